This is an optimization exercise on Yosys and OpenROAD, whose aim is small area, not a production implementation. At most, simulation tests tie the RTL to the original design; equivalence was not proved. Order is by start time. A run may have started before the one above it ended, and the first run may already hold edits. Some runs may be left out. An edit can pass the tests and still lose a function that they never use. For runs 5, 10 and 15, only the layout was checked, not whether the RTL still works. Power figures rest on the tool's default switching activity, not on a simulated workload.

==> flow/design.v <==
module rst_synch(RST_n, clk, rst_n);
input RST_n, clk;
output rst_n;
wire set, out1;
assign set = 1'b1;
d_flipflop 	flop1(.q(out1), .d(set), .rst_n(RST_n), .clk(clk)),
	flop2(.q(rst_n), .d(out1), .rst_n(RST_n), .clk(clk));
endmodule
module d_flipflop(q, d, rst_n, clk);
input d, clk, rst_n;
output reg q;
always @(posedge clk, negedge rst_n)
  if(!rst_n)
    q <= 0;
  else
    q <= d;
endmodule
module SPI_mstr16(clk, rst_n, wrt, cmd, MISO, SS_n, SCLK, MOSI, done, rd_data);
input clk, rst_n, wrt, MISO;
input [15:0] cmd;
output reg SS_n, SCLK, MOSI, done;
output reg [15:0] rd_data;
enum {IDLE, FRONT, BACK, GO} state, nxt_state;
wire MISO_smpl, shft_nxt, smpl;
wire [3:0] bit_cnt;
reg SS_n_d, shft, en_SCLK, set_done, clr_done;
spi_counter_5bit sclk_count(.clk(clk), .rst_n(rst_n), .rst_cnt(SS_n), .en(en_SCLK), .SCLK(SCLK), .rise_next(smpl), .fall_next(shft_nxt));
spi_counter_4bit bit_count(.clk(clk), .rst_n(rst_n), .rst_bit_cnt(SS_n), .inc(shft & (state==GO)), .cnt(bit_cnt));
spi_shft_reg16 shiftreg(.clk(clk), .rst_n(rst_n), .wrt(wrt), .shft(shft), .cmd(cmd), .MISO_smpl(MISO_smpl), .MOSI(MOSI));
sample_MISO sample(.clk(clk), .rst_n(rst_n), .smpl(smpl), .MISO(MISO), .MISO_smpl(MISO_smpl));
sr_ff done_flop(.q(done), .s(set_done), .r(clr_done), .rst_n(rst_n), .clk(clk));
always @(posedge clk, negedge rst_n)
	if(!rst_n) begin
		state <= IDLE;
		SS_n <= 1;	 
	end else begin
		state <= nxt_state;
		SS_n <= SS_n_d;	 
	end
always @(posedge clk, negedge rst_n)
	if(!rst_n)
		rd_data <= 16'h0;
	else if(shft)
		rd_data <= {rd_data[14:0], MISO_smpl};
always_comb begin
	nxt_state = IDLE;
	SS_n_d = 1;
	shft = 0;
	en_SCLK = 0;
	set_done = 0;
	clr_done = 0;
	case(state)
	  IDLE :	 
	    begin
		if(wrt) begin
			nxt_state = FRONT;
			SS_n_d = 0;
			en_SCLK = 1;
			clr_done = 1;
		end
	    end
	  FRONT :	 
	    begin
		if(shft_nxt) begin
			nxt_state = GO;
			SS_n_d = 0;
			en_SCLK = 1;
		end else begin
			nxt_state = FRONT;
			SS_n_d = 0;
			en_SCLK = 1;
		end
	    end
	  GO :		 
	    begin
		if(bit_cnt == 4'hF) begin
			nxt_state = BACK;
			SS_n_d = 0;
		end else begin
			nxt_state = GO;
			SS_n_d = 0;
			en_SCLK = 1;
			if(shft_nxt)
				shft = 1;
			else
				shft = 0;
		end
	    end
	  BACK :	 
	    begin
		if(shft_nxt) begin
			nxt_state = IDLE;
			shft = 1;
			SS_n_d = 1;
			set_done = 1;
		end else begin
			nxt_state = BACK;
			SS_n_d = 0;
			en_SCLK = 1;
		end
	    end
	  default : begin nxt_state = IDLE; end
	endcase
end
endmodule
module spi_counter_5bit(clk, rst_n, rst_cnt, en, SCLK, rise_next, fall_next);
input clk, rst_n, rst_cnt, en;
output SCLK, rise_next, fall_next;
reg [4:0] sclk_div;
assign SCLK = sclk_div[4];
assign rise_next = ~sclk_div[4] & (&sclk_div[3:0]);	 
assign fall_next = &sclk_div;	 
always @(posedge clk, negedge rst_n)
	if(!rst_n)
		sclk_div <= 5'h00;
	else if(rst_cnt)
		sclk_div <= 5'b10111;	 
	else if(en)
		sclk_div <= sclk_div + 1;
endmodule
module spi_counter_4bit(clk, rst_n, rst_bit_cnt, inc, cnt);
input clk, rst_n, inc, rst_bit_cnt;
output reg [3:0] cnt;	 
always @(posedge clk, negedge rst_n)
	if(!rst_n)
		cnt <= 0;
	else if(rst_bit_cnt)
		cnt <= 0;
	else if(inc)
		cnt <= cnt + 1;
endmodule
module spi_shft_reg16(clk, rst_n, wrt, shft, cmd, MISO_smpl, MOSI);
input clk, rst_n, wrt, shft, MISO_smpl;
input [15:0] cmd;
output MOSI;
reg [15:0] shft_reg;
assign MOSI = shft_reg[15];
always @(posedge clk, negedge rst_n)
	if(!rst_n)
		shft_reg <= 16'h0;
	else if(wrt)
		shft_reg <= cmd;
	else if(shft)
		shft_reg <= {shft_reg[14:0], MISO_smpl};
endmodule
module sample_MISO(clk, rst_n, smpl, MISO, MISO_smpl);
input clk, rst_n, smpl, MISO;
output reg MISO_smpl;
always @(posedge clk, negedge rst_n)	 
	if(!rst_n)
		MISO_smpl <= 0;
	else if(smpl)
		MISO_smpl <= MISO;
endmodule
module sr_ff(q, s, r, rst_n, clk);
input clk, s, r, rst_n;
output reg q;
always_ff @(posedge clk, negedge rst_n)
  if(!rst_n)
    q <= 0;
  else if(r)
    q <= 0;
  else if(s)
    q <= 1;
endmodule
module A2D_intf(clk, rst_n, nxt, MISO, lft_ld, rght_ld, batt, a2d_SS_n, SCLK, MOSI);
input clk, rst_n, nxt;
input MISO;
output [11:0] lft_ld, rght_ld, batt;
output a2d_SS_n, SCLK, MOSI;
wire done, lft_en, rght_en, batt_en;
wire [15:0] rd_data;
wire [2:0] chnl;
wire [1:0] rnd_cnt;
reg wrt, update;
reg [15:0] cmd;
SPI_mstr16 SPI(.clk(clk), .rst_n(rst_n), .wrt(wrt), .cmd(cmd), .MISO(MISO), .SS_n(a2d_SS_n), .SCLK(SCLK), .MOSI(MOSI), .done(done), .rd_data(rd_data));
round_counter rnd_counter(.clk(clk), .rst_n(rst_n), .update(update), .rnd_cnt(rnd_cnt));
assign lft_en = update && (rnd_cnt == 2'b00);
assign rght_en = update && rnd_cnt[0];
assign batt_en = update && rnd_cnt[1];
lft_ld_reg LFT(.clk(clk), .rst_n(rst_n), .en(lft_en), .lft_data_in(rd_data[11:0]), .lft_data_out(lft_ld));
rght_ld_reg RGHT(.clk(clk), .rst_n(rst_n), .en(rght_en), .rght_data_in(rd_data[11:0]), .rght_data_out(rght_ld));
batt_reg BATT(.clk(clk), .rst_n(rst_n), .en(batt_en), .batt_data_in(rd_data[11:0]), .batt_data_out(batt));
enum bit [1:0] {IDLE, SEND_1ST, WAIT_1, SEND_2ND} state, nxt_state;
always @(posedge clk, negedge rst_n)
	if(!rst_n)
		state <= IDLE;
	else
		state <= nxt_state;
assign chnl = (rnd_cnt == 2'b01) ? 3'h4 : (rnd_cnt == 2'b10) ? 3'h5 : 3'h0;
assign cmd = {2'b00, chnl, 11'h000};
always_comb begin
	nxt_state = IDLE;
	wrt = 0;
	update = 0;
	case(state)
	  IDLE : begin
		if(nxt) begin
			nxt_state = SEND_1ST;
			wrt = 1;
		end
	  end
	  SEND_1ST : begin
		if(done)
			nxt_state = WAIT_1;
		else
			nxt_state = SEND_1ST;
	  end
	  WAIT_1 : begin
		nxt_state = SEND_2ND;
		wrt = 1;
	  end
	  SEND_2ND : begin
		if(done) begin
			nxt_state = IDLE;
			update = 1;
		end
		else
			nxt_state = SEND_2ND;
	  end
	endcase
end
endmodule
module round_counter(clk, rst_n, update, rnd_cnt);
input clk, rst_n, update;
output reg [1:0] rnd_cnt;
always @(posedge clk, negedge rst_n)
	if(!rst_n)
		rnd_cnt <= 2'b00;
	else if(update)
		if(rnd_cnt == 2'b10)
			rnd_cnt <= 2'b00;
		else
			rnd_cnt <= rnd_cnt + 1;
endmodule
module lft_ld_reg(clk, rst_n, en, lft_data_in, lft_data_out);
input clk, rst_n, en;
input [11:0] lft_data_in;
output reg [11:0] lft_data_out;
always @(posedge clk, negedge rst_n)
	if(!rst_n)
		lft_data_out <= 0;
	else if(en)
		lft_data_out <= lft_data_in;
endmodule
module rght_ld_reg(clk, rst_n, en, rght_data_in, rght_data_out);
input clk, rst_n, en;
input [11:0] rght_data_in;
output reg [11:0] rght_data_out;
always @(posedge clk, negedge rst_n)
	if(!rst_n)
		rght_data_out <= 0;
	else if(en)
		rght_data_out <= rght_data_in;
endmodule
module batt_reg(clk, rst_n, en, batt_data_in, batt_data_out);
input clk, rst_n, en;
input [11:0] batt_data_in;
output reg [11:0] batt_data_out;
always @(posedge clk, negedge rst_n)
	if(!rst_n)
		batt_data_out <= 0;
	else if(en)
		batt_data_out <= batt_data_in;
endmodule
module UART_rcv(clk,rst_n,RX,rdy,rx_data,clr_rdy);
input clk,rst_n;			 
input RX;					 
input clr_rdy;			 
output rdy;				 
output [7:0] rx_data;		 
enum reg {IDLE, RX_STATE} state, nxt_state;
reg [8:0] shift_reg;		 
reg [3:0] bit_cnt;			 
reg [11:0] baud_cnt;			 
reg rdy;					 
reg rx_ff1, rx_ff2;			 
logic start, set_rdy, receiving;		 
wire shift;
always_ff @(posedge clk or negedge rst_n)
  if (!rst_n)
    state <= IDLE;
  else
    state <= nxt_state;
always_ff @(posedge clk or negedge rst_n)
  if (!rst_n)
    bit_cnt <= 4'b0000;
  else if (start)
    bit_cnt <= 4'b0000;
  else if (shift)
    bit_cnt <= bit_cnt+1;
always_ff @(posedge clk or negedge rst_n)
  if (!rst_n)
    baud_cnt <= 1302;			 
  else if (start)
    baud_cnt <= 1302;			 
  else if (shift)
    baud_cnt <= 2604;			 
  else if (receiving)
    baud_cnt <= baud_cnt-1;		 
always_ff @(posedge clk)
  if (shift)
    shift_reg <= {rx_ff2,shift_reg[8:1]};    
always @(posedge clk or negedge rst_n)
  if (!rst_n)
    rdy <= 1'b0;
  else if (start || clr_rdy)
    rdy <= 1'b0;			 
  else if (set_rdy)
    rdy <= 1'b1;
always_ff @(posedge clk or negedge rst_n)
  if (!rst_n)
    begin
      rx_ff1 <= 1'b1;			 
      rx_ff2 <= 1'b1;
    end
  else
    begin
      rx_ff1 <= RX;
      rx_ff2 <= rx_ff1;
    end
always_comb
  begin
    start         = 0;
    set_rdy    = 0;
    receiving     = 0;
    nxt_state     = IDLE;	 
    case (state)
      IDLE : begin
        if (!rx_ff2)		 
          begin
            nxt_state = RX_STATE;
            start = 1;
          end
        else nxt_state = IDLE;
      end
      default : begin		 
        if (bit_cnt==4'b1010)
          begin
            set_rdy = 1;
            nxt_state = IDLE;
          end
        else
          nxt_state = RX_STATE;
        receiving = 1;
      end
    endcase
  end
assign shift = ~|baud_cnt; 						 
assign rx_data = shift_reg[7:0];				 
endmodule
module Auth_blk(clk, rst_n, RX, rider_off, pwr_up);
input clk, rst_n, RX, rider_off;
output reg pwr_up;
wire [7:0] rx_data;
wire rx_rdy, g, s;
reg clr_rx_rdy;
UART_rcv RCV(.clk(clk), .rst_n(rst_n), .RX(RX), .clr_rdy(clr_rx_rdy), .rx_data(rx_data), .rdy(rx_rdy));
enum bit [1:0] {OFF, PWR1, PWR2} state, nxt_state;
assign g = rx_rdy & (rx_data == 8'h67);
assign s = rx_rdy & (rx_data == 8'h73);
always @(posedge clk, negedge rst_n)
	if(!rst_n)
		state <= OFF;
	else
		state <= nxt_state;
always_comb begin
	nxt_state = OFF;
	pwr_up = 0;
	clr_rx_rdy = 0;
	case(state)
	  OFF : begin
		if(g) begin
			nxt_state = PWR1;
			pwr_up = 1;
			clr_rx_rdy = 1;
		end
	  end
	  PWR1 : begin
		if(!s) begin
			nxt_state = PWR1;
			pwr_up = 1;
			clr_rx_rdy = 0;
		end
		else if(s) begin
			nxt_state = PWR2;
			pwr_up = 1;
			clr_rx_rdy = 1;
		end
	  end
	  PWR2 : begin
		if(g) begin
			nxt_state = PWR1;
			pwr_up = 1;
			clr_rx_rdy = 1;
		end
		else if(!rider_off) begin
			nxt_state = PWR2;
			pwr_up = 1;
			clr_rx_rdy = 0;
		end 
		else if(rider_off) begin
			nxt_state = OFF;
			pwr_up = 0;
			clr_rx_rdy = 0;
		end
	  end
	endcase
end
endmodule
module PWM11(clk, rst_n, duty, PWM_sig);
input clk, rst_n;
input unsigned [10:0] duty;
output PWM_sig;
wire set, reset;
reg unsigned [10:0] cnt;
sr_flipflop pwm_flop(.q(PWM_sig), .s(set), .r(reset), .rst_n(rst_n), .clk(clk));
assign reset = (cnt >= duty) ? 1 : 0;
assign set = ~|cnt;
always @(posedge clk, negedge rst_n)
  if(!rst_n)
    cnt <= 0;
  else
    cnt <= cnt + 1;
endmodule
module sr_flipflop(q, s, r, rst_n, clk);
input clk, s, r, rst_n;
output reg q;
always_ff @(posedge clk, negedge rst_n)
  if(!rst_n)
    q <= 0;
  else if(r)
    q <= 0;
  else if(s)
    q <= 1;
  else
    q <= q;
endmodule
module mtr_drv(clk, rst_n, lft_spd, rght_spd, lft_rev, rght_rev, PWM_rev_lft, PWM_rev_rght, PWM_frwrd_lft, PWM_frwrd_rght);
input clk, rst_n;
input [10:0] lft_spd, rght_spd;
input lft_rev, rght_rev;
output PWM_rev_lft, PWM_rev_rght;
output PWM_frwrd_lft, PWM_frwrd_rght;
wire lft_pwm_sig, rght_pwm_sig;
assign PWM_rev_lft = lft_rev & lft_pwm_sig;
assign PWM_frwrd_lft = ~lft_rev & lft_pwm_sig;
assign PWM_rev_rght = rght_rev & rght_pwm_sig;
assign PWM_frwrd_rght = ~rght_rev & rght_pwm_sig;
PWM11	l_pwm(.clk(clk), .rst_n(rst_n), .duty(lft_spd), .PWM_sig(lft_pwm_sig)),		 
	r_pwm(.clk(clk), .rst_n(rst_n), .duty(rght_spd), .PWM_sig(rght_pwm_sig));	 
endmodule
module Piezo_Timer(clk, rst_n, reset, steer_en_tmr_full, cnt);
parameter fast_sim = 1'b0;
input clk, rst_n, reset;
output steer_en_tmr_full;
output reg [26:0] cnt;
assign steer_en_tmr_full = fast_sim ? &cnt[14:0] : &cnt[25:0];
always @(posedge clk, negedge rst_n)
	if(!rst_n) begin
		cnt <= 27'h0000000;
	end
	else if(reset) begin
		cnt <= 27'h0000000;
	end
	else
		cnt <= cnt + 1;
endmodule
module piezo(clk, rst_n, en_steer, ovr_spd, batt_low, steer_en_clr_tmr, piezo, piezo_n, steer_en_tmr_full);
parameter fast_sim = 1'b0;	 
input clk, rst_n, en_steer, ovr_spd, batt_low, steer_en_clr_tmr;
output piezo, piezo_n, steer_en_tmr_full;
wire wave;
wire [26:0] cnt;
Piezo_Timer #(fast_sim) piezo_timer(.clk(clk), .rst_n(rst_n), .reset(~(en_steer | ovr_spd | batt_low) & steer_en_clr_tmr), .cnt(cnt), .steer_en_tmr_full(steer_en_tmr_full));
assign wave = 	(ovr_spd) ? (~cnt[12] & ~cnt[24]) :
		(en_steer) ? (~cnt[14] & ~cnt[25] & ~cnt[26]) : 1'b0;
assign piezo = (wave | (batt_low & ~cnt[15] & cnt[26] & ~cnt[25]));
assign piezo_n = (en_steer | ovr_spd | batt_low) & ~piezo; 
endmodule
module inertial_integrator(clk, rst_n, vld, ptch_rt, AZ, ptch);
input clk, rst_n, vld;
input signed [15:0] ptch_rt, AZ;
output reg [15:0] ptch;
localparam AZ_OFFSET = 16'hFE80;
localparam PTCH_RT_OFFSET = 16'h03C2;
reg [26:0] ptch_int;
wire signed [25:0] ptch_acc_product;
wire signed [15:0] ptch_acc, ptch_rt_comp, AZ_comp;
wire [26:0] fusion_ptch_offset;
assign ptch = ptch_int[26:11];
always @(posedge clk, negedge rst_n)
	if(!rst_n)
		ptch_int <= 0;
	else if(vld)
		ptch_int <= ptch_int - {{11{ptch_rt_comp[15]}}, ptch_rt_comp} + fusion_ptch_offset;
assign AZ_comp = AZ - AZ_OFFSET;
assign ptch_rt_comp = ptch_rt - PTCH_RT_OFFSET;
assign ptch_acc_product = AZ_comp * $signed(327);
assign ptch_acc = {{3{ptch_acc_product[25]}}, ptch_acc_product[25:13]};
assign fusion_ptch_offset = ($signed(ptch_acc) > $signed(ptch)) ? 27'h0000400 : 27'h7FFFC00;
endmodule
module inert_intf(clk, rst_n, vld, ptch, SS_n, SCLK, MOSI, MISO, INT);
  input clk, rst_n;
  input INT;   
  output vld;
  output [15:0] ptch;
  reg INT1, INT_stable;
  reg [7:0] ptchL, ptchH, AZL, AZH;
  input MISO;
  output SS_n, SCLK, MOSI;
  reg [15:0] timer16;   
  reg [15:0] ptch_rt, AZ;   
  typedef enum reg [3:0] {INIT1, INIT2, INIT3, INIT4, WAIT, RD1, RD2, RD3, RD4} state_t;   
  state_t state, nxt_state;
  logic [15:0] cmd, full_rd_data;
  logic [7:0] rd_data;
  logic wrt, done, vldSM, ptchL_en, ptchH_en, AZL_en, AZH_en;
  assign rd_data = full_rd_data[7:0];
  SPI_mstr16 iSPI(.clk(clk), .rst_n(rst_n), .SS_n(SS_n), .SCLK(SCLK), .MOSI(MOSI), 
                  .MISO(MISO), .wrt(wrt), .cmd(cmd), .done(done), .rd_data(full_rd_data));
  inertial_integrator iINT(.clk(clk), .rst_n(rst_n), .vld(vld), .ptch_rt(ptch_rt), .AZ(AZ), .ptch(ptch));
  always_ff@(posedge clk, negedge rst_n)
    if(!rst_n)
      timer16 <= 16'h0000;
    else
      timer16 <= timer16 + 1;  
  always_ff@(posedge clk, negedge rst_n)
    if(!rst_n)
      INT1 <= 1'b0;
    else
      INT1 <= INT;
  always_ff@(posedge clk, negedge rst_n)
    if(!rst_n)
      INT_stable <= 1'b0;
    else
      INT_stable <= INT1;
  always_ff@(posedge clk, negedge rst_n)
    if(!rst_n) begin
      ptch_rt <= 16'h0000;
      AZ <= 16'h0000;
    end
    else if(vld) begin
      ptch_rt <= {ptchH, ptchL};
      AZ <= {AZH, AZL};
    end    
  always_ff@(posedge clk, negedge rst_n)
    if(!rst_n)
      state <= INIT1;
    else
      state <= nxt_state;
  always_comb begin
    wrt = 0;
    vldSM = 0;
    cmd = 16'h0D02;
    ptchL_en = 0;
    ptchH_en = 0;
    AZL_en = 0;
    AZH_en = 0;
    nxt_state = INIT1;
    case(state)
      INIT1: begin
	cmd = 16'h0D02;
	if(&timer16) begin
	  wrt = 1;
	  nxt_state = INIT2;
	end
      end
      INIT2: begin
	cmd = 16'h1053;
	if(done) begin
	  wrt = 1;
	  nxt_state = INIT3;
	end
	else
	  nxt_state = INIT2;
      end
      INIT3: begin
	cmd = 16'h1150;
	if(done) begin
	  wrt = 1;
	  nxt_state = INIT4;
	end
	else
	  nxt_state = INIT3;
      end
      INIT4: begin
	cmd = 16'h1460;
	if(done) begin
	  wrt = 1;
	  nxt_state = WAIT;
	end
	else
	  nxt_state = INIT4;
      end
      WAIT: begin
	cmd = 16'hA200;
	if(done && INT_stable) begin
	  wrt = 1;
	  ptchL_en = 1;
	  nxt_state = RD1;
	end
	else
	  nxt_state = WAIT;
      end
      RD1: begin
	cmd = 16'hA300;
	if(done) begin
	  wrt = 1;
	  ptchH_en = 1;
	  nxt_state = RD2;
	end
	else
	  nxt_state = RD1;
      end
      RD2: begin
	cmd = 16'hAC00;
	if(done) begin
	  wrt = 1;
	  AZL_en = 1;
	  nxt_state = RD3;
	end
	else
	  nxt_state = RD2;
      end
      RD3: begin
	cmd = 16'hAD00;
	if(done) begin
	  wrt = 1;
	  AZH_en = 1;
	  nxt_state = RD4;
	end
	else
	  nxt_state = RD3;
      end
      RD4: begin
	if(done) begin
	  vldSM = 1;
	  nxt_state = WAIT;
	end
	else
	  nxt_state = RD4;
      end
    endcase
  end
  assign vld = vldSM;
  always_ff@(posedge clk, negedge rst_n)
    if(!rst_n)
      ptchL <= 8'h00;
    else if(ptchL_en)
      ptchL <= rd_data;
  always_ff@(posedge clk, negedge rst_n)
    if(!rst_n)
      ptchH <= 8'h00;
    else if(ptchH_en)
      ptchH <= rd_data;
  always_ff@(posedge clk, negedge rst_n)
    if(!rst_n)
      AZL <= 8'h00;
    else if(AZL_en)
      AZL <= rd_data;
  always_ff@(posedge clk, negedge rst_n)
    if(!rst_n)
      AZH <= 8'h00;
    else if(AZH_en)
      AZH <= rd_data;
endmodule
module balance_cntrl(clk, rst_n, vld, pwr_up, ptch, ld_cell_diff, rider_off, en_steer,
		     lft_spd, lft_rev, rght_spd, rght_rev, too_fast);
  parameter fast_sim = 1'b0;
  input clk, rst_n;
  input vld;						 
  input pwr_up;
  input signed [15:0] ptch;			 
  input signed [11:0] ld_cell_diff;	 
  input rider_off;					 
  input en_steer;
  output [10:0] lft_spd;			 
  output lft_rev;					 
  output [10:0] rght_spd;			 
  output rght_rev;					 
  output too_fast;
  	reg [17:0] full_integrator;
	reg [9:0] prev_ptch_err, intermediate;
	wire signed [9:0] ptch_err_sat, ptch_D_diff;
	reg signed [14:0] ptch_P_term;
	wire signed [17:0] next_integrator;
	wire ov, lft_torque_sel, rght_torque_sel;
	wire signed [11:0] integrator;
	wire signed [6:0] ptch_D_diff_sat;
	reg signed [12:0] ptch_D_term;
	wire signed [15:0] 	PID_cntrl,
				lft_torque, rght_torque,
				lft_torque_abs, rght_torque_abs,
				lft_torque_mult, rght_torque_mult,
				lft_torque_adjusted, rght_torque_adjusted,
				lft_shaped, rght_shaped,
				lft_speed_presat, rght_speed_presat;
  localparam P_COEFF = 5'h0E;
  localparam D_COEFF = 6'h14;				 
  localparam LOW_TORQUE_BAND = 8'h46;	 
  localparam GAIN_MULTIPLIER = 6'h0F;	 
  localparam MIN_DUTY = 15'h03D4;		 
	assign ptch_err_sat = ptch[15] ? &ptch[14:9] ? ptch[9:0] : 10'h200 :
					|ptch[14:9] ? 10'h1FF : ptch[9:0];
	assign ptch_P_term = ptch_err_sat * ($signed(P_COEFF));
	assign next_integrator = {{8{ptch_err_sat[9]}}, ptch_err_sat} + full_integrator;
	assign ov = (ptch_err_sat[9] & full_integrator[17] & ~next_integrator[17]) | (~ptch_err_sat[9] & ~full_integrator[17] & next_integrator[17]);
	assign integrator = (fast_sim != 0) ? full_integrator[17:2] : full_integrator[17:6];
	always @(posedge clk, negedge rst_n)
		if(!rst_n)
			full_integrator <= 18'h0;
		else if(rider_off | ~pwr_up)
			full_integrator <= 18'h0;
		else if(vld & ~ov & pwr_up)
			full_integrator <= next_integrator;
	always @(posedge clk, negedge rst_n)
		if(!rst_n) begin
			prev_ptch_err <= 10'h0;
			intermediate <= 10'h0;
		end
		else if(vld) begin
			prev_ptch_err <= intermediate;
			intermediate <= ptch_err_sat;
		end
 	assign ptch_D_diff = ptch_err_sat - prev_ptch_err;
	assign ptch_D_diff_sat = ptch_D_diff[9] ? &ptch_D_diff[8:6] ? ptch_D_diff[6:0] : 7'h40 :
					|ptch_D_diff[8:6] ? 10'h3F : ptch_D_diff[6:0];
	assign ptch_D_term = ptch_D_diff_sat * ($signed(D_COEFF));
	assign PID_cntrl = {ptch_P_term[14], ptch_P_term} + {{4{integrator[11]}}, integrator} + {{3{ptch_D_term[12]}}, ptch_D_term};
	assign lft_torque = en_steer ? PID_cntrl - {{7{ld_cell_diff[11]}}, ld_cell_diff[11:3]} : PID_cntrl;
	assign rght_torque = en_steer ? PID_cntrl + {{7{ld_cell_diff[11]}}, ld_cell_diff[11:3]} : PID_cntrl;
	assign lft_torque_mult = lft_torque * ($signed(GAIN_MULTIPLIER));
	assign rght_torque_mult = rght_torque * ($signed(GAIN_MULTIPLIER));
	assign lft_torque_adjusted = lft_torque[15] ? lft_torque - MIN_DUTY : lft_torque + MIN_DUTY;
	assign rght_torque_adjusted = rght_torque[15] ? rght_torque - MIN_DUTY : rght_torque + MIN_DUTY;
	assign lft_torque_abs = lft_torque[15] ? (~lft_torque + 1) : lft_torque;
	assign rght_torque_abs = rght_torque[15] ? (~rght_torque + 1) : rght_torque;
	assign lft_torque_sel = lft_torque_abs >= LOW_TORQUE_BAND;
	assign rght_torque_sel = rght_torque_abs >= LOW_TORQUE_BAND;
	assign lft_shaped = lft_torque_sel ? lft_torque_adjusted : lft_torque_mult;
	assign rght_shaped = rght_torque_sel ? rght_torque_adjusted : rght_torque_mult;
	reg signed [15:0] lft_shaped_f, rght_shaped_f;
	reg lft_rev_f, rght_rev_f;
	always_ff@(posedge clk,negedge rst_n)
		if (!rst_n) begin
			lft_rev_f <= 0;
			lft_shaped_f <= 0; end
		else 
		begin 
		lft_rev_f <= lft_shaped[15];
		lft_shaped_f <= lft_shaped; end 
	always_ff@(posedge clk,negedge rst_n)
		if (!rst_n) begin
			rght_rev_f <= 0;
			rght_shaped_f <= 0; end
		else 
		begin 
		rght_rev_f <= rght_shaped[15];
		rght_shaped_f <= rght_shaped; end
	assign lft_rev = lft_rev_f;
	assign rght_rev = rght_rev_f;
	assign lft_speed_presat = lft_rev ? (~lft_shaped_f + 1) : lft_shaped_f;
	assign rght_speed_presat = rght_rev ? (~rght_shaped_f + 1) : rght_shaped_f;
	assign lft_spd = pwr_up ? 
				|lft_speed_presat[15:11] ? 11'h7FF : lft_speed_presat[10:0]
			 : 11'h0;
	assign rght_spd = pwr_up ? 
				|rght_speed_presat[15:11] ? 11'h7FF : rght_speed_presat[10:0]
			  : 11'h0;
	assign too_fast = (lft_spd > 11'h600) || (rght_spd > 11'h600);
endmodule 
module steer_en_SM(clk, rst_n, lft_load, rght_load, tmr_full, en_steer, rider_off, clr_tmr, load_cell_diff);
  input clk;				 
  input rst_n;				 
  input [11:0] lft_load, rght_load;      
  input tmr_full;			 
  output reg en_steer;	 
  output reg rider_off;	 
  output reg clr_tmr;		 
  typedef enum reg [1:0] {IDLE, WAIT, STEER} state_t;
  state_t state, nxt_state;
  localparam MIN_RIDER_WEIGHT = 12'h200;
  localparam HYSTERESIS = 12'h020;
  logic sum_gt_min;			 
  logic sum_lt_min;			 
  logic diff_gt_1_4;			 
  logic diff_gt_15_16;			 
  logic [12:0] load_cell_sum;		 
  logic signed [11:0] signed_load_cell_diff;
  output [11:0] load_cell_diff;    
  assign load_cell_sum = lft_load + rght_load;
  assign sum_gt_min = load_cell_sum > (MIN_RIDER_WEIGHT + HYSTERESIS);
  assign sum_lt_min = load_cell_sum < (MIN_RIDER_WEIGHT - HYSTERESIS);
  assign signed_load_cell_diff = lft_load - rght_load;
  assign load_cell_diff = signed_load_cell_diff[11] ? (~signed_load_cell_diff + 1) : signed_load_cell_diff;
  assign diff_gt_1_4 = load_cell_diff > (load_cell_sum>>2);
  assign diff_gt_15_16 = load_cell_diff > ((load_cell_sum>>4) * 15);
  always_ff@(posedge clk, negedge rst_n)
    if(!rst_n)
      state <= IDLE;
    else
      state <= nxt_state;
  always_comb begin
    clr_tmr = 0;
    en_steer = 0;
    rider_off = 1; 
    nxt_state = IDLE;
    case(state)
    IDLE: if(sum_gt_min) begin
      clr_tmr = 1;
      rider_off = 0;
      nxt_state = WAIT;
    end
    WAIT: if(sum_lt_min) begin
      rider_off = 1;
      nxt_state = IDLE;
    end
    else if(diff_gt_1_4) begin
      clr_tmr = 1;
      nxt_state = WAIT;
      rider_off = 0;
    end
    else if(tmr_full) begin
      en_steer = 1;
      nxt_state = STEER;
      rider_off = 0;
    end
    else begin
      nxt_state = WAIT;
      rider_off = 0;
    end
    STEER: if(sum_lt_min) begin
      rider_off = 1;
      nxt_state = IDLE;
    end
    else if(diff_gt_15_16) begin
      clr_tmr = 1;
      nxt_state = WAIT;
      rider_off = 0;
    end
    else begin
      en_steer = 1;
      nxt_state = STEER;
      rider_off = 0;
    end
    default: nxt_state = IDLE;
    endcase
  end
endmodule
module Segway(clk,RST_n,LED,INERT_SS_n,INERT_MOSI,
              INERT_SCLK,INERT_MISO,A2D_SS_n,A2D_MOSI,A2D_SCLK,
			  A2D_MISO,PWM_rev_rght,PWM_frwrd_rght,PWM_rev_lft,
			  PWM_frwrd_lft,piezo_n,piezo,INT,RX);
  input clk,RST_n;
  input INERT_MISO;						 
  input A2D_MISO;						 
  input INT;							 
  input RX;								 
  output [7:0] LED;						 
  output A2D_SS_n, INERT_SS_n;			 
  output A2D_MOSI, INERT_MOSI;			 
  output A2D_SCLK, INERT_SCLK;			 
  output PWM_rev_rght, PWM_frwrd_rght;   
  output PWM_rev_lft, PWM_frwrd_lft;	 
  output piezo_n,piezo;					 
  localparam fast_sim = 1'b1;	 
  wire rst_n;                            
  localparam BATT_THRESHOLD = 12'h800;
  wire [11:0] lft_ld, rght_ld, batt;
  wire pwr_up;
  wire [15:0] ptch;
  wire vld;
  assign LED = ptch[15:8];
  wire [10:0] lft_spd, rght_spd;
  wire lft_rev, rght_rev, too_fast;
  wire rider_off, en_steer, clr_tmr;
  wire batt_low;
  assign batt_low = $unsigned(batt) < $unsigned(BATT_THRESHOLD);
  wire [11:0] load_cell_diff;
  wire steer_en_tmr_full, steer_en_clr_tmr;
  A2D_intf a2d_intf_DUT( 
			.clk(clk),
			.rst_n(rst_n),
			.nxt(vld),
			.MISO(A2D_MISO),
			.lft_ld(lft_ld),
			.rght_ld(rght_ld),
			.batt(batt),
			.a2d_SS_n(A2D_SS_n),
			.SCLK(A2D_SCLK),
			.MOSI(A2D_MOSI)
			);
  Auth_blk auth_blk_DUT( 
			.clk(clk),
			.rst_n(rst_n),
			.RX(RX),
			.rider_off(rider_off),
			.pwr_up(pwr_up));
  mtr_drv mtr_drv_DUT(	 
			.clk(clk),
			.rst_n(rst_n),
			.lft_spd(lft_spd),
			.rght_spd(rght_spd),
			.lft_rev(lft_rev),
			.rght_rev(rght_rev),
			.PWM_rev_lft(PWM_rev_lft),
			.PWM_rev_rght(PWM_rev_rght),
			.PWM_frwrd_lft(PWM_frwrd_lft),
			.PWM_frwrd_rght(PWM_frwrd_rght)
		      );
  piezo #(fast_sim)
	piezo_DUT(	 
			.clk(clk),
			.rst_n(rst_n),
			.en_steer(en_steer),
			.ovr_spd(too_fast),
			.batt_low(batt_low),
			.steer_en_clr_tmr(steer_en_clr_tmr),
			.piezo(piezo),
			.piezo_n(piezo_n),
			.steer_en_tmr_full(steer_en_tmr_full)
		  );
  inert_intf inert_intf_DUT(	 
				.clk(clk),
				.rst_n(rst_n),
				.INT(INT),
				.MISO(INERT_MISO),
				.vld(vld),
				.ptch(ptch),
				.SS_n(INERT_SS_n),
				.SCLK(INERT_SCLK),
				.MOSI(INERT_MOSI)
			    );
  balance_cntrl #(fast_sim)
		balance_ctrl_DUT( 
				.clk(clk),
				.rst_n(rst_n),
				.pwr_up(pwr_up),
				.vld(vld),
				.ptch(ptch),
				.ld_cell_diff(load_cell_diff),	 
				.rider_off(rider_off),
				.en_steer(en_steer),
				.lft_spd(lft_spd),
				.lft_rev(lft_rev),
				.rght_spd(rght_spd),
				.rght_rev(rght_rev),
				.too_fast(too_fast)
				);
  steer_en_SM steer_en_DUT(	 
				.clk(clk),
				.rst_n(rst_n),
				.lft_load(lft_ld),
				.rght_load(rght_ld),
				.tmr_full(steer_en_tmr_full),
				.en_steer(en_steer),
				.rider_off(rider_off),
				.load_cell_diff(load_cell_diff),
				.clr_tmr(steer_en_clr_tmr)
			   );
  rst_synch iRST(.clk(clk), .RST_n(RST_n), .rst_n(rst_n));
endmodule
==> flow/run.sh <==
#!/bin/bash
# synth_recipe.tcl (not shown) runs the flow's synth.tcl, then flattens the netlist and writes it again
# the make line also repeats each setting of config.mk as NAME=value (left out here)
make -C /OpenROAD-flow-scripts/flow DESIGN_CONFIG=/design/flow/config.mk WORK_HOME=/design/flow/orfs CLKGATE_MAP_FILE= SYNTH_SCRIPT=/design/flow/synth_recipe.tcl finish
==> flow/config.mk <==
export PLATFORM = sky130hd
export DESIGN_NAME = Segway
export DESIGN_NICKNAME = Segway
export VERILOG_FILES = /design/flow/design.v
export SDC_FILE = /design/flow/constraint.sdc
export NUM_CORES = 4
export LEC_CHECK = 0
export CAP_MARGIN = 20
export CORE_MARGIN = 2
export CORE_UTILIZATION = 40
export PLACE_DENSITY = 0.6
export SLEW_MARGIN = 20
==> flow/constraint.sdc <==
create_clock -name core_clock -period 20.0 [get_ports {clk}]
set_input_delay 4.0000 -clock core_clock [delete_from_list [all_inputs] [get_ports {clk}]]
set_output_delay 4.0000 -clock core_clock [all_outputs]
set_load 0.01 [all_outputs]
==> results of run 1 <==
[layout by cell type (no fill, tap or decap), types with 112 or more instances in the layout]
master	count
a21oi_1	201
dfrtp_1	358
fa_1	149
ha_1	459
inv_1	456
nand2_1	375
nor2_1	233
o21ai_0	179
xnor2_1	206
xor2_1	112
[power groups by stage]
stage | Sequential [µW] | Combinational (µW) | Clock (µW)
finish | 797 | 48.7 | 837
global route | 799 | 58.4 | 897
CTS | 797 | 50.3 | 870
detailed placement | 810 | 50.2 | 0
global placement | 810 | 49.5 | 0
floorplan | 816 | 30.0 | 0
[cells in the mapped netlist, types with 75 or more instances]
cell type and n:
ha_1 459, inv_1 456, nand2_1 375, nor2_1 234, dfrtp_1 359, mux2_2 75
xor2_1 113, o21ai_0 180, nand3_1 78, xnor2_1 207, fa_1 149, a21oi_1 201
[per-layer routing]
layer,up-vias,track usage [%],share of wire [%]
met1,11940,21.0,47
met3,72,1.77,2.2
met4,0,3.54,1.8
met2,233,29.1,49
met5,-,0,0
li1,12847,-,-
[area by class of cell]
| cell class | count | area, µm² |
|---|---|---|
| clock buffer | 64 | 1290 |
| clock inverter | 20 | 220 |
| fill | 8446 | 47700 |
| inverter | 464 | 1750 |
| multi-input combinational | 2836 | 22800 |
| sequential | 377 | 9490 |
| tap | 1144 | 1430 |
| timing repair buffer | 50 | 439 |
[logic make-up after synthesis]
group / after synthesis
and+or+nand+nor: 1023
AOI/OAI and AO/OA: 723
adders and majority gates: 611
buffers and inverters: 558
DFF: 377
xor gates and xnor gates: 324
muxes: 154
other: 1
[worst register-to-register path, delay by kind of cell, from the launching register on]
family | cells | cell delay [ps]
flip-flops | 1 | 830
multiplexers | 1 | 80
XOR/XNOR | 6 | 1350
AND/OR/NAND/NOR | 9 | 1440
AO/OA/AOI/OAI | 24 | 5590
buffers and inverters | 5 | 780
adder cells (fa/ha/maj) | 8 | 2920
[final timing paths]
path | startpoint | end | slack (ps) | depth (start not counted)
setup / recovery | inert_intf_DUT.iINT.ptch_int[26]$_DFFE_PN0P_ | balance_ctrl_DUT.rght_shaped_f[14]$_DFF_PN0_ | 6850 | 53
hold / removal | iRST.flop2.q$_DFF_PN0_ | a2d_intf_DUT.SPI.sclk_count.sclk_div[2]$_DFFE_PN0P_ | 310 | 0
setup reg to reg | inert_intf_DUT.iINT.ptch_int[26]$_DFFE_PN0P_ | balance_ctrl_DUT.rght_shaped_f[14]$_DFF_PN0_ | 6850 | 53
hold reg to reg | iRST.flop2.q$_DFF_PN0_ | a2d_intf_DUT.SPI.sclk_count.sclk_div[2]$_DFFE_PN0P_ | 310 | 0
max in group asynchronous | RST_n | iRST.flop2.q$_DFF_PN0_ | 16320 | 1
min in group core_clock | iRST.flop1.q$_DFF_PN0_ | iRST.flop2.q$_DFF_PN0_ | 350 | 0
[stage by stage]
| stage | instance area, µm² | cells | hold WS [ps] | setup WS [ps] |
|---|---|---|---|---|
| 2_1_floorplan | 34400 | 3771 | 331 | 8570 |
| 3_3_place_gp | 35900 | 4870 | 333 | 7120 |
| 3_5_place_dp | 35900 | 4871 | 334 | 6910 |
| 4_1_cts | 37400 | 4955 | 340 | 6850 |
| 5_1_grt | 37400 | 4955 | 351 | 5420 |
| 6_report | 37400 | 4955 | 309 | 6850 |
==> impl_results.md, run 1 <==
- Pwr dens: 45.0 nW/µm²
- Crit path arrival time: 13600 ps
- Comb pwr share: 2.9%
- Global route overflow: 0
- Most frequent CP cell: a21oi_1
- Peak VDD IR: 0.0000709 V
- Final Wtd Congestion: 0.863
- Unrepaired setup endpoints after global routing: false
- Net count after synthesis: 4385
- Max Cap Violations: 0
- Multiplexer share of the synthesized area: 4.84%
- Tmin final: 13150 ps
- Final WL: 70.7 mm
- Post-synthesis compound-gate area fraction: 13.4%
- Post-DR wirelength/cell: 14.3 µm
- Final core utilization: 43.9%
- Skew-Pair Late Insertion Delay: 610 ps
- Vias in the first global route: 25368
- Ports: 26
- Max stage delay cell, worst path: dfrtp_1
- Critical Path RT: 20450 ps
- Critical Path Fanout Max: 21
- Simple-gate share of the synthesized area: 14.0%
- Buffers on Ports: 25
- Largest family of logic cells by synthesized area: adder cells
- Internal Pwr Total: 1290 µW
- Post-synth ARST share: 97.6%
- Root Driver: clkbuf_16
- Tot Pwr: 1680 µW
- Cell taking the most area after synthesis: dfrtp_1
- Final setup viols: 0
- Max transition margin: 30.3%
- CP max stage delay: 830 ps
- Setup bufs post-CTS: 0
- Lkg Pwr: 0.0193 µW
- Die W: 297 µm
- Crit end category: register
- Synth Area in Adders: 25.4%
- Slew Limit Fails: 0
- Initial DRT Pass Iterations: 5
- Syn Std Cell Area: 34400 µm²
- Row cnt: 107
- XOR/XNOR Fraction of Synth Area: 8.40%
- Sequential-to-total area share from yosys stat: 27.6%
- WP buf/inv: 5
- Starting Density: 40.4%
- Number of synthesized register bits: 377
- Setup_tns: 0 ps
- Fin crit share: 65.7%
- Outcome: timing/DRC/antenna clean
- Antenna diodes: 0
- Die Height: 297 µm
- Core area: 85100 µm²
- NetSw: 390 µW
- Clk pwr share: 49.8%
- Sw Share: 23.2%
- Die Area: 88400 µm²
- Post-CTS sizing: 0
- Hold WC Path Type: register to async pin
- Worst-Margin Slew: 1050 ps
- Number of flops mapped to enable cells by yosys: 9
- DRC Markers: 0
- Post-route ant nets: 0
- Syn_area_per_cell: 9.13 µm²
- Initial antenna violation count: 0
- Clock sink total: 377
- Vias per Instance: 5.06
- Yosys warning count: 25
- Yosys top cell area share: 26.1%
- Fmax: 76.1 MHz
- Distinct cells, synth: 102
- Iteration-0 DRC Markers: 937
- Critical Path Source Type: register
- Synth area leaders: dfrtp_1, ha_1, fa_1, xnor2_1, inv_1
- Flop pwr share: 47.4%
- Largest net degree at the start of global routing: 97
- Clk buf depth: 3
- Post-Route Skew: 28.5 ps
- Crit Path Class: register to register
- Crit path max-delay family: compound AO/OA/AOI/OAI gates
- Clk pin slew, worst setup/hold paths: 60 ps
- Fraction of layout cells with a size suffix above 1: 6.25%
- Top FF cell, synth: dfrtp_1
- Total Routing Usage GR: 16.2%
- Cts hold-fix bufs: 0
- Synth-to-Final Area Change: 8.74%
- Htree depth: 2
- Regs by FF count: inert_intf_DUT.iINT.ptch_int: 27 flops, piezo_DUT.piezo_timer.cnt: 27 flops, balance_ctrl_DUT.full_integrator: 18 flops
- CTS buffer count: 47
- CTS tree: done
- DR vias: 25092
- DP HPWL: 55.0 mm
- Global-route wire length before repair: 123 mm
- Mapped Cells: 3771
- Count of final hold-check violations: 0
- Nets@finish: 4390
==> inputs of run 2 (changes only) <==
--- a/flow/config.mk
+++ b/flow/config.mk
@@ -5,6 +5,7 @@
 export SDC_FILE = /design/flow/constraint.sdc
 export NUM_CORES = 4
 export LEC_CHECK = 0
+export ABC_AREA = 1
 export CAP_MARGIN = 20
 export CORE_MARGIN = 2
 export CORE_UTILIZATION = 40
==> run 2 against run 1 <==
Against the previous run: global-route usage grew 1.3 points; maximum frequency grew 5.6%; register-to-register slack gained 960 ps; still clean; core utilization is essentially flat; sequential share of layout area shrank 0.53 points; clock power grew 8.4%; die area grew 2.1%; setup slack gained 700 ps; combinational power grew 24%; cell count grew 15%; critical path depth shrank 14.
==> impl_results.md, run 2 <==
- Outcome: timing/DRC/antenna clean
- Synth-to-Final Area Change: 8.79% (about the same)
- Post-route ant nets: 0 (unchanged)
- Clk pin slew, worst setup/hold paths: 60 ps (about the same)
- Max transition margin: 40.1% (+9.8 points)
- Pwr dens: 46.2 nW/µm² (+2.7%)
- Vias per Instance: 4.91 (-3.1%)
- Sequential-to-total area share from yosys stat: 27.0% (-0.57 points)
- Tmin final: 12450 ps (-695 ps)
- Core area: 86900 µm² (+2.0%)
- Filler cells: 8787 (+4.0%)
- DP HPWL: 61.8 mm (+12%)
- Clock sink total: 377 (unchanged)
- DR vias: 27872 (+11%)
- Regs by FF count: inert_intf_DUT.iINT.ptch_int: 27 flops, piezo_DUT.piezo_timer.cnt: 27 flops, balance_ctrl_DUT.full_integrator: 18 flops
- Number of synthesized register bits: 377 (unchanged)
- Crit Path Class: register to primary output
- Most frequent CP cell: nand2_1
- Commonest cells after routing, fill and taps aside: nand2_1, inv_1, ha_1
- Worst R2R Setup Slack: 7810 ps (+960 ps)
- NetSw: 402 µW (+2.9%)
- Final WL: 78.0 mm (+10%)
- Fraction of layout cells with a size suffix above 1: 4.02% (-2.2 points)
- Slew Limit Fails: 0 (unchanged)
- Most frequent cells after synthesis: nand2_1, inv_1, ha_1, dfrtp_1, o21ai_0
- Critical Path Fanout Max: 27 (+29%)
- Final Wtd Congestion: 0.914 (+5.9%)
- Yosys warning count: 25 (unchanged)
- Setup WS post-layout: 7550 ps (+695 ps)
- Row cnt: 108 (+0.93%)
- Antenna diodes: 0 (unchanged)
- Post-DR wirelength/cell: 13.7 µm (-3.7%)
- Clk pwr share: 51.4% (+1.6 points)
- Max stage delay cell, worst path: clkdlybuf4s50_1
- CTS buffer count: 46 (-2.1%)
- Hold WC Path Type: register to register
- Comb pwr share: 3.4% (+0.5 points)
- Mapped Cells: 4481 (+19%)
- Crit end category: primary output
- Lkg Pwr: 0.0207 µW (+7.3%)
- Unrepaired setup endpoints after global routing: false
- Net count after synthesis: 5095 (+16%)
- Root Driver: clkbuf_16
- Final core utilization: 44.0% (about the same)
- Critical Path RT: 16000 ps (-4450 ps)
- Initial antenna violation count: 0 (unchanged)
- Most common cell after layout, fill and taps aside: nand2_1
- Setup WS pre-CTS: 7920 ps (+1010 ps)
- Post-Route Skew: 29.2 ps (+0.629 ps)
- Die W: 300 µm (+1.0%)
- Count of final hold-check violations: 0 (unchanged)
- Clk buf depth: 3 (unchanged)
- Syn_area_per_cell: 7.84 µm² (-14%)
- Die Area: 90200 µm² (+2.1%)
- Count leader, synth: nand2_1
- Peak VDD IR: 0.0000542 V (-24%)
- Ports: 26 (unchanged)
- Initial DRT Pass Iterations: 5 (unchanged)
- Global-route wire length before repair: 133 mm (+8.4%)
- CTS tree: done
- CP max stage delay: 550 ps (-280 ps)
- Top FF cell, synth: dfrtp_1
- Cell taking the most area after synthesis: dfrtp_1
- Largest net degree at the start of global routing: 79 (-19%)
- Syn Std Cell Area: 35100 µm² (+2.1%)
- Nets@finish: 5100 (+16%)
- Worst-Margin Slew: 891 ps (-155 ps)
- Total Routing Usage GR: 17.6% (+1.3 points)
- Flop pwr share: 45.2% (-2.2 points)
- Starting Density: 40.4% (about the same)
- Number of flops mapped to enable cells by yosys: 9 (unchanged)
- Crit path arrival time: 8450 ps (-5150 ps)
- Buffers on Ports: 25 (unchanged)
- Distinct cells, synth: 65 (-36%)
- Max Cap Violations: 0 (unchanged)
- Reg area: 9490 µm² (unchanged)
- Multi-input logic area: 22200 µm² (-2.7%)
- Htree depth: 2 (unchanged)
- Post-synth ARST share: 97.6% (unchanged)
- Fin crit share: 62.3% (-3.5 points)
- Vias in the first global route: 27124 (+6.9%)
- Internal Pwr Total: 1360 µW (+5.5%)
- Setup bufs post-CTS: 0 (unchanged)
- Setup_tns: 0 ps (unchanged)
- Cts hold-fix bufs: 0 (unchanged)
- Fmax: 80.3 MHz (+5.6%)
- Global route overflow: 0 (unchanged)
- Critical Path Source Type: register
- Skew-Pair Late Insertion Delay: 600 ps (about the same)
- Die Height: 300 µm (+1.0%)
- Yosys top cell area share: 25.6% (-0.54 points)
- Iteration-0 DRC Markers: 1305 (+39%)
- Tot Pwr: 1760 µW (+4.9%)
- Synth area leaders: dfrtp_1, ha_1, nand2_1, fa_1, inv_1
- DRC Markers: 0 (unchanged)
- Final setup viols: 0 (unchanged)
- Sw Share: 22.8% (-0.45 points)
- Post-CTS sizing: 0 (unchanged)
- Hold slack: 346 ps (+36.9 ps)
-- run 2: cell count changes after synthesis, moves of 95 or more --
cell,before,now
nand2_1,375,867
xor2_1,113,208
nand3_1,78,230
inv_1,456,794
xnor2_1,207,72
o21ai_0,180,333
-- run 2: layout make-up --
cell class                      instances  area share (%)
Clock buffer                           66            3.50
Clock inverter                         20           0.854
Inverter                              808            7.95
Multi-Input combinational cell       3208            58.0
Sequential cell                       377            24.8
Tap cell                             1155            3.78
Timing Repair Buffer                   45            1.07
-- run 2: power by group through the flow --
stage | clock network, µW | logic [µW] | registers, µW
global route | 974 | 71.9 | 800
detailed placement | 0 | 61.7 | 811
floorplan | 0 | 39.0 | 817
finish | 907 | 60.5 | 798
global placement | 0 | 61.1 | 811
CTS | 941 | 62.1 | 798
-- run 2: stage by stage --
stage	std cells	area (µm²)
2_1_floorplan	4481	35100
3_3_place_gp	5592	36500
3_5_place_dp	5592	36500
4_1_cts	5678	38200
5_1_grt	5679	38200
6_report	5679	38200
-- run 2: worst paths after layout --
kind / to / depth (start not counted) / start
min in group asynchronous: a2d_intf_DUT.SPI.bit_count.cnt[3]$_DFFE_PN0P_ / 0 / iRST.flop2.q$_DFF_PN0_
max reg2reg: balance_ctrl_DUT.rght_shaped_f[14]$_DFF_PN0_ / 64 / inert_intf_DUT.iINT.ptch_int[26]$_DFFE_PN0P_
min reg2reg: iRST.flop2.q$_DFF_PN0_ / 0 / iRST.flop1.q$_DFF_PN0_
max in group asynchronous: iRST.flop2.q$_DFF_PN0_ / 1 / RST_n
max: piezo / 39 / a2d_intf_DUT.RGHT.rght_data_out[2]$_DFFE_PN0P_
min: iRST.flop2.q$_DFF_PN0_ / 0 / iRST.flop1.q$_DFF_PN0_
-- run 2: routing by layer --
layer  vias up  global-route usage, %  share of wire [%]
met5         -                      0                  0
met1     12989                   23.9                 48
met3        77                   1.83                2.8
li1      14465                      -                  -
met4         0                   4.00                2.1
met2       341                   30.1                 47
-- run 2: logic make-up after synthesis --
kind of cell	share of synthesized area (%)
AND/OR/NAND/NOR	19.3
multiplexers	0.0320
XOR/XNOR	6.98
adder cells (fa/ha/maj)	24.8
AO/OA/AOI/OAI	11.9
buffers and inverters	9.96
flip-flops	27.0
other	0.0107
-- run 2: critical path: cells and delay by family, from the launching register on --
family	cells	cell delay [ps]
compound gates	9	1580
simple gates	16	2200
fa+ha+maj	5	2060
buf+inv	7	1020
flops	1	370
xor+xnor	2	640
==> inputs of run 3 (changes only) <==
==> flow/design.v (replaced) <==
module rst_synch(RST_n, clk, rst_n);
input RST_n, clk;
output reg rst_n;
reg out1;
always @(posedge clk, negedge RST_n)
  if (!RST_n) begin
    out1 <= 1'b0;
    rst_n <= 1'b0;
  end else begin
    out1 <= 1'b1;
    rst_n <= out1;
  end
endmodule
module SPI_mstr16(clk, rst_n, wrt, MISO, SS_n, SCLK, done, busy, shft, bit_cnt, MISO_smpl, first_smpl);
input clk, rst_n, wrt, MISO;
output reg SS_n, done;
output SCLK;
output busy;			 
output reg shft;		 
output reg [3:0] bit_cnt;
output reg MISO_smpl;
output reg first_smpl;		 
localparam IDLE = 2'd0, FRONT = 2'd1, GO = 2'd2, BACK = 2'd3;
reg [1:0] state, nxt_state;
reg [4:0] sclk_div;
reg SS_n_d, en_SCLK, set_done;
wire [4:0] sclk_inc;
wire sclk_all1;
rc_inc #(5) u_sinc(.a(sclk_div), .ci(1'b1), .s(sclk_inc), .co(sclk_all1));
wire [3:0] bit_inc;
wire bit_all1;
rc_inc #(4) u_binc(.a(bit_cnt), .ci(1'b1), .s(bit_inc), .co(bit_all1));
assign SCLK = sclk_div[4];
wire smpl = ~sclk_div[4] & (&sclk_div[3:0]);
wire shft_nxt = sclk_all1;
assign busy = (state != IDLE);
always @(posedge clk, negedge rst_n)
	if(!rst_n) begin
		state <= IDLE;
		SS_n <= 1'b1;
	end else begin
		state <= nxt_state;
		SS_n <= SS_n_d;
	end
always @(posedge clk, negedge rst_n)
	if(!rst_n)
		sclk_div <= 5'h00;
	else if(SS_n)
		sclk_div <= 5'b10111;
	else if(en_SCLK)
		sclk_div <= sclk_inc;
always @(posedge clk, negedge rst_n)
	if(!rst_n)
		bit_cnt <= 4'h0;
	else if(SS_n)
		bit_cnt <= 4'h0;
	else if(shft & (state == GO))
		bit_cnt <= bit_inc;
always @(posedge clk, negedge rst_n)
	if(!rst_n)
		MISO_smpl <= 1'b0;
	else if(smpl)
		MISO_smpl <= MISO;
always @(posedge clk, negedge rst_n)
	if(!rst_n)
		first_smpl <= 1'b0;
	else if(shft & (state == GO) & (bit_cnt == 4'h0))
		first_smpl <= MISO_smpl;
always @(posedge clk, negedge rst_n)
	if(!rst_n)
		done <= 1'b0;
	else if(wrt & (state == IDLE))
		done <= 1'b0;
	else if(set_done)
		done <= 1'b1;
always @* begin
	nxt_state = state;
	SS_n_d = 1'b0;
	shft = 1'b0;
	en_SCLK = 1'b0;
	set_done = 1'b0;
	case(state)
	  IDLE : begin
		SS_n_d = ~wrt;
		en_SCLK = wrt;
		if(wrt) nxt_state = FRONT;
	  end
	  FRONT : begin
		en_SCLK = 1'b1;
		if(shft_nxt) nxt_state = GO;
	  end
	  GO : begin
		if(bit_all1) nxt_state = BACK;
		else begin
			en_SCLK = 1'b1;
			shft = shft_nxt;
		end
	  end
	  default : begin	 
		if(shft_nxt) begin
			nxt_state = IDLE;
			shft = 1'b1;
			SS_n_d = 1'b1;
			set_done = 1'b1;
		end else
			en_SCLK = 1'b1;
	  end
	endcase
end
endmodule
module A2D_intf(clk, rst_n, nxt, MISO, lft_ld, rght_ld, batt_low, a2d_SS_n, SCLK, MOSI);
input clk, rst_n, nxt;
input MISO;
output reg [11:0] lft_ld, rght_ld;
output batt_low;
output a2d_SS_n, SCLK, MOSI;
wire done, busy, shft, MISO_smpl, first_smpl;
wire [3:0] bit_cnt;
reg wrt, update;
reg [1:0] rnd_cnt;
reg [11:0] rd;		 
reg batt11;		 
SPI_mstr16 SPI(.clk(clk), .rst_n(rst_n), .wrt(wrt), .MISO(MISO), .SS_n(a2d_SS_n), .SCLK(SCLK),
		.done(done), .busy(busy), .shft(shft), .bit_cnt(bit_cnt), .MISO_smpl(MISO_smpl), .first_smpl(first_smpl));
wire [2:0] chnl = {rnd_cnt[0] | rnd_cnt[1], 1'b0, rnd_cnt[1]};
reg cmd_bit;
always @* begin
	case(bit_cnt)
	  4'd2: cmd_bit = chnl[2];
	  4'd3: cmd_bit = chnl[1];
	  4'd4: cmd_bit = chnl[0];
	  default: cmd_bit = 1'b0;
	endcase
end
assign MOSI = busy ? cmd_bit : first_smpl;
always @(posedge clk)
	if(shft)
		rd <= {rd[10:0], MISO_smpl};
always @(posedge clk, negedge rst_n)
	if(!rst_n)
		rnd_cnt <= 2'b00;
	else if(update)
		rnd_cnt <= {rnd_cnt[0], ~rnd_cnt[0] & ~rnd_cnt[1]};
always @(posedge clk, negedge rst_n)
	if(!rst_n)
		lft_ld <= 12'h000;
	else if(update & ~rnd_cnt[0] & ~rnd_cnt[1])
		lft_ld <= rd;
always @(posedge clk, negedge rst_n)
	if(!rst_n)
		rght_ld <= 12'h000;
	else if(update & rnd_cnt[0])
		rght_ld <= rd;
always @(posedge clk, negedge rst_n)
	if(!rst_n)
		batt11 <= 1'b0;
	else if(update & rnd_cnt[1])
		batt11 <= rd[11];
assign batt_low = ~batt11;
localparam IDLE = 2'd0, SEND_1ST = 2'd1, WAIT_1 = 2'd2, SEND_2ND = 2'd3;
reg [1:0] state, nxt_state;
always @(posedge clk, negedge rst_n)
	if(!rst_n)
		state <= IDLE;
	else
		state <= nxt_state;
always @* begin
	nxt_state = state;
	wrt = 1'b0;
	update = 1'b0;
	case(state)
	  IDLE : if(nxt) begin nxt_state = SEND_1ST; wrt = 1'b1; end
	  SEND_1ST : if(done) nxt_state = WAIT_1;
	  WAIT_1 : begin nxt_state = SEND_2ND; wrt = 1'b1; end
	  default : if(done) begin nxt_state = IDLE; update = 1'b1; end
	endcase
end
endmodule
module UART_rcv(clk, rst_n, RX, clr_rdy, rdy_g, rdy_s);
input clk, rst_n;
input RX;
input clr_rdy;
output rdy_g, rdy_s;		 
reg state;			 
reg [3:0] bit_cnt;
reg [11:0] baud_cnt;
reg rx_ff1, rx_ff2;
reg gm, sm;			 
wire [11:0] baud_dec;
wire baud_nz;
wire [12:0] br;
assign br[0] = 1'b1;
genvar i;
generate for (i = 0; i < 12; i = i + 1) begin : g
	assign baud_dec[i] = baud_cnt[i] ^ br[i];
	assign br[i+1] = ~baud_cnt[i] & br[i];
end endgenerate
wire shift = br[12];		 
wire [3:0] bit_inc;
wire bit_co;
rc_inc #(4) u_binc(.a(bit_cnt), .ci(1'b1), .s(bit_inc), .co(bit_co));
wire start = ~state & ~rx_ff2;
wire last = state & (bit_cnt == 4'b1010);
always @(posedge clk or negedge rst_n)
  if (!rst_n)
    state <= 1'b0;
  else if (start)
    state <= 1'b1;
  else if (last)
    state <= 1'b0;
always @(posedge clk or negedge rst_n)
  if (!rst_n)
    bit_cnt <= 4'b0000;
  else if (start)
    bit_cnt <= 4'b0000;
  else if (shift)
    bit_cnt <= bit_inc;
always @(posedge clk or negedge rst_n)
  if (!rst_n)
    baud_cnt <= 12'd1302;
  else if (start)
    baud_cnt <= 12'd1302;
  else if (shift)
    baud_cnt <= 12'd2604;
  else if (state)
    baud_cnt <= baud_dec;
reg exp_g, exp_s, dbit;
always @* begin
  dbit = 1'b1;
  exp_g = 1'b0;
  exp_s = 1'b0;
  case (bit_cnt)
    4'd1: begin exp_g = 1'b1; exp_s = 1'b1; end
    4'd2: begin exp_g = 1'b1; exp_s = 1'b1; end
    4'd3: begin exp_g = 1'b1; exp_s = 1'b0; end
    4'd4: begin exp_g = 1'b0; exp_s = 1'b0; end
    4'd5: begin exp_g = 1'b0; exp_s = 1'b1; end
    4'd6: begin exp_g = 1'b1; exp_s = 1'b1; end
    4'd7: begin exp_g = 1'b1; exp_s = 1'b1; end
    4'd8: begin exp_g = 1'b0; exp_s = 1'b0; end
    default: dbit = 1'b0;
  endcase
end
always @(posedge clk or negedge rst_n)
  if (!rst_n) begin
    gm <= 1'b0;
    sm <= 1'b0;
  end else if (start) begin
    gm <= 1'b1;
    sm <= 1'b1;
  end else if (clr_rdy) begin
    gm <= 1'b0;
    sm <= 1'b0;
  end else if (shift & dbit) begin
    gm <= gm & (rx_ff2 == exp_g);
    sm <= sm & (rx_ff2 == exp_s);
  end
always_ff @(posedge clk or negedge rst_n)
  if (!rst_n)
    begin
      rx_ff1 <= 1'b1;
      rx_ff2 <= 1'b1;
    end
  else
    begin
      rx_ff1 <= RX;
      rx_ff2 <= rx_ff1;
    end
assign rdy_g = ~state & gm;
assign rdy_s = ~state & sm;
endmodule
module Auth_blk(clk, rst_n, RX, rider_off, pwr_up);
input clk, rst_n, RX, rider_off;
output reg pwr_up;
wire g, s;
reg clr_rx_rdy;
UART_rcv RCV(.clk(clk), .rst_n(rst_n), .RX(RX), .clr_rdy(clr_rx_rdy), .rdy_g(g), .rdy_s(s));
localparam OFF = 2'd0, PWR1 = 2'd1, PWR2 = 2'd2;
reg [1:0] state, nxt_state;
always @(posedge clk, negedge rst_n)
	if(!rst_n)
		state <= OFF;
	else
		state <= nxt_state;
always @* begin
	nxt_state = OFF;
	pwr_up = 1'b0;
	clr_rx_rdy = 1'b0;
	case(state)
	  OFF : if(g) begin nxt_state = PWR1; pwr_up = 1'b1; clr_rx_rdy = 1'b1; end
	  PWR1 : begin
		pwr_up = 1'b1;
		if(s) begin nxt_state = PWR2; clr_rx_rdy = 1'b1; end
		else nxt_state = PWR1;
	  end
	  PWR2 : begin
		if(g) begin nxt_state = PWR1; pwr_up = 1'b1; clr_rx_rdy = 1'b1; end
		else if(!rider_off) begin nxt_state = PWR2; pwr_up = 1'b1; end
	  end
	  default : ;
	endcase
end
endmodule
module PWM11(clk, rst_n, cnt, duty, PWM_sig);
input clk, rst_n;
input [10:0] cnt;
input [10:0] duty;
output reg PWM_sig;
wire ge;
rc_carry #(11) u_cmp(.a(cnt), .b(~duty), .ci(1'b1), .co(ge));
always @(posedge clk, negedge rst_n)
  if(!rst_n)
    PWM_sig <= 1'b0;
  else if(ge)
    PWM_sig <= 1'b0;
  else if(~|cnt)
    PWM_sig <= 1'b1;
endmodule
module mtr_drv(clk, rst_n, cnt, lft_spd, rght_spd, lft_rev, rght_rev, PWM_rev_lft, PWM_rev_rght, PWM_frwrd_lft, PWM_frwrd_rght);
input clk, rst_n;
input [10:0] cnt;
input [10:0] lft_spd, rght_spd;
input lft_rev, rght_rev;
output PWM_rev_lft, PWM_rev_rght;
output PWM_frwrd_lft, PWM_frwrd_rght;
wire lft_pwm_sig, rght_pwm_sig;
assign PWM_rev_lft = lft_rev & lft_pwm_sig;
assign PWM_frwrd_lft = ~lft_rev & lft_pwm_sig;
assign PWM_rev_rght = rght_rev & rght_pwm_sig;
assign PWM_frwrd_rght = ~rght_rev & rght_pwm_sig;
PWM11 l_pwm(.clk(clk), .rst_n(rst_n), .cnt(cnt), .duty(lft_spd), .PWM_sig(lft_pwm_sig)),
      r_pwm(.clk(clk), .rst_n(rst_n), .cnt(cnt), .duty(rght_spd), .PWM_sig(rght_pwm_sig));
endmodule
module Piezo_Timer(clk, rst_n, reset, steer_en_tmr_full, cnt);
input clk, rst_n, reset;
output steer_en_tmr_full;
output reg [26:0] cnt;
wire [26:0] nxt;
wire [27:0] c;
assign c[0] = 1'b1;
genvar i;
generate for (i = 0; i < 27; i = i + 1) begin : g
	assign nxt[i] = cnt[i] ^ c[i];
	assign c[i+1] = cnt[i] & c[i];
end endgenerate
assign steer_en_tmr_full = c[15];	 
always @(posedge clk, negedge rst_n)
	if(!rst_n)
		cnt <= 27'h0;
	else if(reset)
		cnt <= 27'h0;
	else
		cnt <= nxt;
endmodule
module piezo(clk, rst_n, en_steer, ovr_spd, batt_low, steer_en_clr_tmr, piezo, piezo_n, steer_en_tmr_full);
input clk, rst_n, en_steer, ovr_spd, batt_low, steer_en_clr_tmr;
output piezo, piezo_n, steer_en_tmr_full;
wire wave;
wire [26:0] cnt;
wire any = en_steer | ovr_spd | batt_low;
Piezo_Timer piezo_timer(.clk(clk), .rst_n(rst_n), .reset(~any & steer_en_clr_tmr), .cnt(cnt), .steer_en_tmr_full(steer_en_tmr_full));
assign wave = 	(ovr_spd) ? (~cnt[12] & ~cnt[24]) :
		(en_steer) ? (~cnt[14] & ~cnt[25] & ~cnt[26]) : 1'b0;
assign piezo = (wave | (batt_low & ~cnt[15] & cnt[26] & ~cnt[25]));
assign piezo_n = any & ~piezo;
endmodule
module inertial_integrator(clk, rst_n, vld, ld_cmp, ptch_rt, AZ, ptch);
input clk, rst_n, vld, ld_cmp;
input [15:0] ptch_rt, AZ;
output [15:0] ptch;
reg [26:0] ptch_int;
reg [16:0] inc;
reg cmp;
assign ptch = ptch_int[26:11];
wire [26:0] ptch_int_nxt;
wire pn_co;
rc_add #(27) u_pn(.a(ptch_int), .b({{10{inc[16]}}, inc}), .ci(1'b0), .s(ptch_int_nxt), .co(pn_co));
wire [15:0] ptch_nxt = ptch_int_nxt[26:11];
wire [15:0] A;
wire a_co;
rc_add #(16) u_a(.a(AZ), .b(16'h0180), .ci(1'b0), .s(A), .co(a_co));
wire [25:0] As = {{10{A[15]}}, A};
wire [25:0] t1, t2, P;
wire t1_co, t2_co, p_co;
rc_add #(26) u_t1(.a({As[22:0], 3'b000}), .b(~As), .ci(1'b1), .s(t1), .co(t1_co));	 
rc_add #(26) u_t2(.a(t1), .b({As[19:0], 6'b000000}), .ci(1'b0), .s(t2), .co(t2_co));	 
rc_add #(26) u_p(.a(t2), .b({As[17:0], 8'h00}), .ci(1'b0), .s(P), .co(p_co));		 
wire [15:0] acc = {{3{P[25]}}, P[25:13]};
wire ge;
rc_carry #(16) u_ge(.a({~ptch_nxt[15], ptch_nxt[14:0]}), .b(~{~acc[15], acc[14:0]}), .ci(1'b1), .co(ge));
always @(posedge clk)
	if(ld_cmp)
		cmp <= ~ge;
wire [15:0] rtc;
wire rtc_co;
rc_add #(16) u_rtc(.a(ptch_rt), .b(16'hFC3E), .ci(1'b0), .s(rtc), .co(rtc_co));
wire [16:0] inc_nxt;
wire in_co;
rc_add #(17) u_in(.a(~{rtc[15], rtc}), .b({{6{~cmp}}, 1'b1, 10'h000}), .ci(1'b1), .s(inc_nxt), .co(in_co));
always @(posedge clk, negedge rst_n)
	if(!rst_n) begin
		ptch_int <= 27'h0;
		inc <= 17'h007C2;
	end else if(vld) begin
		ptch_int <= ptch_int_nxt;
		inc <= inc_nxt;
	end
endmodule
module inert_intf(clk, rst_n, vld, ptch, SS_n, SCLK, MOSI, MISO, INT, init_go);
  input clk, rst_n;
  input INT;
  input init_go;		 
  output vld;
  output [15:0] ptch;
  input MISO;
  output SS_n, SCLK, MOSI;
  reg INT1, INT_stable;
  reg [7:0] ptchL, ptchH, AZL;
  reg [7:0] rd;			 
  localparam INIT1 = 4'd0, INIT2 = 4'd1, INIT3 = 4'd2, INIT4 = 4'd3, WAIT = 4'd4,
	     RD1 = 4'd5, RD2 = 4'd6, RD3 = 4'd7, RD4 = 4'd8;
  reg [3:0] state, nxt_state;
  reg wrt;
  wire done, busy, shft, MISO_smpl, first_smpl;
  wire [3:0] bit_cnt;
  SPI_mstr16 iSPI(.clk(clk), .rst_n(rst_n), .wrt(wrt), .MISO(MISO), .SS_n(SS_n), .SCLK(SCLK),
		  .done(done), .busy(busy), .shft(shft), .bit_cnt(bit_cnt), .MISO_smpl(MISO_smpl), .first_smpl(first_smpl));
  inertial_integrator iINT(.clk(clk), .rst_n(rst_n), .vld(vld), .ld_cmp((state == RD3) & done),
			   .ptch_rt({ptchH, ptchL}), .AZ({rd, AZL}), .ptch(ptch));
  reg [15:0] cip;
  always @* begin
    case(state)
      INIT2: cip = 16'h0D02;
      INIT3: cip = 16'h1053;
      INIT4: cip = 16'h1150;
      WAIT:  cip = 16'h1460;
      RD1:   cip = 16'hA200;
      RD2:   cip = 16'hA300;
      RD3:   cip = 16'hAC00;
      RD4:   cip = 16'hAD00;
      default: cip = 16'h0D02;
    endcase
  end
  assign MOSI = busy ? cip[~bit_cnt] : first_smpl;
  always @(posedge clk)
    if(shft)
      rd <= {rd[6:0], MISO_smpl};
  always_ff@(posedge clk, negedge rst_n)
    if(!rst_n) begin
      INT1 <= 1'b0;
      INT_stable <= 1'b0;
    end else begin
      INT1 <= INT;
      INT_stable <= INT1;
    end
  always_ff@(posedge clk, negedge rst_n)
    if(!rst_n)
      state <= INIT1;
    else
      state <= nxt_state;
  always_comb begin
    wrt = 1'b0;
    nxt_state = state;
    case(state)
      INIT1: if(init_go) begin wrt = 1'b1; nxt_state = INIT2; end
      INIT2: if(done) begin wrt = 1'b1; nxt_state = INIT3; end
      INIT3: if(done) begin wrt = 1'b1; nxt_state = INIT4; end
      INIT4: if(done) begin wrt = 1'b1; nxt_state = WAIT; end
      WAIT:  if(done & INT_stable) begin wrt = 1'b1; nxt_state = RD1; end
      RD1:   if(done) begin wrt = 1'b1; nxt_state = RD2; end
      RD2:   if(done) begin wrt = 1'b1; nxt_state = RD3; end
      RD3:   if(done) begin wrt = 1'b1; nxt_state = RD4; end
      RD4:   if(done) nxt_state = WAIT;
      default: nxt_state = INIT1;
    endcase
  end
  assign vld = (state == RD4) & done;
  always_ff@(posedge clk)
    if((state == WAIT) & done & INT_stable)
      ptchL <= rd;
  always_ff@(posedge clk)
    if((state == RD1) & done)
      ptchH <= rd;
  always_ff@(posedge clk)
    if((state == RD2) & done)
      AZL <= rd;
endmodule
module balance_cntrl(clk, rst_n, vld, pwr_up, ptch, ld_cell_diff, rider_off, en_steer,
		     lft_spd, lft_rev, rght_spd, rght_rev, too_fast);
  input clk, rst_n;
  input vld;
  input pwr_up;
  input [15:0] ptch;
  input [11:0] ld_cell_diff;
  input rider_off;
  input en_steer;
  output [10:0] lft_spd;
  output lft_rev;
  output [10:0] rght_spd;
  output rght_rev;
  output too_fast;
  reg [17:0] full_integrator;
  reg [9:0] prev_ptch_err, intermediate;
  wire [9:0] e = ptch[15] ? (&ptch[14:9] ? ptch[9:0] : 10'h200) :
			     (|ptch[14:9] ? 10'h1FF : ptch[9:0]);
  wire [17:0] next_integrator;
  wire ni_co;
  rc_add #(18) u_int(.a(full_integrator), .b({{8{e[9]}}, e}), .ci(1'b0), .s(next_integrator), .co(ni_co));
  wire ov = (e[9] & full_integrator[17] & ~next_integrator[17]) |
	    (~e[9] & ~full_integrator[17] & next_integrator[17]);
  always @(posedge clk, negedge rst_n)
	if(!rst_n)
		full_integrator <= 18'h0;
	else if(rider_off | ~pwr_up)
		full_integrator <= 18'h0;
	else if(vld & ~ov)
		full_integrator <= next_integrator;
  always @(posedge clk, negedge rst_n)
	if(!rst_n) begin
		prev_ptch_err <= 10'h0;
		intermediate <= 10'h0;
	end
	else if(vld) begin
		prev_ptch_err <= intermediate;
		intermediate <= e;
	end
  wire [9:0] dd;
  wire dd_co;
  rc_add #(10) u_dd(.a(e), .b(~prev_ptch_err), .ci(1'b1), .s(dd), .co(dd_co));
  wire [6:0] d = dd[9] ? (&dd[8:6] ? dd[6:0] : 7'h40) :
			 (|dd[8:6] ? 7'h3F : dd[6:0]);
  wire [10:0] w;		 
  wire w_co;
  rc_add #(11) u_w(.a({e[9], e}), .b({{4{d[6]}}, d}), .ci(1'b0), .s(w), .co(w_co));
  wire [13:0] v1;
  wire v1_co;
  rc_add #(13) u_v1(.a({w, 2'b00}), .b({{6{d[6]}}, d}), .ci(1'b0), .s(v1[13:1]), .co(v1_co));
  assign v1[0] = 1'b0;
  wire [13:0] v;
  wire v_co;
  rc_add #(14) u_v(.a(v1), .b(~{{4{e[9]}}, e}), .ci(1'b1), .s(v), .co(v_co));
  wire [11:0] I = full_integrator[13:2];
  wire [14:0] pid;
  wire pid_co;
  rc_add #(14) u_pid(.a(v), .b({{3{I[11]}}, I[11:1]}), .ci(1'b0), .s(pid[14:1]), .co(pid_co));
  assign pid[0] = I[0];
  wire [8:0] st = ld_cell_diff[11:3];
  wire [14:0] st_l = en_steer ? ~{{6{st[8]}}, st} : 15'h0;	 
  wire [14:0] st_r = en_steer ?  {{6{st[8]}}, st} : 15'h0;
  wire [10:0] lspd_n, rspd_n;
  wire lrev_n, rrev_n;
  torque_shape u_l(.pid(pid), .x(st_l), .ci(en_steer), .spd(lspd_n), .rev(lrev_n));
  torque_shape u_r(.pid(pid), .x(st_r), .ci(1'b0), .spd(rspd_n), .rev(rrev_n));
  reg [10:0] lspd_f, rspd_f;
  reg lft_rev_f, rght_rev_f;
  always_ff@(posedge clk,negedge rst_n)
	if (!rst_n) begin
		lft_rev_f <= 0;
		lspd_f <= 0;
		rght_rev_f <= 0;
		rspd_f <= 0;
	end else begin
		lft_rev_f <= lrev_n;
		lspd_f <= lspd_n;
		rght_rev_f <= rrev_n;
		rspd_f <= rspd_n;
	end
  assign lft_rev = lft_rev_f;
  assign rght_rev = rght_rev_f;
  assign lft_spd = pwr_up ? lspd_f : 11'h0;
  assign rght_spd = pwr_up ? rspd_f : 11'h0;
  assign too_fast = pwr_up & ((lspd_f[10] & lspd_f[9] & (|lspd_f[8:0])) |
			      (rspd_f[10] & rspd_f[9] & (|rspd_f[8:0])));
endmodule
module torque_shape(input [14:0] pid, input [14:0] x, input ci, output [10:0] spd, output rev);
  wire [14:0] t;
  wire t_co;
  rc_add #(15) u_t(.a(pid), .b(x), .ci(ci), .s(t), .co(t_co));
  assign rev = t[14];
  wire [13:0] oc = t[13:0] ^ {14{t[14]}};	 
  wire big = (|oc[13:7]) | (oc[6] & (oc[5] | oc[4] | oc[3] | (oc[2] & (oc[1] | (rev & oc[0])))));
  wire [10:0] adj;
  wire adj_co;
  rc_add #(11) u_adj(.a(oc[10:0]), .b(11'd980), .ci(rev), .s(adj), .co(adj_co));
  wire sat = adj_co | (|oc[13:11]);
  wire [6:0] a;
  wire a_co;
  rc_inc #(7) u_a(.a(oc[6:0]), .ci(rev), .s(a), .co(a_co));
  wire [10:0] m;
  wire m_co;
  rc_add #(11) u_m(.a({a, 4'b0000}), .b(~{4'b0000, a}), .ci(1'b1), .s(m), .co(m_co));
  assign spd = big ? (sat ? 11'h7FF : adj) : m;
endmodule
module steer_en_SM(clk, rst_n, lft_load, rght_load, tmr_full, en_steer, rider_off, clr_tmr, load_cell_diff);
  input clk;
  input rst_n;
  input [11:0] lft_load, rght_load;
  input tmr_full;
  output reg en_steer;
  output reg rider_off;
  output reg clr_tmr;
  output [11:0] load_cell_diff;
  localparam IDLE = 2'd0, WAIT = 2'd1, STEER = 2'd2;
  reg [1:0] state, nxt_state;
  wire [11:0] sum_lo;
  wire sum_hi;
  rc_add #(12) u_sum(.a(lft_load), .b(rght_load), .ci(1'b0), .s(sum_lo), .co(sum_hi));
  wire [12:0] sum = {sum_hi, sum_lo};
  wire sum_gt_min = sum > 13'h220;
  wire sum_lt_min = sum < 13'h1E0;
  wire [11:0] dif;
  wire dif_co;
  rc_add #(12) u_dif(.a(lft_load), .b(~rght_load), .ci(1'b1), .s(dif), .co(dif_co));
  wire [11:0] dif_oc = dif ^ {12{dif[11]}};
  wire abs_co;
  rc_inc #(12) u_abs(.a(dif_oc), .ci(dif[11]), .s(load_cell_diff), .co(abs_co));
  wire diff_gt_1_4;
  rc_carry #(12) u_c14(.a(load_cell_diff), .b(~{1'b0, sum[12:2]}), .ci(1'b0), .co(diff_gt_1_4));
  wire [8:0] q = sum[12:4];
  wire [11:0] y_lo;
  wire y_co;
  rc_add #(12) u_y(.a(load_cell_diff), .b({3'b000, q}), .ci(1'b0), .s(y_lo), .co(y_co));
  wire [12:0] y = {y_co, y_lo};
  wire diff_gt_15_16;
  rc_carry #(9) u_c1516(.a(y[12:4]), .b(~q), .ci(|y[3:0]), .co(diff_gt_15_16));
  always_ff@(posedge clk, negedge rst_n)
    if(!rst_n)
      state <= IDLE;
    else
      state <= nxt_state;
  always_comb begin
    clr_tmr = 0;
    en_steer = 0;
    rider_off = 1;
    nxt_state = IDLE;
    case(state)
    IDLE: if(sum_gt_min) begin
      clr_tmr = 1;
      rider_off = 0;
      nxt_state = WAIT;
    end
    WAIT: if(sum_lt_min) begin
      rider_off = 1;
      nxt_state = IDLE;
    end
    else if(diff_gt_1_4) begin
      clr_tmr = 1;
      nxt_state = WAIT;
      rider_off = 0;
    end
    else if(tmr_full) begin
      en_steer = 1;
      nxt_state = STEER;
      rider_off = 0;
    end
    else begin
      nxt_state = WAIT;
      rider_off = 0;
    end
    STEER: if(sum_lt_min) begin
      rider_off = 1;
      nxt_state = IDLE;
    end
    else if(diff_gt_15_16) begin
      clr_tmr = 1;
      nxt_state = WAIT;
      rider_off = 0;
    end
    else begin
      en_steer = 1;
      nxt_state = STEER;
      rider_off = 0;
    end
    default: nxt_state = IDLE;
    endcase
  end
endmodule
module Segway(clk,RST_n,LED,INERT_SS_n,INERT_MOSI,
              INERT_SCLK,INERT_MISO,A2D_SS_n,A2D_MOSI,A2D_SCLK,
			  A2D_MISO,PWM_rev_rght,PWM_frwrd_rght,PWM_rev_lft,
			  PWM_frwrd_lft,piezo_n,piezo,INT,RX);
  input clk,RST_n;
  input INERT_MISO;
  input A2D_MISO;
  input INT;
  input RX;
  output [7:0] LED;
  output A2D_SS_n, INERT_SS_n;
  output A2D_MOSI, INERT_MOSI;
  output A2D_SCLK, INERT_SCLK;
  output PWM_rev_rght, PWM_frwrd_rght;
  output PWM_rev_lft, PWM_frwrd_lft;
  output piezo_n,piezo;
  wire rst_n;
  wire [11:0] lft_ld, rght_ld;
  wire batt_low;
  wire pwr_up;
  wire [15:0] ptch;
  wire vld;
  wire [10:0] lft_spd, rght_spd;
  wire lft_rev, rght_rev, too_fast;
  wire rider_off, en_steer;
  wire [11:0] load_cell_diff;
  wire steer_en_tmr_full, steer_en_clr_tmr;
  wire [15:0] tmr16;
  wire init_go;
  assign LED = ptch[15:8];
  free_tmr iTMR(.clk(clk), .rst_n(rst_n), .cnt(tmr16), .full(init_go));
  A2D_intf a2d_intf_DUT(.clk(clk), .rst_n(rst_n), .nxt(vld), .MISO(A2D_MISO),
			.lft_ld(lft_ld), .rght_ld(rght_ld), .batt_low(batt_low),
			.a2d_SS_n(A2D_SS_n), .SCLK(A2D_SCLK), .MOSI(A2D_MOSI));
  Auth_blk auth_blk_DUT(.clk(clk), .rst_n(rst_n), .RX(RX), .rider_off(rider_off), .pwr_up(pwr_up));
  mtr_drv mtr_drv_DUT(.clk(clk), .rst_n(rst_n), .cnt(tmr16[10:0]),
			.lft_spd(lft_spd), .rght_spd(rght_spd), .lft_rev(lft_rev), .rght_rev(rght_rev),
			.PWM_rev_lft(PWM_rev_lft), .PWM_rev_rght(PWM_rev_rght),
			.PWM_frwrd_lft(PWM_frwrd_lft), .PWM_frwrd_rght(PWM_frwrd_rght));
  piezo piezo_DUT(.clk(clk), .rst_n(rst_n), .en_steer(en_steer), .ovr_spd(too_fast),
			.batt_low(batt_low), .steer_en_clr_tmr(steer_en_clr_tmr),
			.piezo(piezo), .piezo_n(piezo_n), .steer_en_tmr_full(steer_en_tmr_full));
  inert_intf inert_intf_DUT(.clk(clk), .rst_n(rst_n), .INT(INT), .MISO(INERT_MISO), .init_go(init_go),
				.vld(vld), .ptch(ptch), .SS_n(INERT_SS_n), .SCLK(INERT_SCLK), .MOSI(INERT_MOSI));
  balance_cntrl balance_ctrl_DUT(.clk(clk), .rst_n(rst_n), .pwr_up(pwr_up), .vld(vld), .ptch(ptch),
				.ld_cell_diff(load_cell_diff), .rider_off(rider_off), .en_steer(en_steer),
				.lft_spd(lft_spd), .lft_rev(lft_rev), .rght_spd(rght_spd), .rght_rev(rght_rev),
				.too_fast(too_fast));
  steer_en_SM steer_en_DUT(.clk(clk), .rst_n(rst_n), .lft_load(lft_ld), .rght_load(rght_ld),
				.tmr_full(steer_en_tmr_full), .en_steer(en_steer), .rider_off(rider_off),
				.load_cell_diff(load_cell_diff), .clr_tmr(steer_en_clr_tmr));
  rst_synch iRST(.clk(clk), .RST_n(RST_n), .rst_n(rst_n));
endmodule
module rc_add #(parameter W = 8) (input [W-1:0] a, input [W-1:0] b, input ci, output [W-1:0] s, output co);
  wire [W:0] c;
  assign c[0] = ci;
  genvar i;
  generate for (i = 0; i < W; i = i + 1) begin : g
    wire p = a[i] ^ b[i];
    assign s[i] = p ^ c[i];
    assign c[i+1] = (a[i] & b[i]) | (p & c[i]);
  end endgenerate
  assign co = c[W];
endmodule
module rc_carry #(parameter W = 8) (input [W-1:0] a, input [W-1:0] b, input ci, output co);
  wire [W:0] c;
  assign c[0] = ci;
  genvar i;
  generate for (i = 0; i < W; i = i + 1) begin : g
    assign c[i+1] = (a[i] & b[i]) | ((a[i] | b[i]) & c[i]);
  end endgenerate
  assign co = c[W];
endmodule
module rc_inc #(parameter W = 8) (input [W-1:0] a, input ci, output [W-1:0] s, output co);
  wire [W:0] c;
  assign c[0] = ci;
  genvar i;
  generate for (i = 0; i < W; i = i + 1) begin : g
    assign s[i] = a[i] ^ c[i];
    assign c[i+1] = a[i] & c[i];
  end endgenerate
  assign co = c[W];
endmodule
module free_tmr(input clk, input rst_n, output reg [15:0] cnt, output full);
  wire [15:0] nxt;
  rc_inc #(16) u_inc(.a(cnt), .ci(1'b1), .s(nxt), .co(full));
  always @(posedge clk, negedge rst_n)
    if (!rst_n) cnt <= 16'h0;
    else cnt <= nxt;
endmodule
--- a/flow/config.mk
+++ b/flow/config.mk
@@ -5,7 +5,6 @@
 export SDC_FILE = /design/flow/constraint.sdc
 export NUM_CORES = 4
 export LEC_CHECK = 0
-export ABC_AREA = 1
 export CAP_MARGIN = 20
 export CORE_MARGIN = 2
 export CORE_UTILIZATION = 40
==> run 3 against run 2 <==
Against the previous run: still clean; critical path depth is 32 higher; maximum frequency is 35% lower; combinational power is 21% lower; synthesized cell count is 59% lower; critical endpoint is now balance_ctrl_DUT.rspd_f[10]$_DFF_PN0_; largest cell class unchanged.
==> impl_results.md, run 3 <==
- Outcome: timing/DRC/antenna clean
- Critical Path Fanout Max: 5 (-81%)
- DRC Markers: 0 (unchanged)
- Synth-to-Final Area Change: 11.3%
- Ports: 26 (unchanged)
- Iteration-0 DRC Markers: 622 (-52%)
- Antenna diodes: 0 (unchanged)
- CTS buffer count: 35 (-24%)
- Setup_tns: 0 ps (unchanged)
- Total Routing Usage GR: 14.6% (-3.0 points)
- Post-route ant nets: 0 (unchanged)
- Vias in the first global route: 13360 (-51%)
- WP buf/inv: 11 (+4)
- Regs by FF count: inert_intf_DUT.iINT.ptch_int: 27 flops, piezo_DUT.piezo_timer.cnt: 27 flops, balance_ctrl_DUT.full_integrator: 18 flops
- Crit path max-delay family: adder cells
- Finished Layout Cells: 2591 (-54%)
- Core area: 50300 µm² (-42%)
- Syn_area_per_cell: 11.0 µm² (+40%)
- Row cnt: 82 (-24%)
- Htree depth: 2 (unchanged)
- Crit path arrival time: 19740 ps (+11290 ps)
- Max Cap Violations: 0 (unchanged)
- Initial antenna violation count: 0 (unchanged)
- Cts hold-fix bufs: 0 (unchanged)
- Root Driver: clkbuf_16
- Die Area: 53000 µm² (-41%)
- Buffers on Ports: 25 (unchanged)
- Lkg Pwr: 0.0110 µW (-47%)
- Final WL: 36.7 mm (-53%)
- Final Wtd Congestion: 0.828 (-9.4%)
- Commonest cells after routing, fill and taps aside: inv_1, dfrtp_1, ha_1
- Starting Density: 40.7% (+0.24 points)
- Top FF cell, synth: dfrtp_1
- Vias per Instance: 4.87 (-0.73%)
- Syn Std Cell Area: 20500 µm² (-42%)
- Peak VDD IR: 0.0000471 V (-13%)
- Yosys warning count: 12 (-52%)
- Fin crit share: 96.4% (+34 points)
- Most frequent CP cell: fa_1
- Global-route wire length before repair: 64.6 mm (-51%)
- Cell taking the most area after synthesis: dfrtp_1
- Global route overflow: 0 (unchanged)
- Die W: 230 µm (-23%)
- Critical Path Source Type: register
- Final setup viols: 0 (unchanged)
- Distinct cells, synth: 82 (+26%)
- Pwr dens: 57.7 nW/µm² (+25%)
- Max transition margin: 35.9% (-4.2 points)
- Post-DR wirelength/cell: 14.2 µm (+3.1%)
- Crit end category: register
- Most common cell after layout, fill and taps aside: inv_1
- Count leader, synth: inv_1
- Nets@finish: 2305 (-55%)
- CP max stage delay: 460 ps (-90 ps)
- Max stage delay cell, worst path: fa_1
- DP HPWL: 27.7 mm (-55%)
- Clock sink total: 288 (-24%)
- Critical path launch point: a2d_intf_DUT.lft_ld[0]$_DFFE_PN0P_
- Number of synthesized register bits: 288 (-24%)
- Clk pin slew, worst setup/hold paths: 60 ps (about the same)
- Die Height: 230 µm (-23%)
- Count of final hold-check violations: 0 (unchanged)
- Largest net degree at the start of global routing: 98 (+24%)
- Skew-Pair Late Insertion Delay: 550 ps (-50 ps)
- Net count after synthesis: 2270 (-55%)
- Yosys top cell area share: 27.9% (+2.3 points)
- Final Instance Area: 22800 µm² (-40%)
- Tot Pwr: 1310 µW (-26%)
- Fmax: 51.9 MHz (-35%)
- Tmin final: 19280 ps (+6830 ps)
- Fraction of layout cells with a size suffix above 1: 8.08% (+4.1 points)
- Worst-Margin Slew: 949 ps (+58.4 ps)
- Initial DRT Pass Iterations: 4 (-1)
- Hold WC Path Type: register to async pin
- Post-synth ARST share: 84.4% (-13 points)
- Number of flops mapped to enable cells by yosys: 45 (+36)
- Sequential-to-total area share from yosys stat: 36.4% (+9.4 points)
- Clk buf depth: 3 (unchanged)
- Placed Instances: 2520 (-55%)
- R2R Path Start: a2d_intf_DUT.lft_ld[0]$_DFFE_PN0P_
- Most frequent cells after synthesis: inv_1, dfrtp_1, fa_1, ha_1, nand2_1
- Crit Path Class: register to register
- DR vias: 12624 (-55%)
- Placement Cell Area: 21500 µm² (-41%)
- Slew Limit Fails: 0 (unchanged)
- Mapped Cells: 1858 (-59%)
- Synth area leaders: dfrtp_1, fa_1, ha_1, edfxtp_1, inv_1
- Post-Route Skew: 33.3 ps (+4.12 ps)
- CTS tree: done
- Critical Path RT: 20460 ps (+4460 ps)
==> run 3: area by class of cell <==
| type | instances | area [µm²] |
|---|---|---|
| clock buffers | 49 | 958 |
| clock inverters | 14 | 211 |
| repair buffers | 51 | 453 |
| inverters | 281 | 1060 |
| multi-input cells | 1236 | 11800 |
| fillers | 4688 | 27500 |
| flip-flops and latches | 288 | 7450 |
| well taps | 672 | 841 |
==> run 3: worst paths after layout <==
check | end | slack [ps] | cells past startpoint
max in group asynchronous | iRST.rst_n$_DFF_PN0_ | 16250 | 1
min in group core_clock | iRST.rst_n$_DFF_PN0_ | 350 | 0
worst min-delay path | inert_intf_DUT.state[3]$_DFFE_PN0P_ | 220 | 0
worst max-delay path | balance_ctrl_DUT.rspd_f[10]$_DFF_PN0_ | 720 | 71
worst min register to register | inert_intf_DUT.state[3]$_DFFE_PN0P_ | 220 | 0
worst max register to register | balance_ctrl_DUT.rspd_f[10]$_DFF_PN0_ | 720 | 71
==> run 3: where the power goes <==
part           internal [µW]  switching, µW  total (µW)
Clock                    390            257         647
Sequential               611           7.63         619
Combinational           19.4           28.2        47.6
Total                   1020            292        1310
==> run 3: cells by family (layout without fill, tap and decap cells) <==
logic type / count (synthesis) / in the layout / share of synthesized area [%]
compound gates: 263 / 263 / 8.41
xor+xnor: 63 / 63 / 3.03
fa+ha+maj: 426 / 426 / 33.3
buf+inv: 334 / 395 / 6.45
flops: 288 / 288 / 36.4
mux: 50 / 50 / 2.58
other cells: 1 / 1 / 0.0183
simple gates: 433 / 433 / 9.77
==> run 3: routing by layer <==
metal / wire length (µm) / up-vias / track usage, %
met5: 0 / - / 0
met4: 696 / 0 / 3.77
met3: 1100 / 48 / 2.48
met2: 18100 / 130 / 24.7
met1: 16800 / 6299 / 19.5
li1: - / 6147 / -
==> run 3: stage by stage <==
| step | hold WS (ps) | utilization, % | setup slack (ps) |
|---|---|---|---|
| 6_report | 219 | 45.3 | 719 |
| 5_1_grt | 256 | 45.3 | -11.5 |
| 4_1_cts | 235 | 45.1 | 5.32 |
| 3_5_place_dp | 230 | 42.7 | -262 |
| 3_3_place_gp | 225 | 42.7 | 229 |
| 2_1_floorplan | 331 | - | 31.5 |
==> run 3: what timing repair did <==
item	4_1_cts	5_1_grt
pin swaps	2	7
buffers inserted	3	5
endpoints found under the setup margin	3	22
resized for setup	4	23
hold endpoints to repair	0	0
==> inputs of run 4 (changes only) <==
--- a/flow/config.mk
+++ b/flow/config.mk
@@ -8,5 +8,8 @@
 export CAP_MARGIN = 20
 export CORE_MARGIN = 2
 export CORE_UTILIZATION = 40
+export CTS_BUF_LIST = sky130_fd_sc_hd__clkbuf_16
+export CTS_CLUSTER_DIAMETER = 100
+export CTS_CLUSTER_SIZE = 30
 export PLACE_DENSITY = 0.6
 export SLEW_MARGIN = 20
==> run 4 against run 3 <==
Against the previous run: still clean on timing, DRC and antenna; critical path depth unchanged; count of clock-buffer cells in the layout decreased by 32; sequential share of layout area increased by 0.89 points; clock power decreased by about 40%; global-route usage decreased by 0.36 points; clock skew decreased by 4.4 ps; wire length decreased by 1.8%; core utilization decreased by 1.2 points; first-iteration DRC count decreased by 0.96%; via count decreased by 0.90%; register-to-register slack improved by 40 ps; setup slack improved by 38 ps; critical path type unchanged; largest power group is now registers; highest routed layer unchanged.
==> impl_results.md, run 4 <==
- Outcome: timing/DRC/antenna clean
- DR vias: 12511 (-0.90%)
- Fraction of layout cells with a size suffix above 1: 6.95% (-1.1 points)
- Final WL: 36.0 mm (-1.8%)
- Peak VDD IR: 0.0000412 V (-12%)
- Mapped Cells: 1858 (unchanged)
- Fmax: 52.0 MHz (+0.20%)
- Post-synth ARST share: 84.4% (unchanged)
- Net count after synthesis: 2270 (unchanged)
- Pwr dens: 47.5 nW/µm² (-18%)
- Htree depth: 1 (-1)
- Total Routing Usage GR: 14.2% (-0.36 points)
- Filler cells: 4736 (+1.0%)
- Global route overflow: 0 (unchanged)
- Slew Limit Fails: 0 (unchanged)
- Critical Path RT: 20460 ps (about the same)
- Ports: 26 (unchanged)
- DP HPWL: 27.7 mm (unchanged)
- Commonest cells after routing, fill and taps aside: inv_1, dfrtp_1, ha_1
- Die W: 230 µm (unchanged)
- Number of synthesized register bits: 288 (unchanged)
- Worst-Margin Slew: 977 ps (+28.4 ps)
- Max stage delay cell, worst path: fa_1
- Syn_area_per_cell: 11.0 µm² (unchanged)
- Max Cap Violations: 0 (unchanged)
- Max transition margin: 34.8% (-1.1 points)
- Critical Path Source Type: register
- Multi-input logic area: 11800 µm² (about the same)
- Die Height: 230 µm (unchanged)
- Distinct cells, synth: 82 (unchanged)
- Crit end category: register
- Die Area: 53000 µm² (unchanged)
- Skew-Pair Late Insertion Delay: 530 ps (-20 ps)
- Largest net degree at the start of global routing: 98 (unchanged)
- Root Driver: clkbuf_16
- Nets@finish: 2287 (-0.78%)
- Most frequent cells after synthesis: inv_1, dfrtp_1, fa_1, ha_1, nand2_1
- Cell taking the most area after synthesis: dfrtp_1
- Initial antenna violation count: 0 (unchanged)
- CTS tree: done
- Tmin final: 19240 ps (-37.9 ps)
- Clk buf depth: 3 (unchanged)
- Crit Path Class: register to register
- Worst R2R Setup Slack: 760 ps (+40 ps)
- Unrepaired setup endpoints after global routing: false
- R2R Path Start: a2d_intf_DUT.lft_ld[0]$_DFFE_PN0P_
- FF-to-FF End: balance_ctrl_DUT.rspd_f[10]$_DFF_PN0_
- Regs by FF count: inert_intf_DUT.iINT.ptch_int: 27 flops, piezo_DUT.piezo_timer.cnt: 27 flops, balance_ctrl_DUT.full_integrator: 18 flops
- Final setup viols: 0 (unchanged)
- Post-DR wirelength/cell: 14.1 µm (-0.51%)
- Buffers on Ports: 25 (unchanged)
- Final Wtd Congestion: 0.828 (unchanged)
- Antenna diodes: 0 (unchanged)
- Sequential-to-total area share from yosys stat: 36.4% (unchanged)
- Count leader, synth: inv_1
- Crit path arrival time: 19710 ps (-30 ps)
- Vias per Instance: 4.89 (+0.42%)
- Yosys top cell area share: 27.9% (unchanged)
- Core area: 50300 µm² (unchanged)
- WP buf/inv: 11 (unchanged)
- Post-route ant nets: 0 (unchanged)
- Starting Density: 40.7% (unchanged)
- Fin crit share: 96.2% (-0.19 points)
- Global-route wire length before repair: 63.6 mm (-1.5%)
- Tot Pwr: 1050 µW (-20%)
- Most common cell after layout, fill and taps aside: inv_1
- Post-Route Skew: 28.9 ps (-4.38 ps)
- Crit path max-delay family: adder cells
- Reg area: 7450 µm² (unchanged)
- DRC Markers: 0 (unchanged)
- Count of final hold-check violations: 0 (unchanged)
- Final Instance Area: 22200 µm² (-2.6%)
- Yosys warning count: 12 (unchanged)
- Placement Cell Area: 21500 µm² (unchanged)
- Top FF cell, synth: dfrtp_1
- Number of flops mapped to enable cells by yosys: 45 (unchanged)
- Most frequent CP cell: fa_1
- Synth area leaders: dfrtp_1, fa_1, ha_1, edfxtp_1, inv_1
- Hold WC Path Type: register to async pin
- Row cnt: 82 (unchanged)
- Synth-to-Final Area Change: 8.41%
- Clock sink total: 288 (unchanged)
- Syn Std Cell Area: 20500 µm² (unchanged)
- Lkg Pwr: 0.0107 µW (-2.6%)
- Vias in the first global route: 13052 (-2.3%)
- CTS buffer count: 16 (-54%)
- FF-to-FF path depth: 71 (unchanged)
- Initial DRT Pass Iterations: 6 (+2)
- Clk pin slew, worst setup/hold paths: 110 ps (+50 ps)
- Critical Path Fanout Max: 5 (unchanged)
- Iteration-0 DRC Markers: 616 (-0.96%)
- CP max stage delay: 460 ps (about the same)
[run 4: cell counts after synthesis]
No cell type changed its count.
[run 4: repair_timing]
item                                    in CTS  in global routing
endpoints found under the setup margin       3                 22
setup buffers                                3                  6
pin swaps                                    2                  7
hold buffers                                 0                  0
resized for setup                            4                 24
[run 4: how the worst max path moves through the flow]
stage	startpoint	endpoint	cells past startpoint
after global placement	a2d_intf_DUT.lft_ld[0]$_DFFE_PN0P_	balance_ctrl_DUT.rspd_f[10]$_DFF_PN0_	70
after floorplan	a2d_intf_DUT.lft_ld[0]$_DFFE_PN0P_	balance_ctrl_DUT.rspd_f[10]$_DFF_PN0_	74
after CTS	a2d_intf_DUT.lft_ld[0]$_DFFE_PN0P_	balance_ctrl_DUT.rspd_f[10]$_DFF_PN0_	71
after global routing	a2d_intf_DUT.lft_ld[0]$_DFFE_PN0P_	balance_ctrl_DUT.rspd_f[10]$_DFF_PN0_	71
after detailed placement	a2d_intf_DUT.lft_ld[0]$_DFFE_PN0P_	balance_ctrl_DUT.rspd_f[10]$_DFF_PN0_	70
final	a2d_intf_DUT.lft_ld[0]$_DFFE_PN0P_	balance_ctrl_DUT.rspd_f[10]$_DFF_PN0_	71
[run 4: power by group]
group          total (µW)  switching [µW]  internal, µW  leakage (µW)
clock                 388             219           168      0.000284
sequential            618            7.64           610       0.00364
combinational        47.5            28.1          19.4       0.00675
total                1050             255           798        0.0107
[run 4: cell type report]
cell class,count,area share (%)
Timing Repair Buffer,52,2.08
Clock inverter,11,0.604
Inverter,281,4.77
Sequential cell,288,33.6
Clock buffer,17,1.92
Multi-Input combinational cell,1236,53.2
Tap cell,672,3.79
[run 4: kinds of logic after synthesis]
logic type / synth area share [%]
compound gates: 8.41
xor+xnor: 3.03
fa+ha+maj: 33.3
buf+inv: 6.45
flops: 36.4
mux: 2.58
other cells: 0.0183
simple gates: 9.77
[run 4: layer usage]
| metal | global-route usage [%] | wire length [µm] | vias up |
|---|---|---|---|
| met5 | 0 | 0 | - |
| met4 | 2.68 | 646 | 0 |
| met3 | 1.66 | 723 | 37 |
| met2 | 24.6 | 18100 | 101 |
| met1 | 19.4 | 16600 | 6285 |
| li1 | - | - | 6088 |
[run 4: metrics by stage]
| step | setup TNS, ps | std cells | hold slack [ps] | utilization, % | setup slack [ps] |
|---|---|---|---|---|---|
| floorplan | 0 | 1858 | 331 | - | 31.5 |
| global placement | 0 | 2520 | 225 | 42.7 | 229 |
| detailed placement | -425 | 2520 | 230 | 42.7 | -262 |
| CTS | 0 | 2551 | 233 | 43.9 | 44.8 |
| global route | 0 | 2557 | 260 | 44.1 | 21.7 |
| finish | 0 | 2557 | 217 | 44.1 | 757 |
==> inputs of run 5 (changes only) <==
--- a/flow/design.v
+++ b/flow/design.v
@@ -44,22 +44,23 @@
 	end
 always @(posedge clk, negedge rst_n)
 	if(!rst_n)
-		sclk_div <= 5'h00;
+		sclk_div[4] <= 1'b0;
 	else if(SS_n)
-		sclk_div <= 5'b10111;
+		sclk_div[4] <= 1'b1;
 	else if(en_SCLK)
-		sclk_div <= sclk_inc;
-always @(posedge clk, negedge rst_n)
-	if(!rst_n)
-		bit_cnt <= 4'h0;
-	else if(SS_n)
+		sclk_div[4] <= sclk_inc[4];
+always @(posedge clk)
+	if(SS_n)
+		sclk_div[3:0] <= 4'b0111;
+	else if(en_SCLK)
+		sclk_div[3:0] <= sclk_inc[3:0];
+always @(posedge clk)
+	if(SS_n)
 		bit_cnt <= 4'h0;
 	else if(shft & (state == GO))
 		bit_cnt <= bit_inc;
-always @(posedge clk, negedge rst_n)
-	if(!rst_n)
-		MISO_smpl <= 1'b0;
-	else if(smpl)
+always @(posedge clk)
+	if(smpl)
 		MISO_smpl <= MISO;
 always @(posedge clk, negedge rst_n)
 	if(!rst_n)
@@ -208,17 +209,13 @@
     state <= 1'b1;
   else if (last)
     state <= 1'b0;
-always @(posedge clk or negedge rst_n)
-  if (!rst_n)
-    bit_cnt <= 4'b0000;
-  else if (start)
+always @(posedge clk)
+  if (start)
     bit_cnt <= 4'b0000;
   else if (shift)
     bit_cnt <= bit_inc;
-always @(posedge clk or negedge rst_n)
-  if (!rst_n)
-    baud_cnt <= 12'd1302;
-  else if (start)
+always @(posedge clk)
+  if (start)
     baud_cnt <= 12'd1302;
   else if (shift)
     baud_cnt <= 12'd2604;
@@ -445,14 +442,10 @@
   always @(posedge clk)
     if(shft)
       rd <= {rd[6:0], MISO_smpl};
-  always_ff@(posedge clk, negedge rst_n)
-    if(!rst_n) begin
-      INT1 <= 1'b0;
-      INT_stable <= 1'b0;
-    end else begin
-      INT1 <= INT;
-      INT_stable <= INT1;
-    end
+  always_ff@(posedge clk) begin
+    INT1 <= INT;
+    INT_stable <= INT1;
+  end
   always_ff@(posedge clk, negedge rst_n)
     if(!rst_n)
       state <= INIT1;
@@ -508,10 +501,8 @@
   rc_add #(18) u_int(.a(full_integrator), .b({{8{e[9]}}, e}), .ci(1'b0), .s(next_integrator), .co(ni_co));
   wire ov = (e[9] & full_integrator[17] & ~next_integrator[17]) |
 	    (~e[9] & ~full_integrator[17] & next_integrator[17]);
-  always @(posedge clk, negedge rst_n)
-	if(!rst_n)
-		full_integrator <= 18'h0;
-	else if(rider_off | ~pwr_up)
+  always @(posedge clk)
+	if(rider_off | ~pwr_up)
 		full_integrator <= 18'h0;
 	else if(vld & ~ov)
 		full_integrator <= next_integrator;
@@ -544,27 +535,26 @@
   wire pid_co;
   rc_add #(14) u_pid(.a(v), .b({{3{I[11]}}, I[11:1]}), .ci(1'b0), .s(pid[14:1]), .co(pid_co));
   assign pid[0] = I[0];
-  wire [8:0] st = ld_cell_diff[11:3];
-  wire [14:0] st_l = en_steer ? ~{{6{st[8]}}, st} : 15'h0;	 
-  wire [14:0] st_r = en_steer ?  {{6{st[8]}}, st} : 15'h0;
+  wire [11:0] dif = ld_cell_diff;
+  wire [14:0] D8 = {{6{dif[11]}}, dif[11:3]};
+  wire nz = |dif[2:0];
+  wire neg = dif[11] & (|dif[10:0]);
+  wire [14:0] st_l = en_steer ? (neg ? D8 : ~D8) : 15'h0;
+  wire [14:0] st_r = en_steer ? (neg ? ~D8 : D8) : 15'h0;
+  wire ci_l = en_steer & (neg ? nz : 1'b1);
+  wire ci_r = en_steer & neg & ~nz;
   wire [10:0] lspd_n, rspd_n;
   wire lrev_n, rrev_n;
-  torque_shape u_l(.pid(pid), .x(st_l), .ci(en_steer), .spd(lspd_n), .rev(lrev_n));
-  torque_shape u_r(.pid(pid), .x(st_r), .ci(1'b0), .spd(rspd_n), .rev(rrev_n));
+  torque_shape u_l(.pid(pid), .x(st_l), .ci(ci_l), .spd(lspd_n), .rev(lrev_n));
+  torque_shape u_r(.pid(pid), .x(st_r), .ci(ci_r), .spd(rspd_n), .rev(rrev_n));
   reg [10:0] lspd_f, rspd_f;
   reg lft_rev_f, rght_rev_f;
-  always_ff@(posedge clk,negedge rst_n)
-	if (!rst_n) begin
-		lft_rev_f <= 0;
-		lspd_f <= 0;
-		rght_rev_f <= 0;
-		rspd_f <= 0;
-	end else begin
+  always_ff@(posedge clk) begin
 		lft_rev_f <= lrev_n;
 		lspd_f <= lspd_n;
 		rght_rev_f <= rrev_n;
 		rspd_f <= rspd_n;
-	end
+  end
   assign lft_rev = lft_rev_f;
   assign rght_rev = rght_rev_f;
   assign lft_spd = pwr_up ? lspd_f : 11'h0;
@@ -611,15 +601,15 @@
   wire [11:0] dif;
   wire dif_co;
   rc_add #(12) u_dif(.a(lft_load), .b(~rght_load), .ci(1'b1), .s(dif), .co(dif_co));
-  wire [11:0] dif_oc = dif ^ {12{dif[11]}};
-  wire abs_co;
-  rc_inc #(12) u_abs(.a(dif_oc), .ci(dif[11]), .s(load_cell_diff), .co(abs_co));
+  wire sgn = dif[11];
+  wire [11:0] dif_oc = dif ^ {12{sgn}};
+  assign load_cell_diff = dif;	 
   wire diff_gt_1_4;
-  rc_carry #(12) u_c14(.a(load_cell_diff), .b(~{1'b0, sum[12:2]}), .ci(1'b0), .co(diff_gt_1_4));
+  rc_carry #(12) u_c14(.a(dif_oc), .b(~{1'b0, sum[12:2]}), .ci(sgn), .co(diff_gt_1_4));
   wire [8:0] q = sum[12:4];
   wire [11:0] y_lo;
   wire y_co;
-  rc_add #(12) u_y(.a(load_cell_diff), .b({3'b000, q}), .ci(1'b0), .s(y_lo), .co(y_co));
+  rc_add #(12) u_y(.a(dif_oc), .b({3'b000, q}), .ci(sgn), .s(y_lo), .co(y_co));
   wire [12:0] y = {y_co, y_lo};
   wire diff_gt_15_16;
   rc_carry #(9) u_c1516(.a(y[12:4]), .b(~q), .ci(|y[3:0]), .co(diff_gt_15_16));
--- a/flow/config.mk
+++ b/flow/config.mk
@@ -8,8 +8,8 @@
 export CAP_MARGIN = 20
 export CORE_MARGIN = 2
 export CORE_UTILIZATION = 40
-export CTS_BUF_LIST = sky130_fd_sc_hd__clkbuf_16
-export CTS_CLUSTER_DIAMETER = 100
-export CTS_CLUSTER_SIZE = 30
+export CTS_BUF_LIST = sky130_fd_sc_hd__clkbuf_8
+export CTS_CLUSTER_DIAMETER = 80
+export CTS_CLUSTER_SIZE = 16
 export PLACE_DENSITY = 0.6
 export SLEW_MARGIN = 20
==> run 5 against run 4 <==
Against the previous run: still clean on timing, DRC and antenna; sequential share of layout area down 1.3 points; flip-flop and latch count is 3 higher; global-route usage is 0.59 points higher; synthesized cell count rose by 4.5%; first-iteration DRC count is 16% higher; largest power group unchanged.
==> impl_results.md, run 5 <==
- Ports: 26 (unchanged)
- Most frequent cells after synthesis: inv_1, fa_1, nand2_1, ha_1, dfrtp_1
- Post-DR wirelength/cell: 14.2 µm (+1.0%)
- Htree depth: 1 (unchanged)
- Met3 Usage GRT: 1.82% (+0.16 points)
- Global-route wire length before repair: 66.1 mm (+3.9%)
- CTS buffer count: 26 (+10)
- Crit path arrival time: 19670 ps (-40 ps)
- Number of flops mapped to enable cells by yosys: 47 (+4.4%)
- Yosys top cell area share: 20.0% (-7.9 points)
- Met2 Usage GRT: 25.7% (+1.0 points)
- Total Routing Usage GR: 14.8% (+0.59 points)
- Fmax: 52.2 MHz (+0.38%)
- Root Driver: clkbuf_8
- Nets@finish: 2351 (+2.8%)
- Fin crit share: 95.8% (-0.37 points)
- Clk pin slew, worst setup/hold paths: 110 ps (about the same)
- Synth-to-Final Area Change: 7.89%
- Critical Path Source Type: register
- Post-synth ARST share: 56.7% (-28 points)
- Hold WC Path Type: register to async pin
- Vias per Instance: 4.87 (-0.44%)
- Crit Path Class: register to register
- Die W: 230 µm (about the same)
- Count of final hold-check violations: 0 (unchanged)
- Setup WS pre-CTS: -50.7 ps (+212 ps)
- Lkg Pwr: 0.0100 µW (-5.9%)
- Most used routing layer: met2
- Initial DRT Pass Iterations: 5 (-1)
- Number of synthesized register bits: 291 (+1.0%)
- Regs by FF count: inert_intf_DUT.iINT.ptch_int: 27 flops, piezo_DUT.piezo_timer.cnt: 27 flops, balance_ctrl_DUT.full_integrator: 18 flops
- Critical Path RT: 20500 ps (+40 ps)
- Tot Pwr: 1060 µW (+0.28%)
- Max stage delay cell, worst path: fa_2
- Vias in the first global route: 13554 (+3.8%)
- DP HPWL: 29.1 mm (+5.0%)
- Initial antenna violation count: 0 (unchanged)
- Yosys warning count: 12 (unchanged)
- Crit end category: register
- Core area: 50300 µm² (unchanged)
- Clk buf depth: 3 (unchanged)
- Placement Cell Area: 21400 µm² (-0.26%)
- Sequential-to-total area share from yosys stat: 34.9% (-1.5 points)
- Largest net degree at the start of global routing: 85 (-13%)
- Final Wtd Congestion: 0.831 (+0.35%)
- Outcome: timing/DRC/antenna clean
- DR vias: 12885 (+3.0%)
- Pwr dens: 47.9 nW/µm² (+0.81%)
- Final WL: 37.6 mm (+4.5%)
- Max transition margin: 36.8% (+2.0 points)
- Starting Density: 40.7% (about the same)
- Most common cell after layout, fill and taps aside: inv_1
- Synth area leaders: fa_1, dfrtp_1, ha_1, dfxtp_1, edfxtp_1
- Top FF cell, synth: dfrtp_1
- Slew Limit Fails: 0 (unchanged)
- Cts hold-fix bufs: 0 (unchanged)
- Worst R2R Setup Slack: 830 ps (+70 ps)
- Count leader, synth: inv_1
- Critical Path Fanout Max: 9 (+4)
- Post-route ant nets: 0 (unchanged)
- Row cnt: 82 (unchanged)
- Skew-Pair Late Insertion Delay: 630 ps (+100 ps)
- Final Instance Area: 22100 µm² (-0.53%)
- Tmin final: 19170 ps (-73.5 ps)
- Clock sink total: 291 (+1.0%)
- Final core utilization: 43.9% (-0.23 points)
- Net count after synthesis: 2340 (+3.1%)
- Peak VDD IR: 0.0000477 V (+16%)
- Fraction of layout cells with a size suffix above 1: 6.59% (-0.36 points)
- Iteration-0 DRC Markers: 712 (+16%)
- Final setup viols: 0 (unchanged)
- Commonest cells after routing, fill and taps aside: inv_1, fa_1, nand2_1
- Worst-Margin Slew: 943 ps (-34.4 ps)
- Syn_area_per_cell: 10.5 µm² (-4.4%)
- Global route overflow: 0 (unchanged)
- Antenna diodes: 0 (unchanged)
- Post-Route Skew: 22.6 ps (-6.31 ps)
- Filler cells: 4799 (+1.3%)
- Max Cap Violations: 0 (unchanged)
- CTS tree: done
- Syn Std Cell Area: 20400 µm² (about the same)
- Distinct cells, synth: 80 (-2.4%)
- Placed Instances: 2590 (+2.8%)
- Finished Layout Cells: 2645 (+3.4%)
- Die Area: 52900 µm² (about the same)
- Die Height: 230 µm (about the same)
- Mapped Cells: 1942 (+4.5%)
- CP max stage delay: 480 ps (+20 ps)
- DRC Markers: 0 (unchanged)
- Setup WS post-layout: 831 ps (+73.5 ps)
- Cell taking the most area after synthesis: fa_1
- Most frequent CP cell: fa_1
- Met1 Use GR: 19.6% (+0.23 points)
- Buffers on Ports: 25 (unchanged)
## run 5: area by class of cell
cell class | instances | area [µm²] | share of cell area [%]
clock inverter | 21 | 150 | 0.681
multi-input combinational | 1304 | 12100 | 54.7
timing repair buffer | 52 | 453 | 2.05
sequential | 291 | 7140 | 32.4
tap | 672 | 841 | 3.81
inverter | 278 | 1040 | 4.73
clock buffer | 27 | 372 | 1.68
## run 5: repair_timing
item	in CTS	in global routing
setup buffers	0	7
gates resized for setup	1	9
pin swaps	0	3
setup endpoints to repair	4	22
## run 5: kinds of logic after synthesis
family	share of synthesized area [%]
and+or+nand+nor	11.0
adders and majority gates	32.6
buffers and inverters	6.68
AOI/OAI and AO/OA	9.66
DFF	34.9
xor gates and xnor gates	3.11
muxes	2.07
other	0.0183
## run 5: through the flow
step / setup TNS [ps] / hold slack, ps
final: 0 / 290
after detailed placement: -109 / 301
after global placement: 0 / 296
after CTS: 0 / 316
after global routing: -0.350 / 338
after floorplan: 0 / 310
## run 5: worst paths after layout
path,depth (start not counted),startpoint,end
worst min register to register,0,iRST.rst_n$_DFF_PN0_,a2d_intf_DUT.SPI.state[1]$_DFFE_PN0P_
worst max-delay path,70,a2d_intf_DUT.lft_ld[0]$_DFFE_PN0P_,balance_ctrl_DUT.lspd_f[10]$_DFF_P_
worst min-delay path,0,iRST.rst_n$_DFF_PN0_,a2d_intf_DUT.SPI.state[1]$_DFFE_PN0P_
min in group core_clock,0,inert_intf_DUT.INT1$_DFF_P_,inert_intf_DUT.INT_stable$_DFF_P_
max in group asynchronous,1,RST_n,iRST.rst_n$_DFF_PN0_
worst max register to register,70,a2d_intf_DUT.lft_ld[0]$_DFFE_PN0P_,balance_ctrl_DUT.lspd_f[10]$_DFF_P_
## run 5: critical path: cells and delay by family (launching register included)
family | cells | cell delay, ps
XOR/XNOR | 5 | 980
AND/OR/NAND/NOR | 5 | 840
flip-flops | 1 | 390
adder cells (fa/ha/maj) | 45 | 15100
AO/OA/AOI/OAI | 5 | 1060
buffers and inverters | 10 | 670
## run 5: where the power goes
group,total [µW],internal [µW],switching (µW)
clock network,364,135,229
registers,629,617,11.9
logic,63.0,28.1,34.9
## run 5: metal layers
metal	part of all wire, %	up-vias
met1	47	6303
li1	-	6387
met3	2.3	58
met2	48	137
met4	2.7	0
met5	0	-
==> inputs of run 6 (changes only) <==
--- a/flow/design.v
+++ b/flow/design.v
@@ -11,9 +11,9 @@
     rst_n <= out1;
   end
 endmodule
-module SPI_mstr16(clk, rst_n, wrt, MISO, SS_n, SCLK, done, busy, shft, bit_cnt, MISO_smpl, first_smpl);
+module SPI_mstr16(clk, rst_n, wrt, MISO, SS_n, SCLK, busy, shft, bit_cnt, MISO_smpl, first_smpl);
 input clk, rst_n, wrt, MISO;
-output reg SS_n, done;
+output SS_n;
 output SCLK;
 output busy;			 
 output reg shft;		 
@@ -23,7 +23,7 @@
 localparam IDLE = 2'd0, FRONT = 2'd1, GO = 2'd2, BACK = 2'd3;
 reg [1:0] state, nxt_state;
 reg [4:0] sclk_div;
-reg SS_n_d, en_SCLK, set_done;
+reg en_SCLK;
 wire [4:0] sclk_inc;
 wire sclk_all1;
 rc_inc #(5) u_sinc(.a(sclk_div), .ci(1'b1), .s(sclk_inc), .co(sclk_all1));
@@ -34,14 +34,12 @@
 wire smpl = ~sclk_div[4] & (&sclk_div[3:0]);
 wire shft_nxt = sclk_all1;
 assign busy = (state != IDLE);
+assign SS_n = ~busy;
 always @(posedge clk, negedge rst_n)
-	if(!rst_n) begin
+	if(!rst_n)
 		state <= IDLE;
-		SS_n <= 1'b1;
-	end else begin
+	else
 		state <= nxt_state;
-		SS_n <= SS_n_d;
-	end
 always @(posedge clk, negedge rst_n)
 	if(!rst_n)
 		sclk_div[4] <= 1'b0;
@@ -67,25 +65,12 @@
 		first_smpl <= 1'b0;
 	else if(shft & (state == GO) & (bit_cnt == 4'h0))
 		first_smpl <= MISO_smpl;
-always @(posedge clk, negedge rst_n)
-	if(!rst_n)
-		done <= 1'b0;
-	else if(wrt & (state == IDLE))
-		done <= 1'b0;
-	else if(set_done)
-		done <= 1'b1;
 always @* begin
 	nxt_state = state;
-	SS_n_d = 1'b0;
 	shft = 1'b0;
 	en_SCLK = 1'b0;
-	set_done = 1'b0;
 	case(state)
-	  IDLE : begin
-		SS_n_d = ~wrt;
-		en_SCLK = wrt;
-		if(wrt) nxt_state = FRONT;
-	  end
+	  IDLE : if(wrt) nxt_state = FRONT;
 	  FRONT : begin
 		en_SCLK = 1'b1;
 		if(shft_nxt) nxt_state = GO;
@@ -101,8 +86,6 @@
 		if(shft_nxt) begin
 			nxt_state = IDLE;
 			shft = 1'b1;
-			SS_n_d = 1'b1;
-			set_done = 1'b1;
 		end else
 			en_SCLK = 1'b1;
 	  end
@@ -115,14 +98,15 @@
 output reg [11:0] lft_ld, rght_ld;
 output batt_low;
 output a2d_SS_n, SCLK, MOSI;
-wire done, busy, shft, MISO_smpl, first_smpl;
+wire busy, shft, MISO_smpl, first_smpl;
 wire [3:0] bit_cnt;
 reg wrt, update;
 reg [1:0] rnd_cnt;
 reg [11:0] rd;		 
 reg batt11;		 
+wire done = ~busy;
 SPI_mstr16 SPI(.clk(clk), .rst_n(rst_n), .wrt(wrt), .MISO(MISO), .SS_n(a2d_SS_n), .SCLK(SCLK),
-		.done(done), .busy(busy), .shft(shft), .bit_cnt(bit_cnt), .MISO_smpl(MISO_smpl), .first_smpl(first_smpl));
+		.busy(busy), .shft(shft), .bit_cnt(bit_cnt), .MISO_smpl(MISO_smpl), .first_smpl(first_smpl));
 wire [2:0] chnl = {rnd_cnt[0] | rnd_cnt[1], 1'b0, rnd_cnt[1]};
 reg cmd_bit;
 always @* begin
@@ -417,11 +401,12 @@
   localparam INIT1 = 4'd0, INIT2 = 4'd1, INIT3 = 4'd2, INIT4 = 4'd3, WAIT = 4'd4,
 	     RD1 = 4'd5, RD2 = 4'd6, RD3 = 4'd7, RD4 = 4'd8;
   reg [3:0] state, nxt_state;
+  wire done = ~busy & (state != INIT1);
   reg wrt;
-  wire done, busy, shft, MISO_smpl, first_smpl;
+  wire busy, shft, MISO_smpl, first_smpl;
   wire [3:0] bit_cnt;
   SPI_mstr16 iSPI(.clk(clk), .rst_n(rst_n), .wrt(wrt), .MISO(MISO), .SS_n(SS_n), .SCLK(SCLK),
-		  .done(done), .busy(busy), .shft(shft), .bit_cnt(bit_cnt), .MISO_smpl(MISO_smpl), .first_smpl(first_smpl));
+		  .busy(busy), .shft(shft), .bit_cnt(bit_cnt), .MISO_smpl(MISO_smpl), .first_smpl(first_smpl));
   inertial_integrator iINT(.clk(clk), .rst_n(rst_n), .vld(vld), .ld_cmp((state == RD3) & done),
 			   .ptch_rt({ptchH, ptchL}), .AZ({rd, AZL}), .ptch(ptch));
   reg [15:0] cip;
@@ -520,21 +505,9 @@
   rc_add #(10) u_dd(.a(e), .b(~prev_ptch_err), .ci(1'b1), .s(dd), .co(dd_co));
   wire [6:0] d = dd[9] ? (&dd[8:6] ? dd[6:0] : 7'h40) :
 			 (|dd[8:6] ? 7'h3F : dd[6:0]);
-  wire [10:0] w;		 
-  wire w_co;
-  rc_add #(11) u_w(.a({e[9], e}), .b({{4{d[6]}}, d}), .ci(1'b0), .s(w), .co(w_co));
-  wire [13:0] v1;
-  wire v1_co;
-  rc_add #(13) u_v1(.a({w, 2'b00}), .b({{6{d[6]}}, d}), .ci(1'b0), .s(v1[13:1]), .co(v1_co));
-  assign v1[0] = 1'b0;
-  wire [13:0] v;
-  wire v_co;
-  rc_add #(14) u_v(.a(v1), .b(~{{4{e[9]}}, e}), .ci(1'b1), .s(v), .co(v_co));
   wire [11:0] I = full_integrator[13:2];
   wire [14:0] pid;
-  wire pid_co;
-  rc_add #(14) u_pid(.a(v), .b({{3{I[11]}}, I[11:1]}), .ci(1'b0), .s(pid[14:1]), .co(pid_co));
-  assign pid[0] = I[0];
+  pid_sum u_pid(.e(e), .d(d), .I(I), .y(pid));
   wire [11:0] dif = ld_cell_diff;
   wire [14:0] D8 = {{6{dif[11]}}, dif[11:3]};
   wire nz = |dif[2:0];
@@ -581,6 +554,72 @@
   rc_add #(11) u_m(.a({a, 4'b0000}), .b(~{4'b0000, a}), .ci(1'b1), .s(m), .co(m_co));
   assign spd = big ? (sat ? 11'h7FF : adj) : m;
 endmodule
+module pid_sum(input [9:0] e, input [6:0] d, input [11:0] I, output [14:0] y);
+  wire s0 = ~e[0] ^ I[1] ^ 1'b1;
+  wire c0 = (~e[0] & I[1]) | (~e[0] & 1'b1) | (I[1] & 1'b1);
+  wire s1 = ~e[1] ^ d[0] ^ I[2];
+  wire c1 = (~e[1] & d[0]) | (~e[1] & I[2]) | (d[0] & I[2]);
+  wire s2 = ~e[2] ^ d[1] ^ I[3];
+  wire c2 = (~e[2] & d[1]) | (~e[2] & I[3]) | (d[1] & I[3]);
+  wire s3 = e[0] ^ ~e[3] ^ d[0];
+  wire c3 = (e[0] & ~e[3]) | (e[0] & d[0]) | (~e[3] & d[0]);
+  wire s4 = d[2] ^ I[4] ^ c2;
+  wire c4 = (d[2] & I[4]) | (d[2] & c2) | (I[4] & c2);
+  wire s5 = e[1] ^ ~e[4] ^ d[1];
+  wire c5 = (e[1] & ~e[4]) | (e[1] & d[1]) | (~e[4] & d[1]);
+  wire s6 = d[3] ^ I[5] ^ c3;
+  wire c6 = (d[3] & I[5]) | (d[3] & c3) | (I[5] & c3);
+  wire s7 = c4 ^ s5 ^ s6;
+  wire c7 = (c4 & s5) | (c4 & s6) | (s5 & s6);
+  wire s8 = e[2] ^ ~e[5] ^ d[2];
+  wire c8 = (e[2] & ~e[5]) | (e[2] & d[2]) | (~e[5] & d[2]);
+  wire s9 = d[4] ^ I[6] ^ c5;
+  wire c9 = (d[4] & I[6]) | (d[4] & c5) | (I[6] & c5);
+  wire s10 = c6 ^ c7 ^ s8;
+  wire c10 = (c6 & c7) | (c6 & s8) | (c7 & s8);
+  wire s11 = e[3] ^ ~e[6] ^ d[3];
+  wire c11 = (e[3] & ~e[6]) | (e[3] & d[3]) | (~e[6] & d[3]);
+  wire s12 = d[5] ^ I[7] ^ c8;
+  wire c12 = (d[5] & I[7]) | (d[5] & c8) | (I[7] & c8);
+  wire s13 = c9 ^ c10 ^ s11;
+  wire c13 = (c9 & c10) | (c9 & s11) | (c10 & s11);
+  wire s14 = e[4] ^ ~e[7] ^ d[4];
+  wire c14 = (e[4] & ~e[7]) | (e[4] & d[4]) | (~e[7] & d[4]);
+  wire s15 = ~d[6] ^ I[8] ^ 1'b1;
+  wire c15 = (~d[6] & I[8]) | (~d[6] & 1'b1) | (I[8] & 1'b1);
+  wire s16 = c11 ^ c12 ^ c13;
+  wire c16 = (c11 & c12) | (c11 & c13) | (c12 & c13);
+  wire s17 = s14 ^ s15 ^ s16;
+  wire c17 = (s14 & s15) | (s14 & s16) | (s15 & s16);
+  wire s18 = e[5] ^ ~e[8] ^ d[5];
+  wire c18 = (e[5] & ~e[8]) | (e[5] & d[5]) | (~e[8] & d[5]);
+  wire s19 = I[9] ^ 1'b1 ^ c14;
+  wire c19 = (I[9] & 1'b1) | (I[9] & c14) | (1'b1 & c14);
+  wire s20 = c15 ^ c16 ^ c17;
+  wire c20 = (c15 & c16) | (c15 & c17) | (c16 & c17);
+  wire s21 = s18 ^ s19 ^ s20;
+  wire c21 = (s18 & s19) | (s18 & s20) | (s19 & s20);
+  wire s22 = e[6] ^ e[9] ^ ~d[6];
+  wire c22 = (e[6] & e[9]) | (e[6] & ~d[6]) | (e[9] & ~d[6]);
+  wire s23 = I[10] ^ 1'b1 ^ c18;
+  wire c23 = (I[10] & 1'b1) | (I[10] & c18) | (1'b1 & c18);
+  wire s24 = c19 ^ c20 ^ c21;
+  wire c24 = (c19 & c20) | (c19 & c21) | (c20 & c21);
+  wire s25 = s22 ^ s23 ^ s24;
+  wire c25 = (s22 & s23) | (s22 & s24) | (s23 & s24);
+  wire s26 = e[7] ^ ~I[11] ^ 1'b1;
+  wire c26 = (e[7] & ~I[11]) | (e[7] & 1'b1) | (~I[11] & 1'b1);
+  wire s27 = c22 ^ c23 ^ c24;
+  wire c27 = (c22 & c23) | (c22 & c24) | (c23 & c24);
+  wire s28 = c25 ^ s26 ^ s27;
+  wire c28 = (c25 & s26) | (c25 & s27) | (s26 & s27);
+  wire s29 = e[8] ^ c26 ^ c27;
+  wire c29 = (e[8] & c26) | (e[8] & c27) | (c26 & c27);
+  wire [14:0] r1 = {1'b1, ~e[9], c28, s28, s25, s21, s17, s12, s9, s7, s3, c1, c0, s0, I[0]};
+  wire [14:0] r2 = {1'b0, c29, s29, 1'b0, 1'b0, 1'b0, 1'b0, s13, s10, 1'b0, s4, s2, s1, 1'b0, 1'b0};
+  wire co;
+  rc_add #(15) u_add(.a(r1), .b(r2), .ci(1'b0), .s(y), .co(co));
+endmodule
 module steer_en_SM(clk, rst_n, lft_load, rght_load, tmr_full, en_steer, rider_off, clr_tmr, load_cell_diff);
   input clk;
   input rst_n;
==> run 6 against run 5 <==
Against the previous run: maximum frequency up 0.65%; wire length down 2.4%; critical path type unchanged; hold slack worse by 11 ps; highest routed layer unchanged; critical path depth down 2; clock power about the same; sequential share of layout area down 0.077 points; sequential power down 1%; global-route usage down 0.21 points; still clean; non-clock buffer count down 1; combinational power down 4.9%; total power down 0.87%; register-to-register slack better by 120 ps.
==> impl_results.md, run 6 <==
- Synth-to-Final Area Change: 8.04%
- Critical Path Fanout Max: 4 (-5)
- Reg area: 7040 µm² (-1.4%)
- Tmin final: 19050 ps (-124 ps)
- Worst-Margin Slew: 880 ps (-62.6 ps)
- Final WL: 36.7 mm (-2.4%)
- Cell taking the most area after synthesis: fa_1
- Post-synth ARST share: 56.1% (-0.60 points)
- Most common cell after layout, fill and taps aside: inv_1
- Critical Path RT: 20500 ps (about the same)
- Row cnt: 82 (unchanged)
- Placed Instances: 2534 (-2.2%)
- Skew-Pair Late Insertion Delay: 610 ps (-20 ps)
- Ports: 26 (unchanged)
- FF-to-FF End: balance_ctrl_DUT.rspd_f[10]$_DFF_P_
- Hold WC Path Type: register to async pin
- Number of flops mapped to enable cells by yosys: 47 (unchanged)
- Starting Density: 40.4% (-0.30 points)
- Yosys top cell area share: 19.2% (-0.82 points)
- Antenna diodes: 0 (unchanged)
- Slew Limit Fails: 0 (unchanged)
- Fmax: 52.5 MHz (+0.65%)
- Max transition margin: 41.3% (+4.5 points)
- DRC Markers: 0 (unchanged)
- Syn_area_per_cell: 10.7 µm² (+1.5%)
- Nets@finish: 2290 (-2.6%)
- Post-route ant nets: 0 (unchanged)
- Synth area leaders: fa_1, dfrtp_1, ha_1, dfxtp_1, edfxtp_1
- Count of final hold-check violations: 0 (unchanged)
- Die Height: 229 µm (-0.66%)
- Buffers on Ports: 25 (unchanged)
- Initial DRT Pass Iterations: 5 (unchanged)
- Outcome: timing/DRC/antenna clean
- Simple-gate share of the synthesized area: 9.14% (-1.8 points)
- Net count after synthesis: 2279 (-2.6%)
- Synth Area in Adders: 32.3% (-0.25 points)
- Lkg Pwr: 0.00999 µW (-0.51%)
- Htree depth: 1 (unchanged)
- Final Wtd Congestion: 0.822 (-1.1%)
- Final Instance Area: 21800 µm² (-1.2%)
- Critical path launch point: a2d_intf_DUT.lft_ld[0]$_DFFE_PN0P_
- Core area: 50000 µm² (-0.61%)
- Commonest cells after routing, fill and taps aside: inv_1, ha_1, fa_1
- Iteration-0 DRC Markers: 664 (-6.7%)
- Placement Cell Area: 21100 µm² (-1.3%)
- Post-Route Skew: 34.2 ps (+11.6 ps)
- CTS buffer count: 25 (-3.8%)
- Die W: 229 µm (-0.66%)
- Multiplexer share of the synthesized area: 4.21% (+2.1 points)
- Root Driver: clkbuf_8
- Crit end category: register
- DP HPWL: 28.4 mm (-2.5%)
- Vias in the first global route: 13247 (-2.3%)
- FF-to-FF path depth: 68 (-2.9%)
- Largest net degree at the start of global routing: 80 (-5.9%)
- Multi-input logic area: 11800 µm² (-2.5%)
- Critical Path Source Type: register
- Clk buf depth: 3 (unchanged)
- Finished Layout Cells: 2589 (-2.1%)
- Most frequent cells after synthesis: inv_1, fa_1, ha_1, dfrtp_1, nor2_1
- Pwr dens: 48.0 nW/µm² (+0.33%)
- Fraction of layout cells with a size suffix above 1: 8.50% (+1.9 points)
- Global route overflow: 0 (unchanged)
- Max Cap Violations: 0 (unchanged)
- XOR/XNOR Fraction of Synth Area: 3.19% (+0.086 points)
- Clk pin slew, worst setup/hold paths: 110 ps (about the same)
- Die Area: 52200 µm² (-1.3%)
- Initial antenna violation count: 0 (unchanged)
- Setup_tns: 0 ps (unchanged)
- Post-synthesis compound-gate area fraction: 8.85% (-0.82 points)
- Cts hold-fix bufs: 0 (unchanged)
- CP max stage delay: 480 ps (about the same)
- Capture point of the worst path: balance_ctrl_DUT.rspd_f[10]$_DFF_P_
- Hold slack: 279 ps (-11.3 ps)
- Top FF cell, synth: dfrtp_1
- Clock sink total: 287 (-1.4%)
- Post-DR wirelength/cell: 14.2 µm (-0.27%)
- Worst R2R Setup Slack: 950 ps (+120 ps)
- Most frequent CP cell: fa_1
- Final setup viols: 0 (unchanged)
- Max stage delay cell, worst path: fa_1
- CTS tree: done
- Vias per Instance: 4.86 (-0.22%)
- Global-route wire length before repair: 64.7 mm (-2.2%)
- Number of synthesized register bits: 287 (-1.4%)
- Crit path arrival time: 19540 ps (-130 ps)
- Distinct cells, synth: 78 (-2.5%)
- Total Routing Usage GR: 14.6% (-0.21 points)
- Yosys warning count: 12 (unchanged)
- Largest family of logic cells by synthesized area: adder cells
- R2R Path Start: a2d_intf_DUT.lft_ld[0]$_DFFE_PN0P_
- Peak VDD IR: 0.0000435 V (-8.9%)
- Syn Std Cell Area: 20200 µm² (-1.3%)
- Unrepaired setup endpoints after global routing: false
- Fin crit share: 95.2% (-0.62 points)
- Mapped Cells: 1888 (-2.8%)
- Count leader, synth: inv_1
- Crit Path Class: register to register
- Filler cells: 4716 (-1.7%)
- Regs by FF count: inert_intf_DUT.iINT.ptch_int: 27 flops, piezo_DUT.piezo_timer.cnt: 27 flops, balance_ctrl_DUT.full_integrator: 18 flops
- DR vias: 12584 (-2.3%)
- Sequential-to-total area share from yosys stat: 34.9% (about the same)
-- run 6: cell types whose count changed after synthesis, sizes merged, moves of 7 or more --
cell     before  now
nor3         10   23
and2         16   28
inv         278  317
a21oi        60   69
and2b         7    0
nor2b        43   19
nand2       190  103
nor3b         2    9
nor2        126  108
a2bb2oi       7    0
fa          204  193
mux2         20   57
-- run 6: where the power goes --
group          internal, µW  switching, µW  total (µW)
clock                   150            217         367
sequential              608           11.8         620
combinational          28.1           31.8        59.9
-- run 6: final cells by class --
| cell class | count | share of cell area, % |
|---|---|---|
| clock buffer | 25 | 1.58 |
| clock inverter | 20 | 0.810 |
| inverter | 317 | 5.46 |
| multi-input combinational | 1217 | 53.9 |
| sequential | 287 | 32.3 |
| tap | 672 | 3.86 |
| timing repair buffer | 51 | 2.06 |
-- run 6: repair_timing --
| action | 4_1_cts | 5_1_grt |
|---|---|---|
| resized for setup | 0 | 11 |
| endpoints found under the setup margin | 0 | 22 |
| setup buffers | 0 | 9 |
| hold endpoints to repair | 0 | 0 |
-- run 6: through the flow --
step	setup WS (ps)	util, %	total power [µW]
after global placement	699	42.3	689
after global routing	39.1	43.6	1100
after CTS	206	43.3	1070
final	955	43.6	1050
after floorplan	310	-	678
after detailed placement	213	42.3	695
-- run 6: how the worst min path moves through the flow --
stage	start	endpoint	slack, ps	cells after the start
after floorplan	inert_intf_DUT.INT1$_DFF_P_	inert_intf_DUT.INT_stable$_DFF_P_	310	0
after global placement	iRST.rst_n$_DFF_PN0_	a2d_intf_DUT.SPI.sclk_div[4]$_DFFE_PN0P_	300	0
after detailed placement	iRST.rst_n$_DFF_PN0_	inert_intf_DUT.state[1]$_DFFE_PN0P_	300	0
after CTS	iRST.rst_n$_DFF_PN0_	a2d_intf_DUT.SPI.sclk_div[4]$_DFFE_PN0P_	310	0
after global routing	iRST.rst_n$_DFF_PN0_	a2d_intf_DUT.SPI.sclk_div[4]$_DFFE_PN0P_	320	0
final	iRST.rst_n$_DFF_PN0_	a2d_intf_DUT.SPI.sclk_div[4]$_DFFE_PN0P_	280	0
-- run 6: routing by layer --
layer / track usage, % / share of wire, %
met1: 19.6 / 47
met5: 0 / 0
met3: 1.78 / 2.5
met4: 2.96 / 2.1
met2: 25.4 / 49
-- run 6: logic make-up after synthesis --
logic type | Yosys count
AOI/OAI and AO/OA | 285
xor gates and xnor gates | 69
adders and majority gates | 409
buffers and inverters | 385
DFF | 287
muxes | 77
other | 1
and+or+nand+nor | 375
-- run 6: worst max-delay path, delay by kind of cell, from the launching register on --
family,cells,cell delay (ps)
simple gates,2,180
fa+ha+maj,45,15660
compound gates,6,930
xor+xnor,7,1270
buf+inv,8,510
flops,1,390
==> inputs of run 7 (changes only) <==
--- a/flow/design.v
+++ b/flow/design.v
@@ -11,11 +11,12 @@
     rst_n <= out1;
   end
 endmodule
-module SPI_mstr16(clk, rst_n, wrt, MISO, SS_n, SCLK, busy, shft, bit_cnt, MISO_smpl, first_smpl);
+module SPI_mstr16(clk, rst_n, wrt, MISO, SS_n, SCLK, busy, front, shft, bit_cnt, MISO_smpl, first_smpl);
 input clk, rst_n, wrt, MISO;
 output SS_n;
 output SCLK;
 output busy;			 
+output front;			 
 output reg shft;		 
 output reg [3:0] bit_cnt;
 output reg MISO_smpl;
@@ -24,17 +25,17 @@
 reg [1:0] state, nxt_state;
 reg [4:0] sclk_div;
 reg en_SCLK;
-wire [4:0] sclk_inc;
-wire sclk_all1;
-rc_inc #(5) u_sinc(.a(sclk_div), .ci(1'b1), .s(sclk_inc), .co(sclk_all1));
-wire [3:0] bit_inc;
-wire bit_all1;
-rc_inc #(4) u_binc(.a(bit_cnt), .ci(1'b1), .s(bit_inc), .co(bit_all1));
+wire [8:0] cnt_inc;
+wire cnt_co;
+rc_inc #(9) u_cinc(.a({bit_cnt, sclk_div}), .ci(1'b1), .s(cnt_inc), .co(cnt_co));
+wire sclk_all1 = &sclk_div;
+wire bit_all1 = &bit_cnt;
 assign SCLK = sclk_div[4];
 wire smpl = ~sclk_div[4] & (&sclk_div[3:0]);
 wire shft_nxt = sclk_all1;
 assign busy = (state != IDLE);
 assign SS_n = ~busy;
+assign front = (state == FRONT);
 always @(posedge clk, negedge rst_n)
 	if(!rst_n)
 		state <= IDLE;
@@ -46,17 +47,12 @@
 	else if(SS_n)
 		sclk_div[4] <= 1'b1;
 	else if(en_SCLK)
-		sclk_div[4] <= sclk_inc[4];
+		sclk_div[4] <= cnt_inc[4];
 always @(posedge clk)
 	if(SS_n)
-		sclk_div[3:0] <= 4'b0111;
+		{bit_cnt, sclk_div[3:0]} <= 8'hF7;
 	else if(en_SCLK)
-		sclk_div[3:0] <= sclk_inc[3:0];
-always @(posedge clk)
-	if(SS_n)
-		bit_cnt <= 4'h0;
-	else if(shft & (state == GO))
-		bit_cnt <= bit_inc;
+		{bit_cnt, sclk_div[3:0]} <= {cnt_inc[8:5], cnt_inc[3:0]};
 always @(posedge clk)
 	if(smpl)
 		MISO_smpl <= MISO;
@@ -106,7 +102,7 @@
 reg batt11;		 
 wire done = ~busy;
 SPI_mstr16 SPI(.clk(clk), .rst_n(rst_n), .wrt(wrt), .MISO(MISO), .SS_n(a2d_SS_n), .SCLK(SCLK),
-		.busy(busy), .shft(shft), .bit_cnt(bit_cnt), .MISO_smpl(MISO_smpl), .first_smpl(first_smpl));
+		.busy(busy), .front(), .shft(shft), .bit_cnt(bit_cnt), .MISO_smpl(MISO_smpl), .first_smpl(first_smpl));
 wire [2:0] chnl = {rnd_cnt[0] | rnd_cnt[1], 1'b0, rnd_cnt[1]};
 reg cmd_bit;
 always @* begin
@@ -171,16 +167,9 @@
 reg [11:0] baud_cnt;
 reg rx_ff1, rx_ff2;
 reg gm, sm;			 
-wire [11:0] baud_dec;
-wire baud_nz;
-wire [12:0] br;
-assign br[0] = 1'b1;
-genvar i;
-generate for (i = 0; i < 12; i = i + 1) begin : g
-	assign baud_dec[i] = baud_cnt[i] ^ br[i];
-	assign br[i+1] = ~baud_cnt[i] & br[i];
-end endgenerate
-wire shift = br[12];		 
+localparam [11:0] BAUD_END = 12'h800, BAUD_HALF = 12'h564, BAUD_FULL = 12'hE47;
+wire shift = (baud_cnt == BAUD_END);
+wire [11:0] baud_step = {baud_cnt[10:0], baud_cnt[11] ^ baud_cnt[10]};
 wire [3:0] bit_inc;
 wire bit_co;
 rc_inc #(4) u_binc(.a(bit_cnt), .ci(1'b1), .s(bit_inc), .co(bit_co));
@@ -200,11 +189,11 @@
     bit_cnt <= bit_inc;
 always @(posedge clk)
   if (start)
-    baud_cnt <= 12'd1302;
+    baud_cnt <= BAUD_HALF;
   else if (shift)
-    baud_cnt <= 12'd2604;
+    baud_cnt <= BAUD_FULL;
   else if (state)
-    baud_cnt <= baud_dec;
+    baud_cnt <= baud_step;
 reg exp_g, exp_s, dbit;
 always @* begin
   dbit = 1'b1;
@@ -403,10 +392,10 @@
   reg [3:0] state, nxt_state;
   wire done = ~busy & (state != INIT1);
   reg wrt;
-  wire busy, shft, MISO_smpl, first_smpl;
+  wire busy, front, shft, MISO_smpl, first_smpl;
   wire [3:0] bit_cnt;
   SPI_mstr16 iSPI(.clk(clk), .rst_n(rst_n), .wrt(wrt), .MISO(MISO), .SS_n(SS_n), .SCLK(SCLK),
-		  .busy(busy), .shft(shft), .bit_cnt(bit_cnt), .MISO_smpl(MISO_smpl), .first_smpl(first_smpl));
+		  .busy(busy), .front(front), .shft(shft), .bit_cnt(bit_cnt), .MISO_smpl(MISO_smpl), .first_smpl(first_smpl));
   inertial_integrator iINT(.clk(clk), .rst_n(rst_n), .vld(vld), .ld_cmp((state == RD3) & done),
 			   .ptch_rt({ptchH, ptchL}), .AZ({rd, AZL}), .ptch(ptch));
   reg [15:0] cip;
@@ -423,7 +412,7 @@
       default: cip = 16'h0D02;
     endcase
   end
-  assign MOSI = busy ? cip[~bit_cnt] : first_smpl;
+  assign MOSI = busy ? cip[front ? 4'hF : ~bit_cnt] : first_smpl;
   always @(posedge clk)
     if(shft)
       rd <= {rd[6:0], MISO_smpl};
==> run 7 against run 6 <==
Against the previous run: register-to-register slack got worse by 120 ps; count of clock-buffer cells in the layout rose by 3; synthesized cell count rose by 3.0%; sequential power rose by 2%; clock power fell by 1%; core utilization fell by 0.14 points; first-iteration DRC count fell by 8.6%; hold slack got worse by 140 ps; maximum frequency fell by 0.64%; critical path type unchanged.
==> impl_results.md, run 7 <==
- Max stage delay cell, worst path: fa_1
- Peak VDD IR: 0.0000441 V (+1.4%)
- Cell taking the most area after synthesis: fa_1
- Nets@finish: 2330 (+1.7%)
- Critical Path Source Type: register
- Post-CTS sizing: 0 (unchanged)
- DR vias: 13003 (+3.3%)
- Yosys warning count: 12 (unchanged)
- Slew Limit Fails: 0 (unchanged)
- Number of synthesized register bits: 287 (unchanged)
- Initial antenna violation count: 0 (unchanged)
- Fraction of layout cells with a size suffix above 1: 6.44% (-2.1 points)
- Post-synth ARST share: 56.1% (unchanged)
- Lkg Pwr: 0.00978 µW (-2.1%)
- Final setup viols: 0 (unchanged)
- Clock sink total: 287 (unchanged)
- Yosys top cell area share: 19.3% (+0.13 points)
- Die W: 228 µm (-0.33%)
- Hold WC Path Type: register to async pin
- Cts hold-fix bufs: 0 (unchanged)
- CTS tree: done
- Mapped Cells: 1944 (+3.0%)
- Finished Layout Cells: 2644 (+2.1%)
- DP HPWL: 28.6 mm (+0.74%)
- Fin crit share: 95.8% (+0.61 points)
- Final WL: 37.1 mm (+0.99%)
- Synth-to-Final Area Change: 7.98% (about the same)
- Die Height: 228 µm (-0.33%)
- Root Driver: clkbuf_8
- Ports: 26 (unchanged)
- Max transition margin: 31.6% (-9.8 points)
- CP max stage delay: 460 ps (-20 ps)
- Count leader, synth: inv_1
- Setup WS pre-CTS: 293 ps (+79.6 ps)
- Largest net degree at the start of global routing: 97 (+21%)
- Worst R2R Setup Slack: 830 ps (-120 ps)
- Setup bufs post-CTS: 0 (unchanged)
- Regs by FF count: inert_intf_DUT.iINT.ptch_int: 27 flops, piezo_DUT.piezo_timer.cnt: 27 flops, balance_ctrl_DUT.full_integrator: 18 flops
- Crit end category: register
- Critical Path RT: 20530 ps (+30 ps)
- Setup WS post-layout: 833 ps (-122 ps)
- Core area: 49800 µm² (-0.41%)
- Critical Path Fanout Max: 17 (+13)
- Post-route ant nets: 0 (unchanged)
- Number of flops mapped to enable cells by yosys: 47 (unchanged)
- Sequential-to-total area share from yosys stat: 35.1% (+0.24 points)
- CTS buffer count: 26 (+4.0%)
- Placed Instances: 2595 (+2.4%)
- Skew-Pair Late Insertion Delay: 620 ps (about the same)
- Clk pin slew, worst setup/hold paths: 110 ps (about the same)
- Die Area: 51900 µm² (-0.66%)
- Synth area leaders: fa_1, dfrtp_1, ha_1, dfxtp_1, edfxtp_1
- Most frequent CP cell: fa_1
- Row cnt: 82 (unchanged)
- Most common cell after layout, fill and taps aside: inv_1
- Max Cap Violations: 0 (unchanged)
- R2R Path Start: a2d_intf_DUT.lft_ld[0]$_DFFE_PN0P_
- Post-DR wirelength/cell: 14.0 µm (-1.1%)
- Outcome: timing/DRC/antenna clean
- Distinct cells, synth: 81 (+3.8%)
- Iteration-0 DRC Markers: 607 (-8.6%)
- Hold slack: 143 ps (-136 ps)
- Tmin final: 19170 ps (+122 ps)
- Crit path arrival time: 19700 ps (+160 ps)
- Buffers on Ports: 25 (unchanged)
- Top FF cell, synth: dfrtp_1
- Vias per Instance: 4.92 (+1.2%)
- Starting Density: 40.3% (-0.11 points)
- DRC Markers: 0 (unchanged)
- Global-route wire length before repair: 64.6 mm (-0.11%)
- Unrepaired setup endpoints after global routing: false
- Vias in the first global route: 13334 (+0.66%)
- Worst-Margin Slew: 1020 ps (+139 ps)
- Htree depth: 1 (unchanged)
- Initial DRT Pass Iterations: 6 (+1)
- Most frequent cells after synthesis: inv_1, nand2_1, fa_1, ha_1, dfrtp_1
- Final core utilization: 43.5% (-0.14 points)
- Final Wtd Congestion: 0.872 (+6.1%)
- Count of final hold-check violations: 0 (unchanged)
- Post-Route Skew: 34.3 ps (+0.0686 ps)
- Total Routing Usage GR: 14.6% (about the same)
- Fmax: 52.2 MHz (-0.64%)
- Pwr dens: 48.4 nW/µm² (+0.83%)
- Net count after synthesis: 2322 (+1.9%)
- Setup_tns: 0 ps (unchanged)
- Syn Std Cell Area: 20000 µm² (-0.68%)
- Commonest cells after routing, fill and taps aside: inv_1, nand2_1, fa_1
- Clk buf depth: 3 (unchanged)
- Critical path launch point: a2d_intf_DUT.lft_ld[0]$_DFFE_PN0P_
- Syn_area_per_cell: 10.3 µm² (-3.5%)
- Antenna diodes: 0 (unchanged)
- Crit Path Class: register to register
- Global route overflow: 0 (unchanged)
[run 7: cells by family after synthesis]
| family | after synthesis | synth area share, % |
|---|---|---|
| compound gates | 309 | 10.1 |
| xor+xnor | 60 | 2.73 |
| fa+ha+maj | 391 | 31.5 |
| buf+inv | 373 | 7.20 |
| flops | 287 | 35.1 |
| mux | 38 | 2.02 |
| other cells | 1 | 0.0187 |
| simple gates | 485 | 11.3 |
[run 7: metal layers]
layer  GRT usage, %  share of wire [%]  up-vias
met4           2.75                1.8        0
met2           25.8                 49      134
met5              0                  0        -
met1           19.3                 46     6409
li1               -                  -     6418
met3           1.83                2.5       42
[run 7: path summary, 6_finish.rpt]
kind | endpoint | depth (start not counted)
max in group asynchronous | iRST.rst_n$_DFF_PN0_ | 1
min in group core_clock | inert_intf_DUT.INT_stable$_DFF_P_ | 0
max | balance_ctrl_DUT.rspd_f[10]$_DFF_P_ | 69
min | iTMR.cnt[11]$_DFF_PN0_ | 0
min reg2reg | iTMR.cnt[11]$_DFF_PN0_ | 0
max reg2reg | balance_ctrl_DUT.rspd_f[10]$_DFF_P_ | 69
[run 7: area by class of cell]
cell class | instances | area [µm²]
multi-input combinational | 1284 | 11600
sequential | 287 | 7040
clock inverter | 20 | 141
fill | 4742 | 28100
clock buffer | 28 | 385
timing repair buffer | 46 | 439
inverter | 307 | 1150
tap | 672 | 841
[run 7: critical path: cells and delay by family (launching register included)]
| kind | cells | cell delay [ps] |
|---|---|---|
| AO/OA/AOI/OAI | 6 | 960 |
| XOR/XNOR | 4 | 730 |
| adder cells (fa/ha/maj) | 44 | 15210 |
| flip-flops | 1 | 390 |
| AND/OR/NAND/NOR | 7 | 1050 |
| buffers and inverters | 8 | 690 |
[run 7: report_power, final]
part | internal, µW | total (µW) | switching (µW)
sequential | 612 | 631 | 18.6
clock | 139 | 362 | 223
combinational | 25.7 | 54.5 | 28.8
total | 777 | 1050 | 271
[run 7: stage by stage]
step	area (µm²)	total power, µW
after CTS	21500	1070
after global routing	21600	1100
after global placement	21000	696
final	21600	1050
after detailed placement	21000	699
after floorplan	20000	683
==> inputs of run 8 (changes only) <==
==> flow/flow/run.sh (new file) <==
#!/bin/bash
# The standard layout (standard.sh, unchanged synthesis, floorplan,
# placement and routing), with clock tree synthesis told not to add dummy
# loads.  Each tool's output stays in the ORFS logs under orfs/logs.
set -euo pipefail
bash standard.sh \
  "CTS_ARGS=-sink_clustering_enable -repair_clock_nets -sink_clustering_size 16 -sink_clustering_max_diameter 80 -buf_list sky130_fd_sc_hd__clkbuf_8 -dont_use_dummy_load" \
  finish > standard.log 2>&1
==> flow/standard.sh (new file) <==
#!/bin/bash
# synth_recipe.tcl (not shown) runs the flow's synth.tcl, then flattens the netlist and writes it again
# the make line also repeats each setting of config.mk as NAME=value (left out here)
make -C /OpenROAD-flow-scripts/flow DESIGN_CONFIG=/design/flow/config.mk WORK_HOME=/design/flow/orfs CLKGATE_MAP_FILE= SYNTH_SCRIPT=/design/flow/synth_recipe.tcl "${@:-finish}"
removed: flow/run.sh
==> run 8 against run 7 <==
Against the previous run: still clean; wire length fell by 0.31%; critical path depth did not move; register-to-register slack got worse by 40 ps; core utilization fell by 0.33 points.
==> impl_results.md, run 8 <==
- Slew Limit Fails: 0 (unchanged)
- Synth area leaders: fa_1, dfrtp_1, ha_1, dfxtp_1, edfxtp_1
- CTS tree: done
- Comb pwr share: 5.5% (+0.3 points)
- Starting Density: 40.3% (unchanged)
- CTS buffer count: 26 (unchanged)
- Placement Cell Area: 21000 µm² (unchanged)
- Crit Path Class: register to register
- Synth-to-Final Area Change: 7.16%
- Critical Path RT: 20480 ps (-50 ps)
- FF-to-FF path depth: 69 (unchanged)
- Max Cap Violations: 0 (unchanged)
- Die Height: 228 µm (unchanged)
- Critical Path Source Type: register
- Syn_area_per_cell: 10.3 µm² (unchanged)
- DP HPWL: 28.6 mm (unchanged)
- Most common cell after layout, fill and taps aside: inv_1
- Clk pin slew, worst setup/hold paths: 110 ps (about the same)
- Syn Std Cell Area: 20000 µm² (unchanged)
- Finished Layout Cells: 2622 (-0.83%)
- Die W: 228 µm (unchanged)
- Post-Route Skew: 71.2 ps (+36.9 ps)
- Yosys top cell area share: 19.3% (unchanged)
- NetSw: 239 µW (-12%)
- Final setup viols: 0 (unchanged)
- Reg area: 7040 µm² (unchanged)
- Vias per Instance: 4.94 (+0.47%)
- Sw Share: 24.1% (-1.8 points)
- Htree depth: 1 (unchanged)
- Number of flops mapped to enable cells by yosys: 47 (unchanged)
- Die Area: 51900 µm² (unchanged)
- Setup bufs post-CTS: 0 (unchanged)
- Outcome: timing/DRC/antenna clean
- Ports: 26 (unchanged)
- Internal Pwr Total: 753 µW (-3.0%)
- Hold WC Path Type: register to async pin
- Iteration-0 DRC Markers: 580 (-4.4%)
- Root Driver: clkbuf_8
- Count of final hold-check violations: 0 (unchanged)
- Count leader, synth: inv_1
- Placed Instances: 2595 (unchanged)
- Setup_tns: 0 ps (unchanged)
- DR vias: 12955 (-0.37%)
- Row cnt: 82 (unchanged)
- Critical Path Fanout Max: 17 (unchanged)
- Skew-Pair Late Insertion Delay: 610 ps (about the same)
- Flop pwr share: 63.6% (+3.4 points)
- Most frequent cells after synthesis: inv_1, nand2_1, fa_1, ha_1, dfrtp_1
- Distinct cells, synth: 81 (unchanged)
- Yosys warning count: 12 (unchanged)
- Regs by FF count: inert_intf_DUT.iINT.ptch_int: 27 flops, piezo_DUT.piezo_timer.cnt: 27 flops, balance_ctrl_DUT.full_integrator: 18 flops
- Sequential-to-total area share from yosys stat: 35.1% (unchanged)
- Post-route ant nets: 0 (unchanged)
- Crit end category: register
- Global route overflow: 0 (unchanged)
- Core area: 49800 µm² (unchanged)
- Pwr dens: 46.2 nW/µm² (-4.6%)
- Filler cells: 4749 (+0.15%)
- Global-route wire length before repair: 64.4 mm (-0.24%)
- Vias in the first global route: 13265 (-0.52%)
- Commonest cells after routing, fill and taps aside: inv_1, nand2_1, fa_1
- Top FF cell, synth: dfrtp_1
- Number of synthesized register bits: 287 (unchanged)
- Clock sink total: 287 (unchanged)
- Mapped Cells: 1944 (unchanged)
- Fin crit share: 96.0% (+0.20 points)
- Clk pwr share: 30.9% (-3.7 points)
- Antenna diodes: 0 (unchanged)
- Tmin final: 19210 ps (+39.2 ps)
- Post-synth ARST share: 56.1% (unchanged)
- Most frequent CP cell: fa_1
- Final WL: 37.0 mm (-0.31%)
- Fraction of layout cells with a size suffix above 1: 6.00% (-0.44 points)
- Cell taking the most area after synthesis: fa_1
- Unrepaired setup endpoints after global routing: false
- Crit path arrival time: 19690 ps (about the same)
- Post-DR wirelength/cell: 14.1 µm (+0.53%)
- Buffers on Ports: 25 (unchanged)
- DRC Markers: 0 (unchanged)
- Net count after synthesis: 2322 (unchanged)
- Nets@finish: 2330 (unchanged)
- Max stage delay cell, worst path: fa_1
- Clk buf depth: 3 (unchanged)
- Peak VDD IR: 0.0000378 V (-14%)
- Total Routing Usage GR: 14.6% (-0.028 points)
- Initial antenna violation count: 0 (unchanged)
- Fmax: 52.1 MHz (-0.20%)
- Max transition margin: 30.7% (-0.82 points)
- Initial DRT Pass Iterations: 5 (-1)
- Lkg Pwr: 0.00966 µW (-1.2%)
- Final Wtd Congestion: 0.872 (unchanged)
- CP max stage delay: 460 ps (about the same)
- Worst-Margin Slew: 1030 ps (+12.2 ps)
- Final Instance Area: 21500 µm² (-0.76%)
- Largest net degree at the start of global routing: 97 (unchanged)
- Multi-input logic area: 11600 µm² (about the same)
-- run 8: cell families after synthesis --
logic type | share of synthesized area (%)
simple gates | 11.3
mux | 2.02
flops | 35.1
xor+xnor | 2.73
compound gates | 10.1
fa+ha+maj | 31.5
other cells | 0.0187
buf+inv | 7.20
-- run 8: path summary, 6_finish.rpt --
path,from,slack (ps),endpoint
hold reg to reg,iRST.rst_n$_DFF_PN0_,140,iTMR.cnt[11]$_DFF_PN0_
hold / removal,iRST.rst_n$_DFF_PN0_,140,iTMR.cnt[11]$_DFF_PN0_
max in group asynchronous,RST_n,16330,iRST.rst_n$_DFF_PN0_
setup reg to reg,a2d_intf_DUT.lft_ld[0]$_DFFE_PN0P_,790,balance_ctrl_DUT.rspd_f[10]$_DFF_P_
min in group core_clock,inert_intf_DUT.INT1$_DFF_P_,340,inert_intf_DUT.INT_stable$_DFF_P_
setup / recovery,a2d_intf_DUT.lft_ld[0]$_DFFE_PN0P_,790,balance_ctrl_DUT.rspd_f[10]$_DFF_P_
-- run 8: metal layers --
metal / part of all wire [%] / track usage, % / vias up
met1: 46 / 19.3 / 6395
li1: - / - / 6389
met3: 2.5 / 1.81 / 45
met2: 49 / 25.7 / 126
met4: 1.8 / 2.69 / 0
met5: 0 / 0 / -
-- run 8: worst max-delay path: cells and delay by family (launching register included) --
family	cells	cell delay (ps)
compound gates	6	980
buf+inv	8	690
flops	1	390
xor+xnor	4	730
fa+ha+maj	44	15110
simple gates	7	1160
-- run 8: layout make-up --
type	count	share of cell area, %
Clock buffer	26	1.67
Inverter	307	5.37
Multi-Input combinational cell	1284	54.2
Sequential cell	287	32.8
Tap cell	672	3.92
Timing Repair Buffer	46	2.05
-- run 8: metrics by stage --
step | hold slack, ps | setup slack (ps) | utilization [%] | total power (µW)
floorplan | 310 | 34.9 | - | 683
global placement | 140 | 660 | 42.2 | 696
detailed placement | 135 | 293 | 42.2 | 699
CTS | 147 | 193 | 43.0 | 1010
global route | 156 | 33.9 | 43.1 | 1050
finish | 140 | 794 | 43.1 | 992
-- run 8: what timing repair did --
item,CTS,global route
hold buffers,0,0
hold endpoints to repair,0,0
setup endpoints to repair,0,2
gates resized for setup,0,14
-- run 8: power by group through the flow --
stage | combinational (µW) | clock (µW) | sequential [µW]
finish | 54.6 | 307 | 631
global route | 65.0 | 346 | 635
detailed placement | 56.0 | 0 | 643
floorplan | 42.5 | 0 | 640
global placement | 53.3 | 0 | 643
CTS | 56.2 | 326 | 631
==> inputs of run 9 (changes only) <==
--- a/flow/design.v
+++ b/flow/design.v
@@ -11,7 +11,7 @@
     rst_n <= out1;
   end
 endmodule
-module SPI_mstr16(clk, rst_n, wrt, MISO, SS_n, SCLK, busy, front, shft, bit_cnt, MISO_smpl, first_smpl);
+module SPI_mstr16(clk, rst_n, wrt, MISO, SS_n, SCLK, busy, front, shft, bit_cnt, sclk_cnt, MISO_smpl, first_smpl);
 input clk, rst_n, wrt, MISO;
 output SS_n;
 output SCLK;
@@ -19,6 +19,7 @@
 output front;			 
 output reg shft;		 
 output reg [3:0] bit_cnt;
+output [4:0] sclk_cnt;		 
 output reg MISO_smpl;
 output reg first_smpl;		 
 localparam IDLE = 2'd0, FRONT = 2'd1, GO = 2'd2, BACK = 2'd3;
@@ -31,6 +32,7 @@
 wire sclk_all1 = &sclk_div;
 wire bit_all1 = &bit_cnt;
 assign SCLK = sclk_div[4];
+assign sclk_cnt = sclk_div;
 wire smpl = ~sclk_div[4] & (&sclk_div[3:0]);
 wire shft_nxt = sclk_all1;
 assign busy = (state != IDLE);
@@ -102,7 +104,7 @@
 reg batt11;		 
 wire done = ~busy;
 SPI_mstr16 SPI(.clk(clk), .rst_n(rst_n), .wrt(wrt), .MISO(MISO), .SS_n(a2d_SS_n), .SCLK(SCLK),
-		.busy(busy), .front(), .shft(shft), .bit_cnt(bit_cnt), .MISO_smpl(MISO_smpl), .first_smpl(first_smpl));
+		.busy(busy), .front(), .shft(shft), .bit_cnt(bit_cnt), .sclk_cnt(), .MISO_smpl(MISO_smpl), .first_smpl(first_smpl));
 wire [2:0] chnl = {rnd_cnt[0] | rnd_cnt[1], 1'b0, rnd_cnt[1]};
 reg cmd_bit;
 always @* begin
@@ -192,7 +194,7 @@
     baud_cnt <= BAUD_HALF;
   else if (shift)
     baud_cnt <= BAUD_FULL;
-  else if (state)
+  else
     baud_cnt <= baud_step;
 reg exp_g, exp_s, dbit;
 always @* begin
@@ -221,7 +223,7 @@
   end else if (clr_rdy) begin
     gm <= 1'b0;
     sm <= 1'b0;
-  end else if (shift & dbit) begin
+  end else if (shift & dbit & state) begin
     gm <= gm & (rx_ff2 == exp_g);
     sm <= sm & (rx_ff2 == exp_s);
   end
@@ -334,8 +336,11 @@
 assign piezo = (wave | (batt_low & ~cnt[15] & cnt[26] & ~cnt[25]));
 assign piezo_n = any & ~piezo;
 endmodule
-module inertial_integrator(clk, rst_n, vld, ld_cmp, ptch_rt, AZ, ptch);
+module inertial_integrator(clk, rst_n, vld, ld_cmp, cmp_en, sclk_cnt, bit_cnt, ptch_rt, AZ, ptch);
 input clk, rst_n, vld, ld_cmp;
+input cmp_en;			 
+input [4:0] sclk_cnt;		 
+input [3:0] bit_cnt;		 
 input [15:0] ptch_rt, AZ;
 output [15:0] ptch;
 reg [26:0] ptch_int;
@@ -345,22 +350,68 @@
 wire [26:0] ptch_int_nxt;
 wire pn_co;
 rc_add #(27) u_pn(.a(ptch_int), .b({{10{inc[16]}}, inc}), .ci(1'b0), .s(ptch_int_nxt), .co(pn_co));
-wire [15:0] ptch_nxt = ptch_int_nxt[26:11];
-wire [15:0] A;
-wire a_co;
-rc_add #(16) u_a(.a(AZ), .b(16'h0180), .ci(1'b0), .s(A), .co(a_co));
-wire [25:0] As = {{10{A[15]}}, A};
-wire [25:0] t1, t2, P;
-wire t1_co, t2_co, p_co;
-rc_add #(26) u_t1(.a({As[22:0], 3'b000}), .b(~As), .ci(1'b1), .s(t1), .co(t1_co));	 
-rc_add #(26) u_t2(.a(t1), .b({As[19:0], 6'b000000}), .ci(1'b0), .s(t2), .co(t2_co));	 
-rc_add #(26) u_p(.a(t2), .b({As[17:0], 8'h00}), .ci(1'b0), .s(P), .co(p_co));		 
-wire [15:0] acc = {{3{P[25]}}, P[25:13]};
-wire ge;
-rc_carry #(16) u_ge(.a({~ptch_nxt[15], ptch_nxt[14:0]}), .b(~{~acc[15], acc[14:0]}), .ci(1'b1), .co(ge));
-always @(posedge clk)
-	if(ld_cmp)
-		cmp <= ~ge;
+wire [15:0] p = ptch_int_nxt[26:11];
+reg [7:0] dl;			 
+reg oc;				 
+reg asgn;			 
+reg [2:0] sc;			 
+reg az_k, pb_k, off_k;
+always @* begin
+  az_k = asgn;
+  case (sclk_cnt)
+    5'd23: az_k = AZ[0];   5'd24: az_k = AZ[1];   5'd25: az_k = AZ[2];
+    5'd26: az_k = AZ[3];   5'd27: az_k = AZ[4];   5'd28: az_k = AZ[5];
+    5'd29: az_k = AZ[6];   5'd30: az_k = AZ[7];   5'd31: az_k = AZ[8];
+    5'd0:  az_k = AZ[9];   5'd1:  az_k = AZ[10];  5'd2:  az_k = AZ[11];
+    5'd3:  az_k = AZ[12];  5'd4:  az_k = AZ[13];  5'd5:  az_k = AZ[14];
+    5'd6:  az_k = AZ[15];
+    default: ;
+  endcase
+  off_k = (sclk_cnt == 5'd30) | (sclk_cnt == 5'd31);	 
+  pb_k = 1'b0;
+  case (sclk_cnt)
+    5'd4:  pb_k = ~p[0];   5'd5:  pb_k = ~p[1];   5'd6:  pb_k = ~p[2];
+    5'd7:  pb_k = ~p[3];   5'd8:  pb_k = ~p[4];   5'd9:  pb_k = ~p[5];
+    5'd10: pb_k = ~p[6];   5'd11: pb_k = ~p[7];   5'd12: pb_k = ~p[8];
+    5'd13: pb_k = ~p[9];   5'd14: pb_k = ~p[10];  5'd15: pb_k = ~p[11];
+    5'd16: pb_k = ~p[12];  5'd17: pb_k = ~p[13];  5'd18: pb_k = ~p[14];
+    5'd19: pb_k = ~p[15];  5'd20: pb_k = ~p[15];
+    default: ;
+  endcase
+end
+wire in_az = (sclk_cnt[4] & (sclk_cnt[3] | (sclk_cnt[2] & sclk_cnt[1] & sclk_cnt[0]))) |	 
+	     (~sclk_cnt[4] & ~sclk_cnt[3] & ~(sclk_cnt[2] & sclk_cnt[1] & sclk_cnt[0]));	 
+wire a_k = in_az ? (az_k ^ off_k ^ oc) : asgn;
+wire oc_n = (az_k & off_k) | (az_k & oc) | (off_k & oc);
+wire nak = ~a_k;
+wire f1s = dl[7] ^ dl[5] ^ dl[2];
+wire f1c = (dl[7] & dl[5]) | (dl[7] & dl[2]) | (dl[5] & dl[2]);
+wire f2s = nak ^ pb_k ^ sc[0];
+wire f2c = (nak & pb_k) | (nak & sc[0]) | (pb_k & sc[0]);
+wire x_k = f1s ^ f2s;			 
+wire h0c = f1s & f2s;
+wire f3s = f1c ^ f2c ^ h0c;
+wire f3c = (f1c & f2c) | (f1c & h0c) | (f2c & h0c);
+wire t1 = f3s ^ sc[1];
+wire h1c = f3s & sc[1];
+wire t2 = f3c ^ h1c ^ sc[2];
+wire t3 = (f3c & h1c) | (f3c & sc[2]) | (h1c & sc[2]);
+wire [2:0] sc_n = {t3, t2, t1};
+always @(posedge clk) begin
+  if (ld_cmp) begin
+    dl <= 8'h00;
+    oc <= 1'b0;
+    sc <= 3'd1;
+  end else begin
+    dl <= {dl[6:0], a_k};
+    oc <= oc_n;
+    sc <= sc_n;
+  end
+  if (sclk_cnt == 5'd6)
+    asgn <= a_k;
+  if (cmp_en & (bit_cnt == 4'd0) & (sclk_cnt == 5'd20))
+    cmp <= ~x_k;
+end
 wire [15:0] rtc;
 wire rtc_co;
 rc_add #(16) u_rtc(.a(ptch_rt), .b(16'hFC3E), .ci(1'b0), .s(rtc), .co(rtc_co));
@@ -394,9 +445,11 @@
   reg wrt;
   wire busy, front, shft, MISO_smpl, first_smpl;
   wire [3:0] bit_cnt;
+  wire [4:0] sclk_cnt;
   SPI_mstr16 iSPI(.clk(clk), .rst_n(rst_n), .wrt(wrt), .MISO(MISO), .SS_n(SS_n), .SCLK(SCLK),
-		  .busy(busy), .front(front), .shft(shft), .bit_cnt(bit_cnt), .MISO_smpl(MISO_smpl), .first_smpl(first_smpl));
+		  .busy(busy), .front(front), .shft(shft), .bit_cnt(bit_cnt), .sclk_cnt(sclk_cnt), .MISO_smpl(MISO_smpl), .first_smpl(first_smpl));
   inertial_integrator iINT(.clk(clk), .rst_n(rst_n), .vld(vld), .ld_cmp((state == RD3) & done),
+			   .cmp_en(state == RD4), .sclk_cnt(sclk_cnt), .bit_cnt(bit_cnt),
 			   .ptch_rt({ptchH, ptchL}), .AZ({rd, AZL}), .ptch(ptch));
   reg [15:0] cip;
   always @* begin
==> run 9 against run 8 <==
Against the previous run: critical path depth down 2; maximum frequency down 0.16%; largest power group unchanged; sequential power up 3.8%; critical path type unchanged.
==> impl_results.md, run 9 <==
- Clk buf depth: 3 (unchanged)
- Pwr dens: 48.7 nW/µm² (+5.3%)
- Syn Std Cell Area: 19300 µm² (-3.4%)
- M1 WL: 16.8 mm (-1.8%)
- Post-synth ARST share: 53.7% (-2.4 points)
- CP max stage delay: 480 ps (+20 ps)
- Initial DRT Pass Iterations: 5 (unchanged)
- Clk pin slew, worst setup/hold paths: 100 ps (about the same)
- Mapped Cells: 1821 (-6.3%)
- Cts hold-fix bufs: 0 (unchanged)
- Crit end category: register
- Final core utilization: 43.6% (+0.47 points)
- CTS tree: done
- Vias per Instance: 5.08 (+2.8%)
- Filler cells: 4531 (-4.6%)
- DP HPWL: 27.9 mm (-2.5%)
- WP buf/inv: 7 (-1)
- Largest net degree at the start of global routing: 81 (-16%)
- Met3 WL: 1.07 mm (+15%)
- Fin crit share: 96.2% (+0.15 points)
- Peak VDD IR: 0.0000509 V (+35%)
- Regs by FF count: inert_intf_DUT.iINT.ptch_int: 27 flops, piezo_DUT.piezo_timer.cnt: 27 flops, balance_ctrl_DUT.full_integrator: 18 flops
- Most common cell after layout, fill and taps aside: inv_1
- Fmax: 52.0 MHz (-0.16%)
- Buffers on Ports: 25 (unchanged)
- Cell taking the most area after synthesis: dfrtp_1
- Critical Path RT: 20470 ps (about the same)
- Slew Limit Fails: 0 (unchanged)
- Critical Path Source Type: register
- Reg area: 7310 µm² (+3.8%)
- Synth area leaders: dfrtp_1, fa_1, ha_1, dfxtp_1, edfxtp_1
- Vias in the first global route: 12756 (-3.8%)
- Row cnt: 80 (-2.4%)
- Crit path max-delay family: adder cells
- Max Cap Violations: 0 (unchanged)
- Count leader, synth: inv_1
- Most frequent CP cell: fa_1
- Max transition margin: 35.4% (+4.7 points)
- Yosys top cell area share: 19.8% (+0.50 points)
- DR vias: 12460 (-3.8%)
- DR WL met2: 17.9 mm (-1.8%)
- Post-Route Skew: 111 ps (+40.3 ps)
- Skew-Pair Late Insertion Delay: 630 ps (+20 ps)
- Most frequent cells after synthesis: inv_1, ha_1, fa_1, dfrtp_1, nand2_1
- Global route overflow: 0 (unchanged)
- Starting Density: 40.5% (+0.27 points)
- Critical Path Fanout Max: 7 (-10)
- CTS buffer count: 25 (-3.8%)
- Top FF cell, synth: dfrtp_1
- Post-route ant nets: 0 (unchanged)
- Nets@finish: 2169 (-6.9%)
- Number of flops mapped to enable cells by yosys: 48 (+2.1%)
- Die W: 224 µm (-1.7%)
- Total Routing Usage GR: 15.1% (+0.49 points)
- Initial antenna violation count: 0 (unchanged)
- Tmin final: 19240 ps (+30.2 ps)
- Commonest cells after routing, fill and taps aside: inv_1, ha_1, dfrtp_1
- Synth-to-Final Area Change: 7.60%
- Yosys warning count: 12 (unchanged)
- Iteration-0 DRC Markers: 565 (-2.6%)
- Lkg Pwr: 0.00937 µW (-3.0%)
- Sequential-to-total area share from yosys stat: 37.7% (+2.6 points)
- Net count after synthesis: 2151 (-7.4%)
- Distinct cells, synth: 85 (+4.9%)
- Root Driver: clkbuf_8
- Fraction of layout cells with a size suffix above 1: 8.93% (+2.9 points)
- Max stage delay cell, worst path: fa_1
- Number of synthesized register bits: 300 (+4.5%)
- Count of final hold-check violations: 0 (unchanged)
- Worst-Margin Slew: 964 ps (-68.1 ps)
- Setup_tns: 0 ps (unchanged)
- Final setup viols: 0 (unchanged)
- Hold slack: 224 ps (+84.0 ps)
- Die Height: 224 µm (-1.7%)
- Crit Path Class: register to register
- Final WL: 36.6 mm (-0.99%)
- Global-route wire length before repair: 63.2 mm (-1.9%)
- Multi-input logic area: 10900 µm² (-6.7%)
- Final Wtd Congestion: 0.847 (-2.9%)
- Post-DR wirelength/cell: 14.9 µm (+5.9%)
- Setup WS post-layout: 763 ps (-30.2 ps)
- Antenna diodes: 0 (unchanged)
- Clock sink total: 300 (+4.5%)
- Ports: 26 (unchanged)
- Die Area: 50100 µm² (-3.3%)
- Setup WS pre-CTS: -67.6 ps (-360 ps)
- Max layer used: met4
- Hold WC Path Type: register to async pin
- Core area: 47700 µm² (-4.0%)
- DRC Markers: 0 (unchanged)
- Htree depth: 1 (unchanged)
- Crit path arrival time: 19710 ps (+20 ps)
- Syn_area_per_cell: 10.6 µm² (+3.1%)
- Outcome: timing/DRC/antenna clean
==> run 9: worst register-to-register path: cells and delay by family, from the launching register on <==
| kind | cells | cell delay (ps) |
|---|---|---|
| compound gates | 2 | 290 |
| xor+xnor | 6 | 1210 |
| fa+ha+maj | 46 | 15910 |
| buf+inv | 7 | 470 |
| flops | 1 | 380 |
| mux | 1 | 90 |
| simple gates | 5 | 810 |
==> run 9: cell type report <==
type,instances,share of cell area [%]
Clock buffer,25,1.65
Inverter,264,4.78
Multi-Input combinational cell,1184,52.2
Sequential cell,300,35.1
Tap cell,615,3.70
Timing Repair Buffer,63,2.59
Timing Repair inverter,1,0.0361
==> run 9: where the power goes <==
group	switching, µW	internal, µW
combinational	29.2	24.4
sequential	15.2	640
clock	194	111
==> run 9: per-stage QoR <==
stage                     std cells  power [µW]  cell area, µm²
after floorplan                1821         706           19300
after global placement         2405         719           20200
after detailed placement       2405         723           20200
after CTS                      2430        1030           20500
after global routing           2452        1060           20800
final                          2452        1010           20800
==> run 9: final timing paths <==
| kind | cells after the start | start | slack (ps) | to |
|---|---|---|---|---|
| setup / recovery | 67 | a2d_intf_DUT.lft_ld[0]$_DFFE_PN0P_ | 760 | balance_ctrl_DUT.rspd_f[10]$_DFF_P_ |
| hold / removal | 0 | iRST.rst_n$_DFF_PN0_ | 220 | a2d_intf_DUT.SPI.first_smpl$_DFFE_PN0P_ |
| setup reg to reg | 67 | a2d_intf_DUT.lft_ld[0]$_DFFE_PN0P_ | 760 | balance_ctrl_DUT.rspd_f[10]$_DFF_P_ |
| hold reg to reg | 0 | iRST.rst_n$_DFF_PN0_ | 220 | a2d_intf_DUT.SPI.first_smpl$_DFFE_PN0P_ |
| max in group asynchronous | 1 | RST_n | 16340 | iRST.out1$_DFF_PN0_ |
| min in group core_clock | 0 | inert_intf_DUT.INT1$_DFF_P_ | 330 | inert_intf_DUT.INT_stable$_DFF_P_ |
==> run 9: repair_timing <==
action                                  in CTS  in global routing
setup buffers                                0                 20
pin swaps                                    0                  7
gates cloned                                 0                  1
endpoints found under the setup margin       3                 22
gates resized for setup                      1                 17
endpoints found under the hold margin        0                  0
==> run 9: logic make-up after synthesis <==
| family | synth area share, % |
|---|---|
| AO/OA/AOI/OAI | 9.56 |
| flip-flops | 37.7 |
| XOR/XNOR | 2.92 |
| AND/OR/NAND/NOR | 10.9 |
| other | 0.0194 |
| multiplexers | 4.35 |
| buffers and inverters | 6.83 |
| adder cells (fa/ha/maj) | 27.7 |
==> run 9: per-layer routing <==
metal / track usage (%) / vias up
li1: - / 6097
met1: 20.4 / 6159
met2: 26.0 / 158
met3: 1.76 / 46
met4: 3.25 / 0
met5: 0 / -
==> inputs of run 10 (changes only) <==
--- a/flow/design.v
+++ b/flow/design.v
@@ -273,25 +273,24 @@
 	endcase
 end
 endmodule
-module PWM11(clk, rst_n, cnt, duty, PWM_sig);
+module PWM11(clk, rst_n, cnt, clr, PWM_sig);
 input clk, rst_n;
 input [10:0] cnt;
-input [10:0] duty;
+input clr;
 output reg PWM_sig;
-wire ge;
-rc_carry #(11) u_cmp(.a(cnt), .b(~duty), .ci(1'b1), .co(ge));
 always @(posedge clk, negedge rst_n)
   if(!rst_n)
     PWM_sig <= 1'b0;
-  else if(ge)
+  else if(clr)
     PWM_sig <= 1'b0;
   else if(~|cnt)
     PWM_sig <= 1'b1;
 endmodule
-module mtr_drv(clk, rst_n, cnt, lft_spd, rght_spd, lft_rev, rght_rev, PWM_rev_lft, PWM_rev_rght, PWM_frwrd_lft, PWM_frwrd_rght);
+module mtr_drv(clk, rst_n, cnt, pwr_up, lft_ge, rght_ge, lft_rev, rght_rev, PWM_rev_lft, PWM_rev_rght, PWM_frwrd_lft, PWM_frwrd_rght);
 input clk, rst_n;
 input [10:0] cnt;
-input [10:0] lft_spd, rght_spd;
+input pwr_up;			 
+input lft_ge, rght_ge;		 
 input lft_rev, rght_rev;
 output PWM_rev_lft, PWM_rev_rght;
 output PWM_frwrd_lft, PWM_frwrd_rght;
@@ -300,8 +299,8 @@
 assign PWM_frwrd_lft = ~lft_rev & lft_pwm_sig;
 assign PWM_rev_rght = rght_rev & rght_pwm_sig;
 assign PWM_frwrd_rght = ~rght_rev & rght_pwm_sig;
-PWM11 l_pwm(.clk(clk), .rst_n(rst_n), .cnt(cnt), .duty(lft_spd), .PWM_sig(lft_pwm_sig)),
-      r_pwm(.clk(clk), .rst_n(rst_n), .cnt(cnt), .duty(rght_spd), .PWM_sig(rght_pwm_sig));
+PWM11 l_pwm(.clk(clk), .rst_n(rst_n), .cnt(cnt), .clr(~pwr_up | lft_ge), .PWM_sig(lft_pwm_sig)),
+      r_pwm(.clk(clk), .rst_n(rst_n), .cnt(cnt), .clr(~pwr_up | rght_ge), .PWM_sig(rght_pwm_sig));
 endmodule
 module Piezo_Timer(clk, rst_n, reset, steer_en_tmr_full, cnt);
 input clk, rst_n, reset;
@@ -506,7 +505,7 @@
       AZL <= rd;
 endmodule
 module balance_cntrl(clk, rst_n, vld, pwr_up, ptch, ld_cell_diff, rider_off, en_steer,
-		     lft_spd, lft_rev, rght_spd, rght_rev, too_fast);
+		     cnt_nxt, lft_ge, lft_rev, rght_ge, rght_rev, too_fast);
   input clk, rst_n;
   input vld;
   input pwr_up;
@@ -514,9 +513,10 @@
   input [11:0] ld_cell_diff;
   input rider_off;
   input en_steer;
-  output [10:0] lft_spd;
+  input [10:0] cnt_nxt;		 
+  output lft_ge;		 
   output lft_rev;
-  output [10:0] rght_spd;
+  output rght_ge;
   output rght_rev;
   output too_fast;
   reg [17:0] full_integrator;
@@ -558,29 +558,33 @@
   wire [14:0] st_r = en_steer ? (neg ? ~D8 : D8) : 15'h0;
   wire ci_l = en_steer & (neg ? nz : 1'b1);
   wire ci_r = en_steer & neg & ~nz;
+  wire [14:0] tl, tr;
+  wire tl_co, tr_co;
+  rc_add #(15) u_tl(.a(pid), .b(st_l), .ci(ci_l), .s(tl), .co(tl_co));
+  rc_add #(15) u_tr(.a(pid), .b(st_r), .ci(ci_r), .s(tr), .co(tr_co));
   wire [10:0] lspd_n, rspd_n;
   wire lrev_n, rrev_n;
-  torque_shape u_l(.pid(pid), .x(st_l), .ci(ci_l), .spd(lspd_n), .rev(lrev_n));
-  torque_shape u_r(.pid(pid), .x(st_r), .ci(ci_r), .spd(rspd_n), .rev(rrev_n));
-  reg [10:0] lspd_f, rspd_f;
-  reg lft_rev_f, rght_rev_f;
+  torque_shape u_l(.t(tl), .spd(lspd_n), .rev(lrev_n));
+  torque_shape u_r(.t(tr), .spd(rspd_n), .rev(rrev_n));
+  wire lge_n, rge_n;
+  rc_carry #(11) u_lge(.a(cnt_nxt), .b(~lspd_n), .ci(1'b1), .co(lge_n));
+  rc_carry #(11) u_rge(.a(cnt_nxt), .b(~rspd_n), .ci(1'b1), .co(rge_n));
+  wire tf_n = (lspd_n[10] & lspd_n[9] & (|lspd_n[8:0])) | (rspd_n[10] & rspd_n[9] & (|rspd_n[8:0]));
+  reg lft_ge_f, rght_ge_f, lft_rev_f, rght_rev_f, tf_f;
   always_ff@(posedge clk) begin
+		lft_ge_f <= lge_n;
+		rght_ge_f <= rge_n;
 		lft_rev_f <= lrev_n;
-		lspd_f <= lspd_n;
 		rght_rev_f <= rrev_n;
-		rspd_f <= rspd_n;
+		tf_f <= tf_n;
   end
+  assign lft_ge = lft_ge_f;
+  assign rght_ge = rght_ge_f;
   assign lft_rev = lft_rev_f;
   assign rght_rev = rght_rev_f;
-  assign lft_spd = pwr_up ? lspd_f : 11'h0;
-  assign rght_spd = pwr_up ? rspd_f : 11'h0;
-  assign too_fast = pwr_up & ((lspd_f[10] & lspd_f[9] & (|lspd_f[8:0])) |
-			      (rspd_f[10] & rspd_f[9] & (|rspd_f[8:0])));
-endmodule
-module torque_shape(input [14:0] pid, input [14:0] x, input ci, output [10:0] spd, output rev);
-  wire [14:0] t;
-  wire t_co;
-  rc_add #(15) u_t(.a(pid), .b(x), .ci(ci), .s(t), .co(t_co));
+  assign too_fast = pwr_up & tf_f;
+endmodule
+module torque_shape(input [14:0] t, output [10:0] spd, output rev);
   assign rev = t[14];
   wire [13:0] oc = t[13:0] ^ {14{t[14]}};	 
   wire big = (|oc[13:7]) | (oc[6] & (oc[5] | oc[4] | oc[3] | (oc[2] & (oc[1] | (rev & oc[0])))));
@@ -768,21 +772,21 @@
   wire pwr_up;
   wire [15:0] ptch;
   wire vld;
-  wire [10:0] lft_spd, rght_spd;
   wire lft_rev, rght_rev, too_fast;
   wire rider_off, en_steer;
   wire [11:0] load_cell_diff;
   wire steer_en_tmr_full, steer_en_clr_tmr;
-  wire [15:0] tmr16;
+  wire [15:0] tmr16, tmr16_nxt;
+  wire lft_ge, rght_ge;
   wire init_go;
   assign LED = ptch[15:8];
-  free_tmr iTMR(.clk(clk), .rst_n(rst_n), .cnt(tmr16), .full(init_go));
+  free_tmr iTMR(.clk(clk), .rst_n(rst_n), .cnt(tmr16), .nxt(tmr16_nxt), .full(init_go));
   A2D_intf a2d_intf_DUT(.clk(clk), .rst_n(rst_n), .nxt(vld), .MISO(A2D_MISO),
 			.lft_ld(lft_ld), .rght_ld(rght_ld), .batt_low(batt_low),
 			.a2d_SS_n(A2D_SS_n), .SCLK(A2D_SCLK), .MOSI(A2D_MOSI));
   Auth_blk auth_blk_DUT(.clk(clk), .rst_n(rst_n), .RX(RX), .rider_off(rider_off), .pwr_up(pwr_up));
-  mtr_drv mtr_drv_DUT(.clk(clk), .rst_n(rst_n), .cnt(tmr16[10:0]),
-			.lft_spd(lft_spd), .rght_spd(rght_spd), .lft_rev(lft_rev), .rght_rev(rght_rev),
+  mtr_drv mtr_drv_DUT(.clk(clk), .rst_n(rst_n), .cnt(tmr16[10:0]), .pwr_up(pwr_up),
+			.lft_ge(lft_ge), .rght_ge(rght_ge), .lft_rev(lft_rev), .rght_rev(rght_rev),
 			.PWM_rev_lft(PWM_rev_lft), .PWM_rev_rght(PWM_rev_rght),
 			.PWM_frwrd_lft(PWM_frwrd_lft), .PWM_frwrd_rght(PWM_frwrd_rght));
   piezo piezo_DUT(.clk(clk), .rst_n(rst_n), .en_steer(en_steer), .ovr_spd(too_fast),
@@ -792,7 +796,7 @@
 				.vld(vld), .ptch(ptch), .SS_n(INERT_SS_n), .SCLK(INERT_SCLK), .MOSI(INERT_MOSI));
   balance_cntrl balance_ctrl_DUT(.clk(clk), .rst_n(rst_n), .pwr_up(pwr_up), .vld(vld), .ptch(ptch),
 				.ld_cell_diff(load_cell_diff), .rider_off(rider_off), .en_steer(en_steer),
-				.lft_spd(lft_spd), .lft_rev(lft_rev), .rght_spd(rght_spd), .rght_rev(rght_rev),
+				.cnt_nxt(tmr16_nxt[10:0]), .lft_ge(lft_ge), .lft_rev(lft_rev), .rght_ge(rght_ge), .rght_rev(rght_rev),
 				.too_fast(too_fast));
   steer_en_SM steer_en_DUT(.clk(clk), .rst_n(rst_n), .lft_load(lft_ld), .rght_load(rght_ld),
 				.tmr_full(steer_en_tmr_full), .en_steer(en_steer), .rider_off(rider_off),
@@ -829,8 +833,7 @@
   end endgenerate
   assign co = c[W];
 endmodule
-module free_tmr(input clk, input rst_n, output reg [15:0] cnt, output full);
-  wire [15:0] nxt;
+module free_tmr(input clk, input rst_n, output reg [15:0] cnt, output [15:0] nxt, output full);
   rc_inc #(16) u_inc(.a(cnt), .ci(1'b1), .s(nxt), .co(full));
   always @(posedge clk, negedge rst_n)
     if (!rst_n) cnt <= 16'h0;
==> run 10 against run 9 <==
Against the previous run: still clean on timing, DRC and antenna; non-clock buffer count up 9; clock power decreased by 5%; wire length grew 1.8%; cell count is 0.33% higher; flip-flop and latch count is 19 lower; hold slack got worse by 8.7 ps; total power down 5.5%; first-iteration DRC count rose by 21%; combinational power is 6.0% lower; die area fell by 1.3%; via count is 1.0% higher; largest cell class unchanged.
==> impl_results.md, run 10 <==
- Slew Limit Fails: 0 (unchanged)
- DRC Markers: 0 (unchanged)
- Die Area: 49500 µm² (-1.3%)
- Most frequent CP cell: fa_1
- Synth area leaders: dfrtp_1, fa_1, ha_1, dfxtp_1, edfxtp_1
- Global route overflow: 0 (unchanged)
- Htree depth: 1 (unchanged)
- Final setup viols: 0 (unchanged)
- Number of flops mapped to enable cells by yosys: 48 (unchanged)
- Multi-input logic area: 11000 µm² (+0.91%)
- Crit Path Class: register to register
- Commonest cells after routing, fill and taps aside: inv_1, ha_1, dfrtp_1
- Number of synthesized register bits: 281 (-6.3%)
- Skew-Pair Late Insertion Delay: 620 ps (about the same)
- Worst-Margin Slew: 1030 ps (+62.8 ps)
- Count of final hold-check violations: 0 (unchanged)
- Critical Path RT: 20460 ps (about the same)
- Mapped Cells: 1817 (-0.22%)
- DR vias: 12590 (+1.0%)
- Most common cell after layout, fill and taps aside: inv_1
- Most frequent cells after synthesis: inv_1, ha_1, fa_1, dfrtp_1, nor2_1
- Buffers on Ports: 25 (unchanged)
- Vias in the first global route: 13077 (+2.5%)
- Worst R2R Setup Slack: 860 ps (+90 ps)
- R2R Path Start: a2d_intf_DUT.lft_ld[0]$_DFFE_PN0P_
- Placed Instances: 2432 (+1.1%)
- Pwr dens: 46.5 nW/µm² (-4.5%)
- Syn_area_per_cell: 10.5 µm² (-1.2%)
- Clk buf depth: 3 (unchanged)
- Reg area: 6930 µm² (-5.2%)
- Yosys top cell area share: 20.1% (+0.28 points)
- Lkg Pwr: 0.00936 µW (-0.14%)
- CP max stage delay: 450 ps (-30 ps)
- Critical Path Fanout Max: 13 (+6)
- Distinct cells, synth: 91 (+7.1%)
- Cell taking the most area after synthesis: dfrtp_1
- Die Height: 222 µm (-0.67%)
- Global-route wire length before repair: 64.8 mm (+2.6%)
- Ports: 26 (unchanged)
- Crit path arrival time: 19600 ps (-110 ps)
- Vias per Instance: 5.12 (+0.71%)
- Tmin final: 19140 ps (-92.3 ps)
- Regs by FF count: inert_intf_DUT.iINT.ptch_int: 27 flops, piezo_DUT.piezo_timer.cnt: 27 flops, balance_ctrl_DUT.full_integrator: 18 flops
- Max stage delay cell, worst path: fa_2
- Iteration-0 DRC Markers: 681 (+21%)
- Antenna diodes: 0 (unchanged)
- FF-to-FF End: balance_ctrl_DUT.lft_ge_f$_DFF_P_
- Fraction of layout cells with a size suffix above 1: 10.5% (+1.5 points)
- Filler cells: 4516 (-0.33%)
- Syn Std Cell Area: 19100 µm² (-1.4%)
- Die W: 222 µm (-0.67%)
- Critical Path Source Type: register
- Synth-to-Final Area Change: 7.95%
- Post-DR wirelength/cell: 15.2 µm (+1.5%)
- Final Instance Area: 20600 µm² (-1.1%)
- Fmax: 52.2 MHz (+0.48%)
- Final WL: 37.3 mm (+1.8%)
- Finished Layout Cells: 2460 (+0.33%)
- Total Routing Usage GR: 15.6% (+0.58 points)
- Post-route ant nets: 0 (unchanged)
- Net count after synthesis: 2150 (-0.046%)
- Yosys warning count: 12 (unchanged)
- Sequential-to-total area share from yosys stat: 36.3% (-1.5 points)
- Outcome: timing/DRC/antenna clean
- DP HPWL: 28.8 mm (+3.3%)
- Tot Pwr: 958 µW (-5.5%)
- Root Driver: clkbuf_8
- Placement Cell Area: 20100 µm² (-0.35%)
- Final Wtd Congestion: 0.858 (+1.3%)
- Peak VDD IR: 0.0000401 V (-21%)
- Hold WC Path Type: register to async pin
- Core area: 47400 µm² (-0.63%)
- Cts hold-fix bufs: 0 (unchanged)
- Max transition margin: 31.1% (-4.3 points)
- Initial DRT Pass Iterations: 6 (+1)
- Fin crit share: 95.7% (-0.46 points)
- Clk pin slew, worst setup/hold paths: 100 ps (about the same)
- Row cnt: 80 (unchanged)
- Initial antenna violation count: 0 (unchanged)
- Clock sink total: 281 (-6.3%)
- CTS buffer count: 23 (-8.0%)
- Max Cap Violations: 0 (unchanged)
- Count leader, synth: inv_1
- CTS tree: done
- Top FF cell, synth: dfrtp_1
- Largest net degree at the start of global routing: 84 (+3.7%)
- Post-synth ARST share: 57.3% (+3.6 points)
- Starting Density: 40.2% (-0.30 points)
- Nets@finish: 2180 (+0.51%)
- Post-Route Skew: 109 ps (-2.17 ps)
- Crit end category: register
- FF-to-FF path depth: 78 (+16%)
-- run 10: changes by cell type in the layout (fill, tap and decap cells not counted), sizes merged, moves of 7 or more --
cell / change
a211o: +9
nor2b: -24
nand2: -15
xor2: +7
inv: +9
dfxtp: -19
nor2: +31
buf: +9
xnor2: -12
maj3: -12
nand3: +8
and2: +24
-- run 10: timing repair --
item                       in CTS  in global routing
hold endpoints to repair        0                  0
resized for setup               9                 27
setup endpoints to repair       3                  3
pin swaps                       2                 13
setup buffers                   2                  2
-- run 10: logic make-up (layout without fill, tap and decap cells) --
| kind of cell | count (synthesis) | count (layout) | synth area share, % |
|---|---|---|---|
| xor gates and xnor gates | 56 | 56 | 3.00 |
| adders and majority gates | 330 | 330 | 27.7 |
| buffers and inverters | 340 | 368 | 7.06 |
| AOI/OAI and AO/OA | 310 | 310 | 10.8 |
| and+or+nand+nor | 426 | 426 | 10.9 |
| muxes | 73 | 73 | 4.28 |
| other | 1 | 1 | 0.0196 |
| DFF | 281 | 281 | 36.3 |
-- run 10: area by class of cell --
type                       count  area share (%)
clock buffer                  23            1.54
tap                          615            3.74
timing repair buffer          72            2.95
inverter                     273            4.97
sequential                   281            33.6
multi-input combinational   1196            53.2
-- run 10: per-stage QoR --
stage                     worst slack [ps]  hold slack, ps  util [%]  TNS [ps]
after floorplan                       7.53             310         -         0
after global placement                 126             299      42.4         0
after detailed placement              -257             294      42.4      -350
after CTS                             51.2             238      43.2         0
after global routing                 -7.96             283      43.4     -7.96
final                                  856             215      43.4         0
-- run 10: critical path: cells and delay by family, from the launching register on --
family	cells	cell delay, ps
AOI/OAI and AO/OA	9	1340
xor gates and xnor gates	3	530
adders and majority gates	45	14000
buffers and inverters	13	1320
DFF	1	400
muxes	1	260
and+or+nand+nor	7	1150
-- run 10: layer usage --
layer	routed length (µm)	vias to the layer above	GRT usage (%)	part of all wire (%)
met2	18100	179	26.9	49
met3	1090	63	2.00	2.9
li1	-	6143	-	-
met4	952	0	4.16	2.6
met5	0	-	0	0
met1	17100	6205	20.9	46
-- run 10: worst max path at each step --
stage	from	end	cells after the start
final	a2d_intf_DUT.lft_ld[0]$_DFFE_PN0P_	balance_ctrl_DUT.lft_ge_f$_DFF_P_	78
after global routing	a2d_intf_DUT.lft_ld[0]$_DFFE_PN0P_	balance_ctrl_DUT.lft_ge_f$_DFF_P_	81
after CTS	a2d_intf_DUT.lft_ld[0]$_DFFE_PN0P_	balance_ctrl_DUT.rght_ge_f$_DFF_P_	77
after detailed placement	a2d_intf_DUT.lft_ld[0]$_DFFE_PN0P_	balance_ctrl_DUT.rght_ge_f$_DFF_P_	71
after global placement	a2d_intf_DUT.lft_ld[0]$_DFFE_PN0P_	balance_ctrl_DUT.rght_ge_f$_DFF_P_	76
after floorplan	a2d_intf_DUT.lft_ld[0]$_DFFE_PN0P_	balance_ctrl_DUT.rght_ge_f$_DFF_P_	74
-- run 10: power breakdown --
group | internal (µW) | total, µW | switching, µW | leakage [µW]
clock | 103 | 291 | 188 | 0.000165
combinational | 23.2 | 50.5 | 27.3 | 0.00600
sequential | 601 | 616 | 15.0 | 0.00319
total | 727 | 958 | 230 | 0.00936
==> inputs of run 11 (changes only) <==
--- a/flow/design.v
+++ b/flow/design.v
@@ -302,9 +302,10 @@
 PWM11 l_pwm(.clk(clk), .rst_n(rst_n), .cnt(cnt), .clr(~pwr_up | lft_ge), .PWM_sig(lft_pwm_sig)),
       r_pwm(.clk(clk), .rst_n(rst_n), .cnt(cnt), .clr(~pwr_up | rght_ge), .PWM_sig(rght_pwm_sig));
 endmodule
-module Piezo_Timer(clk, rst_n, reset, steer_en_tmr_full, cnt);
+module Piezo_Timer(clk, rst_n, reset, steer_en_tmr_full, cnt16_full, cnt);
 input clk, rst_n, reset;
 output steer_en_tmr_full;
+output cnt16_full;
 output reg [26:0] cnt;
 wire [26:0] nxt;
 wire [27:0] c;
@@ -315,6 +316,7 @@
 	assign c[i+1] = cnt[i] & c[i];
 end endgenerate
 assign steer_en_tmr_full = c[15];	 
+assign cnt16_full = c[16];		 
 always @(posedge clk, negedge rst_n)
 	if(!rst_n)
 		cnt <= 27'h0;
@@ -323,13 +325,13 @@
 	else
 		cnt <= nxt;
 endmodule
-module piezo(clk, rst_n, en_steer, ovr_spd, batt_low, steer_en_clr_tmr, piezo, piezo_n, steer_en_tmr_full);
+module piezo(clk, rst_n, en_steer, ovr_spd, batt_low, steer_en_clr_tmr, piezo, piezo_n, steer_en_tmr_full, cnt16_full);
 input clk, rst_n, en_steer, ovr_spd, batt_low, steer_en_clr_tmr;
-output piezo, piezo_n, steer_en_tmr_full;
+output piezo, piezo_n, steer_en_tmr_full, cnt16_full;
 wire wave;
 wire [26:0] cnt;
 wire any = en_steer | ovr_spd | batt_low;
-Piezo_Timer piezo_timer(.clk(clk), .rst_n(rst_n), .reset(~any & steer_en_clr_tmr), .cnt(cnt), .steer_en_tmr_full(steer_en_tmr_full));
+Piezo_Timer piezo_timer(.clk(clk), .rst_n(rst_n), .reset(~any & steer_en_clr_tmr), .cnt(cnt), .steer_en_tmr_full(steer_en_tmr_full), .cnt16_full(cnt16_full));
 assign wave = 	(ovr_spd) ? (~cnt[12] & ~cnt[24]) :
 		(en_steer) ? (~cnt[14] & ~cnt[25] & ~cnt[26]) : 1'b0;
 assign piezo = (wave | (batt_low & ~cnt[15] & cnt[26] & ~cnt[25]));
@@ -776,11 +778,11 @@
   wire rider_off, en_steer;
   wire [11:0] load_cell_diff;
   wire steer_en_tmr_full, steer_en_clr_tmr;
-  wire [15:0] tmr16, tmr16_nxt;
+  wire [10:0] tmr16, tmr16_nxt;
   wire lft_ge, rght_ge;
   wire init_go;
   assign LED = ptch[15:8];
-  free_tmr iTMR(.clk(clk), .rst_n(rst_n), .cnt(tmr16), .nxt(tmr16_nxt), .full(init_go));
+  free_tmr iTMR(.clk(clk), .rst_n(rst_n), .cnt(tmr16), .nxt(tmr16_nxt));
   A2D_intf a2d_intf_DUT(.clk(clk), .rst_n(rst_n), .nxt(vld), .MISO(A2D_MISO),
 			.lft_ld(lft_ld), .rght_ld(rght_ld), .batt_low(batt_low),
 			.a2d_SS_n(A2D_SS_n), .SCLK(A2D_SCLK), .MOSI(A2D_MOSI));
@@ -791,7 +793,7 @@
 			.PWM_frwrd_lft(PWM_frwrd_lft), .PWM_frwrd_rght(PWM_frwrd_rght));
   piezo piezo_DUT(.clk(clk), .rst_n(rst_n), .en_steer(en_steer), .ovr_spd(too_fast),
 			.batt_low(batt_low), .steer_en_clr_tmr(steer_en_clr_tmr),
-			.piezo(piezo), .piezo_n(piezo_n), .steer_en_tmr_full(steer_en_tmr_full));
+			.piezo(piezo), .piezo_n(piezo_n), .steer_en_tmr_full(steer_en_tmr_full), .cnt16_full(init_go));
   inert_intf inert_intf_DUT(.clk(clk), .rst_n(rst_n), .INT(INT), .MISO(INERT_MISO), .init_go(init_go),
 				.vld(vld), .ptch(ptch), .SS_n(INERT_SS_n), .SCLK(INERT_SCLK), .MOSI(INERT_MOSI));
   balance_cntrl balance_ctrl_DUT(.clk(clk), .rst_n(rst_n), .pwr_up(pwr_up), .vld(vld), .ptch(ptch),
@@ -833,9 +835,10 @@
   end endgenerate
   assign co = c[W];
 endmodule
-module free_tmr(input clk, input rst_n, output reg [15:0] cnt, output [15:0] nxt, output full);
-  rc_inc #(16) u_inc(.a(cnt), .ci(1'b1), .s(nxt), .co(full));
+module free_tmr(input clk, input rst_n, output reg [10:0] cnt, output [10:0] nxt);
+  wire co;
+  rc_inc #(11) u_inc(.a(cnt), .ci(1'b1), .s(nxt), .co(co));
   always @(posedge clk, negedge rst_n)
-    if (!rst_n) cnt <= 16'h0;
+    if (!rst_n) cnt <= 11'h0;
     else cnt <= nxt;
 endmodule
==> run 11 against run 10 <==
Against the previous run: still clean; maximum frequency shrank 0.36%; final area shrank 0.70%; via count shrank 0.32%; die area shrank 0.44%; non-clock buffer count shrank 14; flip-flop and latch count shrank 5; hold slack gained 4.3 ps; highest routed layer unchanged.
==> impl_results.md, run 11 <==
- DR vias: 12550 (-0.32%)
- Tot Pwr: 943 µW (-1.5%)
- Die Area: 49300 µm² (-0.44%)
- Starting Density: 40.6% (+0.41 points)
- Hold slack: 220 ps (+4.34 ps)
- Vias per Instance: 5.16 (+0.79%)
- Max transition margin: 34.5% (+3.4 points)
- Most frequent CP cell: fa_1
- R2R Path Start: a2d_intf_DUT.lft_ld[0]$_DFFE_PN0P_
- Vias in the first global route: 12834 (-1.9%)
- Synth area leaders: dfrtp_1, fa_1, ha_1, dfxtp_1, edfxtp_1
- Lkg Pwr: 0.00900 µW (-3.8%)
- Unrepaired setup endpoints after global routing: true
- Final core utilization: 43.8% (+0.33 points)
- Fmax: 52.0 MHz (-0.36%)
- Hold WC Path Type: register to async pin
- Final setup viols: 0 (unchanged)
- Multi-input logic area: 11100 µm² (+1.2%)
- Total Routing Usage GR: 15.3% (-0.32 points)
- Yosys warning count: 12 (unchanged)
- Global-route wire length before repair: 63.5 mm (-2.1%)
- Max Cap Violations: 0 (unchanged)
- Max stage delay cell, worst path: fa_2
- Commonest cells after routing, fill and taps aside: inv_1, ha_1, dfrtp_1
- Core area: 46800 µm² (-1.5%)
- Final Wtd Congestion: 0.856 (-0.20%)
- Fraction of layout cells with a size suffix above 1: 10.5% (about the same)
- Worst-Margin Slew: 983 ps (-43.6 ps)
- Largest net degree at the start of global routing: 76 (-9.5%)
- Tmin final: 19210 ps (+69.4 ps)
- Yosys top cell area share: 19.5% (-0.57 points)
- Critical Path Fanout Max: 11 (-2)
- Syn Std Cell Area: 19000 µm² (-0.45%)
- Root Driver: clkbuf_8
- Post-synth ARST share: 56.5% (-0.77 points)
- Number of synthesized register bits: 276 (-1.8%)
- Outcome: timing/DRC/antenna clean
- Antenna diodes: 0 (unchanged)
- Die W: 222 µm (-0.22%)
- Nets@finish: 2154 (-1.2%)
- Most common cell after layout, fill and taps aside: inv_1
- Mapped Cells: 1815 (-0.11%)
- Crit path arrival time: 19670 ps (+70 ps)
- Die Height: 222 µm (-0.22%)
- Ports: 26 (unchanged)
- Critical Path Source Type: register
- Top FF cell, synth: dfrtp_1
- Most frequent cells after synthesis: inv_1, ha_1, fa_1, dfrtp_1, nand2_1
- Distinct cells, synth: 89 (-2.2%)
- DP HPWL: 28.2 mm (-1.8%)
- CTS buffer count: 23 (unchanged)
- Row cnt: 79 (-1.3%)
- Iteration-0 DRC Markers: 815 (+20%)
- Htree depth: 1 (unchanged)
- Final WL: 36.9 mm (-1.0%)
- Post-Route Skew: 89.3 ps (-20.0 ps)
- Slew Limit Fails: 0 (unchanged)
- Buffers on Ports: 25 (unchanged)
- Initial DRT Pass Iterations: 5 (-1)
- Count leader, synth: inv_1
- Regs by FF count: inert_intf_DUT.iINT.ptch_int: 27 flops, piezo_DUT.piezo_timer.cnt: 27 flops, balance_ctrl_DUT.full_integrator: 18 flops
- Clk pin slew, worst setup/hold paths: 110 ps (about the same)
- DRC Markers: 0 (unchanged)
- Count of final hold-check violations: 0 (unchanged)
- Number of flops mapped to enable cells by yosys: 48 (unchanged)
- Critical path launch point: a2d_intf_DUT.lft_ld[0]$_DFFE_PN0P_
- Synth-to-Final Area Change: 7.67%
- Post-route ant nets: 0 (unchanged)
- Crit Path Class: register to register
- Initial antenna violation count: 0 (unchanged)
- Filler cells: 4425 (-2.0%)
- Pwr dens: 46.1 nW/µm² (-0.84%)
- CTS tree: done
- Net count after synthesis: 2141 (-0.42%)
- Clock sink total: 276 (-1.8%)
- CP max stage delay: 470 ps (+20 ps)
- Cell taking the most area after synthesis: dfrtp_1
- Skew-Pair Late Insertion Delay: 610 ps (about the same)
- Clk buf depth: 3 (unchanged)
- Fin crit share: 96.1% (+0.35 points)
- Cts hold-fix bufs: 0 (unchanged)
- Syn_area_per_cell: 10.5 µm² (-0.34%)
- Crit end category: register
- Peak VDD IR: 0.0000388 V (-3.2%)
- Post-DR wirelength/cell: 15.2 µm (about the same)
- Global route overflow: 0 (unchanged)
- Critical Path RT: 20460 ps (about the same)
- Sequential-to-total area share from yosys stat: 35.8% (-0.49 points)
- Reg area: 6800 µm² (-1.8%)
## run 11: cell types whose count changed in the layout (fill, tap and decap cells not counted), moves of 7 or more
| cell | delta |
|---|---|
| nor3_1 | +11 |
| and2_1 | -28 |
| buf_4 | -14 |
| nor2b_1 | +23 |
| inv_1 | -14 |
| nor2_1 | -16 |
| nand2_1 | +8 |
| fa_1 | -7 |
## run 11: layer usage
layer	track usage, %	share of wire, %	vias up
li1	-	-	6127
met1	20.8	47	6215
met2	26.2	48	160
met3	2.08	2.9	48
met4	3.44	1.9	0
met5	0	0	-
## run 11: area by class of cell
| type | count | share of cell area, % |
|---|---|---|
| Inverter | 261 | 4.83 |
| Tap cell | 607 | 3.71 |
| Multi-Input combinational cell | 1208 | 54.2 |
| Sequential cell | 276 | 33.2 |
| Clock buffer | 23 | 1.55 |
| Timing Repair Buffer | 58 | 2.45 |
## run 11: path summary, 6_finish.rpt
check	slack (ps)	cells past startpoint	end
max	790	76	balance_ctrl_DUT.lft_ge_f$_DFF_P_
min	220	0	inert_intf_DUT.state[1]$_DFFE_PN0P_
max reg2reg	790	76	balance_ctrl_DUT.lft_ge_f$_DFF_P_
min reg2reg	220	0	inert_intf_DUT.state[1]$_DFFE_PN0P_
max in group asynchronous	16310	1	iRST.rst_n$_DFF_PN0_
min in group core_clock	330	0	inert_intf_DUT.INT_stable$_DFF_P_
## run 11: report_power, final
group          internal (µW)  switching (µW)  leakage (µW)
clock network            103             181      0.000165
registers                592            15.0       0.00312
logic                   24.2            28.0       0.00571
total                    719             224       0.00900
## run 11: through the flow
stage | instance area [µm²] | instances | worst slack, ps | TNS (ps)
finish | 20500 | 2433 | 786 | 0
global route | 20500 | 2433 | -46.8 | -46.8
CTS | 20300 | 2430 | 32.2 | 0
detailed placement | 20000 | 2406 | -252 | -404
global placement | 20000 | 2406 | 225 | 0
floorplan | 19000 | 1815 | 80.1 | 0
## run 11: worst max-delay path, delay by kind of cell, from the launching register on
| family | cells | cell delay [ps] |
|---|---|---|
| xor+xnor | 3 | 670 |
| flops | 1 | 390 |
| simple gates | 9 | 1140 |
| buf+inv | 11 | 940 |
| fa+ha+maj | 46 | 14830 |
| compound gates | 7 | 1050 |
## run 11: repair_timing
item / 4_1_cts / 5_1_grt
setup buffers: 1 / 2
hold endpoints to repair: 0 / 0
pin swaps: 3 / 9
resized for setup: 4 / 30
setup endpoints to repair: 3 / 3
## run 11: kinds of logic after synthesis
| logic type | count (synthesis) | synth area share (%) |
|---|---|---|
| muxes | 63 | 3.68 |
| other | 1 | 0.0197 |
| buffers and inverters | 331 | 6.90 |
| DFF | 276 | 35.8 |
| and+or+nand+nor | 431 | 11.2 |
| xor gates and xnor gates | 59 | 3.31 |
| AOI/OAI and AO/OA | 328 | 11.6 |
| adders and majority gates | 326 | 27.5 |
==> inputs of run 12 (changes only) <==
--- a/flow/config.mk
+++ b/flow/config.mk
@@ -7,9 +7,9 @@
 export LEC_CHECK = 0
 export CAP_MARGIN = 20
 export CORE_MARGIN = 2
-export CORE_UTILIZATION = 40
+export CORE_UTILIZATION = 60
 export CTS_BUF_LIST = sky130_fd_sc_hd__clkbuf_8
 export CTS_CLUSTER_DIAMETER = 80
 export CTS_CLUSTER_SIZE = 16
-export PLACE_DENSITY = 0.6
+export PLACE_DENSITY = 0.75
 export SLEW_MARGIN = 20
==> run 12 against run 11 <==
Against the previous run: critical path depth up 2; largest cell class unchanged; clock skew down 36 ps; sequential power about the same; core utilization up 21 points; count of clock-buffer cells in the layout unchanged; via count up 2.1%; area after synthesis unchanged; total power down 0.74%; combinational power down 3%; sequential share of layout area up 0.39 points; first-iteration DRC count down 28%.
==> impl_results.md, run 12 <==
- Root Driver: clkbuf_8
- Post-route ant nets: 0 (unchanged)
- Lkg Pwr: 0.00899 µW (-0.18%)
- Count leader, synth: inv_1
- Post-synth ARST share: 56.5% (unchanged)
- Crit end category: register
- Number of flops mapped to enable cells by yosys: 48 (unchanged)
- Most frequent CP cell: fa_2
- Critical Path Source Type: register
- Most frequent cells after synthesis: inv_1, ha_1, fa_1, dfrtp_1, nand2_1
- Worst-Margin Slew: 896 ps (-87.2 ps)
- Fmax: 52.0 MHz (about the same)
- Row cnt: 65 (-18%)
- Filler cells: 2464 (-44%)
- Iteration-0 DRC Markers: 588 (-28%)
- Largest net degree at the start of global routing: 77 (+1.3%)
- Initial DRT Pass Iterations: 8 (+3)
- Post-Route Skew: 53.3 ps (-36.0 ps)
- Core area: 31400 µm² (-33%)
- Fraction of layout cells with a size suffix above 1: 10.8% (+0.37 points)
- Top FF cell, synth: dfrtp_1
- Yosys top cell area share: 19.5% (unchanged)
- Final WL: 36.2 mm (-2.0%)
- Unrepaired setup endpoints after global routing: false
- Finished Layout Cells: 2230 (-8.3%)
- Internal Pwr Total: 719 µW (about the same)
- Peak VDD IR: 0.0000428 V (+10%)
- Comb pwr share: 5.4% (about the same)
- Nets@finish: 2156 (+0.093%)
- Slew Limit Fails: 0 (unchanged)
- Vias per Instance: 5.75 (+11%)
- Clock sink total: 276 (unchanged)
- Flop pwr share: 64.9% (+0.5 points)
- Sw Share: 23.2% (-0.58 points)
- Count of final hold-check violations: 0 (unchanged)
- Die Height: 182 µm (-18%)
- Tmin final: 19220 ps (+3.91 ps)
- Post-DR wirelength/cell: 16.2 µm (+6.9%)
- Cell taking the most area after synthesis: dfrtp_1
- Max transition margin: 40.3% (+5.8 points)
- Placed Instances: 2200 (-8.6%)
- Crit Path Class: register to register
- Clk pwr share: 29.7% (-0.4 points)
- Distinct cells, synth: 89 (unchanged)
- Final Wtd Congestion: 0.913 (+6.6%)
- DRC Markers: 0 (unchanged)
- Sequential-to-total area share from yosys stat: 35.8% (unchanged)
- Final setup viols: 0 (unchanged)
- Synth area leaders: dfrtp_1, fa_1, ha_1, dfxtp_1, edfxtp_1
- CTS tree: done
- Ports: 26 (unchanged)
- CTS buffer count: 23 (unchanged)
- Htree depth: 1 (unchanged)
- Setup WS pre-CTS: -415 ps (-162 ps)
- Clk pin slew, worst setup/hold paths: 100 ps (about the same)
- CP max stage delay: 480 ps (about the same)
- WP buf/inv: 10 (-1)
- Total Routing Usage GR: 22.6% (+7.3 points)
- Vias in the first global route: 13066 (+1.8%)
- Die W: 182 µm (-18%)
- Synth-to-Final Area Change: 6.43%
- Regs by FF count: inert_intf_DUT.iINT.ptch_int: 27 flops, piezo_DUT.piezo_timer.cnt: 27 flops, balance_ctrl_DUT.full_integrator: 18 flops
- Die Area: 33100 µm² (-33%)
- Initial antenna violation count: 0 (unchanged)
- Yosys warning count: 12 (unchanged)
- Antenna diodes: 0 (unchanged)
- Net count after synthesis: 2141 (unchanged)
- Pwr dens: 46.3 nW/µm² (+0.42%)
- Number of synthesized register bits: 276 (unchanged)
- Critical Path Fanout Max: 6 (-5)
- Skew-Pair Late Insertion Delay: 580 ps (-30 ps)
- Clk buf depth: 3 (unchanged)
- NetSw: 217 µW (-3.2%)
- Buffers on Ports: 25 (unchanged)
- Syn_area_per_cell: 10.5 µm² (unchanged)
- Max stage delay cell, worst path: fa_2
- Hold WC Path Type: register to async pin
- Global-route wire length before repair: 61.9 mm (-2.5%)
- Fin crit share: 96.1% (about the same)
- Final core utilization: 64.4% (+21 points)
- Syn Std Cell Area: 19000 µm² (unchanged)
- Crit path max-delay family: adder cells
- Starting Density: 60.5% (+20 points)
- Crit path arrival time: 19630 ps (-40 ps)
- Critical Path RT: 20420 ps (-40 ps)
- Outcome: timing/DRC/antenna clean
- Tot Pwr: 936 µW (-0.74%)
- DP HPWL: 28.0 mm (-0.74%)
- Max Cap Violations: 0 (unchanged)
- Setup WS post-layout: 782 ps (-3.91 ps)
- Hold slack: 336 ps (+116 ps)
- Commonest cells after routing, fill and taps aside: inv_1, ha_1, dfrtp_1
- Mapped Cells: 1815 (unchanged)
- DR vias: 12815 (+2.1%)
- Cts hold-fix bufs: 0 (unchanged)
- Most common cell after layout, fill and taps aside: inv_1
- Global route overflow: 0 (unchanged)
-- run 12: metal layers --
metal / GRT usage, % / wire, µm / vias up
met5: 0 / 0 / -
met4: 6.13 / 874 / 0
met3: 3.07 / 1640 / 76
met2: 39.9 / 18100 / 272
met1: 29.5 / 15500 / 6335
li1: - / - / 6132
-- run 12: power groups by stage --
stage | clock (µW) | sequential, µW | combinational (µW)
after floorplan | 0 | 618 | 38.3
after global placement | 0 | 619 | 49.0
after detailed placement | 0 | 620 | 51.9
after CTS | 290 | 608 | 52.2
after global routing | 309 | 611 | 59.9
final | 278 | 607 | 50.6
-- run 12: cells by family after synthesis --
kind of cell	Yosys count	synth area share [%]
compound gates	328	11.6
fa+ha+maj	326	27.5
mux	63	3.68
buf+inv	331	6.90
simple gates	431	11.2
xor+xnor	59	3.31
flops	276	35.8
other cells	1	0.0197
-- run 12: through the flow --
stage | cell area, µm² | TNS, ps
finish | 20200 | 0
global route | 20200 | 0
CTS | 20000 | 0
detailed placement | 19700 | -689
global placement | 19700 | 0
floorplan | 19000 | 0
-- run 12: path summary, 6_finish.rpt --
kind | startpoint | to | slack [ps] | depth (start not counted)
setup / recovery | a2d_intf_DUT.lft_ld[0]$_DFFE_PN0P_ | balance_ctrl_DUT.rght_ge_f$_DFF_P_ | 780 | 78
hold / removal | iRST.rst_n$_DFF_PN0_ | piezo_DUT.piezo_timer.cnt[16]$_DFF_PN0_ | 340 | 0
setup reg to reg | a2d_intf_DUT.lft_ld[0]$_DFFE_PN0P_ | balance_ctrl_DUT.rght_ge_f$_DFF_P_ | 780 | 78
hold reg to reg | iRST.rst_n$_DFF_PN0_ | piezo_DUT.piezo_timer.cnt[16]$_DFF_PN0_ | 340 | 0
max in group asynchronous | RST_n | iRST.rst_n$_DFF_PN0_ | 16290 | 1
min in group core_clock | inert_intf_DUT.INT1$_DFF_P_ | inert_intf_DUT.INT_stable$_DFF_P_ | 340 | 0
-- run 12: layout make-up --
| cell class | count | area (µm²) | area share, % |
|---|---|---|---|
| multi-input combinational | 1208 | 11100 | 54.9 |
| sequential | 276 | 6800 | 33.6 |
| inverter | 261 | 987 | 4.88 |
| timing repair buffer | 60 | 517 | 2.56 |
| tap | 402 | 503 | 2.49 |
| clock buffer | 23 | 317 | 1.57 |
-- run 12: worst reg2reg max path: cells and delay by family (launching register included) --
kind,cells,cell delay [ps]
AO/OA/AOI/OAI,7,1090
AND/OR/NAND/NOR,9,1090
buffers and inverters,10,520
XOR/XNOR,4,740
multiplexers,1,300
flip-flops,1,390
adder cells (fa/ha/maj),47,14930
-- run 12: timing repair --
action,in CTS,in global routing
gates resized for setup,8,31
setup buffers,1,5
endpoints found under the setup margin,3,3
pin swaps,3,14
==> inputs of run 13 (changes only) <==
==> flow/flow/run.sh (replaced) <==
#!/bin/bash
# The standard layout (standard.sh: unchanged synthesis, floorplan,
# power grid, placement, routing), with two changes: clock tree synthesis
# adds no dummy loads, and the port buffers use the smallest buffer cell.
# Each tool's output stays in the ORFS logs under orfs/logs.
set -euo pipefail
bash standard.sh \
  "CTS_ARGS=-sink_clustering_enable -repair_clock_nets -sink_clustering_size 16 -sink_clustering_max_diameter 80 -buf_list sky130_fd_sc_hd__clkbuf_8 -dont_use_dummy_load" \
  "BUFFER_PORTS_ARGS=-buffer_cell sky130_fd_sc_hd__buf_1" \
  finish > standard.log 2>&1
--- a/flow/config.mk
+++ b/flow/config.mk
@@ -7,9 +7,9 @@
 export LEC_CHECK = 0
 export CAP_MARGIN = 20
 export CORE_MARGIN = 2
-export CORE_UTILIZATION = 60
+export CORE_UTILIZATION = 40
 export CTS_BUF_LIST = sky130_fd_sc_hd__clkbuf_8
 export CTS_CLUSTER_DIAMETER = 80
 export CTS_CLUSTER_SIZE = 16
-export PLACE_DENSITY = 0.75
+export PLACE_DENSITY = 0.6
 export SLEW_MARGIN = 20
==> run 13 against run 12 <==
Against the previous run: area after synthesis unchanged; clock skew increased by 31 ps; highest routed layer unchanged; wire length increased by 2.9%; critical endpoint unchanged; setup slack got worse by 6.2 ps; cell count increased by 9.1%; still clean on timing, DRC and antenna; sequential share of layout area decreased by 0.10 points.
==> impl_results.md, run 13 <==
- Post-route ant nets: 0 (unchanged)
- Initial DRT Pass Iterations: 8 (unchanged)
- Buffers on Ports: 25 (unchanged)
- Global-route wire length before repair: 63.6 mm (+2.7%)
- Cell taking the most area after synthesis: dfrtp_1
- Root Driver: clkbuf_8
- Setup_tns: 0 ps (unchanged)
- Starting Density: 40.6% (-20 points)
- Lkg Pwr: 0.00893 µW (-0.65%)
- Final Instance Area: 20300 µm² (+0.31%)
- Fmax: 52.0 MHz (about the same)
- Ports: 26 (unchanged)
- Clk buf depth: 3 (unchanged)
- Total Routing Usage GR: 15.4% (-7.2 points)
- Post-synth ARST share: 56.5% (unchanged)
- Post-DR wirelength/cell: 15.3 µm (-5.7%)
- Post-Route Skew: 84.4 ps (+31.2 ps)
- Syn_area_per_cell: 10.5 µm² (unchanged)
- Global route overflow: 0 (unchanged)
- Max transition margin: 33.0% (-7.3 points)
- Final Wtd Congestion: 0.866 (-5.1%)
- Max Cap Violations: 0 (unchanged)
- Tmin final: 19220 ps (+6.19 ps)
- Clock sink total: 276 (unchanged)
- Worst R2R Setup Slack: 780 ps (about the same)
- Count of final hold-check violations: 0 (unchanged)
- Slew Limit Fails: 0 (unchanged)
- Regs by FF count: inert_intf_DUT.iINT.ptch_int: 27 flops, piezo_DUT.piezo_timer.cnt: 27 flops, balance_ctrl_DUT.full_integrator: 18 flops
- Htree depth: 1 (unchanged)
- Net count after synthesis: 2141 (unchanged)
- Clk pin slew, worst setup/hold paths: 110 ps (about the same)
- Vias per Instance: 5.16 (-10%)
- Synth-to-Final Area Change: 6.76%
- Skew-Pair Late Insertion Delay: 620 ps (+40 ps)
- Most common cell after layout, fill and taps aside: inv_1
- Die W: 222 µm (+22%)
- Pwr dens: 46.9 nW/µm² (+1.4%)
- Placement Cell Area: 19800 µm² (+0.55%)
- Top FF cell, synth: dfrtp_1
- Final setup viols: 0 (unchanged)
- Die Height: 222 µm (+22%)
- Number of flops mapped to enable cells by yosys: 48 (unchanged)
- Critical Path RT: 20420 ps (about the same)
- Fraction of layout cells with a size suffix above 1: 10.3% (-0.54 points)
- Commonest cells after routing, fill and taps aside: inv_1, ha_1, dfrtp_1
- Sequential-to-total area share from yosys stat: 35.8% (unchanged)
- Vias in the first global route: 12861 (-1.6%)
- Yosys top cell area share: 19.5% (unchanged)
- Crit Path Class: register to register
- Crit path arrival time: 19650 ps (+20 ps)
- Nets@finish: 2154 (-0.093%)
- Max stage delay cell, worst path: fa_2
- Most frequent CP cell: fa_2
- Critical Path Source Type: register
- Worst-Margin Slew: 998 ps (+102 ps)
- Final WL: 37.2 mm (+2.9%)
- Syn Std Cell Area: 19000 µm² (unchanged)
- Yosys warning count: 12 (unchanged)
- Initial antenna violation count: 0 (unchanged)
- Final core utilization: 43.4% (-21 points)
- Iteration-0 DRC Markers: 805 (+37%)
- DP HPWL: 28.3 mm (+0.94%)
- Antenna diodes: 0 (unchanged)
- Most frequent cells after synthesis: inv_1, ha_1, fa_1, dfrtp_1, nand2_1
- Synth area leaders: dfrtp_1, fa_1, ha_1, dfxtp_1, edfxtp_1
- Critical Path Fanout Max: 6 (unchanged)
- Distinct cells, synth: 89 (unchanged)
- Core area: 46800 µm² (+49%)
- Fin crit share: 96.1% (about the same)
- Row cnt: 79 (+22%)
- Number of synthesized register bits: 276 (unchanged)
- Hold WC Path Type: register to async pin
- DRC Markers: 0 (unchanged)
- Largest net degree at the start of global routing: 89 (+16%)
- Mapped Cells: 1815 (unchanged)
- Count leader, synth: inv_1
- Filler cells: 4426 (+80%)
- Outcome: timing/DRC/antenna clean
- Crit end category: register
- Tot Pwr: 952 µW (+1.7%)
- DR vias: 12555 (-2.0%)
- CTS buffer count: 24 (+4.3%)
- Die Area: 49300 µm² (+49%)
- Peak VDD IR: 0.0000546 V (+27%)
- Hold slack: 317 ps (-19.0 ps)
- CTS tree: done
- CP max stage delay: 470 ps (about the same)
-- run 13: cell count changes in the layout (fill, tap and decap cells not counted), sizes merged --
cell / change
clkdlybuf4s50: -25
buf: +22
clkbuf: +1
-- run 13: final timing paths --
path | depth (start not counted) | endpoint | start
setup / recovery | 78 | balance_ctrl_DUT.rght_ge_f$_DFF_P_ | a2d_intf_DUT.lft_ld[0]$_DFFE_PN0P_
hold / removal | 0 | inert_intf_DUT.state[0]$_DFFE_PN0P_ | iRST.rst_n$_DFF_PN0_
setup reg to reg | 78 | balance_ctrl_DUT.rght_ge_f$_DFF_P_ | a2d_intf_DUT.lft_ld[0]$_DFFE_PN0P_
hold reg to reg | 0 | inert_intf_DUT.state[0]$_DFFE_PN0P_ | iRST.rst_n$_DFF_PN0_
max in group asynchronous | 1 | iRST.rst_n$_DFF_PN0_ | RST_n
min in group core_clock | 0 | inert_intf_DUT.INT_stable$_DFF_P_ | inert_intf_DUT.INT1$_DFF_P_
-- run 13: cells by family after synthesis --
family,count (synthesis),share of synthesized area (%)
xor+xnor,59,3.31
other cells,1,0.0197
compound gates,328,11.6
buf+inv,331,6.90
fa+ha+maj,326,27.5
simple gates,431,11.2
mux,63,3.68
flops,276,35.8
-- run 13: cell type report --
cell class / count / area [µm²] / area share, %
sequential: 276 / 6800 / 33.5
inverter: 261 / 987 / 4.87
clock buffer: 24 / 330 / 1.63
timing repair buffer: 57 / 334 / 1.65
multi-input combinational: 1208 / 11100 / 54.6
tap: 607 / 759 / 3.74
-- run 13: worst max-delay path: cells and delay by family, from the launching register on --
kind,cells,cell delay (ps)
DFF,1,390
xor gates and xnor gates,4,720
buffers and inverters,10,540
AOI/OAI and AO/OA,7,1100
adders and majority gates,47,14910
and+or+nand+nor,9,1100
muxes,1,310
-- run 13: routing by layer --
metal  GRT usage (%)  part of all wire (%)  vias up
li1                -                     -     6130
met2            25.9                    48      172
met4            4.12                   2.6        0
met1            20.8                    47     6197
met3            2.21                   3.1       56
met5               0                     0        -
-- run 13: metrics by stage --
| stage | std cells | setup slack, ps |
|---|---|---|
| 2_1_floorplan | 1815 | 80.1 |
| 3_3_place_gp | 2406 | 219 |
| 3_5_place_dp | 2406 | -238 |
| 4_1_cts | 2431 | 20.5 |
| 5_1_grt | 2433 | -35.8 |
| 6_report | 2433 | 776 |
-- run 13: timing repair --
| item | in CTS | in global routing |
|---|---|---|
| endpoints found under the setup margin | 3 | 3 |
| gates resized for setup | 4 | 26 |
| hold buffers | 0 | 0 |
| gates cloned | 0 | 0 |
| pin swaps | 3 | 7 |
| setup buffers | 1 | 1 |
-- run 13: where the power goes --
part	switching [µW]	internal [µW]
clock network	186	107
logic	27.4	23.9
registers	16.0	592
total	229	723
==> inputs of run 14 (changes only) <==
--- a/flow/config.mk
+++ b/flow/config.mk
@@ -5,11 +5,11 @@
 export SDC_FILE = /design/flow/constraint.sdc
 export NUM_CORES = 4
 export LEC_CHECK = 0
-export CAP_MARGIN = 20
+export CAP_MARGIN = 0
 export CORE_MARGIN = 2
 export CORE_UTILIZATION = 40
 export CTS_BUF_LIST = sky130_fd_sc_hd__clkbuf_8
 export CTS_CLUSTER_DIAMETER = 80
 export CTS_CLUSTER_SIZE = 16
 export PLACE_DENSITY = 0.6
-export SLEW_MARGIN = 20
+export SLEW_MARGIN = 0
==> run 14 against run 13 <==
Against the previous run: final area barely moved; still clean; sequential share of layout area barely moved; wire length fell by 0.74%; flip-flop and latch count did not move; first-iteration DRC count rose by 9.7%; critical endpoint unchanged; cell count barely moved; combinational power barely moved; maximum frequency barely moved; largest cell class unchanged; synthesized cell count did not move; core utilization barely moved; clock skew fell by 24 ps.
==> impl_results.md, run 14 <==
- Worst-Margin Slew: 1220 ps (+225 ps)
- Critical Path RT: 20450 ps (+30 ps)
- Filler cells: 4448 (+0.50%)
- Lkg Pwr: 0.00895 µW (+0.21%)
- Crit path arrival time: 19660 ps (about the same)
- DP HPWL: 28.2 mm (-0.19%)
- Sequential-to-total area share from yosys stat: 35.8% (unchanged)
- Most common cell after layout, fill and taps aside: inv_1
- Fin crit share: 96.0% (about the same)
- Iteration-0 DRC Markers: 883 (+9.7%)
- Root Driver: clkbuf_8
- Most frequent cells after synthesis: inv_1, ha_1, fa_1, dfrtp_1, nand2_1
- Hold WC Path Type: register to async pin
- Count of final hold-check violations: 0 (unchanged)
- Commonest cells after routing, fill and taps aside: inv_1, ha_1, dfrtp_1
- Clk pin slew, worst setup/hold paths: 110 ps (about the same)
- Ports: 26 (unchanged)
- Die W: 222 µm (unchanged)
- Total Routing Usage GR: 15.5% (+0.14 points)
- NetSw: 228 µW (-0.29%)
- Clock sink total: 276 (unchanged)
- Global route overflow: 0 (unchanged)
- Post-Route Skew: 60.3 ps (-24.2 ps)
- Htree depth: 1 (unchanged)
- Initial antenna violation count: 0 (unchanged)
- Placement Cell Area: 19800 µm² (about the same)
- Placed Instances: 2406 (unchanged)
- Post-route ant nets: 0 (unchanged)
- Yosys top cell area share: 19.5% (unchanged)
- Initial DRT Pass Iterations: 5 (-3)
- Critical Path Source Type: register
- Max transition margin: 18.4% (-15 points)
- Core area: 46800 µm² (unchanged)
- Syn_area_per_cell: 10.5 µm² (unchanged)
- Final WL: 36.9 mm (-0.74%)
- Finished Layout Cells: 2434 (+0.041%)
- CP max stage delay: 470 ps (about the same)
- Top FF cell, synth: dfrtp_1
- DR vias: 12566 (+0.088%)
- Pwr dens: 46.9 nW/µm² (about the same)
- Syn Std Cell Area: 19000 µm² (unchanged)
- Slew Limit Fails: 0 (unchanged)
- Sw Share: 24.0% (-0.056 points)
- WP buf/inv: 10 (unchanged)
- Final core utilization: 43.4% (about the same)
- Max Cap Violations: 0 (unchanged)
- Regs by FF count: inert_intf_DUT.iINT.ptch_int: 27 flops, piezo_DUT.piezo_timer.cnt: 27 flops, balance_ctrl_DUT.full_integrator: 18 flops
- Comb pwr share: 5.4% (about the same)
- Tmin final: 19210 ps (-15.5 ps)
- Starting Density: 40.6% (unchanged)
- Final setup viols: 0 (unchanged)
- Clk pwr share: 30.7% (about the same)
- Number of flops mapped to enable cells by yosys: 48 (unchanged)
- Fmax: 52.1 MHz (about the same)
- Final Wtd Congestion: 0.866 (unchanged)
- Final Instance Area: 20300 µm² (about the same)
- CTS tree: done
- Flop pwr share: 63.9% (about the same)
- Synth-to-Final Area Change: 6.78% (about the same)
- Die Height: 222 µm (unchanged)
- Crit Path Class: register to register
- Yosys warning count: 12 (unchanged)
- Largest net degree at the start of global routing: 89 (unchanged)
- Row cnt: 79 (unchanged)
- CTS buffer count: 24 (unchanged)
- Most frequent CP cell: fa_2
- Net count after synthesis: 2141 (unchanged)
- Max stage delay cell, worst path: fa_2
- Cell taking the most area after synthesis: dfrtp_1
- Nets@finish: 2155 (+0.046%)
- Crit end category: register
- Post-synth ARST share: 56.5% (unchanged)
- Global-route wire length before repair: 64.3 mm (+1.1%)
- Skew-Pair Late Insertion Delay: 600 ps (-20 ps)
- Buffers on Ports: 25 (unchanged)
- Fraction of layout cells with a size suffix above 1: 10.2% (-0.12 points)
- Number of synthesized register bits: 276 (unchanged)
- Count leader, synth: inv_1
- Outcome: timing/DRC/antenna clean
- Critical Path Fanout Max: 6 (unchanged)
- Die Area: 49300 µm² (unchanged)
- Internal Pwr Total: 723 µW (about the same)
- Post-DR wirelength/cell: 15.2 µm (-0.78%)
- Antenna diodes: 0 (unchanged)
- Crit path max-delay family: adder cells
- Distinct cells, synth: 89 (unchanged)
- Vias per Instance: 5.16 (about the same)
- Setup_tns: 0 ps (unchanged)
- DRC Markers: 0 (unchanged)
- Peak VDD IR: 0.0000395 V (-28%)
- Vias in the first global route: 12939 (+0.61%)
- Synth area leaders: dfrtp_1, fa_1, ha_1, dfxtp_1, edfxtp_1
- Clk buf depth: 3 (unchanged)
- Mapped Cells: 1815 (unchanged)
[run 14: final timing paths]
check	end	cells after the start	start	slack [ps]
min	inert_intf_DUT.state[0]$_DFFE_PN0P_	0	iRST.rst_n$_DFF_PN0_	300
max	balance_ctrl_DUT.rght_ge_f$_DFF_P_	78	a2d_intf_DUT.lft_ld[0]$_DFFE_PN0P_	790
max in group asynchronous	iRST.rst_n$_DFF_PN0_	1	RST_n	16690
min reg2reg	inert_intf_DUT.state[0]$_DFFE_PN0P_	0	iRST.rst_n$_DFF_PN0_	300
min in group core_clock	inert_intf_DUT.INT_stable$_DFF_P_	0	inert_intf_DUT.INT1$_DFF_P_	340
max reg2reg	balance_ctrl_DUT.rght_ge_f$_DFF_P_	78	a2d_intf_DUT.lft_ld[0]$_DFFE_PN0P_	790
[run 14: routing by layer]
layer / up-vias / routed length, µm / part of all wire, % / global-route usage [%]
li1: 6141 / - / - / -
met1: 6180 / 17300 / 47 / 21.3
met2: 190 / 17700 / 48 / 26.1
met3: 55 / 1120 / 3.0 / 1.91
met4: 0 / 816 / 2.2 / 3.81
met5: - / 0 / 0 / 0
[run 14: power by group through the flow]
stage,combinational [µW],sequential [µW],clock [µW]
5_1_grt,59.7,612,331
3_3_place_gp,49.8,619,0
3_5_place_dp,53.2,619,0
2_1_floorplan,38.3,618,0
4_1_cts,53.2,608,310
6_report,51.3,608,293
[run 14: worst reg2reg max path: cells and delay by family, from the launching register on]
family,cells,cell delay (ps)
AOI/OAI and AO/OA,7,1090
buffers and inverters,10,530
and+or+nand+nor,9,1080
adders and majority gates,47,15010
xor gates and xnor gates,4,720
muxes,1,300
DFF,1,390
[run 14: cell type report]
class                   instances  area (µm²)  area share, %
clock buffers                  24         330           1.63
inverters                     261         987           4.87
multi-input cells            1208       11100           54.6
flip-flops and latches        276        6800           33.5
well taps                     607         759           3.74
repair buffers                 58         342           1.68
[run 14: repair_timing]
item | CTS | global route
hold buffers | 0 | 0
pin swaps | 3 | 10
gates resized for setup | 3 | 26
setup endpoints to repair | 2 | 3
setup buffers | 1 | 3
[run 14: kinds of logic (layout without fill, tap and decap cells)]
kind of cell | Yosys count | after routing | share of synthesized area, %
other cells | 1 | 1 | 0.0197
fa+ha+maj | 326 | 326 | 27.5
simple gates | 431 | 431 | 11.2
mux | 63 | 63 | 3.68
buf+inv | 331 | 343 | 6.90
xor+xnor | 59 | 59 | 3.31
compound gates | 328 | 328 | 11.6
flops | 276 | 276 | 35.8
[run 14: metrics by stage]
| step | worst slack [ps] | total power, µW | hold WS [ps] |
|---|---|---|---|
| 3_3_place_gp | 219 | 669 | 316 |
| 6_report | 792 | 952 | 296 |
| 3_5_place_dp | -219 | 673 | 314 |
| 2_1_floorplan | 80.1 | 656 | 310 |
| 4_1_cts | 40.8 | 972 | 334 |
| 5_1_grt | -64.3 | 1000 | 341 |
==> inputs of run 15 (changes only) <==
--- a/flow/design.v
+++ b/flow/design.v
@@ -337,12 +337,12 @@
 assign piezo = (wave | (batt_low & ~cnt[15] & cnt[26] & ~cnt[25]));
 assign piezo_n = any & ~piezo;
 endmodule
-module inertial_integrator(clk, rst_n, vld, ld_cmp, cmp_en, sclk_cnt, bit_cnt, ptch_rt, AZ, ptch);
+module inertial_integrator(clk, rst_n, vld, ld_cmp, cmp_en, sclk_cnt, bit_cnt, ptch_rt_n, AZ_n, ptch);
 input clk, rst_n, vld, ld_cmp;
 input cmp_en;			 
 input [4:0] sclk_cnt;		 
 input [3:0] bit_cnt;		 
-input [15:0] ptch_rt, AZ;
+input [15:0] ptch_rt_n, AZ_n;	 
 output [15:0] ptch;
 reg [26:0] ptch_int;
 reg [16:0] inc;
@@ -360,12 +360,12 @@
 always @* begin
   az_k = asgn;
   case (sclk_cnt)
-    5'd23: az_k = AZ[0];   5'd24: az_k = AZ[1];   5'd25: az_k = AZ[2];
-    5'd26: az_k = AZ[3];   5'd27: az_k = AZ[4];   5'd28: az_k = AZ[5];
-    5'd29: az_k = AZ[6];   5'd30: az_k = AZ[7];   5'd31: az_k = AZ[8];
-    5'd0:  az_k = AZ[9];   5'd1:  az_k = AZ[10];  5'd2:  az_k = AZ[11];
-    5'd3:  az_k = AZ[12];  5'd4:  az_k = AZ[13];  5'd5:  az_k = AZ[14];
-    5'd6:  az_k = AZ[15];
+    5'd23: az_k = ~AZ_n[0];   5'd24: az_k = ~AZ_n[1];   5'd25: az_k = ~AZ_n[2];
+    5'd26: az_k = ~AZ_n[3];   5'd27: az_k = ~AZ_n[4];   5'd28: az_k = ~AZ_n[5];
+    5'd29: az_k = ~AZ_n[6];   5'd30: az_k = ~AZ_n[7];   5'd31: az_k = ~AZ_n[8];
+    5'd0:  az_k = ~AZ_n[9];   5'd1:  az_k = ~AZ_n[10];  5'd2:  az_k = ~AZ_n[11];
+    5'd3:  az_k = ~AZ_n[12];  5'd4:  az_k = ~AZ_n[13];  5'd5:  az_k = ~AZ_n[14];
+    5'd6:  az_k = ~AZ_n[15];
     default: ;
   endcase
   off_k = (sclk_cnt == 5'd30) | (sclk_cnt == 5'd31);	 
@@ -413,12 +413,11 @@
   if (cmp_en & (bit_cnt == 4'd0) & (sclk_cnt == 5'd20))
     cmp <= ~x_k;
 end
-wire [15:0] rtc;
-wire rtc_co;
-rc_add #(16) u_rtc(.a(ptch_rt), .b(16'hFC3E), .ci(1'b0), .s(rtc), .co(rtc_co));
-wire [16:0] inc_nxt;
+wire w = ~ptch_rt_n[15] & (ptch_rt_n[14:0] > 15'h7C3D);	 
+wire [16:0] inc_s;
 wire in_co;
-rc_add #(17) u_in(.a(~{rtc[15], rtc}), .b({{6{~cmp}}, 1'b1, 10'h000}), .ci(1'b1), .s(inc_nxt), .co(in_co));
+rc_add #(17) u_in(.a({ptch_rt_n[15], ptch_rt_n}), .b({{6{~cmp}}, 11'h7C3}), .ci(1'b0), .s(inc_s), .co(in_co));
+wire [16:0] inc_nxt = {inc_s[16] ^ w, inc_s[15:0]};
 always @(posedge clk, negedge rst_n)
 	if(!rst_n) begin
 		ptch_int <= 27'h0;
@@ -451,7 +450,7 @@
 		  .busy(busy), .front(front), .shft(shft), .bit_cnt(bit_cnt), .sclk_cnt(sclk_cnt), .MISO_smpl(MISO_smpl), .first_smpl(first_smpl));
   inertial_integrator iINT(.clk(clk), .rst_n(rst_n), .vld(vld), .ld_cmp((state == RD3) & done),
 			   .cmp_en(state == RD4), .sclk_cnt(sclk_cnt), .bit_cnt(bit_cnt),
-			   .ptch_rt({ptchH, ptchL}), .AZ({rd, AZL}), .ptch(ptch));
+			   .ptch_rt_n({ptchH, ptchL}), .AZ_n({rd, AZL}), .ptch(ptch));
   reg [15:0] cip;
   always @* begin
     case(state)
@@ -469,7 +468,7 @@
   assign MOSI = busy ? cip[front ? 4'hF : ~bit_cnt] : first_smpl;
   always @(posedge clk)
     if(shft)
-      rd <= {rd[6:0], MISO_smpl};
+      rd <= {rd[6:0], ~MISO_smpl};
   always_ff@(posedge clk) begin
     INT1 <= INT;
     INT_stable <= INT1;
--- a/flow/config.mk
+++ b/flow/config.mk
@@ -5,11 +5,11 @@
 export SDC_FILE = /design/flow/constraint.sdc
 export NUM_CORES = 4
 export LEC_CHECK = 0
-export CAP_MARGIN = 0
+export CAP_MARGIN = 20
 export CORE_MARGIN = 2
 export CORE_UTILIZATION = 40
 export CTS_BUF_LIST = sky130_fd_sc_hd__clkbuf_8
 export CTS_CLUSTER_DIAMETER = 80
 export CTS_CLUSTER_SIZE = 16
 export PLACE_DENSITY = 0.6
-export SLEW_MARGIN = 0
+export SLEW_MARGIN = 20
==> run 15 against run 14 <==
Against the previous run: clock skew up 14 ps; still clean on timing, DRC and antenna; die area increased by 2.2%; setup slack lost 80 ps; global-route usage is 0.74 points higher; combinational power fell by 2%; synthesized cell count increased by 5.7%; core utilization is essentially flat; via count is 6.3% higher; first-iteration DRC count shrank 6.5%.
==> impl_results.md, run 15 <==
- Number of synthesized register bits: 276 (unchanged)
- Setup WS post-layout: 711 ps (-80.1 ps)
- Net count after synthesis: 2233 (+4.3%)
- Row cnt: 80 (+1.3%)
- Setup_tns: 0 ps (unchanged)
- Critical Path Source Type: register
- Final Wtd Congestion: 0.883 (+1.9%)
- Top FF cell, synth: dfrtp_1
- DP HPWL: 30.3 mm (+7.3%)
- Setup WS pre-CTS: -287 ps (-67.7 ps)
- FF-to-FF path depth: 74 (-5.1%)
- Initial DRT Pass Iterations: 5 (unchanged)
- Crit path arrival time: 19720 ps (+60 ps)
- Mapped Cells: 1918 (+5.7%)
- Tmin final: 19290 ps (+80.1 ps)
- Worst R2R Setup Slack: 710 ps (-80 ps)
- Crit Path Class: register to register
- Root Driver: clkbuf_8
- Hold WC Path Type: register to async pin
- Regs by FF count: inert_intf_DUT.iINT.ptch_int: 27 flops, piezo_DUT.piezo_timer.cnt: 27 flops, balance_ctrl_DUT.full_integrator: 18 flops
- CTS buffer count: 24 (unchanged)
- Core area: 47800 µm² (+2.3%)
- DRC Markers: 0 (unchanged)
- Die Area: 50300 µm² (+2.2%)
- Clock sink total: 276 (unchanged)
- Final core utilization: 43.4% (about the same)
- Sequential-to-total area share from yosys stat: 35.0% (-0.77 points)
- Yosys top cell area share: 19.1% (-0.42 points)
- Cts hold-fix bufs: 0 (unchanged)
- Post-Route Skew: 73.8 ps (+13.5 ps)
- Commonest cells after routing, fill and taps aside: inv_1, ha_1, dfrtp_1
- Yosys warning count: 12 (unchanged)
- Ports: 26 (unchanged)
- Initial antenna violation count: 0 (unchanged)
- Global-route wire length before repair: 68.6 mm (+6.7%)
- Crit end category: register
- Number of flops mapped to enable cells by yosys: 48 (unchanged)
- CTS tree: done
- Most frequent CP cell: fa_2
- Skew-Pair Late Insertion Delay: 600 ps (about the same)
- Max transition margin: 31.2% (+13 points)
- Final WL: 39.6 mm (+7.2%)
- Fmax: 51.8 MHz (-0.42%)
- Final setup viols: 0 (unchanged)
- Hold slack: 196 ps (-100 ps)
- DR vias: 13363 (+6.3%)
- Antenna diodes: 0 (unchanged)
- Post-route ant nets: 0 (unchanged)
- Global route overflow: 0 (unchanged)
- Max stage delay cell, worst path: fa_2
- Most frequent cells after synthesis: inv_1, ha_1, fa_1, dfrtp_1, nand2_1
- Count of final hold-check violations: 0 (unchanged)
- Starting Density: 40.6% (-0.054 points)
- Distinct cells, synth: 93 (+4.5%)
- Count leader, synth: inv_1
- Vias per Instance: 5.27 (+2.0%)
- Cell taking the most area after synthesis: dfrtp_1
- Pwr dens: 45.7 nW/µm² (-2.5%)
- Clk buf depth: 3 (unchanged)
- Placed Instances: 2503 (+4.0%)
- Max Cap Violations: 0 (unchanged)
- Peak VDD IR: 0.0000496 V (+26%)
- Fin crit share: 96.4% (+0.40 points)
- Syn_area_per_cell: 10.1 µm² (-3.3%)
- Htree depth: 1 (unchanged)
- FF-to-FF End: balance_ctrl_DUT.rght_ge_f$_DFF_P_
- Critical Path Fanout Max: 5 (-1)
- Outcome: timing/DRC/antenna clean
- R2R Path Start: a2d_intf_DUT.lft_ld[0]$_DFFE_PN0P_
- Most common cell after layout, fill and taps aside: inv_1
- Lkg Pwr: 0.00894 µW (about the same)
- CP max stage delay: 440 ps (-30 ps)
- Critical Path RT: 20440 ps (about the same)
- Post-DR wirelength/cell: 15.6 µm (+2.9%)
- Fraction of layout cells with a size suffix above 1: 9.89% (-0.30 points)
- Clk pin slew, worst setup/hold paths: 110 ps (about the same)
- Synth area leaders: dfrtp_1, fa_1, ha_1, dfxtp_1, edfxtp_1
- Iteration-0 DRC Markers: 826 (-6.5%)
- Vias in the first global route: 13724 (+6.1%)
- Nets@finish: 2239 (+3.9%)
- Syn Std Cell Area: 19400 µm² (+2.2%)
- Synth-to-Final Area Change: 6.93%
- Die W: 224 µm (+1.1%)
- Post-synth ARST share: 56.5% (unchanged)
- Slew Limit Fails: 0 (unchanged)
- Worst-Margin Slew: 1030 ps (-194 ps)
- Die Height: 224 µm (+1.1%)
- Total Routing Usage GR: 16.2% (+0.74 points)
- Largest net degree at the start of global routing: 85 (-4.5%)
- Buffers on Ports: 25 (unchanged)
- Finished Layout Cells: 2537 (+4.2%)
==> run 15: cell count changes after synthesis, moves of 10 or more <==
cell      before  now
o21ai_0       93  116
o211ai_1       7   19
ha_1         167  155
mux2i_1       11   21
nand2_1      115  145
nor2b_1       43   19
clkbuf_1      46   58
nor2_1       105  122
and2_1        16   42
==> run 15: timing repair <==
action,in CTS,in global routing
buffers inserted,7,3
cloned,0,0
setup endpoints to repair,1,2
pin swaps,5,10
resized for setup,9,24
==> run 15: how the worst max path moves through the flow <==
stage | end | from | cells past startpoint
floorplan | balance_ctrl_DUT.rght_ge_f$_DFF_P_ | a2d_intf_DUT.lft_ld[0]$_DFFE_PN0P_ | 78
CTS | balance_ctrl_DUT.rght_ge_f$_DFF_P_ | a2d_intf_DUT.lft_ld[0]$_DFFE_PN0P_ | 73
finish | balance_ctrl_DUT.rght_ge_f$_DFF_P_ | a2d_intf_DUT.lft_ld[0]$_DFFE_PN0P_ | 74
global placement | balance_ctrl_DUT.rght_ge_f$_DFF_P_ | a2d_intf_DUT.lft_ld[0]$_DFFE_PN0P_ | 73
global route | balance_ctrl_DUT.rght_ge_f$_DFF_P_ | a2d_intf_DUT.lft_ld[0]$_DFFE_PN0P_ | 73
detailed placement | balance_ctrl_DUT.rght_ge_f$_DFF_P_ | a2d_intf_DUT.lft_ld[0]$_DFFE_PN0P_ | 73
==> run 15: metal layers <==
metal | GRT usage (%) | vias to the layer above | routed length, µm
li1 | - | 6497 | -
met1 | 21.4 | 6615 | 18200
met2 | 29.1 | 207 | 19800
met3 | 1.84 | 44 | 1050
met4 | 2.93 | 0 | 657
met5 | 0 | - | 0
==> run 15: final cells by class <==
| type | count | area, µm² |
|---|---|---|
| fillers | 4603 | 27100 |
| multi-input cells | 1298 | 11500 |
| flip-flops and latches | 276 | 6800 |
| inverters | 268 | 1010 |
| well taps | 615 | 769 |
| clock buffers | 24 | 330 |
| repair buffers | 56 | 330 |
==> run 15: stage by stage <==
step / total power (µW) / area [µm²]
finish: 950 / 20800
CTS: 969 / 20600
floorplan: 655 / 19500
global placement: 667 / 20200
global route: 997 / 20800
detailed placement: 670 / 20200
==> run 15: cells by family after synthesis <==
kind of cell | count (synthesis) | synth area share (%)
buf+inv | 344 | 6.87
simple gates | 492 | 12.5
mux | 71 | 4.00
fa+ha+maj | 316 | 26.2
flops | 276 | 35.0
compound gates | 359 | 12.4
xor+xnor | 59 | 2.96
other cells | 1 | 0.0193
==> run 15: critical path: cells and delay by family (launching register included) <==
family,cells,cell delay (ps)
compound gates,10,1520
xor+xnor,3,590
fa+ha+maj,45,15010
buf+inv,9,650
flops,1,390
mux,1,230
simple gates,6,790
==> run 15: where the power goes <==
group	leakage, µW	switching [µW]	total (µW)	internal, µW
Clock	0.000173	185	292	107
Sequential	0.00312	15.6	607	591
Combinational	0.00565	26.9	50.5	23.7
==> inputs of run 16 (changes only) <==
--- a/flow/design.v
+++ b/flow/design.v
@@ -337,12 +337,13 @@
 assign piezo = (wave | (batt_low & ~cnt[15] & cnt[26] & ~cnt[25]));
 assign piezo_n = any & ~piezo;
 endmodule
-module inertial_integrator(clk, rst_n, vld, ld_cmp, cmp_en, sclk_cnt, bit_cnt, ptch_rt_n, AZ_n, ptch);
+module inertial_integrator(clk, rst_n, vld, ld_cmp, cmp_en, inc_en, sclk_cnt, bit_cnt, ptch_rt, AZ, ptch);
 input clk, rst_n, vld, ld_cmp;
 input cmp_en;			 
+input inc_en;			 
 input [4:0] sclk_cnt;		 
 input [3:0] bit_cnt;		 
-input [15:0] ptch_rt_n, AZ_n;	 
+input [15:0] ptch_rt, AZ;
 output [15:0] ptch;
 reg [26:0] ptch_int;
 reg [16:0] inc;
@@ -360,12 +361,12 @@
 always @* begin
   az_k = asgn;
   case (sclk_cnt)
-    5'd23: az_k = ~AZ_n[0];   5'd24: az_k = ~AZ_n[1];   5'd25: az_k = ~AZ_n[2];
-    5'd26: az_k = ~AZ_n[3];   5'd27: az_k = ~AZ_n[4];   5'd28: az_k = ~AZ_n[5];
-    5'd29: az_k = ~AZ_n[6];   5'd30: az_k = ~AZ_n[7];   5'd31: az_k = ~AZ_n[8];
-    5'd0:  az_k = ~AZ_n[9];   5'd1:  az_k = ~AZ_n[10];  5'd2:  az_k = ~AZ_n[11];
-    5'd3:  az_k = ~AZ_n[12];  5'd4:  az_k = ~AZ_n[13];  5'd5:  az_k = ~AZ_n[14];
-    5'd6:  az_k = ~AZ_n[15];
+    5'd23: az_k = AZ[0];   5'd24: az_k = AZ[1];   5'd25: az_k = AZ[2];
+    5'd26: az_k = AZ[3];   5'd27: az_k = AZ[4];   5'd28: az_k = AZ[5];
+    5'd29: az_k = AZ[6];   5'd30: az_k = AZ[7];   5'd31: az_k = AZ[8];
+    5'd0:  az_k = AZ[9];   5'd1:  az_k = AZ[10];  5'd2:  az_k = AZ[11];
+    5'd3:  az_k = AZ[12];  5'd4:  az_k = AZ[13];  5'd5:  az_k = AZ[14];
+    5'd6:  az_k = AZ[15];
     default: ;
   endcase
   off_k = (sclk_cnt == 5'd30) | (sclk_cnt == 5'd31);	 
@@ -410,22 +411,41 @@
   end
   if (sclk_cnt == 5'd6)
     asgn <= a_k;
-  if (cmp_en & (bit_cnt == 4'd0) & (sclk_cnt == 5'd20))
-    cmp <= ~x_k;
 end
-wire w = ~ptch_rt_n[15] & (ptch_rt_n[14:0] > 15'h7C3D);	 
-wire [16:0] inc_s;
-wire in_co;
-rc_add #(17) u_in(.a({ptch_rt_n[15], ptch_rt_n}), .b({{6{~cmp}}, 11'h7C3}), .ci(1'b0), .s(inc_s), .co(in_co));
-wire [16:0] inc_nxt = {inc_s[16] ^ w, inc_s[15:0]};
+always @(posedge clk, negedge rst_n)
+  if (!rst_n)
+    cmp <= 1'b1;
+  else if (cmp_en & (bit_cnt == 4'd0) & (sclk_cnt == 5'd20))
+    cmp <= ~x_k;
+localparam [15:0] RTC_K = 16'hFC3E;
+wire [4:0] j = sclk_cnt;
+wire inc_step = inc_en & (bit_cnt == 4'd0) & ~j[4] | inc_en & (bit_cnt == 4'd0) & (j == 5'd16);
+wire first = (j == 5'd0);
+reg c1, c2, rl;
+wire c1e = c1 & ~first;
+wire c2e = c2 | first;
+wire kc = j[4] ? 1'b0 : RTC_K[j[3:0]];
+wire rtc_j = j[4] ? rl : (inc[0] ^ kc ^ c1e);
+wire c1n = (inc[0] & kc) | (inc[0] & c1e) | (kc & c1e);
+wire kk = (j == 5'd10) | (~cmp & ((j[3] & (j[2] | (j[1] & j[0]))) | j[4]));	 
+wire nr = ~rtc_j;
+wire inc_j = kk ^ nr ^ c2e;
+wire c2n = (kk & nr) | (kk & c2e) | (nr & c2e);
+always @(posedge clk)
+  if (inc_step) begin
+    c1 <= c1n;
+    c2 <= c2n;
+    rl <= rtc_j;
+  end
 always @(posedge clk, negedge rst_n)
 	if(!rst_n) begin
 		ptch_int <= 27'h0;
-		inc <= 17'h007C2;
+		inc <= 17'h00000;
 	end else if(vld) begin
 		ptch_int <= ptch_int_nxt;
-		inc <= inc_nxt;
-	end
+		inc <= {ptch_rt[15], ptch_rt};
+	end else if(inc_step)
+		inc <= {inc_j, inc[16:1]};
 endmodule
 module inert_intf(clk, rst_n, vld, ptch, SS_n, SCLK, MOSI, MISO, INT, init_go);
   input clk, rst_n;
@@ -449,8 +469,8 @@
   SPI_mstr16 iSPI(.clk(clk), .rst_n(rst_n), .wrt(wrt), .MISO(MISO), .SS_n(SS_n), .SCLK(SCLK),
 		  .busy(busy), .front(front), .shft(shft), .bit_cnt(bit_cnt), .sclk_cnt(sclk_cnt), .MISO_smpl(MISO_smpl), .first_smpl(first_smpl));
   inertial_integrator iINT(.clk(clk), .rst_n(rst_n), .vld(vld), .ld_cmp((state == RD3) & done),
-			   .cmp_en(state == RD4), .sclk_cnt(sclk_cnt), .bit_cnt(bit_cnt),
-			   .ptch_rt_n({ptchH, ptchL}), .AZ_n({rd, AZL}), .ptch(ptch));
+			   .cmp_en(state == RD4), .inc_en(state == RD1), .sclk_cnt(sclk_cnt), .bit_cnt(bit_cnt),
+			   .ptch_rt({ptchH, ptchL}), .AZ({rd, AZL}), .ptch(ptch));
   reg [15:0] cip;
   always @* begin
     case(state)
@@ -468,7 +488,7 @@
   assign MOSI = busy ? cip[front ? 4'hF : ~bit_cnt] : first_smpl;
   always @(posedge clk)
     if(shft)
-      rd <= {rd[6:0], ~MISO_smpl};
+      rd <= {rd[6:0], MISO_smpl};
   always_ff@(posedge clk) begin
     INT1 <= INT;
     INT_stable <= INT1;
==> run 16 against run 15 <==
Against the previous run: still clean; wire length decreased by 4.6%; flip-flop and latch count increased by 3; critical path depth increased by 4; maximum frequency increased by 0.32%; highest routed layer unchanged.
==> impl_results.md, run 16 <==
- Global-route wire length before repair: 64.4 mm (-6.1%)
- Post-synth ARST share: 56.3% (-0.25 points)
- Yosys warning count: 12 (unchanged)
- Most frequent cells after synthesis: inv_1, nand2_1, dfrtp_1, fa_1, ha_1
- Hold slack: 353 ps (+157 ps)
- Crit Path Class: register to register
- Finished Layout Cells: 2477 (-2.4%)
- Vias in the first global route: 13017 (-5.2%)
- Yosys top cell area share: 20.6% (+1.6 points)
- Commonest cells after routing, fill and taps aside: inv_1, nand2_1, dfrtp_1
- Root Driver: clkbuf_8
- Total Routing Usage GR: 16.1% (-0.12 points)
- Fin crit share: 96.1% (-0.31 points)
- Critical Path RT: 20470 ps (+30 ps)
- Most frequent CP cell: fa_2
- Critical Path Fanout Max: 4 (-1)
- Final WL: 37.8 mm (-4.6%)
- Multiplexer share of the synthesized area: 2.55% (-1.5 points)
- DR vias: 12827 (-4.0%)
- Number of flops mapped to enable cells by yosys: 50 (+4.2%)
- Skew-Pair Late Insertion Delay: 600 ps (about the same)
- Iteration-0 DRC Markers: 762 (-7.7%)
- Core area: 46400 µm² (-3.1%)
- Post-Route Skew: 88.6 ps (+14.8 ps)
- Lkg Pwr: 0.00900 µW (+0.67%)
- Fraction of layout cells with a size suffix above 1: 8.02% (-1.9 points)
- Pwr dens: 48.2 nW/µm² (+5.4%)
- Global route overflow: 0 (unchanged)
- Setup_tns: 0 ps (unchanged)
- Vias per Instance: 5.18 (-1.7%)
- Most common cell after layout, fill and taps aside: inv_1
- Final core utilization: 43.1% (-0.25 points)
- Final setup viols: 0 (unchanged)
- Synth-to-Final Area Change: 7.12%
- Die Height: 220 µm (-1.9%)
- Largest family of logic cells by synthesized area: adder cells
- Clk pin slew, worst setup/hold paths: 90 ps (-20 ps)
- Row cnt: 79 (-1.3%)
- Simple-gate share of the synthesized area: 13.9% (+1.4 points)
- Post-synthesis compound-gate area fraction: 11.4% (-1.0 points)
- Fmax: 52.0 MHz (+0.32%)
- Placed Instances: 2443 (-2.4%)
- Net count after synthesis: 2163 (-3.1%)
- Hold WC Path Type: register to register
- Crit path arrival time: 19700 ps (-20 ps)
- Tmin final: 19230 ps (-61.4 ps)
- Post-DR wirelength/cell: 15.3 µm (-2.3%)
- Critical Path Source Type: register
- Count leader, synth: inv_1
- Ports: 26 (unchanged)
- Clk buf depth: 3 (unchanged)
- Number of synthesized register bits: 279 (+1.1%)
- CTS tree: done
- Distinct cells, synth: 88 (-5.4%)
- Peak VDD IR: 0.0000481 V (-3.0%)
- Nets@finish: 2173 (-2.9%)
- Top FF cell, synth: dfrtp_1
- Die W: 220 µm (-1.9%)
- Synth Area in Adders: 26.0% (-0.26 points)
- Outcome: timing/DRC/antenna clean
- Post-route ant nets: 0 (unchanged)
- Syn Std Cell Area: 18700 µm² (-3.8%)
- Clock sink total: 279 (+1.1%)
- DRC Markers: 0 (unchanged)
- Antenna diodes: 0 (unchanged)
- Max stage delay cell, worst path: fa_2
- Final Wtd Congestion: 0.887 (+0.41%)
- CTS buffer count: 26 (+8.3%)
- DP HPWL: 28.7 mm (-5.4%)
- Max Cap Violations: 0 (unchanged)
- Syn_area_per_cell: 10.0 µm² (-0.96%)
- Worst-Margin Slew: 1080 ps (+52.7 ps)
- Buffers on Ports: 25 (unchanged)
- Largest net degree at the start of global routing: 74 (-13%)
- Max transition margin: 27.7% (-3.5 points)
- Regs by FF count: inert_intf_DUT.iINT.ptch_int: 27 flops, piezo_DUT.piezo_timer.cnt: 27 flops, balance_ctrl_DUT.full_integrator: 18 flops
- Initial antenna violation count: 0 (unchanged)
- Starting Density: 40.3% (-0.31 points)
- Mapped Cells: 1862 (-2.9%)
- Die Area: 48400 µm² (-3.8%)
- Htree depth: 1 (unchanged)
- CP max stage delay: 430 ps (about the same)
- Cell taking the most area after synthesis: dfrtp_1
- Initial DRT Pass Iterations: 5 (unchanged)
- XOR/XNOR Fraction of Synth Area: 2.84% (-0.12 points)
- Slew Limit Fails: 0 (unchanged)
- Synth area leaders: dfrtp_1, fa_1, ha_1, edfxtp_1, dfxtp_1
- Crit end category: register
- Cts hold-fix bufs: 0 (unchanged)
- Sequential-to-total area share from yosys stat: 36.8% (+1.8 points)
- Count of final hold-check violations: 0 (unchanged)
- Tot Pwr: 965 µW (+1.6%)
run 16: cell types whose count changed in the layout (fill, tap and decap cells not counted), moves of 13 or more:
cell	delta
a22oi_1	+13
inv_1	-30
mux2_2	-26
o211ai_1	-13
o21ai_0	-34
nand2_1	+59
run 16: what timing repair did:
item                                    in CTS  in global routing
setup buffers                                3                  4
endpoints found under the setup margin       1                  3
gates resized for setup                      4                 34
pin swaps                                    3                 10
run 16: power breakdown:
| part | switching (µW) | internal (µW) |
|---|---|---|
| clock | 183 | 115 |
| sequential | 16.5 | 598 |
| combinational | 26.7 | 24.7 |
| total | 226 | 738 |
run 16: cell families after synthesis:
group | Yosys count
AO/OA/AOI/OAI | 320
XOR/XNOR | 59
adder cells (fa/ha/maj) | 298
buffers and inverters | 313
flip-flops | 279
multiplexers | 44
other | 1
AND/OR/NAND/NOR | 548
run 16: worst max-delay path: cells and delay by family (launching register included):
kind	cells	cell delay (ps)
adders and majority gates	47	14640
and+or+nand+nor	8	1260
buffers and inverters	10	520
DFF	1	380
xor gates and xnor gates	4	580
AOI/OAI and AO/OA	9	1730
run 16: stage by stage:
stage          area, µm²  setup slack [ps]
4_1_cts            19800              52.9
3_3_place_gp       19400               173
5_1_grt            20000             -11.3
2_1_floorplan      18700              28.1
6_report           20000               773
3_5_place_dp       19400              -187
run 16: per-layer routing:
layer | up-vias | global-route usage, % | routed length (µm)
li1 | 6285 | - | -
met1 | 6317 | 21.5 | 17500
met2 | 166 | 27.5 | 18300
met3 | 59 | 2.17 | 1130
met4 | 0 | 4.41 | 908
met5 | - | 0 | 0
run 16: final cells by class:
type,count,area (µm²)
Fill cell,4372,26400
Tap cell,607,759
Inverter,239,897
Sequential cell,279,6880
Multi-Input combinational cell,1270,10800
Timing Repair Buffer,56,327
Clock buffer,26,358
run 16: path summary, 6_finish.rpt:
kind / start / end / slack (ps) / cells past startpoint
min reg2reg: inert_intf_DUT.INT1$_DFF_P_ / inert_intf_DUT.INT_stable$_DFF_P_ / 350 / 0
max: a2d_intf_DUT.lft_ld[0]$_DFFE_PN0P_ / balance_ctrl_DUT.rght_ge_f$_DFF_P_ / 770 / 78
max in group asynchronous: RST_n / iRST.rst_n$_DFF_PN0_ / 16690 / 1
max reg2reg: a2d_intf_DUT.lft_ld[0]$_DFFE_PN0P_ / balance_ctrl_DUT.rght_ge_f$_DFF_P_ / 770 / 78
min in group asynchronous: iRST.rst_n$_DFF_PN0_ / a2d_intf_DUT.SPI.state[1]$_DFFE_PN0P_ / 360 / 0
min: inert_intf_DUT.INT1$_DFF_P_ / inert_intf_DUT.INT_stable$_DFF_P_ / 350 / 0
==> inputs of run 17 (changes only) <==
==> flow/flow/run.sh (replaced) <==
#!/bin/bash
# The standard layout (standard.sh: unchanged synthesis, floorplan,
# power grid, placement, routing), with two changes: clock tree synthesis
# adds no dummy loads, and the port buffers use the smallest buffer cell.
# Each tool's output stays in the ORFS logs under orfs/logs.
set -euo pipefail
bash standard.sh \
  "CTS_ARGS=-sink_clustering_enable -repair_clock_nets -sink_clustering_size 10 -sink_clustering_max_diameter 50 -buf_list sky130_fd_sc_hd__clkbuf_4 -dont_use_dummy_load" \
  "BUFFER_PORTS_ARGS=-buffer_cell sky130_fd_sc_hd__buf_1" \
  finish > standard.log 2>&1
==> run 17 against run 16 <==
Against the previous run: still clean; via count increased by 0.73%; final area fell by 0.23%; hold slack lost 74 ps; cell count grew 0.69%; synthesized cell count stayed put; critical path depth is the same; setup slack got worse by 0.53 ps; maximum frequency about the same; global-route usage is 0.29 points higher; total power is 1.0% lower; area after synthesis did not move; die area stayed put; largest cell class unchanged; highest routed layer unchanged.
==> impl_results.md, run 17 <==
- Worst R2R Setup Slack: 770 ps (about the same)
- Regs by FF count: inert_intf_DUT.iINT.ptch_int: 27 flops, piezo_DUT.piezo_timer.cnt: 27 flops, balance_ctrl_DUT.full_integrator: 18 flops
- Critical Path Source Type: register
- DP HPWL: 28.7 mm (unchanged)
- Fmax: 52.0 MHz (about the same)
- Crit path arrival time: 19830 ps (+130 ps)
- Commonest cells after routing, fill and taps aside: inv_1, nand2_1, dfrtp_1
- DRC Markers: 0 (unchanged)
- Core area: 46400 µm² (unchanged)
- Slew Limit Fails: 0 (unchanged)
- Synth area leaders: dfrtp_1, fa_1, ha_1, edfxtp_1, dfxtp_1
- Critical Path Fanout Max: 4 (unchanged)
- Fraction of layout cells with a size suffix above 1: 8.80% (+0.78 points)
- Worst-Margin Slew: 1060 ps (-19.7 ps)
- Distinct cells, synth: 88 (unchanged)
- Count of final hold-check violations: 0 (unchanged)
- Largest net degree at the start of global routing: 74 (unchanged)
- Placed Instances: 2443 (unchanged)
- Max stage delay cell, worst path: fa_2
- WP buf/inv: 10 (unchanged)
- Syn Std Cell Area: 18700 µm² (unchanged)
- Finished Layout Cells: 2494 (+0.69%)
- Sequential-to-total area share from yosys stat: 36.8% (unchanged)
- Die Height: 220 µm (unchanged)
- Die Area: 48400 µm² (unchanged)
- Tmin final: 19230 ps (+0.533 ps)
- Setup_tns: 0 ps (unchanged)
- Peak VDD IR: 0.0000353 V (-27%)
- Yosys warning count: 12 (unchanged)
- Final Wtd Congestion: 0.887 (unchanged)
- Clk buf depth: 3 (unchanged)
- Skew-Pair Late Insertion Delay: 810 ps (+210 ps)
- Critical Path RT: 20600 ps (+130 ps)
- Fin crit share: 96.1% (about the same)
- Htree depth: 2 (+1)
- Post-synth ARST share: 56.3% (unchanged)
- Max Cap Violations: 0 (unchanged)
- DR WL met2: 18.3 mm (unchanged)
- Syn_area_per_cell: 10.0 µm² (unchanged)
- Lkg Pwr: 0.00900 µW (about the same)
- Ports: 26 (unchanged)
- Mapped Cells: 1862 (unchanged)
- Cell taking the most area after synthesis: dfrtp_1
- Max layer used: met4
- Hold WC Path Type: register to async pin
- Outcome: timing/DRC/antenna clean
- Crit Path Class: register to register
- DR vias: 12920 (+0.73%)
- Clock sink total: 279 (unchanged)
- M1 WL: 17.4 mm (-0.34%)
- Hold slack: 279 ps (-73.5 ps)
- Global route overflow: 0 (unchanged)
- Global-route wire length before repair: 64.8 mm (+0.75%)
- Number of synthesized register bits: 279 (unchanged)
- Vias in the first global route: 13170 (+1.2%)
- Root Driver: clkbuf_4
- CTS buffer count: 42 (+62%)
- Nets@finish: 2189 (+0.74%)
- Yosys top cell area share: 20.6% (unchanged)
- R2R Path Start: a2d_intf_DUT.lft_ld[0]$_DFFE_PN0P_
- Post-DR wirelength/cell: 15.2 µm (-0.21%)
- Buffers on Ports: 25 (unchanged)
- Top FF cell, synth: dfrtp_1
- FF-to-FF path depth: 78 (unchanged)
- Most frequent CP cell: fa_2
- Count leader, synth: inv_1
- Crit path max-delay family: adder cells
- CP max stage delay: 430 ps (about the same)
- Final setup viols: 0 (unchanged)
- Initial DRT Pass Iterations: 5 (unchanged)
- Most frequent cells after synthesis: inv_1, nand2_1, dfrtp_1, fa_1, ha_1
- Vias per Instance: 5.18 (about the same)
- Row cnt: 79 (unchanged)
- Post-route ant nets: 0 (unchanged)
- Most common cell after layout, fill and taps aside: inv_1
- Number of flops mapped to enable cells by yosys: 50 (unchanged)
- FF-to-FF End: balance_ctrl_DUT.rght_ge_f$_DFF_P_
- Initial antenna violation count: 1 (+1)
- Crit end category: register
- Met3 WL: 1.22 mm (+7.4%)
- Clk pin slew, worst setup/hold paths: 110 ps (+20 ps)
- Final WL: 38.0 mm (+0.48%)
- Starting Density: 40.3% (unchanged)
- Post-Route Skew: 142 ps (+53.0 ps)
- Iteration-0 DRC Markers: 796 (+4.5%)
- Die W: 220 µm (unchanged)
- CTS tree: done
- Total Routing Usage GR: 16.4% (+0.29 points)
- Synth-to-Final Area Change: 6.88%
- Net count after synthesis: 2163 (unchanged)
- Max transition margin: 29.0% (+1.3 points)
- Pwr dens: 47.8 nW/µm² (-0.82%)
==> run 17: cells by family (layout without fill, tap and decap cells) <==
group / Yosys count / count (layout) / synth area share (%)
flip-flops: 279 / 279 / 36.8
other: 1 / 2 / 0.0201
AO/OA/AOI/OAI: 320 / 320 / 11.4
XOR/XNOR: 59 / 59 / 2.84
buffers and inverters: 313 / 337 / 6.52
AND/OR/NAND/NOR: 548 / 548 / 13.9
adder cells (fa/ha/maj): 298 / 298 / 26.0
multiplexers: 44 / 44 / 2.55
==> run 17: worst reg2reg max path, delay by kind of cell (launching register included) <==
kind | cells | cell delay [ps]
AO/OA/AOI/OAI | 9 | 1730
XOR/XNOR | 4 | 580
flip-flops | 1 | 390
buffers and inverters | 10 | 520
AND/OR/NAND/NOR | 8 | 1250
adder cells (fa/ha/maj) | 47 | 14630
==> run 17: per-layer routing <==
metal  vias up  track usage (%)
li1       6329                -
met1      6337             21.4
met2       184             27.6
met3        70             2.50
met4         0             6.11
met5         -                0
==> run 17: timing repair <==
item | in CTS | in global routing
gates resized for setup | 4 | 34
setup endpoints to repair | 2 | 3
setup buffers | 3 | 4
pin swaps | 3 | 10
hold buffers | 0 | 0
==> run 17: per-stage QoR <==
step           instance area, µm²  utilization, %  power, µW  setup WS (ps)
2_1_floorplan               18700               -        665           28.1
3_3_place_gp                19400            41.9        677            173
3_5_place_dp                19400            41.9        680           -187
4_1_cts                     19800            42.7        975           8.28
5_1_grt                     20000            43.0       1010          -39.2
6_report                    20000            43.0        954            772
==> run 17: area by class of cell <==
type,instances,area [µm²]
Antenna cell,1,2.50
Clock buffer,42,315
Fill cell,4397,26400
Inverter,239,897
Multi-Input combinational cell,1270,10800
Sequential cell,279,6880
Tap cell,607,759
Timing Repair Buffer,56,327
==> run 17: power by group <==
group	internal [µW]	switching, µW	leakage (µW)
Sequential	598	16.4	0.00316
Clock	96.0	192	0.000193
Combinational	24.7	26.7	0.00564
==> run 17: worst max-delay path by stage <==
stage / cells past startpoint / start / end
global route: 79 / a2d_intf_DUT.lft_ld[0]$_DFFE_PN0P_ / balance_ctrl_DUT.lft_ge_f$_DFF_P_
floorplan: 81 / a2d_intf_DUT.lft_ld[0]$_DFFE_PN0P_ / balance_ctrl_DUT.rght_ge_f$_DFF_P_
global placement: 77 / a2d_intf_DUT.lft_ld[0]$_DFFE_PN0P_ / balance_ctrl_DUT.rght_ge_f$_DFF_P_
detailed placement: 77 / a2d_intf_DUT.lft_ld[0]$_DFFE_PN0P_ / balance_ctrl_DUT.rght_ge_f$_DFF_P_
CTS: 77 / a2d_intf_DUT.lft_ld[0]$_DFFE_PN0P_ / balance_ctrl_DUT.rght_ge_f$_DFF_P_
finish: 78 / a2d_intf_DUT.lft_ld[0]$_DFFE_PN0P_ / balance_ctrl_DUT.rght_ge_f$_DFF_P_
==> inputs of run 18 (changes only) <==
==> flow/flow/run.sh (replaced) <==
#!/bin/bash
# The standard layout (standard.sh: unchanged synthesis, floorplan,
# power grid, placement, routing), with two changes: clock tree synthesis
# adds no dummy loads, and the port buffers use the smallest buffer cell.
# Each tool's output stays in the ORFS logs under orfs/logs.
set -euo pipefail
bash standard.sh \
  "CTS_ARGS=-sink_clustering_enable -repair_clock_nets -sink_clustering_size 20 -sink_clustering_max_diameter 60 -buf_list sky130_fd_sc_hd__clkbuf_8 -dont_use_dummy_load" \
  "BUFFER_PORTS_ARGS=-buffer_cell sky130_fd_sc_hd__buf_1" \
  finish > standard.log 2>&1
==> run 18 against run 17 <==
Against the previous run: core utilization up 0.18 points; clock power up 9.4%; cell count down 0.60%; hold slack better by 60 ps; die area unchanged; sequential share of layout area down 0.14 points; largest power group unchanged; clock skew down 29 ps; register-to-register slack about the same; via count down 0.53%; area after synthesis unchanged; final area up 0.41%; critical path type unchanged; flip-flop and latch count unchanged.
==> impl_results.md, run 18 <==
- Outcome: timing/DRC/antenna clean
- Clk pwr share: 32.1% (+1.9 points)
- Syn_area_per_cell: 10.0 µm² (unchanged)
- Top FF cell, synth: dfrtp_1
- Internal Pwr Total: 751 µW (+4.4%)
- Commonest cells after routing, fill and taps aside: inv_1, nand2_1, dfrtp_1
- Met2 Usage GRT: 27.6% (about the same)
- Clk buf depth: 3 (unchanged)
- Fin crit share: 96.1% (about the same)
- Number of synthesized register bits: 279 (unchanged)
- Die Height: 220 µm (unchanged)
- Reg area: 6880 µm² (unchanged)
- Post-Route Skew: 113 ps (-29.0 ps)
- Root Driver: clkbuf_8
- Row cnt: 79 (unchanged)
- Distinct cells, synth: 88 (unchanged)
- Mapped Cells: 1862 (unchanged)
- CTS tree: done
- Met3 Usage GRT: 2.21% (-0.29 points)
- Synth area leaders: dfrtp_1, fa_1, ha_1, edfxtp_1, dfxtp_1
- Die W: 220 µm (unchanged)
- Most used routing layer: met2
- CTS buffer count: 29 (-31%)
- Filler cells: 4386 (-0.25%)
- Sw Share: 23.6% (-1.1 points)
- Critical Path Source Type: register
- Buffers on Ports: 25 (unchanged)
- Crit path arrival time: 19660 ps (-170 ps)
- Crit Path Class: register to register
- Global route overflow: 0 (unchanged)
- Regs by FF count: inert_intf_DUT.iINT.ptch_int: 27 flops, piezo_DUT.piezo_timer.cnt: 27 flops, balance_ctrl_DUT.full_integrator: 18 flops
- Global-route wire length before repair: 64.6 mm (-0.44%)
- Post-DR wirelength/cell: 15.2 µm (+0.19%)
- Yosys top cell area share: 20.6% (unchanged)
- Max transition margin: 28.7% (-0.32 points)
- Hold slack: 339 ps (+60.5 ps)
- Sequential-to-total area share from yosys stat: 36.8% (unchanged)
- DR vias: 12852 (-0.53%)
- Tot Pwr: 982 µW (+2.9%)
- Die Area: 48400 µm² (unchanged)
- Post-synth ARST share: 56.3% (unchanged)
- Post-route ant nets: 0 (unchanged)
- Most frequent cells after synthesis: inv_1, nand2_1, dfrtp_1, fa_1, ha_1
- Pwr dens: 49.0 nW/µm² (+2.5%)
- Total Routing Usage GR: 16.2% (-0.22 points)
- Lkg Pwr: 0.00902 µW (+0.15%)
- Final Wtd Congestion: 0.887 (unchanged)
- Clk pin slew, worst setup/hold paths: 90 ps (-20 ps)
- DRC Markers: 0 (unchanged)
- Initial antenna violation count: 0 (-1)
- Fmax: 52.0 MHz (about the same)
- Cell taking the most area after synthesis: dfrtp_1
- Peak VDD IR: 0.0000479 V (+36%)
- Placement Cell Area: 19400 µm² (unchanged)
- Htree depth: 1 (-1)
- Initial DRT Pass Iterations: 5 (unchanged)
- Vias in the first global route: 13043 (-0.96%)
- CP max stage delay: 470 ps (+40 ps)
- Unrepaired setup endpoints after global routing: false
- Flop pwr share: 62.7% (-1.7 points)
- Yosys warning count: 12 (unchanged)
- Max stage delay cell, worst path: o41a_1
- Final Instance Area: 20000 µm² (+0.41%)
- Net count after synthesis: 2163 (unchanged)
- Count leader, synth: inv_1
- DP HPWL: 28.7 mm (unchanged)
- Largest net degree at the start of global routing: 74 (unchanged)
- Crit end category: register
- Core area: 46400 µm² (unchanged)
- Setup_tns: 0 ps (unchanged)
- Iteration-0 DRC Markers: 769 (-3.4%)
- Worst-Margin Slew: 1070 ps (+4.86 ps)
- Met1 Use GR: 21.7% (+0.29 points)
- Slew Limit Fails: 0 (unchanged)
- Number of flops mapped to enable cells by yosys: 50 (unchanged)
- Tmin final: 19210 ps (-13.4 ps)
- Nets@finish: 2175 (-0.64%)
- Starting Density: 40.3% (unchanged)
- Synth-to-Final Area Change: 7.31%
- Clock sink total: 279 (unchanged)
- Most common cell after layout, fill and taps aside: inv_1
- Max Cap Violations: 0 (unchanged)
- Fraction of layout cells with a size suffix above 1: 8.23% (-0.58 points)
- Count of final hold-check violations: 0 (unchanged)
- Skew-Pair Late Insertion Delay: 650 ps (-160 ps)
- Multi-input logic area: 10800 µm² (about the same)
- Ports: 26 (unchanged)
- Critical Path Fanout Max: 4 (unchanged)
- Most frequent CP cell: fa_2
- Hold WC Path Type: register to async pin
- Final WL: 37.8 mm (-0.41%)
- Vias per Instance: 5.18 (about the same)
- Syn Std Cell Area: 18700 µm² (unchanged)
- Critical Path RT: 20450 ps (-150 ps)
- NetSw: 231 µW (-1.7%)
- Comb pwr share: 5.3% (about the same)
- Final setup viols: 0 (unchanged)
- Antenna diodes: 0 (-1)
-- run 18: cell counts after synthesis --
No cell type changed its count.
-- run 18: critical path, delay by kind of cell (launching register included) --
kind	cells	cell delay, ps
fa+ha+maj	47	14520
compound gates	10	1820
simple gates	7	1170
xor+xnor	4	580
buf+inv	10	530
flops	1	390
-- run 18: logic make-up after synthesis --
family	after synthesis	synth area share, %
and+or+nand+nor	548	13.9
AOI/OAI and AO/OA	320	11.4
buffers and inverters	313	6.52
adders and majority gates	298	26.0
DFF	279	36.8
xor gates and xnor gates	59	2.84
muxes	44	2.55
other	1	0.0201
-- run 18: timing repair --
| action | CTS | global route |
|---|---|---|
| resized for setup | 5 | 36 |
| setup endpoints to repair | 2 | 3 |
| hold buffers | 0 | 0 |
| gates cloned | 0 | 0 |
| buffers inserted | 3 | 3 |
| pin swaps | 3 | 13 |
-- run 18: path summary, 6_finish.rpt --
check                      slack, ps  cells past startpoint                               start                                       to
setup / recovery                 790                     78  a2d_intf_DUT.lft_ld[0]$_DFFE_PN0P_       balance_ctrl_DUT.rght_ge_f$_DFF_P_
hold / removal                   340                      0                iRST.rst_n$_DFF_PN0_  piezo_DUT.piezo_timer.cnt[23]$_DFF_PN0_
setup reg to reg                 790                     78  a2d_intf_DUT.lft_ld[0]$_DFFE_PN0P_       balance_ctrl_DUT.rght_ge_f$_DFF_P_
hold reg to reg                  340                      0                iRST.rst_n$_DFF_PN0_  piezo_DUT.piezo_timer.cnt[23]$_DFF_PN0_
max in group asynchronous      16700                      1                               RST_n                     iRST.rst_n$_DFF_PN0_
min in group core_clock          350                      0                 iRST.out1$_DFF_PN0_                     iRST.rst_n$_DFF_PN0_
-- run 18: per-layer routing --
layer | wire (µm) | part of all wire (%) | up-vias
met5 | 0 | 0 | -
met4 | 845 | 2.2 | 0
met3 | 1130 | 3.0 | 56
met2 | 18300 | 48 | 167
met1 | 17500 | 46 | 6347
li1 | - | - | 6282
-- run 18: cell type report --
| class | count | share of cell area (%) |
|---|---|---|
| Clock buffer | 29 | 1.99 |
| Inverter | 239 | 4.48 |
| Multi-Input combinational cell | 1270 | 53.8 |
| Sequential cell | 279 | 34.3 |
| Tap cell | 607 | 3.79 |
| Timing Repair Buffer | 55 | 1.59 |
-- run 18: stage by stage --
| stage | setup slack [ps] | std cells | util, % |
|---|---|---|---|
| 2_1_floorplan | 28.1 | 1862 | - |
| 3_3_place_gp | 173 | 2443 | 41.9 |
| 3_5_place_dp | -187 | 2443 | 41.9 |
| 4_1_cts | 39.8 | 2475 | 42.9 |
| 5_1_grt | 13.7 | 2479 | 43.2 |
| 6_report | 786 | 2479 | 43.2 |
-- run 18: power groups by stage --
stage	Sequential [µW]	Clock, µW	Combinational, µW
floorplan	625	0	39.7
global placement	626	0	50.5
detailed placement	627	0	52.7
CTS	616	331	52.5
global route	619	352	60.5
finish	616	315	51.7
==> inputs of run 19 (changes only) <==
==> flow/flow/run.sh (replaced) <==
#!/bin/bash
# The standard layout (standard.sh) with three changes:
#  1. after the standard synthesis, the combinational cells (all but the
#     flip-flops, adder cells and tie cells) are re-mapped by ABC with an
#     area-leaning script (resynth.tcl, abc_resynth.script);
#  2. clock tree synthesis adds no dummy loads;
#  3. the port buffers use the smallest buffer cell.
# Each tool's output goes to a log file in this folder (and ORFS's own logs).
set -euo pipefail
R=$PWD/orfs/results/$FLOW_PLATFORM/Segway/base
bash standard.sh synth > standard_synth.log 2>&1
cp $R/1_2_yosys.v $R/1_2_yosys_std.v
RESYNTH_RESULTS=$R yosys -c flow/resynth.tcl > resynth.log 2>&1
rm -f $R/1_synth.odb $R/1_synth.sdc
bash standard.sh \
  "CTS_ARGS=-sink_clustering_enable -repair_clock_nets -sink_clustering_size 16 -sink_clustering_max_diameter 80 -buf_list sky130_fd_sc_hd__clkbuf_8 -dont_use_dummy_load" \
  "BUFFER_PORTS_ARGS=-buffer_cell sky130_fd_sc_hd__buf_1" \
  finish > standard.log 2>&1
==> flow/flow/abc_resynth.script (new file) <==
&get -n
&st
&dch
&nf -R 1000
&st
&syn2
&if -g -K 6
&synch2
&nf -R 1000
&st
&syn2
&if -g -K 6
&synch2
&nf -R 1000
&st
&syn2
&if -g -K 6
&synch2
&nf -R 1000
&st
&syn2
&if -g -K 6
&synch2
&nf -R 1000
&st
&syn2
&if -g -K 6
&synch2
&nf -R 1000
&put
==> flow/flow/resynth.tcl (new file) <==
# Re-map the combinational logic of the standard synthesis with an
# area-leaning ABC script.  Flip-flops, full/half adders and tie cells of the
# standard netlist are kept as they are (same instances, names and cell
# types); every other cell is read as its liberty function and re-mapped.
set lib $::env(FLOW_HOME)/platforms/sky130hd/lib/sky130_fd_sc_hd__tt_025C_1v80.lib
set res $::env(RESYNTH_RESULTS)
yosys read_liberty -ignore_miss_func $lib
foreach c {conb_1 dfrtp_1 dfrtp_2 dfrtp_4 dfstp_1 dfstp_2 dfstp_4 dfxtp_1 dfxtp_2 dfxtp_4 edfxtp_1 fa_1 fa_2 fa_4 ha_1 ha_2 ha_4 dfrbp_1 dfrbp_2 dfsbp_1 dfsbp_2 dfxbp_1 dfxbp_2 edfxbp_1 dlxtp_1} {
  yosys setattr -mod -set blackbox 1 sky130_fd_sc_hd__$c
}
yosys read_verilog $res/1_2_yosys_std.v
yosys hierarchy -top $::env(FLOW_TOP)
yosys tee -o resynth_before.txt stat -liberty $lib
yosys flatten
yosys opt_clean
set f [open abc.constr w]
puts $f "set_driving_cell sky130_fd_sc_hd__buf_1"
puts $f "set_load 5"
close $f
yosys abc -script [file normalize flow/abc_resynth.script] -liberty $lib -constr [file normalize abc.constr] \
  -dont_use sky130_fd_sc_hd__probe_p_8 -dont_use sky130_fd_sc_hd__probec_p_8 -dont_use sky130_fd_sc_hd__lpflow_*
yosys splitnets
yosys opt_clean -purge
yosys tee -o resynth_after.txt stat -liberty $lib
yosys write_verilog -noattr -nohex -nodec $res/1_2_yosys.v
==> run 19 against run 18 <==
Against the previous run: sequential share of layout area rose by 0.60 points; setup slack improved by 40 ps; synthesized cell count fell by 5.0%; largest cell class unchanged; final area fell by 1.7%; critical path depth fell by 9; die area fell by 3.0%; total power fell by 6.7%.
==> impl_results.md, run 19 <==
- Unrepaired setup endpoints after global routing: false
- Antenna diodes: 0 (unchanged)
- Cts hold-fix bufs: 0 (unchanged)
- Row cnt: 77 (-2.5%)
- Hold WC Path Type: register to async pin
- Worst-Margin Slew: 1030 ps (-39.6 ps)
- CP max stage delay: 460 ps (about the same)
- Max transition margin: 31.6% (+2.9 points)
- Starting Density: 40.7% (+0.46 points)
- Critical Path RT: 20480 ps (+30 ps)
- Initial antenna violation count: 0 (unchanged)
- Lkg Pwr: 0.00803 µW (-11%)
- Final Wtd Congestion: 0.832 (-6.1%)
- Htree depth: 1 (unchanged)
- Fmax: 52.2 MHz (+0.21%)
- Buffers on Ports: 25 (unchanged)
- Iteration-0 DRC Markers: 853 (+11%)
- Skew-Pair Late Insertion Delay: 590 ps (-60 ps)
- Yosys warning count: 12 (unchanged)
- Post-Route Skew: 49.4 ps (-63.1 ps)
- Root Driver: clkbuf_8
- Outcome: timing/DRC/antenna clean
- Post-route ant nets: 0 (unchanged)
- Die Height: 217 µm (-1.5%)
- Core area: 44400 µm² (-4.2%)
- Largest net degree at the start of global routing: 78 (+5.4%)
- Clk buf depth: 3 (unchanged)
- DRC Markers: 0 (unchanged)
- Die Area: 46900 µm² (-3.0%)
- Slew Limit Fails: 0 (unchanged)
- Tmin final: 19170 ps (-40.0 ps)
- Final WL: 37.2 mm (-1.7%)
- Final setup viols: 0 (unchanged)
- Net count after synthesis: 2069 (-4.3%)
- Global route overflow: 0 (unchanged)
- CTS tree: done
- Count of final hold-check violations: 0 (unchanged)
- Global-route wire length before repair: 64.6 mm (about the same)
- Vias per Instance: 5.18 (-0.17%)
- Setup WS post-layout: 826 ps (+40.0 ps)
- Initial DRT Pass Iterations: 5 (unchanged)
- Post-DR wirelength/cell: 15.2 µm (-0.11%)
- Vias in the first global route: 12936 (-0.82%)
- DP HPWL: 28.1 mm (-2.0%)
- Ports: 26 (unchanged)
- Most frequent CP cell: fa_2
- Mapped Cells: 1768 (-5.0%)
- Nets@finish: 2150 (-1.1%)
- Fin crit share: 95.9% (-0.20 points)
- Critical Path Fanout Max: 6 (+2)
- Clock sink total: 279 (unchanged)
- Die W: 217 µm (-1.5%)
- Hold slack: 275 ps (-64.3 ps)
- Fraction of layout cells with a size suffix above 1: 5.25% (-3.0 points)
- Filler cells: 4228 (-3.6%)
- Syn_area_per_cell: 10.2 µm² (+2.1%)
- Max Cap Violations: 0 (unchanged)
- Regs by FF count: inert_intf_DUT.iINT.ptch_int: 27 flops, piezo_DUT.piezo_timer.cnt: 27 flops, balance_ctrl_DUT.full_integrator: 18 flops
- Crit Path Class: register to register
- Syn Std Cell Area: 18100 µm² (-3.1%)
- Most common cell after layout, fill and taps aside: clkinv_1
- Commonest cells after routing, fill and taps aside: clkinv_1, nand2_1, dfrtp_1
- Critical Path Source Type: register
- Max stage delay cell, worst path: fa_2
- Total Routing Usage GR: 16.4% (+0.23 points)
- Peak VDD IR: 0.0000446 V (-6.8%)
- DR vias: 12623 (-1.8%)
- Clk pin slew, worst setup/hold paths: 100 ps (about the same)
- Pwr dens: 46.5 nW/µm² (-5.1%)
- Setup WS pre-CTS: -262 ps (-74.5 ps)
- Synth-to-Final Area Change: 8.82%
- Crit path arrival time: 19650 ps (about the same)
- CTS buffer count: 23 (-21%)
- Crit end category: register
run 19: cell count changes in the layout (fill, tap and decap cells not counted), moves of 12 or more:
cell      change
mux2_2       -23
a211oi_1     -18
o21ai_0      +21
and2_1       -37
mux2_1       +18
nor2_1       -12
and2_0       +38
a21oi_1      +27
clkinv_1    +238
inv_1       -236
run 19: report_power, final:
part / leakage, µW / total [µW] / internal [µW] / switching [µW]
clock network: 0.000165 / 288 / 103 / 185
logic: 0.00470 / 26.3 / 11.4 / 14.9
registers: 0.00316 / 602 / 591 / 10.3
total: 0.00803 / 916 / 706 / 210
run 19: final timing paths:
check,from,end,slack [ps],depth (start not counted)
max in group asynchronous,RST_n,iRST.rst_n$_DFF_PN0_,16680,1
setup reg to reg,a2d_intf_DUT.lft_ld[0]$_DFFE_PN0P_,balance_ctrl_DUT.rght_ge_f$_DFF_P_,830,69
setup / recovery,a2d_intf_DUT.lft_ld[0]$_DFFE_PN0P_,balance_ctrl_DUT.rght_ge_f$_DFF_P_,830,69
hold reg to reg,iRST.rst_n$_DFF_PN0_,inert_intf_DUT.state[0]$_DFFE_PN0P_,280,0
hold / removal,iRST.rst_n$_DFF_PN0_,inert_intf_DUT.state[0]$_DFFE_PN0P_,280,0
min in group core_clock,auth_blk_DUT.RCV.rx_ff1$_DFF_PN1_,auth_blk_DUT.RCV.rx_ff2$_DFF_PN1_,350,0
run 19: critical path: cells and delay by family (launching register included):
family	cells	cell delay (ps)
AOI/OAI and AO/OA	6	1180
xor gates and xnor gates	5	900
adders and majority gates	44	15200
buffers and inverters	8	620
DFF	1	400
and+or+nand+nor	6	740
run 19: routing by layer:
metal	up-vias	global-route usage, %	wire length, µm
met5	-	0	0
met4	0	3.56	747
met3	41	2.04	1200
met2	204	27.9	17800
met1	6217	22.5	17400
li1	6161	-	-
run 19: metrics by stage:
stage                     power (µW)  area, µm²  std cells  utilization, %  TNS [ps]
after floorplan                  631      18200       1768               -         0
after global placement           639      19200       2410            43.3         0
after detailed placement         641      19200       2410            43.3      -262
after CTS                        934      19600       2436            44.1         0
after global routing             958      19700       2439            44.3         0
final                            916      19700       2439            44.3         0
run 19: final cells by class:
| class | instances | area, µm² | area share [%] |
|---|---|---|---|
| inverters | 240 | 901 | 4.58 |
| flip-flops and latches | 279 | 6880 | 34.9 |
| clock buffers | 23 | 317 | 1.61 |
| multi-input cells | 1249 | 10500 | 53.4 |
| repair buffers | 56 | 330 | 1.68 |
| well taps | 592 | 741 | 3.76 |
run 19: what timing repair did:
action | in CTS | in global routing
setup endpoints to repair | 1 | 3
buffers inserted | 3 | 2
resized for setup | 7 | 24
pin swaps | 3 | 5
==> inputs of run 20 (changes only) <==
==> flow/flow/abc_resynth.script (replaced) <==
&get -n
&st
&dch
&nf -R 1000
&st
&dch -f
&nf -R 1000
&st
&dch -f
&nf -R 1000
&st
&dch -f
&nf -R 1000
&put
--- a/flow/flow/resynth.tcl
+++ b/flow/flow/resynth.tcl
@@ -12,7 +12,9 @@
 yosys hierarchy -top $::env(FLOW_TOP)
 yosys tee -o resynth_before.txt stat -liberty $lib
 yosys flatten
-yosys opt_clean
+# nets named after the flattened cells' pins are internal
+yosys rename -hide w:_*
+yosys opt_clean -purge
 set f [open abc.constr w]
 puts $f "set_driving_cell sky130_fd_sc_hd__buf_1"
 puts $f "set_load 5"
@@ -21,5 +23,7 @@
   -dont_use sky130_fd_sc_hd__probe_p_8 -dont_use sky130_fd_sc_hd__probec_p_8 -dont_use sky130_fd_sc_hd__lpflow_*
 yosys splitnets
 yosys opt_clean -purge
+# as ORFS: buffer nets that go straight from a cell or input to an output port
+yosys insbuf -buf sky130_fd_sc_hd__buf_4 A X
 yosys tee -o resynth_after.txt stat -liberty $lib
 yosys write_verilog -noattr -nohex -nodec $res/1_2_yosys.v
==> run 20 against run 19 <==
Against the previous run: clock skew grew 57 ps; highest routed layer unchanged; largest power group unchanged; sequential share of layout area rose by 0.58 points; total power grew 2.8%; critical endpoint unchanged; clock power hardly changed; cell count fell by 1.1%; via count fell by 1.0%; first-iteration DRC count down 16%; area after synthesis down 1.7%.
==> impl_results.md, run 20 <==
- Outcome: timing/DRC/antenna clean
- Critical Path RT: 20460 ps (-20 ps)
- Fraction of layout cells with a size suffix above 1: 5.88% (+0.62 points)
- DR vias: 12495 (-1.0%)
- Syn Std Cell Area: 17800 µm² (-1.7%)
- Clk buf depth: 3 (unchanged)
- Post-DR wirelength/cell: 15.2 µm (-0.50%)
- Hold WC Path Type: register to async pin
- CP max stage delay: 450 ps (about the same)
- Placement Cell Area: 18800 µm² (-2.0%)
- Ports: 26 (unchanged)
- Syn_area_per_cell: 10.2 µm² (-0.67%)
- Hold slack: 260 ps (-14.8 ps)
- NetSw: 224 µW (+6.5%)
- Flop pwr share: 64.6% (-1.1 points)
- Internal Pwr Total: 718 µW (+1.7%)
- Critical Path Source Type: register
- Final Wtd Congestion: 0.836 (+0.47%)
- Pwr dens: 48.6 nW/µm² (+4.5%)
- Max Cap Violations: 0 (unchanged)
- Max transition margin: 43.7% (+12 points)
- Fmax: 52.1 MHz (about the same)
- Crit end category: register
- Regs by FF count: inert_intf_DUT.iINT.ptch_int: 27 flops, piezo_DUT.piezo_timer.cnt: 27 flops, balance_ctrl_DUT.full_integrator: 18 flops
- Buffers on Ports: 25 (unchanged)
- FF-to-FF path depth: 72 (+4.3%)
- Initial DRT Pass Iterations: 5 (unchanged)
- Largest net degree at the start of global routing: 65 (-17%)
- Cts hold-fix bufs: 0 (unchanged)
- Commonest cells after routing, fill and taps aside: clkinv_1, nor2_1, dfrtp_1
- Critical Path Fanout Max: 12 (+6)
- Tmin final: 19190 ps (+13.7 ps)
- Final WL: 36.6 mm (-1.6%)
- Row cnt: 77 (unchanged)
- Final core utilization: 44.0% (-0.34 points)
- Core area: 44000 µm² (-0.87%)
- CTS tree: done
- DP HPWL: 27.4 mm (-2.3%)
- Synth-to-Final Area Change: 8.89% (about the same)
- Slew Limit Fails: 0 (unchanged)
- Global route overflow: 0 (unchanged)
- Most common cell after layout, fill and taps aside: clkinv_1
- Global-route wire length before repair: 62.9 mm (-2.7%)
- Worst-Margin Slew: 841 ps (-185 ps)
- Yosys warning count: 12 (unchanged)
- Die W: 215 µm (-0.83%)
- Skew-Pair Late Insertion Delay: 610 ps (+20 ps)
- Mapped Cells: 1750 (-1.0%)
- Count of final hold-check violations: 0 (unchanged)
- Lkg Pwr: 0.00803 µW (about the same)
- DRC Markers: 0 (unchanged)
- Iteration-0 DRC Markers: 715 (-16%)
- Clk pin slew, worst setup/hold paths: 100 ps (about the same)
- Crit path arrival time: 19650 ps (about the same)
- Setup_tns: 0 ps (unchanged)
- Clk pwr share: 30.6% (-0.8 points)
- Vias per Instance: 5.18 (about the same)
- Fin crit share: 95.9% (about the same)
- Comb pwr share: 4.8% (+1.9 points)
- Nets@finish: 2124 (-1.2%)
- Initial antenna violation count: 0 (unchanged)
- FF-to-FF End: balance_ctrl_DUT.rght_ge_f$_DFF_P_
- Root Driver: clkbuf_8
- CTS buffer count: 23 (unchanged)
- Most frequent CP cell: fa_1
- Final Instance Area: 19400 µm² (-1.6%)
- Vias in the first global route: 12554 (-3.0%)
- Net count after synthesis: 2051 (-0.87%)
- Die Height: 215 µm (-0.83%)
- Post-route ant nets: 0 (unchanged)
- Final setup viols: 0 (unchanged)
- Max stage delay cell, worst path: fa_1
- Worst R2R Setup Slack: 810 ps (about the same)
- Antenna diodes: 0 (unchanged)
- R2R Path Start: a2d_intf_DUT.lft_ld[0]$_DFFE_PN0P_
- Htree depth: 1 (unchanged)
- Crit Path Class: register to register
- Starting Density: 40.4% (-0.33 points)
- Clock sink total: 279 (unchanged)
- Total Routing Usage GR: 16.1% (-0.28 points)
- Sw Share: 23.8% (+0.82 points)
- Peak VDD IR: 0.0000399 V (-11%)
- Die Area: 46200 µm² (-1.7%)
- Post-Route Skew: 107 ps (+57.1 ps)
[run 20: cell types whose count changed in the layout (fill, tap and decap cells not counted), moves of 14 or more]
cell,delta
nor2_1,+94
a211oi_1,+15
o21ai_0,-25
nand2_1,-70
mux2i_1,-14
a21oi_1,+30
mux2_1,-14
[run 20: routing by layer]
metal,routed length (µm),track usage (%),share of wire [%],up-vias
met2,17300,27.1,47,203
met1,17400,22.3,48,6146
met5,0,0,0,-
met3,1180,2.14,3.2,53
met4,711,3.63,1.9,0
li1,-,-,-,6093
[run 20: worst max-delay path by stage]
stage	from	endpoint	slack [ps]	cells after the start
6_report	a2d_intf_DUT.lft_ld[0]$_DFFE_PN0P_	balance_ctrl_DUT.rght_ge_f$_DFF_P_	810	72
5_1_grt	a2d_intf_DUT.lft_ld[0]$_DFFE_PN0P_	balance_ctrl_DUT.rght_ge_f$_DFF_P_	-70	71
4_1_cts	a2d_intf_DUT.lft_ld[0]$_DFFE_PN0P_	balance_ctrl_DUT.lft_ge_f$_DFF_P_	70	84
3_5_place_dp	a2d_intf_DUT.lft_ld[0]$_DFFE_PN0P_	balance_ctrl_DUT.rght_ge_f$_DFF_P_	30	80
3_3_place_gp	a2d_intf_DUT.lft_ld[0]$_DFFE_PN0P_	balance_ctrl_DUT.rght_ge_f$_DFF_P_	580	79
2_1_floorplan	a2d_intf_DUT.lft_ld[0]$_DFFE_PN0P_	balance_ctrl_DUT.rght_ge_f$_DFF_P_	50	79
[run 20: power groups by stage]
stage / clock network [µW] / logic (µW) / registers (µW)
after floorplan: 0 / 33.1 / 620
after global placement: 0 / 44.7 / 621
after detailed placement: 0 / 46.0 / 621
after CTS: 303 / 46.1 / 609
after global routing: 321 / 53.4 / 612
final: 289 / 44.8 / 609
[run 20: timing repair]
action	4_1_cts	5_1_grt
setup buffers	0	7
endpoints found under the setup margin	0	3
resized for setup	0	37
[run 20: stage by stage]
step	setup WS (ps)	instances	total power, µW
2_1_floorplan	49.0	1750	654
3_3_place_gp	578	2382	665
3_5_place_dp	25.5	2382	667
4_1_cts	68.3	2405	958
5_1_grt	-74.1	2413	987
6_report	812	2413	942
[run 20: final cells by class]
class                   instances  area [µm²]
inverters                     230         868
fillers                      4218       24700
flip-flops and latches        279        6880
clock buffers                  23         317
repair buffers                 56         334
well taps                     592         741
multi-input cells            1233       10200
[run 20: worst max-delay path: cells and delay by family (launching register included)]
kind,cells,cell delay [ps]
DFF,1,390
and+or+nand+nor,4,380
adders and majority gates,45,15120
AOI/OAI and AO/OA,8,1440
xor gates and xnor gates,4,760
buffers and inverters,11,960
==> inputs of run 21 (changes only) <==
--- a/flow/flow/resynth.tcl
+++ b/flow/flow/resynth.tcl
@@ -1,11 +1,11 @@
 # Re-map the combinational logic of the standard synthesis with an
-# area-leaning ABC script.  Flip-flops, full/half adders and tie cells of the
+# area-leaning ABC script.  Flip-flops, full adders and tie cells of the
 # standard netlist are kept as they are (same instances, names and cell
 # types); every other cell is read as its liberty function and re-mapped.
 set lib $::env(FLOW_HOME)/platforms/sky130hd/lib/sky130_fd_sc_hd__tt_025C_1v80.lib
 set res $::env(RESYNTH_RESULTS)
 yosys read_liberty -ignore_miss_func $lib
-foreach c {conb_1 dfrtp_1 dfrtp_2 dfrtp_4 dfstp_1 dfstp_2 dfstp_4 dfxtp_1 dfxtp_2 dfxtp_4 edfxtp_1 fa_1 fa_2 fa_4 ha_1 ha_2 ha_4 dfrbp_1 dfrbp_2 dfsbp_1 dfsbp_2 dfxbp_1 dfxbp_2 edfxbp_1 dlxtp_1} {
+foreach c {conb_1 dfrtp_1 dfrtp_2 dfrtp_4 dfstp_1 dfstp_2 dfstp_4 dfxtp_1 dfxtp_2 dfxtp_4 edfxtp_1 fa_1 fa_2 fa_4 dfrbp_1 dfrbp_2 dfsbp_1 dfsbp_2 dfxbp_1 dfxbp_2 edfxbp_1 dlxtp_1} {
   yosys setattr -mod -set blackbox 1 sky130_fd_sc_hd__$c
 }
 yosys read_verilog $res/1_2_yosys_std.v
==> run 21 against run 20 <==
Against the previous run: global-route usage is 0.49 points higher; cell count is 2.9% lower; sequential power is 0.7% lower; flip-flop and latch count stayed put; critical endpoint unchanged; largest cell class unchanged.
==> impl_results.md, run 21 <==
- Final setup viols: 0 (unchanged)
- Vias in the first global route: 12384 (-1.4%)
- Setup WS pre-CTS: 254 ps (+229 ps)
- Die Area: 43800 µm² (-5.2%)
- Syn Std Cell Area: 16800 µm² (-5.3%)
- DP HPWL: 26.3 mm (-4.3%)
- Worst-Margin Slew: 968 ps (+126 ps)
- Final Wtd Congestion: 0.897 (+7.3%)
- CTS buffer count: 24 (+4.3%)
- Antenna diodes: 0 (unchanged)
- DRC Markers: 0 (unchanged)
- Buffers on Ports: 25 (unchanged)
- CP max stage delay: 480 ps (+30 ps)
- Mapped Cells: 1733 (-0.97%)
- Pwr dens: 50.7 nW/µm² (+4.2%)
- Die W: 209 µm (-2.6%)
- Tmin final: 19230 ps (+38.9 ps)
- Max stage delay cell, worst path: fa_1
- Hold WC Path Type: register to async pin
- Outcome: timing/DRC/antenna clean
- Regs by FF count: inert_intf_DUT.iINT.ptch_int: 27 flops, piezo_DUT.piezo_timer.cnt: 27 flops, balance_ctrl_DUT.full_integrator: 18 flops
- Cts hold-fix bufs: 0 (unchanged)
- Crit end category: register
- Nets@finish: 1963 (-7.6%)
- Peak VDD IR: 0.0000443 V (+11%)
- Post-route ant nets: 0 (unchanged)
- Crit path arrival time: 19760 ps (+110 ps)
- Largest net degree at the start of global routing: 73 (+12%)
- Critical Path RT: 20530 ps (+70 ps)
- CTS tree: done
- Clock sink total: 279 (unchanged)
- Root Driver: clkbuf_8
- R2R Path Start: a2d_intf_DUT.lft_ld[0]$_DFFE_PN0P_
- Hold slack: 309 ps (+48.7 ps)
- Post-Route Skew: 63.8 ps (-42.8 ps)
- Row cnt: 75 (-2.6%)
- Crit path max-delay family: adder cells
- Global route overflow: 0 (unchanged)
- Skew-Pair Late Insertion Delay: 600 ps (about the same)
- Global-route wire length before repair: 60.6 mm (-3.6%)
- Max transition margin: 35.3% (-8.5 points)
- Net count after synthesis: 1889 (-7.9%)
- Critical Path Fanout Max: 7 (-5)
- Die Height: 209 µm (-2.6%)
- Starting Density: 40.3% (-0.054 points)
- Initial antenna violation count: 0 (unchanged)
- Fin crit share: 96.1% (+0.19 points)
- Yosys warning count: 12 (unchanged)
- Clk pin slew, worst setup/hold paths: 100 ps (about the same)
- Lkg Pwr: 0.00718 µW (-11%)
- Placed Instances: 2314 (-2.9%)
- Syn_area_per_cell: 9.72 µm² (-4.4%)
- Initial DRT Pass Iterations: 5 (unchanged)
- Total Routing Usage GR: 16.6% (+0.49 points)
- Critical Path Source Type: register
- Ports: 26 (unchanged)
- DR vias: 12151 (-2.8%)
- Count of final hold-check violations: 0 (unchanged)
- Post-DR wirelength/cell: 15.0 µm (-0.86%)
- Most frequent CP cell: fa_1
- Slew Limit Fails: 0 (unchanged)
- Synth-to-Final Area Change: 8.46%
- Final core utilization: 43.8% (-0.23 points)
- WP buf/inv: 5 (-6)
- Finished Layout Cells: 2344 (-2.9%)
- Crit Path Class: register to register
- Fmax: 52.0 MHz (-0.20%)
- Fraction of layout cells with a size suffix above 1: 4.71% (-1.2 points)
- Critical path launch point: a2d_intf_DUT.lft_ld[0]$_DFFE_PN0P_
- Most common cell after layout, fill and taps aside: nor2_1
- Commonest cells after routing, fill and taps aside: nor2_1, clkinv_1, dfrtp_1
- Clk buf depth: 3 (unchanged)
- Tot Pwr: 926 µW (-1.7%)
- Max Cap Violations: 0 (unchanged)
- Setup WS post-layout: 773 ps (-38.9 ps)
- Core area: 41800 µm² (-5.2%)
- Htree depth: 1 (unchanged)
- Final WL: 35.2 mm (-3.7%)
- Vias per Instance: 5.18 (+0.11%)
- Iteration-0 DRC Markers: 643 (-10%)
## run 21: power breakdown
group / internal, µW / switching [µW]
Sequential: 592 / 13.1
Combinational: 12.5 / 16.7
Clock: 107 / 186
Total: 711 / 215
## run 21: path summary, 6_finish.rpt
path | to | slack [ps] | cells past startpoint
min | a2d_intf_DUT.state[0]$_DFFE_PN0P_ | 310 | 0
min in group core_clock | inert_intf_DUT.INT_stable$_DFF_P_ | 340 | 0
max in group asynchronous | iRST.rst_n$_DFF_PN0_ | 16650 | 1
min reg2reg | a2d_intf_DUT.state[0]$_DFFE_PN0P_ | 310 | 0
max | balance_ctrl_DUT.rght_ge_f$_DFF_P_ | 770 | 65
max reg2reg | balance_ctrl_DUT.rght_ge_f$_DFF_P_ | 770 | 65
## run 21: routing by layer
metal / global-route usage [%] / share of wire [%] / vias to the layer above
met2: 29.9 / 50 / 145
met3: 1.77 / 2.4 / 47
met1: 21.4 / 45 / 5931
met5: 0 / 0 / -
li1: - / - / 6028
met4: 4.29 / 2.4 / 0
## run 21: cell type report
class                           instances  area [µm²]
Fill cell                            4033       23500
Multi-Input combinational cell       1277        9430
Sequential cell                       279        6880
Tap cell                              539         674
Inverter                              169         634
Clock buffer                           24         330
Timing Repair Buffer                   56         327
## run 21: timing repair
item                       in CTS  in global routing
gates resized for setup         0                 23
buffers inserted                0                  6
setup endpoints to repair       0                  3
## run 21: per-stage QoR
stage / setup TNS, ps / area (µm²)
final: 0 / 18300
after global routing: -59.0 / 18300
after global placement: 0 / 17800
after floorplan: 0 / 16900
after detailed placement: 0 / 17800
after CTS: 0 / 18100
==> inputs of run 22 (changes only) <==
==> flow/design.v: back to that of run 11 <==
==> run 22 against run 21 <==
Against the previous run: wire length is 0.94% lower; count of clock-buffer cells in the layout down 2; synthesized cell count fell by 1.4%; register-to-register slack better by 100 ps; final area fell by 1.0%; flip-flop and latch count fell by 3; first-iteration DRC count is 16% higher; clock skew fell by 16 ps; setup slack better by 100 ps; non-clock buffer count decreased by 4; core utilization up 0.35 points.
==> impl_results.md, run 22 <==
- Flop pwr share: 65.8% (+0.5 points)
- Slew Limit Fails: 0 (unchanged)
- Iteration-0 DRC Markers: 743 (+16%)
- Initial antenna violation count: 0 (unchanged)
- Row cnt: 74 (-1.3%)
- Critical path launch point: a2d_intf_DUT.lft_ld[0]$_DFFE_PN0P_
- Initial DRT Pass Iterations: 5 (unchanged)
- Setup WS pre-CTS: -502 ps (-756 ps)
- Clock sink total: 276 (-1.1%)
- Fmax: 52.3 MHz (+0.54%)
- Regs by FF count: inert_intf_DUT.iINT.ptch_int: 27 flops, piezo_DUT.piezo_timer.cnt: 27 flops, balance_ctrl_DUT.full_integrator: 18 flops
- Critical Path Fanout Max: 10 (+3)
- Fin crit share: 95.6% (-0.52 points)
- Count of final hold-check violations: 0 (unchanged)
- Largest net degree at the start of global routing: 75 (+2.7%)
- Syn_area_per_cell: 9.79 µm² (+0.74%)
- Antenna diodes: 0 (unchanged)
- Lkg Pwr: 0.00709 µW (-1.3%)
- Hold WC Path Type: register to async pin
- Setup WS post-layout: 877 ps (+104 ps)
- Tmin final: 19120 ps (-104 ps)
- Post-route ant nets: 0 (unchanged)
- Final core utilization: 44.1% (+0.35 points)
- Final setup viols: 0 (unchanged)
- CTS buffer count: 22 (-8.3%)
- Die Height: 209 µm (-0.35%)
- Sw Share: 23.3% (+0.053 points)
- Post-Route Skew: 48.1 ps (-15.7 ps)
- Htree depth: 1 (unchanged)
- Vias in the first global route: 12132 (-2.0%)
- Clk pin slew, worst setup/hold paths: 100 ps (about the same)
- Nets@finish: 1935 (-1.4%)
- Final WL: 34.9 mm (-0.94%)
- CTS tree: done
- Most frequent CP cell: fa_1
- Pwr dens: 50.1 nW/µm² (-1.1%)
- Skew-Pair Late Insertion Delay: 590 ps (about the same)
- Finished Layout Cells: 2306 (-1.6%)
- Outcome: timing/DRC/antenna clean
- Commonest cells after routing, fill and taps aside: nor2_1, clkinv_1, fa_1
- Fraction of layout cells with a size suffix above 1: 4.85% (+0.14 points)
- Post-DR wirelength/cell: 15.1 µm (+0.69%)
- Syn Std Cell Area: 16700 µm² (-0.71%)
- Final Instance Area: 18100 µm² (-1.0%)
- Root Driver: clkbuf_8
- DP HPWL: 26.1 mm (-0.64%)
- DRC Markers: 0 (unchanged)
- DR vias: 12067 (-0.69%)
- Die W: 209 µm (-0.35%)
- Mapped Cells: 1708 (-1.4%)
- Final Wtd Congestion: 0.850 (-5.2%)
- Net count after synthesis: 1867 (-1.2%)
- CP max stage delay: 520 ps (+40 ps)
- Total Routing Usage GR: 16.6% (-0.058 points)
- Synth-to-Final Area Change: 8.15%
- Max Cap Violations: 0 (unchanged)
- Die Area: 43500 µm² (-0.70%)
- Crit Path Class: register to register
- Yosys warning count: 12 (unchanged)
- Filler cells: 3973 (-1.5%)
- Clk pwr share: 31.1% (-0.5 points)
- Critical Path Source Type: register
- Internal Pwr Total: 696 µW (-2.2%)
- Global-route wire length before repair: 60.2 mm (-0.56%)
- Peak VDD IR: 0.0000561 V (+27%)
- Cts hold-fix bufs: 0 (unchanged)
- Buffers on Ports: 25 (unchanged)
- Comb pwr share: 3.1% (about the same)
- Most common cell after layout, fill and taps aside: nor2_1
- NetSw: 211 µW (-1.9%)
- Starting Density: 40.8% (+0.44 points)
- Worst-Margin Slew: 1030 ps (+64.1 ps)
- FF-to-FF path depth: 67 (+3.1%)
- Crit path arrival time: 19600 ps (-160 ps)
- Core area: 41000 µm² (-1.8%)
- Placement Cell Area: 17600 µm² (-0.90%)
- Vias per Instance: 5.23 (+0.95%)
- Worst R2R Setup Slack: 880 ps (+100 ps)
- FF-to-FF End: balance_ctrl_DUT.rght_ge_f$_DFF_P_
- R2R Path Start: a2d_intf_DUT.lft_ld[0]$_DFFE_PN0P_
- Global route overflow: 0 (unchanged)
- Hold slack: 314 ps (+4.86 ps)
- Clk buf depth: 3 (unchanged)
- Placed Instances: 2279 (-1.5%)
- Ports: 26 (unchanged)
- Max transition margin: 30.6% (-4.6 points)
- Max stage delay cell, worst path: fa_1
- Crit end category: register
- Critical Path RT: 20480 ps (-50 ps)
run 22: cell types whose count changed in the layout (fill, tap and decap cells not counted), sizes merged, moves of 6 or more:
| cell | delta |
|---|---|
| a21oi | -41 |
| o21ai | +34 |
| nor2 | -16 |
| a211oi | +13 |
| nor2b | -11 |
| nor3 | -8 |
| a22oi | -7 |
| nand3 | -7 |
| and3 | +6 |
| dfrtp | -6 |
run 22: through the flow:
step	total power, µW	setup TNS, ps
floorplan	628	0
global placement	637	0
detailed placement	638	-620
CTS	923	0
global route	949	-96.2
finish	907	0
run 22: cell type report:
cell class              instances  area, µm²  area share, %
clock buffers                  22        303           1.67
flip-flops and latches        276       6800           37.6
repair buffers                 52        300           1.66
inverters                     170        638           3.53
well taps                     532        666           3.68
multi-input cells            1254       9380           51.9
run 22: timing repair:
item	in CTS	in global routing
pin swaps	1	9
hold endpoints to repair	0	0
resized for setup	5	26
buffers inserted	2	3
setup endpoints to repair	2	3
run 22: worst max-delay path, delay by kind of cell (launching register included):
kind,cells,cell delay (ps)
flip-flops,1,410
buffers and inverters,5,550
XOR/XNOR,6,1130
AND/OR/NAND/NOR,8,1290
adder cells (fa/ha/maj),35,13740
AO/OA/AOI/OAI,13,1880
run 22: routing by layer:
metal | wire [µm] | vias up | track usage, %
met3 | 1080 | 51 | 2.19
met5 | 0 | - | 0
met2 | 16700 | 168 | 28.0
met4 | 861 | 0 | 4.44
met1 | 16200 | 5921 | 22.5
li1 | - | 5927 | -
run 22: how the worst max path moves through the flow:
stage | cells after the start | endpoint | slack, ps
after floorplan | 66 | balance_ctrl_DUT.rght_ge_f$_DFF_P_ | 10
after CTS | 67 | balance_ctrl_DUT.rght_ge_f$_DFF_P_ | 60
after global routing | 66 | balance_ctrl_DUT.rght_ge_f$_DFF_P_ | -100
after global placement | 66 | balance_ctrl_DUT.rght_ge_f$_DFF_P_ | 150
after detailed placement | 65 | balance_ctrl_DUT.rght_ge_f$_DFF_P_ | -500
final | 67 | balance_ctrl_DUT.rght_ge_f$_DFF_P_ | 880
run 22: power by group through the flow:
stage / Combinational [µW] / Sequential [µW] / Clock [µW]
after floorplan: 19.1 / 609 / 0
after global placement: 27.7 / 609 / 0
after detailed placement: 29.1 / 609 / 0
after CTS: 29.0 / 598 / 297
after global routing: 33.3 / 600 / 315
final: 28.1 / 597 / 282
==> inputs of run 23 (changes only) <==
--- a/flow/flow/run.sh
+++ b/flow/flow/run.sh
@@ -13,6 +13,6 @@
 RESYNTH_RESULTS=$R yosys -c flow/resynth.tcl > resynth.log 2>&1
 rm -f $R/1_synth.odb $R/1_synth.sdc
 bash standard.sh \
-  "CTS_ARGS=-sink_clustering_enable -repair_clock_nets -sink_clustering_size 16 -sink_clustering_max_diameter 80 -buf_list sky130_fd_sc_hd__clkbuf_8 -dont_use_dummy_load" \
+  "CTS_ARGS=-sink_clustering_enable -repair_clock_nets -sink_clustering_size 10 -sink_clustering_max_diameter 50 -buf_list sky130_fd_sc_hd__clkbuf_4 -dont_use_dummy_load" \
   "BUFFER_PORTS_ARGS=-buffer_cell sky130_fd_sc_hd__buf_1" \
   finish > standard.log 2>&1
==> run 23 against run 22 <==
Against the previous run: register-to-register slack worse by 40 ps; flip-flop and latch count stayed put; setup slack worse by 37 ps; first-iteration DRC count is 13% higher; cell count is 0.69% higher; sequential power hardly changed; total power is 1.2% lower; highest routed layer is now met5; maximum frequency is 0.19% lower; area after synthesis stayed put; combinational power hardly changed; hold slack worse by 19 ps.
==> impl_results.md, run 23 <==
- Max Cap Violations: 0 (unchanged)
- Clock sink total: 276 (unchanged)
- Ports: 26 (unchanged)
- Global-route wire length before repair: 60.5 mm (+0.38%)
- Row cnt: 74 (unchanged)
- Post-DR wirelength/cell: 15.1 µm (-0.28%)
- Mapped Cells: 1708 (unchanged)
- CTS buffer count: 37 (+68%)
- Commonest cells after routing, fill and taps aside: nor2_1, clkinv_1, fa_1
- Comb pwr share: 3.1% (about the same)
- Largest net degree at the start of global routing: 75 (unchanged)
- Crit Path Class: register to register
- Die Area: 43500 µm² (unchanged)
- Fin crit share: 95.8% (+0.18 points)
- Total Routing Usage GR: 16.7% (+0.16 points)
- Final Instance Area: 18100 µm² (-0.18%)
- Fmax: 52.2 MHz (-0.19%)
- Crit end category: register
- Setup_tns: 0 ps (unchanged)
- Pwr dens: 49.6 nW/µm² (-1.1%)
- DRC Markers: 0 (unchanged)
- Critical Path Source Type: register
- Clk pin slew, worst setup/hold paths: 110 ps (about the same)
- DR vias: 12176 (+0.90%)
- Max transition margin: 28.2% (-2.4 points)
- Synth-to-Final Area Change: 7.95%
- Cts hold-fix bufs: 0 (unchanged)
- CP max stage delay: 520 ps (about the same)
- Syn Std Cell Area: 16700 µm² (unchanged)
- Most frequent CP cell: fa_1
- Internal Pwr Total: 682 µW (-1.9%)
- DP HPWL: 26.1 mm (unchanged)
- Setup WS post-layout: 840 ps (-36.8 ps)
- Peak VDD IR: 0.0000390 V (-30%)
- Crit path arrival time: 19720 ps (+120 ps)
- Net count after synthesis: 1867 (unchanged)
- Critical Path RT: 20560 ps (+80 ps)
- Htree depth: 2 (+1)
- Lkg Pwr: 0.00709 µW (about the same)
- Slew Limit Fails: 0 (unchanged)
- Hold WC Path Type: register to async pin
- CTS tree: done
- Filler cells: 4001 (+0.70%)
- Die W: 209 µm (unchanged)
- Vias in the first global route: 12230 (+0.81%)
- NetSw: 214 µW (+1.1%)
- Buffers on Ports: 25 (unchanged)
- Starting Density: 40.8% (unchanged)
- Yosys warning count: 12 (unchanged)
- Syn_area_per_cell: 9.79 µm² (unchanged)
- Post-Route Skew: 116 ps (+67.4 ps)
- Fraction of layout cells with a size suffix above 1: 5.53% (+0.69 points)
- Setup WS pre-CTS: -502 ps (unchanged)
- Final Wtd Congestion: 0.850 (unchanged)
- Vias per Instance: 5.24 (+0.21%)
- Regs by FF count: inert_intf_DUT.iINT.ptch_int: 27 flops, piezo_DUT.piezo_timer.cnt: 27 flops, balance_ctrl_DUT.full_integrator: 18 flops
- Sw Share: 23.8% (+0.54 points)
- Root Driver: clkbuf_4
- Clk buf depth: 3 (unchanged)
- Global route overflow: 0 (unchanged)
- Placement Cell Area: 17600 µm² (unchanged)
- Hold slack: 295 ps (-19.3 ps)
- Final setup viols: 0 (unchanged)
- Count of final hold-check violations: 0 (unchanged)
- Max stage delay cell, worst path: fa_1
- Flop pwr share: 66.7% (+0.9 points)
- Final WL: 35.0 mm (+0.41%)
- Core area: 41000 µm² (unchanged)
- Post-route ant nets: 0 (unchanged)
- Initial antenna violation count: 3 (+3)
- Critical Path Fanout Max: 10 (unchanged)
- Die Height: 209 µm (unchanged)
- Iteration-0 DRC Markers: 838 (+13%)
- Tmin final: 19160 ps (+36.8 ps)
- Skew-Pair Late Insertion Delay: 740 ps (+150 ps)
- Clk pwr share: 30.2% (-0.9 points)
- Worst-Margin Slew: 1070 ps (+36.4 ps)
- Most common cell after layout, fill and taps aside: nor2_1
- Initial DRT Pass Iterations: 7 (+2)
- Outcome: timing/DRC/antenna clean
- Nets@finish: 1950 (+0.78%)
## run 23: worst paths after layout
check                                                    from                                        to  slack, ps  cells after the start
max in group asynchronous                               RST_n                      iRST.rst_n$_DFF_PN0_      16820                      1
min reg2reg                              iRST.rst_n$_DFF_PN0_  inert_intf_DUT.iSPI.state[0]$_DFFE_PN0P_        290                      0
max                        a2d_intf_DUT.lft_ld[0]$_DFFE_PN0P_        balance_ctrl_DUT.rght_ge_f$_DFF_P_        840                     64
min in group core_clock           inert_intf_DUT.INT1$_DFF_P_         inert_intf_DUT.INT_stable$_DFF_P_        330                      0
min                                      iRST.rst_n$_DFF_PN0_  inert_intf_DUT.iSPI.state[0]$_DFFE_PN0P_        290                      0
max reg2reg                a2d_intf_DUT.lft_ld[0]$_DFFE_PN0P_        balance_ctrl_DUT.rght_ge_f$_DFF_P_        840                     64
## run 23: area by class of cell
type                            instances  area [µm²]  share of cell area, %
Inverter                              170         638                   3.53
Timing Repair Buffer                   52         300                   1.66
Clock buffer                           37         278                   1.54
Multi-Input combinational cell       1254        9370                   51.9
Antenna cell                            1        2.50                 0.0139
Tap cell                              532         666                   3.69
Sequential cell                       276        6800                   37.7
## run 23: repair_timing
action | in CTS | in global routing
endpoints found under the setup margin | 2 | 3
pin swaps | 1 | 9
resized for setup | 3 | 26
buffers inserted | 2 | 3
## run 23: critical path, delay by kind of cell, from the launching register on
kind	cells	cell delay, ps
xor gates and xnor gates	7	1620
adders and majority gates	35	13870
DFF	1	420
buffers and inverters	3	250
and+or+nand+nor	7	1150
AOI/OAI and AO/OA	12	1780
## run 23: power by group through the flow
| stage | clock network [µW] | logic [µW] | registers [µW] |
|---|---|---|---|
| CTS | 286 | 29.0 | 598 |
| detailed placement | 0 | 29.1 | 609 |
| global route | 310 | 33.3 | 600 |
| global placement | 0 | 27.7 | 609 |
| floorplan | 0 | 19.1 | 609 |
| finish | 270 | 28.2 | 597 |
## run 23: per-stage QoR
stage	cells	util, %	total power (µW)
floorplan	1708	-	628
global placement	2279	43.0	637
detailed placement	2279	43.0	638
CTS	2318	43.8	913
global route	2322	44.0	943
finish	2322	44.0	896
## run 23: layer usage
metal	part of all wire, %	vias up	GRT usage, %
li1	-	5983	-
met1	46	5928	22.5
met2	48	196	27.6
met3	4.0	65	3.06
met4	2.2	4	4.94
met5	0.10	-	0
==> inputs of run 24 (changes only) <==
--- a/flow/design.v
+++ b/flow/design.v
@@ -552,14 +552,11 @@
   wire [11:0] I = full_integrator[13:2];
   wire [14:0] pid;
   pid_sum u_pid(.e(e), .d(d), .I(I), .y(pid));
-  wire [11:0] dif = ld_cell_diff;
-  wire [14:0] D8 = {{6{dif[11]}}, dif[11:3]};
-  wire nz = |dif[2:0];
-  wire neg = dif[11] & (|dif[10:0]);
-  wire [14:0] st_l = en_steer ? (neg ? D8 : ~D8) : 15'h0;
-  wire [14:0] st_r = en_steer ? (neg ? ~D8 : D8) : 15'h0;
-  wire ci_l = en_steer & (neg ? nz : 1'b1);
-  wire ci_r = en_steer & neg & ~nz;
+  wire [8:0] st = ld_cell_diff[11:3];
+  wire [14:0] st_l = en_steer ? ~{{6{st[8]}}, st} : 15'h0;	 
+  wire [14:0] st_r = en_steer ?  {{6{st[8]}}, st} : 15'h0;
+  wire ci_l = en_steer;
+  wire ci_r = 1'b0;
   wire [14:0] tl, tr;
   wire tl_co, tr_co;
   rc_add #(15) u_tl(.a(pid), .b(st_l), .ci(ci_l), .s(tl), .co(tl_co));
@@ -690,13 +687,14 @@
   rc_add #(12) u_dif(.a(lft_load), .b(~rght_load), .ci(1'b1), .s(dif), .co(dif_co));
   wire sgn = dif[11];
   wire [11:0] dif_oc = dif ^ {12{sgn}};
-  assign load_cell_diff = dif;	 
+  wire abs_co;
+  rc_inc #(12) u_abs(.a(dif_oc), .ci(sgn), .s(load_cell_diff), .co(abs_co));
   wire diff_gt_1_4;
-  rc_carry #(12) u_c14(.a(dif_oc), .b(~{1'b0, sum[12:2]}), .ci(sgn), .co(diff_gt_1_4));
+  rc_carry #(12) u_c14(.a(load_cell_diff), .b(~{1'b0, sum[12:2]}), .ci(1'b0), .co(diff_gt_1_4));
   wire [8:0] q = sum[12:4];
   wire [11:0] y_lo;
   wire y_co;
-  rc_add #(12) u_y(.a(dif_oc), .b({3'b000, q}), .ci(sgn), .s(y_lo), .co(y_co));
+  rc_add #(12) u_y(.a(load_cell_diff), .b({3'b000, q}), .ci(1'b0), .s(y_lo), .co(y_co));
   wire [12:0] y = {y_co, y_lo};
   wire diff_gt_15_16;
   rc_carry #(9) u_c1516(.a(y[12:4]), .b(~q), .ci(|y[3:0]), .co(diff_gt_15_16));
--- a/flow/flow/run.sh
+++ b/flow/flow/run.sh
@@ -13,6 +13,6 @@
 RESYNTH_RESULTS=$R yosys -c flow/resynth.tcl > resynth.log 2>&1
 rm -f $R/1_synth.odb $R/1_synth.sdc
 bash standard.sh \
-  "CTS_ARGS=-sink_clustering_enable -repair_clock_nets -sink_clustering_size 10 -sink_clustering_max_diameter 50 -buf_list sky130_fd_sc_hd__clkbuf_4 -dont_use_dummy_load" \
+  "CTS_ARGS=-sink_clustering_enable -repair_clock_nets -sink_clustering_size 16 -sink_clustering_max_diameter 80 -buf_list sky130_fd_sc_hd__clkbuf_8 -dont_use_dummy_load" \
   "BUFFER_PORTS_ARGS=-buffer_cell sky130_fd_sc_hd__buf_1" \
   finish > standard.log 2>&1
==> run 24 against run 23 <==
Against the previous run: clock power rose by 12%; largest power group unchanged; hold slack got worse by 110 ps; flip-flop and latch count did not move; core utilization fell by 0.26 points; area after synthesis fell by 0.55%; still clean on timing, DRC and antenna; clock skew fell by 59 ps; first-iteration DRC count fell by 41%; highest routed layer is now met4; sequential share of layout area rose by 0.31 points; sequential power rose by 0.7%; die area fell by 0.54%; total power rose by 4.9%.
==> impl_results.md, run 24 <==
- Initial DRT Pass Iterations: 5 (-2)
- Hold WC Path Type: register to async pin
- R2R Path Start: a2d_intf_DUT.lft_ld[0]$_DFFE_PN0P_
- Buffers on Ports: 25 (unchanged)
- Global-route wire length before repair: 57.6 mm (-4.8%)
- FF-to-FF End: balance_ctrl_DUT.lft_ge_f$_DFF_P_
- Crit path max-delay family: adder cells
- Crit path arrival time: 19480 ps (-240 ps)
- Filler cells: 3969 (-0.80%)
- Clock sink total: 276 (unchanged)
- Skew-Pair Late Insertion Delay: 600 ps (-140 ps)
- Crit Path Class: register to register
- Fmax: 52.7 MHz (+0.93%)
- Post-route ant nets: 0 (unchanged)
- DRC Markers: 0 (unchanged)
- Most frequent CP cell: fa_1
- Slew Limit Fails: 0 (unchanged)
- Met3 WL: 890 µm (-37%)
- Initial antenna violation count: 0 (-3)
- Unrepaired setup endpoints after global routing: false
- Net count after synthesis: 1840 (-1.4%)
- DR vias: 11857 (-2.6%)
- Lkg Pwr: 0.00697 µW (-1.7%)
- Commonest cells after routing, fill and taps aside: nor2_1, clkinv_1, fa_1
- Syn_area_per_cell: 9.90 µm² (+1.0%)
- Fin crit share: 94.9% (-0.88 points)
- Yosys warning count: 12 (unchanged)
- Clk buf depth: 3 (unchanged)
- CTS tree: done
- Die W: 208 µm (-0.27%)
- Total Routing Usage GR: 15.7% (-1.0 points)
- Die Height: 208 µm (-0.27%)
- Vias per Instance: 5.21 (-0.65%)
- Ports: 26 (unchanged)
- Row cnt: 74 (unchanged)
- Regs by FF count: inert_intf_DUT.iINT.ptch_int: 27 flops, piezo_DUT.piezo_timer.cnt: 27 flops, balance_ctrl_DUT.full_integrator: 18 flops
- Max layer used: met4
- Critical Path RT: 20490 ps (-70 ps)
- CP max stage delay: 470 ps (-50 ps)
- Global route overflow: 0 (unchanged)
- Pwr dens: 52.5 nW/µm² (+5.7%)
- Worst-Margin Slew: 1070 ps (+2.67 ps)
- Largest net degree at the start of global routing: 78 (+4.0%)
- DP HPWL: 25.2 mm (-3.5%)
- WP buf/inv: 6 (+3)
- Final WL: 33.3 mm (-4.8%)
- Vias in the first global route: 11856 (-3.1%)
- Worst R2R Setup Slack: 1020 ps (+180 ps)
- Post-Route Skew: 56.7 ps (-58.8 ps)
- Critical Path Source Type: register
- Iteration-0 DRC Markers: 498 (-41%)
- Tot Pwr: 939 µW (+4.9%)
- Fraction of layout cells with a size suffix above 1: 3.90% (-1.6 points)
- Outcome: timing/DRC/antenna clean
- Setup WS post-layout: 1020 ps (+176 ps)
- Most common cell after layout, fill and taps aside: nor2_1
- Htree depth: 1 (-1)
- Die Area: 43200 µm² (-0.54%)
- Peak VDD IR: 0.0000493 V (+26%)
- Starting Density: 40.7% (-0.13 points)
- Tmin final: 18980 ps (-176 ps)
- Root Driver: clkbuf_8
- Setup_tns: 0 ps (unchanged)
- Crit end category: register
- Post-DR wirelength/cell: 14.6 µm (-2.9%)
- CTS buffer count: 26 (-30%)
- Setup WS pre-CTS: 351 ps (+852 ps)
- M1 WL: 14.8 mm (-8.1%)
- Syn Std Cell Area: 16600 µm² (-0.55%)
- Synth-to-Final Area Change: 7.66%
- Max stage delay cell, worst path: fa_1
- Count of final hold-check violations: 0 (unchanged)
- Final Wtd Congestion: 0.874 (+2.8%)
- Core area: 40900 µm² (-0.23%)
- FF-to-FF path depth: 67 (+4.7%)
- Max transition margin: 28.5% (+0.28 points)
- DR WL met2: 16.7 mm (+0.18%)
- Final setup viols: 0 (unchanged)
- Mapped Cells: 1681 (-1.6%)
- Clk pin slew, worst setup/hold paths: 100 ps (about the same)
- Max Cap Violations: 0 (unchanged)
- Antenna diodes: 0 (-1)
- Nets@finish: 1905 (-2.3%)
- Critical Path Fanout Max: 15 (+5)
run 24: repair_timing:
| item | in CTS | in global routing |
|---|---|---|
| hold buffers | 0 | 0 |
| buffers inserted | 0 | 2 |
| gates resized for setup | 0 | 8 |
| endpoints found under the setup margin | 0 | 3 |
| endpoints found under the hold margin | 0 | 0 |
run 24: area by class of cell:
class | instances | area [µm²] | share of cell area [%]
Clock buffer | 26 | 358 | 2.00
Inverter | 164 | 619 | 3.46
Multi-Input combinational cell | 1233 | 9220 | 51.5
Sequential cell | 276 | 6800 | 38.0
Tap cell | 532 | 666 | 3.72
Timing Repair Buffer | 45 | 244 | 1.36
run 24: report_power, final:
| part | switching [µW] | leakage, µW | internal, µW |
|---|---|---|---|
| logic | 20.7 | 0.00366 | 15.6 |
| registers | 12.4 | 0.00313 | 588 |
| clock network | 187 | 0.000187 | 115 |
run 24: worst max-delay path by stage:
| stage | depth (start not counted) | end | startpoint | slack [ps] |
|---|---|---|---|---|
| 2_1_floorplan | 64 | balance_ctrl_DUT.lft_ge_f$_DFF_P_ | a2d_intf_DUT.lft_ld[0]$_DFFE_PN0P_ | 480 |
| 3_3_place_gp | 65 | balance_ctrl_DUT.lft_ge_f$_DFF_P_ | a2d_intf_DUT.lft_ld[0]$_DFFE_PN0P_ | 880 |
| 3_5_place_dp | 65 | balance_ctrl_DUT.lft_ge_f$_DFF_P_ | a2d_intf_DUT.lft_ld[0]$_DFFE_PN0P_ | 350 |
| 4_1_cts | 65 | balance_ctrl_DUT.lft_ge_f$_DFF_P_ | a2d_intf_DUT.lft_ld[0]$_DFFE_PN0P_ | 360 |
| 5_1_grt | 72 | balance_ctrl_DUT.rght_ge_f$_DFF_P_ | a2d_intf_DUT.lft_ld[0]$_DFFE_PN0P_ | 20 |
| 6_report | 67 | balance_ctrl_DUT.lft_ge_f$_DFF_P_ | a2d_intf_DUT.lft_ld[0]$_DFFE_PN0P_ | 1020 |
run 24: per-layer routing:
| metal | vias to the layer above | track usage, % |
|---|---|---|
| met3 | 57 | 1.95 |
| met5 | - | 0 |
| met1 | 5829 | 20.1 |
| met4 | 0 | 4.16 |
| met2 | 154 | 28.1 |
| li1 | 5817 | - |
run 24: through the flow:
step	util [%]	instances	hold WS, ps	area, µm²
6_report	43.8	2276	182	17900
5_1_grt	43.8	2276	198	17900
4_1_cts	43.6	2274	195	17900
3_5_place_dp	42.7	2248	186	17500
3_3_place_gp	42.7	2248	188	17500
2_1_floorplan	-	1681	310	16600
==> inputs of run 25 (changes only) <==
--- a/flow/design.v
+++ b/flow/design.v
@@ -11,16 +11,15 @@
     rst_n <= out1;
   end
 endmodule
-module SPI_mstr16(clk, rst_n, wrt, MISO, SS_n, SCLK, busy, front, shft, bit_cnt, sclk_cnt, MISO_smpl, first_smpl);
+module SPI_mstr16(clk, rst_n, wrt, MISO, SS_n, SCLK, busy, front, smpl, bit_cnt, sclk_cnt, first_smpl);
 input clk, rst_n, wrt, MISO;
 output SS_n;
 output SCLK;
 output busy;			 
 output front;			 
-output reg shft;		 
+output smpl;			 
 output reg [3:0] bit_cnt;
 output [4:0] sclk_cnt;		 
-output reg MISO_smpl;
 output reg first_smpl;		 
 localparam IDLE = 2'd0, FRONT = 2'd1, GO = 2'd2, BACK = 2'd3;
 reg [1:0] state, nxt_state;
@@ -33,7 +32,8 @@
 wire bit_all1 = &bit_cnt;
 assign SCLK = sclk_div[4];
 assign sclk_cnt = sclk_div;
-wire smpl = ~sclk_div[4] & (&sclk_div[3:0]);
+assign smpl = ~sclk_div[4] & (&sclk_div[3:0]);
+reg shft;
 wire shft_nxt = sclk_all1;
 assign busy = (state != IDLE);
 assign SS_n = ~busy;
@@ -55,14 +55,11 @@
 		{bit_cnt, sclk_div[3:0]} <= 8'hF7;
 	else if(en_SCLK)
 		{bit_cnt, sclk_div[3:0]} <= {cnt_inc[8:5], cnt_inc[3:0]};
-always @(posedge clk)
-	if(smpl)
-		MISO_smpl <= MISO;
 always @(posedge clk, negedge rst_n)
 	if(!rst_n)
 		first_smpl <= 1'b0;
-	else if(shft & (state == GO) & (bit_cnt == 4'h0))
-		first_smpl <= MISO_smpl;
+	else if(smpl & (state == GO) & (bit_cnt == 4'h0))
+		first_smpl <= MISO;
 always @* begin
 	nxt_state = state;
 	shft = 1'b0;
@@ -96,7 +93,7 @@
 output reg [11:0] lft_ld, rght_ld;
 output batt_low;
 output a2d_SS_n, SCLK, MOSI;
-wire busy, shft, MISO_smpl, first_smpl;
+wire busy, smpl, first_smpl;
 wire [3:0] bit_cnt;
 reg wrt, update;
 reg [1:0] rnd_cnt;
@@ -104,7 +101,7 @@
 reg batt11;		 
 wire done = ~busy;
 SPI_mstr16 SPI(.clk(clk), .rst_n(rst_n), .wrt(wrt), .MISO(MISO), .SS_n(a2d_SS_n), .SCLK(SCLK),
-		.busy(busy), .front(), .shft(shft), .bit_cnt(bit_cnt), .sclk_cnt(), .MISO_smpl(MISO_smpl), .first_smpl(first_smpl));
+		.busy(busy), .front(), .smpl(smpl), .bit_cnt(bit_cnt), .sclk_cnt(), .first_smpl(first_smpl));
 wire [2:0] chnl = {rnd_cnt[0] | rnd_cnt[1], 1'b0, rnd_cnt[1]};
 reg cmd_bit;
 always @* begin
@@ -117,8 +114,8 @@
 end
 assign MOSI = busy ? cmd_bit : first_smpl;
 always @(posedge clk)
-	if(shft)
-		rd <= {rd[10:0], MISO_smpl};
+	if(smpl)
+		rd <= {rd[10:0], MISO};
 always @(posedge clk, negedge rst_n)
 	if(!rst_n)
 		rnd_cnt <= 2'b00;
@@ -444,11 +441,11 @@
   reg [3:0] state, nxt_state;
   wire done = ~busy & (state != INIT1);
   reg wrt;
-  wire busy, front, shft, MISO_smpl, first_smpl;
+  wire busy, front, smpl, first_smpl;
   wire [3:0] bit_cnt;
   wire [4:0] sclk_cnt;
   SPI_mstr16 iSPI(.clk(clk), .rst_n(rst_n), .wrt(wrt), .MISO(MISO), .SS_n(SS_n), .SCLK(SCLK),
-		  .busy(busy), .front(front), .shft(shft), .bit_cnt(bit_cnt), .sclk_cnt(sclk_cnt), .MISO_smpl(MISO_smpl), .first_smpl(first_smpl));
+		  .busy(busy), .front(front), .smpl(smpl), .bit_cnt(bit_cnt), .sclk_cnt(sclk_cnt), .first_smpl(first_smpl));
   inertial_integrator iINT(.clk(clk), .rst_n(rst_n), .vld(vld), .ld_cmp((state == RD3) & done),
 			   .cmp_en(state == RD4), .sclk_cnt(sclk_cnt), .bit_cnt(bit_cnt),
 			   .ptch_rt({ptchH, ptchL}), .AZ({rd, AZL}), .ptch(ptch));
@@ -468,8 +465,8 @@
   end
   assign MOSI = busy ? cip[front ? 4'hF : ~bit_cnt] : first_smpl;
   always @(posedge clk)
-    if(shft)
-      rd <= {rd[6:0], MISO_smpl};
+    if(smpl)
+      rd <= {rd[6:0], MISO};
   always_ff@(posedge clk) begin
     INT1 <= INT;
     INT_stable <= INT1;
==> run 25 against run 24 <==
Against the previous run: total power decreased by 3.4%; hold slack gained 92 ps; via count down 1.5%; sequential power hardly changed; register-to-register slack better by 110 ps; setup slack improved by 110 ps; critical path type unchanged; largest cell class unchanged; largest power group unchanged; highest routed layer unchanged.
==> impl_results.md, run 25 <==
- M1 WL: 15.4 mm (+4.0%)
- Worst-Margin Slew: 959 ps (-112 ps)
- Unrepaired setup endpoints after global routing: false
- Comb pwr share: 3.8% (about the same)
- Nets@finish: 1889 (-0.84%)
- Final WL: 33.3 mm (-0.16%)
- Ports: 26 (unchanged)
- Flop pwr share: 66.0% (+2.1 points)
- Slew Limit Fails: 0 (unchanged)
- Clk pwr share: 30.2% (-2.0 points)
- Lkg Pwr: 0.00679 µW (-2.6%)
- Tmin final: 18880 ps (-108 ps)
- Initial antenna violation count: 0 (unchanged)
- Clock sink total: 274 (-0.72%)
- Skew-Pair Late Insertion Delay: 590 ps (about the same)
- Core area: 40900 µm² (unchanged)
- DP HPWL: 25.3 mm (+0.32%)
- Syn Std Cell Area: 16600 µm² (-0.31%)
- Critical Path RT: 20490 ps (about the same)
- Die W: 208 µm (-0.15%)
- Post-Route Skew: 77.7 ps (+21.0 ps)
- Row cnt: 74 (unchanged)
- Post-route ant nets: 0 (unchanged)
- Peak VDD IR: 0.0000371 V (-25%)
- Antenna diodes: 0 (unchanged)
- Regs by FF count: inert_intf_DUT.iINT.ptch_int: 27 flops, piezo_DUT.piezo_timer.cnt: 27 flops, balance_ctrl_DUT.full_integrator: 18 flops
- Fraction of layout cells with a size suffix above 1: 3.76% (-0.14 points)
- CTS tree: done
- FF-to-FF path depth: 68 (+1.5%)
- Crit path max-delay family: adder cells
- Outcome: timing/DRC/antenna clean
- Clk buf depth: 3 (unchanged)
- DR WL met2: 16.3 mm (-2.8%)
- Setup WS pre-CTS: 85.8 ps (-265 ps)
- Die Area: 43100 µm² (-0.30%)
- CTS buffer count: 22 (-15%)
- Max transition margin: 35.8% (+7.4 points)
- Clk pin slew, worst setup/hold paths: 100 ps (about the same)
- Net count after synthesis: 1826 (-0.76%)
- WP buf/inv: 6 (unchanged)
- Internal Pwr Total: 699 µW (-2.9%)
- DR vias: 11677 (-1.5%)
- Setup_tns: 0 ps (unchanged)
- Setup WS post-layout: 1120 ps (+108 ps)
- Fin crit share: 94.4% (-0.54 points)
- Count of final hold-check violations: 0 (unchanged)
- Max stage delay cell, worst path: fa_1
- CP max stage delay: 500 ps (+30 ps)
- Fmax: 53.0 MHz (+0.57%)
- Max Cap Violations: 0 (unchanged)
- Starting Density: 40.5% (-0.13 points)
- Worst R2R Setup Slack: 1120 ps (+110 ps)
- Global-route wire length before repair: 57.5 mm (-0.12%)
- Die Height: 208 µm (-0.15%)
- Most common cell after layout, fill and taps aside: nor2_1
- Critical Path Source Type: register
- Total Routing Usage GR: 15.8% (+0.059 points)
- NetSw: 209 µW (-5.0%)
- Sw Share: 23.0% (-0.41 points)
- Syn_area_per_cell: 9.95 µm² (+0.53%)
- Iteration-0 DRC Markers: 812 (+63%)
- Post-DR wirelength/cell: 14.7 µm (+0.55%)
- Largest net degree at the start of global routing: 75 (-3.8%)
- Critical Path Fanout Max: 15 (unchanged)
- Met3 WL: 1.07 mm (+21%)
- Global route overflow: 0 (unchanged)
- Crit end category: register
- Vias in the first global route: 11556 (-2.5%)
- Synth-to-Final Area Change: 7.54%
- Htree depth: 1 (unchanged)
- Buffers on Ports: 25 (unchanged)
- Cts hold-fix bufs: 0 (unchanged)
- Most frequent CP cell: fa_1
- Mapped Cells: 1667 (-0.83%)
- DRC Markers: 0 (unchanged)
- Pwr dens: 50.9 nW/µm² (-3.0%)
- Root Driver: clkbuf_8
- Final Wtd Congestion: 0.861 (-1.5%)
- R2R Path Start: a2d_intf_DUT.lft_ld[0]$_DFFE_PN0P_
- Vias per Instance: 5.17 (-0.82%)
- Crit path arrival time: 19370 ps (-110 ps)
- Commonest cells after routing, fill and taps aside: nor2_1, clkinv_1, fa_1
- Hold WC Path Type: register to async pin
- Initial DRT Pass Iterations: 6 (+1)
- Max layer used: met4
- Final setup viols: 0 (unchanged)
- Yosys warning count: 12 (unchanged)
- FF-to-FF End: balance_ctrl_DUT.lft_ge_f$_DFF_P_
- Crit Path Class: register to register
==> run 25: worst max-delay path by stage <==
stage | start | endpoint | slack (ps) | cells after the start
global placement | a2d_intf_DUT.lft_ld[0]$_DFFE_PN0P_ | balance_ctrl_DUT.lft_ge_f$_DFF_P_ | 720 | 68
floorplan | a2d_intf_DUT.lft_ld[0]$_DFFE_PN0P_ | balance_ctrl_DUT.lft_ge_f$_DFF_P_ | 370 | 66
global route | a2d_intf_DUT.lft_ld[0]$_DFFE_PN0P_ | balance_ctrl_DUT.lft_ge_f$_DFF_P_ | 40 | 68
finish | a2d_intf_DUT.lft_ld[0]$_DFFE_PN0P_ | balance_ctrl_DUT.lft_ge_f$_DFF_P_ | 1120 | 68
detailed placement | a2d_intf_DUT.lft_ld[0]$_DFFE_PN0P_ | balance_ctrl_DUT.lft_ge_f$_DFF_P_ | 90 | 68
CTS | a2d_intf_DUT.lft_ld[0]$_DFFE_PN0P_ | balance_ctrl_DUT.lft_ge_f$_DFF_P_ | 80 | 68
==> run 25: layout make-up <==
type,count,area [µm²]
inverters,170,642
repair buffers,47,259
multi-input cells,1215,9230
flip-flops and latches,274,6740
fillers,3960,23100
well taps,532,666
clock buffers,22,303
==> run 25: power by group through the flow <==
stage	clock network [µW]	logic, µW	registers [µW]
after CTS	291	35.5	599
after floorplan	0	24.3	610
final	274	34.5	599
after global placement	0	34.1	610
after global routing	308	40.6	602
after detailed placement	0	35.5	610
==> run 25: per-layer routing <==
layer | vias up | global-route usage (%)
met4 | 0 | 3.03
met3 | 44 | 2.25
li1 | 5782 | -
met5 | - | 0
met1 | 5688 | 21.9
met2 | 163 | 26.6
==> run 25: what timing repair did <==
item | CTS | global route
buffers inserted | 0 | 4
setup endpoints to repair | 0 | 3
resized for setup | 0 | 8
==> run 25: metrics by stage <==
step	instance area, µm²	hold slack, ps	total power [µW]	utilization, %	std cells
after detailed placement	17400	298	646	42.6	2234
after floorplan	16600	310	634	-	1667
after global routing	17800	316	951	43.6	2260
after CTS	17800	301	925	43.4	2256
final	17800	274	908	43.6	2260
after global placement	17400	294	644	42.6	2233
==> inputs of run 26 (changes only) <==
--- a/flow/design.v
+++ b/flow/design.v
@@ -303,30 +303,41 @@
 input clk, rst_n, reset;
 output steer_en_tmr_full;
 output cnt16_full;
-output reg [26:0] cnt;
-wire [26:0] nxt;
-wire [27:0] c;
-assign c[0] = 1'b1;
+output [26:12] cnt;		 
+reg [11:0] lo;
+reg [26:12] hi;
+wire lo_fb = lo[11] ^ lo[7] ^ lo[1] ^ lo[0] ^ ~(|lo[10:0]);
+wire wrap = (lo == 12'h800);		 
+wire [26:12] hi_nxt;
+wire [27:12] c;
+assign c[12] = wrap;
 genvar i;
-generate for (i = 0; i < 27; i = i + 1) begin : g
-	assign nxt[i] = cnt[i] ^ c[i];
-	assign c[i+1] = cnt[i] & c[i];
+generate for (i = 12; i < 27; i = i + 1) begin : g
+	assign hi_nxt[i] = hi[i] ^ c[i];
+	assign c[i+1] = hi[i] & c[i];
 end endgenerate
-assign steer_en_tmr_full = c[15];	 
-assign cnt16_full = c[16];		 
+assign cnt = hi;
+assign steer_en_tmr_full = wrap & hi[12] & hi[13] & hi[14];	 
+assign cnt16_full = steer_en_tmr_full & hi[15];			 
 always @(posedge clk, negedge rst_n)
-	if(!rst_n)
-		cnt <= 27'h0;
-	else if(reset)
-		cnt <= 27'h0;
-	else
-		cnt <= nxt;
+	if(!rst_n) begin
+		lo <= 12'h000;
+		hi <= 15'h0000;
+	end
+	else if(reset) begin
+		lo <= 12'h000;
+		hi <= 15'h0000;
+	end
+	else begin
+		lo <= {lo[10:0], lo_fb};
+		hi <= hi_nxt;
+	end
 endmodule
 module piezo(clk, rst_n, en_steer, ovr_spd, batt_low, steer_en_clr_tmr, piezo, piezo_n, steer_en_tmr_full, cnt16_full);
 input clk, rst_n, en_steer, ovr_spd, batt_low, steer_en_clr_tmr;
 output piezo, piezo_n, steer_en_tmr_full, cnt16_full;
 wire wave;
-wire [26:0] cnt;
+wire [26:12] cnt;
 wire any = en_steer | ovr_spd | batt_low;
 Piezo_Timer piezo_timer(.clk(clk), .rst_n(rst_n), .reset(~any & steer_en_clr_tmr), .cnt(cnt), .steer_en_tmr_full(steer_en_tmr_full), .cnt16_full(cnt16_full));
 assign wave = 	(ovr_spd) ? (~cnt[12] & ~cnt[24]) :
==> run 26 against run 25 <==
Against the previous run: total power rose by 0.50%; critical path depth shrank 1; area after synthesis down 0.23%; critical endpoint unchanged; setup slack lost 310 ps; core utilization up 0.19 points; clock power grew 1%; sequential power hardly changed.
==> impl_results.md, run 26 <==
- Clock sink total: 274 (unchanged)
- Final Wtd Congestion: 0.855 (-0.69%)
- DR vias: 11679 (+0.017%)
- Max transition margin: 32.7% (-3.1 points)
- Crit Path Class: register to register
- Vias in the first global route: 11802 (+2.1%)
- Ports: 26 (unchanged)
- FF-to-FF path depth: 67 (-1.5%)
- Crit path max-delay family: adder cells
- Post-DR wirelength/cell: 14.8 µm (+0.75%)
- Yosys warning count: 12 (unchanged)
- WP buf/inv: 6 (unchanged)
- Pwr dens: 51.1 nW/µm² (+0.29%)
- Setup_tns: 0 ps (unchanged)
- Crit end category: register
- Cts hold-fix bufs: 0 (unchanged)
- Skew-Pair Late Insertion Delay: 610 ps (+20 ps)
- Syn_area_per_cell: 9.93 µm² (-0.23%)
- DP HPWL: 25.2 mm (-0.20%)
- Largest Register: inert_intf_DUT.iINT.ptch_int
- Nets@finish: 1893 (+0.21%)
- Filler cells: 3946 (-0.35%)
- Count of final hold-check violations: 0 (unchanged)
- Critical Path Source Type: register
- Final setup viols: 0 (unchanged)
- Final core utilization: 43.8% (+0.19 points)
- Lkg Pwr: 0.00685 µW (+0.87%)
- Htree depth: 1 (unchanged)
- Hold slack: 273 ps (-0.286 ps)
- Commonest cells after routing, fill and taps aside: nor2_1, clkinv_1, fa_1
- Root Driver: clkbuf_8
- Max stage delay cell, worst path: dfrtp_2
- Fmax: 52.1 MHz (-1.6%)
- Syn Std Cell Area: 16500 µm² (-0.23%)
- Max Cap Violations: 0 (unchanged)
- Synth-to-Final Area Change: 8.01%
- Global-route wire length before repair: 58.1 mm (+1.0%)
- CTS buffer count: 22 (unchanged)
- CP max stage delay: 460 ps (-40 ps)
- Largest register FFs: 27
- Total Routing Usage GR: 15.9% (+0.091 points)
- Core area: 40800 µm² (-0.23%)
- Global route overflow: 0 (unchanged)
- Iteration-0 DRC Markers: 653 (-20%)
- Critical Path RT: 20430 ps (-60 ps)
- CTS tree: done
- Fin crit share: 95.9% (+1.5 points)
- Row cnt: 74 (unchanged)
- Regs by FF count: inert_intf_DUT.iINT.ptch_int: 27 flops, balance_ctrl_DUT.full_integrator: 18 flops, inert_intf_DUT.iINT.inc: 17 flops
- Post-route ant nets: 0 (unchanged)
- Die W: 207 µm (-0.11%)
- Clk pin slew, worst setup/hold paths: 110 ps (about the same)
- Die Area: 43000 µm² (-0.23%)
- FF-to-FF End: balance_ctrl_DUT.lft_ge_f$_DFF_P_
- Fraction of layout cells with a size suffix above 1: 4.56% (+0.80 points)
- Tot Pwr: 912 µW (+0.50%)
- Most frequent CP cell: fa_1
- Buffers on Ports: 25 (unchanged)
- Post-Route Skew: 79.4 ps (+1.72 ps)
- Worst-Margin Slew: 982 ps (+22.5 ps)
- Initial antenna violation count: 0 (unchanged)
- Antenna diodes: 0 (unchanged)
- Outcome: timing/DRC/antenna clean
- Placed Instances: 2236 (+0.090%)
- Finished Layout Cells: 2264 (+0.18%)
- Final WL: 33.6 mm (+0.93%)
- Tmin final: 19180 ps (+307 ps)
- Vias per Instance: 5.16 (-0.16%)
- Crit path arrival time: 19620 ps (+250 ps)
- Peak VDD IR: 0.0000428 V (+15%)
- Initial DRT Pass Iterations: 5 (-1)
- R2R Path Start: a2d_intf_DUT.lft_ld[0]$_DFFE_PN0P_
- DRC Markers: 0 (unchanged)
- Clk buf depth: 3 (unchanged)
- Largest net degree at the start of global routing: 82 (+9.3%)
- Die Height: 207 µm (-0.11%)
- Net count after synthesis: 1826 (unchanged)
- Worst R2R Setup Slack: 820 ps (-310 ps)
- Mapped Cells: 1667 (unchanged)
- Slew Limit Fails: 0 (unchanged)
- Most common cell after layout, fill and taps aside: nor2_1
- Starting Density: 40.5% (about the same)
- Critical Path Fanout Max: 10 (-5)
- Hold WC Path Type: register to async pin
==> run 26: how the worst max path moves through the flow <==
stage                                  startpoint                           endpoint  slack (ps)  cells past startpoint
2_1_floorplan  a2d_intf_DUT.lft_ld[0]$_DFFE_PN0P_  balance_ctrl_DUT.lft_ge_f$_DFF_P_         130                     67
3_3_place_gp   a2d_intf_DUT.lft_ld[0]$_DFFE_PN0P_  balance_ctrl_DUT.lft_ge_f$_DFF_P_         530                     66
3_5_place_dp   a2d_intf_DUT.lft_ld[0]$_DFFE_PN0P_  balance_ctrl_DUT.lft_ge_f$_DFF_P_         -40                     67
4_1_cts        a2d_intf_DUT.lft_ld[0]$_DFFE_PN0P_  balance_ctrl_DUT.lft_ge_f$_DFF_P_          40                     67
5_1_grt        a2d_intf_DUT.lft_ld[0]$_DFFE_PN0P_  balance_ctrl_DUT.lft_ge_f$_DFF_P_         -20                     67
6_report       a2d_intf_DUT.lft_ld[0]$_DFFE_PN0P_  balance_ctrl_DUT.lft_ge_f$_DFF_P_         820                     67
==> run 26: stage by stage <==
step                setup slack (ps)  cell area (µm²)
floorplan                        133            16600
global placement                 531            17400
detailed placement             -39.1            17400
CTS                             38.1            17800
global route                   -21.6            17900
finish                           817            17900
==> run 26: cell type report <==
class                      count  area (µm²)  share of cell area, %
multi-input combinational   1213        9230                   51.6
inverter                     172         646                   3.61
clock buffer                  22         303                   1.69
tap                          532         666                   3.72
sequential                   274        6740                   37.7
timing repair buffer          51         290                   1.62
==> run 26: per-layer routing <==
| metal | vias up | part of all wire, % | GRT usage (%) |
|---|---|---|---|
| met3 | 46 | 2.7 | 1.80 |
| li1 | 5751 | - | - |
| met2 | 141 | 47 | 26.4 |
| met5 | - | 0 | 0 |
| met1 | 5741 | 48 | 22.4 |
| met4 | 0 | 2.2 | 3.42 |
==> run 26: what timing repair did <==
item / CTS / global route
setup buffers: 3 / 3
resized for setup: 1 / 22
pin swaps: 1 / 5
hold endpoints to repair: 0 / 0
setup endpoints to repair: 1 / 3
==> run 26: power by group <==
group | total (µW) | switching [µW] | internal [µW]
registers | 599 | 15.2 | 584
clock network | 278 | 179 | 98.6
logic | 35.0 | 20.1 | 15.0
total | 912 | 215 | 698
==> inputs of run 27 (changes only) <==
--- a/flow/design.v
+++ b/flow/design.v
@@ -303,41 +303,30 @@
 input clk, rst_n, reset;
 output steer_en_tmr_full;
 output cnt16_full;
-output [26:12] cnt;		 
-reg [11:0] lo;
-reg [26:12] hi;
-wire lo_fb = lo[11] ^ lo[7] ^ lo[1] ^ lo[0] ^ ~(|lo[10:0]);
-wire wrap = (lo == 12'h800);		 
-wire [26:12] hi_nxt;
-wire [27:12] c;
-assign c[12] = wrap;
+output reg [26:0] cnt;
+wire [26:0] nxt;
+wire [27:0] c;
+assign c[0] = 1'b1;
 genvar i;
-generate for (i = 12; i < 27; i = i + 1) begin : g
-	assign hi_nxt[i] = hi[i] ^ c[i];
-	assign c[i+1] = hi[i] & c[i];
+generate for (i = 0; i < 27; i = i + 1) begin : g
+	assign nxt[i] = cnt[i] ^ c[i];
+	assign c[i+1] = cnt[i] & c[i];
 end endgenerate
-assign cnt = hi;
-assign steer_en_tmr_full = wrap & hi[12] & hi[13] & hi[14];	 
-assign cnt16_full = steer_en_tmr_full & hi[15];			 
+assign steer_en_tmr_full = c[15];	 
+assign cnt16_full = c[16];		 
 always @(posedge clk, negedge rst_n)
-	if(!rst_n) begin
-		lo <= 12'h000;
-		hi <= 15'h0000;
-	end
-	else if(reset) begin
-		lo <= 12'h000;
-		hi <= 15'h0000;
-	end
-	else begin
-		lo <= {lo[10:0], lo_fb};
-		hi <= hi_nxt;
-	end
+	if(!rst_n)
+		cnt <= 27'h0;
+	else if(reset)
+		cnt <= 27'h0;
+	else
+		cnt <= nxt;
 endmodule
 module piezo(clk, rst_n, en_steer, ovr_spd, batt_low, steer_en_clr_tmr, piezo, piezo_n, steer_en_tmr_full, cnt16_full);
 input clk, rst_n, en_steer, ovr_spd, batt_low, steer_en_clr_tmr;
 output piezo, piezo_n, steer_en_tmr_full, cnt16_full;
 wire wave;
-wire [26:12] cnt;
+wire [26:0] cnt;
 wire any = en_steer | ovr_spd | batt_low;
 Piezo_Timer piezo_timer(.clk(clk), .rst_n(rst_n), .reset(~any & steer_en_clr_tmr), .cnt(cnt), .steer_en_tmr_full(steer_en_tmr_full), .cnt16_full(cnt16_full));
 assign wave = 	(ovr_spd) ? (~cnt[12] & ~cnt[24]) :
--- a/flow/config.mk
+++ b/flow/config.mk
@@ -11,5 +11,6 @@
 export CTS_BUF_LIST = sky130_fd_sc_hd__clkbuf_8
 export CTS_CLUSTER_DIAMETER = 80
 export CTS_CLUSTER_SIZE = 16
+export GPL_TIMING_DRIVEN = 0
 export PLACE_DENSITY = 0.6
 export SLEW_MARGIN = 20
==> run 27 against run 26 <==
Against the previous run: count of clock-buffer cells in the layout increased by 1; final area increased by 1.2%; synthesized cell count unchanged; largest power group unchanged.
==> impl_results.md, run 27 <==
- Outcome: timing/DRC/antenna clean
- Buffers on Ports: 25 (unchanged)
- Most frequent CP cell: fa_1
- CTS buffer count: 23 (+4.5%)
- Syn Std Cell Area: 16600 µm² (+0.23%)
- Critical Path Fanout Max: 8 (-2)
- Initial DRT Pass Iterations: 6 (+1)
- Fmax: 52.9 MHz (+1.5%)
- DRC Markers: 0 (unchanged)
- FF-to-FF path depth: 69 (+3.0%)
- Row cnt: 74 (unchanged)
- Slew Limit Fails: 0 (unchanged)
- Post-Route Skew: 103 ps (+23.4 ps)
- Die Area: 43100 µm² (+0.23%)
- Die Height: 208 µm (+0.11%)
- Post-DR wirelength/cell: 14.6 µm (-1.7%)
- Clk pin slew, worst setup/hold paths: 110 ps (about the same)
- Vias per Instance: 5.19 (+0.65%)
- Max transition margin: 33.3% (+0.65 points)
- Crit path max-delay family: adder cells
- Tmin final: 18900 ps (-279 ps)
- CP max stage delay: 470 ps (about the same)
- Core area: 40900 µm² (+0.23%)
- Global-route wire length before repair: 57.7 mm (-0.72%)
- Setup WS pre-CTS: -871 ps (-832 ps)
- Starting Density: 40.5% (about the same)
- Peak VDD IR: 0.0000546 V (+28%)
- Largest net degree at the start of global routing: 76 (-7.3%)
- Crit path arrival time: 19380 ps (-240 ps)
- Tot Pwr: 919 µW (+0.75%)
- Pwr dens: 50.8 nW/µm² (-0.40%)
- Count of final hold-check violations: 0 (unchanged)
- Max stage delay cell, worst path: fa_1
- Regs by FF count: inert_intf_DUT.iINT.ptch_int: 27 flops, piezo_DUT.piezo_timer.cnt: 27 flops, balance_ctrl_DUT.full_integrator: 18 flops
- Hold WC Path Type: register to async pin
- Final setup viols: 0 (unchanged)
- CTS tree: done
- Crit end category: register
- Skew-Pair Late Insertion Delay: 610 ps (about the same)
- Lkg Pwr: 0.00690 µW (+0.78%)
- Initial antenna violation count: 0 (unchanged)
- Commonest cells after routing, fill and taps aside: nor2_1, clkinv_1, fa_1
- Most common cell after layout, fill and taps aside: nor2_1
- Yosys warning count: 12 (unchanged)
- Vias in the first global route: 11882 (+0.68%)
- Nets@finish: 1901 (+0.42%)
- Total Routing Usage GR: 15.7% (-0.19 points)
- Worst path depth: 69 (+3.0%)
- Post-route ant nets: 0 (unchanged)
- Worst-Margin Slew: 996 ps (+14.6 ps)
- Global route overflow: 0 (unchanged)
- Critical Path Source Type: register
- Synth-to-Final Area Change: 9.00%
- Max Cap Violations: 0 (unchanged)
- Final Wtd Congestion: 0.823 (-3.8%)
- Syn_area_per_cell: 9.95 µm² (+0.23%)
- Critical Path RT: 20480 ps (+50 ps)
- Antenna diodes: 0 (unchanged)
- Crit Path Class: register to register
- Net count after synthesis: 1826 (unchanged)
- Htree depth: 1 (unchanged)
- Clk buf depth: 3 (unchanged)
- Setup WS post-layout: 1100 ps (+279 ps)
- DR vias: 11797 (+1.0%)
- WP buf/inv: 9 (+3)
- Ports: 26 (unchanged)
- Setup_tns: 0 ps (unchanged)
- Fin crit share: 94.5% (-1.4 points)
- Clock sink total: 274 (unchanged)
- Iteration-0 DRC Markers: 713 (+9.2%)
- Die W: 208 µm (+0.11%)
- Final WL: 33.1 mm (-1.4%)
- Root Driver: clkbuf_8
- Final core utilization: 44.2% (+0.41 points)
- Fraction of layout cells with a size suffix above 1: 4.77% (+0.21 points)
- Mapped Cells: 1667 (unchanged)
- DP HPWL: 24.9 mm (-1.2%)
run 27: changes by cell type in the layout (fill, tap and decap cells not counted), moves of 7 or more:
cell,change
nor4_1,-7
and3_1,+9
a31oi_1,-7
nand2b_1,-7
xnor2_1,+8
xor2_1,-8
a21oi_1,+17
o21ai_0,-22
nor3_1,+11
run 27: what timing repair did:
action | 4_1_cts | 5_1_grt
pin swaps | 1 | 2
setup endpoints to repair | 3 | 3
hold buffers | 0 | 0
buffers inserted | 1 | 14
gates resized for setup | 3 | 11
run 27: cell type report:
class	instances	area, µm²
buffer	8	60.1
clock buffer	23	317
fill	3979	22800
inverter	170	643
multi-input combinational	1215	9270
sequential	274	6740
tap	532	666
timing repair buffer	50	379
run 27: worst register-to-register path: cells and delay by family, from the launching register on:
| kind | cells | cell delay (ps) |
|---|---|---|
| flip-flops | 1 | 460 |
| AO/OA/AOI/OAI | 6 | 1090 |
| AND/OR/NAND/NOR | 14 | 2180 |
| buffers and inverters | 9 | 960 |
| XOR/XNOR | 5 | 1360 |
| adder cells (fa/ha/maj) | 35 | 12760 |
run 27: path summary, 6_finish.rpt:
check	start	endpoint	slack, ps
setup / recovery	a2d_intf_DUT.lft_ld[0]$_DFFE_PN0P_	balance_ctrl_DUT.rght_ge_f$_DFF_P_	1100
hold / removal	iRST.rst_n$_DFF_PN0_	inert_intf_DUT.state[2]$_DFFE_PN0P_	290
setup reg to reg	a2d_intf_DUT.lft_ld[0]$_DFFE_PN0P_	balance_ctrl_DUT.rght_ge_f$_DFF_P_	1100
hold reg to reg	iRST.rst_n$_DFF_PN0_	inert_intf_DUT.state[2]$_DFFE_PN0P_	290
max in group asynchronous	RST_n	iRST.rst_n$_DFF_PN0_	16710
min in group core_clock	inert_intf_DUT.INT1$_DFF_P_	inert_intf_DUT.INT_stable$_DFF_P_	360
run 27: per-layer routing:
| layer | GRT usage (%) | part of all wire (%) |
|---|---|---|
| met2 | 27.4 | 50 |
| met5 | 0 | 0 |
| met3 | 1.89 | 2.6 |
| met1 | 20.8 | 46 |
| met4 | 3.74 | 2.2 |
run 27: report_power, final:
| part | switching (µW) | internal (µW) |
|---|---|---|
| Combinational | 18.5 | 16.6 |
| Clock | 182 | 103 |
| Sequential | 14.5 | 584 |
| Total | 215 | 704 |
run 27: through the flow:
stage | instance area [µm²] | instances | hold WS (ps)
2_1_floorplan | 16600 | 1667 | 310
3_3_place_gp | 17300 | 2224 | 335
3_5_place_dp | 17500 | 2232 | 301
4_1_cts | 17900 | 2256 | 313
5_1_grt | 18100 | 2272 | 342
6_report | 18100 | 2272 | 290
==> inputs of run 28 (changes only) <==
==> flow/flow/run.sh (replaced) <==
#!/bin/bash
# The standard layout (standard.sh) with three changes:
#  1. after the standard synthesis, the combinational cells (all but the
#     flip-flops, full adders and tie cells) are re-mapped by ABC with an
#     area-leaning script (resynth.tcl, abc_resynth.script), twice;
#  2. clock tree synthesis adds no dummy loads;
#  3. the port buffers use the smallest buffer cell.
# Each tool's output goes to a log file in this folder (and ORFS's own logs).
set -euo pipefail
R=$PWD/orfs/results/$FLOW_PLATFORM/Segway/base
bash standard.sh synth > standard_synth.log 2>&1
cp $R/1_2_yosys.v $R/1_2_yosys_std.v
RESYNTH_RESULTS=$R yosys -c flow/resynth.tcl > resynth.log 2>&1
# a second pass of the same re-mapping, on the first pass's result
cp $R/1_2_yosys.v $R/1_2_yosys_std.v
RESYNTH_RESULTS=$R yosys -c flow/resynth.tcl > resynth2.log 2>&1
rm -f $R/1_synth.odb $R/1_synth.sdc
bash standard.sh \
  "CTS_ARGS=-sink_clustering_enable -repair_clock_nets -sink_clustering_size 16 -sink_clustering_max_diameter 80 -buf_list sky130_fd_sc_hd__clkbuf_8 -dont_use_dummy_load" \
  "BUFFER_PORTS_ARGS=-buffer_cell sky130_fd_sc_hd__buf_1" \
  finish > standard.log 2>&1
--- a/flow/config.mk
+++ b/flow/config.mk
@@ -11,6 +11,5 @@
 export CTS_BUF_LIST = sky130_fd_sc_hd__clkbuf_8
 export CTS_CLUSTER_DIAMETER = 80
 export CTS_CLUSTER_SIZE = 16
-export GPL_TIMING_DRIVEN = 0
 export PLACE_DENSITY = 0.6
 export SLEW_MARGIN = 20
==> run 28 against run 27 <==
Against the previous run: flip-flop and latch count stayed put; count of clock-buffer cells in the layout is 1 lower; total power is 0.27% lower; setup slack worse by 29 ps; first-iteration DRC count is 10% lower; die area is 0.33% lower.
==> impl_results.md, run 28 <==
- Buffers on Ports: 25 (unchanged)
- Total Routing Usage GR: 16.0% (+0.35 points)
- Starting Density: 40.5% (-0.046 points)
- Reg area: 6740 µm² (unchanged)
- Root Driver: clkbuf_8
- Most common cell after layout, fill and taps aside: nand2_1
- Critical Path Source Type: register
- Core area: 40800 µm² (-0.23%)
- Skew-Pair Late Insertion Delay: 610 ps (about the same)
- Placement Cell Area: 17400 µm² (-0.76%)
- Ports: 26 (unchanged)
- Clock sink total: 274 (unchanged)
- Final Wtd Congestion: 0.847 (+2.9%)
- CTS buffer count: 22 (-4.3%)
- Global-route wire length before repair: 58.4 mm (+1.2%)
- Syn_area_per_cell: 9.94 µm² (about the same)
- Final WL: 33.6 mm (+1.4%)
- Nets@finish: 1883 (-0.95%)
- Post-route ant nets: 0 (unchanged)
- Post-DR wirelength/cell: 14.9 µm (+2.2%)
- Largest net degree at the start of global routing: 76 (unchanged)
- Row cnt: 74 (unchanged)
- DRC Markers: 0 (unchanged)
- Antenna diodes: 0 (unchanged)
- Critical Path RT: 20390 ps (-90 ps)
- Max stage delay cell, worst path: o32a_2
- DP HPWL: 25.5 mm (+2.3%)
- Die Area: 43000 µm² (-0.33%)
- Post-Route Skew: 115 ps (+12.3 ps)
- Net count after synthesis: 1821 (-0.27%)
- Commonest cells after routing, fill and taps aside: nand2_1, clkinv_1, nor2_1
- DR vias: 11593 (-1.7%)
- Filler cells: 3964 (-0.38%)
- Slew Limit Fails: 0 (unchanged)
- Worst-Margin Slew: 1050 ps (+50.5 ps)
- Syn Std Cell Area: 16500 µm² (-0.34%)
- Global route overflow: 0 (unchanged)
- CTS tree: done
- Vias per Instance: 5.14 (-0.94%)
- Outcome: timing/DRC/antenna clean
- Initial antenna violation count: 1 (+1)
- Peak VDD IR: 0.0000424 V (-22%)
- Max transition margin: 30.0% (-3.4 points)
- Iteration-0 DRC Markers: 639 (-10%)
- Synth-to-Final Area Change: 7.64%
- Max Cap Violations: 0 (unchanged)
- Fraction of layout cells with a size suffix above 1: 4.01% (-0.76 points)
- Multi-input logic area: 9200 µm² (-0.74%)
- Tmin final: 18930 ps (+28.8 ps)
- Crit end category: register
- Htree depth: 1 (unchanged)
- Die W: 207 µm (-0.17%)
- Yosys warning count: 12 (unchanged)
- Crit path arrival time: 19320 ps (-60 ps)
- CP max stage delay: 510 ps (+40 ps)
- Vias in the first global route: 11754 (-1.1%)
- Lkg Pwr: 0.00680 µW (-1.4%)
- Clk buf depth: 3 (unchanged)
- Pwr dens: 51.5 nW/µm² (+1.3%)
- Regs by FF count: inert_intf_DUT.iINT.ptch_int: 27 flops, piezo_DUT.piezo_timer.cnt: 27 flops, balance_ctrl_DUT.full_integrator: 18 flops
- Final setup viols: 0 (unchanged)
- Hold WC Path Type: register to async pin
- Critical Path Fanout Max: 14 (+6)
- Final core utilization: 43.6% (-0.60 points)
- Fmax: 52.8 MHz (-0.15%)
- Count of final hold-check violations: 0 (unchanged)
- Final Instance Area: 17800 µm² (-1.6%)
- Clk pin slew, worst setup/hold paths: 100 ps (about the same)
- Cts hold-fix bufs: 0 (unchanged)
- Mapped Cells: 1662 (-0.30%)
- Initial DRT Pass Iterations: 5 (-1)
- Die Height: 207 µm (-0.17%)
- Fin crit share: 94.7% (+0.14 points)
- Crit Path Class: register to register
- Most frequent CP cell: fa_1
==> run 28: cell types whose count changed in the layout (fill, tap and decap cells not counted), moves of 8 or more <==
cell | previous run | this run
xnor2_1 | 72 | 62
nor2_1 | 213 | 164
xor2_1 | 38 | 46
o21a_1 | 10 | 2
nand3_1 | 22 | 30
nand2_1 | 136 | 201
==> run 28: final cells by class <==
cell class / instances / area share [%]
Multi-Input combinational cell: 1214 / 51.7
Sequential cell: 274 / 37.9
Tap cell: 532 / 3.74
Inverter: 166 / 3.52
Clock buffer: 22 / 1.70
Timing Repair Buffer: 46 / 1.41
==> run 28: where the power goes <==
part / switching (µW) / total (µW) / internal, µW
Sequential: 15.6 / 601 / 585
Combinational: 21.8 / 39.1 / 17.3
Clock: 178 / 277 / 98.6
Total: 215 / 917 / 701
==> run 28: metrics by stage <==
stage	hold WS [ps]	total power (µW)	setup TNS, ps	std cells	setup WS, ps
after CTS	313	934	0	2251	126
final	283	917	0	2254	1070
after floorplan	310	640	0	1662	1060
after global placement	295	651	0	2229	533
after detailed placement	302	652	0	2229	81.9
after global routing	343	960	-28.1	2254	-22.4
==> run 28: final timing paths <==
| path | start | end | slack (ps) | depth (start not counted) |
|---|---|---|---|---|
| max in group asynchronous | RST_n | iRST.rst_n$_DFF_PN0_ | 16700 | 1 |
| worst max-delay path | a2d_intf_DUT.lft_ld[0]$_DFFE_PN0P_ | balance_ctrl_DUT.tf_f$_DFF_P_ | 1070 | 69 |
| worst min register to register | iRST.rst_n$_DFF_PN0_ | inert_intf_DUT.state[2]$_DFFE_PN0P_ | 280 | 0 |
| worst min-delay path | iRST.rst_n$_DFF_PN0_ | inert_intf_DUT.state[2]$_DFFE_PN0P_ | 280 | 0 |
| min in group core_clock | inert_intf_DUT.INT1$_DFF_P_ | inert_intf_DUT.INT_stable$_DFF_P_ | 340 | 0 |
| worst max register to register | a2d_intf_DUT.lft_ld[0]$_DFFE_PN0P_ | balance_ctrl_DUT.tf_f$_DFF_P_ | 1070 | 69 |
==> run 28: worst max-delay path: cells and delay by family (launching register included) <==
kind | cells | cell delay (ps)
flip-flops | 1 | 420
adder cells (fa/ha/maj) | 35 | 12750
buffers and inverters | 10 | 1150
XOR/XNOR | 5 | 950
AO/OA/AOI/OAI | 6 | 1500
multiplexers | 1 | 320
AND/OR/NAND/NOR | 12 | 1730
==> run 28: what timing repair did <==
item | in CTS | in global routing
buffers inserted | 0 | 3
endpoints found under the setup margin | 0 | 3
gates resized for setup | 0 | 13
==> run 28: routing by layer <==
layer | global-route usage (%) | wire length (µm) | up-vias
met5 | 0 | 0 | -
met4 | 2.86 | 568 | 0
met3 | 2.19 | 957 | 45
met2 | 27.9 | 16500 | 124
met1 | 21.6 | 15500 | 5679
li1 | - | - | 5745
==> inputs of run 29 (changes only) <==
--- a/flow/design.v
+++ b/flow/design.v
@@ -121,12 +121,12 @@
 		rnd_cnt <= 2'b00;
 	else if(update)
 		rnd_cnt <= {rnd_cnt[0], ~rnd_cnt[0] & ~rnd_cnt[1]};
-always @(posedge clk, negedge rst_n)
+always @(posedge clk)
 	if(!rst_n)
 		lft_ld <= 12'h000;
 	else if(update & ~rnd_cnt[0] & ~rnd_cnt[1])
 		lft_ld <= rd;
-always @(posedge clk, negedge rst_n)
+always @(posedge clk)
 	if(!rst_n)
 		rght_ld <= 12'h000;
 	else if(update & rnd_cnt[0])
@@ -417,11 +417,16 @@
 wire in_co;
 rc_add #(17) u_in(.a(~{rtc[15], rtc}), .b({{6{~cmp}}, 1'b1, 10'h000}), .ci(1'b1), .s(inc_nxt), .co(in_co));
 always @(posedge clk, negedge rst_n)
+	if(!rst_n)
+		ptch_int[26:19] <= 8'h00;
+	else if(vld)
+		ptch_int[26:19] <= ptch_int_nxt[26:19];
+always @(posedge clk)
 	if(!rst_n) begin
-		ptch_int <= 27'h0;
+		ptch_int[18:0] <= 19'h0;
 		inc <= 17'h007C2;
 	end else if(vld) begin
-		ptch_int <= ptch_int_nxt;
+		ptch_int[18:0] <= ptch_int_nxt[18:0];
 		inc <= inc_nxt;
 	end
 endmodule
@@ -532,7 +537,7 @@
 		full_integrator <= 18'h0;
 	else if(vld & ~ov)
 		full_integrator <= next_integrator;
-  always @(posedge clk, negedge rst_n)
+  always @(posedge clk)
 	if(!rst_n) begin
 		prev_ptch_err <= 10'h0;
 		intermediate <= 10'h0;
==> run 29 against run 28 <==
Against the previous run: area after synthesis decreased by 1.2%; flip-flop and latch count unchanged; wire length increased by 1.3%; register-to-register slack improved by 110 ps; maximum frequency increased by 0.56%; setup slack improved by 110 ps; sequential power decreased by 1%; final area decreased by 1.0%; die area decreased by 1.2%; critical endpoint is now balance_ctrl_DUT.lft_ge_f$_DFF_P_; sequential share of layout area decreased by 1.9 points; clock power about the same; core utilization decreased by 0.16 points.
==> impl_results.md, run 29 <==
- Pwr dens: 51.4 nW/µm² (-0.26%)
- Die W: 206 µm (-0.62%)
- Max transition margin: 32.7% (+2.7 points)
- Most common cell after layout, fill and taps aside: nor2_1
- FF-to-FF path depth: 74 (+7.2%)
- CP max stage delay: 480 ps (-30 ps)
- Crit end category: register
- Finished Layout Cells: 2322 (+3.0%)
- Root Driver: clkbuf_8
- Met1 Use GR: 22.7% (+1.1 points)
- Regs by FF count: inert_intf_DUT.iINT.ptch_int: 27 flops, piezo_DUT.piezo_timer.cnt: 27 flops, balance_ctrl_DUT.full_integrator: 18 flops
- Critical Path Source Type: register
- Net count after synthesis: 1881 (+3.3%)
- Outcome: timing/DRC/antenna clean
- Critical Path RT: 20430 ps (+40 ps)
- Crit Path Class: register to register
- DR vias: 12122 (+4.6%)
- Critical Path Fanout Max: 14 (unchanged)
- Synth-to-Final Area Change: 7.86%
- CTS buffer count: 22 (unchanged)
- Row cnt: 74 (unchanged)
- Die Height: 206 µm (-0.62%)
- Fin crit share: 94.1% (-0.53 points)
- Final WL: 34.0 mm (+1.3%)
- Buffers on Ports: 25 (unchanged)
- Antenna diodes: 0 (unchanged)
- Placed Instances: 2289 (+2.7%)
- DRC Markers: 0 (unchanged)
- Met3 Usage GRT: 1.81% (-0.38 points)
- Clk buf depth: 3 (unchanged)
- Placement Cell Area: 17200 µm² (-1.2%)
- DP HPWL: 25.6 mm (+0.64%)
- Starting Density: 40.2% (-0.23 points)
- Slew Limit Fails: 0 (unchanged)
- Crit path arrival time: 19260 ps (-60 ps)
- FF-to-FF End: balance_ctrl_DUT.lft_ge_f$_DFF_P_
- Final Wtd Congestion: 0.877 (+3.6%)
- Reg area: 6330 µm² (-6.1%)
- Clk pin slew, worst setup/hold paths: 100 ps (about the same)
- Yosys warning count: 12 (unchanged)
- Tmin final: 18830 ps (-105 ps)
- Filler cells: 3918 (-1.2%)
- Syn_area_per_cell: 9.48 µm² (-4.7%)
- Hold slack: 341 ps (+58.3 ps)
- Post-Route Skew: 85.3 ps (-29.9 ps)
- R2R Path Start: a2d_intf_DUT.lft_ld[0]$_SDFFE_PN0P_
- Worst R2R Setup Slack: 1170 ps (+110 ps)
- Initial DRT Pass Iterations: 7 (+2)
- Die Area: 42400 µm² (-1.2%)
- Vias in the first global route: 12017 (+2.2%)
- Final setup viols: 0 (unchanged)
- Fraction of layout cells with a size suffix above 1: 3.52% (-0.49 points)
- Vias per Instance: 5.22 (+1.5%)
- Hold WC Path Type: register to register
- Total Routing Usage GR: 16.7% (+0.64 points)
- Post-route ant nets: 0 (unchanged)
- Critical path launch point: a2d_intf_DUT.lft_ld[0]$_SDFFE_PN0P_
- Global route overflow: 0 (unchanged)
- Worst-Margin Slew: 1010 ps (-40.9 ps)
- Clock sink total: 274 (unchanged)
- Mapped Cells: 1722 (+3.6%)
- Skew-Pair Late Insertion Delay: 600 ps (about the same)
- Most used routing layer: met2
- Setup_tns: 0 ps (unchanged)
- Max Cap Violations: 0 (unchanged)
- Largest net degree at the start of global routing: 94 (+24%)
- Count of final hold-check violations: 0 (unchanged)
- Ports: 26 (unchanged)
- Capture point of the worst path: balance_ctrl_DUT.lft_ge_f$_DFF_P_
- Post-DR wirelength/cell: 14.7 µm (-1.6%)
- Iteration-0 DRC Markers: 602 (-5.8%)
- Fmax: 53.1 MHz (+0.56%)
- Most frequent CP cell: fa_1
- CTS tree: done
- Final core utilization: 43.4% (-0.16 points)
- Htree depth: 1 (unchanged)
- Initial antenna violation count: 0 (-1)
- Global-route wire length before repair: 59.0 mm (+1.0%)
- Syn Std Cell Area: 16300 µm² (-1.2%)
- WP buf/inv: 14 (+4)
- Multi-input logic area: 9320 µm² (+1.3%)
- Nets@finish: 1951 (+3.6%)
- Lkg Pwr: 0.00636 µW (-6.6%)
- Core area: 40600 µm² (-0.68%)
- Final Instance Area: 17600 µm² (-1.0%)
- Max stage delay cell, worst path: fa_1
- Commonest cells after routing, fill and taps aside: nor2_1, clkinv_1, o21ai_0
- Worst path depth: 74 (+7.2%)
- Crit path max-delay family: adder cells
- Peak VDD IR: 0.0000494 V (+17%)
- Met2 Usage GRT: 28.7% (+0.89 points)
-- run 29: report_power, final --
group	switching (µW)	total (µW)	internal [µW]
Clock	176	275	98.8
Sequential	14.3	595	581
Combinational	19.1	34.7	15.6
Total	209	905	695
-- run 29: routing by layer --
layer / share of wire, % / wire, µm / vias to the layer above
met3: 2.9 / 989 / 39
met5: 0 / 0 / -
met4: 1.9 / 649 / 0
met1: 46 / 15800 / 5885
li1: - / - / 6012
met2: 49 / 16600 / 186
-- run 29: worst min-delay path by stage --
stage	from	to	slack, ps	cells past startpoint
2_1_floorplan	inert_intf_DUT.INT1$_DFF_P_	inert_intf_DUT.INT_stable$_DFF_P_	310	0
3_3_place_gp	inert_intf_DUT.INT1$_DFF_P_	inert_intf_DUT.INT_stable$_DFF_P_	310	0
3_5_place_dp	inert_intf_DUT.INT1$_DFF_P_	inert_intf_DUT.INT_stable$_DFF_P_	320	0
4_1_cts	inert_intf_DUT.INT1$_DFF_P_	inert_intf_DUT.INT_stable$_DFF_P_	340	0
5_1_grt	inert_intf_DUT.INT1$_DFF_P_	inert_intf_DUT.INT_stable$_DFF_P_	350	0
6_report	inert_intf_DUT.INT1$_DFF_P_	inert_intf_DUT.INT_stable$_DFF_P_	340	0
-- run 29: final cells by class --
cell class	count	share of cell area (%)
clock buffer	22	1.72
inverter	177	3.77
multi-input combinational	1263	52.9
sequential	274	36.0
tap	532	3.78
timing repair buffer	54	1.81
-- run 29: per-stage QoR --
| stage | setup slack [ps] | power (µW) |
|---|---|---|
| floorplan | 489 | 632 |
| detailed placement | 789 | 643 |
| CTS | 720 | 920 |
| finish | 1170 | 905 |
| global route | -2.85 | 947 |
| global placement | 1180 | 641 |
-- run 29: worst reg2reg max path, delay by kind of cell (launching register included) --
kind                     cells  cell delay, ps
adder cells (fa/ha/maj)     35           12840
AND/OR/NAND/NOR              9            1090
buffers and inverters       14            1610
flip-flops                   1             370
XOR/XNOR                     4             900
AO/OA/AOI/OAI               12            1940
-- run 29: what timing repair did --
action,in CTS,in global routing
setup buffers,0,9
resized for setup,0,10
hold buffers,0,0
setup endpoints to repair,0,3

==> what the ideal ports hide <==
The results above use ideal ports. As a check the final layouts listed here were re-extracted and re-timed, cells and wires unchanged.
Step 1 sets driving cells, clkbuf_16 on the clock port and buf_2 on the other inputs (assumed; they add their load-dependent delay and slew).
Step 2, shift: input delay + t, output delay - t, t = (earliest + latest rising clock arrival at the registers) / 2. This alone moves slack from input paths to output paths.
Slacks: no drivers / after step 1 / after step 2; pairs: no drivers / after step 1.
run | shift t [ns] | setup WS [ns] | worst setup path after step 2 | worst register clock-pin slew, ns
run 1 | 0.665 | 6.851 / 6.851 / 6.851 | register to register | 0.07 / 0.07
run 2 | 0.654 | 7.546 / 7.482 / 7.809 | register to register | 0.07 / 0.07
run 3 | 0.591 | 0.719 / 0.719 / 0.719 | register to register | 0.06 / 0.06
run 4 | 0.574 | 0.757 / 0.757 / 0.757 | register to register | 0.12 / 0.12
run 5 | 0.674 | 0.831 / 0.831 / 0.831 | register to register | 0.11 / 0.11
run 6 | 0.642 | 0.955 / 0.955 / 0.955 | register to register | 0.11 / 0.11
run 7 | 0.652 | 0.833 / 0.833 / 0.833 | register to register | 0.12 / 0.12
run 8 | 0.624 | 0.794 / 0.794 / 0.794 | register to register | 0.11 / 0.11
run 9 | 0.619 | 0.763 / 0.763 / 0.763 | register to register | 0.11 / 0.11
run 10 | 0.614 | 0.856 / 0.856 / 0.856 | register to register | 0.11 / 0.11
run 11 | 0.614 | 0.786 / 0.786 / 0.786 | register to register | 0.11 / 0.11
run 12 | 0.597 | 0.782 / 0.782 / 0.782 | register to register | 0.11 / 0.11
run 13 | 0.623 | 0.776 / 0.776 / 0.776 | register to register | 0.11 / 0.11
run 14 | 0.621 | 0.792 / 0.792 / 0.792 | register to register | 0.11 / 0.11
run 15 | 0.613 | 0.711 / 0.711 / 0.711 | register to register | 0.11 / 0.11
run 16 | 0.612 | 0.773 / 0.773 / 0.773 | register to register | 0.10 / 0.10
run 17 | 0.792 | 0.772 / 0.772 / 0.772 | register to register | 0.11 / 0.11
run 18 | 0.641 | 0.786 / 0.786 / 0.786 | register to register | 0.11 / 0.11
run 19 | 0.611 | 0.826 / 0.826 / 0.826 | register to register | 0.11 / 0.11
run 20 | 0.613 | 0.812 / 0.812 / 0.812 | register to register | 0.11 / 0.11
run 21 | 0.623 | 0.773 / 0.773 / 0.773 | register to register | 0.10 / 0.10
run 22 | 0.615 | 0.877 / 0.877 / 0.877 | register to register | 0.11 / 0.11
run 23 | 0.730 | 0.840 / 0.840 / 0.840 | register to register | 0.12 / 0.12
run 24 | 0.625 | 1.016 / 1.016 / 1.016 | register to register | 0.11 / 0.11
run 25 | 0.593 | 1.124 / 1.124 / 1.124 | register to register | 0.11 / 0.11
run 26 | 0.619 | 0.817 / 0.817 / 0.817 | register to register | 0.11 / 0.11
run 27 | 0.606 | 1.097 / 1.097 / 1.097 | register to register | 0.11 / 0.11
run 28 | 0.598 | 1.068 / 1.068 / 1.068 | register to register | 0.11 / 0.11
run 29 | 0.602 | 1.173 / 1.173 / 1.173 | register to register | 0.11 / 0.11
After both steps every run listed still meets setup and hold.
